What follows belongs to an exercise in optimizing a design on an open flow for small area; a production flow would make more cautious choices.
Where RTL was checked, it was by simulation tests only, not by an equivalence proof against the original.
The runs stand in the order in which they began. Some may have run side by side, so a run need not build on the results above it, and the first need not be the original design.
The series may have gaps, and a smaller design here may also do less where the tests do not look.
Only the layout flow was run in runs 14 and 16 to 18; the RTL was not checked for function there.
Power is estimated from default activity; no workload was simulated.

[run.sh]
#!/bin/bash
# synth_recipe.tcl (not shown) runs the flow's synth.tcl, then flattens the netlist and writes it again
# the make line also repeats each setting of config.mk as NAME=value (left out here)
make -C /OpenROAD-flow-scripts/flow DESIGN_CONFIG=/design/flow/config.mk WORK_HOME=/design/flow/orfs CLKGATE_MAP_FILE= SYNTH_SCRIPT=/design/flow/synth_recipe.tcl finish
[config.mk]
export PLATFORM = sky130hd
export DESIGN_NAME = ImagineThinker
export DESIGN_NICKNAME = ImagineThinker
export VERILOG_FILES = /design/flow/design.v
export SDC_FILE = /design/flow/constraint.sdc
export NUM_CORES = 4
export LEC_CHECK = 0
export CAP_MARGIN = 20
export CORE_MARGIN = 2
export CORE_UTILIZATION = 40
export SLEW_MARGIN = 20
[constraint.sdc]
create_clock -name core_clock -period 10.0 [get_ports {clk}]
set_input_delay 2.0000 -clock core_clock [delete_from_list [all_inputs] [get_ports {clk}]]
set_output_delay 2.0000 -clock core_clock [all_outputs]
set_load 0.01 [all_outputs]
[design.v]
`timescale 1ns / 1ps
module Data_MUX(S_1,S_0,sel,Out);
    input [15:0] S_0;
    input [15:0] S_1;
    input sel;
    output [15:0] Out;
	 reg [15:0] Out;
	 always @ (S_0,S_1,sel)
	 begin
		case(sel)
			0: Out = S_0;
			1: Out = S_1;
		endcase
	 end
endmodule
`timescale 1ns / 1ps
module Decoder(In_Code,J,B,Mem,Store,Div,Im,MWE,Mux,RWE);
    input [7:0] In_Code;
    output J;
    output B;
    output Mem;
    output Store;
    output Div;
    output Im;
    output MWE;
    output Mux;
    output RWE;
    reg J;
    reg B;
    reg Mem;
    reg Store;
    reg Div;
    reg Im;
    reg MWE;
    reg Mux;
    reg RWE;
	 parameter OP_SIZE  = 8;
	 parameter [OP_SIZE-1:0] ADD_OP = 8'b10000000;
	 parameter [OP_SIZE-1:0] SUB_OP = 8'b10000001;
	 parameter [OP_SIZE-1:0] MUL_OP = 8'b10000010;
	 parameter [OP_SIZE-1:0] DIV_OP = 8'b10000011;
	 parameter [OP_SIZE-1:0] REAL_OP = 8'b10000100;
	 parameter [OP_SIZE-1:0] IMAGINE_OP = 8'b10000101;
	 parameter [OP_SIZE-1:0] CONJ_OP = 8'b10000110;
	 parameter [OP_SIZE-1:0] MOVE = 8'b10000111;
	 parameter [OP_SIZE-1:0] LESS_COMP = 8'b10001001;
	 parameter [OP_SIZE-1:0] EQUAL_COMP = 8'b10001010;
	 parameter [OP_SIZE-1:0] LORE_COMP = 8'b10001011;
	 parameter [OP_SIZE-1:0] GREAT_COMP = 8'b10001100;
	 parameter [OP_SIZE-1:0] NEQUAL_COMP = 8'b10001101;
	 parameter [OP_SIZE-1:0] GORE_COMP = 8'b10001110;
	 parameter [OP_SIZE-1:0] STORE = 8'b10001111;
	 parameter [OP_SIZE-1:0] LOAD = 8'b10011111;
	 parameter [OP_SIZE-1:0] BRANCH =  8'b10010000;
	 parameter [OP_SIZE-1:0] JUMP =  8'b10110000;
	 parameter [OP_SIZE-1:0] IMED_LD = 8'b10100000;
	 always @ (In_Code)
	 begin
	 case(In_Code)
	 ADD_OP:
	 begin
		J = 0;
		B = 0;
		Mem = 0;
     	Store = 0;
		Div = 0;
		Im = 0;
		MWE = 0;
		Mux = 0;
		RWE = 1;
	 end
	 SUB_OP:
	 begin
		J = 0;
		B = 0;
		Mem = 0;
     	Store = 0;
		Div = 0;
		Im = 0;
		MWE = 0;
		Mux = 0;
		RWE = 1;
	 end
	 MUL_OP:
	 begin
		J = 0;
		B = 0;
		Mem = 0;
     	Store = 0;
		Div = 0;
		Im = 0;
		MWE = 0;
		Mux = 0;
		RWE = 1;
	 end
	 DIV_OP:
	 begin
		J = 0;
		B = 0;
		Mem = 0;
     	Store = 0;
		Div = 1;
		Im = 0;
		MWE = 0;
		Mux = 0;
		RWE = 1;
	 end
	 REAL_OP:
	 begin
		J = 0;
		B = 0;
		Mem = 0;
     	Store = 0;
		Div = 0;
		Im = 0;
		MWE = 0;
		Mux = 0;
		RWE = 1;
	 end
	 IMAGINE_OP:
	 begin
		J = 0;
		B = 0;
		Mem = 0;
     	Store = 0;
		Div = 0;
		Im = 0;
		MWE = 0;
		Mux = 0;
		RWE = 1;
	 end
	 CONJ_OP:
	 begin
		J = 0;
		B = 0;
		Mem = 0;
     	Store = 0;
		Div = 0;
		Im = 0;
		MWE = 0;
		Mux = 0;
		RWE = 1;
	 end
	 IMED_LD:
	 begin
		J = 0;
		B = 0;
		Mem = 0;
     	Store = 0;
		Div = 0;
		Im = 1;
		MWE = 0;
		Mux = 0;
		RWE = 1;
	 end
	 LESS_COMP:
	 begin
		J = 0;
		B = 0;
		Mem = 0;
     	Store = 0;
		Div = 0;
		Im = 0;
		MWE = 0;
		Mux = 0;
		RWE = 0;
	 end
	 EQUAL_COMP:
	 begin
		J = 0;
		B = 0;
		Mem = 0;
     	Store = 0;
		Div = 0;
		Im = 0;
		MWE = 0;
		Mux = 0;
		RWE = 0;
	 end
	 LORE_COMP:
	 begin
		J = 0;
		B = 0;
		Mem = 0;
     	Store = 0;
		Div = 0;
		Im = 0;
		MWE = 0;
		Mux = 0;
		RWE = 0;
	 end
	 GREAT_COMP:
	 begin
		J = 0;
		B = 0;
		Mem = 0;
     	Store = 0;
		Div = 0;
		Im = 0;
		MWE = 0;
		Mux = 0;
		RWE = 0;
	 end
	 NEQUAL_COMP:
	 begin
		J = 0;
		B = 0;
		Mem = 0;
     	Store = 0;
		Div = 0;
		Im = 0;
		MWE = 0;
		Mux = 0;
		RWE = 0;
	 end
	 GORE_COMP:
	 begin
		J = 0;
		B = 0;
		Mem = 0;
     	Store = 0;
		Div = 0;
		Im = 0;
		MWE = 0;
		Mux = 0;
		RWE = 0;
	 end
	 STORE:
	 begin
		J = 0;
		B = 0;
		Mem = 1;
     	Store = 1;
		Div = 0;
		Im = 0;
		MWE = 1;
		Mux = 0;
		RWE = 0;
	 end
	 LOAD:
	 begin
		J = 0;
		B = 0;
		Mem = 1;
     	Store = 0;
		Div = 0;
		Im = 0;
		MWE = 0;
		Mux = 1;
		RWE = 1;
	 end
	 BRANCH:
	 begin
		J = 0;
		B = 1;
		Mem = 0;
     	Store = 0;
		Div = 0;
		Im = 0;
		MWE = 0;
		Mux = 0;
		RWE = 0;
	 end
	 JUMP:
	 begin
		J = 1;
		B = 0;
		Mem = 0;
     	Store = 0;
		Div = 0;
		Im = 0;
		MWE = 0;
		Mux = 0;
		RWE = 0;
	 end
	 MOVE:
	 begin
		J = 0;
		B = 0;
		Mem = 0;
     	Store = 0;
		Div = 0;
		Im = 0;
		MWE = 0;
		Mux = 0;
		RWE = 1;
	 end
	 default:
	 begin
		J = 0;
		B = 0;
		Mem = 0;
     	Store = 0;
		Div = 0;
		Im = 0;
		MWE = 0;
		Mux = 0;
		RWE = 0;
	 end
	 endcase
	 end
endmodule
`timescale 1ns / 1ps
module ALU(A1,A2,B1,B2,Op,Out1,Out2,CompReg,clk,rst);
	 parameter NUMBER_SIZE = 8;
	 parameter OP_SIZE  = 4;
	 parameter [OP_SIZE-1:0] ADD_OP = 4'b0000;
	 parameter [OP_SIZE-1:0] SUB_OP = 4'b0001;
	 parameter [OP_SIZE-1:0] MUL_OP = 4'b0010;
	 parameter [OP_SIZE-1:0] REAL_OP = 4'b0100;
	 parameter [OP_SIZE-1:0] IMAGINE_OP = 4'b0101;
	 parameter [OP_SIZE-1:0] CONJ_OP = 4'b0110;
	 parameter [OP_SIZE-1:0] LESS_COMP = 4'b1001;
	 parameter [OP_SIZE-1:0] EQUAL_COMP = 4'b1010;
	 parameter [OP_SIZE-1:0] LORE_COMP = 4'b1011;
	 parameter [OP_SIZE-1:0] GREAT_COMP = 4'b1100;
	 parameter [OP_SIZE-1:0] NEQUAL_COMP = 4'b1101;
	 parameter [OP_SIZE-1:0] GORE_COMP = 4'b1110;
	 parameter [OP_SIZE-1:0] MEM_ACCESS = 4'b1111;
	 parameter [OP_SIZE-1:0] MOVE = 4'b0111;
	 parameter [NUMBER_SIZE-1:0] TRUE = 8'b11111111;
	 parameter [NUMBER_SIZE-1:0] FALSE = 8'b00000000;
    input [NUMBER_SIZE-1:0] A1;
	 input [NUMBER_SIZE-1:0] A2;
    input [NUMBER_SIZE-1:0] B1;
    input [NUMBER_SIZE-1:0] B2;	 	 
    input [OP_SIZE-1:0] Op;
	 input clk;
	 input rst;
    output [NUMBER_SIZE-1:0] Out1;
	 output [NUMBER_SIZE-1:0] Out2;
    output CompReg;
    reg [NUMBER_SIZE-1:0] Out1;
    reg [NUMBER_SIZE-1:0] Out2;
    reg CompReg;
	 wire [NUMBER_SIZE*2-1:0] MemSum;
	 assign MemSum = $signed({A1,A2})+$signed({B1,B2});
always @ (A1,A2,B1,B2,Op)
begin
	case(Op)
		ADD_OP : 
		begin
			Out1 = A1+B1;
			Out2 = A2+B2;
		end
		SUB_OP :
		begin
			Out1 = A1-B1;
			Out2 = A2-B2;
		end
		MUL_OP :
		begin
			Out1 = $signed(A1*B1) - $signed(A2*B2);
			Out2 = $signed(A1*B2) + $signed(A2*B1);
		end
		REAL_OP:
		begin
			Out1 = A1;
			Out2 = 8'd0;
		end
		IMAGINE_OP:
		begin
			Out1 = A2;
			Out2 = 8'd0;
		end
		CONJ_OP:
		begin
			Out1 = A1;
			Out2 = -A2;
		end
		LESS_COMP:
		begin
			if(A1<B1)
			begin
				Out1 = TRUE;
				Out2 = TRUE;
			end
			else
			begin
				Out1 = FALSE;
				Out2 = FALSE;
			end
		end 
		EQUAL_COMP:
		begin
			if((A1==B1)&&(A2==B2))
			begin
				Out1 = TRUE;
				Out2 = TRUE;
			end
			else
			begin
				Out1 = FALSE;
				Out2 = FALSE;
			end
		end 
		LORE_COMP:
		begin
			if(A1<=B1)
			begin
				Out1 = TRUE;
				Out2 = TRUE;
			end
			else
			begin
				Out1 = FALSE;
				Out2 = FALSE;
			end
		end 
		GREAT_COMP:
		begin
			if(A1>B1)
			begin
				Out1 = TRUE;
				Out2 = TRUE;
			end
			else
			begin
				Out1 = FALSE;
				Out2 = FALSE;
			end
		end 
		NEQUAL_COMP:
		begin
			if((A1!=B1)||(A2!=B2))
			begin
				Out1 = TRUE;
				Out2 = TRUE;
			end
			else
			begin
				Out1 = FALSE;
				Out2 = FALSE;
			end
		end 
		GORE_COMP:
		begin
			if(A1>=B1)
			begin
				Out1 = TRUE;
				Out2 = TRUE;
			end
			else
			begin
				Out1 = FALSE;
				Out2 = FALSE;
			end
		end
		MEM_ACCESS:
		begin
			Out1 = MemSum[NUMBER_SIZE*2-1:NUMBER_SIZE];
			Out2 = MemSum[NUMBER_SIZE-1:0];
		end
		MOVE:
		begin
			Out1 = A1;
			Out2 = A2;
		end
		default: 
		begin
			Out1 = FALSE;
			Out2 = FALSE;
		end
	endcase
end
always @ (posedge clk)
begin
	if(rst)
		CompReg <= 1'b0;
	else
	case(Op)
		LESS_COMP : CompReg <= A1<B1;
		EQUAL_COMP : CompReg <= (A1==B1)&&(A2==B2);
		LORE_COMP : CompReg <= A1<=B1;
		GREAT_COMP : CompReg <= A1>B1;
		NEQUAL_COMP : CompReg <= (A1!=B1)||(A2!=B2);
		GORE_COMP : CompReg <= A1>=B1;
		default : CompReg <= CompReg;
	endcase
end
endmodule
`timescale 1ns / 1ps
module Division_Mod(A1,A2,B1,B2,Out1,Out2,Stall,Op,clk,rst);
	 parameter DATA_SIZE  = 8;
	 parameter OP_SIZE = 4;
	 parameter [OP_SIZE-1:0] DIV_OP = 4'b0011;
    input clk;
    input rst;
	 input [DATA_SIZE-1:0] A1;
	 input [DATA_SIZE-1:0] A2;
    input [DATA_SIZE-1:0] B1;
    input [DATA_SIZE-1:0] B2;
	 wire [DATA_SIZE*2:0] C1;
	 assign C1 = $signed(A1)*$signed(B1)+$signed(A2)*$signed(B2);
	 wire [DATA_SIZE*2:0] C2;
	 assign C2 = $signed(A2)*$signed(B1)-$signed(A1)*$signed(B2);
	 wire [DATA_SIZE*2:0] div;
	 assign div = $signed(B1)*$signed(B1)+$signed(B2)*$signed(B2);
	 wire neg1;
	 assign neg1 = C1[DATA_SIZE*2];
	 wire neg2;
	 assign neg2 = C2[DATA_SIZE*2];
	 wire negDiv;
	 assign negDiv = div[DATA_SIZE*2];
	 reg [DATA_SIZE*2:0] D1;
	 always @(C1,neg1)
	 begin
		if(neg1)
			D1 = -C1;
		else
			D1 = C1;
	 end
	 reg [DATA_SIZE*2:0] D2;
	 always @(C2,neg2)
	 begin
		if(neg2)
			D2 = -C2;
		else
			D2 = C2;
	 end
	 reg [DATA_SIZE*2:0] divAbs;
	 always @ (div,negDiv)
	 begin
		if(negDiv)
			divAbs = -div;
		else
			divAbs = div;
	 end
	 wire negOut1;
	 assign negOut1 = neg1 ^ negDiv;
	 wire negOut2;
	 assign negOut2 = neg2 ^ negDiv;
    output [DATA_SIZE-1:0] Out1;
    output [DATA_SIZE-1:0] Out2;	 
    output Stall;
    input [3:0] Op;
	 reg [3:0] State;
	 wire Stall;
	 assign Stall = (State!=4'd1)&&(Op==DIV_OP);
	 parameter NUMBER_OF_ZEROS = DATA_SIZE-2;
	 parameter NUMBER_OF_COMPARISIONS = NUMBER_OF_ZEROS + 1;
	 parameter HIGHEST_STATE = NUMBER_OF_ZEROS + 2;
	 parameter SIZE_OF_D1 = DATA_SIZE*2+1;
	 always @ (posedge clk)
	 begin
	 if(rst)
		State <= 4'd0;
	 else if(Op==DIV_OP)
		begin	
			if(State>0)
				State <= State-1;
			else
				State <= HIGHEST_STATE;
		end
	 end
	 reg [DATA_SIZE-1:0] OutAbs1;
	 reg [DATA_SIZE-1:0] OutAbs2;
	 reg [SIZE_OF_D1+NUMBER_OF_ZEROS:0] SubReg1;
	 reg [SIZE_OF_D1+NUMBER_OF_ZEROS:0] SubReg2;
	 reg [SIZE_OF_D1+NUMBER_OF_ZEROS:0] ShiftReg; 
	 reg [DATA_SIZE-1:0] IncReg;
	 always @ (posedge clk)
	 begin
		if((State==4'd0)&&(Op==DIV_OP))
		begin
			OutAbs1 <= 17'd0;
			OutAbs2 <= 17'd0;
			SubReg1 <= {16'd0,D1};
			SubReg2 <= {16'd0,D2};
			ShiftReg <= {divAbs,6'd0};
			IncReg <= 8'b01000000;
		end
		else if(State>1)
		begin
			if(ShiftReg<=SubReg1)
			begin
				SubReg1 <= SubReg1-ShiftReg;
				OutAbs1 <= OutAbs1+IncReg;
			end
			if(ShiftReg<=SubReg2)
			begin
				SubReg2 <= SubReg2-ShiftReg;
				OutAbs2 <= OutAbs2+IncReg;
			end
			IncReg <= IncReg>>1;
			ShiftReg <= ShiftReg>>1;
		end
	 end
	 reg [DATA_SIZE-1:0] Out1;
	 always @ (negOut1,OutAbs1)
	 begin
			if(negOut1)
				Out1 = -OutAbs1;
			else
				Out1 = OutAbs1;
	 end
	 reg [DATA_SIZE-1:0] Out2;
	 always @ (negOut2,OutAbs2)
	 begin
			if(negOut2)
				Out2 = -OutAbs2;
			else
				Out2 = OutAbs2;
	 end
endmodule
`timescale 1ns / 1ps
module EX_Stage(J,B,Mem,Store,Div,Im,OpCode,MWE,Mux,RWE,Data_A,Data_B,A_Reg,B_Reg,C_Reg,clk,
						shouldJump,stall,MWE_Out,Mux_Out,RWE_Out,ALU_Result,Data_B_Out,C_Reg_Out,BranchAmmount,rst);
	 output [15:0] BranchAmmount;
	 wire [15:0] BranchAmmount;
    input J;
    input B;
    input Mem;
    input Store;
    input Div;
    input Im;
    input [3:0] OpCode;
    input MWE;
    input Mux;
    input RWE;
    input [15:0] Data_A;
    input [15:0] Data_B;
    input [7:0] A_Reg;
    input [7:0] B_Reg;
    input [7:0] C_Reg;
	 input clk;
	 input rst;
    output shouldJump;
    output stall;
    output MWE_Out;
    output Mux_Out;
    output RWE_Out;
	 output [15:0] ALU_Result;
	 output [15:0] Data_B_Out;
    output [7:0] C_Reg_Out;
	 wire shouldJump;
    wire stall;
    wire MWE_Out;
    wire Mux_Out;
    wire RWE_Out;
	 wire [15:0] ALU_Result;
	 wire [15:0] Data_B_Out;
    wire [7:0] C_Reg_Out;
	 assign BranchAmmount = {A_Reg,B_Reg};
	 wire [15:0] B_or_C;
	 Data_MUX B_or_C_MUX({8'b00000000,C_Reg},{8'b00000000,B_Reg},Store,B_or_C);
	 wire [15:0] data_or_mem;
	 Data_MUX data_or_mem_MUX(B_or_C,Data_B,Mem,data_or_mem);
	 wire [15:0] div_res;
	 Division_Mod d_mod(Data_A[15:8],Data_A[7:0],data_or_mem[15:8],data_or_mem[7:0],div_res[15:8],div_res[7:0],stall,OpCode,clk,rst);
	 wire [15:0] alu_out;
	 wire compRes;
	 ALU alu(Data_A[15:8],Data_A[7:0],data_or_mem[15:8],data_or_mem[7:0],OpCode,alu_out[15:8],alu_out[7:0],compRes,clk,rst);
	 assign shouldJump = J | (B & compRes);
	 wire [15:0] div_or_not;
	 Data_MUX div_or_not_MUX(div_res,alu_out,Div,div_or_not);
	 Data_MUX alu_out_MUX({A_Reg,B_Reg},div_or_not,Im,ALU_Result);
	 assign Data_B_Out = Data_B;
	 assign C_Reg_Out = C_Reg;
	 assign MWE_Out = MWE;
	 assign Mux_Out = Mux;
	 assign RWE_Out = RWE;
endmodule
`timescale 1ns / 1ps
module PC_MOD(shouldJump,BranchAmmount,clk,PC,stall,rst);
	 parameter DELAY_SUB = 8; 
    input shouldJump;
    input [15:0] BranchAmmount;
    input clk;
    output [15:0] PC;
    reg [15:0] PC;
	 reg [15:0] newPC;
	 input stall;
	 input rst;
	 always @ (shouldJump, BranchAmmount, PC)
	 begin
		if(shouldJump)
			newPC = PC+BranchAmmount - DELAY_SUB;
		else
			newPC = PC + 4;
	 end
	 always @ (posedge clk)
	 begin
	 if(rst)
		PC <= 16'd0;
	 else if(~stall)
		PC <= newPC;
	 end
endmodule
`timescale 1ns / 1ps
module Inst_Reg(Opi,Ai,Bi,Ci,Opo,Ao,Bo,Co,stall,clk,rst);
    input [7:0] Opi;
    input [7:0] Ai;
    input [7:0] Bi;
    input [7:0] Ci;
    output [7:0] Opo;
	 reg [7:0] Opo;
    output [7:0] Ao;
	 reg [7:0] Ao;
    output [7:0] Bo;
	 reg [7:0] Bo;
    output [7:0] Co;
	 reg [7:0] Co;
    input stall;
    input clk;
	 input rst;
	 always @ (posedge clk)
	 begin
	 if(rst)
	 begin
		Opo <= 8'h08;
		Ao <= 8'd0;
		Bo <= 8'd0;
		Co <= 8'd0;
	 end
	 else if(~stall)
	 begin
		Opo <= Opi;
		Ao <= Ai;
		Bo <= Bi;
		Co <= Ci;
	 end
	 end
endmodule
`timescale 1ns / 1ps
module Reg_Block(Addr_Out_A,Addr_Out_B,Addr_In,Data_In,WE,Data_Out_A,Data_Out_B,clk);
	 parameter ADDR_WIDTH = 5;
	 parameter DATA_WIDTH = 16;
	 parameter RAM_DEPTH = 1 << ADDR_WIDTH;
    input [7:0] Addr_Out_A; 
    input [7:0] Addr_Out_B;
    input [7:0] Addr_In;
    input [15:0] Data_In;
    input WE;
    output [15:0] Data_Out_A;
	 wire [15:0] Data_Out_A;
    output [15:0] Data_Out_B;
	 wire [15:0] Data_Out_B;
	 input clk;
	 reg [DATA_WIDTH-1:0] regBlock [RAM_DEPTH-1:0];
	always @ (negedge clk) 
	begin
		if(WE)
		begin
			regBlock[Addr_In[ADDR_WIDTH-1:0]] <= Data_In;
		end
	end
		assign Data_Out_A = regBlock[Addr_Out_A[ADDR_WIDTH-1:0]];
		assign Data_Out_B = regBlock[Addr_Out_B[ADDR_WIDTH-1:0]];
endmodule
`timescale 1ns / 1ps
module Dec_To_Ex_Reg(Ji,Jo,Bi,Bo,Memi,Memo,Storei,Storeo,Divi,Divo,Imi,Imo,MWEi,MWEo,
							Muxi,Muxo,RWEi,RWEo,DATA_Ai,DATA_Ao,DATA_Bi,DATA_Bo,A_Regi,A_Rego,
							B_Regi,B_Rego,C_Regi,C_Rego,stall,clk,Opi,Opo,rst);
    input Ji;
    output Jo;
	 reg Jo;
    input Bi;
    output Bo;
	 reg Bo;
    input Memi;
    output Memo;
	 reg Memo;
    input Storei;
    output Storeo;
	 reg Storeo;
    input Divi;
    output Divo;
	 reg Divo;
    input Imi;
    output Imo;
	 reg Imo;
	 input [3:0] Opi;
    output [3:0] Opo;
	 reg [3:0] Opo;
    input MWEi;
    output MWEo;
	 reg MWEo;
    input Muxi;
    output Muxo;
	 reg Muxo;
    input RWEi;
    output RWEo;
	 reg RWEo;
    input [15:0] DATA_Ai;
    output [15:0] DATA_Ao;
	 reg [15:0] DATA_Ao;
    input [15:0] DATA_Bi;
    output [15:0] DATA_Bo;
	 reg [15:0] DATA_Bo;
    input [7:0] A_Regi;
    output [7:0] A_Rego;
	 reg [7:0] A_Rego;
    input [7:0] B_Regi;
    output [7:0] B_Rego;
	 reg [7:0] B_Rego;
    input [7:0] C_Regi;
    output [7:0] C_Rego;
	 reg [7:0] C_Rego;
    input stall;
    input clk;
    input rst;
	 always @ (posedge clk)
	 begin
	 if(rst)
	 begin
		   Jo<=0;
			Bo<=0;
			Memo<=0;
			Storeo<=0;
			Divo<=0;
			Imo<=0;
			Opo<=0;
			MWEo<=0;
			Muxo<=0;
			RWEo<=0;
			DATA_Ao<=16'd0;
			DATA_Bo<=16'd0;
    		A_Rego<=8'd0;
			B_Rego<=8'd0;
			C_Rego<=8'd0;
		end
	 else if(~stall)
		begin
			Jo<=Ji;
			Bo<=Bi;
			Memo<=Memi;
			Storeo<=Storei;
			Divo<=Divi;
			Imo<=Imi;
			Opo<=Opi;
			MWEo<=MWEi;
			Muxo<=Muxi;
			RWEo<=RWEi;
			DATA_Ao<=DATA_Ai;
			DATA_Bo<=DATA_Bi;
    		A_Rego<=A_Regi;
			B_Rego<=B_Regi;
			C_Rego<=C_Regi;
		end
	 end
endmodule
`timescale 1ns / 1ps
module Ex_To_Mem_Reg(MWEi,MWEo,Muxi,Muxo,RWEi,RWEo,Resi,Reso,DATA_Bi,DATA_Bo,C_Regi,C_Rego,clk,stall,rst);
    input MWEi;
    output MWEo;
	 reg MWEo;
    input Muxi;
    output Muxo;
	 reg Muxo;
    input RWEi;
    output RWEo;
	 reg RWEo;
    input [15:0] Resi;
    output [15:0] Reso;
	 reg [15:0] Reso;
    input [15:0] DATA_Bi;
    output [15:0] DATA_Bo;
	 reg [15:0] DATA_Bo;
    input [7:0] C_Regi;
    output [7:0] C_Rego;
	 reg [7:0] C_Rego;
    input clk;
    input stall;       
    input rst;
	 always @ (posedge clk)
	 begin
	 if(rst)
		begin
			MWEo <= 0;
			Muxo <= 0;
			RWEo <= 0;
			Reso <= 16'd0;
			DATA_Bo <= 16'd0;
			C_Rego <= 8'd0;	 
		end
	 else if(~stall)
		begin
			MWEo <= MWEi;
			Muxo <= Muxi;
			RWEo <= RWEi;
			Reso <= Resi;
			DATA_Bo <= DATA_Bi;
			C_Rego <= C_Regi;
		end
	 end
endmodule
`timescale 1ns / 1ps
module Mem_To_WB_Reg(RWEi,RWEo,Resi,Reso,C_Regi,C_Rego,clk,stall,rst);
    input RWEi;
    output RWEo;
	 reg RWEo;
    input [15:0] Resi;
    output [15:0] Reso;
	 reg [15:0] Reso;
    input [7:0] C_Regi;
    output [7:0] C_Rego;
	 reg [7:0] C_Rego;
    input clk;
    input stall;
    input rst;
	 always @ (posedge clk)
	 begin
		if(rst)
		begin
			RWEo <= 0;
			Reso <= 16'd0;
			C_Rego <= 8'd0;
		end
		else if(~stall)
		begin
			RWEo <= RWEi;
			Reso <= Resi;
			C_Rego <= C_Regi;
		end
	 end
endmodule
`timescale 1ns / 1ps
module ImagineThinker(clk,rst,inst_addr,inst_data,data_addr,data_rdata,data_wdata,data_we);
    input clk;
	 input rst;
	 output [15:0] inst_addr;
	 input [31:0] inst_data;
	 output [15:0] data_addr;
	 input [15:0] data_rdata;
	 output [15:0] data_wdata;
	 output data_we;
	 wire stall; 
	 wire [15:0] BranchAmmount; 
	 wire shouldJump; 
	 wire [15:0] dataAddr; 
	 wire [15:0] dataOut; 
	 wire [15:0] inData; 
	 wire memWE;  
	 wire [15:0] Data_In; 
	 wire [7:0] Addr_In; 
	 wire WE; 
	 wire [15:0] PC;
	 PC_MOD pc(shouldJump,BranchAmmount,clk,PC,stall,rst);
	 wire [31:0] nextInst;
	 assign inst_addr = PC;
	 assign nextInst = inst_data;
	 assign data_addr = dataAddr;
	 assign dataOut = data_rdata;
	 assign data_wdata = inData;
	 assign data_we = memWE;
	 wire [7:0] Opo;
	 wire [7:0] Ao;
	 wire [7:0] Bo;
	 wire [7:0] Co;
	 Inst_Reg instReg(nextInst[31:24],nextInst[23:16],nextInst[15:8],nextInst[7:0],Opo,Ao,Bo,Co,stall,clk,rst);
	 wire J,B,Mem,Store,Div,Im,MWE,Mux,RWE;
	 Decoder dec(Opo,J,B,Mem,Store,Div,Im,MWE,Mux,RWE);
	 wire [15:0] DATA_A;
	 wire [15:0] DATA_B;
    Reg_Block regBlock(Ao,Bo,Addr_In,Data_In,WE,DATA_A,DATA_B,clk);
	 wire Jo2,Bo2,Memo2,Storeo2,Divo2,Imo2,MWEo2,Muxo2,RWEo2;
	 wire [15:0] DATA_Ao2;
	 wire [15:0] DATA_Bo2;
	 wire [7:0]Ao2;
	 wire [7:0]B_Rego2;
	 wire [7:0]Co2;
	 wire [3:0]Opo2;
	 Dec_To_Ex_Reg DTE_Reg(J,Jo2,B,Bo2,Mem,Memo2,Store,Storeo2,Div,Divo2,Im,Imo2,MWE,MWEo2,
							Mux,Muxo2,RWE,RWEo2,DATA_A,DATA_Ao2,DATA_B,DATA_Bo2,Ao,Ao2,
							Bo,B_Rego2,Co,Co2,stall,clk,Opo[3:0],Opo2,rst);
	 wire MWEo3,Muxo3,RWEo3;
	 wire [15:0] ALU_Resulto3;
	 wire [15:0] DATA_Bo3;
	 wire [7:0] C_Rego3;
	 EX_Stage ExStage(Jo2,Bo2,Memo2,Storeo2,Divo2,Imo2,Opo2,MWEo2,Muxo2,RWEo2,DATA_Ao2,DATA_Bo2,Ao2,B_Rego2,Co2,clk,
						shouldJump,stall,MWEo3,Muxo3,RWEo3,ALU_Resulto3,DATA_Bo3,C_Rego3,BranchAmmount,rst);
	 wire Muxo4,RWEo4;
	 wire [7:0] C_Rego4;
	 Ex_To_Mem_Reg ETM_Reg(MWEo3,memWE,Muxo3,Muxo4,RWEo3,RWEo4,ALU_Resulto3,dataAddr,DATA_Bo3,inData,C_Rego3,C_Rego4,clk,stall,rst);
	 wire [15:0] finalStore;
	 Data_MUX DMux(dataOut,dataAddr,Muxo4,finalStore);
	 Mem_To_WB_Reg MTW_Reg(RWEo4,WE,finalStore,Data_In,C_Rego4,Addr_In,clk,stall,rst);
endmodule
==> impl_metrics.yaml, run 1 <==
run_status:
  status: "finished clean"
sta:
  fmax_mhz: 112
  finalMaxSlewViolations: 0
  period_share: 0.893
  slew-limit-headroom: 0.236
  rsz0062_at_grt: "false"
  skew_ps: 65.5
  worst_pin_slew_ps: 1140
  min_period_ps: 8930
  finalHoldViolCount: 0
  setup_tns_ps: 0
  setup_viol: 0
min_path:
  hold_path.class: "reg2reg"
  min_path_cells: 2
  hold_path.startpoint: "ETM_Reg.C_Rego[1]$_SDFFE_PP0N_"
  whs_endpoint: "MTW_Reg.C_Rego[1]$_SDFFE_PP0N_"
power:
  p_per_area_nw_per_um2: 302
  p_leak_uw: 0.0287
  ir_drop_mv: 0.451
cts:
  clkLatencyLatePin_ps: 730
  ctsHoldBuffers: 0
  numCtsBuffers: 83
  path_clk_slew_ps: 70
  clock_path_buffers: 3
  cts-root-buf: "clkbuf_16"
  htreeDepth: 3
  cts_tree: "done"
  clock_sinks: 789
  cts_setup_buffers: 0
  cts-resized-gates: 0
layout:
  stdcell_count: 7710
  mostFrequentLayoutCells: "1235 x inv_1, 563 x edfxtp_1, 459 x fa_1"
  finish.instance_area_um2: 67400
  syn_to_final_growth_pct: 13.9
  finalNetCount: 6569
  final_common_cell: "inv_1"
  drive_above_1_share: 0.118
worst_setup_path:
  reg2reg_to: "ETM_Reg.Reso[11]$_SDFFE_PP0N_"
  start_kind: "register"
  crit_type: "reg2reg"
  cp_max_fo: 19
  crit_arrival_ps: 9500
  cp.required_ps: 10570
  r2r_slack_ps: 1070
  end_kind: "register"
  r2r_cells: 24
  r2r-start: "DTE_Reg.Memo$_SDFFE_PP0N_"
  startpoint: "DTE_Reg.Memo$_SDFFE_PP0N_"
route:
  ant_nets: 0
  drc: 0
  num_vias: 42200
  drtPass1Iterations: 6
  routedWlPerCell_um: 23.2
  avgViaCountPerCell: 5.47
  dr.first_iter.drc_count: 3488
  wl_mm: 179
placement:
  place_hpwl_mm: 126
  dp.cells: 7042
  post_dp_cell_area_um2: 62600
  numPortBuffers: 98
  place_congestion: 0.936
grt:
  grt_usage: 0.237
  grt_max_degree: 88
  top_usage_layer: "met2"
  antenna_found_initial: 11
  first_global_vias: 43400
  globalRouteOverflowTotal: 0
  grt_pass1_wl_mm: 268
  gr-usage-met1: 0.306
  use_met2: 0.382
  gr-usage-met3: 0.0563
die:
  fp-row-count: 141
  die_w_um: 389
  boundaryPins: 99
  die_h_um: 389
  fp.coreArea_um2: 147000
  fp.dieArea_um2: 151000
  initial_core_util: 0.402
flow_run:
  cap_violations: 0
synth:
  ys_ff_latch: 789
  ys_top_cells_by_area: "edfxtp_1 29%, fa_1 16%, mux4_2 12%"
  yosysWarningCount: 10
  async_reset_ff_frac: 0
  ys_types: 90
  synth_area_per_cell_um2: 11.5
  syn_nets: 6016
  yosys.area.top_type_share: 0.286
  synthCells: 5155
  ys_seq_area_frac: 0.362
  ys.flop_type: "edfxtp_1"
  yosysTopAreaCell: "edfxtp_1"
  synth_edf_count: 563
  synthesis.area_um2: 59200
registers in the layout, summed over array words and instances, names as in the netlist, 16 cells and up:
name                    flops
DTE_Reg.DATA_Ao            16
DTE_Reg.DATA_Bo            16
ETM_Reg.DATA_Bo            16
ETM_Reg.Reso               16
ExStage.d_mod.ShiftReg     23
ExStage.d_mod.SubReg1      24
ExStage.d_mod.SubReg2      24
MTW_Reg.Reso               16
pc.PC                      16
regBlock.regBlock         512
area by class of cell:
class | instances | area [µm²]
clock buffers | 99 | 2240
repair buffers | 212 | 1840
diodes | 3 | 7.51
well taps | 1930 | 2410
fillers | 13600 | 79900
inverters | 724 | 2720
flip-flops and latches | 789 | 21500
clock inverters | 567 | 2560
multi-input cells | 3386 | 34100
cell usage after synthesis, types with 41 or more instances:
cell type and count:
buf_1 48, and2_1 101, ha_1 352, o21ai_0 138
xnor2_1 176, mux4_2 320, edfxtp_1 563, a21o_1 80
mux2i_1 81, nor3_1 54, a21oi_1 258, nor2b_1 41
a211oi_1 62, fa_1 459, inv_1 718, nor2_1 354
nand3_1 43, nand2_1 436, clkbuf_1 192, xor2_1 73
dfxtp_1 226
how the worst max path moves through the flow:
stage,to,slack [ps],depth (start not counted)
floorplan,ETM_Reg.Reso[11]$_SDFFE_PP0N_,2580,27
global placement,ETM_Reg.Reso[11]$_SDFFE_PP0N_,1220,26
finish,ETM_Reg.Reso[11]$_SDFFE_PP0N_,1070,24
detailed placement,ETM_Reg.Reso[11]$_SDFFE_PP0N_,1120,24
CTS,ETM_Reg.Reso[11]$_SDFFE_PP0N_,1080,24
global route,ETM_Reg.Reso[11]$_SDFFE_PP0N_,630,24
critical path, cell delays in order, from the launching register on:
cell and delay (ps):
dfxtp_1 510, buf_4 290, nor2_1 70, a21o_1 420, buf_4 300, nor2_1 810, fa_1 590, fa_1 500
fa_1 580, fa_1 440, fa_1 490, inv_1 50, fa_1 470, inv_1 40, ha_1 340, a21oi_1 90
a21oi_1 230, o211ai_2 170, a32oi_2 300, a31oi_4 150, xnor2_4 750, xor2_2 450, mux2_1 370, a221oi_1 300
o21ai_1 80
layer usage:
| metal | wire length, µm | vias to the layer above |
|---|---|---|
| li1 | - | 19000 |
| met1 | 72300 | 21200 |
| met2 | 85300 | 1620 |
| met3 | 14200 | 352 |
| met4 | 7210 | 8 |
| met5 | 45 | - |
cells by family (layout without fill, tap and decap cells):
logic type | Yosys count | after routing | synth area share
mux | 407 | 407 | 0.137
simple gates | 1166 | 1166 | 0.0892
fa+ha+maj | 811 | 811 | 0.230
xor+xnor | 258 | 258 | 0.0398
flops | 789 | 789 | 0.362
buf+inv | 980 | 1602 | 0.0629
compound gates | 744 | 744 | 0.0793
other cells | 0 | 3 | 0
power breakdown:
group          switching [µW]  internal, µW
sequential                164          3630
combinational            7830          4660
clock                    1980          2100
total                    9970         10400
per-stage QoR:
step                       util  hold WS [ps]  power, µW  setup WS (ps)
final                     0.457           453      20400           1070
after floorplan               -           432      12500           2580
after detailed placement  0.425           444      16600           1120
after CTS                 0.457           455      20500           1080
after global routing      0.457           479      21800            634
after global placement    0.425           440      16500           1220
==> inputs of run 2 (changes only) <==
==> design.v (replaced) <==
module it_mul1(x1, x2, y1, y2, s, u);
    input [7:0] x1, x2, y1, y2;
    input s;
    output [16:0] u;
    wire m1_1;
    wire m1_2;
    assign m1_1 = (x1[0] & y1[6]) ^ (x1[1] & y1[5]) ^ (x1[2] & y1[4]);
    assign m1_2 = ((x1[0] & y1[6]) & (x1[1] & y1[5])) | ((x1[2] & y1[4]) & ((x1[0] & y1[6]) ^ (x1[1] & y1[5])));
    wire m1_3;
    wire m1_4;
    assign m1_3 = ~(x1[0] & y1[7]) ^ (x1[1] & y1[6]) ^ (x1[2] & y1[5]);
    assign m1_4 = (~(x1[0] & y1[7]) & (x1[1] & y1[6])) | ((x1[2] & y1[5]) & (~(x1[0] & y1[7]) ^ (x1[1] & y1[6])));
    wire m1_5;
    wire m1_6;
    assign m1_5 = (x1[3] & y1[4]) ^ (x1[4] & y1[3]) ^ (x1[5] & y1[2]);
    assign m1_6 = ((x1[3] & y1[4]) & (x1[4] & y1[3])) | ((x1[5] & y1[2]) & ((x1[3] & y1[4]) ^ (x1[4] & y1[3])));
    wire m1_7;
    wire m1_8;
    assign m1_7 = (x1[6] & y1[1]) ^ ~(x1[7] & y1[0]) ^ ~(x2[0] & y2[7]);
    assign m1_8 = ((x1[6] & y1[1]) & ~(x1[7] & y1[0])) | (~(x2[0] & y2[7]) & ((x1[6] & y1[1]) ^ ~(x1[7] & y1[0])));
    wire m1_9;
    wire m1_10;
    assign m1_9 = ~(x1[1] & y1[7]) ^ (x1[2] & y1[6]) ^ (x1[3] & y1[5]);
    assign m1_10 = (~(x1[1] & y1[7]) & (x1[2] & y1[6])) | ((x1[3] & y1[5]) & (~(x1[1] & y1[7]) ^ (x1[2] & y1[6])));
    wire m1_11;
    wire m1_12;
    assign m1_11 = (x1[4] & y1[4]) ^ (x1[5] & y1[3]) ^ (x1[6] & y1[2]);
    assign m1_12 = ((x1[4] & y1[4]) & (x1[5] & y1[3])) | ((x1[6] & y1[2]) & ((x1[4] & y1[4]) ^ (x1[5] & y1[3])));
    wire m1_13;
    wire m1_14;
    assign m1_13 = ~(x1[7] & y1[1]) ^ ~(x2[1] & y2[7]);
    assign m1_14 = ~(x1[7] & y1[1]) & ~(x2[1] & y2[7]);
    wire m1_15;
    wire m1_16;
    assign m1_15 = ~(x1[2] & y1[7]) ^ (x1[3] & y1[6]) ^ (x1[4] & y1[5]);
    assign m1_16 = (~(x1[2] & y1[7]) & (x1[3] & y1[6])) | ((x1[4] & y1[5]) & (~(x1[2] & y1[7]) ^ (x1[3] & y1[6])));
    wire m1_17;
    wire m1_18;
    assign m1_17 = (x1[0] & y1[4]) ^ (x1[1] & y1[3]) ^ (x1[2] & y1[2]);
    assign m1_18 = ((x1[0] & y1[4]) & (x1[1] & y1[3])) | ((x1[2] & y1[2]) & ((x1[0] & y1[4]) ^ (x1[1] & y1[3])));
    wire m1_19;
    wire m1_20;
    assign m1_19 = (x1[0] & y1[5]) ^ (x1[1] & y1[4]) ^ (x1[2] & y1[3]);
    assign m1_20 = ((x1[0] & y1[5]) & (x1[1] & y1[4])) | ((x1[2] & y1[3]) & ((x1[0] & y1[5]) ^ (x1[1] & y1[4])));
    wire m1_21;
    wire m1_22;
    assign m1_21 = (x1[3] & y1[2]) ^ (x1[4] & y1[1]) ^ (x1[5] & y1[0]);
    assign m1_22 = ((x1[3] & y1[2]) & (x1[4] & y1[1])) | ((x1[5] & y1[0]) & ((x1[3] & y1[2]) ^ (x1[4] & y1[1])));
    wire m1_23;
    wire m1_24;
    assign m1_23 = (x2[0] & y2[5]) ^ (x2[1] & y2[4]);
    assign m1_24 = (x2[0] & y2[5]) & (x2[1] & y2[4]);
    wire m1_25;
    wire m1_26;
    assign m1_25 = m1_1 ^ (x1[3] & y1[3]) ^ (x1[4] & y1[2]);
    assign m1_26 = (m1_1 & (x1[3] & y1[3])) | ((x1[4] & y1[2]) & (m1_1 ^ (x1[3] & y1[3])));
    wire m1_27;
    wire m1_28;
    assign m1_27 = (x1[5] & y1[1]) ^ (x1[6] & y1[0]) ^ (x2[0] & y2[6]);
    assign m1_28 = ((x1[5] & y1[1]) & (x1[6] & y1[0])) | ((x2[0] & y2[6]) & ((x1[5] & y1[1]) ^ (x1[6] & y1[0])));
    wire m1_29;
    wire m1_30;
    assign m1_29 = (x2[1] & y2[5]) ^ (x2[2] & y2[4]) ^ (x2[3] & y2[3]);
    assign m1_30 = ((x2[1] & y2[5]) & (x2[2] & y2[4])) | ((x2[3] & y2[3]) & ((x2[1] & y2[5]) ^ (x2[2] & y2[4])));
    wire m1_31;
    wire m1_32;
    assign m1_31 = (x2[4] & y2[2]) ^ (x2[5] & y2[1]);
    assign m1_32 = (x2[4] & y2[2]) & (x2[5] & y2[1]);
    wire m1_33;
    wire m1_34;
    assign m1_33 = m1_3 ^ m1_5 ^ m1_7;
    assign m1_34 = (m1_3 & m1_5) | (m1_7 & (m1_3 ^ m1_5));
    wire m1_35;
    wire m1_36;
    assign m1_35 = (x2[1] & y2[6]) ^ (x2[2] & y2[5]) ^ (x2[3] & y2[4]);
    assign m1_36 = ((x2[1] & y2[6]) & (x2[2] & y2[5])) | ((x2[3] & y2[4]) & ((x2[1] & y2[6]) ^ (x2[2] & y2[5])));
    wire m1_37;
    wire m1_38;
    assign m1_37 = (x2[4] & y2[3]) ^ (x2[5] & y2[2]) ^ (x2[6] & y2[1]);
    assign m1_38 = ((x2[4] & y2[3]) & (x2[5] & y2[2])) | ((x2[6] & y2[1]) & ((x2[4] & y2[3]) ^ (x2[5] & y2[2])));
    wire m1_39;
    wire m1_40;
    assign m1_39 = ~(x2[7] & y2[0]) ^ ~(s & y2[7]) ^ 1'b1;
    assign m1_40 = (~(x2[7] & y2[0]) & ~(s & y2[7])) | (1'b1 & (~(x2[7] & y2[0]) ^ ~(s & y2[7])));
    wire m1_41;
    wire m1_42;
    assign m1_41 = m1_9 ^ m1_11 ^ m1_13;
    assign m1_42 = (m1_9 & m1_11) | (m1_13 & (m1_9 ^ m1_11));
    wire m1_43;
    wire m1_44;
    assign m1_43 = (x2[2] & y2[6]) ^ (x2[3] & y2[5]) ^ (x2[4] & y2[4]);
    assign m1_44 = ((x2[2] & y2[6]) & (x2[3] & y2[5])) | ((x2[4] & y2[4]) & ((x2[2] & y2[6]) ^ (x2[3] & y2[5])));
    wire m1_45;
    wire m1_46;
    assign m1_45 = (x2[5] & y2[3]) ^ (x2[6] & y2[2]) ^ ~(x2[7] & y2[1]);
    assign m1_46 = ((x2[5] & y2[3]) & (x2[6] & y2[2])) | (~(x2[7] & y2[1]) & ((x2[5] & y2[3]) ^ (x2[6] & y2[2])));
    wire m1_47;
    wire m1_48;
    assign m1_47 = 1'b1 ^ m1_4 ^ m1_6;
    assign m1_48 = (1'b1 & m1_4) | (m1_6 & (1'b1 ^ m1_4));
    wire m1_49;
    wire m1_50;
    assign m1_49 = m1_15 ^ (x1[5] & y1[4]) ^ (x1[6] & y1[3]);
    assign m1_50 = (m1_15 & (x1[5] & y1[4])) | ((x1[6] & y1[3]) & (m1_15 ^ (x1[5] & y1[4])));
    wire m1_51;
    wire m1_52;
    assign m1_51 = ~(x1[7] & y1[2]) ^ ~(x2[2] & y2[7]) ^ (x2[3] & y2[6]);
    assign m1_52 = (~(x1[7] & y1[2]) & ~(x2[2] & y2[7])) | ((x2[3] & y2[6]) & (~(x1[7] & y1[2]) ^ ~(x2[2] & y2[7])));
    wire m1_53;
    wire m1_54;
    assign m1_53 = (x2[4] & y2[5]) ^ (x2[5] & y2[4]) ^ (x2[6] & y2[3]);
    assign m1_54 = ((x2[4] & y2[5]) & (x2[5] & y2[4])) | ((x2[6] & y2[3]) & ((x2[4] & y2[5]) ^ (x2[5] & y2[4])));
    wire m1_55;
    wire m1_56;
    assign m1_55 = ~(x2[7] & y2[2]) ^ m1_10 ^ m1_12;
    assign m1_56 = (~(x2[7] & y2[2]) & m1_10) | (m1_12 & (~(x2[7] & y2[2]) ^ m1_10));
    wire m1_57;
    wire m1_58;
    assign m1_57 = ~(x1[3] & y1[7]) ^ (x1[4] & y1[6]) ^ (x1[5] & y1[5]);
    assign m1_58 = (~(x1[3] & y1[7]) & (x1[4] & y1[6])) | ((x1[5] & y1[5]) & (~(x1[3] & y1[7]) ^ (x1[4] & y1[6])));
    wire m1_59;
    wire m1_60;
    assign m1_59 = (x1[6] & y1[4]) ^ ~(x1[7] & y1[3]) ^ ~(x2[3] & y2[7]);
    assign m1_60 = ((x1[6] & y1[4]) & ~(x1[7] & y1[3])) | (~(x2[3] & y2[7]) & ((x1[6] & y1[4]) ^ ~(x1[7] & y1[3])));
    wire m1_61;
    wire m1_62;
    assign m1_61 = (x2[4] & y2[6]) ^ (x2[5] & y2[5]) ^ (x2[6] & y2[4]);
    assign m1_62 = ((x2[4] & y2[6]) & (x2[5] & y2[5])) | ((x2[6] & y2[4]) & ((x2[4] & y2[6]) ^ (x2[5] & y2[5])));
    wire m1_63;
    wire m1_64;
    assign m1_63 = ~(x1[4] & y1[7]) ^ (x1[5] & y1[6]) ^ (x1[6] & y1[5]);
    assign m1_64 = (~(x1[4] & y1[7]) & (x1[5] & y1[6])) | ((x1[6] & y1[5]) & (~(x1[4] & y1[7]) ^ (x1[5] & y1[6])));
    wire m1_65;
    wire m1_66;
    assign m1_65 = (x1[0] & y1[2]) ^ (x1[1] & y1[1]);
    assign m1_66 = (x1[0] & y1[2]) & (x1[1] & y1[1]);
    wire m1_67;
    wire m1_68;
    assign m1_67 = (x1[0] & y1[3]) ^ (x1[1] & y1[2]) ^ (x1[2] & y1[1]);
    assign m1_68 = ((x1[0] & y1[3]) & (x1[1] & y1[2])) | ((x1[2] & y1[1]) & ((x1[0] & y1[3]) ^ (x1[1] & y1[2])));
    wire m1_69;
    wire m1_70;
    assign m1_69 = (x1[3] & y1[0]) ^ (x2[0] & y2[3]) ^ (x2[1] & y2[2]);
    assign m1_70 = ((x1[3] & y1[0]) & (x2[0] & y2[3])) | ((x2[1] & y2[2]) & ((x1[3] & y1[0]) ^ (x2[0] & y2[3])));
    wire m1_71;
    wire m1_72;
    assign m1_71 = m1_17 ^ (x1[3] & y1[1]) ^ (x1[4] & y1[0]);
    assign m1_72 = (m1_17 & (x1[3] & y1[1])) | ((x1[4] & y1[0]) & (m1_17 ^ (x1[3] & y1[1])));
    wire m1_73;
    wire m1_74;
    assign m1_73 = (x2[0] & y2[4]) ^ (x2[1] & y2[3]) ^ (x2[2] & y2[2]);
    assign m1_74 = ((x2[0] & y2[4]) & (x2[1] & y2[3])) | ((x2[2] & y2[2]) & ((x2[0] & y2[4]) ^ (x2[1] & y2[3])));
    wire m1_75;
    wire m1_76;
    assign m1_75 = (x2[3] & y2[1]) ^ (x2[4] & y2[0]);
    assign m1_76 = (x2[3] & y2[1]) & (x2[4] & y2[0]);
    wire m1_77;
    wire m1_78;
    assign m1_77 = m1_19 ^ m1_21 ^ m1_23;
    assign m1_78 = (m1_19 & m1_21) | (m1_23 & (m1_19 ^ m1_21));
    wire m1_79;
    wire m1_80;
    assign m1_79 = (x2[2] & y2[3]) ^ (x2[3] & y2[2]) ^ (x2[4] & y2[1]);
    assign m1_80 = ((x2[2] & y2[3]) & (x2[3] & y2[2])) | ((x2[4] & y2[1]) & ((x2[2] & y2[3]) ^ (x2[3] & y2[2])));
    wire m1_81;
    wire m1_82;
    assign m1_81 = (x2[5] & y2[0]) ^ (s & y2[5]) ^ m1_18;
    assign m1_82 = ((x2[5] & y2[0]) & (s & y2[5])) | (m1_18 & ((x2[5] & y2[0]) ^ (s & y2[5])));
    wire m1_83;
    wire m1_84;
    assign m1_83 = m1_25 ^ m1_27 ^ m1_29;
    assign m1_84 = (m1_25 & m1_27) | (m1_29 & (m1_25 ^ m1_27));
    wire m1_85;
    wire m1_86;
    assign m1_85 = m1_31 ^ (x2[6] & y2[0]) ^ (s & y2[6]);
    assign m1_86 = (m1_31 & (x2[6] & y2[0])) | ((s & y2[6]) & (m1_31 ^ (x2[6] & y2[0])));
    wire m1_87;
    wire m1_88;
    assign m1_87 = m1_20 ^ m1_22 ^ m1_24;
    assign m1_88 = (m1_20 & m1_22) | (m1_24 & (m1_20 ^ m1_22));
    wire m1_89;
    wire m1_90;
    assign m1_89 = m1_33 ^ m1_35 ^ m1_37;
    assign m1_90 = (m1_33 & m1_35) | (m1_37 & (m1_33 ^ m1_35));
    wire m1_91;
    wire m1_92;
    assign m1_91 = m1_39 ^ m1_2 ^ m1_26;
    assign m1_92 = (m1_39 & m1_2) | (m1_26 & (m1_39 ^ m1_2));
    wire m1_93;
    wire m1_94;
    assign m1_93 = m1_28 ^ m1_30 ^ m1_32;
    assign m1_94 = (m1_28 & m1_30) | (m1_32 & (m1_28 ^ m1_30));
    wire m1_95;
    wire m1_96;
    assign m1_95 = m1_41 ^ m1_43 ^ m1_45;
    assign m1_96 = (m1_41 & m1_43) | (m1_45 & (m1_41 ^ m1_43));
    wire m1_97;
    wire m1_98;
    assign m1_97 = m1_47 ^ m1_8 ^ m1_34;
    assign m1_98 = (m1_47 & m1_8) | (m1_34 & (m1_47 ^ m1_8));
    wire m1_99;
    wire m1_100;
    assign m1_99 = m1_36 ^ m1_38 ^ m1_40;
    assign m1_100 = (m1_36 & m1_38) | (m1_40 & (m1_36 ^ m1_38));
    wire m1_101;
    wire m1_102;
    assign m1_101 = m1_49 ^ m1_51 ^ m1_53;
    assign m1_102 = (m1_49 & m1_51) | (m1_53 & (m1_49 ^ m1_51));
    wire m1_103;
    wire m1_104;
    assign m1_103 = m1_55 ^ m1_14 ^ m1_42;
    assign m1_104 = (m1_55 & m1_14) | (m1_42 & (m1_55 ^ m1_14));
    wire m1_105;
    wire m1_106;
    assign m1_105 = m1_44 ^ m1_46 ^ m1_48;
    assign m1_106 = (m1_44 & m1_46) | (m1_48 & (m1_44 ^ m1_46));
    wire m1_107;
    wire m1_108;
    assign m1_107 = m1_57 ^ m1_59 ^ m1_61;
    assign m1_108 = (m1_57 & m1_59) | (m1_61 & (m1_57 ^ m1_59));
    wire m1_109;
    wire m1_110;
    assign m1_109 = ~(x2[7] & y2[3]) ^ m1_16 ^ m1_50;
    assign m1_110 = (~(x2[7] & y2[3]) & m1_16) | (m1_50 & (~(x2[7] & y2[3]) ^ m1_16));
    wire m1_111;
    wire m1_112;
    assign m1_111 = m1_52 ^ m1_54 ^ m1_56;
    assign m1_112 = (m1_52 & m1_54) | (m1_56 & (m1_52 ^ m1_54));
    wire m1_113;
    wire m1_114;
    assign m1_113 = m1_63 ^ ~(x1[7] & y1[4]) ^ ~(x2[4] & y2[7]);
    assign m1_114 = (m1_63 & ~(x1[7] & y1[4])) | (~(x2[4] & y2[7]) & (m1_63 ^ ~(x1[7] & y1[4])));
    wire m1_115;
    wire m1_116;
    assign m1_115 = (x2[5] & y2[6]) ^ (x2[6] & y2[5]) ^ ~(x2[7] & y2[4]);
    assign m1_116 = ((x2[5] & y2[6]) & (x2[6] & y2[5])) | (~(x2[7] & y2[4]) & ((x2[5] & y2[6]) ^ (x2[6] & y2[5])));
    wire m1_117;
    wire m1_118;
    assign m1_117 = m1_58 ^ m1_60 ^ m1_62;
    assign m1_118 = (m1_58 & m1_60) | (m1_62 & (m1_58 ^ m1_60));
    wire m1_119;
    wire m1_120;
    assign m1_119 = ~(x1[5] & y1[7]) ^ (x1[6] & y1[6]) ^ ~(x1[7] & y1[5]);
    assign m1_120 = (~(x1[5] & y1[7]) & (x1[6] & y1[6])) | (~(x1[7] & y1[5]) & (~(x1[5] & y1[7]) ^ (x1[6] & y1[6])));
    wire m1_121;
    wire m1_122;
    assign m1_121 = ~(x2[5] & y2[7]) ^ (x2[6] & y2[6]) ^ ~(x2[7] & y2[5]);
    assign m1_122 = (~(x2[5] & y2[7]) & (x2[6] & y2[6])) | (~(x2[7] & y2[5]) & (~(x2[5] & y2[7]) ^ (x2[6] & y2[6])));
    wire m1_123;
    wire m1_124;
    assign m1_123 = (x1[0] & y1[1]) ^ (x1[1] & y1[0]);
    assign m1_124 = (x1[0] & y1[1]) & (x1[1] & y1[0]);
    wire m1_125;
    wire m1_126;
    assign m1_125 = m1_65 ^ (x1[2] & y1[0]) ^ (x2[0] & y2[2]);
    assign m1_126 = (m1_65 & (x1[2] & y1[0])) | ((x2[0] & y2[2]) & (m1_65 ^ (x1[2] & y1[0])));
    wire m1_127;
    wire m1_128;
    assign m1_127 = (x2[1] & y2[1]) ^ (x2[2] & y2[0]);
    assign m1_128 = (x2[1] & y2[1]) & (x2[2] & y2[0]);
    wire m1_129;
    wire m1_130;
    assign m1_129 = m1_67 ^ m1_69 ^ (x2[2] & y2[1]);
    assign m1_130 = (m1_67 & m1_69) | ((x2[2] & y2[1]) & (m1_67 ^ m1_69));
    wire m1_131;
    wire m1_132;
    assign m1_131 = (x2[3] & y2[0]) ^ (s & y2[3]) ^ m1_66;
    assign m1_132 = ((x2[3] & y2[0]) & (s & y2[3])) | (m1_66 & ((x2[3] & y2[0]) ^ (s & y2[3])));
    wire m1_133;
    wire m1_134;
    assign m1_133 = m1_71 ^ m1_73 ^ m1_75;
    assign m1_134 = (m1_71 & m1_73) | (m1_75 & (m1_71 ^ m1_73));
    wire m1_135;
    wire m1_136;
    assign m1_135 = (s & y2[4]) ^ m1_68 ^ m1_70;
    assign m1_136 = ((s & y2[4]) & m1_68) | (m1_70 & ((s & y2[4]) ^ m1_68));
    wire m1_137;
    wire m1_138;
    assign m1_137 = m1_77 ^ m1_79 ^ m1_81;
    assign m1_138 = (m1_77 & m1_79) | (m1_81 & (m1_77 ^ m1_79));
    wire m1_139;
    wire m1_140;
    assign m1_139 = m1_72 ^ m1_74 ^ m1_76;
    assign m1_140 = (m1_72 & m1_74) | (m1_76 & (m1_72 ^ m1_74));
    wire m1_141;
    wire m1_142;
    assign m1_141 = m1_83 ^ m1_85 ^ m1_87;
    assign m1_142 = (m1_83 & m1_85) | (m1_87 & (m1_83 ^ m1_85));
    wire m1_143;
    wire m1_144;
    assign m1_143 = m1_78 ^ m1_80 ^ m1_82;
    assign m1_144 = (m1_78 & m1_80) | (m1_82 & (m1_78 ^ m1_80));
    wire m1_145;
    wire m1_146;
    assign m1_145 = m1_89 ^ m1_91 ^ m1_93;
    assign m1_146 = (m1_89 & m1_91) | (m1_93 & (m1_89 ^ m1_91));
    wire m1_147;
    wire m1_148;
    assign m1_147 = m1_84 ^ m1_86 ^ m1_88;
    assign m1_148 = (m1_84 & m1_86) | (m1_88 & (m1_84 ^ m1_86));
    wire m1_149;
    wire m1_150;
    assign m1_149 = m1_95 ^ m1_97 ^ m1_99;
    assign m1_150 = (m1_95 & m1_97) | (m1_99 & (m1_95 ^ m1_97));
    wire m1_151;
    wire m1_152;
    assign m1_151 = m1_90 ^ m1_92 ^ m1_94;
    assign m1_152 = (m1_90 & m1_92) | (m1_94 & (m1_90 ^ m1_92));
    wire m1_153;
    wire m1_154;
    assign m1_153 = m1_101 ^ m1_103 ^ m1_105;
    assign m1_154 = (m1_101 & m1_103) | (m1_105 & (m1_101 ^ m1_103));
    wire m1_155;
    wire m1_156;
    assign m1_155 = m1_96 ^ m1_98 ^ m1_100;
    assign m1_156 = (m1_96 & m1_98) | (m1_100 & (m1_96 ^ m1_98));
    wire m1_157;
    wire m1_158;
    assign m1_157 = m1_107 ^ m1_109 ^ m1_111;
    assign m1_158 = (m1_107 & m1_109) | (m1_111 & (m1_107 ^ m1_109));
    wire m1_159;
    wire m1_160;
    assign m1_159 = m1_102 ^ m1_104 ^ m1_106;
    assign m1_160 = (m1_102 & m1_104) | (m1_106 & (m1_102 ^ m1_104));
    wire m1_161;
    wire m1_162;
    assign m1_161 = m1_113 ^ m1_115 ^ m1_117;
    assign m1_162 = (m1_113 & m1_115) | (m1_117 & (m1_113 ^ m1_115));
    wire m1_163;
    wire m1_164;
    assign m1_163 = m1_108 ^ m1_110 ^ m1_112;
    assign m1_164 = (m1_108 & m1_110) | (m1_112 & (m1_108 ^ m1_110));
    wire m1_165;
    wire m1_166;
    assign m1_165 = m1_119 ^ m1_121 ^ m1_64;
    assign m1_166 = (m1_119 & m1_121) | (m1_64 & (m1_119 ^ m1_121));
    wire m1_167;
    wire m1_168;
    assign m1_167 = m1_114 ^ m1_116 ^ m1_118;
    assign m1_168 = (m1_114 & m1_116) | (m1_118 & (m1_114 ^ m1_116));
    wire m1_169;
    wire m1_170;
    assign m1_169 = ~(x1[6] & y1[7]) ^ ~(x1[7] & y1[6]) ^ ~(x2[6] & y2[7]);
    assign m1_170 = (~(x1[6] & y1[7]) & ~(x1[7] & y1[6])) | (~(x2[6] & y2[7]) & (~(x1[6] & y1[7]) ^ ~(x1[7] & y1[6])));
    wire m1_171;
    wire m1_172;
    assign m1_171 = ~(x2[7] & y2[6]) ^ m1_120 ^ m1_122;
    assign m1_172 = (~(x2[7] & y2[6]) & m1_120) | (m1_122 & (~(x2[7] & y2[6]) ^ m1_120));
    wire m1_173;
    wire m1_174;
    assign m1_173 = m1_123 ^ (x2[0] & y2[1]);
    assign m1_174 = m1_123 & (x2[0] & y2[1]);
    wire m1_175;
    wire m1_176;
    assign m1_175 = m1_125 ^ m1_127 ^ (s & y2[2]);
    assign m1_176 = (m1_125 & m1_127) | ((s & y2[2]) & (m1_125 ^ m1_127));
    wire m1_177;
    wire m1_178;
    assign m1_177 = m1_129 ^ m1_131 ^ m1_126;
    assign m1_178 = (m1_129 & m1_131) | (m1_126 & (m1_129 ^ m1_131));
    wire m1_179;
    wire m1_180;
    assign m1_179 = m1_133 ^ m1_135 ^ m1_130;
    assign m1_180 = (m1_133 & m1_135) | (m1_130 & (m1_133 ^ m1_135));
    wire m1_181;
    wire m1_182;
    assign m1_181 = m1_137 ^ m1_139 ^ m1_134;
    assign m1_182 = (m1_137 & m1_139) | (m1_134 & (m1_137 ^ m1_139));
    wire m1_183;
    wire m1_184;
    assign m1_183 = m1_141 ^ m1_143 ^ m1_138;
    assign m1_184 = (m1_141 & m1_143) | (m1_138 & (m1_141 ^ m1_143));
    wire m1_185;
    wire m1_186;
    assign m1_185 = m1_145 ^ m1_147 ^ m1_142;
    assign m1_186 = (m1_145 & m1_147) | (m1_142 & (m1_145 ^ m1_147));
    wire m1_187;
    wire m1_188;
    assign m1_187 = m1_149 ^ m1_151 ^ m1_146;
    assign m1_188 = (m1_149 & m1_151) | (m1_146 & (m1_149 ^ m1_151));
    wire m1_189;
    wire m1_190;
    assign m1_189 = m1_153 ^ m1_155 ^ m1_150;
    assign m1_190 = (m1_153 & m1_155) | (m1_150 & (m1_153 ^ m1_155));
    wire m1_191;
    wire m1_192;
    assign m1_191 = m1_157 ^ m1_159 ^ m1_154;
    assign m1_192 = (m1_157 & m1_159) | (m1_154 & (m1_157 ^ m1_159));
    wire m1_193;
    wire m1_194;
    assign m1_193 = m1_161 ^ m1_163 ^ m1_158;
    assign m1_194 = (m1_161 & m1_163) | (m1_158 & (m1_161 ^ m1_163));
    wire m1_195;
    wire m1_196;
    assign m1_195 = m1_165 ^ m1_167 ^ m1_162;
    assign m1_196 = (m1_165 & m1_167) | (m1_162 & (m1_165 ^ m1_167));
    wire m1_197;
    wire m1_198;
    assign m1_197 = m1_169 ^ m1_171 ^ m1_166;
    assign m1_198 = (m1_169 & m1_171) | (m1_166 & (m1_169 ^ m1_171));
    wire m1_199;
    wire m1_200;
    assign m1_199 = (x1[7] & y1[7]) ^ (x2[7] & y2[7]) ^ m1_170;
    assign m1_200 = ((x1[7] & y1[7]) & (x2[7] & y2[7])) | (m1_170 & ((x1[7] & y1[7]) ^ (x2[7] & y2[7])));
    wire m1_201;
    wire m1_202;
    assign m1_201 = (x1[0] & y1[0]) ^ (x2[0] & y2[0]);
    assign m1_202 = (x1[0] & y1[0]) & (x2[0] & y2[0]);
    wire m1_203;
    wire m1_204;
    assign m1_203 = m1_173 ^ (x2[1] & y2[0]) ^ (s & y2[1]);
    assign m1_204 = (m1_173 & (x2[1] & y2[0])) | ((s & y2[1]) & (m1_173 ^ (x2[1] & y2[0])));
    wire m1_205;
    wire m1_206;
    assign m1_205 = m1_175 ^ m1_124 ^ m1_174;
    assign m1_206 = (m1_175 & m1_124) | (m1_174 & (m1_175 ^ m1_124));
    wire m1_207;
    wire m1_208;
    assign m1_207 = m1_177 ^ m1_128 ^ m1_176;
    assign m1_208 = (m1_177 & m1_128) | (m1_176 & (m1_177 ^ m1_128));
    wire m1_209;
    wire m1_210;
    assign m1_209 = m1_179 ^ m1_132 ^ m1_178;
    assign m1_210 = (m1_179 & m1_132) | (m1_178 & (m1_179 ^ m1_132));
    wire m1_211;
    wire m1_212;
    assign m1_211 = m1_181 ^ m1_136 ^ m1_180;
    assign m1_212 = (m1_181 & m1_136) | (m1_180 & (m1_181 ^ m1_136));
    wire m1_213;
    wire m1_214;
    assign m1_213 = m1_183 ^ m1_140 ^ m1_182;
    assign m1_214 = (m1_183 & m1_140) | (m1_182 & (m1_183 ^ m1_140));
    wire m1_215;
    wire m1_216;
    assign m1_215 = m1_185 ^ m1_144 ^ m1_184;
    assign m1_216 = (m1_185 & m1_144) | (m1_184 & (m1_185 ^ m1_144));
    wire m1_217;
    wire m1_218;
    assign m1_217 = m1_187 ^ m1_148 ^ m1_186;
    assign m1_218 = (m1_187 & m1_148) | (m1_186 & (m1_187 ^ m1_148));
    wire m1_219;
    wire m1_220;
    assign m1_219 = m1_189 ^ m1_152 ^ m1_188;
    assign m1_220 = (m1_189 & m1_152) | (m1_188 & (m1_189 ^ m1_152));
    wire m1_221;
    wire m1_222;
    assign m1_221 = m1_191 ^ m1_156 ^ m1_190;
    assign m1_222 = (m1_191 & m1_156) | (m1_190 & (m1_191 ^ m1_156));
    wire m1_223;
    wire m1_224;
    assign m1_223 = m1_193 ^ m1_160 ^ m1_192;
    assign m1_224 = (m1_193 & m1_160) | (m1_192 & (m1_193 ^ m1_160));
    wire m1_225;
    wire m1_226;
    assign m1_225 = m1_195 ^ m1_164 ^ m1_194;
    assign m1_226 = (m1_195 & m1_164) | (m1_194 & (m1_195 ^ m1_164));
    wire m1_227;
    wire m1_228;
    assign m1_227 = m1_197 ^ m1_168 ^ m1_196;
    assign m1_228 = (m1_197 & m1_168) | (m1_196 & (m1_197 ^ m1_168));
    wire m1_229;
    wire m1_230;
    assign m1_229 = m1_199 ^ m1_172 ^ m1_198;
    assign m1_230 = (m1_199 & m1_172) | (m1_198 & (m1_199 ^ m1_172));
    wire m1_231;
    wire m1_232;
    assign m1_231 = m1_201 ^ (s & y2[0]);
    assign m1_232 = m1_201 & (s & y2[0]);
    assign u[0] = m1_231;
    wire m1_233;
    wire m1_234;
    assign m1_233 = m1_203 ^ m1_202 ^ m1_232;
    assign m1_234 = (m1_203 & m1_202) | (m1_232 & (m1_203 ^ m1_202));
    assign u[1] = m1_233;
    wire m1_235;
    wire m1_236;
    assign m1_235 = m1_205 ^ m1_204 ^ m1_234;
    assign m1_236 = (m1_205 & m1_204) | (m1_234 & (m1_205 ^ m1_204));
    assign u[2] = m1_235;
    wire m1_237;
    wire m1_238;
    assign m1_237 = m1_207 ^ m1_206 ^ m1_236;
    assign m1_238 = (m1_207 & m1_206) | (m1_236 & (m1_207 ^ m1_206));
    assign u[3] = m1_237;
    wire m1_239;
    wire m1_240;
    assign m1_239 = m1_209 ^ m1_208 ^ m1_238;
    assign m1_240 = (m1_209 & m1_208) | (m1_238 & (m1_209 ^ m1_208));
    assign u[4] = m1_239;
    wire m1_241;
    wire m1_242;
    assign m1_241 = m1_211 ^ m1_210 ^ m1_240;
    assign m1_242 = (m1_211 & m1_210) | (m1_240 & (m1_211 ^ m1_210));
    assign u[5] = m1_241;
    wire m1_243;
    wire m1_244;
    assign m1_243 = m1_213 ^ m1_212 ^ m1_242;
    assign m1_244 = (m1_213 & m1_212) | (m1_242 & (m1_213 ^ m1_212));
    assign u[6] = m1_243;
    wire m1_245;
    wire m1_246;
    assign m1_245 = m1_215 ^ m1_214 ^ m1_244;
    assign m1_246 = (m1_215 & m1_214) | (m1_244 & (m1_215 ^ m1_214));
    assign u[7] = m1_245;
    wire m1_247;
    wire m1_248;
    assign m1_247 = m1_217 ^ m1_216 ^ m1_246;
    assign m1_248 = (m1_217 & m1_216) | (m1_246 & (m1_217 ^ m1_216));
    assign u[8] = m1_247;
    wire m1_249;
    wire m1_250;
    assign m1_249 = m1_219 ^ m1_218 ^ m1_248;
    assign m1_250 = (m1_219 & m1_218) | (m1_248 & (m1_219 ^ m1_218));
    assign u[9] = m1_249;
    wire m1_251;
    wire m1_252;
    assign m1_251 = m1_221 ^ m1_220 ^ m1_250;
    assign m1_252 = (m1_221 & m1_220) | (m1_250 & (m1_221 ^ m1_220));
    assign u[10] = m1_251;
    wire m1_253;
    wire m1_254;
    assign m1_253 = m1_223 ^ m1_222 ^ m1_252;
    assign m1_254 = (m1_223 & m1_222) | (m1_252 & (m1_223 ^ m1_222));
    assign u[11] = m1_253;
    wire m1_255;
    wire m1_256;
    assign m1_255 = m1_225 ^ m1_224 ^ m1_254;
    assign m1_256 = (m1_225 & m1_224) | (m1_254 & (m1_225 ^ m1_224));
    assign u[12] = m1_255;
    wire m1_257;
    wire m1_258;
    assign m1_257 = m1_227 ^ m1_226 ^ m1_256;
    assign m1_258 = (m1_227 & m1_226) | (m1_256 & (m1_227 ^ m1_226));
    assign u[13] = m1_257;
    wire m1_259;
    wire m1_260;
    assign m1_259 = m1_229 ^ m1_228 ^ m1_258;
    assign m1_260 = (m1_229 & m1_228) | (m1_258 & (m1_229 ^ m1_228));
    assign u[14] = m1_259;
    wire m1_261;
    wire m1_262;
    assign m1_261 = m1_200 ^ m1_230 ^ m1_260;
    assign m1_262 = (m1_200 & m1_230) | (m1_260 & (m1_200 ^ m1_230));
    assign u[15] = m1_261;
    wire m1_263;
    wire m1_264;
    assign m1_263 = 1'b1 ^ m1_262;
    assign m1_264 = 1'b1 & m1_262;
    assign u[16] = m1_263;
endmodule
module it_mul2(a1, a2, b1, b2, u);
    input [7:0] a1, a2, b1, b2;
    output [7:0] u;
    wire m2_1;
    wire m2_2;
    assign m2_1 = (a1[0] & b2[6]) ^ (a1[1] & b2[5]);
    assign m2_2 = (a1[0] & b2[6]) & (a1[1] & b2[5]);
    wire m2_3;
    wire m2_4;
    assign m2_3 = (a1[0] & b2[7]) ^ (a1[1] & b2[6]) ^ (a1[2] & b2[5]);
    assign m2_4 = ((a1[0] & b2[7]) & (a1[1] & b2[6])) | ((a1[2] & b2[5]) & ((a1[0] & b2[7]) ^ (a1[1] & b2[6])));
    wire m2_5;
    wire m2_6;
    assign m2_5 = (a1[3] & b2[4]) ^ (a1[4] & b2[3]) ^ (a1[5] & b2[2]);
    assign m2_6 = ((a1[3] & b2[4]) & (a1[4] & b2[3])) | ((a1[5] & b2[2]) & ((a1[3] & b2[4]) ^ (a1[4] & b2[3])));
    wire m2_7;
    wire m2_8;
    assign m2_7 = (a1[0] & b2[4]) ^ (a1[1] & b2[3]);
    assign m2_8 = (a1[0] & b2[4]) & (a1[1] & b2[3]);
    wire m2_9;
    wire m2_10;
    assign m2_9 = (a1[0] & b2[5]) ^ (a1[1] & b2[4]) ^ (a1[2] & b2[3]);
    assign m2_10 = ((a1[0] & b2[5]) & (a1[1] & b2[4])) | ((a1[2] & b2[3]) & ((a1[0] & b2[5]) ^ (a1[1] & b2[4])));
    wire m2_11;
    wire m2_12;
    assign m2_11 = (a1[3] & b2[2]) ^ (a1[4] & b2[1]) ^ (a1[5] & b2[0]);
    assign m2_12 = ((a1[3] & b2[2]) & (a1[4] & b2[1])) | ((a1[5] & b2[0]) & ((a1[3] & b2[2]) ^ (a1[4] & b2[1])));
    wire m2_13;
    wire m2_14;
    assign m2_13 = m2_1 ^ (a1[2] & b2[4]) ^ (a1[3] & b2[3]);
    assign m2_14 = (m2_1 & (a1[2] & b2[4])) | ((a1[3] & b2[3]) & (m2_1 ^ (a1[2] & b2[4])));
    wire m2_15;
    wire m2_16;
    assign m2_15 = (a1[4] & b2[2]) ^ (a1[5] & b2[1]) ^ (a1[6] & b2[0]);
    assign m2_16 = ((a1[4] & b2[2]) & (a1[5] & b2[1])) | ((a1[6] & b2[0]) & ((a1[4] & b2[2]) ^ (a1[5] & b2[1])));
    wire m2_17;
    wire m2_18;
    assign m2_17 = (a2[0] & b1[6]) ^ (a2[1] & b1[5]) ^ (a2[2] & b1[4]);
    assign m2_18 = ((a2[0] & b1[6]) & (a2[1] & b1[5])) | ((a2[2] & b1[4]) & ((a2[0] & b1[6]) ^ (a2[1] & b1[5])));
    wire m2_19;
    wire m2_20;
    assign m2_19 = m2_3 ^ m2_5 ^ (a1[6] & b2[1]);
    assign m2_20 = (m2_3 & m2_5) | ((a1[6] & b2[1]) & (m2_3 ^ m2_5));
    wire m2_21;
    wire m2_22;
    assign m2_21 = (a1[7] & b2[0]) ^ (a2[0] & b1[7]) ^ (a2[1] & b1[6]);
    assign m2_22 = ((a1[7] & b2[0]) & (a2[0] & b1[7])) | ((a2[1] & b1[6]) & ((a1[7] & b2[0]) ^ (a2[0] & b1[7])));
    wire m2_23;
    wire m2_24;
    assign m2_23 = (a2[2] & b1[5]) ^ (a2[3] & b1[4]) ^ (a2[4] & b1[3]);
    assign m2_24 = ((a2[2] & b1[5]) & (a2[3] & b1[4])) | ((a2[4] & b1[3]) & ((a2[2] & b1[5]) ^ (a2[3] & b1[4])));
    wire m2_25;
    wire m2_26;
    assign m2_25 = (a2[5] & b1[2]) ^ (a2[6] & b1[1]);
    assign m2_26 = (a2[5] & b1[2]) & (a2[6] & b1[1]);
    wire m2_27;
    wire m2_28;
    assign m2_27 = (a1[0] & b2[3]) ^ (a1[1] & b2[2]) ^ (a1[2] & b2[1]);
    assign m2_28 = ((a1[0] & b2[3]) & (a1[1] & b2[2])) | ((a1[2] & b2[1]) & ((a1[0] & b2[3]) ^ (a1[1] & b2[2])));
    wire m2_29;
    wire m2_30;
    assign m2_29 = m2_7 ^ (a1[2] & b2[2]) ^ (a1[3] & b2[1]);
    assign m2_30 = (m2_7 & (a1[2] & b2[2])) | ((a1[3] & b2[1]) & (m2_7 ^ (a1[2] & b2[2])));
    wire m2_31;
    wire m2_32;
    assign m2_31 = (a1[4] & b2[0]) ^ (a2[0] & b1[4]) ^ (a2[1] & b1[3]);
    assign m2_32 = ((a1[4] & b2[0]) & (a2[0] & b1[4])) | ((a2[1] & b1[3]) & ((a1[4] & b2[0]) ^ (a2[0] & b1[4])));
    wire m2_33;
    wire m2_34;
    assign m2_33 = m2_9 ^ m2_11 ^ (a2[0] & b1[5]);
    assign m2_34 = (m2_9 & m2_11) | ((a2[0] & b1[5]) & (m2_9 ^ m2_11));
    wire m2_35;
    wire m2_36;
    assign m2_35 = (a2[1] & b1[4]) ^ (a2[2] & b1[3]) ^ (a2[3] & b1[2]);
    assign m2_36 = ((a2[1] & b1[4]) & (a2[2] & b1[3])) | ((a2[3] & b1[2]) & ((a2[1] & b1[4]) ^ (a2[2] & b1[3])));
    wire m2_37;
    wire m2_38;
    assign m2_37 = (a2[4] & b1[1]) ^ (a2[5] & b1[0]);
    assign m2_38 = (a2[4] & b1[1]) & (a2[5] & b1[0]);
    wire m2_39;
    wire m2_40;
    assign m2_39 = m2_13 ^ m2_15 ^ m2_17;
    assign m2_40 = (m2_13 & m2_15) | (m2_17 & (m2_13 ^ m2_15));
    wire m2_41;
    wire m2_42;
    assign m2_41 = (a2[3] & b1[3]) ^ (a2[4] & b1[2]) ^ (a2[5] & b1[1]);
    assign m2_42 = ((a2[3] & b1[3]) & (a2[4] & b1[2])) | ((a2[5] & b1[1]) & ((a2[3] & b1[3]) ^ (a2[4] & b1[2])));
    wire m2_43;
    wire m2_44;
    assign m2_43 = (a2[6] & b1[0]) ^ m2_10 ^ m2_12;
    assign m2_44 = ((a2[6] & b1[0]) & m2_10) | (m2_12 & ((a2[6] & b1[0]) ^ m2_10));
    wire m2_45;
    wire m2_46;
    assign m2_45 = m2_19 ^ m2_21 ^ m2_23;
    assign m2_46 = (m2_19 & m2_21) | (m2_23 & (m2_19 ^ m2_21));
    wire m2_47;
    wire m2_48;
    assign m2_47 = m2_25 ^ (a2[7] & b1[0]) ^ m2_2;
    assign m2_48 = (m2_25 & (a2[7] & b1[0])) | (m2_2 & (m2_25 ^ (a2[7] & b1[0])));
    wire m2_49;
    wire m2_50;
    assign m2_49 = m2_14 ^ m2_16 ^ m2_18;
    assign m2_50 = (m2_14 & m2_16) | (m2_18 & (m2_14 ^ m2_16));
    wire m2_51;
    wire m2_52;
    assign m2_51 = (a1[0] & b2[2]) ^ (a1[1] & b2[1]) ^ (a1[2] & b2[0]);
    assign m2_52 = ((a1[0] & b2[2]) & (a1[1] & b2[1])) | ((a1[2] & b2[0]) & ((a1[0] & b2[2]) ^ (a1[1] & b2[1])));
    wire m2_53;
    wire m2_54;
    assign m2_53 = m2_27 ^ (a1[3] & b2[0]) ^ (a2[0] & b1[3]);
    assign m2_54 = (m2_27 & (a1[3] & b2[0])) | ((a2[0] & b1[3]) & (m2_27 ^ (a1[3] & b2[0])));
    wire m2_55;
    wire m2_56;
    assign m2_55 = (a2[1] & b1[2]) ^ (a2[2] & b1[1]);
    assign m2_56 = (a2[1] & b1[2]) & (a2[2] & b1[1]);
    wire m2_57;
    wire m2_58;
    assign m2_57 = m2_29 ^ m2_31 ^ (a2[2] & b1[2]);
    assign m2_58 = (m2_29 & m2_31) | ((a2[2] & b1[2]) & (m2_29 ^ m2_31));
    wire m2_59;
    wire m2_60;
    assign m2_59 = (a2[3] & b1[1]) ^ (a2[4] & b1[0]) ^ m2_28;
    assign m2_60 = ((a2[3] & b1[1]) & (a2[4] & b1[0])) | (m2_28 & ((a2[3] & b1[1]) ^ (a2[4] & b1[0])));
    wire m2_61;
    wire m2_62;
    assign m2_61 = m2_33 ^ m2_35 ^ m2_37;
    assign m2_62 = (m2_33 & m2_35) | (m2_37 & (m2_33 ^ m2_35));
    wire m2_63;
    wire m2_64;
    assign m2_63 = m2_8 ^ m2_30 ^ m2_32;
    assign m2_64 = (m2_8 & m2_30) | (m2_32 & (m2_8 ^ m2_30));
    wire m2_65;
    wire m2_66;
    assign m2_65 = m2_39 ^ m2_41 ^ m2_43;
    assign m2_66 = (m2_39 & m2_41) | (m2_43 & (m2_39 ^ m2_41));
    wire m2_67;
    wire m2_68;
    assign m2_67 = m2_34 ^ m2_36 ^ m2_38;
    assign m2_68 = (m2_34 & m2_36) | (m2_38 & (m2_34 ^ m2_36));
    wire m2_69;
    wire m2_70;
    assign m2_69 = m2_45 ^ m2_47 ^ m2_49;
    assign m2_70 = (m2_45 & m2_47) | (m2_49 & (m2_45 ^ m2_47));
    wire m2_71;
    wire m2_72;
    assign m2_71 = m2_40 ^ m2_42 ^ m2_44;
    assign m2_72 = (m2_40 & m2_42) | (m2_44 & (m2_40 ^ m2_42));
    wire m2_73;
    wire m2_74;
    assign m2_73 = (a1[0] & b2[1]) ^ (a1[1] & b2[0]);
    assign m2_74 = (a1[0] & b2[1]) & (a1[1] & b2[0]);
    wire m2_75;
    wire m2_76;
    assign m2_75 = m2_51 ^ (a2[0] & b1[2]) ^ (a2[1] & b1[1]);
    assign m2_76 = (m2_51 & (a2[0] & b1[2])) | ((a2[1] & b1[1]) & (m2_51 ^ (a2[0] & b1[2])));
    wire m2_77;
    wire m2_78;
    assign m2_77 = m2_53 ^ m2_55 ^ (a2[3] & b1[0]);
    assign m2_78 = (m2_53 & m2_55) | ((a2[3] & b1[0]) & (m2_53 ^ m2_55));
    wire m2_79;
    wire m2_80;
    assign m2_79 = m2_57 ^ m2_59 ^ m2_54;
    assign m2_80 = (m2_57 & m2_59) | (m2_54 & (m2_57 ^ m2_59));
    wire m2_81;
    wire m2_82;
    assign m2_81 = m2_61 ^ m2_63 ^ m2_58;
    assign m2_82 = (m2_61 & m2_63) | (m2_58 & (m2_61 ^ m2_63));
    wire m2_83;
    wire m2_84;
    assign m2_83 = m2_65 ^ m2_67 ^ m2_62;
    assign m2_84 = (m2_65 & m2_67) | (m2_62 & (m2_65 ^ m2_67));
    wire m2_85;
    wire m2_86;
    assign m2_85 = m2_69 ^ m2_71 ^ m2_66;
    assign m2_86 = (m2_69 & m2_71) | (m2_66 & (m2_69 ^ m2_71));
    wire m2_87;
    wire m2_88;
    assign m2_87 = m2_73 ^ (a2[0] & b1[1]);
    assign m2_88 = m2_73 & (a2[0] & b1[1]);
    wire m2_89;
    wire m2_90;
    assign m2_89 = m2_75 ^ (a2[2] & b1[0]) ^ m2_74;
    assign m2_90 = (m2_75 & (a2[2] & b1[0])) | (m2_74 & (m2_75 ^ (a2[2] & b1[0])));
    wire m2_91;
    wire m2_92;
    assign m2_91 = m2_77 ^ m2_52 ^ m2_76;
    assign m2_92 = (m2_77 & m2_52) | (m2_76 & (m2_77 ^ m2_52));
    wire m2_93;
    wire m2_94;
    assign m2_93 = m2_79 ^ m2_56 ^ m2_78;
    assign m2_94 = (m2_79 & m2_56) | (m2_78 & (m2_79 ^ m2_56));
    wire m2_95;
    wire m2_96;
    assign m2_95 = m2_81 ^ m2_60 ^ m2_80;
    assign m2_96 = (m2_81 & m2_60) | (m2_80 & (m2_81 ^ m2_60));
    wire m2_97;
    wire m2_98;
    assign m2_97 = m2_83 ^ m2_64 ^ m2_82;
    assign m2_98 = (m2_83 & m2_64) | (m2_82 & (m2_83 ^ m2_64));
    wire m2_99;
    wire m2_100;
    assign m2_99 = m2_85 ^ m2_68 ^ m2_84;
    assign m2_100 = (m2_85 & m2_68) | (m2_84 & (m2_85 ^ m2_68));
    wire m2_101;
    wire m2_102;
    assign m2_101 = (a1[0] & b2[0]) ^ (a2[0] & b1[0]);
    assign m2_102 = (a1[0] & b2[0]) & (a2[0] & b1[0]);
    assign u[0] = m2_101;
    wire m2_103;
    wire m2_104;
    assign m2_103 = m2_87 ^ (a2[1] & b1[0]) ^ m2_102;
    assign m2_104 = (m2_87 & (a2[1] & b1[0])) | (m2_102 & (m2_87 ^ (a2[1] & b1[0])));
    assign u[1] = m2_103;
    wire m2_105;
    wire m2_106;
    assign m2_105 = m2_89 ^ m2_88 ^ m2_104;
    assign m2_106 = (m2_89 & m2_88) | (m2_104 & (m2_89 ^ m2_88));
    assign u[2] = m2_105;
    wire m2_107;
    wire m2_108;
    assign m2_107 = m2_91 ^ m2_90 ^ m2_106;
    assign m2_108 = (m2_91 & m2_90) | (m2_106 & (m2_91 ^ m2_90));
    assign u[3] = m2_107;
    wire m2_109;
    wire m2_110;
    assign m2_109 = m2_93 ^ m2_92 ^ m2_108;
    assign m2_110 = (m2_93 & m2_92) | (m2_108 & (m2_93 ^ m2_92));
    assign u[4] = m2_109;
    wire m2_111;
    wire m2_112;
    assign m2_111 = m2_95 ^ m2_94 ^ m2_110;
    assign m2_112 = (m2_95 & m2_94) | (m2_110 & (m2_95 ^ m2_94));
    assign u[5] = m2_111;
    wire m2_113;
    wire m2_114;
    assign m2_113 = m2_97 ^ m2_96 ^ m2_112;
    assign m2_114 = (m2_97 & m2_96) | (m2_112 & (m2_97 ^ m2_96));
    assign u[6] = m2_113;
    wire m2_115;
    wire m2_116;
    assign m2_115 = m2_99 ^ m2_98 ^ m2_114;
    assign m2_116 = (m2_99 & m2_98) | (m2_114 & (m2_99 ^ m2_98));
    assign u[7] = m2_115;
endmodule
`timescale 1ns / 1ps
module ImagineThinker(clk,rst,inst_addr,inst_data,data_addr,data_rdata,data_wdata,data_we);
    input clk;
    input rst;
    output [15:0] inst_addr;
    input [31:0] inst_data;
    output [15:0] data_addr;
    input [15:0] data_rdata;
    output [15:0] data_wdata;
    output data_we;
    reg [15:0] pc;
    reg [7:0]  d_op, d_a, d_b, d_c;           
    reg [7:0]  e_op, e_a, e_b, e_c;           
    reg [15:0] e_da, e_db;
    reg [15:0] m_res, m_wdata;                
    reg        m_we, m_rwe, m_ld;
    reg [4:0]  m_c;
    reg        comp;                          
    reg [3:0]  st;                            
    reg [15:0] p1, p2;                        
    reg [5:0]  l1, l2;                        
    reg        n1, n2;                        
    wire stall;
    function [16:0] radd16;
        input [15:0] x, y;
        input c;
        integer k;
        reg cc;
        begin
            cc = c;
            for (k = 0; k < 16; k = k + 1) begin
                radd16[k] = x[k] ^ y[k] ^ cc;
                cc = (x[k] & y[k]) | (cc & (x[k] ^ y[k]));
            end
            radd16[16] = cc;
        end
    endfunction
    function [8:0] radd8;
        input [7:0] x, y;
        input c;
        integer k;
        reg cc;
        begin
            cc = c;
            for (k = 0; k < 8; k = k + 1) begin
                radd8[k] = x[k] ^ y[k] ^ cc;
                cc = (x[k] & y[k]) | (cc & (x[k] ^ y[k]));
            end
            radd8[8] = cc;
        end
    endfunction
    function [15:0] rinc16;
        input [15:0] x;
        input c;
        integer k;
        reg cc;
        begin
            cc = c;
            for (k = 0; k < 16; k = k + 1) begin
                rinc16[k] = x[k] ^ cc;
                cc = x[k] & cc;
            end
        end
    endfunction
    function [7:0] rinc8;
        input [7:0] x;
        input c;
        integer k;
        reg cc;
        begin
            cc = c;
            for (k = 0; k < 8; k = k + 1) begin
                rinc8[k] = x[k] ^ cc;
                cc = x[k] & cc;
            end
        end
    endfunction
    reg [15:0] rf [0:31];
    wire       rf_we = m_rwe & ~stall & ~rst;
    wire [15:0] rf_wd = m_ld ? data_rdata : m_res;
    always @(posedge clk)
        if (rf_we) rf[m_c] <= rf_wd;
    reg [15:0] rd_a, rd_b;
    integer i;
    always @* begin
        rd_a = 16'd0;
        rd_b = 16'd0;
        for (i = 0; i < 32; i = i + 1) begin
            rd_a = rd_a | (rf[i] & {16{d_a[4:0] == i}});
            rd_b = rd_b | (rf[i] & {16{d_b[4:0] == i}});
        end
    end
    always @(posedge clk)
        if (rst) begin
            d_op <= 8'h08;
        end else if (~stall) begin
            d_op <= inst_data[31:24];
        end
    always @(posedge clk)
        if (~stall) begin
            d_a <= inst_data[23:16];
            d_b <= inst_data[15:8];
            d_c <= inst_data[7:0];
        end
    always @(posedge clk)
        if (rst) begin
            e_op <= 8'h08;
        end else if (~stall) begin
            e_op <= d_op;
        end
    always @(posedge clk)
        if (~stall) begin
            e_a  <= d_a;
            e_b  <= d_b;
            e_c  <= d_c;
            e_da <= rd_a;
            e_db <= rd_b;
        end
    wire [3:0] op = e_op[3:0];
    wire is_j   = (e_op == 8'hB0);
    wire is_br  = (e_op == 8'h90);
    wire is_st  = (e_op == 8'h8F);
    wire is_ld  = (e_op == 8'h9F);
    wire is_mem = is_st | is_ld;
    wire is_div = (e_op == 8'h83);
    wire is_im  = (e_op == 8'hA0);
    wire is_rwe = (e_op[7:3] == 5'b10000) | is_im | is_ld;
    wire [7:0] a1 = e_da[15:8];
    wire [7:0] a2 = e_da[7:0];
    wire [7:0] b1 = e_db[15:8];
    wire [7:0] b2 = e_db[7:0];
    wire sub  = (op == 4'd1) | ((op >= 4'd9) & (op <= 4'd14));
    wire link = (op == 4'd15);
    wire [15:0] yb  = is_mem ? {8'd0, (is_st ? e_c : e_b)} : e_db;
    wire [15:0] yv  = yb ^ {16{sub}};
    wire [8:0]  slo = radd8(a2, yv[7:0], sub);
    wire [8:0]  shi = radd8(a1, yv[15:8], (link ? slo[8] : sub));
    wire eq1 = (shi[7:0] == 8'd0);
    wire eq2 = (slo[7:0] == 8'd0);
    wire lt1 = ~shi[8];
    wire cmp_res = (op == 4'd9)  ? lt1 :
                   (op == 4'd10) ? (eq1 & eq2) :
                   (op == 4'd11) ? (lt1 | eq1) :
                   (op == 4'd12) ? ~(lt1 | eq1) :
                   (op == 4'd13) ? ~(eq1 & eq2) :
                                   ~lt1;
    wire is_cmp = (op >= 4'd9) & (op <= 4'd14);
    wire div_op = (op == 4'd3);
    wire ph_c1  = div_op & (st == 4'd0);
    wire ph_c2  = div_op & (st == 4'd8);
    wire ph_den = div_op & ~ph_c1 & ~ph_c2;
    wire [7:0] x1 = ph_den ? b1 : (ph_c2 ? a2 : a1);
    wire [7:0] x2 = ph_den ? b2 : (ph_c2 ? a1 : a2);
    wire neg2nd = ~(ph_c1 | ph_den);
    wire [7:0] x2n = x2 ^ {8{neg2nd}};
    wire [16:0] u1;
    wire [7:0]  u2;
    it_mul1 mul1(.x1(x1), .x2(x2n), .y1(b1), .y2(b2), .s(neg2nd), .u(u1));
    it_mul2 mul2(.a1(a1), .a2(a2), .b1(b1), .b2(b2), .u(u2));
    wire        u1neg = u1[16];
    wire [15:0] u1mag = rinc16(u1[15:0] ^ {16{u1neg}}, u1neg);
    wire [15:0] den   = u1[15:0];
    wire [16:0] df1 = radd16(p1, ~den, 1'b1);
    wire [16:0] df2 = radd16(p2, ~den, 1'b1);
    wire ge1 = df1[16];
    wire ge2 = df2[16];
    wire [15:0] r1 = ge1 ? df1[15:0] : p1;
    wire [15:0] r2 = ge2 ? df2[15:0] : p2;
    wire step = ph_den & (st != 4'd1);
    always @(posedge clk) begin
        if (ph_c1) begin
            p1 <= {6'd0, u1mag[15:6]};
            l1 <= u1mag[5:0];
            n1 <= u1neg;
        end else if (step) begin
            p1 <= {r1[14:0], l1[5]};
            l1 <= {l1[4:0], ge1};
        end
        if (ph_c2) begin
            p2 <= {6'd0, u1mag[15:6]};
            l2 <= u1mag[5:0];
            n2 <= u1neg;
        end else if (step) begin
            p2 <= {r2[14:0], l2[5]};
            l2 <= {l2[4:0], ge2};
        end
    end
    wire [7:0] q1 = {1'b0, l1, ge1};
    wire [7:0] q2 = {1'b0, l2, ge2};
    wire [7:0] dv1 = rinc8(q1 ^ {8{n1}}, n1);
    wire [7:0] dv2 = rinc8(q2 ^ {8{n2}}, n2);
    always @(posedge clk)
        if (rst) st <= 4'd0;
        else if (div_op) st <= (st == 4'd0) ? 4'd8 : st - 4'd1;
    assign stall = div_op & (st != 4'd1);
    reg [15:0] alu;
    always @* begin
        case (op)
            4'd0, 4'd1, 4'd15: alu = {shi[7:0], slo[7:0]};
            4'd2:  alu = {u1[7:0], u2};
            4'd3:  alu = is_div ? {dv1, dv2} : 16'd0;
            4'd4:  alu = {a1, 8'd0};
            4'd5:  alu = {a2, 8'd0};
            4'd6:  alu = {a1, rinc8(~a2, 1'b1)};
            4'd7:  alu = {a1, a2};
            4'd8:  alu = 16'd0;
            default: alu = {16{cmp_res}};
        endcase
    end
    wire [15:0] result = is_im ? {e_a, e_b} : alu;
    always @(posedge clk)
        if (rst) comp <= 1'b0;
        else if (is_cmp) comp <= cmp_res;
    wire jump = is_j | (is_br & comp);
    wire [15:0] ab_hi = ~rinc16({3'b000, ~e_a, ~e_b[7:3]}, 1'b1);    
    wire [15:0] pc_inc = jump ? {ab_hi[12:0], e_b[2:0]} : 16'd4;
    wire [16:0] pc_nx = radd16(pc, pc_inc, 1'b0);
    always @(posedge clk)
        if (rst) pc <= 16'd0;
        else if (~stall) pc <= pc_nx[15:0];
    always @(posedge clk)
        if (rst) begin
            m_res <= 16'd0;
            m_we  <= 1'b0;
            m_rwe <= 1'b0;
        end else if (~stall) begin
            m_res <= result;
            m_we  <= is_st;
            m_rwe <= is_rwe;
        end
    always @(posedge clk)
        if (~stall) begin
            m_ld    <= is_ld;
            m_c     <= e_c[4:0];
            m_wdata <= e_db;
        end
    assign inst_addr  = pc;
    assign data_addr  = m_res;
    assign data_wdata = m_wdata;
    assign data_we    = m_we;
endmodule
--- a/config.mk
+++ b/config.mk
@@ -5,6 +5,7 @@
 export SDC_FILE = /design/flow/constraint.sdc
 export NUM_CORES = 4
 export LEC_CHECK = 0
+export ABC_CLOCK_PERIOD_IN_PS = 10000
 export CAP_MARGIN = 20
 export CORE_MARGIN = 2
 export CORE_UTILIZATION = 40
==> run 2 against run 1 <==
  * Final area is 33% lower
  * Core utilization is 2.2 points higher
  * Highest routed layer unchanged
  * Global-route usage is 8.7 points higher
  * Critical path depth is 22 higher
  * Now fails the layout checks on setup timing
  * Area after synthesis is 36% lower
  * Worst hold slack worse by 30 ps
==> impl_metrics.yaml, run 2 <==
placement:
  place_congestion: 0.982
  numPortBuffers: 98
  post_dp_cell_area_um2: 42500
  pre_cts_ws_ps: -1620
  place_hpwl_mm: 106
cts:
  numCtsBuffers: 77
  path_clk_slew_ps: 60
  cts_tree: "done"
  clock_path_buffers: 3
  htreeDepth: 3
  clkLatencyLatePin_ps: 670
  clock_sinks: 715
  cts-root-buf: "clkbuf_16"
sta:
  rsz0062_at_grt: "true"
  fmax_mhz: 87.5
  skew_ps: 47.7
  setup_viol: 34
  setup_ws_ps: -1430
  finalMaxSlewViolations: 0
  finalHoldViolCount: 0
  min_period_ps: 11430
  setup_tns_ps: -22170
  period_share: 1.14
  slew-limit-headroom: 0.159
  worst_pin_slew_ps: 1260
grt:
  grt_pass1_wl_mm: 223
  globalRouteOverflowTotal: 0
  grt_usage: 0.324
  antenna_found_initial: 4
  grt_max_degree: 79
  first_global_vias: 29700
layout:
  mostFrequentLayoutCells: "648 x edfxtp_1, 324 x nand2_1, 303 x a22oi_1"
  final_common_cell: "edfxtp_1"
  finalNetCount: 3684
  syn_to_final_growth_pct: 19.3
  drive_above_1_share: 0.167
  finish.instance_area_um2: 45400
  post-route-util: 0.480
  largest_register_ffs: 512
synth:
  yosys.area_share.simple: 0.102
  synth_top_family_by_area: "compound AO/OA/AOI/OAI gates"
  ys_seq_area_frac: 0.546
  synth_edf_count: 648
  yosysWarningCount: 1
  synthAdderAreaFrac: 0.134
  synth.most_common_cell: "edfxtp_1"
  synth-xor-area-share: 0.0199
  async_reset_ff_frac: 0
  syn_nets: 3423
  ys_types: 67
  ys_top_cells_by_area: "edfxtp_1 51%, fa_1 11%, a22oi_1 6.0%"
  yosysTopAreaCell: "edfxtp_1"
  yosys.area.top_type_share: 0.511
  synthCells: 3093
  synthTopCellsByCount: "648 x edfxtp_1, 324 x nand2_1, 303 x a22oi_1"
  synth_compound_area_frac: 0.143
  synthesis.area_um2: 38100
  ys_ff_latch: 715
  ys.flop_type: "edfxtp_1"
  synth.mux.area_fraction: 0.0137
  synth_area_per_cell_um2: 12.3
die:
  die_h_um: 313
  fp-row-count: 113
  boundaryPins: 99
  fp.dieArea_um2: 97700
  die_w_um: 313
  fp.coreArea_um2: 94700
  initial_core_util: 0.402
worst_setup_path:
  slowest_stage: "fa_1"
  cp_common_cell: "ha_4"
  cp.required_ps: 10380
  reg2reg_to: "p2[9]$_DFFE_PP_"
  end_kind: "register"
  r2r_cells: 46
  crit_type: "reg2reg"
  r2r_slack_ps: -1430
  startpoint: "e_op[2]$_SDFFE_PP0N_"
  max_stage_delay_ps: 520
  r2r-start: "e_op[2]$_SDFFE_PP0N_"
  cp_max_fo: 5
  start_kind: "register"
  crit_arrival_ps: 11810
min_path:
  hold_path.startpoint: "d_b[5]$_DFFE_PN_"
  min_path_cells: 0
  hold_path.class: "reg2reg"
  whs_endpoint: "e_b[5]$_DFFE_PN_"
route:
  ant_nets: 0
  num_vias: 30200
  drtPass1Iterations: 8
  routedWlPerCell_um: 34.3
  avgViaCountPerCell: 6.44
  dr.first_iter.drc_count: 5449
  drc: 0
  wl_mm: 160
run_status:
  status: "failed layout checks"
  so_faults: "setup timing"
flow_run:
  cap_violations: 0
[run 2: cell count changes after synthesis, moves of 82 or more]
cell	previous run	this run
a21oi_1	258	103
mux4_2	320	0
edfxtp_1	563	648
inv_1	718	233
nand2_1	436	324
a221oi_1	8	90
nor2_1	354	169
xnor2_1	176	59
fa_1	459	213
dfxtp_1	226	67
a22oi_1	6	303
o21ai_0	138	50
ha_1	352	67
[run 2: critical path: cells and delay by family (launching register included)]
kind | cells | cell delay (ps)
fa+ha+maj | 31 | 8820
simple gates | 5 | 810
compound gates | 3 | 470
xor+xnor | 3 | 470
flops | 1 | 320
buf+inv | 4 | 230
[run 2: per-layer routing]
| layer | vias to the layer above | routed length [µm] | track usage |
|---|---|---|---|
| li1 | 12100 | - | - |
| met3 | 748 | 20800 | 0.109 |
| met4 | 8 | 12100 | 0.194 |
| met5 | - | 196 | 0.0126 |
| met1 | 14900 | 57900 | 0.405 |
| met2 | 2422 | 69400 | 0.488 |
[run 2: cell families (layout without fill, tap and decap cells)]
logic type | after synthesis | after routing
flops | 715 | 715
simple gates | 818 | 818
other cells | 0 | 3
fa+ha+maj | 280 | 280
mux | 50 | 50
xor+xnor | 85 | 85
buf+inv | 408 | 730
compound gates | 737 | 737
[run 2: what timing repair did]
item,in CTS,in global routing
setup buffers,4,4
hold buffers,0,0
endpoints found under the setup margin,43,51
gates cloned,0,1
resized for setup,25,11
pin swaps,19,3
[run 2: how the worst max path moves through the flow]
stage,to,cells past startpoint
2_1_floorplan,p1[9]$_DFFE_PP_,50
3_3_place_gp,p1[9]$_DFFE_PP_,46
3_5_place_dp,p1[9]$_DFFE_PP_,44
4_1_cts,p1[9]$_DFFE_PP_,46
5_1_grt,p1[9]$_DFFE_PP_,46
6_report,p2[9]$_DFFE_PP_,46
[run 2: layout make-up]
class / count / area, µm²
fill: 8543 / 49300
sequential: 715 / 20800
multi-input combinational: 1970 / 16600
timing repair buffer: 353 / 2920
clock buffer: 97 / 2050
tap: 1265 / 1580
inverter: 237 / 901
clock inverter: 43 / 621
antenna: 3 / 7.51
[run 2: per-stage QoR]
step / hold slack, ps / instances
floorplan: 400 / 3093
global placement: 401 / 4533
detailed placement: 405 / 4533
CTS: 420 / 4677
global route: 424 / 4680
finish: 423 / 4683
Power of run 2 is not shown: the default activity estimate is doubtful for this run.
==> inputs of run 3 (changes only) <==
--- a/config.mk
+++ b/config.mk
@@ -8,5 +8,5 @@
 export ABC_CLOCK_PERIOD_IN_PS = 10000
 export CAP_MARGIN = 20
 export CORE_MARGIN = 2
-export CORE_UTILIZATION = 40
+export CORE_UTILIZATION = 65
 export SLEW_MARGIN = 20
==> run 3 against run 2 <==
  * Core utilization grew 30 points
  * The layout still fails its checks (setup timing)
  * Final area shrank 1.3%
  * Register-to-register slack lost 580 ps
  * Critical path type unchanged
  * Highest routed layer unchanged
  * Critical endpoint unchanged
  * Flip-flop and latch count is the same
  * First-iteration DRC count grew 32%
  * Clock skew shrank 5.8 ps
  * Via count grew 8.6%
  * Wire length grew 3.6%
==> impl_metrics.yaml, run 3 <==
run_status:
  status: "failed layout checks"
  so_faults: "setup timing"
synth:
  yosysTopAreaCell: "edfxtp_1"
  yosysWarningCount: 1
  synthesis.area_um2: 38100
  synthCells: 3093
  ys_ff_latch: 715
  ys_types: 67
  ys_seq_area_frac: 0.546
  async_reset_ff_frac: 0
  ys.flop_type: "edfxtp_1"
  yosys.area.top_type_share: 0.511
  synth_area_per_cell_um2: 12.3
  ys_top_cells_by_area: "edfxtp_1 51%, fa_1 11%, a22oi_1 6.0%"
  synthTopCellsByCount: "648 x edfxtp_1, 324 x nand2_1, 303 x a22oi_1"
  synth_edf_count: 648
  syn_nets: 3423
  synth.most_common_cell: "edfxtp_1"
layout:
  finish.instance_area_um2: 44900
  post-route-util: 0.776
  mostFrequentLayoutCells: "648 x edfxtp_1, 315 x nand2_1, 303 x a22oi_1"
  finalNetCount: 3668
  drive_above_1_share: 0.172
  largest_register_ffs: 512
  final_common_cell: "edfxtp_1"
  syn_to_final_growth_pct: 17.8
sta:
  rsz0062_at_grt: "true"
  slew-limit-headroom: 0.0610
  worst_pin_slew_ps: 1400
  skew_ps: 41.9
  setup_ws_ps: -2010
  finalHoldViolCount: 0
  finalMaxSlewViolations: 0
  min_period_ps: 12010
  fmax_mhz: 83.3
  setup_viol: 56
  period_share: 1.20
worst_setup_path:
  r2r-start: "e_op[3]$_SDFFE_PP1N_"
  r2r_slack_ps: -2010
  cp_common_cell: "ha_4"
  cp.required_ps: 10380
  max_stage_delay_ps: 570
  reg2reg_to: "p2[9]$_DFFE_PP_"
  crit_type: "reg2reg"
  r2r_cells: 47
  cp_max_fo: 7
  crit_arrival_ps: 12390
  end_kind: "register"
  slowest_stage: "fa_1"
  start_kind: "register"
grt:
  globalRouteOverflowTotal: 0
  grt_max_degree: 80
  grt_usage: 0.531
  first_global_vias: 31700
  grt_pass1_wl_mm: 224
  antenna_found_initial: 7
cts:
  htreeDepth: 3
  cts_tree: "done"
  clock_path_buffers: 3
  clock_sinks: 715
  numCtsBuffers: 73
  path_clk_slew_ps: 60
  clkLatencyLatePin_ps: 670
  ctsHoldBuffers: 0
  cts-root-buf: "clkbuf_16"
route:
  routedWlPerCell_um: 39.9
  avgViaCountPerCell: 7.87
  drc: 0
  num_vias: 32800
  dr.first_iter.drc_count: 7205
  ant_nets: 0
  drtPass1Iterations: 14
  wl_mm: 166
flow_run:
  cap_violations: 0
placement:
  place_congestion: 1.03
  post_dp_cell_area_um2: 41800
  place_hpwl_mm: 101
  numPortBuffers: 98
min_path:
  hold_path.startpoint: "d_a[6]$_DFFE_PN_"
  hold_path.class: "reg2reg"
  min_path_cells: 0
  whs_endpoint: "e_a[6]$_DFFE_PN_"
die:
  die_w_um: 246
  fp-row-count: 88
  die_h_um: 246
  initial_core_util: 0.659
  fp.coreArea_um2: 57800
  fp.dieArea_um2: 60600
  boundaryPins: 99
[run 3: timing repair]
item,CTS,global route
endpoints found under the setup margin,53,56
pin swaps,22,27
buffers inserted,6,5
gates cloned,0,1
resized for setup,59,60
[run 3: logic make-up (layout without fill, tap and decap cells)]
logic type	after synthesis	after routing	synth area share
flops	715	715	0.546
simple gates	818	818	0.102
fa+ha+maj	280	280	0.134
mux	50	50	0.0137
other cells	0	6	0
compound gates	737	737	0.143
xor+xnor	85	85	0.0199
buf+inv	408	709	0.0415
[run 3: worst max-delay path by stage]
| stage | endpoint | startpoint | slack (ps) | cells after the start |
|---|---|---|---|---|
| final | p2[9]$_DFFE_PP_ | e_op[3]$_SDFFE_PP1N_ | -2010 | 47 |
| after global routing | p1[9]$_DFFE_PP_ | e_op[3]$_SDFFE_PP1N_ | -2180 | 48 |
| after CTS | p2[9]$_DFFE_PP_ | e_op[3]$_SDFFE_PP1N_ | -1570 | 47 |
| after detailed placement | p2[9]$_DFFE_PP_ | e_op[2]$_SDFFE_PP0N_ | -1800 | 45 |
| after global placement | p1[9]$_DFFE_PP_ | e_op[2]$_SDFFE_PP0N_ | -1540 | 47 |
| after floorplan | p1[9]$_DFFE_PP_ | e_op[2]$_SDFFE_PP0N_ | -1830 | 50 |
[run 3: per-layer routing]
layer / vias up / global-route usage / wire [µm]
met2: 3905 / 0.777 / 68700
met4: 8 / 0.414 / 18900
li1: 12000 / - / -
met3: 1384 / 0.241 / 29800
met5: - / 0.0196 / 92
met1: 15400 / 0.603 / 48800
[run 3: worst max-delay path: cells and delay by family, from the launching register on]
| kind | cells | cell delay (ps) |
|---|---|---|
| adders and majority gates | 27 | 8350 |
| and+or+nand+nor | 4 | 760 |
| muxes | 1 | 230 |
| DFF | 1 | 310 |
| xor gates and xnor gates | 4 | 710 |
| buffers and inverters | 9 | 1050 |
| AOI/OAI and AO/OA | 2 | 320 |
[run 3: area by class of cell]
type / count / area [µm²]
Fill cell: 3302 / 12900
Sequential cell: 715 / 20800
Clock inverter: 40 / 531
Inverter: 237 / 910
Clock buffer: 91 / 1920
Tap cell: 765 / 957
Antenna cell: 6 / 15.0
Timing Repair Buffer: 341 / 2870
Multi-Input combinational cell: 1970 / 16900
[run 3: per-stage QoR]
stage	hold slack (ps)	std cells	TNS (ps)	worst slack (ps)
CTS	420	4155	-25790	-1570
global placement	406	4018	-26260	-1540
finish	420	4165	-48770	-2010
detailed placement	406	4018	-34010	-1800
global route	424	4161	-58430	-2180
floorplan	400	3093	-32360	-1830
Power of run 3 is not shown: default switching activity piles up to over one toggle a cycle in this logic, so the estimate is an artifact.
==> inputs of run 4 (changes only) <==
--- a/design.v
+++ b/design.v
@@ -811,7 +811,7 @@
     reg [4:0]  m_c;
     reg        comp;                          
     reg [3:0]  st;                            
-    reg [15:0] p1, p2;                        
+    reg [16:0] p1, p2;                        
     reg [5:0]  l1, l2;                        
     reg        n1, n2;                        
     wire stall;
@@ -829,6 +829,33 @@
             radd16[16] = cc;
         end
     endfunction
+    function [17:0] radd17;
+        input [16:0] x, y;
+        input c;
+        integer k;
+        reg cc;
+        begin
+            cc = c;
+            for (k = 0; k < 17; k = k + 1) begin
+                radd17[k] = x[k] ^ y[k] ^ cc;
+                cc = (x[k] & y[k]) | (cc & (x[k] ^ y[k]));
+            end
+            radd17[17] = cc;
+        end
+    endfunction
+    function [6:0] rinc7;
+        input [6:0] x;
+        input c;
+        integer k;
+        reg cc;
+        begin
+            cc = c;
+            for (k = 0; k < 7; k = k + 1) begin
+                rinc7[k] = x[k] ^ cc;
+                cc = x[k] & cc;
+            end
+        end
+    endfunction
     function [8:0] radd8;
         input [7:0] x, y;
         input c;
@@ -940,53 +967,70 @@
                                    ~lt1;
     wire is_cmp = (op >= 4'd9) & (op <= 4'd14);
     wire div_op = (op == 4'd3);
-    wire ph_c1  = div_op & (st == 4'd0);
-    wire ph_c2  = div_op & (st == 4'd8);
-    wire ph_den = div_op & ~ph_c1 & ~ph_c2;
-    wire [7:0] x1 = ph_den ? b1 : (ph_c2 ? a2 : a1);
-    wire [7:0] x2 = ph_den ? b2 : (ph_c2 ? a1 : a2);
-    wire neg2nd = ~(ph_c1 | ph_den);
+    assign stall = div_op & (st != 4'd1);
+    reg f_c1, f_c2, f_den;
+    always @(posedge clk) begin
+        f_c1  <= ~rst & ~stall & (d_op[3:0] == 4'd3);
+        f_c2  <= ~rst & div_op & (st == 4'd0);
+        f_den <= ~rst & div_op & (st != 4'd0) & (st != 4'd1);
+    end
+    wire [7:0] x1 = f_den ? b1 : (f_c2 ? a2 : a1);
+    wire [7:0] x2 = f_den ? b2 : (f_c2 ? a1 : a2);
+    wire neg2nd = ~(f_c1 | f_den);
     wire [7:0] x2n = x2 ^ {8{neg2nd}};
     wire [16:0] u1;
     wire [7:0]  u2;
     it_mul1 mul1(.x1(x1), .x2(x2n), .y1(b1), .y2(b2), .s(neg2nd), .u(u1));
     it_mul2 mul2(.a1(a1), .a2(a2), .b1(b1), .b2(b2), .u(u2));
     wire        u1neg = u1[16];
-    wire [15:0] u1mag = rinc16(u1[15:0] ^ {16{u1neg}}, u1neg);
+    wire [15:0] v     = u1[15:0] ^ {16{u1neg}};
     wire [15:0] den   = u1[15:0];
-    wire [16:0] df1 = radd16(p1, ~den, 1'b1);
-    wire [16:0] df2 = radd16(p2, ~den, 1'b1);
-    wire ge1 = df1[16];
-    wire ge2 = df2[16];
-    wire [15:0] r1 = ge1 ? df1[15:0] : p1;
-    wire [15:0] r2 = ge2 ? df2[15:0] : p2;
-    wire step = ph_den & (st != 4'd1);
+    wire [17:0] df1 = radd17(p1, ~{1'b0, den}, 1'b1);
+    wire [17:0] df2 = radd17(p2, ~{1'b0, den}, 1'b1);
+    reg [5:0] lmask;
+    always @* begin
+        case (st)
+            4'd7:    lmask = 6'b000000;
+            4'd6:    lmask = 6'b000001;
+            4'd5:    lmask = 6'b000011;
+            4'd4:    lmask = 6'b000111;
+            4'd3:    lmask = 6'b001111;
+            4'd2:    lmask = 6'b011111;
+            default: lmask = 6'b111111;
+        endcase
+    end
+    wire c1 = n1 & (&(l1 | lmask));
+    wire c2 = n2 & (&(l2 | lmask));
+    wire ge1 = ~df1[16] | (c1 & (&df1[16:0]));
+    wire ge2 = ~df2[16] | (c2 & (&df2[16:0]));
+    wire [16:0] r1 = ge1 ? df1[16:0] : p1;
+    wire [16:0] r2 = ge2 ? df2[16:0] : p2;
+    wire step = f_den & (st != 4'd1);
     always @(posedge clk) begin
-        if (ph_c1) begin
-            p1 <= {6'd0, u1mag[15:6]};
-            l1 <= u1mag[5:0];
+        if (f_c1) begin
+            p1 <= {7'd0, v[15:6]};
+            l1 <= v[5:0];
             n1 <= u1neg;
         end else if (step) begin
-            p1 <= {r1[14:0], l1[5]};
+            p1 <= {r1[15:0], l1[5]};
             l1 <= {l1[4:0], ge1};
         end
-        if (ph_c2) begin
-            p2 <= {6'd0, u1mag[15:6]};
-            l2 <= u1mag[5:0];
+        if (f_c2) begin
+            p2 <= {7'd0, v[15:6]};
+            l2 <= v[5:0];
             n2 <= u1neg;
         end else if (step) begin
-            p2 <= {r2[14:0], l2[5]};
+            p2 <= {r2[15:0], l2[5]};
             l2 <= {l2[4:0], ge2};
         end
     end
-    wire [7:0] q1 = {1'b0, l1, ge1};
-    wire [7:0] q2 = {1'b0, l2, ge2};
-    wire [7:0] dv1 = rinc8(q1 ^ {8{n1}}, n1);
-    wire [7:0] dv2 = rinc8(q2 ^ {8{n2}}, n2);
+    wire [6:0] nl1 = rinc7(~{1'b0, l1}, 1'b1);
+    wire [6:0] nl2 = rinc7(~{1'b0, l2}, 1'b1);
+    wire [7:0] dv1 = n1 ? (ge1 ? {1'b1, ~l1, 1'b1} : {nl1, 1'b0}) : {1'b0, l1, ge1};
+    wire [7:0] dv2 = n2 ? (ge2 ? {1'b1, ~l2, 1'b1} : {nl2, 1'b0}) : {1'b0, l2, ge2};
     always @(posedge clk)
         if (rst) st <= 4'd0;
         else if (div_op) st <= (st == 4'd0) ? 4'd8 : st - 4'd1;
-    assign stall = div_op & (st != 4'd1);
     reg [15:0] alu;
     always @* begin
         case (op)
--- a/config.mk
+++ b/config.mk
@@ -8,5 +8,6 @@
 export ABC_CLOCK_PERIOD_IN_PS = 10000
 export CAP_MARGIN = 20
 export CORE_MARGIN = 2
-export CORE_UTILIZATION = 65
+export CORE_UTILIZATION = 45
+export CTS_BUF_LIST = sky130_fd_sc_hd__clkbuf_4 sky130_fd_sc_hd__clkbuf_8
 export SLEW_MARGIN = 20
==> run 4 against run 3 <==
  * The layout still fails its checks (setup timing)
  * Non-clock buffer count decreased by 14
  * Via count down 4.8%
  * Critical path depth fell by 10
  * Synthesized cell count shrank 0.97%
  * Global-route usage decreased by 15 points
  * Worst setup slack gained 1800 ps
  * Final cell count rose by 10%
==> impl_metrics.yaml, run 4 <==
layout:
  syn_to_final_growth_pct: 18.0
  final_common_cell: "edfxtp_1"
  drive_above_1_share: 0.190
  mostFrequentLayoutCells: "648 x edfxtp_1, 311 x a22oi_1, 270 x nand2_1"
  finalNetCount: 3658
  largest_register_ffs: 512
  finish.instance_area_um2: 45000
sta:
  rsz0062_at_grt: "true"
  fmax_mhz: 97.6
  finalMaxSlewViolations: 0
  setup_ws_ps: -242
  period_share: 1.02
  finalHoldViolCount: 0
  slew-limit-headroom: 0.156
  setup_viol: 47
  skew_ps: 93.9
  worst_pin_slew_ps: 1260
  min_period_ps: 10240
cts:
  path_clk_slew_ps: 70
  cts-root-buf: "clkbuf_8"
  cts_tree: "done"
  clkLatencyLatePin_ps: 810
  ctsHoldBuffers: 0
  clock_path_buffers: 3
  numCtsBuffers: 115
  clock_sinks: 720
  htreeDepth: 3
grt:
  globalRouteOverflowTotal: 0
  gr-usage-met3: 0.121
  grt_max_degree: 60
  top_usage_layer: "met2"
  grt_usage: 0.383
  first_global_vias: 30800
  grt_pass1_wl_mm: 231
  gr-usage-met1: 0.469
  antenna_found_initial: 8
  use_met2: 0.584
worst_setup_path:
  cp_max_fo: 6
  startpoint: "e_da[8]$_DFFE_PN_"
  crit_type: "reg2reg"
  cp_top_family: "adder cells"
  reg2reg_to: "m_res[6]$_SDFFE_PP0N_"
  crit_arrival_ps: 10880
  slowest_stage: "fa_1"
  r2r_cells: 37
  cp.depth: 37
  start_kind: "register"
  cp-endpoint: "m_res[6]$_SDFFE_PP0N_"
  end_kind: "register"
  r2r-start: "e_da[8]$_DFFE_PN_"
  cp_common_cell: "fa_2"
  max_stage_delay_ps: 550
  crit_buf_inv: 10
  cp.required_ps: 10640
  r2r_slack_ps: -240
synth:
  yosysWarningCount: 1
  synthesis.area_um2: 38200
  synthCells: 3063
  syn_nets: 3377
  ys_top_cells_by_area: "edfxtp_1 51%, fa_1 11%, a22oi_1 6.1%"
  yosys.area.top_type_share: 0.510
  synth_area_per_cell_um2: 12.5
  ys_types: 69
  async_reset_ff_frac: 0
  synth_edf_count: 648
  yosysTopAreaCell: "edfxtp_1"
  synthTopCellsByCount: "648 x edfxtp_1, 311 x a22oi_1, 278 x nand2_1"
  ys.flop_type: "edfxtp_1"
  ys_seq_area_frac: 0.548
  synth.most_common_cell: "edfxtp_1"
  ys_ff_latch: 720
route:
  wl_mm: 168
  drtPass1Iterations: 9
  drc: 0
  avgViaCountPerCell: 6.81
  ant_nets: 0
  num_vias: 31200
  dr.first_iter.drc_count: 5889
  routedWlPerCell_um: 36.6
placement:
  pre_cts_ws_ps: -261
  place_hpwl_mm: 106
  post_dp_cell_area_um2: 42200
  place_congestion: 0.984
  numPortBuffers: 98
die:
  fp.dieArea_um2: 87100
  fp-row-count: 106
  die_h_um: 295
  boundaryPins: 99
  initial_core_util: 0.455
  die_w_um: 295
  fp.coreArea_um2: 83800
min_path:
  hold_path.startpoint: "d_b[7]$_DFFE_PN_"
  hold_path.class: "reg2reg"
run_status:
  status: "failed layout checks"
  so_faults: "setup timing"
flow_run:
  cap_violations: 0
[run 4: repair_timing]
item	in CTS	in global routing
setup endpoints to repair	49	50
resized for setup	51	40
buffers inserted	11	4
pin swaps	30	6
endpoints found under the hold margin	0	0
cloned	2	1
[run 4: routing by layer]
layer | wire length, µm | up-vias
met4 | 13800 | 6
met5 | 37 | -
met3 | 21700 | 836
met1 | 58500 | 15400
met2 | 73600 | 2780
li1 | - | 12200
[run 4: cell families after synthesis]
kind of cell | synth area share
fa+ha+maj | 0.129
simple gates | 0.0998
compound gates | 0.149
xor+xnor | 0.0167
buf+inv | 0.0384
flops | 0.548
mux | 0.0199
[run 4: final cells by class]
class	count	area, µm²
Multi-Input combinational cell	1958	16600
Antenna cell	8	20.0
Fill cell	7170	38800
Inverter	222	838
Sequential cell	720	20900
Clock inverter	63	445
Clock buffer	154	1890
Tap cell	1134	1420
Timing Repair Buffer	327	2850
[run 4: through the flow]
stage               hold WS [ps]  setup TNS, ps  utilization  std cells
floorplan                    400          -1720            -       3063
finish                       417          -6210        0.537       4586
global route                 430         -21170        0.537       4579
global placement             404          -2800        0.503       4343
detailed placement           405          -8010        0.503       4343
CTS                          418          -3560        0.535       4573
[run 4: worst min path at each step]
stage	endpoint	cells after the start	slack, ps
2_1_floorplan	e_a[5]$_DFFE_PN_	0	400
3_3_place_gp	e_a[6]$_DFFE_PN_	0	400
3_5_place_dp	e_a[5]$_DFFE_PN_	0	400
4_1_cts	e_b[7]$_DFFE_PN_	0	420
5_1_grt	e_a[5]$_DFFE_PN_	0	430
6_report	e_b[7]$_DFFE_PN_	0	420
Power of run 4 is left out for the same reason.
==> inputs of run 5 (changes only) <==
==> config.mk (replaced) <==
export PLATFORM = sky130hd
export DESIGN_NAME = ImagineThinker
export DESIGN_NICKNAME = ImagineThinker
export VERILOG_FILES = /design/flow/design.v
export SDC_FILE = /design/flow/constraint.sdc
export NUM_CORES = 4
export LEC_CHECK = 0
export ABC_CLOCK_PERIOD_IN_PS = 10000
export CAP_MARGIN = 0
export CORE_MARGIN = 2
export CORE_UTILIZATION = 50
export CTS_BUF_LIST = sky130_fd_sc_hd__clkbuf_2 sky130_fd_sc_hd__clkbuf_4
export SLEW_MARGIN = 0
==> run 5 against run 4 <==
  * Wire length fell by 3.3%
  * Worst setup slack got worse by 11 ps
  * Final area fell by 0.88%
  * Synthesized cell count did not move
  * Still fails the layout checks on setup timing
  * Worst hold slack got worse by 18 ps
  * Critical endpoint is now p1[7]$_DFFE_PP_
  * Die area fell by 9.9%
  * Global-route usage rose by 2.9 points
  * First-iteration DRC count fell by 8.2%
  * Flip-flop and latch count did not move
  * Sequential share of layout area rose by 0.41 points
  * Critical path depth fell by 2
  * Largest cell class unchanged
==> impl_metrics.yaml, run 5 <==
route:
  wl_mm: 162
  drc: 0
  avgViaCountPerCell: 6.98
  ant_nets: 0
  dr.first_iter.drc_count: 5408
  num_vias: 31400
  routedWlPerCell_um: 36.0
  drtPass1Iterations: 7
synth:
  synthCells: 3063
  yosysWarningCount: 1
  syn_nets: 3377
  synth.mux.area_fraction: 0.0199
  synth_compound_area_frac: 0.149
  synthesis.area_um2: 38200
  yosys.area_share.simple: 0.0998
  async_reset_ff_frac: 0
  yosys.area.top_type_share: 0.510
  ys_ff_latch: 720
  synth_top_family_by_area: "compound AO/OA/AOI/OAI gates"
  synth.most_common_cell: "edfxtp_1"
  synthTopCellsByCount: "648 x edfxtp_1, 311 x a22oi_1, 278 x nand2_1"
  ys_types: 69
  synth_area_per_cell_um2: 12.5
  ys_top_cells_by_area: "edfxtp_1 51%, fa_1 11%, a22oi_1 6.1%"
  ys_seq_area_frac: 0.548
  synthAdderAreaFrac: 0.129
  synth_edf_count: 648
  yosysTopAreaCell: "edfxtp_1"
  synth-xor-area-share: 0.0167
  ys.flop_type: "edfxtp_1"
die:
  fp-row-count: 101
  die_w_um: 280
  boundaryPins: 99
  die_h_um: 280
  fp.dieArea_um2: 78500
  initial_core_util: 0.504
  fp.coreArea_um2: 75700
cts:
  cts-root-buf: "clkbuf_4"
  path_clk_slew_ps: 70
  clkLatencyLatePin_ps: 1080
  numCtsBuffers: 183
  cts_tree: "done"
  ctsHoldBuffers: 0
  clock_sinks: 720
  clock_path_buffers: 3
  htreeDepth: 4
layout:
  final_common_cell: "edfxtp_1"
  finish.instance_area_um2: 44600
  largest_register_ffs: 512
  regArea_um2: 20900
  syn_to_final_growth_pct: 16.9
  fillCellCount: 6228
  mostFrequentLayoutCells: "648 x edfxtp_1, 311 x a22oi_1, 267 x nand2_1"
  drive_above_1_share: 0.208
  finalNetCount: 3709
  multi_input_area_um2: 16600
sta:
  fmax_mhz: 97.5
  setup_ws_ps: -253
  worst_pin_slew_ps: 1270
  rsz0062_at_grt: "true"
  slew-limit-headroom: 0.152
  skew_ps: 98.0
  finalMaxSlewViolations: 0
  setup_viol: 45
  finalHoldViolCount: 0
  min_period_ps: 10250
  period_share: 1.03
min_path:
  hold_path.class: "reg2reg"
worst_setup_path:
  crit_type: "reg2reg"
  startpoint: "e_da[0]$_DFFE_PN_"
  end_kind: "register"
  reg2reg_to: "p1[7]$_DFFE_PP_"
  cp.required_ps: 10760
  cp_max_fo: 7
  r2r_slack_ps: -250
  max_stage_delay_ps: 550
  r2r-start: "e_da[0]$_DFFE_PN_"
  start_kind: "register"
  r2r_cells: 35
  slowest_stage: "fa_2"
  cp-endpoint: "p1[7]$_DFFE_PP_"
  cp_common_cell: "fa_2"
  crit_arrival_ps: 11020
grt:
  first_global_vias: 31200
  globalRouteOverflowTotal: 0
  antenna_found_initial: 9
  grt_max_degree: 60
  grt_usage: 0.412
  grt_pass1_wl_mm: 225
run_status:
  so_faults: "setup timing"
  status: "failed layout checks"
placement:
  place_congestion: 0.994
  post_dp_cell_area_um2: 41800
  numPortBuffers: 98
  place_hpwl_mm: 101
flow_run:
  cap_violations: 0
run 5: cell counts after synthesis:
Identical to the previous run, type by type.
run 5: metrics by stage:
stage,hold WS [ps],worst slack [ps],setup TNS [ps],utilization,instances
after floorplan,400,-174,-1720,-,3063
after global placement,407,-197,-5230,0.553,4175
after detailed placement,406,-389,-12500,0.553,4175
after CTS,393,-180,-3290,0.585,4491
after global routing,429,-529,-20380,0.589,4499
final,399,-253,-6100,0.589,4508
run 5: worst max-delay path: cells and delay by family, from the launching register on:
| family | cells | cell delay [ps] |
|---|---|---|
| adders and majority gates | 17 | 6970 |
| and+or+nand+nor | 4 | 850 |
| DFF | 1 | 440 |
| muxes | 1 | 170 |
| buffers and inverters | 8 | 810 |
| AOI/OAI and AO/OA | 5 | 780 |
run 5: what timing repair did:
item / in CTS / in global routing
resized for setup: 43 / 66
setup buffers: 5 / 7
setup endpoints to repair: 48 / 50
gates cloned: 1 / 1
pin swaps: 22 / 26
run 5: layout make-up:
class / instances / share of cell area
inverters: 222 / 0.0188
clock buffers: 258 / 0.0434
multi-input cells: 1958 / 0.373
diodes: 10 / 0.000561
clock inverters: 52 / 0.00808
flip-flops and latches: 720 / 0.468
repair buffers: 310 / 0.0606
well taps: 978 / 0.0274
run 5: logic make-up (layout without fill, tap and decap cells):
logic type / count (synthesis) / in the layout
simple gates: 797 / 797
compound gates: 753 / 753
flops: 720 / 720
buf+inv: 385 / 842
fa+ha+maj: 264 / 264
mux: 73 / 73
xor+xnor: 71 / 71
other cells: 0 / 10
run 5: worst min path at each step:
stage / from / endpoint / cells after the start
floorplan: d_a[5]$_DFFE_PN_ / e_a[5]$_DFFE_PN_ / 0
global placement: d_b[6]$_DFFE_PN_ / e_b[6]$_DFFE_PN_ / 0
detailed placement: d_c[3]$_DFFE_PN_ / e_c[3]$_DFFE_PN_ / 0
CTS: d_b[7]$_DFFE_PN_ / e_b[7]$_DFFE_PN_ / 0
global route: d_c[1]$_DFFE_PN_ / e_c[1]$_DFFE_PN_ / 0
finish: d_b[7]$_DFFE_PN_ / e_b[7]$_DFFE_PN_ / 0
run 5: per-layer routing:
layer  up-vias  global-route usage  routed length, µm  part of all wire
met5         -             0.00375                213            0.0013
met4        14               0.266              12800             0.079
met3       907               0.151              22000              0.14
met2      2875               0.625              71600              0.44
met1     15300               0.498              55600              0.34
li1      12400                   -                  -                 -
Power of run 5 is left out for the same reason.
==> inputs of run 6 (changes only) <==
--- a/design.v
+++ b/design.v
@@ -811,7 +811,7 @@
     reg [4:0]  m_c;
     reg        comp;                          
     reg [3:0]  st;                            
-    reg [16:0] p1, p2;                        
+    reg [15:0] pn1, pn2;                      
     reg [5:0]  l1, l2;                        
     reg        n1, n2;                        
     wire stall;
@@ -983,51 +983,48 @@
     it_mul1 mul1(.x1(x1), .x2(x2n), .y1(b1), .y2(b2), .s(neg2nd), .u(u1));
     it_mul2 mul2(.a1(a1), .a2(a2), .b1(b1), .b2(b2), .u(u2));
     wire        u1neg = u1[16];
-    wire [15:0] v     = u1[15:0] ^ {16{u1neg}};
-    wire [15:0] den   = u1[15:0];
-    wire [17:0] df1 = radd17(p1, ~{1'b0, den}, 1'b1);
-    wire [17:0] df2 = radd17(p2, ~{1'b0, den}, 1'b1);
-    reg [5:0] lmask;
+    reg  [15:0] above;
+    integer j;
     always @* begin
-        case (st)
-            4'd7:    lmask = 6'b000000;
-            4'd6:    lmask = 6'b000001;
-            4'd5:    lmask = 6'b000011;
-            4'd4:    lmask = 6'b000111;
-            4'd3:    lmask = 6'b001111;
-            4'd2:    lmask = 6'b011111;
-            default: lmask = 6'b111111;
-        endcase
+        above[0] = 1'b0;
+        for (j = 1; j < 16; j = j + 1)
+            above[j] = above[j-1] | u1[j-1];
     end
-    wire c1 = n1 & (&(l1 | lmask));
-    wire c2 = n2 & (&(l2 | lmask));
-    wire ge1 = ~df1[16] | (c1 & (&df1[16:0]));
-    wire ge2 = ~df2[16] | (c2 & (&df2[16:0]));
-    wire [16:0] r1 = ge1 ? df1[16:0] : p1;
-    wire [16:0] r2 = ge2 ? df2[16:0] : p2;
+    wire [15:0] mag  = u1[15:0] ^ (above & {16{u1neg}});
+    wire [15:0] den  = u1[15:0];
+    wire [16:0] sm1  = radd16(pn1, den, 1'b0);
+    wire [16:0] sm2  = radd16(pn2, den, 1'b0);
+    wire ge1 = ~sm1[16];                       
+    wire ge2 = ~sm2[16];
+    wire [15:0] rn1 = ge1 ? sm1[15:0] : pn1;   
+    wire [15:0] rn2 = ge2 ? sm2[15:0] : pn2;
     wire step = f_den & (st != 4'd1);
     always @(posedge clk) begin
         if (f_c1) begin
-            p1 <= {7'd0, v[15:6]};
-            l1 <= v[5:0];
-            n1 <= u1neg;
+            pn1 <= ~{6'd0, mag[15:6]};
+            l1  <= mag[5:0];
+            n1  <= u1neg;
         end else if (step) begin
-            p1 <= {r1[15:0], l1[5]};
-            l1 <= {l1[4:0], ge1};
+            pn1 <= {rn1[14:0], ~l1[5]};
+            l1  <= {l1[4:0], ge1};
         end
         if (f_c2) begin
-            p2 <= {7'd0, v[15:6]};
-            l2 <= v[5:0];
-            n2 <= u1neg;
+            pn2 <= ~{6'd0, mag[15:6]};
+            l2  <= mag[5:0];
+            n2  <= u1neg;
         end else if (step) begin
-            p2 <= {r2[15:0], l2[5]};
-            l2 <= {l2[4:0], ge2};
+            pn2 <= {rn2[14:0], ~l2[5]};
+            l2  <= {l2[4:0], ge2};
         end
     end
     wire [6:0] nl1 = rinc7(~{1'b0, l1}, 1'b1);
     wire [6:0] nl2 = rinc7(~{1'b0, l2}, 1'b1);
-    wire [7:0] dv1 = n1 ? (ge1 ? {1'b1, ~l1, 1'b1} : {nl1, 1'b0}) : {1'b0, l1, ge1};
-    wire [7:0] dv2 = n2 ? (ge2 ? {1'b1, ~l2, 1'b1} : {nl2, 1'b0}) : {1'b0, l2, ge2};
+    wire [7:0] dv1_1 = n1 ? {1'b1, ~l1, 1'b1} : {1'b0, l1, 1'b1};
+    wire [7:0] dv1_0 = n1 ? {nl1, 1'b0}        : {1'b0, l1, 1'b0};
+    wire [7:0] dv2_1 = n2 ? {1'b1, ~l2, 1'b1} : {1'b0, l2, 1'b1};
+    wire [7:0] dv2_0 = n2 ? {nl2, 1'b0}        : {1'b0, l2, 1'b0};
+    wire [7:0] dv1 = ge1 ? dv1_1 : dv1_0;
+    wire [7:0] dv2 = ge2 ? dv2_1 : dv2_0;
     always @(posedge clk)
         if (rst) st <= 4'd0;
         else if (div_op) st <= (st == 4'd0) ? 4'd8 : st - 4'd1;
==> config.mk (replaced) <==
export PLATFORM = sky130hd
export DESIGN_NAME = ImagineThinker
export DESIGN_NICKNAME = ImagineThinker
export VERILOG_FILES = /design/flow/design.v
export SDC_FILE = /design/flow/constraint.sdc
export NUM_CORES = 4
export LEC_CHECK = 0
export ABC_CLOCK_PERIOD_IN_PS = 10000
export CAP_MARGIN = 20
export CORE_MARGIN = 2
export CORE_UTILIZATION = 45
export SLEW_MARGIN = 20
==> run 6 against run 5 <==
  * Now clean on timing, DRC and antenna
  * Non-clock buffer count is 5 higher
  * Area after synthesis increased by 0.73%
  * Count of clock-buffer cells in the layout fell by 159
  * Global-route usage shrank 2.9 points
  * Via count shrank 0.44%
  * First-iteration DRC count increased by 7.2%
  * Final cell count grew 2.5%
==> impl_metrics.yaml, run 6 <==
run_status:
  status: "finished clean"
synth:
  synth.most_common_cell: "edfxtp_1"
  async_reset_ff_frac: 0
  syn_nets: 3499
  yosysTopAreaCell: "edfxtp_1"
  ys.flop_type: "edfxtp_1"
  synth_edf_count: 660
  ys_top_cells_by_area: "edfxtp_1 52%, fa_1 11%, a22oi_1 8.6%"
  synthesis.area_um2: 38400
  synth_area_per_cell_um2: 12.1
  ys_types: 64
  ys_seq_area_frac: 0.546
  ys_ff_latch: 718
  synthTopCellsByCount: "660 x edfxtp_1, 439 x a22oi_1, 367 x nand2_1"
  synthCells: 3185
  yosysWarningCount: 1
  yosys.area.top_type_share: 0.516
placement:
  pre_cts_ws_ps: -58.3
  numPortBuffers: 98
  place_hpwl_mm: 108
  place_congestion: 0.980
route:
  wl_mm: 169
  drc: 0
  routedWlPerCell_um: 36.6
  wl_met1_mm: 58.4
  route.met2.wl_mm: 75.0
  num_vias: 31300
  dr.first_iter.drc_count: 5796
  drtPass1Iterations: 9
  avgViaCountPerCell: 6.77
  highest_layer: "met5"
  ant_nets: 0
  wl_met3_mm: 22.2
grt:
  first_global_vias: 30700
  antenna_found_initial: 12
  grt_usage: 0.384
  grt_max_degree: 88
  grt_pass1_wl_mm: 233
  globalRouteOverflowTotal: 0
worst_setup_path:
  slowest_stage: "fa_1"
  max_stage_delay_ps: 510
  start_kind: "register"
  crit_type: "reg2reg"
  crit_arrival_ps: 10300
  r2r_slack_ps: 260
  end_kind: "register"
  cp_max_fo: 6
  r2r_cells: 33
  cp_common_cell: "fa_2"
  cp.required_ps: 10560
die:
  fp.dieArea_um2: 87800
  fp-row-count: 107
  die_w_um: 296
  fp.coreArea_um2: 84900
  die_h_um: 296
  initial_core_util: 0.453
  boundaryPins: 99
cts:
  ctsHoldBuffers: 0
  clock_sinks: 718
  htreeDepth: 3
  cts-root-buf: "clkbuf_16"
  cts_tree: "done"
  path_clk_slew_ps: 70
  clkLatencyLatePin_ps: 690
  numCtsBuffers: 81
  clock_path_buffers: 3
sta:
  finalMaxSlewViolations: 0
  worst_pin_slew_ps: 1240
  period_share: 0.974
  min_period_ps: 9740
  skew_ps: 63.4
  fmax_mhz: 103
  finalHoldViolCount: 0
  rsz0062_at_grt: "false"
  fin_hold_ws_ps: 418
  setup_ws_ps: 261
  setup_viol: 0
  setup_tns_ps: 0
  slew-limit-headroom: 0.168
layout:
  mostFrequentLayoutCells: "660 x edfxtp_1, 439 x a22oi_1, 366 x nand2_1"
  syn_to_final_growth_pct: 17.8
  post-route-util: 0.533
  fillCellCount: 7366
  largest_register_ffs: 512
  drive_above_1_share: 0.139
  final_common_cell: "edfxtp_1"
  finalNetCount: 3725
min_path:
  min_path_cells: 0
  hold_path.class: "reg2reg"
flow_run:
  cap_violations: 0
-- run 6: changes by cell type in the layout (fill, tap and decap cells not counted), sizes merged, moves of 22 or more --
cell    previous run  this run
a22oi            311       439
a221oi           101        23
nand2            278       367
a21oi             66        88
nand3             47        24
a22o             101        24
inv              229       264
nor3              11        48
clkbuf           259        99
-- run 6: layout make-up --
type	instances	area (µm²)	share of cell area
timing repair buffer	315	2720	0.0601
multi-input combinational	2035	16400	0.362
sequential	718	21000	0.464
tap	1144	1430	0.0316
inverter	260	981	0.0217
clock buffer	99	2150	0.0474
clock inverter	44	622	0.0137
antenna	6	15.0	0.000332
-- run 6: path summary, 6_finish.rpt --
kind / start / to
max: f_c2$_DFF_P_ / m_res[10]$_SDFFE_PP0N_
min: d_c[6]$_DFFE_PN_ / e_c[6]$_DFFE_PN_
max reg2reg: f_c2$_DFF_P_ / m_res[10]$_SDFFE_PP0N_
min reg2reg: d_c[6]$_DFFE_PN_ / e_c[6]$_DFFE_PN_
-- run 6: timing repair --
| action | CTS | global route |
|---|---|---|
| buffers inserted | 1 | 5 |
| endpoints found under the setup margin | 8 | 49 |
| gates resized for setup | 3 | 41 |
| pin swaps | 2 | 18 |
-- run 6: kinds of logic (layout without fill, tap and decap cells) --
kind of cell | after synthesis | after routing | share of synthesized area
muxes | 65 | 65 | 0.0175
and+or+nand+nor | 904 | 904 | 0.112
buffers and inverters | 432 | 718 | 0.0427
other | 0 | 6 | 0
xor gates and xnor gates | 70 | 70 | 0.0163
DFF | 718 | 718 | 0.546
adders and majority gates | 264 | 264 | 0.128
AOI/OAI and AO/OA | 732 | 732 | 0.138
-- run 6: worst max-delay path, delay by kind of cell, from the launching register on --
kind	cells	cell delay [ps]
compound gates	6	1270
flops	1	370
fa+ha+maj	18	6980
buf+inv	6	480
simple gates	3	520
-- run 6: per-layer routing --
metal  up-vias  GRT usage
met5         -          0
li1      12300          -
met2      2739      0.595
met4        10      0.243
met3       826      0.118
met1     15500      0.467
-- run 6: through the flow --
stage | std cells | area, µm²
finish | 4621 | 45300
global route | 4615 | 45300
CTS | 4606 | 45000
detailed placement | 4462 | 42200
global placement | 4462 | 42200
floorplan | 3185 | 38600
Power of run 6 is left out for the same reason.
==> inputs of run 7 (changes only) <==
==> flow/run.sh (new file) <==
#!/bin/bash
# Own layout flow: the standard ORFS flow (standard.sh) with a copy of the
# ORFS scripts in which
#  - synthesis maps logic with an area-oriented ABC script (flow/abc_area.script);
#    flip-flops are mapped by the unchanged dfflibmap step, before ABC,
#  - port buffering uses the smallest buffer cell,
#  - clock tree synthesis inserts no dummy loads,
#  - after global routing, gates off the critical paths are downsized
#    (RECOVER_POWER).
set -euo pipefail
W=$(pwd)
S=$W/myscripts
{
  rm -rf "$S"
  cp -r "$FLOW_HOME/scripts" "$S"
  cp "$W/flow/abc_area.script" "$S/abc_speed.script"
  cp "$W/flow/abc_area.script" "$S/abc_area.script"
  sed -i 's/buffer_ports {\*}\[env_var_or_empty BUFFER_PORTS_ARGS\]/buffer_ports -buffer_cell sky130_fd_sc_hd__buf_1/' "$S/global_place.tcl"
  sed -i 's/^  -repair_clock_nets\]/  -repair_clock_nets -dont_use_dummy_load]/' "$S/cts.tcl"
  grep -n "buffer_ports" "$S/global_place.tcl"
  grep -n "dont_use_dummy_load" "$S/cts.tcl"
} > "$W/flow_setup.log" 2>&1
bash standard.sh SCRIPTS_DIR="$S" RECOVER_POWER=100 finish > "$W/flow_make.log" 2>&1
==> flow/abc_area.script (new file) <==
strash
dch -f
map -a
topo
==> standard.sh (new file) <==
#!/bin/bash
# synth_recipe.tcl (not shown) runs the flow's synth.tcl, then flattens the netlist and writes it again
# the make line also repeats each setting of config.mk as NAME=value (left out here)
make -C /OpenROAD-flow-scripts/flow DESIGN_CONFIG=/design/flow/config.mk WORK_HOME=/design/flow/orfs CLKGATE_MAP_FILE= SYNTH_SCRIPT=/design/flow/synth_recipe.tcl "${@:-finish}"
removed: run.sh
==> run 7 against run 6 <==
  * Core utilization down 0.33 points
  * The layout now fails its checks (capacitance limit, slew limit)
  * Via count shrank 3.1%
  * Worst hold slack lost 1.2 ps
==> impl_metrics.yaml, run 7 <==
layout:
  post-route-util: 0.530
  finalNetCount: 3980
  fillCellCount: 7248
  drive_above_1_share: 0.125
  final_common_cell: "edfxtp_1"
  syn_to_final_growth_pct: 16.6
  largest_register_ffs: 512
  finish.instance_area_um2: 43500
  mostFrequentLayoutCells: "660 x edfxtp_1, 497 x nand2_1, 384 x clkinv_1"
die:
  fp.coreArea_um2: 82100
  die_w_um: 292
  initial_core_util: 0.455
  boundaryPins: 99
  die_h_um: 292
  fp.dieArea_um2: 85300
  fp-row-count: 105
worst_setup_path:
  cp.required_ps: 10490
  crit_arrival_ps: 10300
  crit_type: "reg2reg"
  end_kind: "register"
  r2r-start: "f_c2$_DFF_P_"
  cp_max_fo: 6
  crit_buf_inv: 10
  max_stage_delay_ps: 540
  cp_top_family: "adder cells"
  cp_common_cell: "fa_2"
  r2r_slack_ps: 180
  r2r_cells: 39
  reg2reg_to: "m_res[5]$_SDFFE_PP0N_"
  slowest_stage: "fa_1"
  start_kind: "register"
synth:
  synth_compound_area_frac: 0.135
  synth.most_common_cell: "edfxtp_1"
  ys.flop_type: "edfxtp_1"
  yosysTopAreaCell: "edfxtp_1"
  synthCells: 3205
  synth_edf_count: 660
  yosys.area_share.simple: 0.117
  synthesis.area_um2: 37300
  ys_ff_latch: 718
  syn_nets: 3519
  synth_top_family_by_area: "compound AO/OA/AOI/OAI gates"
  ys_seq_area_frac: 0.562
  yosysWarningCount: 1
  ys_top_cells_by_area: "edfxtp_1 53%, fa_1 11%, a22oi_1 6.4%"
  async_reset_ff_frac: 0
  yosys.area.top_type_share: 0.531
  ys_types: 33
  synthAdderAreaFrac: 0.131
  synthTopCellsByCount: "660 x edfxtp_1, 501 x nand2_1, 407 x clkinv_1"
  synth_area_per_cell_um2: 11.6
  synth-xor-area-share: 0.0136
  synth.mux.area_fraction: 0
route:
  avgViaCountPerCell: 6.40
  num_vias: 30300
  drc: 0
  drtPass1Iterations: 9
  ant_nets: 0
  routedWlPerCell_um: 31.1
  wl_mm: 147
  dr.first_iter.drc_count: 4678
grt:
  antenna_found_initial: 5
  grt_max_degree: 79
  use_met2: 0.517
  first_global_vias: 29500
  gr-usage-met1: 0.446
  gr-usage-met3: 0.111
  grt_usage: 0.343
  grt_pass1_wl_mm: 208
  top_usage_layer: "met2"
  globalRouteOverflowTotal: 0
sta:
  setup_viol: 0
  worst_pin_slew_ps: 3240
  min_period_ps: 9820
  period_share: 0.982
  finalMaxSlewViolations: 994
  setup_tns_ps: 0
  fmax_mhz: 102
  slew-limit-headroom: -1.16
  rsz0062_at_grt: "true"
  finalHoldViolCount: 0
  skew_ps: 94.9
flow_run:
  cap_violations: 44
cts:
  path_clk_slew_ps: 60
  cts_tree: "done"
  clock_path_buffers: 3
  numCtsBuffers: 80
  cts-root-buf: "clkbuf_16"
  clock_sinks: 718
  htreeDepth: 3
  ctsHoldBuffers: 0
  clkLatencyLatePin_ps: 680
min_path:
  hold_path.class: "reg2reg"
  hold_path.startpoint: "d_b[5]$_DFFE_PN_"
  whs_endpoint: "e_b[5]$_DFFE_PN_"
  min_path_cells: 0
placement:
  place_congestion: 0.950
  numPortBuffers: 98
  place_hpwl_mm: 97.9
  post_dp_cell_area_um2: 41400
run_status:
  so_faults: "capacitance limit, slew limit"
  status: "failed layout checks"
-- run 7: changes by cell type in the layout (fill, tap and decap cells not counted), moves of 48 or more --
cell             delta
a22oi_1           -120
nand2_1           +131
clkdlybuf4s50_1    -97
nor2_1            +128
clkinv_1          +375
a221oi_1           +64
inv_1             -255
o21ai_0            +54
buf_1              +98
mux2i_1            -48
-- run 7: timing repair --
item | CTS | global route
setup endpoints to repair | 33 | 43
gates resized for setup | 24 | 102
buffers inserted | 2 | 5
gates cloned | 0 | 1
pin swaps | 21 | 54
-- run 7: metrics by stage --
step	instances	worst slack (ps)	hold slack [ps]
finish	4736	182	417
global route	4734	-197	432
CTS	4728	0.956	418
detailed placement	4646	-258	405
global placement	4646	-141	403
floorplan	3205	-12.9	399
-- run 7: worst max path at each step --
stage / startpoint / end / depth (start not counted)
after floorplan: f_c2$_DFF_P_ / m_res[11]$_SDFFE_PP0N_ / 37
after global placement: f_c2$_DFF_P_ / m_res[3]$_SDFFE_PP0N_ / 36
after detailed placement: e_da[1]$_DFFE_PN_ / m_res[10]$_SDFFE_PP0N_ / 38
after CTS: e_da[8]$_DFFE_PN_ / m_res[10]$_SDFFE_PP0N_ / 37
after global routing: f_c2$_DFF_P_ / m_res[3]$_SDFFE_PP0N_ / 39
final: f_c2$_DFF_P_ / m_res[5]$_SDFFE_PP0N_ / 39
-- run 7: cell families after synthesis --
| family | Yosys count |
|---|---|
| AND/OR/NAND/NOR | 1034 |
| buffers and inverters | 407 |
| adder cells (fa/ha/maj) | 264 |
| XOR/XNOR | 58 |
| AO/OA/AOI/OAI | 724 |
| flip-flops | 718 |
-- run 7: layout make-up --
class	instances	area (µm²)	share of cell area
multi-input combinational	2080	15300	0.352
tap	1070	1340	0.0308
clock buffer	80	2000	0.0460
sequential	718	21000	0.482
antenna	2	5.00	0.000115
timing repair buffer	379	2300	0.0529
inverter	407	1580	0.0363
-- run 7: metal layers --
metal | up-vias | part of all wire
li1 | 12700 | -
met1 | 14800 | 0.37
met2 | 2292 | 0.43
met3 | 554 | 0.14
met4 | 8 | 0.062
met5 | - | 0.00035
-- run 7: worst reg2reg max path: cells and delay by family (launching register included) --
family                   cells  cell delay (ps)
AO/OA/AOI/OAI                6              830
adder cells (fa/ha/maj)     18             7100
buffers and inverters       10              870
flip-flops                   1              350
AND/OR/NAND/NOR              5              530
Power of run 7 is left out for the same reason.
==> inputs of run 8 (changes only) <==
--- a/design.v
+++ b/design.v
@@ -934,9 +934,13 @@
             e_a  <= d_a;
             e_b  <= d_b;
             e_c  <= d_c;
-            e_da <= rd_a;
             e_db <= rd_b;
         end
+    always @(posedge clk)
+        if (~stall)
+            e_da <= rd_a;
+        else if (f_c2)
+            e_da <= e_db;
     wire [3:0] op = e_op[3:0];
     wire is_j   = (e_op == 8'hB0);
     wire is_br  = (e_op == 8'h90);
@@ -974,8 +978,8 @@
         f_c2  <= ~rst & div_op & (st == 4'd0);
         f_den <= ~rst & div_op & (st != 4'd0) & (st != 4'd1);
     end
-    wire [7:0] x1 = f_den ? b1 : (f_c2 ? a2 : a1);
-    wire [7:0] x2 = f_den ? b2 : (f_c2 ? a1 : a2);
+    wire [7:0] x1 = f_c2 ? a2 : a1;
+    wire [7:0] x2 = f_c2 ? a1 : a2;
     wire neg2nd = ~(f_c1 | f_den);
     wire [7:0] x2n = x2 ^ {8{neg2nd}};
     wire [16:0] u1;
@@ -996,24 +1000,27 @@
     wire [16:0] sm2  = radd16(pn2, den, 1'b0);
     wire ge1 = ~sm1[16];                       
     wire ge2 = ~sm2[16];
-    wire [15:0] rn1 = ge1 ? sm1[15:0] : pn1;   
-    wire [15:0] rn2 = ge2 ? sm2[15:0] : pn2;
     wire step = f_den & (st != 4'd1);
+    wire [15:0] ld_pn = ~{6'd0, mag[15:6]};
+    wire [15:0] pn1_t = f_c1 ? ld_pn : {sm1[14:0], ~l1[5]};
+    wire [15:0] pn1_f = f_c1 ? ld_pn : {pn1[14:0], ~l1[5]};
+    wire [15:0] pn2_t = f_c2 ? ld_pn : {sm2[14:0], ~l2[5]};
+    wire [15:0] pn2_f = f_c2 ? ld_pn : {pn2[14:0], ~l2[5]};
     always @(posedge clk) begin
+        if (f_c1 | step)
+            pn1 <= ge1 ? pn1_t : pn1_f;
         if (f_c1) begin
-            pn1 <= ~{6'd0, mag[15:6]};
             l1  <= mag[5:0];
             n1  <= u1neg;
         end else if (step) begin
-            pn1 <= {rn1[14:0], ~l1[5]};
             l1  <= {l1[4:0], ge1};
         end
+        if (f_c2 | step)
+            pn2 <= ge2 ? pn2_t : pn2_f;
         if (f_c2) begin
-            pn2 <= ~{6'd0, mag[15:6]};
             l2  <= mag[5:0];
             n2  <= u1neg;
         end else if (step) begin
-            pn2 <= {rn2[14:0], ~l2[5]};
             l2  <= {l2[4:0], ge2};
         end
     end
@@ -1023,8 +1030,6 @@
     wire [7:0] dv1_0 = n1 ? {nl1, 1'b0}        : {1'b0, l1, 1'b0};
     wire [7:0] dv2_1 = n2 ? {1'b1, ~l2, 1'b1} : {1'b0, l2, 1'b1};
     wire [7:0] dv2_0 = n2 ? {nl2, 1'b0}        : {1'b0, l2, 1'b0};
-    wire [7:0] dv1 = ge1 ? dv1_1 : dv1_0;
-    wire [7:0] dv2 = ge2 ? dv2_1 : dv2_0;
     always @(posedge clk)
         if (rst) st <= 4'd0;
         else if (div_op) st <= (st == 4'd0) ? 4'd8 : st - 4'd1;
@@ -1033,7 +1038,7 @@
         case (op)
             4'd0, 4'd1, 4'd15: alu = {shi[7:0], slo[7:0]};
             4'd2:  alu = {u1[7:0], u2};
-            4'd3:  alu = is_div ? {dv1, dv2} : 16'd0;
+            4'd3:  alu = 16'd0;
             4'd4:  alu = {a1, 8'd0};
             4'd5:  alu = {a2, 8'd0};
             4'd6:  alu = {a1, rinc8(~a2, 1'b1)};
@@ -1043,6 +1048,10 @@
         endcase
     end
     wire [15:0] result = is_im ? {e_a, e_b} : alu;
+    wire [15:0] res_t = result | (is_div ? {dv1_1, dv2_1} : 16'd0);
+    wire [15:0] res_f = result | (is_div ? {dv1_0, dv2_0} : 16'd0);
+    wire [15:0] mr_t = rst ? 16'd0 : (stall ? m_res : res_t);
+    wire [15:0] mr_f = rst ? 16'd0 : (stall ? m_res : res_f);
     always @(posedge clk)
         if (rst) comp <= 1'b0;
         else if (is_cmp) comp <= cmp_res;
@@ -1053,13 +1062,15 @@
     always @(posedge clk)
         if (rst) pc <= 16'd0;
         else if (~stall) pc <= pc_nx[15:0];
+    always @(posedge clk) begin
+        m_res[15:8] <= ge1 ? mr_t[15:8] : mr_f[15:8];
+        m_res[7:0]  <= ge2 ? mr_t[7:0]  : mr_f[7:0];
+    end
     always @(posedge clk)
         if (rst) begin
-            m_res <= 16'd0;
             m_we  <= 1'b0;
             m_rwe <= 1'b0;
         end else if (~stall) begin
-            m_res <= result;
             m_we  <= is_st;
             m_rwe <= is_rwe;
         end
--- a/flow/run.sh
+++ b/flow/run.sh
@@ -5,8 +5,6 @@
 #    flip-flops are mapped by the unchanged dfflibmap step, before ABC,
 #  - port buffering uses the smallest buffer cell,
 #  - clock tree synthesis inserts no dummy loads,
-#  - after global routing, gates off the critical paths are downsized
-#    (RECOVER_POWER).
 set -euo pipefail
 W=$(pwd)
 S=$W/myscripts
@@ -20,4 +18,4 @@
   grep -n "buffer_ports" "$S/global_place.tcl"
   grep -n "dont_use_dummy_load" "$S/cts.tcl"
 } > "$W/flow_setup.log" 2>&1
-bash standard.sh SCRIPTS_DIR="$S" RECOVER_POWER=100 finish > "$W/flow_make.log" 2>&1
+bash standard.sh SCRIPTS_DIR="$S" finish > "$W/flow_make.log" 2>&1
==> run 8 against run 7 <==
  * Now clean on timing, DRC and antenna
  * Core utilization shrank 0.61 points
  * Die area up 0.91%
  * Synthesized cell count is 0.44% higher
  * Sequential share of layout area grew 0.25 points
  * Final cell count decreased by 0.15%
  * Critical path depth is 5 lower
  * Register-to-register slack gained 110 ps
==> impl_metrics.yaml, run 8 <==
run_status:
  status: "finished clean"
worst_setup_path:
  r2r-start: "f_c2$_DFF_P_"
  crit_arrival_ps: 10050
  end_kind: "register"
  slowest_stage: "fa_2"
  cp-endpoint: "m_res[6]$_DFFE_PP_"
  startpoint: "f_c2$_DFF_P_"
  cp_common_cell: "fa_1"
  r2r_slack_ps: 290
  cp_max_fo: 5
  cp.required_ps: 10340
  crit_type: "reg2reg"
  reg2reg_to: "m_res[6]$_DFFE_PP_"
  r2r_cells: 34
  start_kind: "register"
  max_stage_delay_ps: 580
die:
  fp.coreArea_um2: 83300
  fp.dieArea_um2: 86000
  fp-row-count: 106
  boundaryPins: 99
  initial_core_util: 0.452
  die_h_um: 293
  die_w_um: 293
synth:
  ys_types: 37
  synthesis.area_um2: 37700
  yosys.area.top_type_share: 0.539
  ys.flop_type: "edfxtp_1"
  synthTopCellsByCount: "676 x edfxtp_1, 584 x nand2_1, 458 x clkinv_1"
  yosysWarningCount: 1
  synth_edf_count: 676
  synth_area_per_cell_um2: 11.7
  syn_nets: 3533
  async_reset_ff_frac: 0
  synthCells: 3219
  synth.most_common_cell: "edfxtp_1"
  yosysTopAreaCell: "edfxtp_1"
  ys_top_cells_by_area: "edfxtp_1 54%, fa_1 11%, nand2_1 5.8%"
  ys_ff_latch: 718
  ys_seq_area_frac: 0.561
route:
  dr.first_iter.drc_count: 3494
  num_vias: 28700
  drtPass1Iterations: 6
  avgViaCountPerCell: 6.07
  ant_nets: 0
  wl_mm: 130
  routedWlPerCell_um: 27.5
  drc: 0
layout:
  fillCellCount: 7370
  largest_register_ffs: 512
  syn_to_final_growth_pct: 15.9
  drive_above_1_share: 0.131
  finalNetCount: 3964
  mostFrequentLayoutCells: "676 x edfxtp_1, 580 x nand2_1, 439 x clkinv_1"
  final_common_cell: "edfxtp_1"
placement:
  place_hpwl_mm: 93.4
  numPortBuffers: 98
  place_congestion: 1.00
grt:
  grt_max_degree: 57
  grt_pass1_wl_mm: 189
  first_global_vias: 28300
  globalRouteOverflowTotal: 0
  antenna_found_initial: 3
  grt_usage: 0.303
cts:
  htreeDepth: 3
  cts_tree: "done"
  clock_path_buffers: 3
  cts-root-buf: "clkbuf_16"
  clock_sinks: 718
  ctsHoldBuffers: 0
  path_clk_slew_ps: 70
  numCtsBuffers: 80
  clkLatencyLatePin_ps: 660
min_path:
  min_path_cells: 0
  hold_path.class: "reg2reg"
sta:
  min_period_ps: 9710
  skew_ps: 96.3
  finalHoldViolCount: 0
  slew-limit-headroom: 0.294
  finalMaxSlewViolations: 0
  period_share: 0.971
  setup_tns_ps: 0
  fmax_mhz: 103
  fin_hold_ws_ps: 413
  worst_pin_slew_ps: 1060
  setup_viol: 0
flow_run:
  cap_violations: 0
==> run 8: cell count changes in the layout (fill, tap and decap cells not counted), moves of 18 or more <==
cell / delta
a22oi_1: -157
nand2_1: +83
a221oi_1: +71
clkbuf_1: -61
clkinv_1: +55
nand4_1: -54
nor2_1: -39
a21oi_1: -33
buf_4: +33
o2111ai_1: +25
o211ai_1: +20
o221ai_1: +19
dfxtp_1: -18
==> run 8: logic make-up after synthesis <==
group,Yosys count,share of synthesized area
buffers and inverters,458,0.0456
adder cells (fa/ha/maj),264,0.130
XOR/XNOR,67,0.0156
flip-flops,718,0.561
multiplexers,19,0.00558
AND/OR/NAND/NOR,1003,0.108
AO/OA/AOI/OAI,690,0.134
==> run 8: worst max-delay path: cells and delay by family (launching register included) <==
family,cells,cell delay [ps]
buf+inv,7,690
simple gates,5,550
fa+ha+maj,17,7210
compound gates,5,600
flops,1,370
==> run 8: stage by stage <==
step                      instance area (µm²)  std cells  utilization  setup WS (ps)
after global routing                    43600       4728        0.524          -53.0
after CTS                               43400       4716        0.521          0.597
final                                   43600       4729        0.524            293
after global placement                  41300       4635        0.496          -28.3
after detailed placement                41300       4635        0.496           -207
after floorplan                         37800       3219            -           39.2
==> run 8: area by class of cell <==
cell class / count / area (µm²) / area share
multi-input combinational: 2043 / 15100 / 0.346
clock buffer: 80 / 2000 / 0.0459
inverter: 458 / 1750 / 0.0401
sequential: 718 / 21200 / 0.485
antenna: 1 / 2.50 / 0.0000573
tap: 1080 / 1350 / 0.0310
timing repair buffer: 349 / 2300 / 0.0526
==> run 8: per-layer routing <==
| metal | wire [µm] | global-route usage | vias up | part of all wire |
|---|---|---|---|---|
| met5 | 18 | 0 | - | 0.00014 |
| met1 | 50800 | 0.392 | 14300 | 0.39 |
| met3 | 10800 | 0.0539 | 360 | 0.083 |
| met4 | 7310 | 0.153 | 2 | 0.056 |
| met2 | 61200 | 0.492 | 1473 | 0.47 |
| li1 | - | - | 12600 | - |
==> run 8: worst min-delay path by stage <==
stage / start / slack (ps) / end
detailed placement: d_c[5]$_DFFE_PN_ / 400 / e_c[5]$_DFFE_PN_
finish: d_c[3]$_DFFE_PN_ / 410 / e_c[3]$_DFFE_PN_
CTS: d_c[3]$_DFFE_PN_ / 420 / e_c[3]$_DFFE_PN_
global route: d_c[3]$_DFFE_PN_ / 420 / e_c[3]$_DFFE_PN_
floorplan: d_op[3]$_SDFFE_PP1N_ / 400 / f_c1$_DFF_P_
global placement: d_b[7]$_DFFE_PN_ / 400 / e_b[7]$_DFFE_PN_
==> run 8: timing repair <==
action,in CTS,in global routing
setup endpoints to repair,25,48
setup buffers,1,12
pin swaps,2,28
gates resized for setup,12,62
Power of run 8 is left out for the same reason.
==> inputs of run 9 (changes only) <==
--- a/flow/run.sh
+++ b/flow/run.sh
@@ -4,7 +4,7 @@
 #  - synthesis maps logic with an area-oriented ABC script (flow/abc_area.script);
 #    flip-flops are mapped by the unchanged dfflibmap step, before ABC,
 #  - port buffering uses the smallest buffer cell,
-#  - clock tree synthesis inserts no dummy loads,
+#  - clock tree synthesis inserts no dummy loads.
 set -euo pipefail
 W=$(pwd)
 S=$W/myscripts
==> run 9 against run 8 <==
  * Die area unchanged
  * Global-route usage unchanged
  * Area after synthesis unchanged
  * Final cell count unchanged
  * Count of clock-buffer cells in the layout is the same
  * Synthesized cell count did not move
==> impl_metrics.yaml, run 9 <==
run_status:
  status: "finished clean"
die:
  initial_core_util: 0.452
  fp.dieArea_um2: 86000
  die_w_um: 293
  fp.coreArea_um2: 83300
  boundaryPins: 99
  die_h_um: 293
  fp-row-count: 106
cts:
  clock_path_buffers: 3
  numCtsBuffers: 80
  htreeDepth: 3
  clkLatencyLatePin_ps: 660
  cts_tree: "done"
  cts-root-buf: "clkbuf_16"
  ctsHoldBuffers: 0
  path_clk_slew_ps: 70
  clock_sinks: 718
placement:
  dp.cells: 4635
  place_congestion: 1.00
  place_hpwl_mm: 93.4
  numPortBuffers: 98
worst_setup_path:
  end_kind: "register"
  cp_top_family: "adder cells"
  crit_type: "reg2reg"
  slowest_stage: "fa_2"
  crit_buf_inv: 7
  start_kind: "register"
  cp_max_fo: 5
  crit_arrival_ps: 10050
  cp_common_cell: "fa_1"
  cp.required_ps: 10340
  max_stage_delay_ps: 580
synth:
  async_reset_ff_frac: 0
  synth.most_common_cell: "edfxtp_1"
  ys_types: 37
  ys_ff_latch: 718
  ys_top_cells_by_area: "edfxtp_1 54%, fa_1 11%, nand2_1 5.8%"
  yosys.area.top_type_share: 0.539
  synth_edf_count: 676
  yosysWarningCount: 1
  synthTopCellsByCount: "676 x edfxtp_1, 584 x nand2_1, 458 x clkinv_1"
  syn_nets: 3533
  ys.flop_type: "edfxtp_1"
  yosysTopAreaCell: "edfxtp_1"
  ys_seq_area_frac: 0.561
  synthCells: 3219
  synthesis.area_um2: 37700
  synth_area_per_cell_um2: 11.7
grt:
  use_met2: 0.492
  grt_max_degree: 57
  gr-usage-met1: 0.392
  antenna_found_initial: 3
  globalRouteOverflowTotal: 0
  gr-usage-met3: 0.0539
  top_usage_layer: "met2"
  first_global_vias: 28300
  grt_pass1_wl_mm: 189
  grt_usage: 0.303
route:
  dr.first_iter.drc_count: 3494
  drc: 0
  avgViaCountPerCell: 6.07
  num_vias: 28700
  ant_nets: 0
  wl_mm: 130
  drtPass1Iterations: 6
  routedWlPerCell_um: 27.5
sta:
  skew_ps: 96.3
  finalMaxSlewViolations: 0
  fmax_mhz: 103
  worst_pin_slew_ps: 1060
  setup_tns_ps: 0
  period_share: 0.971
  setup_viol: 0
  slew-limit-headroom: 0.294
  finalHoldViolCount: 0
  min_period_ps: 9710
layout:
  largest_register_ffs: 512
  mostFrequentLayoutCells: "676 x edfxtp_1, 580 x nand2_1, 439 x clkinv_1"
  finalNetCount: 3964
  final_common_cell: "edfxtp_1"
  drive_above_1_share: 0.131
  syn_to_final_growth_pct: 15.9
  post-route-util: 0.524
  stdcell_count: 4729
flow_run:
  cap_violations: 0
min_path:
  hold_path.class: "reg2reg"
run 9: logic make-up (layout without fill, tap and decap cells):
| logic type | after synthesis | after routing | synth area share |
|---|---|---|---|
| buffers and inverters | 458 | 887 | 0.0456 |
| xor gates and xnor gates | 67 | 67 | 0.0156 |
| other | 0 | 1 | 0 |
| AOI/OAI and AO/OA | 690 | 690 | 0.134 |
| DFF | 718 | 718 | 0.561 |
| muxes | 19 | 19 | 0.00558 |
| adders and majority gates | 264 | 264 | 0.130 |
| and+or+nand+nor | 1003 | 1003 | 0.108 |
run 9: path summary, 6_finish.rpt:
path / start / end / slack, ps / cells after the start
worst min-delay path: d_c[3]$_DFFE_PN_ / e_c[3]$_DFFE_PN_ / 410 / 0
worst max register to register: f_c2$_DFF_P_ / m_res[6]$_DFFE_PP_ / 290 / 34
worst min register to register: d_c[3]$_DFFE_PN_ / e_c[3]$_DFFE_PN_ / 410 / 0
worst max-delay path: f_c2$_DFF_P_ / m_res[6]$_DFFE_PP_ / 290 / 34
run 9: area by class of cell:
cell class / count / area, µm²
multi-input cells: 2043 / 15100
diodes: 1 / 2.50
repair buffers: 349 / 2300
inverters: 458 / 1750
clock buffers: 80 / 2000
flip-flops and latches: 718 / 21200
fillers: 7370 / 39700
well taps: 1080 / 1350
run 9: what timing repair did:
item	in CTS	in global routing
buffers inserted	1	12
resized for setup	12	62
endpoints found under the setup margin	25	48
pin swaps	2	28
run 9: worst reg2reg max path: cells and delay by family (launching register included):
kind	cells	cell delay (ps)
adder cells (fa/ha/maj)	17	7210
buffers and inverters	7	690
AO/OA/AOI/OAI	5	600
AND/OR/NAND/NOR	5	550
flip-flops	1	370
run 9: through the flow:
stage,cell area (µm²),worst slack (ps),hold slack [ps]
after floorplan,37800,39.2,397
after global placement,41300,-28.3,402
after detailed placement,41300,-207,405
after CTS,43400,0.597,417
after global routing,43600,-53.0,423
final,43600,293,413
run 9: layer usage:
layer  up-vias  share of wire
li1      12600              -
met1     14300           0.39
met5         -        0.00014
met2      1473           0.47
met3       360          0.083
met4         2          0.056
Power of run 9 is left out for the same reason.
==> inputs of run 10 (changes only) <==
--- a/design.v
+++ b/design.v
@@ -793,6 +793,30 @@
     assign u[7] = m2_115;
 endmodule
 `timescale 1ns / 1ps
+module Reg_Block(clk, we, waddr, wdata, raddr_a, raddr_b, rdata_a, rdata_b);
+    input         clk;
+    input         we;
+    input  [4:0]  waddr;
+    input  [15:0] wdata;
+    input  [4:0]  raddr_a, raddr_b;
+    output [15:0] rdata_a, rdata_b;
+    reg [15:0] rfn [0:31];
+    always @(posedge clk)
+        if (we) rfn[waddr] <= ~wdata;
+    reg [15:0] ta, tb;
+    integer i;
+    always @* begin
+        ta = 16'hffff;
+        tb = 16'hffff;
+        for (i = 0; i < 32; i = i + 1) begin
+            ta = ta & (rfn[i] | {16{raddr_a != i}});
+            tb = tb & (rfn[i] | {16{raddr_b != i}});
+        end
+    end
+    assign rdata_a = ~ta;
+    assign rdata_b = ~tb;
+endmodule
+`timescale 1ns / 1ps
 module ImagineThinker(clk,rst,inst_addr,inst_data,data_addr,data_rdata,data_wdata,data_we);
     input clk;
     input rst;
@@ -896,21 +920,11 @@
             end
         end
     endfunction
-    reg [15:0] rf [0:31];
     wire       rf_we = m_rwe & ~stall & ~rst;
     wire [15:0] rf_wd = m_ld ? data_rdata : m_res;
-    always @(posedge clk)
-        if (rf_we) rf[m_c] <= rf_wd;
-    reg [15:0] rd_a, rd_b;
-    integer i;
-    always @* begin
-        rd_a = 16'd0;
-        rd_b = 16'd0;
-        for (i = 0; i < 32; i = i + 1) begin
-            rd_a = rd_a | (rf[i] & {16{d_a[4:0] == i}});
-            rd_b = rd_b | (rf[i] & {16{d_b[4:0] == i}});
-        end
-    end
+    wire [15:0] rd_a, rd_b;
+    Reg_Block regs(.clk(clk), .we(rf_we), .waddr(m_c), .wdata(rf_wd),
+                   .raddr_a(d_a[4:0]), .raddr_b(d_b[4:0]), .rdata_a(rd_a), .rdata_b(rd_b));
     always @(posedge clk)
         if (rst) begin
             d_op <= 8'h08;
--- a/flow/run.sh
+++ b/flow/run.sh
@@ -4,7 +4,10 @@
 #  - synthesis maps logic with an area-oriented ABC script (flow/abc_area.script);
 #    flip-flops are mapped by the unchanged dfflibmap step, before ABC,
 #  - port buffering uses the smallest buffer cell,
-#  - clock tree synthesis inserts no dummy loads.
+#  - clock tree synthesis inserts no dummy loads,
+#  - synthesis keeps the module hierarchy through technology mapping
+#    (SYNTH_HIERARCHICAL=1, then flattened by the standard flow's synthesis script as usual),
+#    so that each module is mapped on its own.
 set -euo pipefail
 W=$(pwd)
 S=$W/myscripts
@@ -18,4 +21,4 @@
   grep -n "buffer_ports" "$S/global_place.tcl"
   grep -n "dont_use_dummy_load" "$S/cts.tcl"
 } > "$W/flow_setup.log" 2>&1
-bash standard.sh SCRIPTS_DIR="$S" finish > "$W/flow_make.log" 2>&1
+bash standard.sh SCRIPTS_DIR="$S" SYNTH_HIERARCHICAL=1 finish > "$W/flow_make.log" 2>&1
--- a/config.mk
+++ b/config.mk
@@ -9,4 +9,6 @@
 export CAP_MARGIN = 20
 export CORE_MARGIN = 2
 export CORE_UTILIZATION = 45
+export CTS_BUF_LIST = sky130_fd_sc_hd__clkbuf_4
+export GPL_TIMING_DRIVEN = 0
 export SLEW_MARGIN = 20
==> run 10 against run 9 <==
  * Final area shrank 4.0%
  * Non-clock buffer count shrank 88
  * Clock skew grew 59 ps
  * Synthesized cell count shrank 6.6%
  * Via count grew 0.38%
  * Sequential share of layout area grew 2.0 points
  * Register-to-register slack lost 60 ps
  * First-iteration DRC count grew 8.1%
  * Critical path type unchanged
  * Critical endpoint is now pn2[9]$_DFFE_PP_
==> impl_metrics.yaml, run 10 <==
synth:
  ys_types: 31
  yosysTopAreaCell: "edfxtp_1"
  synth.most_common_cell: "edfxtp_1"
  synth_edf_count: 676
  synthTopCellsByCount: "676 x edfxtp_1, 518 x o22ai_1, 349 x clkinv_1"
  synth_area_per_cell_um2: 12.2
  ys_ff_latch: 718
  ys_top_cells_by_area: "edfxtp_1 55%, fa_1 12%, o22ai_1 8.9%"
  syn_nets: 3319
  async_reset_ff_frac: 0
  ys_seq_area_frac: 0.578
  ys.flop_type: "edfxtp_1"
  yosysWarningCount: 8
  synthCells: 3005
  synthesis.area_um2: 36600
  yosys.area.top_type_share: 0.555
layout:
  drive_above_1_share: 0.168
  final_common_cell: "edfxtp_1"
  largest_register_ffs: 512
  mostFrequentLayoutCells: "676 x edfxtp_1, 518 x o22ai_1, 312 x nand2_1"
  finalNetCount: 3744
  syn_to_final_growth_pct: 14.5
cts:
  path_clk_slew_ps: 70
  cts_tree: "done"
  htreeDepth: 4
  clock_sinks: 718
  ctsHoldBuffers: 0
  numCtsBuffers: 183
  clock_path_buffers: 3
  cts-root-buf: "clkbuf_4"
  clkLatencyLatePin_ps: 1030
grt:
  grt_max_degree: 56
  antenna_found_initial: 7
  grt_pass1_wl_mm: 185
  grt_usage: 0.307
  first_global_vias: 28600
  globalRouteOverflowTotal: 0
die:
  die_h_um: 289
  fp.dieArea_um2: 83600
  initial_core_util: 0.454
  fp.coreArea_um2: 80500
  boundaryPins: 99
  fp-row-count: 104
  die_w_um: 289
worst_setup_path:
  max_stage_delay_ps: 740
  crit_type: "reg2reg"
  crit_arrival_ps: 10520
  slowest_stage: "edfxtp_1"
  end_kind: "register"
  crit_buf_inv: 7
  start_kind: "register"
  cp.required_ps: 10760
  cp_top_family: "adder cells"
  cp_max_fo: 11
  cp_common_cell: "fa_2"
sta:
  slew-limit-headroom: 0.131
  finalMaxSlewViolations: 0
  finalHoldViolCount: 0
  setup_viol: 0
  period_share: 0.976
  fmax_mhz: 102
  worst_pin_slew_ps: 1290
  skew_ps: 155
  setup_tns_ps: 0
  min_period_ps: 9760
route:
  wl_met1_mm: 46.4
  ant_nets: 0
  avgViaCountPerCell: 6.41
  wl_mm: 129
  drtPass1Iterations: 9
  routedWlPerCell_um: 28.7
  num_vias: 28800
  highest_layer: "met5"
  wl_met3_mm: 13.1
  drc: 0
  dr.first_iter.drc_count: 3778
  route.met2.wl_mm: 61.6
placement:
  place_congestion: 0.937
  numPortBuffers: 98
  place_hpwl_mm: 86.0
run_status:
  status: "finished clean"
flow_run:
  cap_violations: 0
min_path:
  hold_path.class: "reg2reg"
run 10: final timing paths:
| path | slack (ps) | end | depth (start not counted) | startpoint |
|---|---|---|---|---|
| worst min register to register | 410 | e_a[6]$_DFFE_PN_ | 0 | d_a[6]$_DFFE_PN_ |
| worst max register to register | 240 | pn2[9]$_DFFE_PP_ | 42 | e_db[12]$_DFFE_PN_ |
| worst min-delay path | 410 | e_a[6]$_DFFE_PN_ | 0 | d_a[6]$_DFFE_PN_ |
| worst max-delay path | 240 | pn2[9]$_DFFE_PP_ | 42 | e_db[12]$_DFFE_PN_ |
run 10: cell type report:
type,count,area (µm²)
tap,1060,1330
multi-input combinational,1914,14700
clock buffer,183,1370
timing repair inverter,3,22.5
antenna,5,12.5
sequential,718,21200
inverter,349,1360
timing repair buffer,237,1790
fill,7042,38600
buffer,24,196
run 10: cells by family after synthesis:
| group | synth area share |
|---|---|
| AO/OA/AOI/OAI | 0.126 |
| multiplexers | 0.00629 |
| flip-flops | 0.578 |
| XOR/XNOR | 0.0158 |
| buffers and inverters | 0.0409 |
| adder cells (fa/ha/maj) | 0.134 |
| AND/OR/NAND/NOR | 0.0994 |
run 10: timing repair:
action,4_1_cts,5_1_grt
pin swaps,15,41
cloned,1,3
setup buffers,62,33
gates resized for setup,81,77
endpoints found under the setup margin,61,48
run 10: routing by layer:
metal	GRT usage	vias up
li1	-	12200
met1	0.379	14200
met2	0.507	1937
met3	0.0680	446
met4	0.160	6
met5	0	-
run 10: modules after synthesis, one instance, submodules excluded:
| module | flops+latches | cells inside | times used | area, µm² |
|---|---|---|---|---|
| ImagineThinker | 206 | 1023 | 1 | 11000 |
| Reg_Block | 512 | 1340 | 1 | 20300 |
| it_mul1 | 0 | 434 | 1 | 3730 |
| it_mul2 | 0 | 208 | 1 | 1610 |
run 10: through the flow:
| step | instances | worst slack (ps) | hold slack [ps] | cell area (µm²) | utilization |
|---|---|---|---|---|---|
| after global placement | 4163 | -1880 | 403 | 38400 | 0.476 |
| after global routing | 4490 | -124 | 410 | 41900 | 0.520 |
| after floorplan | 3005 | 1.51 | 399 | 36700 | - |
| after CTS | 4450 | -3.79 | 408 | 41300 | 0.513 |
| after detailed placement | 4204 | -1780 | 405 | 39100 | 0.486 |
| final | 4493 | 238 | 409 | 41900 | 0.520 |
Power of run 10 is left out for the same reason.
==> inputs of run 11 (changes only) <==
--- a/config.mk
+++ b/config.mk
@@ -10,5 +10,4 @@
 export CORE_MARGIN = 2
 export CORE_UTILIZATION = 45
 export CTS_BUF_LIST = sky130_fd_sc_hd__clkbuf_4
-export GPL_TIMING_DRIVEN = 0
 export SLEW_MARGIN = 20
==> run 11 against run 10 <==
  * Via count decreased by 0.41%
  * Wire length increased by 0.60%
  * Die area unchanged
  * Still clean on timing, DRC and antenna
  * Synthesized cell count unchanged
  * Final cell count increased by 0.96%
  * Core utilization decreased by 0.58 points
  * Critical path type unchanged
  * Count of clock-buffer cells in the layout increased by 7
  * Flip-flop and latch count unchanged
==> impl_metrics.yaml, run 11 <==
route:
  route.met2.wl_mm: 61.7
  num_vias: 28700
  highest_layer: "met5"
  drtPass1Iterations: 8
  ant_nets: 0
  dr.first_iter.drc_count: 3415
  wl_met1_mm: 48.4
  wl_mm: 130
  wl_met3_mm: 12.2
  avgViaCountPerCell: 6.32
  drc: 0
  routedWlPerCell_um: 28.6
grt:
  grt_usage: 0.309
  globalRouteOverflowTotal: 0
  antenna_found_initial: 5
  grt_pass1_wl_mm: 186
  grt_max_degree: 54
  first_global_vias: 28200
die:
  fp.dieArea_um2: 83600
  fp.coreArea_um2: 80500
  boundaryPins: 99
  die_w_um: 289
  die_h_um: 289
  initial_core_util: 0.454
  fp-row-count: 104
worst_setup_path:
  cp_top_family: "adder cells"
  crit_arrival_ps: 10430
  cp-endpoint: "pn1[2]$_DFFE_PP_"
  startpoint: "f_c2$_DFF_P_"
  crit_type: "reg2reg"
  cp_common_cell: "fa_1"
  r2r-start: "f_c2$_DFF_P_"
  reg2reg_to: "pn1[2]$_DFFE_PP_"
  start_kind: "register"
  slowest_stage: "fa_1"
  cp_max_fo: 16
  r2r_slack_ps: 340
  cp.depth: 34
  cp.required_ps: 10770
  r2r_cells: 34
  end_kind: "register"
  crit_buf_inv: 9
  max_stage_delay_ps: 550
synth:
  async_reset_ff_frac: 0
  synth_area_per_cell_um2: 12.2
  syn_nets: 3319
  yosysWarningCount: 8
  synthesis.area_um2: 36600
  yosysTopAreaCell: "edfxtp_1"
  ys_ff_latch: 718
  synthCells: 3005
  synth_edf_count: 676
  synthTopCellsByCount: "676 x edfxtp_1, 518 x o22ai_1, 349 x clkinv_1"
  ys_seq_area_frac: 0.578
  yosys.area.top_type_share: 0.555
  ys_top_cells_by_area: "edfxtp_1 55%, fa_1 12%, o22ai_1 8.9%"
  synth.most_common_cell: "edfxtp_1"
  ys.flop_type: "edfxtp_1"
  ys_types: 31
flow_run:
  cap_violations: 0
sta:
  fin_hold_ws_ps: 342
  setup_viol: 0
  slew-limit-headroom: 0.164
  worst_pin_slew_ps: 1240
  finalMaxSlewViolations: 0
  finalHoldViolCount: 0
  fmax_mhz: 104
  skew_ps: 152
  min_period_ps: 9660
  period_share: 0.966
  setup_ws_ps: 339
cts:
  clock_sinks: 718
  htreeDepth: 4
  clkLatencyLatePin_ps: 1090
  cts_tree: "done"
  ctsHoldBuffers: 0
  path_clk_slew_ps: 70
  clock_path_buffers: 3
  cts-root-buf: "clkbuf_4"
  numCtsBuffers: 190
layout:
  syn_to_final_growth_pct: 13.2
  largest_register_ffs: 512
  mostFrequentLayoutCells: "676 x edfxtp_1, 518 x o22ai_1, 328 x clkinv_1"
  final_common_cell: "edfxtp_1"
  drive_above_1_share: 0.146
  finalNetCount: 3783
placement:
  place_hpwl_mm: 88.5
  numPortBuffers: 98
  place_congestion: 0.982
  pre_cts_ws_ps: -242
run_status:
  status: "finished clean"
min_path:
  min_path_cells: 0
  hold_path.class: "reg2reg"
-- run 11: what timing repair did --
action / CTS / global route
gates cloned: 0 / 2
gates resized for setup: 17 / 60
endpoints found under the setup margin: 22 / 34
hold endpoints to repair: 0 / 0
buffers inserted: 6 / 8
pin swaps: 5 / 14
-- run 11: kinds of logic after synthesis --
| family | count (synthesis) | share of synthesized area |
|---|---|---|
| AO/OA/AOI/OAI | 742 | 0.126 |
| XOR/XNOR | 66 | 0.0158 |
| adder cells (fa/ha/maj) | 264 | 0.134 |
| buffers and inverters | 374 | 0.0409 |
| flip-flops | 718 | 0.578 |
| multiplexers | 21 | 0.00629 |
| AND/OR/NAND/NOR | 820 | 0.0994 |
-- run 11: stage by stage --
step	setup TNS [ps]	cell area [µm²]	std cells	util
global route	-135	41400	4532	0.514
floorplan	0	36700	3005	-
CTS	0	41100	4513	0.510
detailed placement	-2910	39600	4317	0.491
global placement	-778	39500	4315	0.491
finish	0	41400	4536	0.514
-- run 11: layer usage --
metal,up-vias,GRT usage
met5,-,0
li1,12300,-
met1,14200,0.389
met2,1802,0.499
met4,4,0.164
met3,374,0.0702
-- run 11: Yosys stat by module (local to each module, per instance) --
module | cell area, µm² | copies in the design
ImagineThinker | 11000 | 1
it_mul1 | 3730 | 1
it_mul2 | 1610 | 1
Reg_Block | 20300 | 1
-- run 11: cell type report --
class / instances / area (µm²)
Fill cell: 7125 / 39100
Tap cell: 1060 / 1330
Sequential cell: 718 / 21100
Timing Repair Buffer: 295 / 1920
Antenna cell: 9 / 22.5
Inverter: 349 / 1340
Clock buffer: 190 / 1430
Multi-Input combinational cell: 1914 / 14300
Timing Repair inverter: 1 / 5.00
-- run 11: worst min path at each step --
| stage | startpoint | endpoint | slack [ps] |
|---|---|---|---|
| 6_report | d_c[0]$_DFFE_PN_ | e_c[0]$_DFFE_PN_ | 340 |
| 4_1_cts | d_c[0]$_DFFE_PN_ | e_c[0]$_DFFE_PN_ | 340 |
| 3_5_place_dp | d_a[5]$_DFFE_PN_ | e_a[5]$_DFFE_PN_ | 410 |
| 3_3_place_gp | d_a[5]$_DFFE_PN_ | e_a[5]$_DFFE_PN_ | 400 |
| 2_1_floorplan | d_op[3]$_SDFFE_PP1N_ | f_c1$_DFF_P_ | 400 |
| 5_1_grt | d_c[0]$_DFFE_PN_ | e_c[0]$_DFFE_PN_ | 360 |
Power of run 11 is left out for the same reason.
==> inputs of run 12 (changes only) <==
==> flow/abc_area.script (replaced) <==
strash
dch -f
map -a
strash
dch -f
map -a
topo
--- a/config.mk
+++ b/config.mk
@@ -8,6 +8,8 @@
 export ABC_CLOCK_PERIOD_IN_PS = 10000
 export CAP_MARGIN = 20
 export CORE_MARGIN = 2
-export CORE_UTILIZATION = 45
+export CORE_UTILIZATION = 50
 export CTS_BUF_LIST = sky130_fd_sc_hd__clkbuf_4
+export CTS_CLUSTER_DIAMETER = 60
+export CTS_CLUSTER_SIZE = 7
 export SLEW_MARGIN = 20
==> run 12 against run 11 <==
  * Wire length increased by 1.4%
  * Non-clock buffer count up 21
  * Die area shrank 10%
  * Clock skew up 51 ps
  * Sequential share of layout area rose by 0.49 points
  * Area after synthesis is 0.21% lower
  * Worst setup slack better by 17 ps
  * Global-route usage up 3.9 points
  * Still clean
  * Critical path depth increased by 10
  * Flip-flop and latch count stayed put
  * First-iteration DRC count increased by 5.7%
  * Via count down 0.71%
==> impl_metrics.yaml, run 12 <==
cts:
  numCtsBuffers: 115
  htreeDepth: 3
  clock_path_buffers: 3
  path_clk_slew_ps: 70
  cts_tree: "done"
  clkLatencyLatePin_ps: 990
  ctsHoldBuffers: 0
  clock_sinks: 718
  cts-root-buf: "clkbuf_4"
synth:
  ys_seq_area_frac: 0.579
  synth-xor-area-share: 0.0161
  ys_types: 34
  synthCells: 2985
  synth.most_common_cell: "edfxtp_1"
  synth_area_per_cell_um2: 12.2
  ys_top_cells_by_area: "edfxtp_1 56%, fa_1 12%, o22ai_1 9.3%"
  synthTopCellsByCount: "676 x edfxtp_1, 543 x o22ai_1, 359 x clkinv_1"
  yosys.area_share.simple: 0.0942
  synth_edf_count: 676
  yosys.area.top_type_share: 0.556
  synthesis.area_um2: 36500
  ys.flop_type: "edfxtp_1"
  async_reset_ff_frac: 0
  yosysWarningCount: 8
  yosysTopAreaCell: "edfxtp_1"
  synthAdderAreaFrac: 0.134
  syn_nets: 3299
  synth_compound_area_frac: 0.130
  synth.mux.area_fraction: 0.00493
  ys_ff_latch: 718
  synth_top_family_by_area: "adder cells"
route:
  num_vias: 28500
  wl_met3_mm: 12.3
  ant_nets: 0
  wl_met1_mm: 47.8
  drc: 0
  dr.first_iter.drc_count: 3608
  highest_layer: "met5"
  avgViaCountPerCell: 6.53
  routedWlPerCell_um: 30.1
  drtPass1Iterations: 6
  route.met2.wl_mm: 63.0
  wl_mm: 131
worst_setup_path:
  crit_arrival_ps: 10260
  start_kind: "register"
  crit_type: "reg2reg"
  max_stage_delay_ps: 540
  slowest_stage: "fa_1"
  end_kind: "register"
  cp_max_fo: 9
  cp.required_ps: 10610
  cp_common_cell: "fa_2"
sta:
  slew-limit-headroom: 0.0761
  finalHoldViolCount: 0
  fmax_mhz: 104
  min_period_ps: 9640
  skew_ps: 203
  setup_tns_ps: 0
  setup_viol: 0
  period_share: 0.964
  worst_pin_slew_ps: 1370
  finalMaxSlewViolations: 0
  setup_ws_ps: 356
layout:
  mostFrequentLayoutCells: "676 x edfxtp_1, 542 x o22ai_1, 329 x clkinv_1"
  largest_register_ffs: 512
  finish.instance_area_um2: 41000
  finalNetCount: 3709
  syn_to_final_growth_pct: 12.4
  final_common_cell: "edfxtp_1"
  drive_above_1_share: 0.143
  post-route-util: 0.566
placement:
  post_dp_cell_area_um2: 39600
  numPortBuffers: 98
  place_congestion: 0.973
  place_hpwl_mm: 91.6
  pre_cts_ws_ps: -218
die:
  fp-row-count: 99
  die_w_um: 274
  fp.dieArea_um2: 75200
  boundaryPins: 99
  die_h_um: 274
  initial_core_util: 0.503
  fp.coreArea_um2: 72600
grt:
  grt_pass1_wl_mm: 188
  grt_max_degree: 77
  grt_usage: 0.347
  first_global_vias: 28100
  antenna_found_initial: 6
  globalRouteOverflowTotal: 0
flow_run:
  cap_violations: 0
min_path:
  hold_path.class: "reg2reg"
run_status:
  status: "finished clean"
[run 12: per-stage QoR]
step / hold slack (ps) / std cells
final: 423 / 4361
after global placement: 403 / 4212
after global routing: 440 / 4358
after CTS: 426 / 4332
after detailed placement: 405 / 4213
after floorplan: 399 / 2985
[run 12: per-layer routing]
layer,vias to the layer above,track usage
met5,-,0
met4,2,0.189
met3,422,0.0669
met2,1775,0.569
met1,14200,0.438
li1,12100,-
[run 12: final timing paths]
kind	start	endpoint	slack [ps]	cells past startpoint
max	f_den$_DFF_P_	pn1[9]$_DFFE_PP_	360	44
min	d_c[3]$_DFFE_PN_	e_c[3]$_DFFE_PN_	420	0
max reg2reg	f_den$_DFF_P_	pn1[9]$_DFFE_PP_	360	44
min reg2reg	d_c[3]$_DFFE_PN_	e_c[3]$_DFFE_PN_	420	0
[run 12: timing repair]
action,in CTS,in global routing
cloned,0,2
gates resized for setup,17,86
buffers inserted,4,12
pin swaps,0,23
setup endpoints to repair,24,43
[run 12: modules after synthesis, one instance, submodules excluded]
module	area [µm²]	flops+latches	copies in the design
Reg_Block	20300	512	1
it_mul1	3730	0	1
it_mul2	1610	0	1
ImagineThinker	10900	206	1
[run 12: cell type report]
| class | count | area (µm²) |
|---|---|---|
| Timing Repair inverter | 1 | 5.00 |
| Inverter | 359 | 1380 |
| Fill cell | 6162 | 31500 |
| Multi-Input combinational cell | 1884 | 14300 |
| Sequential cell | 718 | 21100 |
| Antenna cell | 9 | 22.5 |
| Timing Repair Buffer | 316 | 2170 |
| Tap cell | 959 | 1200 |
| Clock buffer | 115 | 863 |
[run 12: worst max-delay path, delay by kind of cell (launching register included)]
family                   cells  cell delay (ps)
buffers and inverters       12             1230
adder cells (fa/ha/maj)     16             5500
AO/OA/AOI/OAI               12             1580
flip-flops                   1              330
AND/OR/NAND/NOR              2              290
XOR/XNOR                     2              390
[run 12: cells by family after synthesis]
group,after synthesis
and+or+nand+nor,772
buffers and inverters,384
DFF,718
adders and majority gates,264
AOI/OAI and AO/OA,764
xor gates and xnor gates,67
muxes,16
Power of run 12 is left out for the same reason.
==> inputs of run 13 (changes only) <==
--- a/design.v
+++ b/design.v
@@ -793,16 +793,17 @@
     assign u[7] = m2_115;
 endmodule
 `timescale 1ns / 1ps
-module Reg_Block(clk, we, waddr, wdata, raddr_a, raddr_b, rdata_a, rdata_b);
+module Reg_Block(clk, we, waddr, wdata0, wdata1, wsel, raddr_a, raddr_b, rdata_a, rdata_b);
     input         clk;
     input         we;
     input  [4:0]  waddr;
-    input  [15:0] wdata;
+    input  [15:0] wdata0, wdata1;           
+    input         wsel;
     input  [4:0]  raddr_a, raddr_b;
     output [15:0] rdata_a, rdata_b;
     reg [15:0] rfn [0:31];
     always @(posedge clk)
-        if (we) rfn[waddr] <= ~wdata;
+        if (we) rfn[waddr] <= ~(wsel ? wdata1 : wdata0);
     reg [15:0] ta, tb;
     integer i;
     always @* begin
@@ -921,9 +922,8 @@
         end
     endfunction
     wire       rf_we = m_rwe & ~stall & ~rst;
-    wire [15:0] rf_wd = m_ld ? data_rdata : m_res;
     wire [15:0] rd_a, rd_b;
-    Reg_Block regs(.clk(clk), .we(rf_we), .waddr(m_c), .wdata(rf_wd),
+    Reg_Block regs(.clk(clk), .we(rf_we), .waddr(m_c), .wdata0(m_res), .wdata1(data_rdata), .wsel(m_ld),
                    .raddr_a(d_a[4:0]), .raddr_b(d_b[4:0]), .rdata_a(rd_a), .rdata_b(rd_b));
     always @(posedge clk)
         if (rst) begin
==> flow/run.sh (replaced) <==
#!/bin/bash
# Own layout flow: the standard ORFS flow (standard.sh) with a copy of the
# ORFS scripts in which
#  - synthesis maps logic with an area-oriented ABC script (flow/abc_area.script)
#    and keeps the module hierarchy through technology mapping
#    (SYNTH_HIERARCHICAL=1; the standard flow's synthesis script flattens it afterwards as
#    usual), so that each module is mapped on its own; flip-flops are mapped
#    by the unchanged dfflibmap step, before ABC;
#  - the quick ABC pass inside Yosys's synth is skipped for the multiplier
#    modules only (flow/synth_proc.tcl);
#  - port buffering uses the smallest buffer cell;
#  - clock tree synthesis inserts no dummy loads.
# Each tool's output goes to ORFS's own per-step logs under orfs/logs; this
# script's own output goes to flow_setup.log and flow_make.log.
set -euo pipefail
W=$(pwd)
S=$W/myscripts
{
  rm -rf "$S"
  cp -r "$FLOW_HOME/scripts" "$S"
  cp "$W/flow/abc_area.script" "$S/abc_speed.script"
  cp "$W/flow/abc_area.script" "$S/abc_area.script"
  sed -i 's/buffer_ports {\*}\[env_var_or_empty BUFFER_PORTS_ARGS\]/buffer_ports -buffer_cell sky130_fd_sc_hd__buf_1/' "$S/global_place.tcl"
  sed -i 's/^  -repair_clock_nets\]/  -repair_clock_nets -dont_use_dummy_load]/' "$S/cts.tcl"
  { cat "$W/flow/synth_proc.tcl"; tail -n +2 "$W/synth_recipe.tcl"; } > "$W/my_synth.tcl"
  grep -n "buffer_ports" "$S/global_place.tcl"
  grep -n "dont_use_dummy_load" "$S/cts.tcl"
  cat "$W/my_synth.tcl"
} > "$W/flow_setup.log" 2>&1
bash standard.sh SCRIPTS_DIR="$S" SYNTH_HIERARCHICAL=1 SYNTH_SCRIPT="$W/my_synth.tcl" GPL_KEEP_OVERFLOW=0 finish > "$W/flow_make.log" 2>&1
==> flow/synth_proc.tcl (new file) <==
# Replaces the first line of the standard flow's synth_recipe.tcl.  Every synth call still
# runs with -nofsm -noshare.  In the fine stage, the quick ABC pass that
# Yosys's synth runs is skipped for the multiplier modules (it_mul*), whose
# bit-level full-adder equations then reach extract_fa unchanged; every
# other module (all of the registers) gets that pass exactly as before.
proc synth {args} {
  if {[lsearch -exact $args fine:] >= 0} {
    yosys synth -nofsm -noshare -noabc {*}$args
    yosys abc -fast {*}[lsearch -all -inline -not [yosys tee -q -s result.string select -list-mod *] it_mul*]
    yosys opt -fast
  } else {
    yosys synth -nofsm -noshare {*}$args
  }
}
==> run 13 against run 12 <==
  * First-iteration DRC count is 1.1% lower
  * Sequential share of layout area is 0.074 points lower
  * Core utilization is 0.96 points higher
  * Critical path type unchanged
  * Highest routed layer unchanged
  * Count of clock-buffer cells in the layout is 1 lower
  * Flip-flop and latch count stayed put
  * Final area is 0.15% higher
  * Synthesized cell count is 4.0% lower
  * Worst hold slack better by 1.4 ps
  * Critical path depth is 3 lower
==> impl_metrics.yaml, run 13 <==
sta:
  rsz0062_at_grt: "true"
  finalHoldViolCount: 0
  setup_tns_ps: 0
  slew-limit-headroom: 0.122
  worst_pin_slew_ps: 1300
  finalMaxSlewViolations: 0
  skew_ps: 139
  setup_viol: 0
  fmax_mhz: 101
  period_share: 0.985
  min_period_ps: 9850
synth:
  ys.flop_type: "edfxtp_1"
  synth_area_per_cell_um2: 12.6
  synthAdderAreaFrac: 0.136
  yosys.area.top_type_share: 0.563
  synth_edf_count: 676
  synthTopCellsByCount: "676 x edfxtp_1, 529 x o22ai_1, 301 x nor2_1"
  yosysTopAreaCell: "edfxtp_1"
  syn_nets: 3181
  ys_types: 32
  ys_top_cells_by_area: "edfxtp_1 56%, fa_1 12%, o22ai_1 9.2%"
  synth_top_family_by_area: "adder cells"
  yosysWarningCount: 8
  synthCells: 2867
  synth.most_common_cell: "edfxtp_1"
  synthesis.area_um2: 36100
  yosys.area_share.simple: 0.0971
  ys_seq_area_frac: 0.586
  synth.mux.area_fraction: 0.00444
  ys_ff_latch: 718
  async_reset_ff_frac: 0
  synth-xor-area-share: 0.0158
  synth_compound_area_frac: 0.131
worst_setup_path:
  reg2reg_to: "pn1[3]$_DFFE_PP_"
  r2r-start: "e_da[9]$_DFFE_PP_"
  start_kind: "register"
  max_stage_delay_ps: 540
  cp_common_cell: "fa_2"
  slowest_stage: "fa_1"
  r2r_slack_ps: 150
  r2r_cells: 41
  crit_arrival_ps: 10460
  cp_max_fo: 6
  end_kind: "register"
  cp.required_ps: 10610
  crit_type: "reg2reg"
die:
  boundaryPins: 99
  fp.dieArea_um2: 74300
  die_h_um: 273
  fp.coreArea_um2: 71500
  fp-row-count: 98
  die_w_um: 273
  initial_core_util: 0.504
cts:
  cts-root-buf: "clkbuf_4"
  htreeDepth: 3
  clock_sinks: 718
  numCtsBuffers: 114
  clkLatencyLatePin_ps: 990
  cts_tree: "done"
  path_clk_slew_ps: 100
  clock_path_buffers: 3
grt:
  grt_usage: 0.347
  first_global_vias: 27800
  globalRouteOverflowTotal: 0
  antenna_found_initial: 9
  grt_max_degree: 60
  grt_pass1_wl_mm: 187
min_path:
  whs_endpoint: "e_c[6]$_DFFE_PN_"
  hold_path.class: "reg2reg"
  min_path_cells: 0
  hold_path.startpoint: "d_c[6]$_DFFE_PN_"
route:
  routedWlPerCell_um: 31.1
  drtPass1Iterations: 8
  drc: 0
  wl_mm: 130
  ant_nets: 0
  num_vias: 28000
  avgViaCountPerCell: 6.70
  dr.first_iter.drc_count: 3569
layout:
  finalNetCount: 3535
  largest_register_ffs: 512
  regArea_um2: 21100
  fillCellCount: 5891
  drive_above_1_share: 0.159
  final_common_cell: "edfxtp_1"
  mostFrequentLayoutCells: "676 x edfxtp_1, 528 x o22ai_1, 238 x nor2_1"
  finish.instance_area_um2: 41100
  multi_input_area_um2: 14800
  syn_to_final_growth_pct: 14.0
placement:
  place_hpwl_mm: 91.9
  place_congestion: 1.00
  numPortBuffers: 98
  post_dp_cell_area_um2: 38900
flow_run:
  cap_violations: 0
run_status:
  status: "finished clean"
==> run 13: cell count changes in the layout (fill, tap and decap cells not counted), moves of 14 or more <==
cell	change
clkinv_1	-131
buf_4	-103
nand2_1	-84
nor2_2	+45
nor2_1	+42
buf_8	+30
mux2_2	-16
mux2i_4	+16
nor4_1	-16
nor4_2	+15
o22ai_1	-14
==> run 13: area by class of cell <==
type                            count  area share
Sequential cell                   718       0.514
Antenna cell                        9    0.000548
Tap cell                          950      0.0289
Multi-Input combinational cell   1894       0.361
Clock buffer                      114      0.0208
Timing Repair Buffer              261      0.0521
Inverter                          232      0.0227
==> run 13: layer usage <==
layer | part of all wire | up-vias | track usage | routed length (µm)
li1 | - | 11800 | - | -
met1 | 0.36 | 14000 | 0.429 | 46600
met2 | 0.48 | 1801 | 0.579 | 62400
met3 | 0.092 | 440 | 0.0667 | 12000
met4 | 0.067 | 8 | 0.192 | 8690
met5 | 0.00033 | - | 0 | 43
==> run 13: per-stage QoR <==
step           std cells  worst slack (ps)  hold slack, ps  utilization
6_report            4178               147             424        0.575
5_1_grt             4175              -155             427        0.575
4_1_cts             4128              -152             423        0.566
3_5_place_dp        3945             -2130             405        0.544
3_3_place_gp        3890             -2150             403        0.525
2_1_floorplan       2867              21.6             400            -
==> run 13: kinds of logic after synthesis <==
family | after synthesis
xor+xnor | 65
flops | 718
fa+ha+maj | 264
compound gates | 761
buf+inv | 257
simple gates | 786
mux | 16
==> run 13: per-module statistics from Yosys (local to each module, per instance) <==
module	cells	cell area, µm²	flip-flops and latches
Reg_Block	1341	20400	512
it_mul1	356	3440	0
it_mul2	179	1500	0
ImagineThinker	991	10800	206
==> run 13: worst max-delay path by stage <==
stage                                    start            endpoint  slack (ps)  cells after the start
after global routing         e_da[8]$_DFFE_PP_    pn1[9]$_DFFE_PP_        -150                     42
after detailed placement  e_op[1]$_SDFFE_PP0N_  m_res[6]$_DFFE_PP_       -2130                     37
after global placement    e_op[3]$_SDFFE_PP1N_  m_res[6]$_DFFE_PP_       -2150                     33
after floorplan           e_op[3]$_SDFFE_PP1N_  m_res[6]$_DFFE_PP_          20                     33
after CTS                 e_op[7]$_SDFFE_PP0N_  m_res[0]$_DFFE_PP_        -150                     36
final                        e_da[9]$_DFFE_PP_    pn1[3]$_DFFE_PP_         150                     41
==> run 13: repair_timing <==
item	CTS	global route
buffers inserted	68	41
endpoints found under the setup margin	50	34
cloned	1	1
pin swaps	18	37
gates resized for setup	74	87
hold buffers	0	0
hold endpoints to repair	0	0
==> run 13: worst max-delay path: cells and delay by family (launching register included) <==
family / cells / cell delay (ps)
fa+ha+maj: 17 / 6530
buf+inv: 9 / 1000
compound gates: 8 / 740
simple gates: 5 / 530
flops: 1 / 430
xor+xnor: 2 / 370
Power of run 13 is left out for the same reason.
==> inputs of run 14 (changes only) <==
--- a/design.v
+++ b/design.v
@@ -462,91 +462,9 @@
     wire m1_230;
     assign m1_229 = m1_199 ^ m1_172 ^ m1_198;
     assign m1_230 = (m1_199 & m1_172) | (m1_198 & (m1_199 ^ m1_172));
-    wire m1_231;
-    wire m1_232;
-    assign m1_231 = m1_201 ^ (s & y2[0]);
-    assign m1_232 = m1_201 & (s & y2[0]);
-    assign u[0] = m1_231;
-    wire m1_233;
-    wire m1_234;
-    assign m1_233 = m1_203 ^ m1_202 ^ m1_232;
-    assign m1_234 = (m1_203 & m1_202) | (m1_232 & (m1_203 ^ m1_202));
-    assign u[1] = m1_233;
-    wire m1_235;
-    wire m1_236;
-    assign m1_235 = m1_205 ^ m1_204 ^ m1_234;
-    assign m1_236 = (m1_205 & m1_204) | (m1_234 & (m1_205 ^ m1_204));
-    assign u[2] = m1_235;
-    wire m1_237;
-    wire m1_238;
-    assign m1_237 = m1_207 ^ m1_206 ^ m1_236;
-    assign m1_238 = (m1_207 & m1_206) | (m1_236 & (m1_207 ^ m1_206));
-    assign u[3] = m1_237;
-    wire m1_239;
-    wire m1_240;
-    assign m1_239 = m1_209 ^ m1_208 ^ m1_238;
-    assign m1_240 = (m1_209 & m1_208) | (m1_238 & (m1_209 ^ m1_208));
-    assign u[4] = m1_239;
-    wire m1_241;
-    wire m1_242;
-    assign m1_241 = m1_211 ^ m1_210 ^ m1_240;
-    assign m1_242 = (m1_211 & m1_210) | (m1_240 & (m1_211 ^ m1_210));
-    assign u[5] = m1_241;
-    wire m1_243;
-    wire m1_244;
-    assign m1_243 = m1_213 ^ m1_212 ^ m1_242;
-    assign m1_244 = (m1_213 & m1_212) | (m1_242 & (m1_213 ^ m1_212));
-    assign u[6] = m1_243;
-    wire m1_245;
-    wire m1_246;
-    assign m1_245 = m1_215 ^ m1_214 ^ m1_244;
-    assign m1_246 = (m1_215 & m1_214) | (m1_244 & (m1_215 ^ m1_214));
-    assign u[7] = m1_245;
-    wire m1_247;
-    wire m1_248;
-    assign m1_247 = m1_217 ^ m1_216 ^ m1_246;
-    assign m1_248 = (m1_217 & m1_216) | (m1_246 & (m1_217 ^ m1_216));
-    assign u[8] = m1_247;
-    wire m1_249;
-    wire m1_250;
-    assign m1_249 = m1_219 ^ m1_218 ^ m1_248;
-    assign m1_250 = (m1_219 & m1_218) | (m1_248 & (m1_219 ^ m1_218));
-    assign u[9] = m1_249;
-    wire m1_251;
-    wire m1_252;
-    assign m1_251 = m1_221 ^ m1_220 ^ m1_250;
-    assign m1_252 = (m1_221 & m1_220) | (m1_250 & (m1_221 ^ m1_220));
-    assign u[10] = m1_251;
-    wire m1_253;
-    wire m1_254;
-    assign m1_253 = m1_223 ^ m1_222 ^ m1_252;
-    assign m1_254 = (m1_223 & m1_222) | (m1_252 & (m1_223 ^ m1_222));
-    assign u[11] = m1_253;
-    wire m1_255;
-    wire m1_256;
-    assign m1_255 = m1_225 ^ m1_224 ^ m1_254;
-    assign m1_256 = (m1_225 & m1_224) | (m1_254 & (m1_225 ^ m1_224));
-    assign u[12] = m1_255;
-    wire m1_257;
-    wire m1_258;
-    assign m1_257 = m1_227 ^ m1_226 ^ m1_256;
-    assign m1_258 = (m1_227 & m1_226) | (m1_256 & (m1_227 ^ m1_226));
-    assign u[13] = m1_257;
-    wire m1_259;
-    wire m1_260;
-    assign m1_259 = m1_229 ^ m1_228 ^ m1_258;
-    assign m1_260 = (m1_229 & m1_228) | (m1_258 & (m1_229 ^ m1_228));
-    assign u[14] = m1_259;
-    wire m1_261;
-    wire m1_262;
-    assign m1_261 = m1_200 ^ m1_230 ^ m1_260;
-    assign m1_262 = (m1_200 & m1_230) | (m1_260 & (m1_200 ^ m1_230));
-    assign u[15] = m1_261;
-    wire m1_263;
-    wire m1_264;
-    assign m1_263 = 1'b1 ^ m1_262;
-    assign m1_264 = 1'b1 & m1_262;
-    assign u[16] = m1_263;
+    wire [16:0] m1_ra = {1'b1, m1_200, m1_229, m1_227, m1_225, m1_223, m1_221, m1_219, m1_217, m1_215, m1_213, m1_211, m1_209, m1_207, m1_205, m1_203, m1_201};
+    wire [16:0] m1_rb = {1'b0, m1_230, m1_228, m1_226, m1_224, m1_222, m1_220, m1_218, m1_216, m1_214, m1_212, m1_210, m1_208, m1_206, m1_204, m1_202, (s & y2[0])};
+    it_cpa17 m1_add(.a(m1_ra), .b(m1_rb), .s(u));
 endmodule
 module it_mul2(a1, a2, b1, b2, u);
     input [7:0] a1, a2, b1, b2;
@@ -792,6 +710,21 @@
     assign m2_116 = (m2_99 & m2_98) | (m2_114 & (m2_99 ^ m2_98));
     assign u[7] = m2_115;
 endmodule
+module it_cpa17(a, b, s);
+    input  [16:0] a, b;
+    output [16:0] s;
+    wire   [16:0] g = a & b;
+    wire   [16:0] p = a ^ b;
+    wire   [17:0] c;
+    assign c[0] = 1'b0;
+    genvar i;
+    generate
+        for (i = 0; i < 17; i = i + 1) begin : carry
+            assign c[i+1] = g[i] | (p[i] & c[i]);
+        end
+    endgenerate
+    assign s = p ^ c[16:0];
+endmodule
 `timescale 1ns / 1ps
 module Reg_Block(clk, we, waddr, wdata0, wdata1, wsel, raddr_a, raddr_b, rdata_a, rdata_b);
     input         clk;
@@ -969,10 +902,13 @@
     wire [7:0] b1 = e_db[15:8];
     wire [7:0] b2 = e_db[7:0];
     wire sub  = (op == 4'd1) | ((op >= 4'd9) & (op <= 4'd14));
+    wire conj = (op == 4'd6);
     wire link = (op == 4'd15);
-    wire [15:0] yb  = is_mem ? {8'd0, (is_st ? e_c : e_b)} : e_db;
-    wire [15:0] yv  = yb ^ {16{sub}};
-    wire [8:0]  slo = radd8(a2, yv[7:0], sub);
+    wire sublo = sub | conj;
+    wire [15:0] yb  = is_mem ? {8'd0, (is_st ? e_c : e_b)} : (conj ? {8'd0, a2} : e_db);
+    wire [15:0] yv  = yb ^ {{8{sub}}, {8{sublo}}};
+    wire [7:0]  xlo = conj ? 8'd0 : a2;
+    wire [8:0]  slo = radd8(xlo, yv[7:0], sublo);
     wire [8:0]  shi = radd8(a1, yv[15:8], (link ? slo[8] : sub));
     wire eq1 = (shi[7:0] == 8'd0);
     wire eq2 = (slo[7:0] == 8'd0);
@@ -1050,12 +986,11 @@
     reg [15:0] alu;
     always @* begin
         case (op)
-            4'd0, 4'd1, 4'd15: alu = {shi[7:0], slo[7:0]};
+            4'd0, 4'd1, 4'd6, 4'd15: alu = {shi[7:0], slo[7:0]};
             4'd2:  alu = {u1[7:0], u2};
             4'd3:  alu = 16'd0;
             4'd4:  alu = {a1, 8'd0};
             4'd5:  alu = {a2, 8'd0};
-            4'd6:  alu = {a1, rinc8(~a2, 1'b1)};
             4'd7:  alu = {a1, a2};
             4'd8:  alu = 16'd0;
             default: alu = {16{cmp_res}};
--- a/flow/run.sh
+++ b/flow/run.sh
@@ -8,6 +8,9 @@
 #    by the unchanged dfflibmap step, before ABC;
 #  - the quick ABC pass inside Yosys's synth is skipped for the multiplier
 #    modules only (flow/synth_proc.tcl);
+#  - full adders are not extracted in the multiplier's final carry-propagate
+#    adder (module it_cpa17), so ABC maps its carry chain as plain gates,
+#    which are faster than a chain of full-adder cells;
 #  - port buffering uses the smallest buffer cell;
 #  - clock tree synthesis inserts no dummy loads.
 # Each tool's output goes to ORFS's own per-step logs under orfs/logs; this
@@ -23,8 +26,10 @@
   sed -i 's/buffer_ports {\*}\[env_var_or_empty BUFFER_PORTS_ARGS\]/buffer_ports -buffer_cell sky130_fd_sc_hd__buf_1/' "$S/global_place.tcl"
   sed -i 's/^  -repair_clock_nets\]/  -repair_clock_nets -dont_use_dummy_load]/' "$S/cts.tcl"
   { cat "$W/flow/synth_proc.tcl"; tail -n +2 "$W/synth_recipe.tcl"; } > "$W/my_synth.tcl"
+  sed -i 's/^  extract_fa {\*}\[dont_use_extract_fa_args\]$/  extract_fa {*}[dont_use_extract_fa_args] {*}[lsearch -all -inline -not [tee -q -s result.string select -list-mod *] it_cpa*]/' "$S/synth.tcl"
+  grep -n "extract_fa {" "$S/synth.tcl"
   grep -n "buffer_ports" "$S/global_place.tcl"
   grep -n "dont_use_dummy_load" "$S/cts.tcl"
   cat "$W/my_synth.tcl"
 } > "$W/flow_setup.log" 2>&1
-bash standard.sh SCRIPTS_DIR="$S" SYNTH_HIERARCHICAL=1 SYNTH_SCRIPT="$W/my_synth.tcl" GPL_KEEP_OVERFLOW=0 finish > "$W/flow_make.log" 2>&1
+bash standard.sh SCRIPTS_DIR="$S" SYNTH_HIERARCHICAL=1 SYNTH_SCRIPT="$W/my_synth.tcl" finish > "$W/flow_make.log" 2>&1
==> run 14 against run 13 <==
  * Fmax grew 2.0%
  * Area after synthesis grew 0.13%
  * Clock skew grew 25 ps
  * Non-clock buffer count grew 82
  * Flip-flop and latch count is the same
==> impl_metrics.yaml, run 14 <==
run_status:
  status: "finished clean"
die:
  die_h_um: 273
  boundaryPins: 99
  fp.coreArea_um2: 71500
  die_w_um: 273
  initial_core_util: 0.505
  fp-row-count: 98
  fp.dieArea_um2: 74400
synth:
  yosysWarningCount: 8
  synth_edf_count: 676
  synthTopCellsByCount: "676 x edfxtp_1, 532 x o22ai_1, 348 x nor2_1"
  yosysTopAreaCell: "edfxtp_1"
  yosys.area.top_type_share: 0.562
  synthCells: 2958
  ys_types: 35
  synth_area_per_cell_um2: 12.2
  ys_ff_latch: 718
  syn_nets: 3250
  synthesis.area_um2: 36100
  ys_seq_area_frac: 0.586
  ys.flop_type: "edfxtp_1"
  async_reset_ff_frac: 0
  ys_top_cells_by_area: "edfxtp_1 56%, fa_1 11%, o22ai_1 9.2%"
  synth.most_common_cell: "edfxtp_1"
worst_setup_path:
  cp.required_ps: 10600
  slowest_stage: "fa_1"
  max_stage_delay_ps: 570
  cp_max_fo: 17
  end_kind: "register"
  crit_arrival_ps: 10260
  start_kind: "register"
  cp_common_cell: "fa_1"
  crit_type: "reg2reg"
placement:
  place_hpwl_mm: 90.5
  numPortBuffers: 98
  place_congestion: 0.977
  dp.cells: 4223
sta:
  fmax_mhz: 104
  setup_tns_ps: 0
  fin_hold_ws_ps: 417
  finalMaxSlewViolations: 0
  slew-limit-headroom: 0.168
  worst_pin_slew_ps: 1240
  min_period_ps: 9660
  skew_ps: 164
  setup_viol: 0
  period_share: 0.966
  finalHoldViolCount: 0
  rsz0062_at_grt: "true"
route:
  num_vias: 28600
  dr.first_iter.drc_count: 3427
  wl_mm: 130
  ant_nets: 0
  drtPass1Iterations: 6
  drc: 0
  avgViaCountPerCell: 6.56
  routedWlPerCell_um: 29.9
grt:
  grt_pass1_wl_mm: 187
  grt_usage: 0.347
  first_global_vias: 28100
  globalRouteOverflowTotal: 0
  antenna_found_initial: 7
  grt_max_degree: 58
layout:
  largest_register_ffs: 512
  stdcell_count: 4357
  final_common_cell: "edfxtp_1"
  mostFrequentLayoutCells: "676 x edfxtp_1, 532 x o22ai_1, 322 x nor2_1"
  drive_above_1_share: 0.137
  post-route-util: 0.575
  syn_to_final_growth_pct: 13.8
  finalNetCount: 3700
cts:
  htreeDepth: 3
  path_clk_slew_ps: 90
  cts_tree: "done"
  cts-root-buf: "clkbuf_4"
  clock_sinks: 718
  clock_path_buffers: 3
  clkLatencyLatePin_ps: 1000
  numCtsBuffers: 113
min_path:
  hold_path.class: "reg2reg"
flow_run:
  cap_violations: 0
run 14: cell count changes after synthesis, sizes merged, moves of 8 or more:
cell    previous run  this run
nand2            217       241
a21oi             66        82
o221ai             1        10
nor3              16         8
xor2              46        55
o211ai            27        15
fa               213       198
nor2             301       348
clkinv           232       259
buf               25         8
run 14: per-module statistics from Yosys, one instance, submodules excluded:
| module | cell area [µm²] | cells |
|---|---|---|
| it_cpa17 | 475 | 109 |
| it_mul1 | 3000 | 324 |
| it_mul2 | 1500 | 179 |
| Reg_Block | 20400 | 1341 |
| ImagineThinker | 10800 | 1005 |
run 14: cell families (layout without fill, tap and decap cells):
| family | after synthesis | count (layout) | synth area share |
|---|---|---|---|
| flip-flops | 718 | 718 | 0.586 |
| XOR/XNOR | 71 | 71 | 0.0172 |
| adder cells (fa/ha/maj) | 242 | 242 | 0.125 |
| multiplexers | 16 | 16 | 0.00444 |
| AO/OA/AOI/OAI | 788 | 788 | 0.135 |
| buffers and inverters | 267 | 715 | 0.0286 |
| other | 2 | 3 | 0.000208 |
| AND/OR/NAND/NOR | 854 | 854 | 0.104 |
run 14: stage by stage:
step                      cell area [µm²]  setup WS, ps
after floorplan                     36100          63.0
after global placement              39500          23.5
after detailed placement            39700          -199
after CTS                           40600          28.6
after global routing                41100          -140
final                               41100           338
run 14: layout make-up:
cell class | instances | area (µm²)
inverters | 259 | 987
fillers | 5979 | 30400
clock buffers | 113 | 848
multi-input cells | 1973 | 14400
well taps | 950 | 1190
diodes | 1 | 2.50
repair buffers | 343 | 2480
flip-flops and latches | 718 | 21100
run 14: what timing repair did:
| action | 4_1_cts | 5_1_grt |
|---|---|---|
| resized for setup | 5 | 82 |
| hold endpoints to repair | 0 | 0 |
| buffers inserted | 1 | 11 |
| hold buffers | 0 | 0 |
| setup endpoints to repair | 11 | 53 |
| pin swaps | 0 | 19 |
run 14: path summary, 6_finish.rpt:
check,cells past startpoint,slack (ps),end,from
max,35,340,pn1[2]$_DFFE_PP_,e_da[10]$_DFFE_PP_
min,0,420,e_b[6]$_DFFE_PN_,d_b[6]$_DFFE_PN_
max reg2reg,35,340,pn1[2]$_DFFE_PP_,e_da[10]$_DFFE_PP_
min reg2reg,0,420,e_b[6]$_DFFE_PN_,d_b[6]$_DFFE_PN_
run 14: critical path, delay by kind of cell, from the launching register on:
family	cells	cell delay (ps)
simple gates	5	580
compound gates	5	680
fa+ha+maj	16	6640
flops	1	360
buf+inv	9	1140
run 14: routing by layer:
layer	up-vias	global-route usage	wire, µm
li1	12200	-	-
met1	14300	0.439	47900
met2	1699	0.570	62500
met3	382	0.0659	12000
met4	4	0.182	7560
met5	-	0	23
Power of run 14 is left out for the same reason.
==> inputs of run 15 (changes only) <==
==> design.v: back to that of run 13 <==
--- a/flow/run.sh
+++ b/flow/run.sh
@@ -8,9 +8,6 @@
 #    by the unchanged dfflibmap step, before ABC;
 #  - the quick ABC pass inside Yosys's synth is skipped for the multiplier
 #    modules only (flow/synth_proc.tcl);
-#  - full adders are not extracted in the multiplier's final carry-propagate
-#    adder (module it_cpa17), so ABC maps its carry chain as plain gates,
-#    which are faster than a chain of full-adder cells;
 #  - port buffering uses the smallest buffer cell;
 #  - clock tree synthesis inserts no dummy loads.
 # Each tool's output goes to ORFS's own per-step logs under orfs/logs; this
@@ -26,8 +23,6 @@
   sed -i 's/buffer_ports {\*}\[env_var_or_empty BUFFER_PORTS_ARGS\]/buffer_ports -buffer_cell sky130_fd_sc_hd__buf_1/' "$S/global_place.tcl"
   sed -i 's/^  -repair_clock_nets\]/  -repair_clock_nets -dont_use_dummy_load]/' "$S/cts.tcl"
   { cat "$W/flow/synth_proc.tcl"; tail -n +2 "$W/synth_recipe.tcl"; } > "$W/my_synth.tcl"
-  sed -i 's/^  extract_fa {\*}\[dont_use_extract_fa_args\]$/  extract_fa {*}[dont_use_extract_fa_args] {*}[lsearch -all -inline -not [tee -q -s result.string select -list-mod *] it_cpa*]/' "$S/synth.tcl"
-  grep -n "extract_fa {" "$S/synth.tcl"
   grep -n "buffer_ports" "$S/global_place.tcl"
   grep -n "dont_use_dummy_load" "$S/cts.tcl"
   cat "$W/my_synth.tcl"
==> run 15 against run 14 <==
  * Critical path depth increased by 6
  * Worst setup slack lost 170 ps
  * Count of clock-buffer cells in the layout grew 1
  * Worst hold slack improved by 5.0 ps
  * Area after synthesis shrank 0.13%
  * Largest cell class unchanged
  * Clock skew decreased by 33 ps
  * Core utilization down 0.086 points
  * Still clean on timing, DRC and antenna
  * Wire length fell by 3.2%
==> impl_metrics.yaml, run 15 <==
run_status:
  status: "finished clean"
synth:
  async_reset_ff_frac: 0
  ys_ff_latch: 718
  syn_nets: 3181
  synth_area_per_cell_um2: 12.6
  yosysTopAreaCell: "edfxtp_1"
  ys_seq_area_frac: 0.586
  yosys.area.top_type_share: 0.563
  yosysWarningCount: 8
  synthCells: 2867
  ys_types: 32
  synthTopCellsByCount: "676 x edfxtp_1, 529 x o22ai_1, 301 x nor2_1"
  synth.most_common_cell: "edfxtp_1"
  synthesis.area_um2: 36100
  synth_edf_count: 676
  ys.flop_type: "edfxtp_1"
  ys_top_cells_by_area: "edfxtp_1 56%, fa_1 12%, o22ai_1 9.2%"
cts:
  path_clk_slew_ps: 90
  clkLatencyLatePin_ps: 940
  cts-root-buf: "clkbuf_4"
  clock_path_buffers: 3
  clock_sinks: 718
  ctsHoldBuffers: 0
  numCtsBuffers: 114
  cts_tree: "done"
  htreeDepth: 3
worst_setup_path:
  cp.required_ps: 10540
  r2r_cells: 41
  crit_arrival_ps: 10370
  cp_common_cell: "fa_2"
  slowest_stage: "fa_1"
  r2r_slack_ps: 170
  max_stage_delay_ps: 550
  cp_max_fo: 8
  reg2reg_to: "pn1[9]$_DFFE_PP_"
  r2r-start: "f_c2$_DFF_P_"
  cp-endpoint: "pn1[9]$_DFFE_PP_"
  startpoint: "f_c2$_DFF_P_"
  start_kind: "register"
  crit_type: "reg2reg"
  end_kind: "register"
sta:
  finalHoldViolCount: 0
  slew-limit-headroom: 0.164
  worst_pin_slew_ps: 1240
  skew_ps: 130
  finalMaxSlewViolations: 0
  setup_ws_ps: 167
  period_share: 0.983
  fmax_mhz: 102
  rsz0062_at_grt: "true"
  fin_hold_ws_ps: 422
  setup_viol: 0
  min_period_ps: 9830
placement:
  dp.cells: 4100
  post_dp_cell_area_um2: 39400
  pre_cts_ws_ps: -373
  numPortBuffers: 98
  place_hpwl_mm: 88.8
  place_congestion: 1.01
route:
  dr.first_iter.drc_count: 3471
  wl_mm: 126
  ant_nets: 0
  drc: 0
  avgViaCountPerCell: 6.59
  routedWlPerCell_um: 29.6
  num_vias: 28100
  drtPass1Iterations: 6
grt:
  grt_usage: 0.338
  first_global_vias: 27800
  antenna_found_initial: 9
  grt_pass1_wl_mm: 183
  grt_max_degree: 74
  globalRouteOverflowTotal: 0
die:
  fp.dieArea_um2: 74300
  initial_core_util: 0.504
  boundaryPins: 99
  die_w_um: 273
  fp-row-count: 98
  fp.coreArea_um2: 71500
  die_h_um: 273
flow_run:
  cap_violations: 0
layout:
  largest_register_ffs: 512
  drive_above_1_share: 0.150
  mostFrequentLayoutCells: "676 x edfxtp_1, 529 x o22ai_1, 283 x nor2_1"
  finish.instance_area_um2: 41000
  finalNetCount: 3622
  stdcell_count: 4258
  fillCellCount: 5884
  final_common_cell: "edfxtp_1"
  syn_to_final_growth_pct: 13.8
min_path:
  hold_path.class: "reg2reg"
[run 15: cell types whose count changed after synthesis, moves of 8 or more]
cell      previous run  this run
nor3_1               8        16
buf_4                8        25
fa_1               198       213
nand2_1            241       217
a21oi_1             82        66
o221ai_1            10         1
xor2_1              55        46
o211ai_1            15        27
nor2_1             348       301
clkinv_1           259       232
[run 15: how the worst min path moves through the flow]
stage | slack, ps | endpoint | cells past startpoint | startpoint
4_1_cts | 420 | e_c[7]$_DFFE_PN_ | 0 | d_c[7]$_DFFE_PN_
5_1_grt | 430 | e_c[6]$_DFFE_PN_ | 0 | d_c[6]$_DFFE_PN_
2_1_floorplan | 400 | e_a[5]$_DFFE_PN_ | 0 | d_a[5]$_DFFE_PN_
6_report | 420 | e_c[5]$_DFFE_PN_ | 0 | d_c[5]$_DFFE_PN_
3_3_place_gp | 400 | e_a[5]$_DFFE_PN_ | 0 | d_a[5]$_DFFE_PN_
3_5_place_dp | 410 | e_b[5]$_DFFE_PN_ | 0 | d_b[5]$_DFFE_PN_
[run 15: per-layer routing]
metal	routed length, µm	global-route usage	vias to the layer above
met4	7540	0.176	6
met5	56	0	-
met2	61300	0.570	1767
met1	45500	0.411	14000
li1	-	-	11900
met3	11600	0.0724	417
[run 15: cell type report]
| cell class | count | area, µm² | share of cell area |
|---|---|---|---|
| sequential | 718 | 21100 | 0.516 |
| antenna | 2 | 5.00 | 0.000122 |
| tap | 950 | 1190 | 0.0290 |
| inverter | 232 | 885 | 0.0216 |
| timing repair buffer | 349 | 2510 | 0.0612 |
| clock buffer | 114 | 856 | 0.0209 |
| multi-input combinational | 1893 | 14400 | 0.352 |
[run 15: what timing repair did]
item                                    4_1_cts  5_1_grt
gates cloned                                  0        1
endpoints found under the setup margin       30       34
resized for setup                            10       58
endpoints found under the hold margin         0        0
buffers inserted                              8       19
pin swaps                                     9       19
[run 15: modules after synthesis, one instance, submodules excluded]
module,cells,times used
Reg_Block,1341,1
ImagineThinker,991,1
it_mul1,356,1
it_mul2,179,1
[run 15: per-stage QoR]
step | util | setup TNS, ps
finish | 0.574 | 0
global route | 0.574 | -730
CTS | 0.564 | 0
detailed placement | 0.551 | -4940
global placement | 0.550 | -791
floorplan | - | 0
[run 15: critical path, delay by kind of cell (launching register included)]
kind / cells / cell delay (ps)
buffers and inverters: 4 / 430
xor gates and xnor gates: 1 / 210
and+or+nand+nor: 4 / 470
DFF: 1 / 380
AOI/OAI and AO/OA: 14 / 1310
adders and majority gates: 18 / 6730
[run 15: cells by family after synthesis]
kind of cell | count (synthesis) | share of synthesized area
fa+ha+maj | 264 | 0.136
simple gates | 786 | 0.0971
flops | 718 | 0.586
buf+inv | 257 | 0.0294
compound gates | 761 | 0.131
xor+xnor | 65 | 0.0158
mux | 16 | 0.00444
Power of run 15 is left out for the same reason.
==> inputs of run 16 (changes only) <==
--- a/design.v
+++ b/design.v
@@ -969,10 +969,13 @@
     wire [7:0] b1 = e_db[15:8];
     wire [7:0] b2 = e_db[7:0];
     wire sub  = (op == 4'd1) | ((op >= 4'd9) & (op <= 4'd14));
+    wire conj = (op == 4'd6);
     wire link = (op == 4'd15);
-    wire [15:0] yb  = is_mem ? {8'd0, (is_st ? e_c : e_b)} : e_db;
-    wire [15:0] yv  = yb ^ {16{sub}};
-    wire [8:0]  slo = radd8(a2, yv[7:0], sub);
+    wire sublo = sub | conj;
+    wire [15:0] yb  = is_mem ? {8'd0, (is_st ? e_c : e_b)} : (conj ? {8'd0, a2} : e_db);
+    wire [15:0] yv  = yb ^ {{8{sub}}, {8{sublo}}};
+    wire [7:0]  xlo = conj ? 8'd0 : a2;
+    wire [8:0]  slo = radd8(xlo, yv[7:0], sublo);
     wire [8:0]  shi = radd8(a1, yv[15:8], (link ? slo[8] : sub));
     wire eq1 = (shi[7:0] == 8'd0);
     wire eq2 = (slo[7:0] == 8'd0);
@@ -1050,12 +1053,11 @@
     reg [15:0] alu;
     always @* begin
         case (op)
-            4'd0, 4'd1, 4'd15: alu = {shi[7:0], slo[7:0]};
+            4'd0, 4'd1, 4'd6, 4'd15: alu = {shi[7:0], slo[7:0]};
             4'd2:  alu = {u1[7:0], u2};
             4'd3:  alu = 16'd0;
             4'd4:  alu = {a1, 8'd0};
             4'd5:  alu = {a2, 8'd0};
-            4'd6:  alu = {a1, rinc8(~a2, 1'b1)};
             4'd7:  alu = {a1, a2};
             4'd8:  alu = 16'd0;
             default: alu = {16{cmp_res}};
--- a/flow/run.sh
+++ b/flow/run.sh
@@ -9,7 +9,8 @@
 #  - the quick ABC pass inside Yosys's synth is skipped for the multiplier
 #    modules only (flow/synth_proc.tcl);
 #  - port buffering uses the smallest buffer cell;
-#  - clock tree synthesis inserts no dummy loads.
+#  - clock tree synthesis inserts no dummy loads;
+#  - the larger buffers are not used, so repairs use small buffers.
 # Each tool's output goes to ORFS's own per-step logs under orfs/logs; this
 # script's own output goes to flow_setup.log and flow_make.log.
 set -euo pipefail
@@ -27,4 +28,5 @@
   grep -n "dont_use_dummy_load" "$S/cts.tcl"
   cat "$W/my_synth.tcl"
 } > "$W/flow_setup.log" 2>&1
+DONT_USE_CELLS="sky130_fd_sc_hd__buf_4 sky130_fd_sc_hd__buf_6 sky130_fd_sc_hd__buf_8 sky130_fd_sc_hd__buf_12 sky130_fd_sc_hd__buf_16" \
 bash standard.sh SCRIPTS_DIR="$S" SYNTH_HIERARCHICAL=1 SYNTH_SCRIPT="$W/my_synth.tcl" finish > "$W/flow_make.log" 2>&1
==> run 16 against run 15 <==
  * Still clean on timing, DRC and antenna
  * Core utilization rose by 0.079 points
  * Wire length rose by 2.6%
  * Worst setup slack improved by 78 ps
  * Critical endpoint is now pn1[8]$_DFFE_PP_
  * Fmax rose by 0.80%
==> impl_metrics.yaml, run 16 <==
route:
  dr.first_iter.drc_count: 3986
  wl_mm: 129
  ant_nets: 0
  avgViaCountPerCell: 6.58
  drtPass1Iterations: 6
  routedWlPerCell_um: 30.2
  num_vias: 28200
  drc: 0
layout:
  finalNetCount: 3634
  mostFrequentLayoutCells: "676 x edfxtp_1, 532 x o22ai_1, 292 x nor2_1"
  drive_above_1_share: 0.150
  finish.instance_area_um2: 41100
  multi_input_area_um2: 14400
  largest_register_ffs: 512
  post-route-util: 0.575
  fillCellCount: 5949
  final_common_cell: "edfxtp_1"
  regArea_um2: 21100
  syn_to_final_growth_pct: 13.9
worst_setup_path:
  slowest_stage: "fa_1"
  crit_type: "reg2reg"
  start_kind: "register"
  cp.required_ps: 10530
  crit_arrival_ps: 10290
  end_kind: "register"
  cp_max_fo: 6
  reg2reg_to: "pn1[8]$_DFFE_PP_"
  r2r_slack_ps: 240
  max_stage_delay_ps: 570
  cp_common_cell: "fa_2"
  r2r_cells: 42
  r2r-start: "f_c2$_DFF_P_"
synth:
  async_reset_ff_frac: 0
  yosys.area.top_type_share: 0.563
  ys_types: 35
  ys.flop_type: "edfxtp_1"
  synthTopCellsByCount: "676 x edfxtp_1, 533 x o22ai_1, 311 x nor2_1"
  syn_nets: 3189
  ys_seq_area_frac: 0.586
  yosysTopAreaCell: "edfxtp_1"
  synth_edf_count: 676
  synthesis.area_um2: 36100
  yosysWarningCount: 8
  synthCells: 2881
  synth.most_common_cell: "edfxtp_1"
  synth_area_per_cell_um2: 12.5
  ys_top_cells_by_area: "edfxtp_1 56%, fa_1 12%, o22ai_1 9.2%"
  ys_ff_latch: 718
grt:
  grt_max_degree: 77
  first_global_vias: 27700
  antenna_found_initial: 6
  grt_pass1_wl_mm: 187
  globalRouteOverflowTotal: 0
  grt_usage: 0.348
die:
  fp-row-count: 98
  fp.dieArea_um2: 74300
  initial_core_util: 0.504
  die_h_um: 273
  boundaryPins: 99
  die_w_um: 273
  fp.coreArea_um2: 71500
run_status:
  status: "finished clean"
cts:
  path_clk_slew_ps: 100
  cts-root-buf: "clkbuf_4"
  cts_tree: "done"
  ctsHoldBuffers: 0
  clkLatencyLatePin_ps: 980
  clock_path_buffers: 3
  numCtsBuffers: 114
  clock_sinks: 718
  htreeDepth: 3
sta:
  fmax_mhz: 103
  min_period_ps: 9760
  finalHoldViolCount: 0
  setup_viol: 0
  skew_ps: 168
  setup_tns_ps: 0
  period_share: 0.976
  slew-limit-headroom: 0.166
  worst_pin_slew_ps: 1240
  finalMaxSlewViolations: 0
  setup_ws_ps: 244
min_path:
  hold_path.startpoint: "d_c[1]$_DFFE_PN_"
  hold_path.class: "reg2reg"
  whs_endpoint: "e_c[1]$_DFFE_PN_"
  min_path_cells: 0
placement:
  post_dp_cell_area_um2: 39500
  place_hpwl_mm: 90.7
  numPortBuffers: 98
  pre_cts_ws_ps: -329
  place_congestion: 1.04
flow_run:
  cap_violations: 0
## run 16: cell types whose count changed in the layout (fill, tap and decap cells not counted), sizes merged, moves of 4 or more
cell / change
a31oi: +6
o221ai: +5
nand2: +10
a21oi: -13
nand3: +8
o22ai: +4
a22oi: -6
o211ai: -15
nor2: +9
ha: -6
clkbuf: +4
## run 16: layout make-up
type / instances / area share
well taps: 950 / 0.0289
diodes: 3 / 0.000183
inverters: 235 / 0.0219
repair buffers: 354 / 0.0631
flip-flops and latches: 718 / 0.515
multi-input cells: 1903 / 0.350
clock buffers: 114 / 0.0208
## run 16: stage by stage
stage               cells  hold WS (ps)
floorplan            2881           399
global placement     4127           401
detailed placement   4132           405
CTS                  4255           356
global route         4276           381
finish               4277           345
## run 16: cell families after synthesis
family / synth area share
multiplexers: 0.00444
AO/OA/AOI/OAI: 0.130
buffers and inverters: 0.0297
adder cells (fa/ha/maj): 0.134
AND/OR/NAND/NOR: 0.0998
flip-flops: 0.586
XOR/XNOR: 0.0158
## run 16: per-layer routing
layer  routed length, µm  GRT usage  part of all wire
met1               47500      0.447              0.37
met2               60800      0.568              0.47
met3               12800     0.0701             0.099
met4                8140      0.171             0.063
met5                  21          0           0.00016
## run 16: how the worst max path moves through the flow
| stage | startpoint | endpoint | slack (ps) |
|---|---|---|---|
| 3_3_place_gp | f_c2$_DFF_P_ | pn2[9]$_DFFE_PP_ | -200 |
| 3_5_place_dp | f_c2$_DFF_P_ | pn2[9]$_DFFE_PP_ | -330 |
| 5_1_grt | f_c2$_DFF_P_ | pn2[9]$_DFFE_PP_ | -30 |
| 4_1_cts | f_c2$_DFF_P_ | pn2[9]$_DFFE_PP_ | 10 |
| 6_report | f_c2$_DFF_P_ | pn1[8]$_DFFE_PP_ | 240 |
| 2_1_floorplan | f_c2$_DFF_P_ | pn2[9]$_DFFE_PP_ | 2 |
## run 16: Yosys stat by module, one instance, submodules excluded
module | cells | area (µm²) | flip-flops and latches | copies in the design
it_mul2 | 179 | 1500 | 0 | 1
it_mul1 | 356 | 3440 | 0 | 1
Reg_Block | 1341 | 20400 | 512 | 1
ImagineThinker | 1005 | 10800 | 206 | 1
## run 16: timing repair
action,in CTS,in global routing
setup endpoints to repair,12,28
gates cloned,0,1
buffers inserted,9,5
gates resized for setup,14,56
pin swaps,8,17
## run 16: critical path: cells and delay by family (launching register included)
kind	cells	cell delay, ps
XOR/XNOR	1	140
adder cells (fa/ha/maj)	18	6790
buffers and inverters	6	640
AND/OR/NAND/NOR	5	490
AO/OA/AOI/OAI	12	980
flip-flops	1	380
Power of run 16 is left out for the same reason.
==> inputs of run 17 (changes only) <==
--- a/design.v
+++ b/design.v
@@ -462,91 +462,9 @@
     wire m1_230;
     assign m1_229 = m1_199 ^ m1_172 ^ m1_198;
     assign m1_230 = (m1_199 & m1_172) | (m1_198 & (m1_199 ^ m1_172));
-    wire m1_231;
-    wire m1_232;
-    assign m1_231 = m1_201 ^ (s & y2[0]);
-    assign m1_232 = m1_201 & (s & y2[0]);
-    assign u[0] = m1_231;
-    wire m1_233;
-    wire m1_234;
-    assign m1_233 = m1_203 ^ m1_202 ^ m1_232;
-    assign m1_234 = (m1_203 & m1_202) | (m1_232 & (m1_203 ^ m1_202));
-    assign u[1] = m1_233;
-    wire m1_235;
-    wire m1_236;
-    assign m1_235 = m1_205 ^ m1_204 ^ m1_234;
-    assign m1_236 = (m1_205 & m1_204) | (m1_234 & (m1_205 ^ m1_204));
-    assign u[2] = m1_235;
-    wire m1_237;
-    wire m1_238;
-    assign m1_237 = m1_207 ^ m1_206 ^ m1_236;
-    assign m1_238 = (m1_207 & m1_206) | (m1_236 & (m1_207 ^ m1_206));
-    assign u[3] = m1_237;
-    wire m1_239;
-    wire m1_240;
-    assign m1_239 = m1_209 ^ m1_208 ^ m1_238;
-    assign m1_240 = (m1_209 & m1_208) | (m1_238 & (m1_209 ^ m1_208));
-    assign u[4] = m1_239;
-    wire m1_241;
-    wire m1_242;
-    assign m1_241 = m1_211 ^ m1_210 ^ m1_240;
-    assign m1_242 = (m1_211 & m1_210) | (m1_240 & (m1_211 ^ m1_210));
-    assign u[5] = m1_241;
-    wire m1_243;
-    wire m1_244;
-    assign m1_243 = m1_213 ^ m1_212 ^ m1_242;
-    assign m1_244 = (m1_213 & m1_212) | (m1_242 & (m1_213 ^ m1_212));
-    assign u[6] = m1_243;
-    wire m1_245;
-    wire m1_246;
-    assign m1_245 = m1_215 ^ m1_214 ^ m1_244;
-    assign m1_246 = (m1_215 & m1_214) | (m1_244 & (m1_215 ^ m1_214));
-    assign u[7] = m1_245;
-    wire m1_247;
-    wire m1_248;
-    assign m1_247 = m1_217 ^ m1_216 ^ m1_246;
-    assign m1_248 = (m1_217 & m1_216) | (m1_246 & (m1_217 ^ m1_216));
-    assign u[8] = m1_247;
-    wire m1_249;
-    wire m1_250;
-    assign m1_249 = m1_219 ^ m1_218 ^ m1_248;
-    assign m1_250 = (m1_219 & m1_218) | (m1_248 & (m1_219 ^ m1_218));
-    assign u[9] = m1_249;
-    wire m1_251;
-    wire m1_252;
-    assign m1_251 = m1_221 ^ m1_220 ^ m1_250;
-    assign m1_252 = (m1_221 & m1_220) | (m1_250 & (m1_221 ^ m1_220));
-    assign u[10] = m1_251;
-    wire m1_253;
-    wire m1_254;
-    assign m1_253 = m1_223 ^ m1_222 ^ m1_252;
-    assign m1_254 = (m1_223 & m1_222) | (m1_252 & (m1_223 ^ m1_222));
-    assign u[11] = m1_253;
-    wire m1_255;
-    wire m1_256;
-    assign m1_255 = m1_225 ^ m1_224 ^ m1_254;
-    assign m1_256 = (m1_225 & m1_224) | (m1_254 & (m1_225 ^ m1_224));
-    assign u[12] = m1_255;
-    wire m1_257;
-    wire m1_258;
-    assign m1_257 = m1_227 ^ m1_226 ^ m1_256;
-    assign m1_258 = (m1_227 & m1_226) | (m1_256 & (m1_227 ^ m1_226));
-    assign u[13] = m1_257;
-    wire m1_259;
-    wire m1_260;
-    assign m1_259 = m1_229 ^ m1_228 ^ m1_258;
-    assign m1_260 = (m1_229 & m1_228) | (m1_258 & (m1_229 ^ m1_228));
-    assign u[14] = m1_259;
-    wire m1_261;
-    wire m1_262;
-    assign m1_261 = m1_200 ^ m1_230 ^ m1_260;
-    assign m1_262 = (m1_200 & m1_230) | (m1_260 & (m1_200 ^ m1_230));
-    assign u[15] = m1_261;
-    wire m1_263;
-    wire m1_264;
-    assign m1_263 = 1'b1 ^ m1_262;
-    assign m1_264 = 1'b1 & m1_262;
-    assign u[16] = m1_263;
+    wire [16:0] m1_ra = {1'b1, m1_200, m1_229, m1_227, m1_225, m1_223, m1_221, m1_219, m1_217, m1_215, m1_213, m1_211, m1_209, m1_207, m1_205, m1_203, m1_201};
+    wire [16:0] m1_rb = {1'b0, m1_230, m1_228, m1_226, m1_224, m1_222, m1_220, m1_218, m1_216, m1_214, m1_212, m1_210, m1_208, m1_206, m1_204, m1_202, (s & y2[0])};
+    it_cpa17 m1_add(.a(m1_ra), .b(m1_rb), .s(u));
 endmodule
 module it_mul2(a1, a2, b1, b2, u);
     input [7:0] a1, a2, b1, b2;
@@ -792,6 +710,28 @@
     assign m2_116 = (m2_99 & m2_98) | (m2_114 & (m2_99 ^ m2_98));
     assign u[7] = m2_115;
 endmodule
+module it_cpa17(a, b, s);
+    input  [16:0] a, b;
+    output [16:0] s;
+    function [9:0] radd;         
+        input [8:0] x, y;
+        input c;
+        integer k;
+        reg cc;
+        begin
+            cc = c;
+            for (k = 0; k < 9; k = k + 1) begin
+                radd[k] = x[k] ^ y[k] ^ cc;
+                cc = (x[k] & y[k]) | (cc & (x[k] ^ y[k]));
+            end
+            radd[9] = cc;
+        end
+    endfunction
+    wire [9:0] lo  = radd({1'b0, a[7:0]}, {1'b0, b[7:0]}, 1'b0);
+    wire [9:0] hi0 = radd(a[16:8], b[16:8], 1'b0);
+    wire [9:0] hi1 = radd(a[16:8], b[16:8], 1'b1);
+    assign s = {(lo[8] ? hi1[8:0] : hi0[8:0]), lo[7:0]};
+endmodule
 `timescale 1ns / 1ps
 module Reg_Block(clk, we, waddr, wdata0, wdata1, wsel, raddr_a, raddr_b, rdata_a, rdata_b);
     input         clk;
--- a/flow/run.sh
+++ b/flow/run.sh
@@ -9,8 +9,7 @@
 #  - the quick ABC pass inside Yosys's synth is skipped for the multiplier
 #    modules only (flow/synth_proc.tcl);
 #  - port buffering uses the smallest buffer cell;
-#  - clock tree synthesis inserts no dummy loads;
-#  - the larger buffers are not used, so repairs use small buffers.
+#  - clock tree synthesis inserts no dummy loads.
 # Each tool's output goes to ORFS's own per-step logs under orfs/logs; this
 # script's own output goes to flow_setup.log and flow_make.log.
 set -euo pipefail
@@ -28,5 +27,4 @@
   grep -n "dont_use_dummy_load" "$S/cts.tcl"
   cat "$W/my_synth.tcl"
 } > "$W/flow_setup.log" 2>&1
-DONT_USE_CELLS="sky130_fd_sc_hd__buf_4 sky130_fd_sc_hd__buf_6 sky130_fd_sc_hd__buf_8 sky130_fd_sc_hd__buf_12 sky130_fd_sc_hd__buf_16" \
 bash standard.sh SCRIPTS_DIR="$S" SYNTH_HIERARCHICAL=1 SYNTH_SCRIPT="$W/my_synth.tcl" finish > "$W/flow_make.log" 2>&1
==> run 17 against run 16 <==
  * Largest cell class unchanged
  * Critical endpoint is now pn1[7]$_DFFE_PP_
  * Worst setup slack got worse by 27 ps
  * Register-to-register slack worse by 30 ps
  * First-iteration DRC count down 4.1%
  * Core utilization increased by 0.23 points
  * Final area up 0.23%
  * Die area is 0.13% lower
  * Count of clock-buffer cells in the layout did not move
==> impl_metrics.yaml, run 17 <==
run_status:
  status: "finished clean"
die:
  die_h_um: 272
  fp.dieArea_um2: 74200
  initial_core_util: 0.505
  fp.coreArea_um2: 71400
  die_w_um: 272
  fp-row-count: 98
  boundaryPins: 99
route:
  num_vias: 28300
  drtPass1Iterations: 9
  dr.first_iter.drc_count: 3822
  routedWlPerCell_um: 29.8
  avgViaCountPerCell: 6.59
  wl_mm: 128
  drc: 0
  ant_nets: 0
grt:
  grt_usage: 0.343
  first_global_vias: 28000
  antenna_found_initial: 6
  use_met2: 0.562
  top_usage_layer: "met2"
  gr-usage-met1: 0.438
  globalRouteOverflowTotal: 0
  grt_pass1_wl_mm: 185
  gr-usage-met3: 0.0652
  grt_max_degree: 60
min_path:
  hold_path.class: "reg2reg"
sta:
  slew-limit-headroom: 0.173
  worst_pin_slew_ps: 1230
  period_share: 0.978
  fmax_mhz: 102
  setup_ws_ps: 218
  finalMaxSlewViolations: 0
  rsz0062_at_grt: "true"
  skew_ps: 120
  finalHoldViolCount: 0
  setup_viol: 0
  min_period_ps: 9780
  fin_hold_ws_ps: 396
worst_setup_path:
  start_kind: "register"
  max_stage_delay_ps: 570
  cp_top_family: "adder cells"
  cp.depth: 41
  crit_buf_inv: 6
  r2r_slack_ps: 220
  reg2reg_to: "pn1[7]$_DFFE_PP_"
  crit_arrival_ps: 10360
  slowest_stage: "fa_1"
  cp-endpoint: "pn1[7]$_DFFE_PP_"
  crit_type: "reg2reg"
  r2r-start: "f_c2$_DFF_P_"
  cp_common_cell: "fa_2"
  end_kind: "register"
  startpoint: "f_c2$_DFF_P_"
  r2r_cells: 41
  cp_max_fo: 7
  cp.required_ps: 10580
cts:
  htreeDepth: 3
  clock_sinks: 718
  ctsHoldBuffers: 0
  cts_tree: "done"
  path_clk_slew_ps: 90
  clkLatencyLatePin_ps: 970
  cts-root-buf: "clkbuf_4"
  numCtsBuffers: 114
  clock_path_buffers: 3
synth:
  yosys.area.top_type_share: 0.564
  synthTopCellsByCount: "676 x edfxtp_1, 529 x o22ai_1, 305 x nor2_1"
  synthCells: 2881
  synth.most_common_cell: "edfxtp_1"
  ys_seq_area_frac: 0.587
  synthesis.area_um2: 36000
  synth_area_per_cell_um2: 12.5
  ys.flop_type: "edfxtp_1"
  async_reset_ff_frac: 0
  ys_ff_latch: 718
  yosysTopAreaCell: "edfxtp_1"
  ys_types: 32
  syn_nets: 3190
  ys_top_cells_by_area: "edfxtp_1 56%, fa_1 12%, o22ai_1 9.2%"
  yosysWarningCount: 9
  synth_edf_count: 676
placement:
  numPortBuffers: 98
  pre_cts_ws_ps: -250
  place_congestion: 1.03
  place_hpwl_mm: 89.4
  dp.cells: 4143
layout:
  stdcell_count: 4303
  drive_above_1_share: 0.155
  post-route-util: 0.577
  largest_register_ffs: 512
  final_common_cell: "edfxtp_1"
  mostFrequentLayoutCells: "676 x edfxtp_1, 529 x o22ai_1, 280 x nor2_1"
  syn_to_final_growth_pct: 14.3
  finalNetCount: 3661
flow_run:
  cap_violations: 0
## run 17: changes by cell type after synthesis, moves of 3 or more
cell | before | now
nand2_1 | 227 | 222
nor2_1 | 311 | 305
o21ai_0 | 88 | 100
xor2_1 | 44 | 50
a21oi_1 | 53 | 63
clkinv_1 | 235 | 245
buf_4 | 25 | 8
xnor2_1 | 21 | 18
or2_2 | 2 | 5
o22ai_1 | 533 | 529
o211ai_1 | 12 | 20
o2bb2ai_1 | 3 | 0
## run 17: metal layers
metal,vias up,wire (µm)
li1,12000,-
met3,406,12200
met2,1883,60700
met4,4,8080
met5,-,22
met1,14000,47200
## run 17: layout make-up
cell class                      instances  area [µm²]
Sequential cell                       718       21100
Timing Repair Buffer                  362        2550
Fill cell                            5971       30200
Tap cell                              950        1190
Antenna cell                            3        7.51
Multi-Input combinational cell       1911       14500
Clock buffer                          114         856
Inverter                              245         950
## run 17: worst min path at each step
stage / to / cells past startpoint / startpoint
6_report: e_c[2]$_DFFE_PN_ / 0 / d_c[2]$_DFFE_PN_
5_1_grt: e_c[2]$_DFFE_PN_ / 0 / d_c[2]$_DFFE_PN_
4_1_cts: e_c[2]$_DFFE_PN_ / 0 / d_c[2]$_DFFE_PN_
3_5_place_dp: e_c[7]$_DFFE_PN_ / 0 / d_c[7]$_DFFE_PN_
3_3_place_gp: e_b[5]$_DFFE_PN_ / 0 / d_b[5]$_DFFE_PN_
2_1_floorplan: e_a[5]$_DFFE_PN_ / 0 / d_a[5]$_DFFE_PN_
## run 17: stage by stage
stage                     TNS, ps  instance area [µm²]
final                           0                41200
after global routing         -616                41200
after CTS                       0                40600
after detailed placement    -4000                39500
after global placement       -131                39500
after floorplan            -0.147                36100
## run 17: kinds of logic (layout without fill, tap and decap cells)
family,after synthesis,count (layout),synth area share
compound gates,767,767,0.132
xor+xnor,68,68,0.0165
fa+ha+maj,259,259,0.134
buf+inv,253,721,0.0272
flops,718,718,0.587
mux,16,16,0.00445
other cells,2,5,0.000209
simple gates,798,799,0.0986
## run 17: what timing repair did
item | in CTS | in global routing
gates resized for setup | 30 | 72
gates cloned | 1 | 0
buffers inserted | 17 | 13
endpoints found under the setup margin | 25 | 38
pin swaps | 18 | 49
## run 17: per-module statistics from Yosys, one instance, submodules excluded
| module | copies in the design | cell area (µm²) |
|---|---|---|
| it_mul1 | 1 | 3000 |
| it_mul2 | 1 | 1500 |
| ImagineThinker | 1 | 10800 |
| it_cpa17 | 1 | 375 |
| Reg_Block | 1 | 20400 |
Power of run 17 is left out for the same reason.
==> inputs of run 18 (changes only) <==
--- a/config.mk
+++ b/config.mk
@@ -8,7 +8,7 @@
 export ABC_CLOCK_PERIOD_IN_PS = 10000
 export CAP_MARGIN = 20
 export CORE_MARGIN = 2
-export CORE_UTILIZATION = 50
+export CORE_UTILIZATION = 58
 export CTS_BUF_LIST = sky130_fd_sc_hd__clkbuf_4
 export CTS_CLUSTER_DIAMETER = 60
 export CTS_CLUSTER_SIZE = 7
==> run 18 against run 17 <==
  * Register-to-register slack improved by 120 ps
  * Core utilization grew 8.8 points
  * Global-route usage is 4.6 points higher
==> impl_metrics.yaml, run 18 <==
die:
  die_w_um: 253
  boundaryPins: 99
  fp-row-count: 91
  fp.coreArea_um2: 61600
  die_h_um: 253
  initial_core_util: 0.585
  fp.dieArea_um2: 64100
worst_setup_path:
  r2r_cells: 32
  end_kind: "register"
  start_kind: "register"
  crit_arrival_ps: 10330
  slowest_stage: "fa_1"
  crit_buf_inv: 6
  cp_top_family: "adder cells"
  cp_common_cell: "fa_1"
  r2r-start: "f_c2$_DFF_P_"
  cp.depth: 32
  crit_type: "reg2reg"
  cp_max_fo: 13
  startpoint: "f_c2$_DFF_P_"
  max_stage_delay_ps: 520
  cp.required_ps: 10670
  r2r_slack_ps: 340
synth:
  synthCells: 2881
  yosysWarningCount: 9
  synthesis.area_um2: 36000
  async_reset_ff_frac: 0
  syn_nets: 3190
  ys_top_cells_by_area: "edfxtp_1 56%, fa_1 12%, o22ai_1 9.2%"
  synthTopCellsByCount: "676 x edfxtp_1, 529 x o22ai_1, 305 x nor2_1"
  synth.most_common_cell: "edfxtp_1"
  ys_ff_latch: 718
  ys.flop_type: "edfxtp_1"
  ys_seq_area_frac: 0.587
  synth_area_per_cell_um2: 12.5
  ys_types: 32
  synth_edf_count: 676
  yosys.area.top_type_share: 0.564
  yosysTopAreaCell: "edfxtp_1"
layout:
  fillCellCount: 4699
  syn_to_final_growth_pct: 13.8
  final_common_cell: "edfxtp_1"
  mostFrequentLayoutCells: "676 x edfxtp_1, 529 x o22ai_1, 286 x nor2_1"
  largest_register_ffs: 512
  finalNetCount: 3654
  drive_above_1_share: 0.150
flow_run:
  cap_violations: 0
grt:
  globalRouteOverflowTotal: 0
  first_global_vias: 28300
  grt_max_degree: 71
  antenna_found_initial: 2
  grt_usage: 0.389
  grt_pass1_wl_mm: 180
placement:
  place_hpwl_mm: 86.6
  place_congestion: 1.07
  numPortBuffers: 98
sta:
  finalMaxSlewViolations: 0
  fin_hold_ws_ps: 422
  setup_viol: 0
  finalHoldViolCount: 0
  rsz0062_at_grt: "true"
  min_period_ps: 9660
  period_share: 0.966
  worst_pin_slew_ps: 1280
  slew-limit-headroom: 0.140
  skew_ps: 120
  fmax_mhz: 104
route:
  wl_mm: 125
  ant_nets: 0
  drc: 0
  num_vias: 28700
  drtPass1Iterations: 7
  dr.first_iter.drc_count: 3919
  routedWlPerCell_um: 29.8
  avgViaCountPerCell: 6.87
min_path:
  hold_path.class: "reg2reg"
  hold_path.startpoint: "d_c[7]$_DFFE_PN_"
  min_path_cells: 0
cts:
  cts-root-buf: "clkbuf_4"
  path_clk_slew_ps: 100
  ctsHoldBuffers: 0
  clock_path_buffers: 3
  clock_sinks: 718
  cts_tree: "done"
  htreeDepth: 3
  clkLatencyLatePin_ps: 970
  numCtsBuffers: 113
run_status:
  status: "finished clean"
## run 18: cell counts after synthesis
No cell type changed its count.
## run 18: metrics by stage
stage	TNS (ps)	area [µm²]	worst slack [ps]	utilization	std cells
2_1_floorplan	-0.147	36100	-0.147	-	2881
3_3_place_gp	-264	39300	-71.6	0.638	4028
3_5_place_dp	-3720	39400	-290	0.640	4032
4_1_cts	0	40500	27.4	0.657	4162
5_1_grt	-105	41000	-67.5	0.665	4182
6_report	0	41000	339	0.665	4182
## run 18: path summary, 6_finish.rpt
kind                        end
max          m_res[9]$_DFFE_PP_
min            e_c[7]$_DFFE_PN_
max reg2reg  m_res[9]$_DFFE_PP_
min reg2reg    e_c[7]$_DFFE_PN_
## run 18: per-module statistics from Yosys, one instance, submodules excluded
module          area (µm²)  copies in the design  cells  flip-flops and latches
ImagineThinker       10800                     1   1009                     206
Reg_Block            20400                     1   1341                     512
it_cpa17               375                     1     28                       0
it_mul1               3000                     1    324                       0
it_mul2               1500                     1    179                       0
## run 18: cell families after synthesis
kind of cell | share of synthesized area
flip-flops | 0.587
AND/OR/NAND/NOR | 0.0986
adder cells (fa/ha/maj) | 0.134
buffers and inverters | 0.0272
other | 0.000209
XOR/XNOR | 0.0165
multiplexers | 0.00445
AO/OA/AOI/OAI | 0.132
## run 18: area by class of cell
class | count | area (µm²) | area share
Clock buffer | 113 | 848 | 0.0207
Multi-Input combinational cell | 1911 | 14400 | 0.352
Antenna cell | 2 | 5.00 | 0.000122
Tap cell | 837 | 1050 | 0.0256
Inverter | 245 | 947 | 0.0231
Timing Repair Buffer | 356 | 2580 | 0.0629
Sequential cell | 718 | 21100 | 0.516
## run 18: metal layers
layer	track usage	routed length, µm	vias to the layer above
li1	-	-	12000
met1	0.496	44000	14100
met2	0.623	58500	2121
met3	0.0721	13300	447
met4	0.241	8840	0
met5	0	0	-
## run 18: timing repair
item                                    CTS  global route
setup buffers                            16             7
gates resized for setup                  25            61
pin swaps                                20            33
endpoints found under the setup margin   24            31
gates cloned                              1             0
## run 18: worst reg2reg max path, delay by kind of cell (launching register included)
| kind | cells | cell delay, ps |
|---|---|---|
| simple gates | 5 | 520 |
| compound gates | 3 | 520 |
| fa+ha+maj | 17 | 6970 |
| xor+xnor | 1 | 190 |
| buf+inv | 6 | 870 |
| flops | 1 | 390 |
Power of run 18 is left out for the same reason.
==> inputs of run 19 (changes only) <==
--- a/design.v
+++ b/design.v
@@ -713,24 +713,61 @@
 module it_cpa17(a, b, s);
     input  [16:0] a, b;
     output [16:0] s;
-    function [9:0] radd;         
-        input [8:0] x, y;
-        input c;
-        integer k;
-        reg cc;
-        begin
-            cc = c;
-            for (k = 0; k < 9; k = k + 1) begin
-                radd[k] = x[k] ^ y[k] ^ cc;
-                cc = (x[k] & y[k]) | (cc & (x[k] ^ y[k]));
+    wire [16:0] g = a & b;
+    wire [16:0] p = a ^ b;
+    wire [17:0] c;
+    assign c[0] = 1'b0;
+    genvar i;
+    generate
+        for (i = 0; i < 7; i = i + 1) begin : rip
+            assign c[i+1] = g[i] | (p[i] & c[i]);
+        end
+    endgenerate
+    wire [9:0] g0 = g[16:7];
+    wire [9:0] p0 = p[16:7];
+    wire [9:0] g1, p1, g2, p2, g3, p3, g4, p4;
+    generate
+        for (i = 0; i < 10; i = i + 1) begin : l1
+            if ((i % 2) == 1) begin
+                assign g1[i] = g0[i] | (p0[i] & g0[i-1]);
+                assign p1[i] = p0[i] & p0[i-1];
+            end else begin
+                assign g1[i] = g0[i];
+                assign p1[i] = p0[i];
+            end
+        end
+        for (i = 0; i < 10; i = i + 1) begin : l2
+            if ((i % 4) >= 2) begin
+                assign g2[i] = g1[i] | (p1[i] & g1[i - (i % 4) + 1]);
+                assign p2[i] = p1[i] & p1[i - (i % 4) + 1];
+            end else begin
+                assign g2[i] = g1[i];
+                assign p2[i] = p1[i];
+            end
+        end
+        for (i = 0; i < 10; i = i + 1) begin : l3
+            if ((i % 8) >= 4) begin
+                assign g3[i] = g2[i] | (p2[i] & g2[i - (i % 8) + 3]);
+                assign p3[i] = p2[i] & p2[i - (i % 8) + 3];
+            end else begin
+                assign g3[i] = g2[i];
+                assign p3[i] = p2[i];
+            end
+        end
+        for (i = 0; i < 10; i = i + 1) begin : l4
+            if ((i % 16) >= 8) begin
+                assign g4[i] = g3[i] | (p3[i] & g3[7]);
+                assign p4[i] = p3[i] & p3[7];
+            end else begin
+                assign g4[i] = g3[i];
+                assign p4[i] = p3[i];
             end
-            radd[9] = cc;
         end
-    endfunction
-    wire [9:0] lo  = radd({1'b0, a[7:0]}, {1'b0, b[7:0]}, 1'b0);
-    wire [9:0] hi0 = radd(a[16:8], b[16:8], 1'b0);
-    wire [9:0] hi1 = radd(a[16:8], b[16:8], 1'b1);
-    assign s = {(lo[8] ? hi1[8:0] : hi0[8:0]), lo[7:0]};
+        for (i = 0; i < 10; i = i + 1) begin : cy
+            assign c[8+i] = g4[i] | (p4[i] & c[7]);
+        end
+    endgenerate
+    assign s = p ^ c[16:0];
 endmodule
 `timescale 1ns / 1ps
 module Reg_Block(clk, we, waddr, wdata0, wdata1, wsel, raddr_a, raddr_b, rdata_a, rdata_b);
--- a/flow/run.sh
+++ b/flow/run.sh
@@ -8,6 +8,9 @@
 #    by the unchanged dfflibmap step, before ABC;
 #  - the quick ABC pass inside Yosys's synth is skipped for the multiplier
 #    modules only (flow/synth_proc.tcl);
+#  - full adders are not extracted in the multiplier's final carry-propagate
+#    adder (module it_cpa17), so ABC maps its carry chain as plain gates,
+#    which are faster than a chain of full-adder cells;
 #  - port buffering uses the smallest buffer cell;
 #  - clock tree synthesis inserts no dummy loads.
 # Each tool's output goes to ORFS's own per-step logs under orfs/logs; this
@@ -23,6 +26,8 @@
   sed -i 's/buffer_ports {\*}\[env_var_or_empty BUFFER_PORTS_ARGS\]/buffer_ports -buffer_cell sky130_fd_sc_hd__buf_1/' "$S/global_place.tcl"
   sed -i 's/^  -repair_clock_nets\]/  -repair_clock_nets -dont_use_dummy_load]/' "$S/cts.tcl"
   { cat "$W/flow/synth_proc.tcl"; tail -n +2 "$W/synth_recipe.tcl"; } > "$W/my_synth.tcl"
+  sed -i 's/^  extract_fa {\*}\[dont_use_extract_fa_args\]$/  extract_fa {*}[dont_use_extract_fa_args] {*}[lsearch -all -inline -not [tee -q -s result.string select -list-mod *] it_cpa*]/' "$S/synth.tcl"
+  grep -n "extract_fa {" "$S/synth.tcl"
   grep -n "buffer_ports" "$S/global_place.tcl"
   grep -n "dont_use_dummy_load" "$S/cts.tcl"
   cat "$W/my_synth.tcl"
--- a/config.mk
+++ b/config.mk
@@ -8,7 +8,7 @@
 export ABC_CLOCK_PERIOD_IN_PS = 10000
 export CAP_MARGIN = 20
 export CORE_MARGIN = 2
-export CORE_UTILIZATION = 58
+export CORE_UTILIZATION = 50
 export CTS_BUF_LIST = sky130_fd_sc_hd__clkbuf_4
 export CTS_CLUSTER_DIAMETER = 60
 export CTS_CLUSTER_SIZE = 7
==> run 19 against run 18 <==
  * Still clean on timing, DRC and antenna
  * Die area is 16% higher
  * Area after synthesis increased by 0.56%
  * Count of clock-buffer cells in the layout is the same
  * Sequential share of layout area grew 0.14 points
  * First-iteration DRC count decreased by 7.2%
  * Worst hold slack got worse by 5.9 ps
  * Register-to-register slack about the same
  * Worst setup slack gained 4.4 ps
  * Critical path type unchanged
  * Critical endpoint is now m_res[11]$_DFFE_PP_
  * Highest routed layer is now met5
==> impl_metrics.yaml, run 19 <==
run_status:
  status: "finished clean"
worst_setup_path:
  r2r_cells: 35
  crit_arrival_ps: 10270
  crit_type: "reg2reg"
  r2r-start: "f_c2$_DFF_P_"
  cp_max_fo: 8
  max_stage_delay_ps: 570
  end_kind: "register"
  slowest_stage: "fa_1"
  start_kind: "register"
  reg2reg_to: "m_res[11]$_DFFE_PP_"
  cp_common_cell: "fa_1"
  r2r_slack_ps: 340
  cp.required_ps: 10610
route:
  routedWlPerCell_um: 29.6
  num_vias: 28400
  avgViaCountPerCell: 6.57
  ant_nets: 0
  wl_mm: 128
  drtPass1Iterations: 7
  drc: 0
  dr.first_iter.drc_count: 3638
placement:
  place_congestion: 1.04
  numPortBuffers: 98
  place_hpwl_mm: 87.9
cts:
  path_clk_slew_ps: 90
  numCtsBuffers: 113
  htreeDepth: 3
  cts_tree: "done"
  clock_sinks: 718
  clkLatencyLatePin_ps: 980
  ctsHoldBuffers: 0
  clock_path_buffers: 3
  cts-root-buf: "clkbuf_4"
synth:
  ys_types: 35
  yosys.area_share.simple: 0.108
  synthesis.area_um2: 36200
  synthAdderAreaFrac: 0.125
  synthCells: 2977
  ys.flop_type: "edfxtp_1"
  yosys.area.top_type_share: 0.561
  synth_compound_area_frac: 0.132
  yosysWarningCount: 8
  synth.most_common_cell: "edfxtp_1"
  async_reset_ff_frac: 0
  synth.mux.area_fraction: 0.00442
  synth_edf_count: 676
  synth_area_per_cell_um2: 12.2
  yosysTopAreaCell: "edfxtp_1"
  synth_top_family_by_area: "compound AO/OA/AOI/OAI gates"
  ys_ff_latch: 718
  synth-xor-area-share: 0.0191
  synthTopCellsByCount: "676 x edfxtp_1, 542 x o22ai_1, 363 x nor2_1"
  ys_top_cells_by_area: "edfxtp_1 56%, fa_1 11%, o22ai_1 9.4%"
  syn_nets: 3269
  ys_seq_area_frac: 0.584
die:
  boundaryPins: 99
  die_h_um: 273
  fp-row-count: 98
  fp.coreArea_um2: 71600
  fp.dieArea_um2: 74600
  die_w_um: 273
  initial_core_util: 0.506
sta:
  skew_ps: 187
  finalMaxSlewViolations: 0
  period_share: 0.966
  setup_tns_ps: 0
  fin_hold_ws_ps: 416
  setup_viol: 0
  slew-limit-headroom: 0.0783
  worst_pin_slew_ps: 1370
  fmax_mhz: 104
  min_period_ps: 9660
  finalHoldViolCount: 0
layout:
  drive_above_1_share: 0.131
  syn_to_final_growth_pct: 12.9
  largest_register_ffs: 512
  mostFrequentLayoutCells: "676 x edfxtp_1, 542 x o22ai_1, 337 x nor2_1"
  final_common_cell: "edfxtp_1"
  fillCellCount: 6037
  finalNetCount: 3671
min_path:
  hold_path.startpoint: "d_a[7]$_DFFE_PN_"
  min_path_cells: 0
  whs_endpoint: "e_a[7]$_DFFE_PN_"
  hold_path.class: "reg2reg"
grt:
  grt_max_degree: 87
  antenna_found_initial: 9
  globalRouteOverflowTotal: 0
  grt_pass1_wl_mm: 184
  grt_usage: 0.340
  first_global_vias: 28000
flow_run:
  cap_violations: 0
## run 19: layout make-up
class	instances	area (µm²)	area share
tap	950	1190	0.0291
clock buffer	113	848	0.0208
multi-input combinational	2003	14600	0.356
antenna	4	10.0	0.000245
sequential	718	21100	0.517
timing repair buffer	294	2150	0.0526
inverter	249	962	0.0235
## run 19: kinds of logic after synthesis
| family | count (synthesis) |
|---|---|
| AOI/OAI and AO/OA | 781 |
| xor gates and xnor gates | 79 |
| adders and majority gates | 242 |
| buffers and inverters | 257 |
| DFF | 718 |
| muxes | 16 |
| other | 2 |
| and+or+nand+nor | 882 |
## run 19: worst max-delay path by stage
stage | startpoint | end | depth (start not counted) | slack, ps
floorplan | e_op[1]$_SDFFE_PP0N_ | m_res[9]$_DFFE_PP_ | 42 | 20
global placement | e_op[7]$_SDFFE_PP0N_ | m_res[9]$_DFFE_PP_ | 44 | -100
detailed placement | e_op[7]$_SDFFE_PP0N_ | m_res[9]$_DFFE_PP_ | 44 | -320
CTS | f_c2$_DFF_P_ | m_res[1]$_DFFE_PP_ | 33 | 30
global route | e_op[7]$_SDFFE_PP0N_ | m_res[9]$_DFFE_PP_ | 43 | -20
finish | f_c2$_DFF_P_ | m_res[11]$_DFFE_PP_ | 35 | 340
## run 19: metrics by stage
step	area [µm²]	utilization	setup slack, ps	cells
2_1_floorplan	36200	-	16.0	2977
3_3_place_gp	39100	0.546	-97.6	4171
3_5_place_dp	39200	0.547	-322	4175
4_1_cts	40100	0.560	27.1	4290
5_1_grt	40900	0.571	-18.0	4329
6_report	40900	0.571	344	4331
## run 19: worst max-delay path: cells and delay by family (launching register included)
family                   cells  cell delay (ps)
AO/OA/AOI/OAI                6              830
adder cells (fa/ha/maj)     16             6490
buffers and inverters        7              890
flip-flops                   1              380
AND/OR/NAND/NOR              6              740
## run 19: metal layers
layer / GRT usage / routed length (µm) / share of wire
met5: 0 / 41 / 0.00032
met3: 0.0795 / 12700 / 0.099
met1: 0.429 / 46700 / 0.36
met4: 0.191 / 8270 / 0.065
met2: 0.544 / 60400 / 0.47
## run 19: what timing repair did
item	4_1_cts	5_1_grt
pin swaps	6	16
setup buffers	1	25
resized for setup	18	81
setup endpoints to repair	28	49
cloned	1	1
## run 19: Yosys stat by module (local to each module, per instance)
module / flip-flops and latches / copies in the design / area, µm² / cells inside
ImagineThinker: 206 / 1 / 10800 / 1018
Reg_Block: 512 / 1 / 20400 / 1341
it_cpa17: 0 / 1 / 568 / 115
it_mul1: 0 / 1 / 3000 / 324
it_mul2: 0 / 1 / 1500 / 179
Power of run 19 is left out for the same reason.
==> inputs of run 20 (changes only) <==
--- a/flow/run.sh
+++ b/flow/run.sh
@@ -9,8 +9,8 @@
 #  - the quick ABC pass inside Yosys's synth is skipped for the multiplier
 #    modules only (flow/synth_proc.tcl);
 #  - full adders are not extracted in the multiplier's final carry-propagate
-#    adder (module it_cpa17), so ABC maps its carry chain as plain gates,
-#    which are faster than a chain of full-adder cells;
+#    adder (module it_cpa17, a parallel-prefix adder), so ABC maps it as
+#    written;
 #  - port buffering uses the smallest buffer cell;
 #  - clock tree synthesis inserts no dummy loads.
 # Each tool's output goes to ORFS's own per-step logs under orfs/logs; this
==> run 20 against run 19 <==
  * Final area stayed put
  * Sequential share of layout area unchanged
  * Fmax stayed put
  * Still clean
  * Synthesized cell count unchanged
  * Final cell count unchanged
  * Global-route usage is the same
  * Register-to-register slack about the same
  * Via count unchanged
  * Area after synthesis did not move
  * Highest routed layer unchanged
==> impl_metrics.yaml, run 20 <==
layout:
  multi_input_area_um2: 14600
  final_common_cell: "edfxtp_1"
  syn_to_final_growth_pct: 12.9
  stdcell_count: 4331
  finalNetCount: 3671
  largest_register_ffs: 512
  mostFrequentLayoutCells: "676 x edfxtp_1, 542 x o22ai_1, 337 x nor2_1"
  fillCellCount: 6037
  regArea_um2: 21100
  drive_above_1_share: 0.131
synth:
  synthesis.area_um2: 36200
  syn_nets: 3269
  async_reset_ff_frac: 0
  ys_seq_area_frac: 0.584
  synth_area_per_cell_um2: 12.2
  yosysTopAreaCell: "edfxtp_1"
  yosysWarningCount: 8
  synthTopCellsByCount: "676 x edfxtp_1, 542 x o22ai_1, 363 x nor2_1"
  synth_edf_count: 676
  ys_ff_latch: 718
  synth.most_common_cell: "edfxtp_1"
  synthCells: 2977
  ys_top_cells_by_area: "edfxtp_1 56%, fa_1 11%, o22ai_1 9.4%"
  ys_types: 35
  yosys.area.top_type_share: 0.561
  ys.flop_type: "edfxtp_1"
min_path:
  hold_path.class: "reg2reg"
sta:
  setup_viol: 0
  slew-limit-headroom: 0.0783
  finalMaxSlewViolations: 0
  setup_tns_ps: 0
  finalHoldViolCount: 0
  worst_pin_slew_ps: 1370
  skew_ps: 187
  setup_ws_ps: 344
  min_period_ps: 9660
  fmax_mhz: 104
  fin_hold_ws_ps: 416
  period_share: 0.966
cts:
  clock_path_buffers: 3
  cts-root-buf: "clkbuf_4"
  ctsHoldBuffers: 0
  clkLatencyLatePin_ps: 980
  numCtsBuffers: 113
  htreeDepth: 3
  cts_tree: "done"
  path_clk_slew_ps: 90
  clock_sinks: 718
worst_setup_path:
  cp.required_ps: 10610
  crit_type: "reg2reg"
  start_kind: "register"
  slowest_stage: "fa_1"
  cp_common_cell: "fa_1"
  max_stage_delay_ps: 570
  crit_arrival_ps: 10270
  end_kind: "register"
  cp_max_fo: 8
route:
  dr.first_iter.drc_count: 3638
  num_vias: 28400
  routedWlPerCell_um: 29.6
  drtPass1Iterations: 7
  ant_nets: 0
  avgViaCountPerCell: 6.57
  drc: 0
  wl_mm: 128
placement:
  numPortBuffers: 98
  place_congestion: 1.04
  dp.cells: 4175
  place_hpwl_mm: 87.9
  pre_cts_ws_ps: -322
grt:
  antenna_found_initial: 9
  gr-usage-met1: 0.429
  first_global_vias: 28000
  gr-usage-met3: 0.0795
  globalRouteOverflowTotal: 0
  top_usage_layer: "met2"
  grt_max_degree: 87
  grt_usage: 0.340
  grt_pass1_wl_mm: 184
  use_met2: 0.544
flow_run:
  cap_violations: 0
die:
  boundaryPins: 99
  fp.coreArea_um2: 71600
  fp.dieArea_um2: 74600
  initial_core_util: 0.506
  fp-row-count: 98
  die_w_um: 273
  die_h_um: 273
run_status:
  status: "finished clean"
[run 20: cell counts in the layout (fill, tap and decap cells not counted)]
No cell type changed its count.
[run 20: modules after synthesis (local to each module, per instance)]
module / copies in the design / cell area [µm²] / flops+latches
ImagineThinker: 1 / 10800 / 206
it_mul1: 1 / 3000 / 0
it_mul2: 1 / 1500 / 0
it_cpa17: 1 / 568 / 0
Reg_Block: 1 / 20400 / 512
[run 20: per-layer routing]
| layer | up-vias | share of wire | wire (µm) |
|---|---|---|---|
| li1 | 12200 | - | - |
| met4 | 6 | 0.065 | 8270 |
| met5 | - | 0.00032 | 41 |
| met1 | 14000 | 0.36 | 46700 |
| met3 | 414 | 0.099 | 12700 |
| met2 | 1800 | 0.47 | 60400 |
[run 20: path summary, 6_finish.rpt]
| kind | from | endpoint | slack [ps] | depth (start not counted) |
|---|---|---|---|---|
| setup / recovery | f_c2$_DFF_P_ | m_res[11]$_DFFE_PP_ | 340 | 35 |
| hold reg to reg | d_a[7]$_DFFE_PN_ | e_a[7]$_DFFE_PN_ | 420 | 0 |
| hold / removal | d_a[7]$_DFFE_PN_ | e_a[7]$_DFFE_PN_ | 420 | 0 |
| setup reg to reg | f_c2$_DFF_P_ | m_res[11]$_DFFE_PP_ | 340 | 35 |
[run 20: cells by family (layout without fill, tap and decap cells)]
family          after synthesis  in the layout  synth area share
compound gates              781            781             0.132
flops                       718            718             0.584
mux                          16             16           0.00442
fa+ha+maj                   242            242             0.125
other cells                   2              6          0.000207
xor+xnor                     79             79            0.0191
buf+inv                     257            656            0.0275
simple gates                882            883             0.108
[run 20: layout make-up]
| type | instances | share of cell area |
|---|---|---|
| inverters | 249 | 0.0235 |
| flip-flops and latches | 718 | 0.517 |
| repair buffers | 294 | 0.0526 |
| well taps | 950 | 0.0291 |
| diodes | 4 | 0.000245 |
| clock buffers | 113 | 0.0208 |
| multi-input cells | 2003 | 0.356 |
[run 20: worst max-delay path: cells and delay by family, from the launching register on]
family	cells	cell delay, ps
fa+ha+maj	16	6490
simple gates	6	740
compound gates	6	830
buf+inv	7	890
flops	1	380
[run 20: through the flow]
stage | area, µm² | utilization
after global routing | 40900 | 0.571
after floorplan | 36200 | -
after detailed placement | 39200 | 0.547
final | 40900 | 0.571
after global placement | 39100 | 0.546
after CTS | 40100 | 0.560
[run 20: what timing repair did]
item | 4_1_cts | 5_1_grt
gates resized for setup | 18 | 81
endpoints found under the setup margin | 28 | 49
buffers inserted | 1 | 25
endpoints found under the hold margin | 0 | 0
cloned | 1 | 1
pin swaps | 6 | 16
Power of run 20 is left out for the same reason.
==> inputs of run 21 (changes only) <==
--- a/design.v
+++ b/design.v
@@ -464,7 +464,7 @@
     assign m1_230 = (m1_199 & m1_172) | (m1_198 & (m1_199 ^ m1_172));
     wire [16:0] m1_ra = {1'b1, m1_200, m1_229, m1_227, m1_225, m1_223, m1_221, m1_219, m1_217, m1_215, m1_213, m1_211, m1_209, m1_207, m1_205, m1_203, m1_201};
     wire [16:0] m1_rb = {1'b0, m1_230, m1_228, m1_226, m1_224, m1_222, m1_220, m1_218, m1_216, m1_214, m1_212, m1_210, m1_208, m1_206, m1_204, m1_202, (s & y2[0])};
-    it_cpa17 m1_add(.a(m1_ra), .b(m1_rb), .s(u));
+    it_fast_cpa17 m1_add(.a(m1_ra), .b(m1_rb), .s(u));
 endmodule
 module it_mul2(a1, a2, b1, b2, u);
     input [7:0] a1, a2, b1, b2;
@@ -710,7 +710,7 @@
     assign m2_116 = (m2_99 & m2_98) | (m2_114 & (m2_99 ^ m2_98));
     assign u[7] = m2_115;
 endmodule
-module it_cpa17(a, b, s);
+module it_fast_cpa17(a, b, s);
     input  [16:0] a, b;
     output [16:0] s;
     wire [16:0] g = a & b;
@@ -769,6 +769,21 @@
     endgenerate
     assign s = p ^ c[16:0];
 endmodule
+module it_fast_add16(a, b, s);
+    input  [15:0] a, b;
+    output [16:0] s;
+    wire [15:0] g = a & b;
+    wire [15:0] p = a ^ b;
+    wire [16:0] c;
+    assign c[0] = 1'b0;
+    genvar i;
+    generate
+        for (i = 0; i < 16; i = i + 1) begin : carry
+            assign c[i+1] = g[i] | (p[i] & c[i]);
+        end
+    endgenerate
+    assign s = {c[16], p ^ c[15:0]};
+endmodule
 `timescale 1ns / 1ps
 module Reg_Block(clk, we, waddr, wdata0, wdata1, wsel, raddr_a, raddr_b, rdata_a, rdata_b);
     input         clk;
@@ -990,8 +1005,9 @@
     end
     wire [15:0] mag  = u1[15:0] ^ (above & {16{u1neg}});
     wire [15:0] den  = u1[15:0];
-    wire [16:0] sm1  = radd16(pn1, den, 1'b0);
-    wire [16:0] sm2  = radd16(pn2, den, 1'b0);
+    wire [16:0] sm1, sm2;
+    it_fast_add16 sub1(.a(pn1), .b(den), .s(sm1));
+    it_fast_add16 sub2(.a(pn2), .b(den), .s(sm2));
     wire ge1 = ~sm1[16];                       
     wire ge2 = ~sm2[16];
     wire step = f_den & (st != 4'd1);
--- a/flow/run.sh
+++ b/flow/run.sh
@@ -8,9 +8,10 @@
 #    by the unchanged dfflibmap step, before ABC;
 #  - the quick ABC pass inside Yosys's synth is skipped for the multiplier
 #    modules only (flow/synth_proc.tcl);
-#  - full adders are not extracted in the multiplier's final carry-propagate
-#    adder (module it_cpa17, a parallel-prefix adder), so ABC maps it as
-#    written;
+#  - full adders are not extracted in the modules named it_fast* (the
+#    multiplier's final parallel-prefix adder and the divider's two
+#    subtractors), so ABC maps their carry logic as plain gates, which are
+#    faster than a chain of full-adder cells;
 #  - port buffering uses the smallest buffer cell;
 #  - clock tree synthesis inserts no dummy loads.
 # Each tool's output goes to ORFS's own per-step logs under orfs/logs; this
@@ -26,7 +27,7 @@
   sed -i 's/buffer_ports {\*}\[env_var_or_empty BUFFER_PORTS_ARGS\]/buffer_ports -buffer_cell sky130_fd_sc_hd__buf_1/' "$S/global_place.tcl"
   sed -i 's/^  -repair_clock_nets\]/  -repair_clock_nets -dont_use_dummy_load]/' "$S/cts.tcl"
   { cat "$W/flow/synth_proc.tcl"; tail -n +2 "$W/synth_recipe.tcl"; } > "$W/my_synth.tcl"
-  sed -i 's/^  extract_fa {\*}\[dont_use_extract_fa_args\]$/  extract_fa {*}[dont_use_extract_fa_args] {*}[lsearch -all -inline -not [tee -q -s result.string select -list-mod *] it_cpa*]/' "$S/synth.tcl"
+  sed -i 's/^  extract_fa {\*}\[dont_use_extract_fa_args\]$/  extract_fa {*}[dont_use_extract_fa_args] {*}[lsearch -all -inline -not [tee -q -s result.string select -list-mod *] it_fast*]/' "$S/synth.tcl"
   grep -n "extract_fa {" "$S/synth.tcl"
   grep -n "buffer_ports" "$S/global_place.tcl"
   grep -n "dont_use_dummy_load" "$S/cts.tcl"
==> run 21 against run 20 <==
  * Flip-flop and latch count stayed put
  * Final cell count rose by 1.9%
  * Wire length is 0.61% lower
  * Count of clock-buffer cells in the layout up 1
  * First-iteration DRC count grew 1.4%
  * Final area fell by 1.2%
  * Sequential share of layout area increased by 0.62 points
  * Global-route usage fell by 0.28 points
  * Clock skew about the same
  * Fmax grew 0.98%
  * Register-to-register slack improved by 90 ps
  * Worst setup slack better by 94 ps
  * Critical endpoint is now m_res[4]$_DFFE_PP_
  * Largest cell class unchanged
==> impl_metrics.yaml, run 21 <==
sta:
  min_period_ps: 9560
  rsz0062_at_grt: "false"
  skew_ps: 187
  fmax_mhz: 105
  fin_hold_ws_ps: 423
  setup_viol: 0
  period_share: 0.956
  worst_pin_slew_ps: 1360
  setup_ws_ps: 438
  slew-limit-headroom: 0.0844
  setup_tns_ps: 0
  finalHoldViolCount: 0
  finalMaxSlewViolations: 0
placement:
  place_congestion: 0.959
  dp.cells: 4284
  place_hpwl_mm: 87.9
  pre_cts_ws_ps: -208
  numPortBuffers: 98
layout:
  final_common_cell: "edfxtp_1"
  stdcell_count: 4415
  syn_to_final_growth_pct: 11.1
  drive_above_1_share: 0.102
  mostFrequentLayoutCells: "676 x edfxtp_1, 528 x o22ai_1, 425 x nor2_1"
  largest_register_ffs: 512
  finalNetCount: 3725
grt:
  antenna_found_initial: 4
  first_global_vias: 28200
  grt_pass1_wl_mm: 184
  grt_max_degree: 85
  globalRouteOverflowTotal: 0
  grt_usage: 0.337
synth:
  synth_area_per_cell_um2: 11.7
  yosysWarningCount: 8
  syn_nets: 3369
  synthCells: 3109
  synthesis.area_um2: 36400
cts:
  htreeDepth: 3
  ctsHoldBuffers: 0
  numCtsBuffers: 114
  clkLatencyLatePin_ps: 950
  clock_path_buffers: 3
  cts_tree: "done"
  cts-root-buf: "clkbuf_4"
  clock_sinks: 718
  path_clk_slew_ps: 90
route:
  num_vias: 29000
  routedWlPerCell_um: 28.8
  ant_nets: 0
  drtPass1Iterations: 8
  dr.first_iter.drc_count: 3688
  drc: 0
  wl_mm: 127
  avgViaCountPerCell: 6.57
die:
  fp.dieArea_um2: 74900
  die_h_um: 274
  boundaryPins: 99
  die_w_um: 274
  fp.coreArea_um2: 71700
  initial_core_util: 0.507
  fp-row-count: 98
run_status:
  status: "finished clean"
worst_setup_path:
  max_stage_delay_ps: 520
  slowest_stage: "fa_1"
  cp_max_fo: 16
  start_kind: "register"
  cp.required_ps: 10660
  cp_common_cell: "fa_1"
  crit_type: "reg2reg"
  end_kind: "register"
  crit_arrival_ps: 10220
flow_run:
  cap_violations: 0
min_path:
  hold_path.class: "reg2reg"
## run 21: cell type report
class                   instances  area (µm²)
flip-flops and latches        718       21100
repair buffers                248        1730
clock buffers                 114         856
inverters                     266        1000
well taps                     950        1190
fillers                      6115       31400
multi-input cells            2117       14500
diodes                          2        5.00
## run 21: final timing paths
check / startpoint / end / slack (ps) / cells past startpoint
max: e_op[1]$_SDFFE_PP0N_ / m_res[4]$_DFFE_PP_ / 440 / 36
min: d_c[0]$_DFFE_PN_ / e_c[0]$_DFFE_PN_ / 420 / 0
max reg2reg: e_op[1]$_SDFFE_PP0N_ / m_res[4]$_DFFE_PP_ / 440 / 36
min reg2reg: d_c[0]$_DFFE_PN_ / e_c[0]$_DFFE_PN_ / 420 / 0
## run 21: what timing repair did
item / in CTS / in global routing
setup buffers: 0 / 6
cloned: 0 / 0
endpoints found under the hold margin: 0 / 0
endpoints found under the setup margin: 16 / 49
resized for setup: 1 / 32
## run 21: routing by layer
metal,global-route usage,wire [µm]
met4,0.192,8260
met3,0.0634,13000
met1,0.421,45600
met2,0.554,60500
met5,0,7
## run 21: worst max-delay path: cells and delay by family, from the launching register on
family	cells	cell delay [ps]
fa+ha+maj	15	5810
compound gates	8	1340
simple gates	8	980
buf+inv	4	430
mux	1	370
flops	1	360
## run 21: per-stage QoR
stage,cell area [µm²],util
5_1_grt,40400,0.563
2_1_floorplan,36400,-
3_3_place_gp,39100,0.545
4_1_cts,40000,0.558
6_report,40400,0.563
3_5_place_dp,39200,0.546
Power of run 21 is left out for the same reason.
==> inputs of run 22 (changes only) <==
--- a/config.mk
+++ b/config.mk
@@ -8,7 +8,7 @@
 export ABC_CLOCK_PERIOD_IN_PS = 10000
 export CAP_MARGIN = 20
 export CORE_MARGIN = 2
-export CORE_UTILIZATION = 50
+export CORE_UTILIZATION = 56
 export CTS_BUF_LIST = sky130_fd_sc_hd__clkbuf_4
 export CTS_CLUSTER_DIAMETER = 60
 export CTS_CLUSTER_SIZE = 7
==> run 22 against run 21 <==
  * Worst hold slack worse by 30 ps
  * Wire length is 0.38% higher
  * Non-clock buffer count unchanged
  * Area after synthesis unchanged
  * Worst setup slack worse by 16 ps
  * Flip-flop and latch count unchanged
  * Via count hardly changed
  * Sequential share of layout area up 0.082 points
  * Critical endpoint is now m_res[8]$_DFFE_PP_
==> impl_metrics.yaml, run 22 <==
worst_setup_path:
  max_stage_delay_ps: 520
  r2r_slack_ps: 420
  end_kind: "register"
  start_kind: "register"
  cp_max_fo: 16
  crit_arrival_ps: 10200
  startpoint: "e_op[1]$_SDFFE_PP0N_"
  cp-endpoint: "m_res[8]$_DFFE_PP_"
  cp_common_cell: "fa_1"
  r2r_cells: 35
  slowest_stage: "fa_1"
  cp.required_ps: 10620
  r2r-start: "e_op[1]$_SDFFE_PP0N_"
  crit_type: "reg2reg"
  reg2reg_to: "m_res[8]$_DFFE_PP_"
layout:
  finalNetCount: 3724
  fillCellCount: 5178
  syn_to_final_growth_pct: 10.9
  largest_register_ffs: 512
  multi_input_area_um2: 14500
  mostFrequentLayoutCells: "676 x edfxtp_1, 528 x o22ai_1, 425 x nor2_1"
  drive_above_1_share: 0.102
  post-route-util: 0.626
  finish.instance_area_um2: 40300
  regArea_um2: 21100
  final_common_cell: "edfxtp_1"
synth:
  syn_nets: 3369
  synth_area_per_cell_um2: 11.7
  yosysWarningCount: 8
  synthesis.area_um2: 36400
  synthCells: 3109
die:
  fp.dieArea_um2: 67000
  fp-row-count: 93
  die_h_um: 259
  boundaryPins: 99
  initial_core_util: 0.565
  die_w_um: 259
  fp.coreArea_um2: 64300
grt:
  globalRouteOverflowTotal: 0
  grt_max_degree: 55
  gr-usage-met1: 0.471
  top_usage_layer: "met2"
  first_global_vias: 28500
  gr-usage-met3: 0.0789
  antenna_found_initial: 6
  grt_pass1_wl_mm: 184
  grt_usage: 0.380
  use_met2: 0.620
flow_run:
  cap_violations: 0
route:
  wl_mm: 128
  drtPass1Iterations: 9
  num_vias: 29000
  ant_nets: 0
  routedWlPerCell_um: 29.6
  avgViaCountPerCell: 6.72
  dr.first_iter.drc_count: 4004
  drc: 0
cts:
  ctsHoldBuffers: 0
  numCtsBuffers: 113
  htreeDepth: 3
  clock_sinks: 718
  clock_path_buffers: 3
  clkLatencyLatePin_ps: 940
  cts-root-buf: "clkbuf_4"
  cts_tree: "done"
  path_clk_slew_ps: 90
placement:
  post_dp_cell_area_um2: 39000
  numPortBuffers: 98
  place_congestion: 1.02
  place_hpwl_mm: 87.8
sta:
  worst_pin_slew_ps: 1300
  min_period_ps: 9580
  fmax_mhz: 104
  period_share: 0.958
  rsz0062_at_grt: "false"
  skew_ps: 106
  finalHoldViolCount: 0
  slew-limit-headroom: 0.122
  finalMaxSlewViolations: 0
  setup_viol: 0
  setup_tns_ps: 0
min_path:
  hold_path.class: "reg2reg"
  hold_path.startpoint: "d_op[3]$_SDFFE_PP1N_"
run_status:
  status: "finished clean"
run 22: worst min path at each step:
stage / to / cells past startpoint
detailed placement: e_c[3]$_DFFE_PN_ / 0
global placement: e_a[6]$_DFFE_PN_ / 0
CTS: e_b[7]$_DFFE_PN_ / 0
floorplan: e_a[5]$_DFFE_PN_ / 0
finish: f_c1$_DFF_P_ / 1
global route: e_c[6]$_DFFE_PN_ / 0
run 22: metal layers:
metal | share of wire | wire [µm]
met1 | 0.35 | 45000
met2 | 0.48 | 60800
met3 | 0.10 | 13300
met4 | 0.067 | 8590
met5 | 0.00016 | 21
run 22: critical path, delay by kind of cell, from the launching register on:
kind	cells	cell delay [ps]
buffers and inverters	5	540
AO/OA/AOI/OAI	8	1550
multiplexers	1	300
flip-flops	1	360
AND/OR/NAND/NOR	6	770
adder cells (fa/ha/maj)	15	5810
run 22: cell type report:
class,count,area share
flip-flops and latches,718,0.524
inverters,266,0.0250
multi-input cells,2117,0.360
diodes,5,0.000310
clock buffers,113,0.0210
well taps,855,0.0265
repair buffers,248,0.0428
run 22: metrics by stage:
stage                     worst slack (ps)  cells  hold slack [ps]
after floorplan                        432   3109              400
after global placement                53.4   4187              404
after detailed placement              -234   4189              405
after CTS                              102   4302              398
after global routing                  4.59   4322              407
final                                  422   4322              393
run 22: timing repair:
action	in CTS	in global routing
endpoints found under the hold margin	0	0
resized for setup	2	31
endpoints found under the setup margin	16	49
buffers inserted	0	4
pin swaps	0	1
Power of run 22 is left out for the same reason.
==> inputs of run 23 (changes only) <==
--- a/config.mk
+++ b/config.mk
@@ -6,10 +6,10 @@
 export NUM_CORES = 4
 export LEC_CHECK = 0
 export ABC_CLOCK_PERIOD_IN_PS = 10000
-export CAP_MARGIN = 20
+export CAP_MARGIN = 5
 export CORE_MARGIN = 2
-export CORE_UTILIZATION = 56
+export CORE_UTILIZATION = 50
 export CTS_BUF_LIST = sky130_fd_sc_hd__clkbuf_4
 export CTS_CLUSTER_DIAMETER = 60
 export CTS_CLUSTER_SIZE = 7
-export SLEW_MARGIN = 20
+export SLEW_MARGIN = 5
==> run 23 against run 22 <==
  * Still clean
  * Synthesized cell count unchanged
  * Final cell count up 2.0%
  * Global-route usage down 4.3 points
  * Clock skew up 68 ps
  * Count of clock-buffer cells in the layout up 1
  * Worst hold slack better by 22 ps
  * Via count down 0.29%
  * Register-to-register slack about the same
  * Worst setup slack worse by 3.4 ps
  * Fmax about the same
==> impl_metrics.yaml, run 23 <==
run_status:
  status: "finished clean"
synth:
  yosysWarningCount: 8
  synth_area_per_cell_um2: 11.7
  synthesis.area_um2: 36400
  syn_nets: 3369
  synthCells: 3109
die:
  initial_core_util: 0.507
  fp-row-count: 98
  boundaryPins: 99
  die_h_um: 274
  die_w_um: 274
  fp.coreArea_um2: 71700
  fp.dieArea_um2: 74900
worst_setup_path:
  crit_type: "reg2reg"
  cp_top_family: "adder cells"
  end_kind: "register"
  start_kind: "register"
  cp_common_cell: "fa_1"
  crit_buf_inv: 4
  cp.required_ps: 10670
  max_stage_delay_ps: 520
  slowest_stage: "fa_1"
  crit_arrival_ps: 10250
  cp_max_fo: 16
cts:
  cts-root-buf: "clkbuf_4"
  htreeDepth: 3
  clkLatencyLatePin_ps: 980
  path_clk_slew_ps: 90
  clock_path_buffers: 3
  clock_sinks: 718
  cts_tree: "done"
  ctsHoldBuffers: 0
  numCtsBuffers: 114
route:
  wl_mm: 127
  dr.first_iter.drc_count: 3707
  num_vias: 29000
  drc: 0
  ant_nets: 0
  drtPass1Iterations: 6
  avgViaCountPerCell: 6.57
  routedWlPerCell_um: 28.8
grt:
  first_global_vias: 28300
  grt_usage: 0.337
  grt_max_degree: 85
  grt_pass1_wl_mm: 184
  globalRouteOverflowTotal: 0
  antenna_found_initial: 5
sta:
  slew-limit-headroom: 0.0977
  worst_pin_slew_ps: 1340
  skew_ps: 174
  setup_ws_ps: 419
  finalHoldViolCount: 0
  min_period_ps: 9580
  setup_viol: 0
  finalMaxSlewViolations: 0
  setup_tns_ps: 0
  period_share: 0.958
  fmax_mhz: 104
layout:
  mostFrequentLayoutCells: "676 x edfxtp_1, 528 x o22ai_1, 425 x nor2_1"
  finalNetCount: 3716
  drive_above_1_share: 0.0993
  final_common_cell: "edfxtp_1"
  largest_register_ffs: 512
  syn_to_final_growth_pct: 10.2
placement:
  numPortBuffers: 98
  place_hpwl_mm: 87.4
  pre_cts_ws_ps: -238
  place_congestion: 0.959
flow_run:
  cap_violations: 0
min_path:
  hold_path.class: "reg2reg"
run 23: final timing paths:
check,cells past startpoint,start,end,slack [ps]
max,36,e_op[5]$_SDFFE_PP0N_,m_res[15]$_DFFE_PP_,420
min,0,d_c[1]$_DFFE_PN_,e_c[1]$_DFFE_PN_,420
max reg2reg,36,e_op[5]$_SDFFE_PP0N_,m_res[15]$_DFFE_PP_,420
min reg2reg,0,d_c[1]$_DFFE_PN_,e_c[1]$_DFFE_PN_,420
run 23: area by class of cell:
type,instances,area [µm²]
fillers,6096,31600
diodes,4,10.0
flip-flops and latches,718,21100
inverters,266,1000
well taps,950,1190
repair buffers,239,1430
multi-input cells,2117,14500
clock buffers,114,856
run 23: metal layers:
metal  vias to the layer above  GRT usage  share of wire
met2                      1854      0.548           0.47
met5                         -          0              0
li1                      12500          -              -
met1                     14100      0.420           0.36
met3                       429     0.0654          0.098
met4                         0      0.201          0.068
run 23: worst register-to-register path: cells and delay by family (launching register included):
| kind | cells | cell delay (ps) |
|---|---|---|
| buf+inv | 4 | 620 |
| flops | 1 | 350 |
| compound gates | 8 | 1220 |
| simple gates | 8 | 1080 |
| fa+ha+maj | 15 | 5910 |
| xor+xnor | 1 | 170 |
run 23: repair_timing:
action                     CTS  global route
buffers inserted             0            10
gates resized for setup      2            32
setup endpoints to repair   16            49
pin swaps                    0             0
run 23: stage by stage:
stage               std cells  utilization  hold WS, ps  cell area, µm²
floorplan                3109            -          400           36400
global placement         4280        0.545          405           39100
detailed placement       4280        0.545          405           39100
CTS                      4394        0.557          419           39900
global route             4406        0.559          433           40100
finish                   4408        0.559          416           40100
Power of run 23 is left out for the same reason.
==> inputs of run 24 (changes only) <==
--- a/config.mk
+++ b/config.mk
@@ -6,10 +6,10 @@
 export NUM_CORES = 4
 export LEC_CHECK = 0
 export ABC_CLOCK_PERIOD_IN_PS = 10000
-export CAP_MARGIN = 5
+export CAP_MARGIN = 0
 export CORE_MARGIN = 2
 export CORE_UTILIZATION = 50
 export CTS_BUF_LIST = sky130_fd_sc_hd__clkbuf_4
 export CTS_CLUSTER_DIAMETER = 60
 export CTS_CLUSTER_SIZE = 7
-export SLEW_MARGIN = 5
+export SLEW_MARGIN = 0
==> run 24 against run 23 <==
  * Non-clock buffer count unchanged
  * Flip-flop and latch count unchanged
  * Critical path type unchanged
  * Fmax unchanged
  * Still clean
  * Register-to-register slack about the same
  * Wire length unchanged
  * Final cell count unchanged
  * Clock skew unchanged
  * Count of clock-buffer cells in the layout unchanged
  * Die area unchanged
  * Core utilization unchanged
==> impl_metrics.yaml, run 24 <==
run_status:
  status: "finished clean"
synth:
  synthesis.area_um2: 36400
  syn_nets: 3369
  synth_area_per_cell_um2: 11.7
  synthCells: 3109
  yosysWarningCount: 8
layout:
  syn_to_final_growth_pct: 10.2
  finalNetCount: 3716
  post-route-util: 0.559
  final_common_cell: "edfxtp_1"
  largest_register_ffs: 512
  drive_above_1_share: 0.0993
  stdcell_count: 4408
  mostFrequentLayoutCells: "676 x edfxtp_1, 528 x o22ai_1, 425 x nor2_1"
route:
  drtPass1Iterations: 6
  ant_nets: 0
  wl_mm: 127
  routedWlPerCell_um: 28.8
  num_vias: 29000
  avgViaCountPerCell: 6.57
  drc: 0
  dr.first_iter.drc_count: 3707
sta:
  setup_ws_ps: 419
  period_share: 0.958
  fmax_mhz: 104
  finalHoldViolCount: 0
  min_period_ps: 9580
  worst_pin_slew_ps: 1340
  finalMaxSlewViolations: 0
  skew_ps: 174
  slew-limit-headroom: 0.0977
  setup_viol: 0
  setup_tns_ps: 0
die:
  fp-row-count: 98
  fp.dieArea_um2: 74900
  die_h_um: 274
  die_w_um: 274
  boundaryPins: 99
  initial_core_util: 0.507
  fp.coreArea_um2: 71700
grt:
  grt_usage: 0.337
  antenna_found_initial: 5
  gr-usage-met1: 0.420
  top_usage_layer: "met2"
  grt_max_degree: 85
  use_met2: 0.548
  first_global_vias: 28300
  globalRouteOverflowTotal: 0
  gr-usage-met3: 0.0654
  grt_pass1_wl_mm: 184
cts:
  clkLatencyLatePin_ps: 980
  clock_sinks: 718
  ctsHoldBuffers: 0
  htreeDepth: 3
  path_clk_slew_ps: 90
  numCtsBuffers: 114
  clock_path_buffers: 3
  cts-root-buf: "clkbuf_4"
  cts_tree: "done"
worst_setup_path:
  cp_max_fo: 16
  end_kind: "register"
  r2r_slack_ps: 420
  r2r-start: "e_op[5]$_SDFFE_PP0N_"
  start_kind: "register"
  cp_common_cell: "fa_1"
  reg2reg_to: "m_res[15]$_DFFE_PP_"
  slowest_stage: "fa_1"
  r2r_cells: 36
  crit_type: "reg2reg"
  crit_arrival_ps: 10250
  max_stage_delay_ps: 520
  cp.required_ps: 10670
placement:
  pre_cts_ws_ps: -238
  numPortBuffers: 98
  place_hpwl_mm: 87.4
  place_congestion: 0.959
  dp.cells: 4280
min_path:
  hold_path.class: "reg2reg"
  hold_path.startpoint: "d_c[1]$_DFFE_PN_"
  whs_endpoint: "e_c[1]$_DFFE_PN_"
  min_path_cells: 0
flow_run:
  cap_violations: 0
## run 24: worst max path at each step
stage / startpoint / to / slack [ps] / depth (start not counted)
2_1_floorplan: e_op[3]$_SDFFE_PP1N_ / m_res[4]$_DFFE_PP_ / 430 / 35
3_3_place_gp: e_op[3]$_SDFFE_PP1N_ / m_res[4]$_DFFE_PP_ / 30 / 36
3_5_place_dp: e_op[3]$_SDFFE_PP1N_ / m_res[10]$_DFFE_PP_ / -240 / 36
4_1_cts: e_op[3]$_SDFFE_PP1N_ / m_res[15]$_DFFE_PP_ / 4 / 37
5_1_grt: e_op[5]$_SDFFE_PP0N_ / m_res[8]$_DFFE_PP_ / -40 / 36
6_report: e_op[5]$_SDFFE_PP0N_ / m_res[15]$_DFFE_PP_ / 420 / 36
## run 24: what timing repair did
item / in CTS / in global routing
buffers inserted: 0 / 10
gates resized for setup: 2 / 32
endpoints found under the setup margin: 16 / 49
## run 24: worst max-delay path, delay by kind of cell (launching register included)
kind / cells / cell delay, ps
DFF: 1 / 350
and+or+nand+nor: 8 / 1080
adders and majority gates: 15 / 5910
buffers and inverters: 4 / 620
xor gates and xnor gates: 1 / 170
AOI/OAI and AO/OA: 8 / 1200
## run 24: stage by stage
| stage | area (µm²) | hold WS [ps] |
|---|---|---|
| 5_1_grt | 40100 | 433 |
| 6_report | 40100 | 416 |
| 3_5_place_dp | 39100 | 405 |
| 2_1_floorplan | 36400 | 400 |
| 4_1_cts | 39900 | 419 |
| 3_3_place_gp | 39100 | 405 |
## run 24: layout make-up
type / instances / area [µm²]
Tap cell: 950 / 1190
Fill cell: 6096 / 31600
Sequential cell: 718 / 21100
Inverter: 266 / 1000
Timing Repair Buffer: 239 / 1430
Multi-Input combinational cell: 2117 / 14500
Antenna cell: 4 / 10.0
Clock buffer: 114 / 856
## run 24: metal layers
layer | vias to the layer above | wire [µm]
li1 | 12500 | -
met1 | 14100 | 45800
met2 | 1854 | 60300
met3 | 429 | 12400
met4 | 0 | 8600
met5 | - | 0
Power of run 24 is left out for the same reason.
==> inputs of run 25 (changes only) <==
--- a/config.mk
+++ b/config.mk
@@ -6,10 +6,10 @@
 export NUM_CORES = 4
 export LEC_CHECK = 0
 export ABC_CLOCK_PERIOD_IN_PS = 10000
-export CAP_MARGIN = 0
+export CAP_MARGIN = 5
 export CORE_MARGIN = 2
-export CORE_UTILIZATION = 50
+export CORE_UTILIZATION = 45
 export CTS_BUF_LIST = sky130_fd_sc_hd__clkbuf_4
 export CTS_CLUSTER_DIAMETER = 60
 export CTS_CLUSTER_SIZE = 7
-export SLEW_MARGIN = 0
+export SLEW_MARGIN = 5
==> run 25 against run 24 <==
  * Core utilization is 5.8 points lower
  * Highest routed layer unchanged
  * Critical path depth is 1 higher
  * Count of clock-buffer cells in the layout is 1 higher
  * Register-to-register slack hardly changed
  * Worst hold slack better by 5.2 ps
  * Global-route usage is 3.0 points lower
  * Die area is 11% higher
  * Flip-flop and latch count stayed put
==> impl_metrics.yaml, run 25 <==
cts:
  clock_sinks: 718
  numCtsBuffers: 115
  cts-root-buf: "clkbuf_4"
  cts_tree: "done"
  clock_path_buffers: 3
  path_clk_slew_ps: 90
  ctsHoldBuffers: 0
  clkLatencyLatePin_ps: 990
  htreeDepth: 3
synth:
  synthCells: 3109
  syn_nets: 3369
  synth_area_per_cell_um2: 11.7
  synthesis.area_um2: 36400
  yosysWarningCount: 8
min_path:
  hold_path.startpoint: "d_c[5]$_DFFE_PN_"
  whs_endpoint: "e_c[5]$_DFFE_PN_"
  min_path_cells: 0
  hold_path.class: "reg2reg"
route:
  avgViaCountPerCell: 6.46
  routedWlPerCell_um: 28.6
  dr.first_iter.drc_count: 3438
  wl_mm: 129
  ant_nets: 0
  drc: 0
  drtPass1Iterations: 7
  num_vias: 29200
layout:
  fillCellCount: 7112
  mostFrequentLayoutCells: "676 x edfxtp_1, 528 x o22ai_1, 424 x nor2_1"
  drive_above_1_share: 0.0991
  finish.instance_area_um2: 40200
  post-route-util: 0.501
  largest_register_ffs: 512
  regArea_um2: 21100
  final_common_cell: "edfxtp_1"
  syn_to_final_growth_pct: 10.6
  finalNetCount: 3714
  multi_input_area_um2: 14500
sta:
  skew_ps: 213
  finalMaxSlewViolations: 0
  worst_pin_slew_ps: 1430
  finalHoldViolCount: 0
  period_share: 0.958
  min_period_ps: 9580
  setup_viol: 0
  slew-limit-headroom: 0.0411
  fmax_mhz: 104
  fin_hold_ws_ps: 421
  setup_tns_ps: 0
worst_setup_path:
  end_kind: "register"
  slowest_stage: "fa_1"
  max_stage_delay_ps: 510
  crit_type: "reg2reg"
  start_kind: "register"
  r2r_cells: 37
  cp_common_cell: "fa_1"
  cp_top_family: "adder cells"
  r2r-start: "e_op[3]$_SDFFE_PP1N_"
  reg2reg_to: "m_res[6]$_DFFE_PP_"
  crit_arrival_ps: 10200
  cp.required_ps: 10610
  cp_max_fo: 16
  crit_buf_inv: 5
  r2r_slack_ps: 420
run_status:
  status: "finished clean"
flow_run:
  cap_violations: 0
grt:
  first_global_vias: 28600
  antenna_found_initial: 2
  grt_usage: 0.307
  grt_pass1_wl_mm: 186
  grt_max_degree: 80
  globalRouteOverflowTotal: 0
die:
  fp-row-count: 104
  fp.coreArea_um2: 80300
  initial_core_util: 0.453
  die_h_um: 288
  boundaryPins: 99
  fp.dieArea_um2: 83100
  die_w_um: 288
placement:
  place_congestion: 1.03
  place_hpwl_mm: 88.7
  post_dp_cell_area_um2: 39100
  numPortBuffers: 98
==> run 25: layout make-up <==
cell class	instances	share of cell area
Clock buffer	115	0.0215
Sequential cell	718	0.526
Inverter	266	0.0251
Multi-Input combinational cell	2117	0.360
Tap cell	1060	0.0330
Timing Repair Buffer	236	0.0349
Antenna cell	6	0.000373
==> run 25: how the worst max path moves through the flow <==
stage                               from                  end  slack [ps]  cells past startpoint
detailed placement  e_op[3]$_SDFFE_PP1N_   m_res[4]$_DFFE_PP_        -100                     36
global placement    e_op[3]$_SDFFE_PP1N_   m_res[4]$_DFFE_PP_         120                     36
finish              e_op[3]$_SDFFE_PP1N_   m_res[6]$_DFFE_PP_         420                     37
floorplan           e_op[3]$_SDFFE_PP1N_   m_res[4]$_DFFE_PP_         430                     35
global route        e_op[1]$_SDFFE_PP0N_  m_res[10]$_DFFE_PP_         -30                     37
CTS                 e_op[3]$_SDFFE_PP1N_  m_res[13]$_DFFE_PP_           9                     39
==> run 25: routing by layer <==
metal  track usage  routed length, µm  vias up
li1              -                  -    12500
met1         0.381              47800    14400
met2         0.501              61000     1840
met3        0.0618              12200      415
met4         0.183               8460        0
met5             0                  0        -
==> run 25: through the flow <==
stage               worst slack, ps  instances
floorplan                       432       3109
global placement                116       4384
detailed placement             -102       4384
CTS                            9.09       4499
global route                  -30.8       4514
finish                          419       4518
==> run 25: timing repair <==
action | in CTS | in global routing
endpoints found under the hold margin | 0 | 0
endpoints found under the setup margin | 15 | 49
setup buffers | 0 | 13
gates resized for setup | 1 | 46
Power of run 25 is left out for the same reason.
==> inputs of run 26 (changes only) <==
--- a/config.mk
+++ b/config.mk
@@ -8,8 +8,8 @@
 export ABC_CLOCK_PERIOD_IN_PS = 10000
 export CAP_MARGIN = 5
 export CORE_MARGIN = 2
-export CORE_UTILIZATION = 45
+export CORE_UTILIZATION = 50
 export CTS_BUF_LIST = sky130_fd_sc_hd__clkbuf_4
-export CTS_CLUSTER_DIAMETER = 60
-export CTS_CLUSTER_SIZE = 7
+export CTS_CLUSTER_DIAMETER = 50
+export CTS_CLUSTER_SIZE = 8
 export SLEW_MARGIN = 5
==> run 26 against run 25 <==
  * Sequential share of layout area rose by 0.31 points
  * Largest cell class unchanged
  * Critical path depth fell by 2
  * Final area fell by 0.58%
  * Highest routed layer is now met5
  * Worst setup slack improved by 21 ps
  * Core utilization rose by 5.7 points
  * Critical path type unchanged
  * Global-route usage rose by 2.9 points
==> impl_metrics.yaml, run 26 <==
die:
  die_w_um: 274
  fp-row-count: 98
  die_h_um: 274
  initial_core_util: 0.507
  boundaryPins: 99
  fp.dieArea_um2: 74900
  fp.coreArea_um2: 71700
route:
  dr.first_iter.drc_count: 3594
  wl_mm: 127
  avgViaCountPerCell: 6.58
  drc: 0
  ant_nets: 0
  routedWlPerCell_um: 28.8
  num_vias: 28900
  drtPass1Iterations: 6
grt:
  globalRouteOverflowTotal: 0
  antenna_found_initial: 6
  first_global_vias: 28100
  grt_max_degree: 85
  grt_usage: 0.337
  grt_pass1_wl_mm: 183
placement:
  place_congestion: 0.959
  place_hpwl_mm: 87.4
  post_dp_cell_area_um2: 39100
  numPortBuffers: 98
cts:
  path_clk_slew_ps: 90
  numCtsBuffers: 104
  htreeDepth: 3
  cts_tree: "done"
  clock_sinks: 718
  clkLatencyLatePin_ps: 950
  clock_path_buffers: 3
  cts-root-buf: "clkbuf_4"
flow_run:
  cap_violations: 0
sta:
  fin_hold_ws_ps: 425
  finalHoldViolCount: 0
  worst_pin_slew_ps: 1300
  slew-limit-headroom: 0.123
  min_period_ps: 9560
  period_share: 0.956
  finalMaxSlewViolations: 0
  setup_viol: 0
  fmax_mhz: 105
  setup_tns_ps: 0
  skew_ps: 135
synth:
  yosysWarningCount: 8
  syn_nets: 3369
  synth_area_per_cell_um2: 11.7
  synthesis.area_um2: 36400
  synthCells: 3109
layout:
  syn_to_final_growth_pct: 10.0
  largest_register_ffs: 512
  mostFrequentLayoutCells: "676 x edfxtp_1, 528 x o22ai_1, 425 x nor2_1"
  finish.instance_area_um2: 40000
  final_common_cell: "edfxtp_1"
  drive_above_1_share: 0.0965
  finalNetCount: 3704
worst_setup_path:
  crit_type: "reg2reg"
  end_kind: "register"
  max_stage_delay_ps: 520
  cp_max_fo: 16
  cp_common_cell: "fa_1"
  start_kind: "register"
  crit_arrival_ps: 10190
  cp.required_ps: 10630
  slowest_stage: "fa_1"
min_path:
  hold_path.class: "reg2reg"
run_status:
  status: "finished clean"
-- run 26: changes by cell type in the layout (fill, tap and decap cells not counted), sizes merged --
cell,delta
clkinv,-1
inv,+2
clkinvlp,-1
buf,+1
clkbuf,-11
diode,-2
-- run 26: final timing paths --
kind | from | end | slack [ps] | cells past startpoint
worst max register to register | e_op[1]$_SDFFE_PP0N_ | m_res[15]$_DFFE_PP_ | 440 | 35
worst max-delay path | e_op[1]$_SDFFE_PP0N_ | m_res[15]$_DFFE_PP_ | 440 | 35
worst min register to register | d_c[0]$_DFFE_PN_ | e_c[0]$_DFFE_PN_ | 420 | 0
worst min-delay path | d_c[0]$_DFFE_PN_ | e_c[0]$_DFFE_PN_ | 420 | 0
-- run 26: area by class of cell --
cell class	instances	area, µm²
repair buffers	237	1410
multi-input cells	2117	14500
well taps	950	1190
inverters	266	1000
diodes	4	10.0
clock buffers	104	781
fillers	6090	31700
flip-flops and latches	718	21100
-- run 26: repair_timing --
| item | in CTS | in global routing |
|---|---|---|
| setup endpoints to repair | 16 | 49 |
| hold buffers | 0 | 0 |
| gates resized for setup | 2 | 33 |
| buffers inserted | 0 | 8 |
-- run 26: critical path, delay by kind of cell, from the launching register on --
family | cells | cell delay (ps)
buffers and inverters | 5 | 550
AO/OA/AOI/OAI | 8 | 1530
adder cells (fa/ha/maj) | 15 | 5830
multiplexers | 1 | 300
flip-flops | 1 | 380
AND/OR/NAND/NOR | 6 | 760
-- run 26: stage by stage --
step / std cells / utilization / setup slack [ps]
floorplan: 3109 / - / 432
detailed placement: 4280 / 0.545 / -238
finish: 4396 / 0.558 / 441
global placement: 4280 / 0.545 / 33.0
CTS: 4384 / 0.556 / 50.2
global route: 4396 / 0.558 / -13.7
-- run 26: layer usage --
metal | vias to the layer above | GRT usage | part of all wire
li1 | 12500 | - | -
met1 | 14200 | 0.422 | 0.36
met2 | 1812 | 0.550 | 0.48
met3 | 426 | 0.0626 | 0.094
met4 | 4 | 0.194 | 0.067
met5 | - | 0 | 0.00054
Power of run 26 is left out for the same reason.

[static timing again, ports no longer ideal]
No port has a modelled driver above. Below, the same layouts with a new extraction and two added sets of constraints. Step 1 (the two cells are an assumption about what drives the block):
set clk [get_ports {clk}]
set_driving_cell -lib_cell sky130_fd_sc_hd__clkbuf_16 $clk
set_driving_cell -lib_cell sky130_fd_sc_hd__buf_2 [delete_from_list [all_inputs] $clk]
Step 2 times the ports against the registers' clock, not the clock port: input delays grow and output delays shrink by t, the midpoint of the rising clock arrivals with the driver on. Slacks: ideal / step 1 / step 2; pairs: ideal / step 1.
| run | t (ns) | setup slack, ns | worst setup path at the end | clock arrival spread, ns | slew at the worst register clock pin (ns) |
|---|---|---|---|---|---|
| run 2 | 0.720 | -1.425 / -1.425 / -1.425 | register to register | 0.050 / 0.050 | 0.08 / 0.08 |
| run 3 | 0.724 | -2.005 / -2.005 / -2.005 | register to register | 0.043 / 0.043 | 0.07 / 0.07 |
| run 4 | 0.838 | -0.242 / -0.242 / -0.242 | register to register | 0.095 / 0.095 | 0.07 / 0.07 |
| run 5 | 1.097 | -0.253 / -0.253 / -0.253 | register to register | 0.105 / 0.104 | 0.09 / 0.09 |
| run 6 | 0.736 | 0.261 / 0.261 / 0.261 | register to register | 0.066 / 0.065 | 0.07 / 0.07 |
| run 7 | 0.683 | 0.182 / 0.182 / 0.182 | register to register | 0.115 / 0.115 | 0.06 / 0.06 |
| run 8 | 0.680 | 0.293 / 0.293 / 0.293 | register to register | 0.098 / 0.098 | 0.07 / 0.07 |
| run 9 | 0.680 | 0.293 / 0.293 / 0.293 | register to register | 0.098 / 0.098 | 0.07 / 0.07 |
| run 10 | 1.018 | 0.238 / 0.238 / 0.238 | register to register | 0.156 / 0.155 | 0.07 / 0.07 |
| run 11 | 1.076 | 0.339 / 0.339 / 0.339 | register to register | 0.163 / 0.164 | 0.07 / 0.07 |
| run 12 | 0.964 | 0.356 / 0.356 / 0.356 | register to register | 0.204 / 0.203 | 0.10 / 0.10 |
| run 13 | 0.992 | 0.147 / 0.147 / 0.147 | register to register | 0.143 / 0.143 | 0.10 / 0.10 |
| run 14 | 0.971 | 0.338 / 0.338 / 0.338 | register to register | 0.202 / 0.203 | 0.10 / 0.10 |
| run 15 | 0.946 | 0.167 / 0.167 / 0.167 | register to register | 0.149 / 0.149 | 0.10 / 0.10 |
| run 16 | 0.956 | 0.244 / 0.244 / 0.244 | register to register | 0.168 / 0.168 | 0.10 / 0.10 |
| run 17 | 0.963 | 0.218 / 0.218 / 0.218 | register to register | 0.150 / 0.150 | 0.11 / 0.11 |
| run 18 | 0.967 | 0.339 / 0.339 / 0.339 | register to register | 0.130 / 0.130 | 0.10 / 0.10 |
| run 19 | 0.949 | 0.344 / 0.344 / 0.344 | register to register | 0.187 / 0.187 | 0.10 / 0.10 |
| run 20 | 0.949 | 0.344 / 0.344 / 0.344 | register to register | 0.187 / 0.187 | 0.10 / 0.10 |
| run 21 | 0.926 | 0.438 / 0.438 / 0.438 | register to register | 0.198 / 0.197 | 0.10 / 0.10 |
| run 22 | 0.953 | 0.422 / 0.422 / 0.422 | register to register | 0.120 / 0.120 | 0.10 / 0.10 |
| run 23 | 0.960 | 0.419 / 0.419 / 0.419 | register to register | 0.180 / 0.180 | 0.10 / 0.10 |
| run 24 | 0.960 | 0.419 / 0.419 / 0.419 | register to register | 0.180 / 0.180 | 0.10 / 0.10 |
| run 25 | 0.959 | 0.419 / 0.419 / 0.419 | register to register | 0.218 / 0.218 | 0.10 / 0.10 |
| run 26 | 0.934 | 0.441 / 0.441 / 0.441 | register to register | 0.176 / 0.176 | 0.11 / 0.11 |
